What follows belongs to an exercise in optimizing a design on an open flow for small area, a short achievable clock period and few clock cycles; a production flow would make more cautious choices. Where RTL was checked, it was by simulation tests only, not by an equivalence proof against the original. Order is by start time. A run may have started before the one above it ended, and the first run may already hold edits. The series may have gaps, and a smaller design here may also do less where the tests do not look. The RTL of runs 2 and 3 was laid out without a check of its function.

### design/flow/config.mk
export PLATFORM = sky130hd
export DESIGN_NAME = zmc_alu
export DESIGN_NICKNAME = zmc_alu
export VERILOG_FILES = /design/flow/design.v
export SDC_FILE = /design/flow/constraint.sdc
export NUM_CORES = 4
export LEC_CHECK = 0
export CAP_MARGIN = 20
export CORE_MARGIN = 2
export CORE_UTILIZATION = 40
export SLEW_MARGIN = 20
### design/flow/constraint.sdc
create_clock -name core_clock -period 16.0 [get_ports {clk}]
set_input_delay 3.2000 -clock core_clock [delete_from_list [all_inputs] [get_ports {clk}]]
set_output_delay 3.2000 -clock core_clock [all_outputs]
set_load 0.01 [all_outputs]
### design/flow/design.v
`timescale 1ns/10ps
module full_add (
	a,
	b,
	c_in,
	c_out,
	s
);
	input	a;
	input	b;
	input	c_in;
	output	c_out;
	output	s;
	reg c_out, s;
always @(*)
	begin
		{c_out,s} = a + b + c_in;
	end
endmodule
`timescale 1ns/10ps
module alu_arith (
	a_in,
	b_in,
	op_in,
	z_flag_in,
	s_flag_in,
	c_flag_in,
	ovr_flag_in,
	c_out,
	z_flag_out,
	s_flag_out,
	c_flag_out,
	ovr_flag_out,
	op_active	
);
	parameter data_wl	= 16;
	parameter op_wl 	= 8;
	input	[data_wl-1:0] 	a_in;
	input	[data_wl-1:0]	b_in;
	input 	[op_wl	-1:0]	op_in;
	input 	z_flag_in;
	input 	s_flag_in;
	input 	c_flag_in;
	input 	ovr_flag_in;
	output 	[data_wl-1:0]	c_out;
	output 	z_flag_out;
	output 	s_flag_out;
	output 	c_flag_out;
	output 	ovr_flag_out;
	output  op_active;
	wire 	z_flag_out;
	wire 	s_flag_out;
	wire 	c_flag_out;
	wire 	ovr_flag_out;
	reg  	[data_wl-1:0]		a_reg;
	reg 	[data_wl-1:0]		b_reg;
	reg 				carry_in_reg;
	wire 	[data_wl:0]		carry_reg;
	wire 	[data_wl-1:0]		s_reg;
	reg 	z_flag;
	reg 	s_flag;
	reg		c_flag;
	reg		ovr_flag;
	reg		op_active;
	parameter 	I_MOV	= 8'h00;
	parameter 	I_INC	= 8'h01;
	parameter 	I_NEG	= 8'h03;
	parameter 	I_DEC	= 8'h04;
	parameter 	I_ADD	= 8'h08;
	parameter 	I_SUB	= 8'h0B;
	parameter 	I_MOVC	= 8'h20;
	parameter 	I_INCC	= 8'h21;
	parameter 	I_NEGC	= 8'h23;
	parameter 	I_DECC	= 8'h24;
	parameter 	I_ADC	= 8'h28;
	parameter 	I_SUBC	= 8'h2B;
	genvar i;
	generate for (i = 0; i < data_wl; i = i + 1)
		begin: gen_loop	
			full_add full_add_i(a_reg[i],b_reg[i],carry_reg[i],carry_reg[i+1],s_reg[i]);  
		end 
	endgenerate
always @(*)
	begin
		a_reg	= 0;
		b_reg	= 0; 
		carry_in_reg = 1'b0;
		z_flag	= 1'h0;
		op_active = 1'b0;
		case(op_in)
			I_MOV:
				begin
					a_reg = 0;
					b_reg = b_in;
					carry_in_reg = 1'b0;
					op_active = 1'b1;
				end
			I_INC:	
				begin
					a_reg = 1;
					b_reg = b_in;
					carry_in_reg = 1'b0;
					op_active = 1'b1;
				end
			I_NEG:	
				begin
					a_reg = 0;
					b_reg = -b_in;
					carry_in_reg = 1'b0;
					op_active = 1'b1;
				end
			I_DEC:
				begin
					a_reg = -1;
					b_reg = b_in;
					carry_in_reg = 1'b0;
					op_active = 1'b1;
				end
			I_ADD:	
				begin
					a_reg = a_in;
					b_reg = b_in;
					carry_in_reg = 1'b0;
					op_active = 1'b1;
				end
			I_SUB:	
				begin
					a_reg = a_in;
					b_reg = -b_in;
					carry_in_reg = 1'b0;
					op_active = 1'b1;
				end
			I_MOVC:	 
				begin
					a_reg = 0;
					b_reg = b_in;
					carry_in_reg = 1'b0;
					op_active = 1'b1;
				end
			I_INCC:	
				begin
					a_reg = 0;
					b_reg = b_in;
					carry_in_reg = c_flag_in;
					op_active = 1'b1;
				end
			I_NEGC:	
				begin
					a_reg = -1;
					b_reg = -b_in;
					carry_in_reg  = c_flag_in;
					op_active = 1'b1;
				end
			I_DECC:	
				begin
					a_reg = -1;
					b_reg = b_in;
					carry_in_reg = c_flag_in;
					op_active = 1'b1;
				end
			I_ADC:	
				begin
					a_reg = a_in;
					b_reg = b_in;
					carry_in_reg = c_flag_in;
					op_active = 1'b1;
				end
			I_SUBC:	
				begin
					a_reg = a_in;
					b_reg = -b_in -1;
					carry_in_reg = c_flag_in;
					op_active = 1'b1;
				end
			default:
				begin
					op_active = 1'b0;
				end
		endcase
		if( op_in != I_MOVC && op_in != I_MOV)
			begin
				if (s_reg == 0 && op_in[7:4] == 4'h0) 
					begin		 
						z_flag = 1'h1;
					end
				else if(s_reg == 0 && op_in[7:4] == 4'h2 && z_flag_in == 1'b1)	 
					begin
						z_flag = 1'h1;
					end
				else 
					begin
						z_flag = 1'h0;
					end
				s_flag 		= s_reg[data_wl-1];		 
				c_flag 		= carry_reg[data_wl]; 		 
				ovr_flag 	= carry_reg[data_wl] ^ carry_reg[data_wl-1];	 
			end		
		else
			begin
				z_flag = z_flag_in;
				s_flag = s_flag_in;
				c_flag = c_flag_in;
				ovr_flag = ovr_flag_in;
			end
	end  
	assign carry_reg[0]	= carry_in_reg;
	assign c_out	= s_reg;	 
	assign z_flag_out 	= z_flag;
	assign s_flag_out 	= s_flag;	 
	assign c_flag_out 	= c_flag; 	 
	assign ovr_flag_out	= ovr_flag;	 
endmodule
module alu_logic (
	a_in,
	b_in,
	op_in,
	z_flag_in,
	s_flag_in,
	c_flag_in,
	ovr_flag_in,
	c_out,
	z_flag_out,
	s_flag_out,
	c_flag_out,
	ovr_flag_out,
	op_active	
);
	parameter data_wl	= 16;
	parameter op_wl 	= 8;
	input	[data_wl-1:0] 	a_in;
	input	[data_wl-1:0]	b_in;
	input 	[op_wl	-1:0]	op_in;
	input 	z_flag_in;
	input 	s_flag_in;
	input 	c_flag_in;
	input 	ovr_flag_in;
	output 	[data_wl-1:0]	c_out;
	output 	z_flag_out;
	output 	s_flag_out;
	output 	c_flag_out;
	output 	ovr_flag_out;
	output 	op_active;
	reg 	[data_wl-1:0]	c_reg;
	reg 	z_flag_out;
    	reg     s_flag_out;
	reg 	op_active;
	parameter 	I_LG_0			= 8'h40;
	parameter 	I_NOR			= 8'h41;
	parameter 	I_A_AND_NOT_B	= 8'h42;
	parameter 	I_NOT_B			= 8'h43;
	parameter 	I_NOT_A_AND_B	= 8'h44;
	parameter 	I_NOT_A			= 8'h45;
	parameter 	I_XOR			= 8'h46;
	parameter 	I_NAND			= 8'h47;
	parameter 	I_AND			= 8'h48;
	parameter 	I_XNOR			= 8'h49;
	parameter 	I_LG_A			= 8'h4A;
	parameter 	I_A_OR_NOT_B	= 8'h4B;
	parameter 	I_LG_B			= 8'h4C;
	parameter 	I_NOT_A_OR_B	= 8'h4D;
	parameter 	I_OR			= 8'h4E;
	parameter 	I_LG_1			= 8'h4F;
	assign 	c_flag_out	= c_flag_in;		 
	assign 	ovr_flag_out	= ovr_flag_in;
	always @(*)
	begin
		op_active = 1'b0;
		case(op_in)
			I_LG_0:
				begin
					c_reg = 0;
					op_active = 1'b1;
				end
			I_NOR:	
				begin
					c_reg = ~(a_in | b_in);
					op_active = 1'b1;
				end
			I_A_AND_NOT_B:	
				begin
					c_reg = a_in & (~b_in);
					op_active = 1'b1;
				end
			I_NOT_B:
				begin
					c_reg = (~b_in);
					op_active = 1'b1;
				end
			I_NOT_A_AND_B:	
				begin
					c_reg = (~a_in) & b_in;
					op_active = 1'b1;
				end
			I_NOT_A:		
				begin
					c_reg = (~a_in);
					op_active = 1'b1;
				end
			I_XOR:		
				begin
					c_reg = a_in ^ b_in;
					op_active = 1'b1;
				end
			I_NAND:			
				begin
					c_reg = ~(a_in & b_in);
					op_active = 1'b1;
				end
			I_AND:			
				begin
					c_reg = a_in & b_in;
					op_active = 1'b1;
				end
			I_XNOR:		
				begin
					c_reg = a_in ^~ b_in;
					op_active = 1'b1;
				end
			I_LG_A:		
				begin
					c_reg = a_in;
					op_active = 1'b1;
				end
			I_A_OR_NOT_B:	
				begin
					c_reg = a_in | (~b_in);
					op_active = 1'b1;
				end
			I_LG_B:			
				begin
					c_reg = b_in;
					op_active = 1'b1;
				end
			I_NOT_A_OR_B:	
				begin
					c_reg = (~a_in) | b_in;
					op_active = 1'b1;
				end
			I_OR:			
				begin
					c_reg = a_in | b_in;
					op_active = 1'b1;
				end
			I_LG_1:			
				begin
					c_reg = 1;
					op_active = 1'b1;
				end
			default:
				begin
					c_reg = 0;
				end
		endcase
		if (c_reg == 0)
			z_flag_out = 1'b1;
		else
			z_flag_out = 1'b0;
		s_flag_out 	=  c_reg[data_wl-1];
	end
	assign c_out = c_reg;
endmodule
module alu_shift (
	a_in,
	b_in,
	op_in,
	z_flag_in,
	s_flag_in,
	c_flag_in,
	ovr_flag_in,
	c_out,
	z_flag_out,
	s_flag_out,
	c_flag_out,
	ovr_flag_out,
	op_active	
);
	parameter data_wl	= 16;
	parameter op_wl 	= 8;
	input	[data_wl-1:0] 	a_in;
	input	[data_wl-1:0]	b_in;
	input 	[op_wl	-1:0]	op_in;
	input 	z_flag_in;
	input 	s_flag_in;
	input 	c_flag_in;
	input 	ovr_flag_in;
	output 	[data_wl-1:0]	c_out;
	output 	z_flag_out;
	output 	s_flag_out;
	output 	c_flag_out;
	output	ovr_flag_out;
	output  op_active;
	reg 	[data_wl-1:0]	c_reg;
	reg 	z_flag_out;
   	reg     s_flag_out;
	reg     c_flag_out;
	reg 	op_active_int;
	parameter 	I_SHR0 			= 8'h80; 		
	parameter 	I_SHR1 			= 8'h81; 		
	parameter 	I_SHRA 			= 8'h82; 		
	parameter 	I_SHRC 			= 8'h83; 		
	parameter 	I_ROTR 			= 8'h84; 		
	parameter 	I_ROTRC 		= 8'h85; 		
	parameter 	I_SHL0 			= 8'h88; 		
	parameter 	I_SHL1 			= 8'h89; 		
	parameter 	I_SHLA 			= 8'h8A; 		
	parameter 	I_SHLC 			= 8'h8B; 		
	parameter 	I_ROTL 			= 8'h8C; 		
	parameter 	I_ROTLC 		= 8'h8D; 
	assign ovr_flag_out = ovr_flag_in;
	always @(*)
	begin
		op_active_int = 1'b0;
		case(op_in)
			I_SHR0: 	 
				begin
					c_reg [data_wl-2:0] = b_in [data_wl-1:1];
					c_reg [data_wl-1] 	= 1'b0;
					c_flag_out			= c_flag_in;
					op_active_int 		= 1'b1;
				end
			I_SHR1:		 
				begin
					c_reg [data_wl-2:0] = b_in [data_wl-1:1];
					c_reg [data_wl-1]	= 1'b1;
					c_flag_out 			= c_flag_in;
					op_active_int 		= 1'b1;
				end
			I_SHRA: 	 
				begin
					c_reg [data_wl-2:0] = b_in [data_wl-1:1];
					c_reg [data_wl-1]	= b_in [data_wl-1];
					c_flag_out			= c_flag_in;
					op_active_int 		= 1'b1;
				end
			I_SHRC: 	 
				begin
					c_reg [data_wl-2:0] = b_in [data_wl-1:1];
					c_reg [data_wl-1]	= c_flag_in;
					c_flag_out			= c_flag_in;
					op_active_int 		= 1'b1;
				end
			I_ROTR: 	 
				begin
					c_reg [data_wl-2:0] = b_in [data_wl-1:1];
					c_reg [data_wl-1]	= b_in [0];
					c_flag_out		 	= c_flag_in;
					op_active_int 		= 1'b1;
				end
			I_ROTRC:
				begin
					c_reg [data_wl-2:0] = b_in [data_wl-1:1];
					c_reg [data_wl-1]	= c_flag_in;
					c_flag_out 			= b_in[0];
					op_active_int 		= 1'b1;
				end
			I_SHL0: 
				begin
					c_reg [data_wl-1:1] = b_in [data_wl-2:0];
					c_reg [0]		 	= 1'b0;
					c_flag_out 			= c_flag_in;
					op_active_int 		= 1'b1;
				end
			I_SHL1: 
				begin
					c_reg [data_wl-1:1] = b_in [data_wl-2:0];
					c_reg [0]		 	= 1'b1;
					c_flag_out 			= c_flag_in;
					op_active_int 		= 1'b1;
				end
			I_SHLA: 
				begin
					c_reg [data_wl-1:1] = b_in [data_wl-2:0];
					c_reg [0]		 	= b_in [0];  
					c_flag_out 			= c_flag_in;
					op_active_int 		= 1'b1;
				end
			I_SHLC: 
				begin
					c_reg [data_wl-1:1] = b_in [data_wl-2:0];
					c_reg [0]		 	= c_flag_in;
					c_flag_out 			= c_flag_in;
					op_active_int 		= 1'b1;
				end
			I_ROTL: 
				begin
					c_reg [data_wl-1:1] = b_in [data_wl-2:0];
					c_reg [0]		 	= b_in [data_wl-1];
					c_flag_out 			= c_flag_in;
					op_active_int 		= 1'b1;
				end
			I_ROTLC:
				begin
					c_reg [data_wl-1:1] = b_in [data_wl-2:0];
					c_reg [0]		 	= c_flag_in;
					c_flag_out 			= b_in [data_wl-1];
					op_active_int 		= 1'b1;
				end
			default:
				begin
					c_reg 		= 0;
					c_flag_out 	= 1'b0;
				end
		endcase
		if (c_reg == 0)
			z_flag_out = 1'b1;
		else
			z_flag_out = 1'b0;
		s_flag_out 	=  c_reg[data_wl-1];
	end
	assign c_out = c_reg;
	assign op_active = op_active_int;
endmodule
`timescale 1ns/10ps
module alu_mul (
	a_in,
	b_in,
	signd,
	clk,
	a_reset_l,
	ld,	
	p_out,
	valid,
	z_flag,
	s_flag
);
	parameter data_wl	= 16;
	parameter op_wl 	= 8;
	input	[data_wl-1:0] 	a_in;
	input	[data_wl-1:0]	b_in;
	input 					signd;		 
	input					clk;
	input					a_reset_l;
	input					ld;			 
	output 	[data_wl-1:0]	p_out;		 
	output					valid;		 
	output					z_flag;
	output					s_flag;
	reg 	[data_wl-1:0]		p_out_reg;
	reg 	[2*data_wl:0]		pa_reg, nxt_pa_reg;  
	reg		[data_wl-1:0]		a_reg, nxt_a_reg;
	reg		[data_wl-1:0]		b_reg, nxt_b_reg;
	reg 	ld_reg;
	reg		valid_reg, nxt_valid_reg;
	reg 	z_flag_reg;
	reg 	s_flag_reg;
	reg		[3:0] cnt, nxt_cnt;
	localparam [3:0]
    IDLE  = 4'b0001,
    ADD   = 4'b0010,
	OUTP  = 4'b0100;
	reg [3:0] current_state, next_state;
	always @(posedge clk or negedge a_reset_l)
	begin
		if (a_reset_l == 1'b0)
			begin
				current_state <= IDLE;
				pa_reg  <= 'b0;
				a_reg	<= 'b0;
				b_reg	<= 'b0;
				cnt  	<= 'b0;
				ld_reg	<= 'b0;
			end
		else
			begin
				current_state <= next_state;
				pa_reg 	<= nxt_pa_reg;
				a_reg	<= nxt_a_reg;
				b_reg	<= nxt_b_reg;
				cnt 	<= nxt_cnt;
				ld_reg	<= ld;
			end
	end
   	always @(*)
	begin	
		p_out_reg 	= 'b0;
		valid_reg 	= 1'b0;
		z_flag_reg 	= 1'b0;
		s_flag_reg 	= 1'b0;
		nxt_pa_reg 	= pa_reg;
		nxt_a_reg	= a_reg;
		nxt_b_reg	= b_reg;
		next_state	= current_state;
		nxt_cnt 	= cnt;
		case (current_state )
			IDLE:
				begin		
					p_out_reg 	= a_in;			
			  		if(ld_reg == 1'b1 && ld == 1'b1)
						begin
							nxt_pa_reg = 'b0;
							nxt_pa_reg[data_wl-1:0] = a_in;	 
							nxt_a_reg  = a_in;
							nxt_b_reg  = b_in;
							nxt_cnt    = 'b0;
							next_state = ADD;
						end
					else
						begin
							nxt_pa_reg = 'b0;
							nxt_a_reg  = 'b0;
							nxt_b_reg  = 'b0;
							nxt_cnt    = 'b0;
							next_state 	= IDLE;	 
						end	
				end
			ADD:
				begin
					if(pa_reg[0] == 1'b0) 
						begin
							nxt_pa_reg[2*data_wl:data_wl] = pa_reg[2*data_wl-1:data_wl] + 0;
							nxt_pa_reg = nxt_pa_reg >> 1;
						end
					else
						begin
							nxt_pa_reg[2*data_wl:data_wl] = pa_reg[2*data_wl-1:data_wl] + b_reg;
							nxt_pa_reg = nxt_pa_reg >> 1;
						end
					nxt_cnt  = cnt + 1;
					if(nxt_cnt == 0) 
						begin
							next_state = OUTP;
							p_out_reg = nxt_pa_reg[data_wl-1:0];	 
						end
					else 
						next_state = ADD;
				end
			OUTP:
				begin
					valid_reg = 1'b1;	 
					if(signd == 1'b1)	 
						begin
							if(a_reg[data_wl-1] == 1'b1 && b_reg[data_wl-1] == 1'b0 )		  
								begin
									p_out_reg = nxt_pa_reg[2*data_wl-1:data_wl] + (~b_reg+1);
									s_flag_reg = 1'b1;
								end
							else if(a_reg[data_wl-1] == 1'b0 && b_reg[data_wl-1] == 1'b1 )	  
								begin
									p_out_reg = nxt_pa_reg[2*data_wl-1:data_wl] + (~a_reg+1);
									s_flag_reg = 1'b1;
								end
							else if(a_reg[data_wl-1] == 1'b1 && b_reg[data_wl-1] == 1'b1 )	  
								p_out_reg = nxt_pa_reg[2*data_wl-1:data_wl] + (~a_reg+1) + (~b_reg+1);
							else
								p_out_reg = nxt_pa_reg[2*data_wl-1:data_wl];
						end
					else 
						begin
							p_out_reg = nxt_pa_reg[2*data_wl-1:data_wl];
							s_flag_reg = 1'b0;
						end
					if(nxt_pa_reg == 0)
						z_flag_reg = 1'b1;  
					else
						z_flag_reg = 1'b0;
					next_state = IDLE;
				end
			default:
				begin
				end
		endcase
	end  
	assign p_out = p_out_reg;
	assign valid = valid_reg;
	assign z_flag = z_flag_reg;
	assign s_flag = s_flag_reg;
endmodule 
`timescale 1ns/10ps
module alu_div (
	a_in,	 
	b_in,	 
	clk,
	a_reset_l,
	ld,	
	p_out,
	valid,
	z_flag,
	ovr_flag
);
	parameter data_wl	= 16;
	parameter op_wl 	= 8;
	input	[data_wl-1:0] 	a_in;  
	input	[data_wl-1:0]	b_in;  
	input	clk;
	input	a_reset_l;
	input	ld;
	output 	[data_wl-1:0]	p_out;
	output	valid;
	output	z_flag;
	output	ovr_flag;
	reg		[data_wl-1:0]	m_reg, nxt_m_reg, cm_reg, nxt_cm_reg; 	 
	reg 	[2*data_wl:0]	rd_reg, nxt_rd_reg;		         
	reg		[data_wl-1:0]	p_out_reg;
	reg 					ld_reg;
	reg						valid_reg, nxt_valid_reg;
	reg 					z_flag_reg;
	reg 					ovr_flag_reg;
	reg		[4:0] 			cnt, nxt_cnt;
	localparam [4:0]
   	IDLE  = 5'b00001,
	SUB1  = 5'b00010,
   	ADD1  = 5'b00100,
	ADD2  = 5'b01000,
	OUTP  = 5'b10000;
	reg [4:0] current_state, nxt_state;
	always @(posedge clk or negedge a_reset_l)
	begin
		if (a_reset_l == 1'b0)
			begin
				current_state <= IDLE;
				m_reg	<= 'b0;
				cm_reg	<= 'b0;
				rd_reg  <= 'b0;
				cnt  	<= 'b0;
				ld_reg	<= 'b0;
			end
		else
			begin
				current_state <= nxt_state;
				m_reg	<= nxt_m_reg;
				cm_reg	<= nxt_cm_reg;
				rd_reg  <= nxt_rd_reg;
				cnt 	<= nxt_cnt;
				ld_reg	<= ld;
			end
	end
   	always @(*)
	begin	
		p_out_reg 	= 'b0;
		valid_reg 	= 1'b0;
		nxt_m_reg	= m_reg;
		nxt_cm_reg 	= cm_reg;
		nxt_rd_reg 	= rd_reg;
		nxt_state	= current_state;
		nxt_cnt 	= cnt;
		z_flag_reg   = 'b0;
		ovr_flag_reg = 'b0;
		case (current_state)
			IDLE:
				begin	
				p_out_reg 	= a_in;				
			  		if(ld_reg == 1'b1 && ld == 1'b1)
						begin
							nxt_rd_reg 	= 'b0;
							nxt_rd_reg[data_wl-1:0] = a_in;	 
							nxt_m_reg	= b_in;
							nxt_cm_reg 	= (~b_in-1);
							nxt_cnt    	= data_wl-1;
							nxt_state 	= SUB1;
						end
					else
						begin
							nxt_rd_reg 	= rd_reg ;
							nxt_m_reg  	= 'b0;
							nxt_cm_reg 	= 'b0;
							nxt_cnt    	= 'b0;
							nxt_state  	= IDLE;	 
							end	
				end
			SUB1:
				begin
					nxt_rd_reg = nxt_rd_reg << 1;
					nxt_rd_reg[2*data_wl:data_wl]  = nxt_rd_reg[2*data_wl:data_wl] - {1'b0, m_reg};
					nxt_state  = ADD1;
				end	
			ADD1:
				begin
					if(rd_reg[2*data_wl]  == 1'b1 ) 
						begin
							nxt_rd_reg[0] = 1'b0;
							nxt_rd_reg = nxt_rd_reg << 1;
							nxt_rd_reg[2*data_wl:data_wl] = nxt_rd_reg[2*data_wl:data_wl] + {1'b0, m_reg};
						end
					else
						begin
							nxt_rd_reg[0] = 1'b1;
							nxt_rd_reg = nxt_rd_reg << 1;
							nxt_rd_reg[2*data_wl:data_wl] = nxt_rd_reg[2*data_wl:data_wl] - {1'b0, m_reg};
						end
					nxt_cnt = cnt - 1;
					if(nxt_cnt == 0)
						nxt_state = ADD2;
					else
						nxt_state = ADD1;
				end
			ADD2:
				begin
					if(rd_reg[2*data_wl]  == 1'b1 ) 
						begin
							nxt_rd_reg[0] = 1'b0;
							nxt_rd_reg[2*data_wl:data_wl] = nxt_rd_reg[2*data_wl:data_wl] + {1'b0, m_reg};
						end
					else
						begin
							nxt_rd_reg[0] = 1'b1;
						end
					p_out_reg = nxt_rd_reg[data_wl-1:0];
					valid_reg = 1'b0;	
					nxt_state = OUTP;
				end
			OUTP:
				begin
					valid_reg = 1'b1;
					if (rd_reg == 0)
						z_flag_reg = 1'b1;	
					else
						z_flag_reg = 1'b0;	
					if(b_in == 0)
						ovr_flag_reg 	= 1'b1;
					else
						ovr_flag_reg 	= 1'b0;
					p_out_reg = rd_reg[2*data_wl-1:data_wl];
					valid_reg = 1'b1;	
					nxt_state = IDLE;
				end
			default
				begin
					p_out_reg 	= 'b0;
					valid_reg 	= 1'b0;
					nxt_m_reg	= m_reg;
					nxt_cm_reg 	= cm_reg;
					nxt_state 	= IDLE;
				end
		endcase
	end  
	assign p_out = p_out_reg;
	assign valid = valid_reg;
	assign z_flag = z_flag_reg;
	assign ovr_flag = ovr_flag_reg;
endmodule 
`timescale 1ns/10ps
module alu_muldiv (
	a_in,
	b_in,
	op_in,
	clk,
	a_reset_l,
	z_flag_in,
	s_flag_in,
	c_flag_in,
	ovr_flag_in,
	c_out,
	z_flag_out,
	s_flag_out,
	c_flag_out,
	ovr_flag_out,
	valid_out,
	op_active	
);
	parameter data_wl	= 16;
	parameter op_wl 	= 8;
	input	[data_wl-1:0] 	a_in;
	input	[data_wl-1:0]	b_in;
	input 	[op_wl	-1:0]	op_in;
	output 	[data_wl-1:0]	c_out;
	input	clk;
	input	a_reset_l;	
	input 	z_flag_in;
	input 	s_flag_in;
	input 	c_flag_in;
	input 	ovr_flag_in;
	output 	z_flag_out;
	output 	s_flag_out;
	output 	c_flag_out;
	output 	ovr_flag_out;
	output	valid_out;
	output  op_active;
	parameter 	I_MUL	= 8'h02;
	parameter 	I_SMUL	= 8'h22;
	parameter 	I_DIV	= 8'h0F;
	reg ld_mul, ld_div;
	reg signd_int;
	reg [data_wl-1:0] c_out_int;
	reg valid_int;
	reg z_flag_int, s_flag_int, ovr_flag_int;
	wire  z_flag_mul, s_flag_mul;	
	wire  z_flag_div, ovr_flag_div;	
	wire  [data_wl-1:0]	c_out_div;
	wire  [data_wl-1:0]	c_out_mul;
	wire  valid_div, valid_mul;
	reg op_active_int;
	assign c_flag_out 	= c_flag_in;	 
always @(*)
	begin		
		ld_mul = 1'b0;
		ld_div = 1'b0;
		signd_int = 1'b0;
		valid_int = 1'b0;
		c_out_int = 'b0;
		z_flag_int = z_flag_in;
		s_flag_int = s_flag_in;
		ovr_flag_int = ovr_flag_in;
		op_active_int = 1'b0;
		case(op_in)
			I_MUL:
				begin
					ld_mul = 1'b1;
					signd_int = 1'b0;
					valid_int = valid_mul;
					c_out_int = c_out_mul;
					z_flag_int = z_flag_mul; 
					s_flag_int = s_flag_mul;
					op_active_int = 1'b1;
				end
			I_SMUL:
				begin
					ld_mul = 1'b1;
					signd_int = 1'b1;
					valid_int = valid_mul;
					c_out_int = c_out_mul;
					z_flag_int = z_flag_mul;
					s_flag_int = s_flag_mul;
					op_active_int = 1'b1;
				end
			I_DIV:
				begin
					ld_div = 1'b1;
					ld_mul = 1'b0;
					valid_int = valid_div;
					c_out_int = c_out_div;
					z_flag_int = z_flag_div;
					s_flag_int = s_flag_in;
					ovr_flag_int = ovr_flag_div;
					op_active_int = 1'b1;
				end	
			default:
				begin
					valid_int = 1'b0;
					op_active_int = 1'b0;
				end
		endcase
	end
alu_mul alu_mul_i (
	.a_in(a_in),
	.b_in(b_in),
	.signd(signd_int),
	.clk(clk),
	.a_reset_l(a_reset_l),
	.ld(ld_mul),	
	.p_out(c_out_mul),
	.valid(valid_mul),
	.z_flag(z_flag_mul),
	.s_flag(s_flag_mul)
);
alu_div alu_div_i(
	.a_in(a_in),	 
	.b_in(b_in),	 
	.clk(clk),
	.a_reset_l(a_reset_l),
	.ld(ld_div),	
	.p_out(c_out_div),
	.valid(valid_div),
	.z_flag(z_flag_div),
	.ovr_flag(ovr_flag_div)
);
assign c_out = c_out_int ;
assign z_flag_out = z_flag_int;
assign s_flag_out = s_flag_int;
assign ovr_flag_out = ovr_flag_int;
assign valid_out = valid_int ;
assign op_active = op_active_int;
endmodule 
`timescale 1ns/10ps
module alu_selector (
	c_in_arith,	 
	z_flag_in_arith,
	s_flag_in_arith,
	c_flag_in_arith,
	ovr_flag_in_arith,
	c_in_logic,	 
	z_flag_in_logic,
	s_flag_in_logic,
	c_flag_in_logic,
	ovr_flag_in_logic,
	c_in_shift,	 
	z_flag_in_shift,
	s_flag_in_shift,
	c_flag_in_shift,
	ovr_flag_in_shift,
	c_in_muldiv,	 
	z_flag_in_muldiv,
	s_flag_in_muldiv,
	c_flag_in_muldiv,
	ovr_flag_in_muldiv,
	valid_in_muldiv,
	op_in,		 
	active_vec,
	c_out,		 
	z_flag_out,
	s_flag_out,
	c_flag_out,
	ovr_flag_out
);
	parameter data_wl = 16;
	parameter op_wl   = 8;
	input   [data_wl-1:0]   c_in_arith;	 
	input   		z_flag_in_arith;
	input 			s_flag_in_arith;
	input 			c_flag_in_arith;
	input 			ovr_flag_in_arith;
	input   [data_wl-1:0]   c_in_logic;	 
	input   		z_flag_in_logic;
	input 			s_flag_in_logic;
	input			c_flag_in_logic;
	input			ovr_flag_in_logic;
	input   [data_wl-1:0]   c_in_shift;	 
	input   		z_flag_in_shift;
	input 			s_flag_in_shift;
	input			c_flag_in_shift;
	input			ovr_flag_in_shift;
	input   [data_wl-1:0]   c_in_muldiv;	 
	input   		z_flag_in_muldiv;
	input 			s_flag_in_muldiv;
	input			c_flag_in_muldiv;
	input			ovr_flag_in_muldiv;
	input			valid_in_muldiv;
	input	[op_wl	-1:0] 	op_in;		 
	input   [3:0]		active_vec;
	output  [data_wl-1:0]	c_out;		 
	output			z_flag_out;
	output			s_flag_out;	
	output			c_flag_out;
	output			ovr_flag_out;
	reg 	[data_wl:0]     c_reg;
	reg			z_flag_out_reg;
	reg			s_flag_out_reg;	
	reg			c_flag_out_reg;	
	reg			ovr_flag_out_reg;
	always @(*)
	begin
		case(active_vec)
			1: 
			 begin  
			     c_reg = c_in_arith;
			     z_flag_out_reg = z_flag_in_arith;
			     s_flag_out_reg = s_flag_in_arith;
			     c_flag_out_reg = c_flag_in_arith;
			     ovr_flag_out_reg = ovr_flag_in_arith;
			 end
			2: 
			 begin  
			     c_reg = c_in_logic;
			     z_flag_out_reg = z_flag_in_logic;
			     s_flag_out_reg = s_flag_in_logic;
			     c_flag_out_reg = c_flag_in_logic;
			     ovr_flag_out_reg = ovr_flag_in_logic;
			 end
			4: 
			 begin  
			     c_reg = c_in_shift;
			     z_flag_out_reg = z_flag_in_shift;
			     s_flag_out_reg = s_flag_in_shift;
			     c_flag_out_reg = c_flag_in_shift;	
			     ovr_flag_out_reg = ovr_flag_in_shift; 
			 end
			8: 
			 begin  
			     c_reg = c_in_muldiv;
			     z_flag_out_reg = z_flag_in_muldiv;
			     s_flag_out_reg = s_flag_in_muldiv;
			     c_flag_out_reg = c_flag_in_muldiv;
			     ovr_flag_out_reg = ovr_flag_in_muldiv;	
			 end
			default:
			 begin
			     c_reg = 0;
			     z_flag_out_reg = 0;
			     s_flag_out_reg = 0;
			     c_flag_out_reg = 0;
			     ovr_flag_out_reg = 0;	
			 end
		endcase		 
	end
	assign c_out = c_reg;
	assign z_flag_out = z_flag_out_reg;
	assign s_flag_out = s_flag_out_reg;
	assign c_flag_out = c_flag_out_reg;
	assign ovr_flag_out = ovr_flag_out_reg;
endmodule
`timescale 1ns/10ps
module zmc_alu (
	a_in,
	b_in,
	op_in,
	z_flag_in,
	s_flag_in,
	c_flag_in,
	ovr_flag_in,
	clk,
	a_reset_l,
	c_out,
	z_flag_out,
	s_flag_out,
	c_flag_out,
	ovr_flag_out,
	valid_out
);
parameter data_wl	= 16;
parameter op_wl 	= 8;
input	[data_wl-1:0] 	a_in;		 
input	[data_wl-1:0]	b_in;		 
input 	[op_wl	-1:0]	op_in;		 
input	s_flag_in;					 
input 	z_flag_in;
input 	c_flag_in;
input   ovr_flag_in;
input 	clk;
input	a_reset_l;
output 	[data_wl-1:0]	c_out;		 
output 	z_flag_out;					 
output 	s_flag_out;
output 	c_flag_out;
output 	ovr_flag_out;
output	valid_out;					 
wire [data_wl-1:0] c_out_arith;
wire [data_wl-1:0] c_out_logic;
wire [data_wl-1:0] c_out_shift;
wire [data_wl-1:0] c_out_muldiv;
wire [3:0] op_active_vec;
wire s_flag_out_arith, s_flag_out_logic, s_flag_out_shift, s_flag_out_muldiv;
wire z_flag_out_arith, z_flag_out_logic, z_flag_out_shift, z_flag_out_muldiv;
wire c_flag_out_arith, c_flag_out_logic, c_flag_out_shift, c_flag_out_muldiv;
wire ovr_flag_out_arith, ovr_flag_out_logic,ovr_flag_out_shift, ovr_flag_out_muldiv;
wire valid_out_muldiv;
assign valid_out = valid_out_muldiv;
alu_arith alu_arith_i (
	.a_in(a_in),
	.b_in(b_in),
	.op_in(op_in),
	.z_flag_in(z_flag_in),
	.s_flag_in(s_flag_in),
	.c_flag_in(c_flag_in),
	.ovr_flag_in(ovr_flag_in),
	.c_out(c_out_arith),
	.z_flag_out(z_flag_out_arith),
	.s_flag_out(s_flag_out_arith),
	.c_flag_out(c_flag_out_arith),
	.ovr_flag_out(ovr_flag_out_arith),
	.op_active(op_active_vec[0])	
);
alu_logic alu_logic_i (
	.a_in(a_in),
	.b_in(b_in),
	.op_in(op_in),
	.z_flag_in(z_flag_in),
	.s_flag_in(s_flag_in),
	.c_flag_in(c_flag_in),
	.ovr_flag_in(ovr_flag_in),
	.c_out(c_out_logic),
	.z_flag_out(z_flag_out_logic),
	.s_flag_out(s_flag_out_logic),
	.c_flag_out(c_flag_out_logic),
	.ovr_flag_out(ovr_flag_out_logic),
	.op_active(op_active_vec[1])	
);
alu_shift alu_shift_i (
	.a_in(a_in),
	.b_in(b_in),
	.op_in(op_in),
	.z_flag_in(z_flag_in),
	.s_flag_in(s_flag_in),
	.c_flag_in(c_flag_in),
	.ovr_flag_in(ovr_flag_in),
	.c_out(c_out_shift),
	.z_flag_out(z_flag_out_shift),
	.s_flag_out(s_flag_out_shift),
	.c_flag_out(c_flag_out_shift),
	.ovr_flag_out(ovr_flag_out_shift),
	.op_active(op_active_vec[2])	
);
alu_muldiv alu_muldiv_i (
	.a_in(a_in),
	.b_in(b_in),
	.op_in(op_in),
	.clk(clk),
	.a_reset_l(a_reset_l),
	.z_flag_in(z_flag_in),
	.s_flag_in(s_flag_in),
	.c_flag_in(c_flag_in),
	.ovr_flag_in(ovr_flag_in),
	.c_out(c_out_muldiv),
	.z_flag_out(z_flag_out_muldiv),
	.s_flag_out(s_flag_out_muldiv),
	.c_flag_out(c_flag_out_muldiv),
	.ovr_flag_out(ovr_flag_out_muldiv),
	.valid_out(valid_out_muldiv),
	.op_active(op_active_vec[3])	
);
alu_selector alu_selector_i (
	.c_in_arith(c_out_arith),
	.c_flag_in_arith(c_flag_out_arith),
	.ovr_flag_in_arith(ovr_flag_out_arith),
	.c_in_logic(c_out_logic),
	.c_flag_in_logic(c_flag_out_logic),
	.ovr_flag_in_logic(ovr_flag_out_logic),
	.c_in_shift(c_out_shift),
	.c_flag_in_shift(c_flag_out_shift),
	.ovr_flag_in_shift(ovr_flag_out_shift),
	.c_in_muldiv(c_out_muldiv),
	.c_flag_in_muldiv(c_flag_out_muldiv),
	.ovr_flag_in_muldiv(ovr_flag_out_muldiv),
	.valid_in_muldiv(valid_out_muldiv),
	.z_flag_in_arith(z_flag_out_arith),
	.s_flag_in_arith(s_flag_out_arith),
	.z_flag_in_logic(z_flag_out_logic),
	.s_flag_in_logic(s_flag_out_logic),
	.z_flag_in_shift(z_flag_out_shift),
	.s_flag_in_shift(s_flag_out_shift),
	.z_flag_in_muldiv(z_flag_out_muldiv),
	.s_flag_in_muldiv(s_flag_out_muldiv),
	.op_in(op_in),
	.active_vec(op_active_vec),
	.c_out(c_out),
	.z_flag_out(z_flag_out),
	.s_flag_out(s_flag_out),
	.c_flag_out(c_flag_out),
	.ovr_flag_out(ovr_flag_out)
);
endmodule
### design/flow/run.sh
#!/bin/bash
# synth_recipe.tcl (not shown) runs the flow's synth.tcl, then flattens the netlist and writes it again
# the make line also repeats each setting of config.mk as NAME=value (left out here)
make -C /OpenROAD-flow-scripts/flow DESIGN_CONFIG=/design/flow/config.mk WORK_HOME=/design/flow/orfs CLKGATE_MAP_FILE= SYNTH_SCRIPT=/design/flow/synth_recipe.tcl finish
==> results.txt, run 1 <==
run status complete, no violations; Yosys top cell area share 0.200; most used cell along the critical path fa_2; Critical Path Source Type primary input; initial antenna violation count 0; Max Cap Violations 0; nets@finish 2401; clock buffer depth 2; largest family of logic cells by synthesized area compound AO/OA/AOI/OAI gates; fin worst setup slack 0.290 ns; postcts setup bufs 0; Total Neg Setup Slack 0 ns; PortBufs 66; Slew Viols, Final 0; Yosys Warn Count 8; adder-cell share of the synthesized area 0.168; post-DR vias/cell 6.33; Place WS -1.42 ns; area grow syn2layout 13.4%; synth top area cells dfrtp_1 (20%), ha_1 (14%), o21ai_0 (5.1%); Final setup viols 0; Post-Syn Instances 2107; cts bufs inserted 17; Hold Vio Cnt, Final 0; mapped cell area 16300 µm²; first-pass GRT wire length 97.5 mm; Slowest-stage cell, CP fa_1; cell taking the most area after synthesis dfrtp_1; drt pass-1 iters 9; layout cells sized above 1 0.0906; top-count cell post-synth nand2_1; post-synthesis mux area share 0.0285; clock tree root buffer cell clkbuf_16; Net Count, Synth 2357; Clk pin slew, worst setup/hold paths 0.06 ns; number of H-tree levels 4; DIE HEIGHT 206 µm; I/O Pins 67; hold slack 0.537 ns; WP data required 12.80 ns; Synth Register Bits 132; Iter 0 DRT Violations 1880; Least-Margin Pin Slew 1.09 ns; core area 40000 µm²; Worst-Skew Late Latency 0.44 ns; max FFs per register 33; WL final 63.8 mm; Max FO, Critical Path 2; complex-gate fraction of the synthesized area 0.282; Initial Utilization 0.407; largest net degree at the start of global routing 86; dpl hpwl 48.4 mm; die area 42400 µm²; Simple-Gate Fraction of Synth Area 0.197; # placed instances 2657; total gr overflow 0; Rel. slew slack 0.270; Post-synth ARST share 1.00; CP max stage delay 0.56 ns; Setup CP Type primary input to primary output; vias in the first global route 16.1k; Cell variety after synth 103; Die X-Extent 206 µm; DRC errors left 0; routability cong. 1.00; highest clock rate 0.0637 GHz; routed len/inst 23.7 µm; RSZ-0062 raised after global routing no; Finished Layout Cells 2689; crit end category primary output; final worst path period share 0.982; Post-synth top cells nand2_1 (215), nor2_1 (185), ha_1 (181); diodes inserted 0; Post-Route Skew 0.0148 ns; critical path arrival 12.51 ns; worst hold path class flip-flop to flip-flop; Top FF cell, synth dfrtp_1; post-layout minimum cycle time 15.71 ns; number of enable flip-flop cells after synthesis 0; Final ANT Viol Nets 0; clk sinks 132; Total Routing Usage GR 0.301; Avg Cell Area, Syn 7.74 µm²; Synth Area in XOR/XNOR 0.0574; routed vias 17.0k; TritonCTS clock tree yes; post-synthesis sequential area ratio 0.203; # rows 73
cell type report:
type                            count  area (µm²)
Sequential cell                   132        3310
Multi-Input combinational cell   1717       12100
Clock inverter                     12         155
Inverter                          123         462
Clock buffer                       20         447
Tap cell                          525         657
Fill cell                        3981       21500
Timing Repair Buffer              160        1360
path summary, 6_finish.rpt:
check | cells after the start | slack [ns] | startpoint | endpoint
setup / recovery | 29 | 0.29 | op_in[2] | z_flag_out
hold / removal | 2 | 0.54 | alu_muldiv_i.alu_div_i.cnt[4]$_DFFE_PN0P_ | alu_muldiv_i.alu_div_i.cnt[4]$_DFFE_PN0P_
setup reg to reg | 12 | 12.47 | alu_muldiv_i.alu_mul_i.pa_reg[16]$_DFFE_PN0P_ | alu_muldiv_i.alu_mul_i.pa_reg[29]$_DFFE_PN0P_
hold reg to reg | 2 | 0.54 | alu_muldiv_i.alu_div_i.cnt[4]$_DFFE_PN0P_ | alu_muldiv_i.alu_div_i.cnt[4]$_DFFE_PN0P_
max in group asynchronous | 2 | 11.92 | a_reset_l | alu_muldiv_i.alu_div_i.rd_reg[28]$_DFFE_PN0P_
min in group asynchronous | 1 | 2.80 | a_reset_l | alu_muldiv_i.alu_mul_i.cnt[3]$_DFFE_PN0P_
through the flow:
step                area (µm²)  utilization
floorplan                16300            -
detailed placement       17800        0.445
global route             18500        0.462
finish                   18500        0.462
CTS                      18400        0.461
global placement         17800        0.445
cells in the final DEF (no fill, tap or decap), types with 24 or more instances in the layout:
master,Yosys,routed
clkdlybuf4s50_1,0,59
ha_1,181,181
mux2i_1,43,43
o221ai_1,28,27
a222oi_1,26,26
nand2_1,215,215
a21oi_1,126,125
a22oi_1,27,27
a21o_1,29,29
nor4_1,28,25
nor2_1,185,182
xnor2_1,81,81
o21ai_0,167,165
dfrtp_1,130,130
o22ai_1,50,50
a31oi_1,44,44
buf_4,6,93
nand3_1,46,46
xor2_1,24,24
nor3_1,65,64
inv_1,120,120
worst max-delay path: cells and delay by family:
kind,cells,cell delay (ns)
AO/OA/AOI/OAI,4,0.62
adder cells (fa/ha/maj),17,6.88
buffers and inverters,3,0.71
AND/OR/NAND/NOR,5,1.09
cells by family after synthesis:
logic type | count (synthesis)
xor gates and xnor gates | 106
DFF | 132
and+or+nand+nor | 673
muxes | 45
AOI/OAI and AO/OA | 687
buffers and inverters | 258
adders and majority gates | 206
layer usage:
metal	GRT usage	routed length, µm	vias up
li1	-	-	7886
met1	0.419	28000	8232
met2	0.462	28200	753
met3	0.0501	4950	140
met4	0.122	2620	0
met5	0	0	-
timing repair:
action	CTS	global route
gates cloned	0	0
gates resized for setup	25	12
pin swaps	3	5
hold buffers	0	0
endpoints found under the setup margin	6	4
Testbench counts, summed over its fixed seeds: cycles 22,642.
Power of run 1 is not shown: the default activity estimate is doubtful for this run.
==> run 2: changes to the inputs <==
==> design/flow/design.v (replaced) <==
`timescale 1ns/10ps
module pfx_add #(parameter N = 16) (
	input  [N-1:0] x,
	input  [N-1:0] y,
	input          cin,
	output [N-1:0] s,
	output [N-1:0] c,
	output         cout
);
	localparam L = $clog2(N);
	wire [N-1:0] g0 = x & y;
	wire [N-1:0] p0 = x ^ y;
	wire [N-1:0] G [0:L];
	wire [N-1:0] P [0:L];
	assign G[0] = {g0[N-1:1], g0[0] | (p0[0] & cin)};
	assign P[0] = p0;
	genvar l, i;
	generate
		for (l = 1; l <= L; l = l + 1) begin : lv
			for (i = 0; i < N; i = i + 1) begin : bt
				if ((i >> (l - 1)) & 1) begin : op
					localparam integer J = ((i >> (l - 1)) << (l - 1)) - 1;
					assign G[l][i] = G[l-1][i] | (P[l-1][i] & G[l-1][J]);
					assign P[l][i] = P[l-1][i] & P[l-1][J];
				end else begin : pass
					assign G[l][i] = G[l-1][i];
					assign P[l][i] = P[l-1][i];
				end
			end
		end
	endgenerate
	assign c = {G[L][N-2:0], cin};
	assign s = p0 ^ c;
	assign cout = G[L][N-1];
endmodule
`timescale 1ns/10ps
module mul_step (
	input  [16:0] h,      
	input  [16:0] A,      
	input  [7:0]  C,      
	input         neg,    
	output [24:0] t
);
	wire w1, w2, w3, w4, w5, w6, w7, w8, w9, w10, w11, w12, w13, w14, w15, w16, w17, w18, w19, w20, w21, w22, w23, w24, w25, w26, w27, w28, w29, w30, w31, w32, w33, w34, w35, w36, w37, w38, w39, w40, w41, w42, w43, w44, w45, w46, w47, w48, w49, w50, w51, w52, w53, w54, w55, w56, w57, w58, w59, w60, w61, w62, w63, w64, w65, w66, w67, w68, w69, w70, w71, w72, w73, w74, w75, w76, w77, w78, w79, w80, w81, w82, w83, w84, w85, w86, w87, w88, w89, w90, w91, w92, w93, w94, w95, w96, w97, w98, w99, w100, w101, w102, w103, w104, w105, w106, w107, w108, w109, w110, w111, w112, w113, w114, w115, w116, w117, w118, w119, w120, w121, w122, w123, w124, w125, w126, w127, w128, w129, w130, w131, w132, w133, w134, w135, w136, w137, w138, w139, w140, w141, w142, w143, w144, w145, w146, w147, w148, w149, w150, w151, w152, w153, w154, w155, w156, w157, w158, w159, w160, w161, w162, w163, w164, w165, w166, w167, w168, w169, w170, w171, w172, w173, w174, w175, w176, w177, w178, w179, w180, w181, w182, w183, w184, w185, w186, w187, w188, w189, w190, w191, w192, w193, w194, w195, w196, w197, w198, w199, w200, w201, w202, w203, w204, w205, w206, w207, w208, w209, w210, w211, w212, w213, w214, w215, w216, w217, w218, w219, w220, w221, w222, w223, w224, w225, w226, w227, w228, w229, w230, w231, w232, w233, w234, w235, w236, w237, w238, w239, w240, w241, w242, w243, w244, w245, w246, w247, w248, w249, w250, w251, w252, w253, w254, w255, w256, w257, w258;
	assign w1 = h[7] ^ (C[0] & A[7]);
	assign w2 = h[7] & (C[0] & A[7]);
	assign w3 = h[8] ^ (C[0] & A[8]);
	assign w4 = h[8] & (C[0] & A[8]);
	assign w5 = h[9] ^ (C[0] & A[9]);
	assign w6 = h[9] & (C[0] & A[9]);
	assign w7 = h[10] ^ (C[0] & A[10]);
	assign w8 = h[10] & (C[0] & A[10]);
	assign w9 = h[11] ^ (C[0] & A[11]);
	assign w10 = h[11] & (C[0] & A[11]);
	assign w11 = h[12] ^ (C[0] & A[12]);
	assign w12 = h[12] & (C[0] & A[12]);
	assign w13 = h[13] ^ (C[0] & A[13]);
	assign w14 = h[13] & (C[0] & A[13]);
	assign w15 = h[14] ^ (C[0] & A[14]);
	assign w16 = h[14] & (C[0] & A[14]);
	assign w17 = h[15] ^ (C[0] & A[15]);
	assign w18 = h[15] & (C[0] & A[15]);
	assign w19 = ~h[16] ^ ~(C[0] & A[16]);
	assign w20 = ~h[16] & ~(C[0] & A[16]);
	assign w21 = h[5] ^ (C[0] & A[5]);
	assign w22 = h[5] & (C[0] & A[5]);
	assign w23 = h[6] ^ (C[0] & A[6]) ^ (C[1] & A[5]);
	assign w24 = (h[6] & (C[0] & A[6])) | ((C[1] & A[5]) & (h[6] ^ (C[0] & A[6])));
	assign w25 = (C[2] & A[4]) ^ (C[3] & A[3]);
	assign w26 = (C[2] & A[4]) & (C[3] & A[3]);
	assign w27 = w1 ^ (C[1] & A[6]) ^ (C[2] & A[5]);
	assign w28 = (w1 & (C[1] & A[6])) | ((C[2] & A[5]) & (w1 ^ (C[1] & A[6])));
	assign w29 = (C[3] & A[4]) ^ (C[4] & A[3]) ^ (C[5] & A[2]);
	assign w30 = ((C[3] & A[4]) & (C[4] & A[3])) | ((C[5] & A[2]) & ((C[3] & A[4]) ^ (C[4] & A[3])));
	assign w31 = (C[6] & A[1]) ^ (C[7] & (A[0] ^ neg));
	assign w32 = (C[6] & A[1]) & (C[7] & (A[0] ^ neg));
	assign w33 = w2 ^ w3 ^ (C[1] & A[7]);
	assign w34 = (w2 & w3) | ((C[1] & A[7]) & (w2 ^ w3));
	assign w35 = (C[2] & A[6]) ^ (C[3] & A[5]) ^ (C[4] & A[4]);
	assign w36 = ((C[2] & A[6]) & (C[3] & A[5])) | ((C[4] & A[4]) & ((C[2] & A[6]) ^ (C[3] & A[5])));
	assign w37 = (C[5] & A[3]) ^ (C[6] & A[2]) ^ (C[7] & (A[1] ^ neg));
	assign w38 = ((C[5] & A[3]) & (C[6] & A[2])) | ((C[7] & (A[1] ^ neg)) & ((C[5] & A[3]) ^ (C[6] & A[2])));
	assign w39 = w4 ^ w5 ^ (C[1] & A[8]);
	assign w40 = (w4 & w5) | ((C[1] & A[8]) & (w4 ^ w5));
	assign w41 = (C[2] & A[7]) ^ (C[3] & A[6]) ^ (C[4] & A[5]);
	assign w42 = ((C[2] & A[7]) & (C[3] & A[6])) | ((C[4] & A[5]) & ((C[2] & A[7]) ^ (C[3] & A[6])));
	assign w43 = (C[5] & A[4]) ^ (C[6] & A[3]) ^ (C[7] & (A[2] ^ neg));
	assign w44 = ((C[5] & A[4]) & (C[6] & A[3])) | ((C[7] & (A[2] ^ neg)) & ((C[5] & A[4]) ^ (C[6] & A[3])));
	assign w45 = w6 ^ w7 ^ (C[1] & A[9]);
	assign w46 = (w6 & w7) | ((C[1] & A[9]) & (w6 ^ w7));
	assign w47 = (C[2] & A[8]) ^ (C[3] & A[7]) ^ (C[4] & A[6]);
	assign w48 = ((C[2] & A[8]) & (C[3] & A[7])) | ((C[4] & A[6]) & ((C[2] & A[8]) ^ (C[3] & A[7])));
	assign w49 = (C[5] & A[5]) ^ (C[6] & A[4]) ^ (C[7] & (A[3] ^ neg));
	assign w50 = ((C[5] & A[5]) & (C[6] & A[4])) | ((C[7] & (A[3] ^ neg)) & ((C[5] & A[5]) ^ (C[6] & A[4])));
	assign w51 = w8 ^ w9 ^ (C[1] & A[10]);
	assign w52 = (w8 & w9) | ((C[1] & A[10]) & (w8 ^ w9));
	assign w53 = (C[2] & A[9]) ^ (C[3] & A[8]) ^ (C[4] & A[7]);
	assign w54 = ((C[2] & A[9]) & (C[3] & A[8])) | ((C[4] & A[7]) & ((C[2] & A[9]) ^ (C[3] & A[8])));
	assign w55 = (C[5] & A[6]) ^ (C[6] & A[5]) ^ (C[7] & (A[4] ^ neg));
	assign w56 = ((C[5] & A[6]) & (C[6] & A[5])) | ((C[7] & (A[4] ^ neg)) & ((C[5] & A[6]) ^ (C[6] & A[5])));
	assign w57 = w10 ^ w11 ^ (C[1] & A[11]);
	assign w58 = (w10 & w11) | ((C[1] & A[11]) & (w10 ^ w11));
	assign w59 = (C[2] & A[10]) ^ (C[3] & A[9]) ^ (C[4] & A[8]);
	assign w60 = ((C[2] & A[10]) & (C[3] & A[9])) | ((C[4] & A[8]) & ((C[2] & A[10]) ^ (C[3] & A[9])));
	assign w61 = (C[5] & A[7]) ^ (C[6] & A[6]) ^ (C[7] & (A[5] ^ neg));
	assign w62 = ((C[5] & A[7]) & (C[6] & A[6])) | ((C[7] & (A[5] ^ neg)) & ((C[5] & A[7]) ^ (C[6] & A[6])));
	assign w63 = w12 ^ w13 ^ (C[1] & A[12]);
	assign w64 = (w12 & w13) | ((C[1] & A[12]) & (w12 ^ w13));
	assign w65 = (C[2] & A[11]) ^ (C[3] & A[10]) ^ (C[4] & A[9]);
	assign w66 = ((C[2] & A[11]) & (C[3] & A[10])) | ((C[4] & A[9]) & ((C[2] & A[11]) ^ (C[3] & A[10])));
	assign w67 = (C[5] & A[8]) ^ (C[6] & A[7]) ^ (C[7] & (A[6] ^ neg));
	assign w68 = ((C[5] & A[8]) & (C[6] & A[7])) | ((C[7] & (A[6] ^ neg)) & ((C[5] & A[8]) ^ (C[6] & A[7])));
	assign w69 = w14 ^ w15 ^ (C[1] & A[13]);
	assign w70 = (w14 & w15) | ((C[1] & A[13]) & (w14 ^ w15));
	assign w71 = (C[2] & A[12]) ^ (C[3] & A[11]) ^ (C[4] & A[10]);
	assign w72 = ((C[2] & A[12]) & (C[3] & A[11])) | ((C[4] & A[10]) & ((C[2] & A[12]) ^ (C[3] & A[11])));
	assign w73 = (C[5] & A[9]) ^ (C[6] & A[8]) ^ (C[7] & (A[7] ^ neg));
	assign w74 = ((C[5] & A[9]) & (C[6] & A[8])) | ((C[7] & (A[7] ^ neg)) & ((C[5] & A[9]) ^ (C[6] & A[8])));
	assign w75 = w16 ^ w17 ^ (C[1] & A[14]);
	assign w76 = (w16 & w17) | ((C[1] & A[14]) & (w16 ^ w17));
	assign w77 = (C[2] & A[13]) ^ (C[3] & A[12]) ^ (C[4] & A[11]);
	assign w78 = ((C[2] & A[13]) & (C[3] & A[12])) | ((C[4] & A[11]) & ((C[2] & A[13]) ^ (C[3] & A[12])));
	assign w79 = (C[5] & A[10]) ^ (C[6] & A[9]) ^ (C[7] & (A[8] ^ neg));
	assign w80 = ((C[5] & A[10]) & (C[6] & A[9])) | ((C[7] & (A[8] ^ neg)) & ((C[5] & A[10]) ^ (C[6] & A[9])));
	assign w81 = w18 ^ w19 ^ (C[1] & A[15]);
	assign w82 = (w18 & w19) | ((C[1] & A[15]) & (w18 ^ w19));
	assign w83 = (C[2] & A[14]) ^ (C[3] & A[13]) ^ (C[4] & A[12]);
	assign w84 = ((C[2] & A[14]) & (C[3] & A[13])) | ((C[4] & A[12]) & ((C[2] & A[14]) ^ (C[3] & A[13])));
	assign w85 = (C[5] & A[11]) ^ (C[6] & A[10]) ^ (C[7] & (A[9] ^ neg));
	assign w86 = ((C[5] & A[11]) & (C[6] & A[10])) | ((C[7] & (A[9] ^ neg)) & ((C[5] & A[11]) ^ (C[6] & A[10])));
	assign w87 = w20 ^ ~(C[1] & A[16]) ^ (C[2] & A[15]);
	assign w88 = (w20 & ~(C[1] & A[16])) | ((C[2] & A[15]) & (w20 ^ ~(C[1] & A[16])));
	assign w89 = (C[3] & A[14]) ^ (C[4] & A[13]) ^ (C[5] & A[12]);
	assign w90 = ((C[3] & A[14]) & (C[4] & A[13])) | ((C[5] & A[12]) & ((C[3] & A[14]) ^ (C[4] & A[13])));
	assign w91 = (C[6] & A[11]) ^ (C[7] & (A[10] ^ neg));
	assign w92 = (C[6] & A[11]) & (C[7] & (A[10] ^ neg));
	assign w93 = ~(C[2] & A[16]) ^ (C[3] & A[15]) ^ (C[4] & A[14]);
	assign w94 = (~(C[2] & A[16]) & (C[3] & A[15])) | ((C[4] & A[14]) & (~(C[2] & A[16]) ^ (C[3] & A[15])));
	assign w95 = (C[5] & A[13]) ^ (C[6] & A[12]);
	assign w96 = (C[5] & A[13]) & (C[6] & A[12]);
	assign w97 = ~(C[3] & A[16]) ^ (C[4] & A[15]);
	assign w98 = ~(C[3] & A[16]) & (C[4] & A[15]);
	assign w99 = h[3] ^ (C[0] & A[3]);
	assign w100 = h[3] & (C[0] & A[3]);
	assign w101 = h[4] ^ (C[0] & A[4]) ^ (C[1] & A[3]);
	assign w102 = (h[4] & (C[0] & A[4])) | ((C[1] & A[3]) & (h[4] ^ (C[0] & A[4])));
	assign w103 = (C[2] & A[2]) ^ (C[3] & A[1]);
	assign w104 = (C[2] & A[2]) & (C[3] & A[1]);
	assign w105 = w21 ^ (C[1] & A[4]) ^ (C[2] & A[3]);
	assign w106 = (w21 & (C[1] & A[4])) | ((C[2] & A[3]) & (w21 ^ (C[1] & A[4])));
	assign w107 = (C[3] & A[2]) ^ (C[4] & A[1]) ^ (C[5] & A[0]);
	assign w108 = ((C[3] & A[2]) & (C[4] & A[1])) | ((C[5] & A[0]) & ((C[3] & A[2]) ^ (C[4] & A[1])));
	assign w109 = w22 ^ w23 ^ w25;
	assign w110 = (w22 & w23) | (w25 & (w22 ^ w23));
	assign w111 = (C[4] & A[2]) ^ (C[5] & A[1]) ^ (C[6] & A[0]);
	assign w112 = ((C[4] & A[2]) & (C[5] & A[1])) | ((C[6] & A[0]) & ((C[4] & A[2]) ^ (C[5] & A[1])));
	assign w113 = w24 ^ w26 ^ w27;
	assign w114 = (w24 & w26) | (w27 & (w24 ^ w26));
	assign w115 = w29 ^ w31 ^ (C[7] & neg);
	assign w116 = (w29 & w31) | ((C[7] & neg) & (w29 ^ w31));
	assign w117 = w28 ^ w30 ^ w32;
	assign w118 = (w28 & w30) | (w32 & (w28 ^ w30));
	assign w119 = w33 ^ w35 ^ w37;
	assign w120 = (w33 & w35) | (w37 & (w33 ^ w35));
	assign w121 = w34 ^ w36 ^ w38;
	assign w122 = (w34 & w36) | (w38 & (w34 ^ w36));
	assign w123 = w39 ^ w41 ^ w43;
	assign w124 = (w39 & w41) | (w43 & (w39 ^ w41));
	assign w125 = w40 ^ w42 ^ w44;
	assign w126 = (w40 & w42) | (w44 & (w40 ^ w42));
	assign w127 = w45 ^ w47 ^ w49;
	assign w128 = (w45 & w47) | (w49 & (w45 ^ w47));
	assign w129 = w46 ^ w48 ^ w50;
	assign w130 = (w46 & w48) | (w50 & (w46 ^ w48));
	assign w131 = w51 ^ w53 ^ w55;
	assign w132 = (w51 & w53) | (w55 & (w51 ^ w53));
	assign w133 = w52 ^ w54 ^ w56;
	assign w134 = (w52 & w54) | (w56 & (w52 ^ w54));
	assign w135 = w57 ^ w59 ^ w61;
	assign w136 = (w57 & w59) | (w61 & (w57 ^ w59));
	assign w137 = w58 ^ w60 ^ w62;
	assign w138 = (w58 & w60) | (w62 & (w58 ^ w60));
	assign w139 = w63 ^ w65 ^ w67;
	assign w140 = (w63 & w65) | (w67 & (w63 ^ w65));
	assign w141 = w64 ^ w66 ^ w68;
	assign w142 = (w64 & w66) | (w68 & (w64 ^ w66));
	assign w143 = w69 ^ w71 ^ w73;
	assign w144 = (w69 & w71) | (w73 & (w69 ^ w71));
	assign w145 = w70 ^ w72 ^ w74;
	assign w146 = (w70 & w72) | (w74 & (w70 ^ w72));
	assign w147 = w75 ^ w77 ^ w79;
	assign w148 = (w75 & w77) | (w79 & (w75 ^ w77));
	assign w149 = w76 ^ w78 ^ w80;
	assign w150 = (w76 & w78) | (w80 & (w76 ^ w78));
	assign w151 = w81 ^ w83 ^ w85;
	assign w152 = (w81 & w83) | (w85 & (w81 ^ w83));
	assign w153 = w82 ^ w84 ^ w86;
	assign w154 = (w82 & w84) | (w86 & (w82 ^ w84));
	assign w155 = w87 ^ w89 ^ w91;
	assign w156 = (w87 & w89) | (w91 & (w87 ^ w89));
	assign w157 = w88 ^ w90 ^ w92;
	assign w158 = (w88 & w90) | (w92 & (w88 ^ w90));
	assign w159 = w93 ^ w95 ^ (C[7] & (A[11] ^ neg));
	assign w160 = (w93 & w95) | ((C[7] & (A[11] ^ neg)) & (w93 ^ w95));
	assign w161 = w94 ^ w96 ^ w97;
	assign w162 = (w94 & w96) | (w97 & (w94 ^ w96));
	assign w163 = (C[5] & A[14]) ^ (C[6] & A[13]) ^ (C[7] & (A[12] ^ neg));
	assign w164 = ((C[5] & A[14]) & (C[6] & A[13])) | ((C[7] & (A[12] ^ neg)) & ((C[5] & A[14]) ^ (C[6] & A[13])));
	assign w165 = w98 ^ ~(C[4] & A[16]) ^ (C[5] & A[15]);
	assign w166 = (w98 & ~(C[4] & A[16])) | ((C[5] & A[15]) & (w98 ^ ~(C[4] & A[16])));
	assign w167 = (C[6] & A[14]) ^ (C[7] & (A[13] ^ neg));
	assign w168 = (C[6] & A[14]) & (C[7] & (A[13] ^ neg));
	assign w169 = ~(C[5] & A[16]) ^ (C[6] & A[15]);
	assign w170 = ~(C[5] & A[16]) & (C[6] & A[15]);
	assign w171 = h[2] ^ (C[0] & A[2]);
	assign w172 = h[2] & (C[0] & A[2]);
	assign w173 = w99 ^ (C[1] & A[2]) ^ (C[2] & A[1]);
	assign w174 = (w99 & (C[1] & A[2])) | ((C[2] & A[1]) & (w99 ^ (C[1] & A[2])));
	assign w175 = w100 ^ w101 ^ w103;
	assign w176 = (w100 & w101) | (w103 & (w100 ^ w101));
	assign w177 = w102 ^ w104 ^ w105;
	assign w178 = (w102 & w104) | (w105 & (w102 ^ w104));
	assign w179 = w106 ^ w108 ^ w109;
	assign w180 = (w106 & w108) | (w109 & (w106 ^ w108));
	assign w181 = w110 ^ w112 ^ w113;
	assign w182 = (w110 & w112) | (w113 & (w110 ^ w112));
	assign w183 = w114 ^ w116 ^ w117;
	assign w184 = (w114 & w116) | (w117 & (w114 ^ w116));
	assign w185 = w118 ^ w120 ^ w121;
	assign w186 = (w118 & w120) | (w121 & (w118 ^ w120));
	assign w187 = w122 ^ w124 ^ w125;
	assign w188 = (w122 & w124) | (w125 & (w122 ^ w124));
	assign w189 = w126 ^ w128 ^ w129;
	assign w190 = (w126 & w128) | (w129 & (w126 ^ w128));
	assign w191 = w130 ^ w132 ^ w133;
	assign w192 = (w130 & w132) | (w133 & (w130 ^ w132));
	assign w193 = w134 ^ w136 ^ w137;
	assign w194 = (w134 & w136) | (w137 & (w134 ^ w136));
	assign w195 = w138 ^ w140 ^ w141;
	assign w196 = (w138 & w140) | (w141 & (w138 ^ w140));
	assign w197 = w142 ^ w144 ^ w145;
	assign w198 = (w142 & w144) | (w145 & (w142 ^ w144));
	assign w199 = w146 ^ w148 ^ w149;
	assign w200 = (w146 & w148) | (w149 & (w146 ^ w148));
	assign w201 = w150 ^ w152 ^ w153;
	assign w202 = (w150 & w152) | (w153 & (w150 ^ w152));
	assign w203 = w154 ^ w156 ^ w157;
	assign w204 = (w154 & w156) | (w157 & (w154 ^ w156));
	assign w205 = w158 ^ w160 ^ w161;
	assign w206 = (w158 & w160) | (w161 & (w158 ^ w160));
	assign w207 = w162 ^ w164 ^ w165;
	assign w208 = (w162 & w164) | (w165 & (w162 ^ w164));
	assign w209 = w166 ^ w168 ^ w169;
	assign w210 = (w166 & w168) | (w169 & (w166 ^ w168));
	assign w211 = w170 ^ ~(C[6] & A[16]);
	assign w212 = w170 & ~(C[6] & A[16]);
	assign w213 = h[1] ^ (C[0] & A[1]);
	assign w214 = h[1] & (C[0] & A[1]);
	assign w215 = w171 ^ (C[1] & A[1]) ^ (C[2] & A[0]);
	assign w216 = (w171 & (C[1] & A[1])) | ((C[2] & A[0]) & (w171 ^ (C[1] & A[1])));
	assign w217 = w172 ^ w173 ^ (C[3] & A[0]);
	assign w218 = (w172 & w173) | ((C[3] & A[0]) & (w172 ^ w173));
	assign w219 = w174 ^ w175 ^ (C[4] & A[0]);
	assign w220 = (w174 & w175) | ((C[4] & A[0]) & (w174 ^ w175));
	assign w221 = w176 ^ w177 ^ w107;
	assign w222 = (w176 & w177) | (w107 & (w176 ^ w177));
	assign w223 = w178 ^ w179 ^ w111;
	assign w224 = (w178 & w179) | (w111 & (w178 ^ w179));
	assign w225 = w180 ^ w181 ^ w115;
	assign w226 = (w180 & w181) | (w115 & (w180 ^ w181));
	assign w227 = w182 ^ w183 ^ w119;
	assign w228 = (w182 & w183) | (w119 & (w182 ^ w183));
	assign w229 = w184 ^ w185 ^ w123;
	assign w230 = (w184 & w185) | (w123 & (w184 ^ w185));
	assign w231 = w186 ^ w187 ^ w127;
	assign w232 = (w186 & w187) | (w127 & (w186 ^ w187));
	assign w233 = w188 ^ w189 ^ w131;
	assign w234 = (w188 & w189) | (w131 & (w188 ^ w189));
	assign w235 = w190 ^ w191 ^ w135;
	assign w236 = (w190 & w191) | (w135 & (w190 ^ w191));
	assign w237 = w192 ^ w193 ^ w139;
	assign w238 = (w192 & w193) | (w139 & (w192 ^ w193));
	assign w239 = w194 ^ w195 ^ w143;
	assign w240 = (w194 & w195) | (w143 & (w194 ^ w195));
	assign w241 = w196 ^ w197 ^ w147;
	assign w242 = (w196 & w197) | (w147 & (w196 ^ w197));
	assign w243 = w198 ^ w199 ^ w151;
	assign w244 = (w198 & w199) | (w151 & (w198 ^ w199));
	assign w245 = w200 ^ w201 ^ w155;
	assign w246 = (w200 & w201) | (w155 & (w200 ^ w201));
	assign w247 = w202 ^ w203 ^ w159;
	assign w248 = (w202 & w203) | (w159 & (w202 ^ w203));
	assign w249 = w204 ^ w205 ^ w163;
	assign w250 = (w204 & w205) | (w163 & (w204 ^ w205));
	assign w251 = w206 ^ w207 ^ w167;
	assign w252 = (w206 & w207) | (w167 & (w206 ^ w207));
	assign w253 = w208 ^ w209 ^ (C[7] & (A[14] ^ neg));
	assign w254 = (w208 & w209) | ((C[7] & (A[14] ^ neg)) & (w208 ^ w209));
	assign w255 = w210 ^ w211 ^ (C[7] & (A[15] ^ neg));
	assign w256 = (w210 & w211) | ((C[7] & (A[15] ^ neg)) & (w210 ^ w211));
	assign w257 = w212 ^ ~(C[7] & (A[16] ^ neg));
	assign w258 = w212 & ~(C[7] & (A[16] ^ neg));
	wire [24:0] xx = {w258, w256, w254, w252, w250, w248, w246, w244, w242, w240, w238, w236, w234, w232, w230, w228, w226, w224, w222, w220, w218, w216, w214, w213, h[0]};
	wire [24:0] yy = {1'b1, w257, w255, w253, w251, w249, w247, w245, w243, w241, w239, w237, w235, w233, w231, w229, w227, w225, w223, w221, w219, w217, w215, (C[1] & A[0]), (C[0] & A[0])};
	wire [24:0] cc;
	wire co;
	pfx_add #(25) add_i (.x(xx), .y(yy), .cin(1'b0), .s(t), .c(cc), .cout(co));
endmodule
`timescale 1ns/10ps
module div_step (
	input  [15:0] r,
	input         abit,
	input  [15:0] b,
	output [15:0] rn,
	output        q
);
	wire [16:0] tt = {r, abit};
	wire [16:0] d;
	wire [16:0] c;
	pfx_add #(17) sub_i (.x(tt), .y({1'b1, ~b}), .cin(1'b1), .s(d), .c(c), .cout(q));
	assign rn = q ? d[15:0] : tt[15:0];
endmodule
`timescale 1ns/10ps
module zmc_alu (
	input  [15:0] a_in,
	input  [15:0] b_in,
	input  [7:0]  op_in,
	input         z_flag_in,
	input         s_flag_in,
	input         c_flag_in,
	input         ovr_flag_in,
	input         clk,
	input         a_reset_l,
	output reg [15:0] c_out,
	output reg    z_flag_out,
	output reg    s_flag_out,
	output reg    c_flag_out,
	output reg    ovr_flag_out,
	output        valid_out
);
	wire [15:0] a = a_in;
	wire [15:0] b = b_in;
	wire [3:0]  n = op_in[3:0];
	wire        cont = op_in[5];
	wire        zi = z_flag_in, si = s_flag_in, ci = c_flag_in, vi = ovr_flag_in;
	wire hi00    = (op_in[7:6] == 2'b00) & ~op_in[4];
	wire n_arith = (n == 4'h0) | (n == 4'h1) | (n == 4'h3) | (n == 4'h4) | (n == 4'h8) | (n == 4'hB);
	wire g_arith = hi00 & n_arith;
	wire g_logic = (op_in[7:4] == 4'h4);
	wire g_shift = (op_in[7:4] == 4'h8) & ~(op_in[2] & op_in[1]);
	wire is_mul  = hi00 & (n == 4'h2);
	wire is_div  = (op_in == 8'h0F);
	wire is_md   = is_mul | is_div;
	wire signd   = op_in[5];
	wire        x_a    = (n == 4'h8) | (n == 4'hB);
	wire        x_ones = (n == 4'h4);
	wire        y_inv  = (n == 4'h3) | (n == 4'hB);
	wire        cin    = cont ? (ci & (n != 4'h0)) : ((n == 4'h1) | (n == 4'h3) | (n == 4'hB));
	wire [15:0] x = x_a ? a : {16{x_ones}};
	wire [15:0] y = y_inv ? ~b : b;
	wire [15:0] sum, carry;
	wire        c16;
	pfx_add #(16) add_i (.x(x), .y(y), .cin(cin), .s(sum), .c(carry), .cout(c16));
	wire        c15 = carry[15];
	wire        sum_zero = ((x ^ y) == {x[14:0] | y[14:0], cin});
	wire        b_nz   = |b;
	wire        b_lnz  = |b[14:0];
	wire        neg_sub = ~cont & y_inv;       
	wire        negc    = cont & (n == 4'h3);  
	reg ar_c, ar_v;
	always @(*) begin
		if (negc) begin
			ar_c = b_nz | ci;
			ar_v = ~ci & b[15] & ~b_lnz;
		end else if (neg_sub) begin
			ar_c = c16 & b_nz;
			ar_v = (c16 & b_nz) ^ (c15 & b_lnz);
		end else begin
			ar_c = c16;
			ar_v = c16 ^ c15;
		end
	end
	wire mov   = (n == 4'h0);
	wire ar_z  = mov ? zi : (sum_zero & (~cont | zi));
	wire ar_s  = mov ? si : sum[15];
	wire ar_cf = mov ? ci : ar_c;
	wire ar_vf = mov ? vi : ar_v;
	reg [15:0] lg;
	integer i;
	always @(*) begin
		for (i = 0; i < 16; i = i + 1)
			lg[i] = op_in[{b[i], a[i]}];
		if (n == 4'hF) lg = 16'h0001;
	end
	reg        sh_fill, sh_c;
	reg [15:0] sh;
	always @(*) begin
		sh_c = ci;
		case (op_in[2:0])
			3'd0: sh_fill = 1'b0;
			3'd1: sh_fill = 1'b1;
			3'd2: sh_fill = op_in[3] ? b[0] : b[15];
			3'd4: sh_fill = op_in[3] ? b[15] : b[0];
			default: sh_fill = ci;
		endcase
		if (op_in[2:0] == 3'd5) sh_c = op_in[3] ? b[15] : b[0];
		sh = op_in[3] ? {b[14:0], sh_fill} : {sh_fill, b[15:1]};
	end
	reg  [2:0]  cnt;
	reg         vreg;
	reg  [16:0] ra;    
	reg  [14:0] rb;    
	wire        first = (cnt == 3'd0);
	wire [24:0] t;
	mul_step mul_i (
		.h(first ? 17'd0 : ra),
		.A({signd & a[15], a}),
		.C(first ? b[7:0] : b[15:8]),
		.neg(signd & ~first),
		.t(t)
	);
	reg  [2:0] abits;
	always @(*) begin
		case (cnt)
			3'd0: abits = a[15:13];
			3'd1: abits = a[12:10];
			3'd2: abits = a[9:7];
			3'd3: abits = a[6:4];
			3'd4: abits = a[3:1];
			default: abits = {a[0], 2'b00};
		endcase
	end
	wire [15:0] r0 = first ? 16'd0 : ra[15:0];
	wire [15:0] r1, r2, r3;
	wire        q1, q2, q3;
	div_step d1 (.r(r0), .abit(abits[2]), .b(b), .rn(r1), .q(q1));
	div_step d2 (.r(r1), .abit(abits[1]), .b(b), .rn(r2), .q(q2));
	div_step d3 (.r(r2), .abit(abits[0]), .b(b), .rn(r3), .q(q3));
	wire div_last = (cnt == 3'd5);
	always @(posedge clk or negedge a_reset_l) begin
		if (!a_reset_l) begin
			cnt  <= 3'd0;
			vreg <= 1'b0;
		end else begin
			cnt  <= (is_md & ~vreg) ? cnt + 3'd1 : 3'd0;
			vreg <= ~vreg & ((is_mul & (cnt == 3'd1)) | (is_div & div_last));
		end
	end
	always @(posedge clk) begin
		if (is_mul) begin
			ra <= t[24:8];
			if (first) rb[7:0] <= t[7:0];
		end else if (is_div) begin
			ra <= {1'b0, div_last ? r1 : r3};
			if (~div_last) rb <= {rb[11:0], q1, q2, q3};
		end
	end
	assign valid_out = vreg;
	wire [15:0] md_out = vreg ? ra[15:0] :
	                     is_mul ? {t[7:0], rb[7:0]} : {rb[14:0], q1};
	wire a_z  = ~(|a);
	wire md_z = is_div ? (a_z & b_nz) : (a_z | ~b_nz);
	wire md_s = is_div ? si : (signd & (a[15] ^ b[15]));
	wire md_v = is_div ? ~b_nz : vi;
	always @(*) begin
		c_out = 16'd0; z_flag_out = 1'b0; s_flag_out = 1'b0; c_flag_out = 1'b0; ovr_flag_out = 1'b0;
		if (g_arith) begin
			c_out = sum; z_flag_out = ar_z; s_flag_out = ar_s; c_flag_out = ar_cf; ovr_flag_out = ar_vf;
		end else if (g_logic) begin
			c_out = lg; z_flag_out = (lg == 16'd0); s_flag_out = lg[15]; c_flag_out = ci; ovr_flag_out = vi;
		end else if (g_shift) begin
			c_out = sh; z_flag_out = (sh == 16'd0); s_flag_out = sh[15]; c_flag_out = sh_c; ovr_flag_out = vi;
		end else if (is_md) begin
			c_out = md_out; z_flag_out = md_z; s_flag_out = md_s; c_flag_out = ci; ovr_flag_out = md_v;
		end
	end
endmodule
==> run 2 against run 1 <==
Compared with the run above:
- clock skew is 0.012 ns lower
- maximum frequency is 24% higher
- cell count is 30% lower
- synthesized cell count is 31% lower
- routed wire length is 35% lower
- critical path depth is 5 higher
- die area is 26% lower
- global-route usage is 3.1 points lower
- area after synthesis is 26% lower
- design area is 28% lower
- register-to-register slack worse by 6.3 ns
- largest cell class unchanged
==> results.txt, run 2 <==
DIE HEIGHT 178 µm; Critical Path Source Type primary input; Hold Buf Count CTS 0; dpl hpwl 33.2 mm; total gr overflow 0; Final setup viols 0; Slowest-stage cell, CP clkdlybuf4s50_1; Setup crit start a_in[9]; Slew Viols, Final 0; Worst-Skew Late Latency 0.30 ns; reg-to-reg startpoint cnt[0]$_DFF_PN0_; final worst path period share 0.793; synth top area cells fa_1 (21%), ha_1 (13%), edfxtp_1 (8.0%); initial antenna violation count 0; Total Routing Usage GR 0.270; PortBufs 66; Final ANT Viol Nets 0; TritonCTS clock tree yes; WP data required 16.05 ns; Post-Syn Instances 1462; Initial Utilization 0.407; top-count cell post-synth inv_1; worst hold path class flip-flop to flip-flop; layout cells sized above 1 0.0464; Least-Margin Pin Slew 1.07 ns; mapped cell area 12100 µm²; DRC errors left 0; clock buffer depth 2; cell taking the most area after synthesis fa_1; number of enable flip-flop cells after synthesis 32; I/O Pins 67; RSZ-0062 raised after global routing no; WL final 41.8 mm; Place WS 3.19 ns; PostCTS Resize Cnt 0; Setup CP Type primary input to flip-flop; largest net degree at the start of global routing 38; Net Count, Synth 1762; Rel. slew slack 0.284; Iter 0 DRT Violations 1168; post-DR vias/cell 5.89; clock tree root buffer cell clkbuf_16; cts bufs inserted 5; Yosys Warn Count 4; Synth Register Bits 36; most common cell after layout, fill and taps aside inv_1; drt pass-1 iters 6; Post-synth top cells inv_1 (181), fa_1 (127), ha_1 (127); worst hold path cell count 0; highest clock rate 0.0788 GHz; postcts setup bufs 0; Total Neg Setup Slack 0 ns; crit end category flip-flop; most frequent cells in the layout inv_1 (181), fa_1 (127), ha_1 (127); routed vias 11.1k; post-synthesis sequential area ratio 0.0880; first-pass GRT wire length 64.8 mm; Max Cap Violations 0; number of H-tree levels 2; routability cong. 0.992; vias in the first global route 11.0k; Clk pin slew, worst setup/hold paths 0.07 ns; Hold Vio Cnt, Final 0; Worst Hold Launch rb[11]$_DFFE_PP_; critical path arrival 12.73 ns; Cell variety after synth 71; fin worst setup slack 3.32 ns; Post-synth ARST share 0.111; # rows 63; Avg Cell Area, Syn 8.25 µm²; Die X-Extent 178 µm; Top FF cell, synth edfxtp_1; CP max stage delay 0.75 ns; post-layout minimum cycle time 12.68 ns; Reg2Reg Depth 33; core area 29600 µm²; area grow syn2layout 10.3%; clk sinks 36; Post-Route Skew 0.00286 ns; run status complete, no violations; max FFs per register 17; number of fillers in the final layout 2963; die area 31600 µm²; nets@finish 1786; hold slack 0.457 ns; Max FO, Critical Path 21; Yosys top cell area share 0.211; routed len/inst 22.2 µm
==> run 2: cell count changes after synthesis, moves of 40 or more <==
| cell | before | now |
|---|---|---|
| inv_1 | 120 | 181 |
| a21oi_1 | 126 | 80 |
| dfrtp_1 | 130 | 4 |
| nor2_1 | 185 | 93 |
| o21ai_0 | 167 | 56 |
| nand2_1 | 215 | 125 |
| and2_1 | 6 | 46 |
| ha_1 | 181 | 127 |
| fa_1 | 23 | 127 |
==> run 2: final cells by class <==
| type | instances | area, µm² | share of cell area |
|---|---|---|---|
| multi-input combinational | 1166 | 10000 | 0.753 |
| clock inverter | 3 | 46.3 | 0.00348 |
| inverter | 181 | 679 | 0.0511 |
| timing repair buffer | 96 | 886 | 0.0666 |
| antenna | 1 | 2.50 | 0.000188 |
| sequential | 36 | 1060 | 0.0798 |
| clock buffer | 5 | 125 | 0.00941 |
| tap | 390 | 488 | 0.0367 |
==> run 2: final timing paths <==
check	endpoint	slack [ns]
max	ra[12]$_DFFE_PN_	3.32
min in group asynchronous	cnt[1]$_DFF_PN0_	3.13
max in group asynchronous	vreg$_DFF_PN0_	12.67
min	rb[14]$_DFFE_PP_	0.46
max reg2reg	ra[12]$_DFFE_PN_	6.15
min reg2reg	rb[14]$_DFFE_PP_	0.46
==> run 2: cells by family after synthesis <==
| kind of cell | after synthesis | share of synthesized area |
|---|---|---|
| buf+inv | 260 | 0.0828 |
| flops | 36 | 0.0880 |
| xor+xnor | 102 | 0.0741 |
| fa+ha+maj | 254 | 0.343 |
| compound gates | 303 | 0.165 |
| simple gates | 446 | 0.182 |
| mux | 61 | 0.0657 |
==> run 2: through the flow <==
step | instance area, µm² | util | std cells
final | 13300 | 0.449 | 1878
after global routing | 13300 | 0.449 | 1877
after CTS | 13300 | 0.449 | 1877
after detailed placement | 13100 | 0.443 | 1869
after global placement | 13100 | 0.443 | 1869
after floorplan | 12100 | - | 1462
==> run 2: metal layers <==
| layer | GRT usage | vias up | share of wire | wire length [µm] |
|---|---|---|---|---|
| met5 | 0 | - | 0 | 0 |
| met3 | 0.0383 | 90 | 0.084 | 3510 |
| li1 | - | 5022 | - | - |
| met4 | 0.0898 | 0 | 0.036 | 1520 |
| met1 | 0.371 | 5407 | 0.42 | 17800 |
| met2 | 0.436 | 551 | 0.45 | 19000 |
==> run 2: critical path, delay by kind of cell <==
| family | cells | cell delay [ns] |
|---|---|---|
| multiplexers | 3 | 1.26 |
| buffers and inverters | 5 | 1.22 |
| AND/OR/NAND/NOR | 5 | 1.78 |
| AO/OA/AOI/OAI | 17 | 4.10 |
| adder cells (fa/ha/maj) | 4 | 1.17 |
Power of run 2 is not shown: the default activity estimate is doubtful for this run.
==> run 3: changes to the inputs <==
--- a/design/flow/config.mk
+++ b/design/flow/config.mk
@@ -5,7 +5,9 @@
 export SDC_FILE = /design/flow/constraint.sdc
 export NUM_CORES = 4
 export LEC_CHECK = 0
+export ABC_CLOCK_PERIOD_IN_PS = 8000
 export CAP_MARGIN = 20
 export CORE_MARGIN = 2
 export CORE_UTILIZATION = 40
+export SETUP_SLACK_MARGIN = 5
 export SLEW_MARGIN = 20
==> run 3 against run 2 <==
Compared with the run above:
- count of clock-buffer cells in the layout did not move
- highest routed layer unchanged
- synthesized cell count did not move
- critical path type unchanged
- flip-flop and latch count did not move
- critical endpoint unchanged
- largest cell class unchanged
- still clean
- maximum frequency rose by 16%
- area after synthesis is the same
- worst hold slack improved by 0.0012 ns
- non-clock buffer count rose by 21
- cell count rose by 1.1%
- die area is the same
- clock skew about the same
==> results.txt, run 3 <==
dpl hpwl 33.2 mm; drt pass-1 iters 9; WP data required 16.05 ns; cts bufs inserted 5; Place WS 3.19 ns; RSZ-0062 raised after global routing yes; WL final 43.1 mm; Yosys top cell area share 0.211; Clk pin slew, worst setup/hold paths 0.07 ns; Slowest-stage cell, CP fa_1; Cell variety after synth 71; top-count cell post-synth inv_1; Post-synth top cells inv_1 (181), fa_1 (127), ha_1 (127); Post-Route Skew 0.00263 ns; CP max stage delay 0.43 ns; Yosys Warn Count 4; worst hold path class flip-flop to flip-flop; Final ANT Viol Nets 0; area grow syn2layout 15.0%; I/O Pins 67; Net Count, Synth 1762; TritonCTS clock tree yes; Hold Buf Count CTS 0; run status complete, no violations; Reg area 1060 µm²; post-layout minimum cycle time 10.91 ns; diodes inserted 0; number of enable flip-flop cells after synthesis 32; Post-Syn Instances 1462; end-of-flow core utilization 0.468; initial antenna violation count 0; Max FO, Critical Path 21; clk sinks 36; Rel. slew slack 0.263; Iter 0 DRT Violations 1116; critical path arrival 10.96 ns; mapped cell area 12100 µm²; Total Routing Usage GR 0.274; routed vias 11.3k; Total Neg Setup Slack 0 ns; DRC errors left 0; Worst-Skew Late Latency 0.30 ns; largest net degree at the start of global routing 38; Critical Path Source Type primary input; Least-Margin Pin Slew 1.10 ns; crit end category flip-flop; vias in the first global route 11.1k; nets@finish 1808; clock tree root buffer cell clkbuf_16; die area 31600 µm²; number of H-tree levels 2; highest clock rate 0.0916 GHz; multi-input logic area 10400 µm²; routed len/inst 22.7 µm; Final setup viols 0; Setup CP Type primary input to flip-flop; Synth Register Bits 36; routability cong. 0.992; total gr overflow 0; DIE HEIGHT 178 µm; Top FF cell, synth edfxtp_1; Initial Utilization 0.407; most common cell after layout, fill and taps aside inv_1; cell taking the most area after synthesis fa_1; Die X-Extent 178 µm; core area 29600 µm²; Slew Viols, Final 0; # rows 63; Hold Vio Cnt, Final 0; Post-synth ARST share 0.111; clock buffer depth 2; layout cells sized above 1 0.105; first-pass GRT wire length 65.6 mm; max FFs per register 17; most used cell along the critical path buf_4; post-synthesis sequential area ratio 0.0880; PortBufs 66; synth top area cells fa_1 (21%), ha_1 (13%), edfxtp_1 (8.0%); Avg Cell Area, Syn 8.25 µm²; most frequent cells in the layout inv_1 (178), fa_1 (126), ha_1 (123); number of fillers in the final layout 2908; Max Cap Violations 0; final worst path period share 0.682; fin worst setup slack 5.09 ns; post-DR vias/cell 5.98
run 3: cell counts after synthesis:
No cell type changed its count.
run 3: what timing repair did:
action,CTS,global route
gates cloned,1,1
pin swaps,5,15
buffers inserted,14,6
endpoints found under the setup margin,30,26
gates resized for setup,90,57
run 3: through the flow:
stage / instances / area (µm²) / hold slack (ns)
finish: 1899 / 13900 / 0.458
global route: 1899 / 13900 / 0.475
CTS: 1892 / 13600 / 0.455
detailed placement: 1869 / 13100 / 0.440
global placement: 1869 / 13100 / 0.437
floorplan: 1462 / 12100 / 0.426
run 3: cells by family (layout without fill, tap and decap cells):
logic type      count (synthesis)  in the layout  synth area share
mux                            61             61            0.0657
fa+ha+maj                     254            254             0.343
buf+inv                       260            306            0.0828
simple gates                  446            447             0.182
flops                          36             36            0.0880
xor+xnor                      102            102            0.0741
compound gates                303            303             0.165
run 3: routing by layer:
layer | track usage | part of all wire
met5 | 0 | 0
met4 | 0.0987 | 0.042
met3 | 0.0409 | 0.092
met2 | 0.440 | 0.45
met1 | 0.374 | 0.42
run 3: area by class of cell:
cell class / instances / share of cell area
multi-input combinational: 1167 / 0.748
timing repair buffer: 117 / 0.0790
sequential: 36 / 0.0765
inverter: 181 / 0.0493
tap: 390 / 0.0352
clock buffer: 5 / 0.00902
clock inverter: 3 / 0.00334
run 3: final timing paths:
path	slack [ns]	from	depth (start not counted)	endpoint
hold reg to reg	0.46	rb[9]$_DFFE_PP_	0	rb[12]$_DFFE_PP_
max in group asynchronous	12.68	a_reset_l	1	cnt[2]$_DFF_PN0_
setup reg to reg	7.52	cnt[0]$_DFF_PN0_	33	ra[12]$_DFFE_PN_
hold / removal	0.46	rb[9]$_DFFE_PP_	0	rb[12]$_DFFE_PP_
setup / recovery	5.09	a_in[15]	35	ra[12]$_DFFE_PN_
min in group asynchronous	3.13	a_reset_l	1	cnt[1]$_DFF_PN0_
run 3: critical path, delay by kind of cell:
family          cells  cell delay (ns)
compound gates     16             3.46
fa+ha+maj           4             1.31
buf+inv             6             1.14
mux                 3             1.05
simple gates        6             0.75
Power of run 3 is not shown: the default activity estimate is doubtful for this run.
==> run 4: changes to the inputs <==
--- a/design/flow/design.v
+++ b/design/flow/design.v
@@ -1,5 +1,5 @@
 `timescale 1ns/10ps
-module pfx_add #(parameter N = 16) (
+module pfx_add #(parameter N = 16, parameter L = 4) (
 	input  [N-1:0] x,
 	input  [N-1:0] y,
 	input          cin,
@@ -7,7 +7,6 @@
 	output [N-1:0] c,
 	output         cout
 );
-	localparam L = $clog2(N);
 	wire [N-1:0] g0 = x & y;
 	wire [N-1:0] p0 = x ^ y;
 	wire [N-1:0] G [0:L];
@@ -304,7 +303,7 @@
 	wire [24:0] yy = {1'b1, w257, w255, w253, w251, w249, w247, w245, w243, w241, w239, w237, w235, w233, w231, w229, w227, w225, w223, w221, w219, w217, w215, (C[1] & A[0]), (C[0] & A[0])};
 	wire [24:0] cc;
 	wire co;
-	pfx_add #(25) add_i (.x(xx), .y(yy), .cin(1'b0), .s(t), .c(cc), .cout(co));
+	pfx_add #(25, 5) add_i (.x(xx), .y(yy), .cin(1'b0), .s(t), .c(cc), .cout(co));
 endmodule
 `timescale 1ns/10ps
 module div_step (
@@ -317,7 +316,7 @@
 	wire [16:0] tt = {r, abit};
 	wire [16:0] d;
 	wire [16:0] c;
-	pfx_add #(17) sub_i (.x(tt), .y({1'b1, ~b}), .cin(1'b1), .s(d), .c(c), .cout(q));
+	pfx_add #(17, 5) sub_i (.x(tt), .y({1'b1, ~b}), .cin(1'b1), .s(d), .c(c), .cout(q));
 	assign rn = q ? d[15:0] : tt[15:0];
 endmodule
 `timescale 1ns/10ps
==> run 4 against run 3 <==
Compared with the run above:
- clock skew unchanged
- first-iteration DRC count unchanged
- design area unchanged
- routed wire length unchanged
- maximum frequency unchanged
- critical endpoint unchanged
- critical path depth unchanged
- utilization unchanged
- count of clock-buffer cells in the layout unchanged
==> results.txt, run 4 <==
CP max stage delay 0.43 ns; nets@finish 1808; clock buffer depth 2; WP data required 16.05 ns; Final ANT Viol Nets 0; largest family of logic cells by synthesized area adder cells; hold path endpoint rb[12]$_DFFE_PP_; DIE HEIGHT 178 µm; Total Neg Setup Slack 0 ns; highest clock rate 0.0916 GHz; complex-gate fraction of the synthesized area 0.165; layout cells sized above 1 0.105; post-DR vias/cell 5.98; Rel. slew slack 0.263; Synth Register Bits 36; metal3 WL 3.95 mm; DRC errors left 0; adder-cell share of the synthesized area 0.343; Post-Syn Instances 1462; Max FO, Critical Path 21; Yosys Warn Count 4; RSZ-0062 raised after global routing yes; synth top area cells fa_1 (21%), ha_1 (13%), edfxtp_1 (8.0%); routed len/inst 22.7 µm; Simple-Gate Fraction of Synth Area 0.182; Reg2Reg Depth 33; worst hold path class flip-flop to flip-flop; total gr overflow 0; dpl hpwl 33.2 mm; Critical Path Source Type primary input; core area 29600 µm²; Cell variety after synth 71; WL final 43.1 mm; reg-to-reg startpoint cnt[0]$_DFF_PN0_; most used cell along the critical path buf_4; Post-synth ARST share 0.111; area grow syn2layout 15.0%; most frequent cells in the layout inv_1 (178), fa_1 (126), ha_1 (123); PortBufs 66; M1 WL 18.0 mm; I/O Pins 67; run status complete, no violations; Post-synth top cells inv_1 (181), fa_1 (127), ha_1 (127); largest net degree at the start of global routing 38; Clk pin slew, worst setup/hold paths 0.07 ns; Worst Hold Launch rb[9]$_DFFE_PP_; drt pass-1 iters 9; Least-Margin Pin Slew 1.10 ns; post-synthesis sequential area ratio 0.0880; Final setup viols 0; Max Cap Violations 0; critical path arrival 10.96 ns; post-synthesis mux area share 0.0657; Reg2Reg Capture Point ra[12]$_DFFE_PN_; most common cell after layout, fill and taps aside inv_1; Worst-Skew Late Latency 0.30 ns; top-count cell post-synth inv_1; # rows 63; Slew Viols, Final 0; Hold Buf Count CTS 0; Setup CP Type primary input to flip-flop; cts bufs inserted 5; cell taking the most area after synthesis fa_1; Final Cell Area 13900 µm²; Die X-Extent 178 µm; Synth Area in XOR/XNOR 0.0741; Avg Cell Area, Syn 8.25 µm²; placed cell areas 13100 µm²; Post-Route Skew 0.00263 ns; number of enable flip-flop cells after synthesis 32; routability cong. 0.992; Net Count, Synth 1762; Slowest-stage cell, CP fa_1; crit end category flip-flop; post-layout minimum cycle time 10.91 ns; number of fillers in the final layout 2908; Initial Utilization 0.407; clk sinks 36; first-pass GRT wire length 65.6 mm; Yosys top cell area share 0.211; Hold Vio Cnt, Final 0; die area 31600 µm²; number of H-tree levels 2; clock tree root buffer cell clkbuf_16; vias in the first global route 11.1k; mapped cell area 12100 µm²; initial antenna violation count 0; TritonCTS clock tree yes; highest metal used met4; worst hold path cell count 0; diodes inserted 0; Total Routing Usage GR 0.274; Top FF cell, synth edfxtp_1; Met2 Routed Length 19.4 mm; final worst path period share 0.682; routed vias 11.3k; max FFs per register 17; flop-to-flop setup slack 7.52 ns; Iter 0 DRT Violations 1116
run 4: cell counts in the layout (fill, tap and decap cells not counted):
Identical to the previous run, type by type.
run 4: metrics by stage:
step | util | hold WS (ns) | setup slack [ns] | std cells
finish | 0.468 | 0.458 | 5.09 | 1899
global route | 0.468 | 0.475 | 4.74 | 1899
CTS | 0.458 | 0.455 | 4.84 | 1892
detailed placement | 0.443 | 0.440 | 3.19 | 1869
global placement | 0.443 | 0.437 | 3.53 | 1869
floorplan | - | 0.426 | 5.43 | 1462
run 4: logic make-up (layout without fill, tap and decap cells):
group / count (synthesis) / count (layout)
AOI/OAI and AO/OA: 303 / 303
buffers and inverters: 260 / 306
xor gates and xnor gates: 102 / 102
muxes: 61 / 61
adders and majority gates: 254 / 254
DFF: 36 / 36
and+or+nand+nor: 446 / 447
run 4: area by class of cell:
cell class	instances	area (µm²)	share of cell area
Inverter	181	683	0.0493
Clock inverter	3	46.3	0.00334
Multi-Input combinational cell	1167	10400	0.748
Sequential cell	36	1060	0.0765
Timing Repair Buffer	117	1090	0.0790
Tap cell	390	488	0.0352
Clock buffer	5	125	0.00902
run 4: worst max path at each step:
stage             start               end  slack [ns]  cells after the start
6_report       a_in[15]  ra[12]$_DFFE_PN_        5.09                     35
5_1_grt        a_in[15]  ra[12]$_DFFE_PN_        4.74                     35
4_1_cts        a_in[15]  ra[12]$_DFFE_PN_        4.84                     33
3_5_place_dp    a_in[9]  ra[12]$_DFFE_PN_        3.19                     34
3_3_place_gp    a_in[9]  ra[12]$_DFFE_PN_        3.53                     33
2_1_floorplan  a_in[15]   ra[8]$_DFFE_PN_        5.43                     36
run 4: what timing repair did:
action | in CTS | in global routing
pin swaps | 5 | 15
gates cloned | 1 | 1
endpoints found under the setup margin | 30 | 26
setup buffers | 14 | 6
gates resized for setup | 90 | 57
run 4: worst max-delay path: cells and delay by family:
family / cells / cell delay (ns)
AOI/OAI and AO/OA: 16 / 3.46
buffers and inverters: 6 / 1.14
muxes: 3 / 1.05
and+or+nand+nor: 6 / 0.75
adders and majority gates: 4 / 1.31
run 4: layer usage:
metal	up-vias	GRT usage
met5	-	0
met4	0	0.0987
met3	111	0.0409
met2	615	0.440
met1	5550	0.374
li1	5071	-
Testbench counts for the RTL of run 4, summed over its fixed seeds: cycles 6,584.
Power of run 4 is not shown: the default activity estimate is doubtful for this run.
==> run 5: changes to the inputs <==
==> design/flow/flow/run.sh (new file) <==
#!/bin/bash
set -e
sed 's/SETUP_SLACK_MARGIN=[0-9.]*/SETUP_SLACK_MARGIN=8/' standard.sh > standard_margin.sh
bash standard_margin.sh > standard.log 2>&1
==> design/flow/standard.sh (new file) <==
#!/bin/bash
# synth_recipe.tcl (not shown) runs the flow's synth.tcl, then flattens the netlist and writes it again
# the make line also repeats each setting of config.mk as NAME=value (left out here)
make -C /OpenROAD-flow-scripts/flow DESIGN_CONFIG=/design/flow/config.mk WORK_HOME=/design/flow/orfs CLKGATE_MAP_FILE= SYNTH_SCRIPT=/design/flow/synth_recipe.tcl "${@:-finish}"
removed: design/flow/run.sh
==> run 5 against run 4 <==
Compared with the run above:
- still clean on timing, DRC and antenna
- via count is 8.7% higher
- critical path depth is 15 lower
- non-clock buffer count is 161 higher
- cell count is 8.6% higher
- utilization is 9.6 points higher
- area after synthesis stayed put
- first-iteration DRC count is 24% higher
==> results.txt, run 5 <==
die area 31600 µm²; Total Neg Setup Slack 0 ns; mapped cell area 12100 µm²; Synth Register Bits 36; Clk pin slew, worst setup/hold paths 0.07 ns; clock tree root buffer cell clkbuf_16; Critical Path Source Type primary input; initial antenna violation count 1; Least-Margin Pin Slew 1.03 ns; Reg2Reg Depth 37; WL final 49.6 mm; global routing usage on met3 0.0666; Worst-Skew Late Latency 0.30 ns; Worst Hold Launch rb[11]$_DFFE_PP_; Reg2Reg Capture Point ra[4]$_DFFE_PN_; met1 global-route usage 0.398; RSZ-0062 raised after global routing yes; final worst path period share 0.653; GR Layer Usage met2 0.494; Final ANT Viol Nets 0; dpl hpwl 34.0 mm; first-pass GRT wire length 74.0 mm; post-synthesis sequential area ratio 0.0880; max FFs per register 17; total gr overflow 0; routability cong. 0.957; number of enable flip-flop cells after synthesis 32; Die X-Extent 178 µm; clock buffer depth 2; cell taking the most area after synthesis fa_1; Yosys top cell area share 0.211; routed vias 12.3k; top-count cell post-synth inv_1; Avg Cell Area, Syn 8.25 µm²; most frequent cells in the layout inv_1 (164), buf_4 (144), nand2_1 (116); Net Count, Synth 1762; I/O Pins 67; Post-synth ARST share 0.111; TritonCTS clock tree yes; post-layout minimum cycle time 10.45 ns; area grow syn2layout 38.5%; Initial Utilization 0.407; nets@finish 1970; core area 29600 µm²; Post-synth top cells inv_1 (181), fa_1 (127), ha_1 (127); number of H-tree levels 2; busiest grt layer met2; Total Routing Usage GR 0.314; run status complete, no violations; largest net degree at the start of global routing 38; # rows 63; DIE HEIGHT 178 µm; reg-to-reg startpoint cnt[1]$_DFF_PN0_; cts bufs inserted 5; Cell variety after synth 71; crit end category primary output; Rel. slew slack 0.309; DRC errors left 0; Setup CP Type primary input to primary output; routed len/inst 24.1 µm; most common cell after layout, fill and taps aside inv_1; hold path endpoint rb[14]$_DFFE_PP_; Post-Route Skew 0.00313 ns; Max Cap Violations 0; clk sinks 36; drt pass-1 iters 6; worst hold path class flip-flop to flip-flop; Hold Vio Cnt, Final 0; critical path arrival 7.25 ns; Top FF cell, synth edfxtp_1; worst hold path cell count 0; Final setup viols 0; Yosys Warn Count 4; layout cells sized above 1 0.327; post-DR vias/cell 5.98; synth top area cells fa_1 (21%), ha_1 (13%), edfxtp_1 (8.0%); WP data required 12.80 ns; vias in the first global route 12.5k; highest clock rate 0.0957 GHz; flop-to-flop setup slack 7.70 ns; Iter 0 DRT Violations 1388; Post-Syn Instances 1462; Max FO, Critical Path 5; Slew Viols, Final 0; PortBufs 66
run 5: timing repair:
item | CTS | global route
pin swaps | 108 | 109
endpoints found under the setup margin | 39 | 39
resized for setup | 438 | 140
cloned | 7 | 0
setup buffers | 117 | 57
hold buffers | 0 | 0
run 5: critical path, stage by stage:
cell and delay (ns):
buf_6 0.09, buf_6 0.11, mux2i_4 0.25, buf_6 0.14, buf_6 0.08, buf_6 0.08, buf_4 0.10, nor2b_2 0.04
fa_1 0.46, fa_1 0.50, fa_1 0.52, buf_4 0.16, fa_2 0.55, nand2_2 0.08, a21oi_2 0.16, a21oi_2 0.05
o221ai_2 0.24, o21ai_1 0.11, o21ai_1 0.13, buf_2 0.17
run 5: cell type report:
cell class / instances / area (µm²)
diodes: 1 / 2.50
clock buffers: 5 / 125
clock inverters: 3 / 18.8
fillers: 2624 / 12900
inverters: 181 / 696
multi-input cells: 1168 / 11600
flip-flops and latches: 36 / 1060
well taps: 390 / 488
repair buffers: 278 / 2720
run 5: how the worst max path moves through the flow:
stage	from	endpoint	slack, ns
final	b_in[0]	c_out[12]	5.55
after global routing	a_in[15]	ra[4]$_DFFE_PN_	5.38
after CTS	b_in[0]	c_out[15]	5.70
after detailed placement	a_in[15]	ra[12]$_DFFE_PN_	3.97
after global placement	b_in[1]	c_out[14]	4.04
after floorplan	b_in[0]	c_out[15]	5.98
run 5: layer usage:
layer  wire length [µm]  share of wire
met2              22100           0.45
met3               5000           0.10
met5                  0              0
met1              19200           0.39
met4               3290          0.066
run 5: per-stage QoR:
step	util	cell area [µm²]	setup WS (ns)	hold slack (ns)	std cells
after floorplan	-	12700	5.98	0.426	1462
after global placement	0.461	13700	4.04	0.435	1872
after detailed placement	0.461	13700	3.97	0.435	1872
after CTS	0.532	15800	5.70	0.447	2004
after global routing	0.564	16700	5.38	0.471	2062
final	0.564	16700	5.55	0.456	2062
run 5: cell families (layout without fill, tap and decap cells):
kind of cell / after synthesis / count (layout) / share of synthesized area
DFF: 36 / 36 / 0.0880
other: 0 / 1 / 0
buffers and inverters: 260 / 467 / 0.0828
AOI/OAI and AO/OA: 303 / 303 / 0.165
xor gates and xnor gates: 102 / 102 / 0.0741
adders and majority gates: 254 / 254 / 0.343
muxes: 61 / 61 / 0.0657
and+or+nand+nor: 446 / 448 / 0.182
Power of run 5 is not shown: the default activity estimate is doubtful for this run.
==> run 6: changes to the inputs <==
--- a/design/flow/design.v
+++ b/design/flow/design.v
@@ -306,20 +306,6 @@
 	pfx_add #(25, 5) add_i (.x(xx), .y(yy), .cin(1'b0), .s(t), .c(cc), .cout(co));
 endmodule
 `timescale 1ns/10ps
-module div_step (
-	input  [15:0] r,
-	input         abit,
-	input  [15:0] b,
-	output [15:0] rn,
-	output        q
-);
-	wire [16:0] tt = {r, abit};
-	wire [16:0] d;
-	wire [16:0] c;
-	pfx_add #(17, 5) sub_i (.x(tt), .y({1'b1, ~b}), .cin(1'b1), .s(d), .c(c), .cout(q));
-	assign rn = q ? d[15:0] : tt[15:0];
-endmodule
-`timescale 1ns/10ps
 module zmc_alu (
 	input  [15:0] a_in,
 	input  [15:0] b_in,
@@ -353,9 +339,11 @@
 	wire signd   = op_in[5];
 	wire        x_a    = (n == 4'h8) | (n == 4'hB);
 	wire        x_ones = (n == 4'h4);
-	wire        y_inv  = (n == 4'h3) | (n == 4'hB);
-	wire        cin    = cont ? (ci & (n != 4'h0)) : ((n == 4'h1) | (n == 4'h3) | (n == 4'hB));
-	wire [15:0] x = x_a ? a : {16{x_ones}};
+	wire        x_d    = (n == 4'hF);
+	wire        y_inv  = (n == 4'h3) | (n == 4'hB) | (n == 4'hF);
+	wire        cin    = cont ? (ci & (n != 4'h0)) : ((n == 4'h1) | (n == 4'h3) | (n == 4'hB) | (n == 4'hF));
+	wire [15:0] dx;
+	wire [15:0] x = x_a ? a : x_d ? dx : {16{x_ones}};
 	wire [15:0] y = y_inv ? ~b : b;
 	wire [15:0] sum, carry;
 	wire        c16;
@@ -405,11 +393,12 @@
 		if (op_in[2:0] == 3'd5) sh_c = op_in[3] ? b[15] : b[0];
 		sh = op_in[3] ? {b[14:0], sh_fill} : {sh_fill, b[15:1]};
 	end
-	reg  [2:0]  cnt;
-	reg         vreg;
+	reg         busy;  
+	reg         vreg;  
+	reg  [3:0]  pos;   
 	reg  [16:0] ra;    
 	reg  [14:0] rb;    
-	wire        first = (cnt == 3'd0);
+	wire        first = ~busy;
 	wire [24:0] t;
 	mul_step mul_i (
 		.h(first ? 17'd0 : ra),
@@ -418,45 +407,40 @@
 		.neg(signd & ~first),
 		.t(t)
 	);
-	reg  [2:0] abits;
+	reg  [3:0]  nf;
+	integer k;
 	always @(*) begin
-		case (cnt)
-			3'd0: abits = a[15:13];
-			3'd1: abits = a[12:10];
-			3'd2: abits = a[9:7];
-			3'd3: abits = a[6:4];
-			3'd4: abits = a[3:1];
-			default: abits = {a[0], 2'b00};
-		endcase
-	end
-	wire [15:0] r0 = first ? 16'd0 : ra[15:0];
-	wire [15:0] r1, r2, r3;
-	wire        q1, q2, q3;
-	div_step d1 (.r(r0), .abit(abits[2]), .b(b), .rn(r1), .q(q1));
-	div_step d2 (.r(r1), .abit(abits[1]), .b(b), .rn(r2), .q(q2));
-	div_step d3 (.r(r2), .abit(abits[0]), .b(b), .rn(r3), .q(q3));
-	wire div_last = (cnt == 3'd5);
+		nf = 4'd15;
+		for (k = 0; k < 16; k = k + 1)
+			if (b[k]) nf = 15 - k;
+	end
+	wire [15:0] r_init = {1'b0, a[15:1]} >> nf;
+	wire        abit = a[pos];
+	assign      dx = {ra[14:0], abit};
+	wire        q = ra[15] | c16;
+	wire [15:0] r_next = q ? sum : dx;
 	always @(posedge clk or negedge a_reset_l) begin
 		if (!a_reset_l) begin
-			cnt  <= 3'd0;
+			busy <= 1'b0;
 			vreg <= 1'b0;
 		end else begin
-			cnt  <= (is_md & ~vreg) ? cnt + 3'd1 : 3'd0;
-			vreg <= ~vreg & ((is_mul & (cnt == 3'd1)) | (is_div & div_last));
+			busy <= is_md & ~vreg;
+			vreg <= ~vreg & busy & (is_mul | (is_div & (pos == 4'd0)));
 		end
 	end
 	always @(posedge clk) begin
+		pos <= busy ? pos - 4'd1 : nf;
 		if (is_mul) begin
 			ra <= t[24:8];
-			if (first) rb[7:0] <= t[7:0];
-		end else if (is_div) begin
-			ra <= {1'b0, div_last ? r1 : r3};
-			if (~div_last) rb <= {rb[11:0], q1, q2, q3};
+			rb <= {7'd0, t[7:0]};
+		end else begin
+			ra <= {1'b0, busy ? r_next : r_init};
+			rb <= busy ? {rb[13:0], q} : 15'd0;
 		end
 	end
 	assign valid_out = vreg;
 	wire [15:0] md_out = vreg ? ra[15:0] :
-	                     is_mul ? {t[7:0], rb[7:0]} : {rb[14:0], q1};
+	                     is_mul ? {t[7:0], rb[7:0]} : {rb[14:0], q};
 	wire a_z  = ~(|a);
 	wire md_z = is_div ? (a_z & b_nz) : (a_z | ~b_nz);
 	wire md_s = is_div ? si : (signd & (a[15] ^ b[15]));
==> design/flow/run.sh (new file) <==
#!/bin/bash
# synth_recipe.tcl (not shown) runs the flow's synth.tcl, then flattens the netlist and writes it again
# the make line also repeats each setting of config.mk as NAME=value (left out here)
make -C /OpenROAD-flow-scripts/flow DESIGN_CONFIG=/design/flow/config.mk WORK_HOME=/design/flow/orfs CLKGATE_MAP_FILE= SYNTH_SCRIPT=/design/flow/synth_recipe.tcl finish
removed: design/flow/flow/run.sh
removed: design/flow/standard.sh
==> run 6 against run 5 <==
Compared with the run above:
- synthesized cell count decreased by 3.5%
- via count decreased by 14%
- cell count decreased by 11%
- non-clock buffer count decreased by 135
- largest cell class unchanged
- highest routed layer unchanged
==> results.txt, run 6 <==
most common cell after layout, fill and taps aside inv_1; Post-Route Skew 0.00709 ns; Die X-Extent 171 µm; first-pass GRT wire length 62.5 mm; synth top area cells fa_1 (21%), ha_1 (8.9%), mux2i_1 (7.3%); # rows 61; reg-to-reg startpoint busy$_DFF_PN0_; final worst path period share 0.685; DRC errors left 0; Least-Margin Pin Slew 1.00 ns; number of fillers in the final layout 2794; post-layout minimum cycle time 10.95 ns; routed vias 10.6k; Post-synth top cells inv_1 (204), nand2_1 (164), fa_1 (115); Iter 0 DRT Violations 1048; I/O Pins 67; Yosys Warn Count 3; WL final 41.5 mm; CP max stage delay 0.47 ns; Final setup viols 0; Finished Layout Cells 1834; Reg2Reg Capture Point ra[15]$_DFF_P_; worst hold path class flip-flop to flip-flop; Clk pin slew, worst setup/hold paths 0.06 ns; RSZ-0062 raised after global routing yes; total gr overflow 0; nets@finish 1694; die area 29200 µm²; end-of-flow core utilization 0.469; clock buffer depth 2; Reg2Reg Depth 24; top-count cell post-synth inv_1; post-DR vias/cell 5.80; number of enable flip-flop cells after synthesis 0; Worst Hold Launch rb[6]$_DFF_P_; hold path endpoint rb[7]$_DFF_P_; cts bufs inserted 5; cell taking the most area after synthesis fa_1; PortBufs 66; largest net degree at the start of global routing 62; core area 27600 µm²; Post-synth ARST share 0.0526; TritonCTS clock tree yes; Rel. slew slack 0.328; Max Cap Violations 0; layout cells sized above 1 0.131; Post-Syn Instances 1411; Final ANT Viol Nets 0; dpl hpwl 29.9 mm; routed len/inst 22.6 µm; critical path arrival 7.75 ns; Avg Cell Area, Syn 7.90 µm²; routability cong. 0.977; Worst-Skew Late Latency 0.30 ns; WP data required 12.80 ns; max FFs per register 17; post-synthesis sequential area ratio 0.0691; Top FF cell, synth dfxtp_1; run status complete, no violations; area grow syn2layout 16.3%; highest clock rate 0.0913 GHz; flop-to-flop setup slack 9.15 ns; Initial Utilization 0.404; Critical Path Source Type primary input; Cell variety after synth 76; DIE HEIGHT 171 µm; clock tree root buffer cell clkbuf_16; mapped cell area 11100 µm²; Slew Viols, Final 0; crit end category primary output; Net Count, Synth 1651; # placed instances 1776; Slowest-stage cell, CP mux4_2; Total Neg Setup Slack 0 ns; worst path cell trace clkdlybuf4s50_1 -> buf_12 -> mux4_2 -> mux4_2 -> mux2i_1 -> o21ai_2 -> a21oi_2 -> fa_2 -> inv_1 -> fa_2 -> a211oi_2 -> o21ai_2 -> nand3_2 -> nand3b_1 -> buf_4 -> a211oi_1 -> nor4bb_1 -> nor2_1 -> o311ai_1 -> dlygate4sd2_1; clk sinks 38; Setup CP Type primary input to primary output; Yosys top cell area share 0.206; vias in the first global route 10.3k; Max FO, Critical Path 10; worst hold path cell count 2; most frequent cells in the layout inv_1 (203), nand2_1 (162), fa_1 (111); Total Routing Usage GR 0.285; Hold Vio Cnt, Final 0; drt pass-1 iters 5; initial antenna violation count 2; hold slack 0.468 ns; number of H-tree levels 2; Synth Register Bits 38
-- run 6: cell types whose count changed after synthesis, moves of 32 or more --
cell | before | now
dfxtp_1 | 0 | 36
edfxtp_1 | 32 | 0
mux2i_1 | 36 | 81
nor2b_1 | 53 | 19
ha_1 | 127 | 79
nand2_1 | 125 | 164
-- run 6: layout make-up --
cell class	instances	area (µm²)	share of cell area
clock inverters	3	68.8	0.00531
well taps	378	473	0.0365
flip-flops and latches	38	772	0.0595
clock buffers	5	125	0.00965
multi-input cells	1061	9390	0.724
diodes	1	2.50	0.000193
repair buffers	143	1370	0.106
inverters	205	769	0.0593
-- run 6: layer usage --
metal	share of wire	routed length (µm)	GRT usage	up-vias
li1	-	-	-	4740
met1	0.42	17300	0.388	5286
met2	0.45	18600	0.453	495
met3	0.078	3220	0.0319	121
met4	0.054	2260	0.135	0
met5	0	0	0	-
-- run 6: worst max path at each step --
stage / slack, ns / end / startpoint / cells past startpoint
global route: 4.88 / c_out[15] / b_in[11] / 22
CTS: 4.98 / c_out[15] / b_in[13] / 20
global placement: 3.96 / c_out[15] / b_in[1] / 20
finish: 5.05 / ovr_flag_out / a_in[7] / 20
floorplan: 5.26 / c_out[15] / b_in[8] / 20
detailed placement: 3.78 / c_out[15] / b_in[1] / 20
-- run 6: cell families (layout without fill, tap and decap cells) --
| group | after synthesis | in the layout | synth area share |
|---|---|---|---|
| AND/OR/NAND/NOR | 418 | 419 | 0.183 |
| buffers and inverters | 314 | 356 | 0.110 |
| AO/OA/AOI/OAI | 251 | 252 | 0.150 |
| adder cells (fa/ha/maj) | 194 | 194 | 0.295 |
| multiplexers | 117 | 117 | 0.130 |
| XOR/XNOR | 79 | 79 | 0.0621 |
| flip-flops | 38 | 38 | 0.0691 |
| other | 0 | 1 | 0 |
-- run 6: per-stage QoR --
step	instance area [µm²]	worst slack, ns
after floorplan	11100	5.26
after global placement	12000	3.96
after detailed placement	12100	3.78
after CTS	12600	4.98
after global routing	13000	4.88
final	13000	5.05
-- run 6: what timing repair did --
| item | 4_1_cts | 5_1_grt |
|---|---|---|
| endpoints found under the setup margin | 18 | 14 |
| setup buffers | 24 | 22 |
| hold buffers | 0 | 0 |
| cloned | 0 | 3 |
| endpoints found under the hold margin | 0 | 0 |
| resized for setup | 79 | 60 |
| pin swaps | 10 | 14 |
-- run 6: worst max-delay path, delay by kind of cell --
| family | cells | cell delay [ns] |
|---|---|---|
| multiplexers | 3 | 1.10 |
| AND/OR/NAND/NOR | 4 | 0.57 |
| AO/OA/AOI/OAI | 6 | 0.99 |
| buffers and inverters | 5 | 1.24 |
| adder cells (fa/ha/maj) | 2 | 0.63 |
Testbench counts for the RTL of run 6, summed over its fixed seeds: cycles 6,068.
Power of run 6 is not shown: the default activity estimate is doubtful for this run.
==> run 7: changes to the inputs <==
--- a/design/flow/design.v
+++ b/design/flow/design.v
@@ -38,7 +38,8 @@
 	input  [16:0] A,      
 	input  [7:0]  C,      
 	input         neg,    
-	output [24:0] t
+	output [24:0] xx,
+	output [24:0] yy
 );
 	wire w1, w2, w3, w4, w5, w6, w7, w8, w9, w10, w11, w12, w13, w14, w15, w16, w17, w18, w19, w20, w21, w22, w23, w24, w25, w26, w27, w28, w29, w30, w31, w32, w33, w34, w35, w36, w37, w38, w39, w40, w41, w42, w43, w44, w45, w46, w47, w48, w49, w50, w51, w52, w53, w54, w55, w56, w57, w58, w59, w60, w61, w62, w63, w64, w65, w66, w67, w68, w69, w70, w71, w72, w73, w74, w75, w76, w77, w78, w79, w80, w81, w82, w83, w84, w85, w86, w87, w88, w89, w90, w91, w92, w93, w94, w95, w96, w97, w98, w99, w100, w101, w102, w103, w104, w105, w106, w107, w108, w109, w110, w111, w112, w113, w114, w115, w116, w117, w118, w119, w120, w121, w122, w123, w124, w125, w126, w127, w128, w129, w130, w131, w132, w133, w134, w135, w136, w137, w138, w139, w140, w141, w142, w143, w144, w145, w146, w147, w148, w149, w150, w151, w152, w153, w154, w155, w156, w157, w158, w159, w160, w161, w162, w163, w164, w165, w166, w167, w168, w169, w170, w171, w172, w173, w174, w175, w176, w177, w178, w179, w180, w181, w182, w183, w184, w185, w186, w187, w188, w189, w190, w191, w192, w193, w194, w195, w196, w197, w198, w199, w200, w201, w202, w203, w204, w205, w206, w207, w208, w209, w210, w211, w212, w213, w214, w215, w216, w217, w218, w219, w220, w221, w222, w223, w224, w225, w226, w227, w228, w229, w230, w231, w232, w233, w234, w235, w236, w237, w238, w239, w240, w241, w242, w243, w244, w245, w246, w247, w248, w249, w250, w251, w252, w253, w254, w255, w256, w257, w258;
 	assign w1 = h[7] ^ (C[0] & A[7]);
@@ -299,11 +300,8 @@
 	assign w256 = (w210 & w211) | ((C[7] & (A[15] ^ neg)) & (w210 ^ w211));
 	assign w257 = w212 ^ ~(C[7] & (A[16] ^ neg));
 	assign w258 = w212 & ~(C[7] & (A[16] ^ neg));
-	wire [24:0] xx = {w258, w256, w254, w252, w250, w248, w246, w244, w242, w240, w238, w236, w234, w232, w230, w228, w226, w224, w222, w220, w218, w216, w214, w213, h[0]};
-	wire [24:0] yy = {1'b1, w257, w255, w253, w251, w249, w247, w245, w243, w241, w239, w237, w235, w233, w231, w229, w227, w225, w223, w221, w219, w217, w215, (C[1] & A[0]), (C[0] & A[0])};
-	wire [24:0] cc;
-	wire co;
-	pfx_add #(25, 5) add_i (.x(xx), .y(yy), .cin(1'b0), .s(t), .c(cc), .cout(co));
+	assign xx = {w258, w256, w254, w252, w250, w248, w246, w244, w242, w240, w238, w236, w234, w232, w230, w228, w226, w224, w222, w220, w218, w216, w214, w213, h[0]};
+	assign yy = {1'b1, w257, w255, w253, w251, w249, w247, w245, w243, w241, w239, w237, w235, w233, w231, w229, w227, w225, w223, w221, w219, w217, w215, (C[1] & A[0]), (C[0] & A[0])};
 endmodule
 `timescale 1ns/10ps
 module zmc_alu (
@@ -340,11 +338,15 @@
 	wire        x_a    = (n == 4'h8) | (n == 4'hB);
 	wire        x_ones = (n == 4'h4);
 	wire        x_d    = (n == 4'hF);
+	wire        xy_m   = (n == 4'h2);
 	wire        y_inv  = (n == 4'h3) | (n == 4'hB) | (n == 4'hF);
-	wire        cin    = cont ? (ci & (n != 4'h0)) : ((n == 4'h1) | (n == 4'h3) | (n == 4'hB) | (n == 4'hF));
+	wire        c9;
+	wire        cin    = xy_m ? c9 :
+	                     cont ? (ci & (n != 4'h0)) : ((n == 4'h1) | (n == 4'h3) | (n == 4'hB) | (n == 4'hF));
 	wire [15:0] dx;
-	wire [15:0] x = x_a ? a : x_d ? dx : {16{x_ones}};
-	wire [15:0] y = y_inv ? ~b : b;
+	wire [24:0] mx, my;
+	wire [15:0] x = x_a ? a : x_d ? dx : xy_m ? mx[24:9] : {16{x_ones}};
+	wire [15:0] y = xy_m ? my[24:9] : y_inv ? ~b : b;
 	wire [15:0] sum, carry;
 	wire        c16;
 	pfx_add #(16) add_i (.x(x), .y(y), .cin(cin), .s(sum), .c(carry), .cout(c16));
@@ -399,14 +401,17 @@
 	reg  [16:0] ra;    
 	reg  [14:0] rb;    
 	wire        first = ~busy;
-	wire [24:0] t;
 	mul_step mul_i (
 		.h(first ? 17'd0 : ra),
 		.A({signd & a[15], a}),
 		.C(first ? b[7:0] : b[15:8]),
 		.neg(signd & ~first),
-		.t(t)
+		.xx(mx),
+		.yy(my)
 	);
+	wire [8:0] t_lo, t_lo_c;
+	pfx_add #(9, 4) mlo_i (.x(mx[8:0]), .y(my[8:0]), .cin(1'b0), .s(t_lo), .c(t_lo_c), .cout(c9));
+	wire [24:0] t = {sum, t_lo};
 	reg  [3:0]  nf;
 	integer k;
 	always @(*) begin
==> run 7 against run 6 <==
Compared with the run above:
- area after synthesis down 5.6%
- worst setup slack got worse by 1.8 ns
- critical path type unchanged
- global-route usage up 2.3 points
- routed wire length up 5.2%
- first-iteration DRC count is 11% higher
- still clean
- sequential share of layout area hardly changed
- design area up 0.25%
==> results.txt, run 7 <==
number of enable flip-flop cells after synthesis 0; Total Neg Setup Slack 0 ns; Critical Path Source Type primary input; PortBufs 66; Final ANT Viol Nets 0; diodes inserted 0; post-DR vias/cell 5.98; run status complete, no violations; Hold Buf Count CTS 0; die area 27600 µm²; number of fillers in the final layout 2545; RSZ-0062 raised after global routing yes; end-of-flow core utilization 0.500; CP delay by family, top adder cells; drt pass-1 iters 5; mapped cell area 10500 µm²; most frequent cells in the layout inv_1 (181), nand2_1 (155), fa_1 (100); Net Count, Synth 1599; initial antenna violation count 1; Yosys top cell area share 0.217; Synth Register Bits 38; Setup CP Type primary input to primary output; Slew Viols, Final 0; Reg2Reg Capture Point ra[8]$_DFF_P_; Initial Utilization 0.405; Final setup viols 0; post-layout minimum cycle time 12.76 ns; top-count cell post-synth inv_1; Iter 0 DRT Violations 1159; max FFs per register 17; clk sinks 38; crit end category primary output; worst hold path class flip-flop to flip-flop; Critical path buffers and inverters 6; clock tree root buffer cell clkbuf_16; Die X-Extent 166 µm; WP depth 27; largest net degree at the start of global routing 55; Post-synth ARST share 0.0526; Post-Syn Instances 1376; total gr overflow 0; Clk pin slew, worst setup/hold paths 0.06 ns; routed len/inst 24.4 µm; Reg2Reg Depth 31; cell taking the most area after synthesis fa_1; CP max stage delay 0.51 ns; cts bufs inserted 5; # rows 59; core area 26000 µm²; flop-to-flop setup slack 8.42 ns; dpl hpwl 31.0 mm; highest clock rate 0.0784 GHz; Max FO, Critical Path 4; layout cells sized above 1 0.216; crit path capture c_out[0]; routed vias 10.7k; Max Cap Violations 0; Slowest-stage cell, CP fa_1; Post-Route Skew 0.00791 ns; clock buffer depth 2; Avg Cell Area, Syn 7.65 µm²; Hold Vio Cnt, Final 0; Cell variety after synth 76; synth top area cells fa_1 (22%), ha_1 (7.5%), dfxtp_1 (6.8%); most used cell along the critical path fa_1; Rel. slew slack 0.278; routability cong. 0.959; first-pass GRT wire length 65.7 mm; final worst path period share 0.798; DRC errors left 0; most common cell after layout, fill and taps aside inv_1; TritonCTS clock tree yes; WP data required 12.80 ns; DIE HEIGHT 166 µm; Top FF cell, synth dfxtp_1; Post-synth top cells inv_1 (192), nand2_1 (161), fa_1 (114); Worst-Skew Late Latency 0.29 ns; area grow syn2layout 23.5%; I/O Pins 67; vias in the first global route 10.5k; Setup crit start b_in[0]; post-synthesis sequential area ratio 0.0732; reg-to-reg startpoint busy$_DFF_PN0_; WL final 43.6 mm; Total Routing Usage GR 0.308; Yosys Warn Count 3; nets@finish 1674; number of H-tree levels 2; Least-Margin Pin Slew 1.08 ns; critical path arrival 9.56 ns
## run 7: changes by cell type in the layout (fill, tap and decap cells not counted), moves of 12 or more
| cell | change |
|---|---|
| clkdlybuf4s50_1 | -17 |
| and2_1 | -27 |
| buf_2 | +15 |
| ha_1 | -30 |
| mux2i_1 | -54 |
| nand2b_1 | +16 |
| xor2_1 | -20 |
| buf_6 | +12 |
| nor2b_1 | +29 |
| inv_1 | -22 |
| o22a_1 | +13 |
| buf_4 | +21 |
| a21oi_1 | +29 |
## run 7: how the worst min path moves through the flow
stage | from | to | slack [ns] | cells past startpoint
after floorplan | rb[1]$_DFF_P_ | rb[2]$_DFF_P_ | 0.44 | 2
after CTS | rb[5]$_DFF_P_ | rb[6]$_DFF_P_ | 0.49 | 1
final | rb[5]$_DFF_P_ | rb[6]$_DFF_P_ | 0.48 | 1
after global placement | rb[12]$_SDFF_PP0_ | rb[13]$_SDFF_PP0_ | 0.47 | 1
after detailed placement | rb[5]$_DFF_P_ | rb[6]$_DFF_P_ | 0.47 | 1
after global routing | rb[12]$_SDFF_PP0_ | rb[13]$_SDFF_PP0_ | 0.51 | 1
## run 7: what timing repair did
action,4_1_cts,5_1_grt
setup endpoints to repair,20,20
hold endpoints to repair,0,0
cloned,0,1
setup buffers,43,25
resized for setup,201,114
pin swaps,51,79
## run 7: area by class of cell
type,count,area [µm²],area share
clock buffers,6,139,0.0107
clock inverters,2,60.1,0.00462
inverters,192,723,0.0556
multi-input cells,1042,9360,0.720
flip-flops and latches,38,772,0.0594
well taps,335,419,0.0322
repair buffers,172,1530,0.118
## run 7: cells by family after synthesis
group / Yosys count / share of synthesized area
DFF: 38 / 0.0732
muxes: 61 / 0.0836
adders and majority gates: 177 / 0.292
xor gates and xnor gates: 65 / 0.0541
buffers and inverters: 296 / 0.109
AOI/OAI and AO/OA: 283 / 0.174
and+or+nand+nor: 456 / 0.215
## run 7: metrics by stage
step | hold WS [ns] | setup WS, ns | instances | area, µm²
after floorplan | 0.436 | 3.54 | 1376 | 10700
after detailed placement | 0.472 | 1.58 | 1710 | 11600
final | 0.482 | 3.24 | 1787 | 13000
after global routing | 0.505 | 3.03 | 1787 | 13000
after global placement | 0.465 | 1.61 | 1710 | 11600
after CTS | 0.487 | 3.20 | 1761 | 12400
## run 7: routing by layer
layer	vias to the layer above	part of all wire	routed length, µm	GRT usage
met3	139	0.10	4480	0.0641
li1	4714	-	-	-
met1	5222	0.41	17800	0.416
met2	605	0.44	19200	0.488
met5	-	0	0	0
met4	0	0.048	2100	0.115
Testbench counts for the RTL of run 7, summed over its fixed seeds: cycles 6,068.
Power of run 7 is not shown: the default activity estimate is doubtful for this run.
==> run 8: changes to the inputs <==
--- a/design/flow/design.v
+++ b/design/flow/design.v
@@ -38,8 +38,7 @@
 	input  [16:0] A,      
 	input  [7:0]  C,      
 	input         neg,    
-	output [24:0] xx,
-	output [24:0] yy
+	output [24:0] t
 );
 	wire w1, w2, w3, w4, w5, w6, w7, w8, w9, w10, w11, w12, w13, w14, w15, w16, w17, w18, w19, w20, w21, w22, w23, w24, w25, w26, w27, w28, w29, w30, w31, w32, w33, w34, w35, w36, w37, w38, w39, w40, w41, w42, w43, w44, w45, w46, w47, w48, w49, w50, w51, w52, w53, w54, w55, w56, w57, w58, w59, w60, w61, w62, w63, w64, w65, w66, w67, w68, w69, w70, w71, w72, w73, w74, w75, w76, w77, w78, w79, w80, w81, w82, w83, w84, w85, w86, w87, w88, w89, w90, w91, w92, w93, w94, w95, w96, w97, w98, w99, w100, w101, w102, w103, w104, w105, w106, w107, w108, w109, w110, w111, w112, w113, w114, w115, w116, w117, w118, w119, w120, w121, w122, w123, w124, w125, w126, w127, w128, w129, w130, w131, w132, w133, w134, w135, w136, w137, w138, w139, w140, w141, w142, w143, w144, w145, w146, w147, w148, w149, w150, w151, w152, w153, w154, w155, w156, w157, w158, w159, w160, w161, w162, w163, w164, w165, w166, w167, w168, w169, w170, w171, w172, w173, w174, w175, w176, w177, w178, w179, w180, w181, w182, w183, w184, w185, w186, w187, w188, w189, w190, w191, w192, w193, w194, w195, w196, w197, w198, w199, w200, w201, w202, w203, w204, w205, w206, w207, w208, w209, w210, w211, w212, w213, w214, w215, w216, w217, w218, w219, w220, w221, w222, w223, w224, w225, w226, w227, w228, w229, w230, w231, w232, w233, w234, w235, w236, w237, w238, w239, w240, w241, w242, w243, w244, w245, w246, w247, w248, w249, w250, w251, w252, w253, w254, w255, w256, w257, w258;
 	assign w1 = h[7] ^ (C[0] & A[7]);
@@ -300,8 +299,11 @@
 	assign w256 = (w210 & w211) | ((C[7] & (A[15] ^ neg)) & (w210 ^ w211));
 	assign w257 = w212 ^ ~(C[7] & (A[16] ^ neg));
 	assign w258 = w212 & ~(C[7] & (A[16] ^ neg));
-	assign xx = {w258, w256, w254, w252, w250, w248, w246, w244, w242, w240, w238, w236, w234, w232, w230, w228, w226, w224, w222, w220, w218, w216, w214, w213, h[0]};
-	assign yy = {1'b1, w257, w255, w253, w251, w249, w247, w245, w243, w241, w239, w237, w235, w233, w231, w229, w227, w225, w223, w221, w219, w217, w215, (C[1] & A[0]), (C[0] & A[0])};
+	wire [24:0] xx = {w258, w256, w254, w252, w250, w248, w246, w244, w242, w240, w238, w236, w234, w232, w230, w228, w226, w224, w222, w220, w218, w216, w214, w213, h[0]};
+	wire [24:0] yy = {1'b1, w257, w255, w253, w251, w249, w247, w245, w243, w241, w239, w237, w235, w233, w231, w229, w227, w225, w223, w221, w219, w217, w215, (C[1] & A[0]), (C[0] & A[0])};
+	wire [24:0] cc;
+	wire co;
+	pfx_add #(25, 5) add_i (.x(xx), .y(yy), .cin(1'b0), .s(t), .c(cc), .cout(co));
 endmodule
 `timescale 1ns/10ps
 module zmc_alu (
@@ -338,15 +340,11 @@
 	wire        x_a    = (n == 4'h8) | (n == 4'hB);
 	wire        x_ones = (n == 4'h4);
 	wire        x_d    = (n == 4'hF);
-	wire        xy_m   = (n == 4'h2);
 	wire        y_inv  = (n == 4'h3) | (n == 4'hB) | (n == 4'hF);
-	wire        c9;
-	wire        cin    = xy_m ? c9 :
-	                     cont ? (ci & (n != 4'h0)) : ((n == 4'h1) | (n == 4'h3) | (n == 4'hB) | (n == 4'hF));
+	wire        cin    = cont ? (ci & (n != 4'h0)) : ((n == 4'h1) | (n == 4'h3) | (n == 4'hB) | (n == 4'hF));
 	wire [15:0] dx;
-	wire [24:0] mx, my;
-	wire [15:0] x = x_a ? a : x_d ? dx : xy_m ? mx[24:9] : {16{x_ones}};
-	wire [15:0] y = xy_m ? my[24:9] : y_inv ? ~b : b;
+	wire [15:0] x = x_a ? a : x_d ? dx : {16{x_ones}};
+	wire [15:0] y = y_inv ? ~b : b;
 	wire [15:0] sum, carry;
 	wire        c16;
 	pfx_add #(16) add_i (.x(x), .y(y), .cin(cin), .s(sum), .c(carry), .cout(c16));
@@ -401,17 +399,14 @@
 	reg  [16:0] ra;    
 	reg  [14:0] rb;    
 	wire        first = ~busy;
+	wire [24:0] t;
 	mul_step mul_i (
 		.h(first ? 17'd0 : ra),
 		.A({signd & a[15], a}),
 		.C(first ? b[7:0] : b[15:8]),
 		.neg(signd & ~first),
-		.xx(mx),
-		.yy(my)
+		.t(t)
 	);
-	wire [8:0] t_lo, t_lo_c;
-	pfx_add #(9, 4) mlo_i (.x(mx[8:0]), .y(my[8:0]), .cin(1'b0), .s(t_lo), .c(t_lo_c), .cout(c9));
-	wire [24:0] t = {sum, t_lo};
 	reg  [3:0]  nf;
 	integer k;
 	always @(*) begin
@@ -419,10 +414,12 @@
 		for (k = 0; k < 16; k = k + 1)
 			if (b[k]) nf = 15 - k;
 	end
+	wire        nf_small = b[15] | b[14];
 	wire [15:0] r_init = {1'b0, a[15:1]} >> nf;
 	wire        abit = a[pos];
-	assign      dx = {ra[14:0], abit};
-	wire        q = ra[15] | c16;
+	wire [3:0]  pos_m1 = (busy ? pos : nf) - 4'd1;
+	assign      dx = busy ? {ra[14:0], abit} : b[15] ? a : {1'b0, a[15:1]};
+	wire        q = (busy & ra[15]) | c16;
 	wire [15:0] r_next = q ? sum : dx;
 	always @(posedge clk or negedge a_reset_l) begin
 		if (!a_reset_l) begin
@@ -430,22 +427,22 @@
 			vreg <= 1'b0;
 		end else begin
 			busy <= is_md & ~vreg;
-			vreg <= ~vreg & busy & (is_mul | (is_div & (pos == 4'd0)));
+			vreg <= ~vreg & ((busy & (is_mul | (is_div & (pos == 4'd0)))) | (~busy & is_div & b[15]));
 		end
 	end
 	always @(posedge clk) begin
-		pos <= busy ? pos - 4'd1 : nf;
+		pos <= (busy | nf_small) ? pos_m1 : nf;
 		if (is_mul) begin
 			ra <= t[24:8];
 			rb <= {7'd0, t[7:0]};
 		end else begin
-			ra <= {1'b0, busy ? r_next : r_init};
-			rb <= busy ? {rb[13:0], q} : 15'd0;
+			ra <= {1'b0, (busy | nf_small) ? r_next : r_init};
+			rb <= busy ? {rb[13:0], q} : {14'd0, q & nf_small};
 		end
 	end
 	assign valid_out = vreg;
 	wire [15:0] md_out = vreg ? ra[15:0] :
-	                     is_mul ? {t[7:0], rb[7:0]} : {rb[14:0], q};
+	                     is_mul ? {t[7:0], rb[7:0]} : {busy ? rb[14:0] : 15'd0, q};
 	wire a_z  = ~(|a);
 	wire md_z = is_div ? (a_z & b_nz) : (a_z | ~b_nz);
 	wire md_s = is_div ? si : (signd & (a[15] ^ b[15]));
==> run 8 against run 7 <==
Compared with the run above:
- flip-flop and latch count unchanged
- first-iteration DRC count increased by 6.5%
- worst hold slack got worse by 0.016 ns
- critical path depth decreased by 10
- global-route usage decreased by 2.7 points
- count of clock-buffer cells in the layout decreased by 1
- utilization decreased by 3.7 points
- via count about the same
==> results.txt, run 8 <==
Setup CP Type primary input to primary output; nets@finish 1711; routed len/inst 21.8 µm; Clk pin slew, worst setup/hold paths 0.07 ns; Initial Utilization 0.403; largest net degree at the start of global routing 50; adder-cell share of the synthesized area 0.295; layout cells sized above 1 0.128; clock buffer depth 2; complex-gate fraction of the synthesized area 0.170; PortBufs 66; placed cell areas 12100 µm²; max FFs per register 17; cell taking the most area after synthesis fa_1; Reg2Reg Depth 21; DRC errors left 0; Iter 0 DRT Violations 1234; DIE HEIGHT 171 µm; drt pass-1 iters 7; Net Count, Synth 1676; TritonCTS clock tree yes; Yosys Warn Count 3; Top FF cell, synth dfxtp_1; worst hold path class flip-flop to flip-flop; post-synthesis mux area share 0.113; number of enable flip-flop cells after synthesis 0; end-of-flow core utilization 0.464; Post-synth ARST share 0.0526; Slew Viols, Final 0; initial antenna violation count 2; total gr overflow 0; flop-to-flop setup slack 9.41 ns; Reg2Reg Capture Point ra[15]$_DFF_P_; top-count cell post-synth inv_1; Rel. slew slack 0.273; highest clock rate 0.0918 GHz; cts bufs inserted 5; hold path endpoint rb[6]$_DFF_P_; worst hold path cell count 2; RSZ-0062 raised after global routing no; reg-to-reg startpoint busy$_DFF_PN0_; routability cong. 0.964; Avg Cell Area, Syn 7.76 µm²; Synth Register Bits 38; Hold Buf Count CTS 0; WP data required 12.80 ns; mapped cell area 11100 µm²; Post-Route Skew 0.00832 ns; routed vias 10.7k; # placed instances 1800; Die X-Extent 171 µm; most common cell after layout, fill and taps aside inv_1; Max Cap Violations 0; Cell variety after synth 78; clk sinks 38; Final Cell Area 12800 µm²; post-synthesis sequential area ratio 0.0691; Critical Path Source Type primary input; core area 27600 µm²; Least-Margin Pin Slew 1.09 ns; I/O Pins 67; Worst-Skew Late Latency 0.31 ns; number of H-tree levels 2; post-layout minimum cycle time 10.89 ns; area grow syn2layout 14.9%; most frequent cells in the layout inv_1 (201), nand2_1 (176), fa_1 (112); final worst path period share 0.681; Hold Vio Cnt, Final 0; die area 29200 µm²; Yosys top cell area share 0.207; WL final 40.3 mm; vias in the first global route 10.4k; Synth Area in XOR/XNOR 0.0574; post-DR vias/cell 5.78; dpl hpwl 29.9 mm; synth top area cells fa_1 (21%), ha_1 (8.9%), inv_1 (6.8%); Post-synth top cells inv_1 (202), nand2_1 (176), fa_1 (115); Final ANT Viol Nets 0; Total Routing Usage GR 0.281; crit end category primary output; Finished Layout Cells 1850; Final setup viols 0; number of fillers in the final layout 2803; run status complete, no violations; critical path arrival 7.69 ns; largest family of logic cells by synthesized area adder cells; clock tree root buffer cell clkbuf_16; Worst Hold Launch rb[5]$_DFF_P_; diodes inserted 0; first-pass GRT wire length 62.3 mm; Post-Syn Instances 1436; # rows 61; Max FO, Critical Path 29; Total Neg Setup Slack 0 ns; Simple-Gate Fraction of Synth Area 0.186
## run 8: changes by cell type after synthesis, sizes merged, moves of 14 or more
cell / previous run / this run
and2: 38 / 62
ha: 63 / 79
mux2: 12 / 32
mux2i: 29 / 45
nand2: 161 / 176
nand2b: 29 / 5
nor2b: 47 / 21
o21ai: 59 / 82
o22a: 15 / 1
xor2: 35 / 55
## run 8: logic make-up after synthesis
group,Yosys count
simple gates,429
buf+inv,314
compound gates,291
fa+ha+maj,194
mux,97
xor+xnor,73
flops,38
## run 8: through the flow
stage,hold WS [ns],setup WS [ns]
final,0.466,5.11
after detailed placement,0.453,3.58
after CTS,0.454,4.77
after floorplan,0.405,5.37
after global routing,0.496,5.00
after global placement,0.423,3.61
## run 8: timing repair
item	CTS	global route
resized for setup	109	56
setup endpoints to repair	18	16
setup buffers	30	11
gates cloned	1	0
pin swaps	11	15
## run 8: cell type report
class                           instances  area (µm²)  area share
Clock inverter                          3        68.8     0.00537
Tap cell                              378         473      0.0369
Clock buffer                            5         125     0.00977
Timing Repair Buffer                  136        1280      0.0999
Multi-Input combinational cell       1084        9320       0.727
Sequential cell                        38         771      0.0602
Inverter                              206         773      0.0604
## run 8: worst max path at each step
stage,from,slack [ns],depth (start not counted),endpoint
after floorplan,b_in[0],5.37,18,c_out[15]
after global placement,b_in[0],3.61,21,c_out[13]
after detailed placement,b_in[0],3.58,19,c_out[15]
after CTS,b_in[0],4.77,19,c_out[15]
after global routing,b_in[0],5.00,23,c_out[12]
final,b_in[15],5.11,17,c_out[14]
## run 8: per-layer routing
layer	track usage	vias to the layer above	share of wire
met1	0.388	5228	0.42
li1	-	4812	-
met5	0	-	0.00032
met4	0.115	2	0.047
met2	0.443	534	0.45
met3	0.0379	110	0.081
## run 8: critical path, cell delays in order
cell and delay [ns]:
clkdlybuf4s50_1 0.46, buf_4 0.38, mux2_2 0.38, a21oi_1 0.31, o21ai_0 0.24, a21o_1 0.28, fa_2 0.43, a211oi_2 0.27
o21a_1 0.23, nor4b_4 0.08, o31a_1 0.32, or3_1 0.37, a21oi_2 0.15, xor2_1 0.15, buf_4 0.15, o22ai_2 0.07
buf_2 0.20
Testbench counts for the RTL of run 8, summed over its fixed seeds: cycles 5,871.
Power of run 8 is not shown: the default activity estimate is doubtful for this run.
==> run 9: changes to the inputs <==
==> design/flow/flow/run.sh (new file) <==
#!/bin/bash
# Layout flow: the standard flow (standard.sh) with one change: the port
# buffers that global placement inserts on every input and output are
# sky130_fd_sc_hd__buf_2 instead of the cell the resizer picks by default.
# The output of the whole run goes to standard.log in this folder; ORFS keeps
# each step's log under orfs/logs.
set -e
export BUFFER_PORTS_ARGS="-buffer_cell sky130_fd_sc_hd__buf_2"
bash standard.sh > standard.log 2>&1
==> design/flow/standard.sh (new file) <==
#!/bin/bash
# synth_recipe.tcl (not shown) runs the flow's synth.tcl, then flattens the netlist and writes it again
# the make line also repeats each setting of config.mk as NAME=value (left out here)
make -C /OpenROAD-flow-scripts/flow DESIGN_CONFIG=/design/flow/config.mk WORK_HOME=/design/flow/orfs CLKGATE_MAP_FILE= SYNTH_SCRIPT=/design/flow/synth_recipe.tcl "${@:-finish}"
removed: design/flow/run.sh
==> run 9 against run 8 <==
Compared with the run above:
- still clean on timing, DRC and antenna
- cell count down 2.8%
- area after synthesis unchanged
- worst setup slack improved by 0.031 ns
- critical endpoint unchanged
- highest routed layer unchanged
==> results.txt, run 9 <==
Total Neg Setup Slack 0 ns; most frequent cells in the layout inv_1 (202), nand2_1 (176), fa_1 (115); layout cells sized above 1 0.118; end-of-flow core utilization 0.435; diodes inserted 0; RSZ-0062 raised after global routing yes; number of enable flip-flop cells after synthesis 0; Least-Margin Pin Slew 1.08 ns; synth top area cells fa_1 (21%), ha_1 (8.9%), inv_1 (6.8%); Simple-Gate Fraction of Synth Area 0.186; Reg2Reg Depth 22; DRC errors left 0; TritonCTS clock tree yes; first-pass GRT wire length 60.8 mm; Rel. slew slack 0.276; Post-synth top cells inv_1 (202), nand2_1 (176), fa_1 (115); most common cell after layout, fill and taps aside inv_1; crit end category primary output; post-synthesis sequential area ratio 0.0691; Slew Viols, Final 0; Initial Utilization 0.403; WP data required 12.80 ns; Yosys top cell area share 0.207; routed vias 10.5k; post-synthesis mux area share 0.113; Post-synth ARST share 0.0526; core area 27600 µm²; Synth Area in XOR/XNOR 0.0574; Post-Route Skew 0.00785 ns; Cell variety after synth 78; routed len/inst 21.7 µm; final worst path period share 0.679; Post-Syn Instances 1436; Iter 0 DRT Violations 1128; post-DR vias/cell 5.84; area grow syn2layout 7.82%; initial antenna violation count 1; Critical Path Source Type primary input; Total Routing Usage GR 0.273; Yosys Warn Count 3; worst hold path class flip-flop to flip-flop; Setup CP Type primary input to primary output; Avg Cell Area, Syn 7.76 µm²; Clk pin slew, worst setup/hold paths 0.07 ns; drt pass-1 iters 5; dpl hpwl 29.3 mm; PortBufs 66; die area 29200 µm²; run status complete, no violations; clock tree root buffer cell clkbuf_16; critical path arrival 7.66 ns; Net Count, Synth 1676; mapped cell area 11100 µm²; number of fillers in the final layout 2861; Final setup viols 0; Final ANT Viol Nets 0; routability cong. 0.999; DIE HEIGHT 171 µm; Max FO, Critical Path 13; largest family of logic cells by synthesized area adder cells; clock buffer depth 2; WL final 39.0 mm; Die X-Extent 171 µm; number of H-tree levels 2; top-count cell post-synth inv_1; highest clock rate 0.0921 GHz; Reg area 771 µm²; post-layout minimum cycle time 10.86 ns; Worst-Skew Late Latency 0.30 ns; max FFs per register 17; # rows 61; vias in the first global route 10.3k; Top FF cell, synth dfxtp_1; Max Cap Violations 0; multi-input logic area 9280 µm²; worst hold path cell count 2; Synth Register Bits 38; I/O Pins 67; largest net degree at the start of global routing 50; nets@finish 1659; clk sinks 38; Hold Vio Cnt, Final 0; Hold Buf Count CTS 0; cts bufs inserted 5; complex-gate fraction of the synthesized area 0.170; total gr overflow 0; cell taking the most area after synthesis fa_1; adder-cell share of the synthesized area 0.295
## run 9: metal layers
layer / up-vias / track usage / wire length, µm
met5: - / 0 / 11
met4: 2 / 0.115 / 1850
met3: 104 / 0.0349 / 2990
met2: 499 / 0.438 / 17500
met1: 5166 / 0.370 / 16600
li1: 4729 / - / -
## run 9: final timing paths
check	start	to	slack [ns]
hold / removal	rb[10]$_SDFF_PP0_	rb[11]$_SDFF_PP0_	0.45
setup / recovery	a_in[0]	c_out[14]	5.14
max in group asynchronous	a_reset_l	busy$_DFF_PN0_	13.24
min in group asynchronous	a_reset_l	busy$_DFF_PN0_	2.67
hold reg to reg	rb[10]$_SDFF_PP0_	rb[11]$_SDFF_PP0_	0.45
setup reg to reg	busy$_DFF_PN0_	ra[15]$_DFF_P_	9.52
## run 9: critical path, stage by stage
cell and delay, ns:
clkbuf_4 0.23, mux4_2 0.51, mux4_2 0.50, a21oi_4 0.21, o21ai_0 0.15, a21oi_2 0.24
fa_1 0.20, inv_1 0.05, fa_1 0.42, a211oi_2 0.24, o21a_1 0.22, nor4b_4 0.09
o31a_1 0.33, or3_1 0.33, a21oi_2 0.15, xor2_1 0.22, o22ai_1 0.16, buf_2 0.22
## run 9: cell families after synthesis
kind of cell	count (synthesis)
XOR/XNOR	73
buffers and inverters	314
flip-flops	38
AO/OA/AOI/OAI	291
AND/OR/NAND/NOR	429
multiplexers	97
adder cells (fa/ha/maj)	194
## run 9: layout make-up
class	count	area share
multi-input combinational	1084	0.772
sequential	38	0.0641
inverter	206	0.0646
timing repair buffer	84	0.0440
tap	378	0.0394
clock inverter	3	0.00573
clock buffer	5	0.0104
## run 9: what timing repair did
item,CTS,global route
pin swaps,1,5
setup buffers,1,3
setup endpoints to repair,13,9
resized for setup,10,44
## run 9: through the flow
step	instances	area [µm²]	hold slack, ns	setup WS, ns
6_report	1798	12000	0.454	5.14
5_1_grt	1798	12000	0.480	5.02
4_1_cts	1795	11900	0.463	5.04
3_5_place_dp	1786	11600	0.442	4.27
3_3_place_gp	1786	11600	0.443	4.45
2_1_floorplan	1436	11100	0.405	5.37
Power of run 9 is not shown: the default activity estimate is doubtful for this run.
==> run 10: changes to the inputs <==
==> design/flow/flow/run.sh (replaced) <==
#!/bin/bash
# Layout flow: the standard flow (standard.sh) with two changes: the port
# buffers that global placement inserts on every input and output are
# sky130_fd_sc_hd__buf_2 instead of the cell the resizer picks by default, and
# timing repair aims at 6 ns of setup slack instead of config.mk's 5.
# The output of the whole run goes to standard.log in this folder; ORFS keeps
# each step's log under orfs/logs.
set -e
export BUFFER_PORTS_ARGS="-buffer_cell sky130_fd_sc_hd__buf_2"
sed 's/SETUP_SLACK_MARGIN=[0-9.]*/SETUP_SLACK_MARGIN=6/' standard.sh > standard_margin.sh
bash standard_margin.sh > standard.log 2>&1
==> run 10 against run 9 <==
Compared with the run above:
- clock skew increased by 0.0014 ns
- area after synthesis unchanged
- synthesized cell count unchanged
- design area increased by 5.5%
- global-route usage increased by 0.062 points
- flip-flop and latch count unchanged
- via count increased by 1.8%
- register-to-register slack about the same
- first-iteration DRC count increased by 1.5%
- critical endpoint is now c_out[9]
==> results.txt, run 10 <==
crit path capture c_out[9]; Reg2Reg Depth 24; worst hold path class flip-flop to flip-flop; largest net degree at the start of global routing 50; layout cells sized above 1 0.175; Initial Utilization 0.403; synth top area cells fa_1 (21%), ha_1 (8.9%), inv_1 (6.8%); clk sinks 38; Iter 0 DRT Violations 1145; run status complete, no violations; reg-to-reg startpoint busy$_DFF_PN0_; routed vias 10.7k; cts bufs inserted 5; routed len/inst 21.8 µm; initial antenna violation count 0; Yosys Warn Count 3; number of H-tree levels 2; crit end category primary output; nets@finish 1700; Final ANT Viol Nets 0; clock tree root buffer cell clkbuf_16; Reg2Reg Capture Point ra[15]$_DFF_P_; Avg Cell Area, Syn 7.76 µm²; DIE HEIGHT 171 µm; final worst path period share 0.662; drt pass-1 iters 5; mapped cell area 11100 µm²; flop-to-flop setup slack 9.51 ns; Setup crit start op_in[2]; Yosys top cell area share 0.207; dpl hpwl 29.1 mm; DRC errors left 0; RSZ-0062 raised after global routing yes; area grow syn2layout 13.8%; routability cong. 0.935; Cell variety after synth 78; WP data required 12.80 ns; vias in the first global route 10.5k; core area 27600 µm²; diodes inserted 0; Post-synth top cells inv_1 (202), nand2_1 (176), fa_1 (115); highest clock rate 0.0945 GHz; Total Routing Usage GR 0.273; Rel. slew slack 0.212; I/O Pins 67; TritonCTS clock tree yes; Net Count, Synth 1676; cell taking the most area after synthesis fa_1; Max FO, Critical Path 47; Synth Register Bits 38; # rows 61; max FFs per register 17; first-pass GRT wire length 60.9 mm; Total Neg Setup Slack 0 ns; critical path arrival 7.39 ns; top-count cell post-synth inv_1; post-DR vias/cell 5.81; number of enable flip-flop cells after synthesis 0; Hold Buf Count CTS 0; Critical Path Source Type primary input; Die X-Extent 171 µm; clock buffer depth 2; Max Cap Violations 0; total gr overflow 0; post-synthesis sequential area ratio 0.0691; Post-Syn Instances 1436; Least-Margin Pin Slew 1.17 ns; Post-Route Skew 0.00922 ns; Clk pin slew, worst setup/hold paths 0.07 ns; WL final 40.1 mm; Slew Viols, Final 0; Hold Vio Cnt, Final 0; Final setup viols 0; most frequent cells in the layout inv_1 (199), nand2_1 (174), fa_1 (110); PortBufs 66; Post-synth ARST share 0.0526; Top FF cell, synth dfxtp_1; Setup CP Type primary input to primary output; Worst-Skew Late Latency 0.30 ns; die area 29200 µm²; most common cell after layout, fill and taps aside inv_1; post-layout minimum cycle time 10.59 ns; worst hold path cell count 2
run 10: worst min path at each step:
| stage | from | to | slack [ns] |
|---|---|---|---|
| floorplan | rb[10]$_SDFF_PP0_ | rb[11]$_SDFF_PP0_ | 0.40 |
| global placement | rb[10]$_SDFF_PP0_ | rb[11]$_SDFF_PP0_ | 0.44 |
| detailed placement | rb[10]$_SDFF_PP0_ | rb[11]$_SDFF_PP0_ | 0.44 |
| CTS | rb[10]$_SDFF_PP0_ | rb[11]$_SDFF_PP0_ | 0.45 |
| global route | rb[0]$_DFF_P_ | rb[1]$_DFF_P_ | 0.51 |
| finish | rb[2]$_DFF_P_ | rb[3]$_DFF_P_ | 0.48 |
run 10: cell type report:
type | count | area [µm²]
multi-input cells | 1084 | 9540
well taps | 378 | 473
clock buffers | 5 | 125
fillers | 2815 | 14900
repair buffers | 125 | 942
inverters | 206 | 782
clock inverters | 3 | 45.0
flip-flops and latches | 38 | 771
run 10: metal layers:
layer,global-route usage,vias up,part of all wire
met5,0,-,0
met4,0.133,0,0.052
met3,0.0273,111,0.079
met2,0.447,551,0.46
met1,0.362,5226,0.41
li1,-,4805,-
run 10: cells by family after synthesis:
logic type | share of synthesized area
adder cells (fa/ha/maj) | 0.295
AND/OR/NAND/NOR | 0.186
multiplexers | 0.113
AO/OA/AOI/OAI | 0.170
XOR/XNOR | 0.0574
flip-flops | 0.0691
buffers and inverters | 0.109
run 10: critical path, stage by stage:
cell	delay, ns
buf_2	0.67
nand2_1	0.48
o21ai_0	0.50
a21o_1	0.22
ha_1	0.26
o21ai_1	0.11
o21a_2	0.25
buf_4	0.14
buf_6	0.10
buf_6	0.10
nor2_4	0.15
a21oi_4	0.08
fa_2	0.38
xor2_2	0.17
o22a_1	0.23
o221ai_2	0.11
buf_2	0.19
run 10: through the flow:
stage	hold slack, ns	util	std cells	instance area (µm²)	setup slack (ns)
global route	0.510	0.459	1839	12700	5.29
finish	0.481	0.459	1839	12700	5.41
detailed placement	0.437	0.423	1782	11700	4.38
CTS	0.449	0.449	1824	12400	5.37
global placement	0.443	0.423	1782	11700	4.49
floorplan	0.405	-	1436	11300	5.82
run 10: repair_timing:
item,CTS,global route
setup buffers,34,15
gates resized for setup,78,36
endpoints found under the setup margin,20,18
pin swaps,28,44
Power of run 10 is not shown: the default activity estimate is doubtful for this run.
==> run 11: changes to the inputs <==
==> design/flow/flow/run.sh (replaced) <==
#!/bin/bash
# Layout flow: the standard flow (standard.sh) with two changes: the port
# buffers that global placement inserts on every input and output are
# sky130_fd_sc_hd__buf_2 instead of the cell the resizer picks by default, and
# timing repair aims at 7 ns of setup slack instead of config.mk's 5.
# The output of the whole run goes to standard.log in this folder; ORFS keeps
# each step's log under orfs/logs.
set -e
export BUFFER_PORTS_ARGS="-buffer_cell sky130_fd_sc_hd__buf_2"
sed 's/SETUP_SLACK_MARGIN=[0-9.]*/SETUP_SLACK_MARGIN=7/' standard.sh > standard_margin.sh
bash standard_margin.sh > standard.log 2>&1
==> run 11 against run 10 <==
Compared with the run above:
- utilization up 2.4 points
- global-route usage is 0.77 points higher
- register-to-register slack got worse by 0.11 ns
- non-clock buffer count up 27
- count of clock-buffer cells in the layout stayed put
- flip-flop and latch count stayed put
- critical path depth increased by 3
- worst setup slack improved by 0.11 ns
- worst hold slack worse by 0.016 ns
- area after synthesis stayed put
- maximum frequency rose by 1.1%
- clock skew is 0.0051 ns lower
- critical path type unchanged
- largest cell class unchanged
- highest routed layer unchanged
==> results.txt, run 11 <==
Post-synth top cells inv_1 (202), nand2_1 (176), fa_1 (115); # rows 61; Die X-Extent 171 µm; clock buffer depth 2; final worst path period share 0.654; top-count cell post-synth inv_1; Hold Buf Count CTS 0; area grow syn2layout 19.7%; worst hold path class flip-flop to flip-flop; number of fillers in the final layout 2734; Iter 0 DRT Violations 1049; max FFs per register 17; routability cong. 0.975; Top FF cell, synth dfxtp_1; WL final 40.7 mm; DRC errors left 0; WP data required 12.80 ns; Total Routing Usage GR 0.281; Critical Path Source Type primary input; Worst-Skew Late Latency 0.29 ns; DIE HEIGHT 171 µm; end-of-flow core utilization 0.483; Net Count, Synth 1676; diodes inserted 0; CP delay by family, top adder cells; largest net degree at the start of global routing 50; Max FO, Critical Path 7; layout cells sized above 1 0.200; Synth Register Bits 38; Max Cap Violations 0; Slew Viols, Final 0; dpl hpwl 29.4 mm; nets@finish 1727; post-synthesis sequential area ratio 0.0691; Yosys top cell area share 0.207; most frequent cells in the layout inv_1 (198), nand2_1 (175), fa_1 (110); mapped cell area 11100 µm²; total gr overflow 0; vias in the first global route 10.6k; post-DR vias/cell 5.78; RSZ-0062 raised after global routing yes; post-layout minimum cycle time 10.47 ns; CP max stage delay 0.56 ns; synth top area cells fa_1 (21%), ha_1 (8.9%), inv_1 (6.8%); Setup CP Type primary input to primary output; most used cell along the critical path fa_1; Initial Utilization 0.403; number of enable flip-flop cells after synthesis 0; highest clock rate 0.0955 GHz; Final ANT Viol Nets 0; I/O Pins 67; critical path arrival 7.27 ns; clk sinks 38; most common cell after layout, fill and taps aside inv_1; Reg area 771 µm²; Post-Syn Instances 1436; Final setup viols 0; Critical path buffers and inverters 6; cell taking the most area after synthesis fa_1; multi-input logic area 9670 µm²; routed len/inst 21.8 µm; Clk pin slew, worst setup/hold paths 0.06 ns; PortBufs 66; Post-synth ARST share 0.0526; clock tree root buffer cell clkbuf_16; Total Neg Setup Slack 0 ns; Cell variety after synth 78; crit end category primary output; Hold Vio Cnt, Final 0; run status complete, no violations; drt pass-1 iters 6; cts bufs inserted 5; Yosys Warn Count 3; core area 27600 µm²; Least-Margin Pin Slew 1.25 ns; routed vias 10.8k; initial antenna violation count 0; Post-Route Skew 0.00412 ns; worst path cell trace buf_2 -> inv_4 -> o21ai_4 -> buf_12 -> and2_1 -> fa_1 -> fa_1 -> inv_1 -> fa_1 -> inv_1 -> ha_1 -> o21a_1 -> o31a_1 -> o211ai_1 -> nand2_1 -> xor2_2 -> a22oi_2 -> o21ai_1 -> a221o_1 -> buf_2; Slowest-stage cell, CP fa_1; die area 29200 µm²; first-pass GRT wire length 62.4 mm; TritonCTS clock tree yes; Rel. slew slack 0.161; number of H-tree levels 2; Avg Cell Area, Syn 7.76 µm²; hold slack 0.465 ns
[run 11: cell count changes in the layout (fill, tap and decap cells not counted), moves of 3 or more]
cell	change
clkbuf_4	-3
buf_6	-9
buf_16	+15
nor2_2	+3
xor2_2	+5
ha_1	-3
a21oi_2	+3
xor2_1	-6
buf_4	+23
[run 11: logic make-up (layout without fill, tap and decap cells)]
family | after synthesis | in the layout | synth area share
and+or+nand+nor | 429 | 429 | 0.186
buffers and inverters | 314 | 366 | 0.109
AOI/OAI and AO/OA | 291 | 291 | 0.170
adders and majority gates | 194 | 194 | 0.295
muxes | 97 | 97 | 0.113
xor gates and xnor gates | 73 | 73 | 0.0574
DFF | 38 | 38 | 0.0691
[run 11: per-stage QoR]
stage	instances	instance area [µm²]	worst slack, ns
finish	1866	13300	5.53
global route	1866	13300	5.41
CTS	1844	13000	5.48
detailed placement	1781	11800	4.49
global placement	1781	11800	4.62
floorplan	1436	11500	5.82
[run 11: path summary, 6_finish.rpt]
kind | from | to | slack, ns | cells past startpoint
max in group asynchronous | a_reset_l | busy$_DFF_PN0_ | 13.22 | 1
setup reg to reg | busy$_DFF_PN0_ | ra[15]$_DFF_P_ | 9.40 | 25
hold / removal | rb[5]$_DFF_P_ | rb[6]$_DFF_P_ | 0.47 | 2
min in group asynchronous | a_reset_l | busy$_DFF_PN0_ | 2.68 | 1
setup / recovery | b_in[1] | c_out[15] | 5.53 | 20
hold reg to reg | rb[5]$_DFF_P_ | rb[6]$_DFF_P_ | 0.47 | 2
[run 11: tightest hold or removal path: stages, from the launching register on]
cell and delay [ns]:
dfxtp_1 0.32, nand2_1 0.06, nand2_1 0.04
[run 11: per-layer routing]
layer  GRT usage  vias up  part of all wire
li1            -     4856                 -
met4       0.130        0             0.061
met3      0.0361      160             0.078
met1       0.359     5220              0.40
met5           0        -                 0
met2       0.473      545              0.47
[run 11: final cells by class]
cell class | count | share of cell area
Clock inverter | 3 | 0.00516
Sequential cell | 38 | 0.0578
Clock buffer | 5 | 0.00938
Timing Repair Buffer | 152 | 0.109
Tap cell | 378 | 0.0355
Inverter | 206 | 0.0585
Multi-Input combinational cell | 1084 | 0.725
[run 11: timing repair]
action	4_1_cts	5_1_grt
setup endpoints to repair	20	20
pin swaps	36	23
setup buffers	54	21
cloned	1	0
gates resized for setup	136	24
Power of run 11 is not shown: the default activity estimate is doubtful for this run.
==> run 12: changes to the inputs <==
==> design/flow/design.v (replaced) <==
`timescale 1ns/10ps
module pfx_add #(parameter N = 16, parameter L = 4) (
	input  [N-1:0] x,
	input  [N-1:0] y,
	input          cin,
	output [N-1:0] s,
	output [N-1:0] c,
	output         cout
);
	wire [N-1:0] g0 = x & y;
	wire [N-1:0] p0 = x ^ y;
	wire [N-1:0] G [0:L];
	wire [N-1:0] P [0:L];
	assign G[0] = {g0[N-1:1], g0[0] | (p0[0] & cin)};
	assign P[0] = p0;
	genvar l, i;
	generate
		for (l = 1; l <= L; l = l + 1) begin : lv
			for (i = 0; i < N; i = i + 1) begin : bt
				if ((i >> (l - 1)) & 1) begin : op
					localparam integer J = ((i >> (l - 1)) << (l - 1)) - 1;
					assign G[l][i] = G[l-1][i] | (P[l-1][i] & G[l-1][J]);
					assign P[l][i] = P[l-1][i] & P[l-1][J];
				end else begin : pass
					assign G[l][i] = G[l-1][i];
					assign P[l][i] = P[l-1][i];
				end
			end
		end
	endgenerate
	assign c = {G[L][N-2:0], cin};
	assign s = p0 ^ c;
	assign cout = G[L][N-1];
endmodule
`timescale 1ns/10ps
module mul_step (
	input  [16:0] h,      
	input  [16:0] A,      
	input  [7:0]  C,      
	input         neg,    
	output [24:0] t
);
	wire w1, w2, w3, w4, w5, w6, w7, w8, w9, w10, w11, w12, w13, w14, w15, w16, w17, w18, w19, w20, w21, w22, w23, w24, w25, w26, w27, w28, w29, w30, w31, w32, w33, w34, w35, w36, w37, w38, w39, w40, w41, w42, w43, w44, w45, w46, w47, w48, w49, w50, w51, w52, w53, w54, w55, w56, w57, w58, w59, w60, w61, w62, w63, w64, w65, w66, w67, w68, w69, w70, w71, w72, w73, w74, w75, w76, w77, w78, w79, w80, w81, w82, w83, w84, w85, w86, w87, w88, w89, w90, w91, w92, w93, w94, w95, w96, w97, w98, w99, w100, w101, w102, w103, w104, w105, w106, w107, w108, w109, w110, w111, w112, w113, w114, w115, w116, w117, w118, w119, w120, w121, w122, w123, w124, w125, w126, w127, w128, w129, w130, w131, w132, w133, w134, w135, w136, w137, w138, w139, w140, w141, w142, w143, w144, w145, w146, w147, w148, w149, w150, w151, w152, w153, w154, w155, w156, w157, w158, w159, w160, w161, w162, w163, w164, w165, w166, w167, w168, w169, w170, w171, w172, w173, w174, w175, w176, w177, w178, w179, w180, w181, w182, w183, w184, w185, w186, w187, w188, w189, w190, w191, w192, w193, w194, w195, w196, w197, w198, w199, w200, w201, w202, w203, w204, w205, w206, w207, w208, w209, w210, w211, w212, w213, w214, w215, w216, w217, w218, w219, w220, w221, w222, w223, w224;
	assign w1 = h[1] ^ (C[0] & A[1]) ^ (C[1] & A[0]);
	assign w2 = (h[1] & (C[0] & A[1])) | (h[1] & (C[1] & A[0])) | ((C[0] & A[1]) & (C[1] & A[0]));
	assign w3 = h[2] ^ (C[0] & A[2]) ^ (C[1] & A[1]);
	assign w4 = (h[2] & (C[0] & A[2])) | (h[2] & (C[1] & A[1])) | ((C[0] & A[2]) & (C[1] & A[1]));
	assign w5 = (C[2] & A[0]) ^ w2 ^ w3;
	assign w6 = ((C[2] & A[0]) & w2) | ((C[2] & A[0]) & w3) | (w2 & w3);
	assign w7 = h[3] ^ (C[0] & A[3]) ^ (C[1] & A[2]);
	assign w8 = (h[3] & (C[0] & A[3])) | (h[3] & (C[1] & A[2])) | ((C[0] & A[3]) & (C[1] & A[2]));
	assign w9 = (C[2] & A[1]) ^ (C[3] & A[0]) ^ w4;
	assign w10 = ((C[2] & A[1]) & (C[3] & A[0])) | ((C[2] & A[1]) & w4) | ((C[3] & A[0]) & w4);
	assign w11 = w7 ^ w6 ^ w9;
	assign w12 = (w7 & w6) | (w7 & w9) | (w6 & w9);
	assign w13 = h[4] ^ (C[0] & A[4]) ^ (C[1] & A[3]);
	assign w14 = (h[4] & (C[0] & A[4])) | (h[4] & (C[1] & A[3])) | ((C[0] & A[4]) & (C[1] & A[3]));
	assign w15 = (C[2] & A[2]) ^ (C[3] & A[1]) ^ (C[4] & A[0]);
	assign w16 = ((C[2] & A[2]) & (C[3] & A[1])) | ((C[2] & A[2]) & (C[4] & A[0])) | ((C[3] & A[1]) & (C[4] & A[0]));
	assign w17 = w8 ^ w13 ^ w15;
	assign w18 = (w8 & w13) | (w8 & w15) | (w13 & w15);
	assign w19 = w10 ^ w17 ^ w12;
	assign w20 = (w10 & w17) | (w10 & w12) | (w17 & w12);
	assign w21 = h[5] ^ (C[0] & A[5]) ^ (C[1] & A[4]);
	assign w22 = (h[5] & (C[0] & A[5])) | (h[5] & (C[1] & A[4])) | ((C[0] & A[5]) & (C[1] & A[4]));
	assign w23 = (C[2] & A[3]) ^ (C[3] & A[2]) ^ (C[4] & A[1]);
	assign w24 = ((C[2] & A[3]) & (C[3] & A[2])) | ((C[2] & A[3]) & (C[4] & A[1])) | ((C[3] & A[2]) & (C[4] & A[1]));
	assign w25 = (C[5] & A[0]) ^ w14 ^ w16;
	assign w26 = ((C[5] & A[0]) & w14) | ((C[5] & A[0]) & w16) | (w14 & w16);
	assign w27 = w21 ^ w23 ^ w18;
	assign w28 = (w21 & w23) | (w21 & w18) | (w23 & w18);
	assign w29 = w25 ^ w27 ^ w20;
	assign w30 = (w25 & w27) | (w25 & w20) | (w27 & w20);
	assign w31 = h[6] ^ (C[0] & A[6]) ^ (C[1] & A[5]);
	assign w32 = (h[6] & (C[0] & A[6])) | (h[6] & (C[1] & A[5])) | ((C[0] & A[6]) & (C[1] & A[5]));
	assign w33 = (C[2] & A[4]) ^ (C[3] & A[3]) ^ (C[4] & A[2]);
	assign w34 = ((C[2] & A[4]) & (C[3] & A[3])) | ((C[2] & A[4]) & (C[4] & A[2])) | ((C[3] & A[3]) & (C[4] & A[2]));
	assign w35 = (C[5] & A[1]) ^ (C[6] & A[0]) ^ w22;
	assign w36 = ((C[5] & A[1]) & (C[6] & A[0])) | ((C[5] & A[1]) & w22) | ((C[6] & A[0]) & w22);
	assign w37 = w24 ^ w31 ^ w33;
	assign w38 = (w24 & w31) | (w24 & w33) | (w31 & w33);
	assign w39 = w26 ^ w35 ^ w37;
	assign w40 = (w26 & w35) | (w26 & w37) | (w35 & w37);
	assign w41 = w28 ^ w39 ^ w30;
	assign w42 = (w28 & w39) | (w28 & w30) | (w39 & w30);
	assign w43 = h[7] ^ (C[0] & A[7]) ^ (C[1] & A[6]);
	assign w44 = (h[7] & (C[0] & A[7])) | (h[7] & (C[1] & A[6])) | ((C[0] & A[7]) & (C[1] & A[6]));
	assign w45 = (C[2] & A[5]) ^ (C[3] & A[4]) ^ (C[4] & A[3]);
	assign w46 = ((C[2] & A[5]) & (C[3] & A[4])) | ((C[2] & A[5]) & (C[4] & A[3])) | ((C[3] & A[4]) & (C[4] & A[3]));
	assign w47 = (C[5] & A[2]) ^ (C[6] & A[1]) ^ (C[7] & (A[0] ^ neg));
	assign w48 = ((C[5] & A[2]) & (C[6] & A[1])) | ((C[5] & A[2]) & (C[7] & (A[0] ^ neg))) | ((C[6] & A[1]) & (C[7] & (A[0] ^ neg)));
	assign w49 = (C[7] & neg) ^ w32 ^ w34;
	assign w50 = ((C[7] & neg) & w32) | ((C[7] & neg) & w34) | (w32 & w34);
	assign w51 = w43 ^ w45 ^ w47;
	assign w52 = (w43 & w45) | (w43 & w47) | (w45 & w47);
	assign w53 = w36 ^ w38 ^ w49;
	assign w54 = (w36 & w38) | (w36 & w49) | (w38 & w49);
	assign w55 = w51 ^ w40 ^ w53;
	assign w56 = (w51 & w40) | (w51 & w53) | (w40 & w53);
	assign w57 = h[8] ^ (C[0] & A[8]) ^ (C[1] & A[7]);
	assign w58 = (h[8] & (C[0] & A[8])) | (h[8] & (C[1] & A[7])) | ((C[0] & A[8]) & (C[1] & A[7]));
	assign w59 = (C[2] & A[6]) ^ (C[3] & A[5]) ^ (C[4] & A[4]);
	assign w60 = ((C[2] & A[6]) & (C[3] & A[5])) | ((C[2] & A[6]) & (C[4] & A[4])) | ((C[3] & A[5]) & (C[4] & A[4]));
	assign w61 = (C[5] & A[3]) ^ (C[6] & A[2]) ^ (C[7] & (A[1] ^ neg));
	assign w62 = ((C[5] & A[3]) & (C[6] & A[2])) | ((C[5] & A[3]) & (C[7] & (A[1] ^ neg))) | ((C[6] & A[2]) & (C[7] & (A[1] ^ neg)));
	assign w63 = w44 ^ w46 ^ w48;
	assign w64 = (w44 & w46) | (w44 & w48) | (w46 & w48);
	assign w65 = w57 ^ w59 ^ w61;
	assign w66 = (w57 & w59) | (w57 & w61) | (w59 & w61);
	assign w67 = w50 ^ w52 ^ w63;
	assign w68 = (w50 & w52) | (w50 & w63) | (w52 & w63);
	assign w69 = w65 ^ w54 ^ w67;
	assign w70 = (w65 & w54) | (w65 & w67) | (w54 & w67);
	assign w71 = h[9] ^ (C[0] & A[9]) ^ (C[1] & A[8]);
	assign w72 = (h[9] & (C[0] & A[9])) | (h[9] & (C[1] & A[8])) | ((C[0] & A[9]) & (C[1] & A[8]));
	assign w73 = (C[2] & A[7]) ^ (C[3] & A[6]) ^ (C[4] & A[5]);
	assign w74 = ((C[2] & A[7]) & (C[3] & A[6])) | ((C[2] & A[7]) & (C[4] & A[5])) | ((C[3] & A[6]) & (C[4] & A[5]));
	assign w75 = (C[5] & A[4]) ^ (C[6] & A[3]) ^ (C[7] & (A[2] ^ neg));
	assign w76 = ((C[5] & A[4]) & (C[6] & A[3])) | ((C[5] & A[4]) & (C[7] & (A[2] ^ neg))) | ((C[6] & A[3]) & (C[7] & (A[2] ^ neg)));
	assign w77 = w58 ^ w60 ^ w62;
	assign w78 = (w58 & w60) | (w58 & w62) | (w60 & w62);
	assign w79 = w71 ^ w73 ^ w75;
	assign w80 = (w71 & w73) | (w71 & w75) | (w73 & w75);
	assign w81 = w64 ^ w66 ^ w77;
	assign w82 = (w64 & w66) | (w64 & w77) | (w66 & w77);
	assign w83 = w79 ^ w68 ^ w81;
	assign w84 = (w79 & w68) | (w79 & w81) | (w68 & w81);
	assign w85 = h[10] ^ (C[0] & A[10]) ^ (C[1] & A[9]);
	assign w86 = (h[10] & (C[0] & A[10])) | (h[10] & (C[1] & A[9])) | ((C[0] & A[10]) & (C[1] & A[9]));
	assign w87 = (C[2] & A[8]) ^ (C[3] & A[7]) ^ (C[4] & A[6]);
	assign w88 = ((C[2] & A[8]) & (C[3] & A[7])) | ((C[2] & A[8]) & (C[4] & A[6])) | ((C[3] & A[7]) & (C[4] & A[6]));
	assign w89 = (C[5] & A[5]) ^ (C[6] & A[4]) ^ (C[7] & (A[3] ^ neg));
	assign w90 = ((C[5] & A[5]) & (C[6] & A[4])) | ((C[5] & A[5]) & (C[7] & (A[3] ^ neg))) | ((C[6] & A[4]) & (C[7] & (A[3] ^ neg)));
	assign w91 = w72 ^ w74 ^ w76;
	assign w92 = (w72 & w74) | (w72 & w76) | (w74 & w76);
	assign w93 = w85 ^ w87 ^ w89;
	assign w94 = (w85 & w87) | (w85 & w89) | (w87 & w89);
	assign w95 = w78 ^ w80 ^ w91;
	assign w96 = (w78 & w80) | (w78 & w91) | (w80 & w91);
	assign w97 = w93 ^ w82 ^ w95;
	assign w98 = (w93 & w82) | (w93 & w95) | (w82 & w95);
	assign w99 = h[11] ^ (C[0] & A[11]) ^ (C[1] & A[10]);
	assign w100 = (h[11] & (C[0] & A[11])) | (h[11] & (C[1] & A[10])) | ((C[0] & A[11]) & (C[1] & A[10]));
	assign w101 = (C[2] & A[9]) ^ (C[3] & A[8]) ^ (C[4] & A[7]);
	assign w102 = ((C[2] & A[9]) & (C[3] & A[8])) | ((C[2] & A[9]) & (C[4] & A[7])) | ((C[3] & A[8]) & (C[4] & A[7]));
	assign w103 = (C[5] & A[6]) ^ (C[6] & A[5]) ^ (C[7] & (A[4] ^ neg));
	assign w104 = ((C[5] & A[6]) & (C[6] & A[5])) | ((C[5] & A[6]) & (C[7] & (A[4] ^ neg))) | ((C[6] & A[5]) & (C[7] & (A[4] ^ neg)));
	assign w105 = w86 ^ w88 ^ w90;
	assign w106 = (w86 & w88) | (w86 & w90) | (w88 & w90);
	assign w107 = w99 ^ w101 ^ w103;
	assign w108 = (w99 & w101) | (w99 & w103) | (w101 & w103);
	assign w109 = w92 ^ w94 ^ w105;
	assign w110 = (w92 & w94) | (w92 & w105) | (w94 & w105);
	assign w111 = w107 ^ w96 ^ w109;
	assign w112 = (w107 & w96) | (w107 & w109) | (w96 & w109);
	assign w113 = h[12] ^ (C[0] & A[12]) ^ (C[1] & A[11]);
	assign w114 = (h[12] & (C[0] & A[12])) | (h[12] & (C[1] & A[11])) | ((C[0] & A[12]) & (C[1] & A[11]));
	assign w115 = (C[2] & A[10]) ^ (C[3] & A[9]) ^ (C[4] & A[8]);
	assign w116 = ((C[2] & A[10]) & (C[3] & A[9])) | ((C[2] & A[10]) & (C[4] & A[8])) | ((C[3] & A[9]) & (C[4] & A[8]));
	assign w117 = (C[5] & A[7]) ^ (C[6] & A[6]) ^ (C[7] & (A[5] ^ neg));
	assign w118 = ((C[5] & A[7]) & (C[6] & A[6])) | ((C[5] & A[7]) & (C[7] & (A[5] ^ neg))) | ((C[6] & A[6]) & (C[7] & (A[5] ^ neg)));
	assign w119 = w100 ^ w102 ^ w104;
	assign w120 = (w100 & w102) | (w100 & w104) | (w102 & w104);
	assign w121 = w113 ^ w115 ^ w117;
	assign w122 = (w113 & w115) | (w113 & w117) | (w115 & w117);
	assign w123 = w106 ^ w108 ^ w119;
	assign w124 = (w106 & w108) | (w106 & w119) | (w108 & w119);
	assign w125 = w121 ^ w110 ^ w123;
	assign w126 = (w121 & w110) | (w121 & w123) | (w110 & w123);
	assign w127 = h[13] ^ (C[0] & A[13]) ^ (C[1] & A[12]);
	assign w128 = (h[13] & (C[0] & A[13])) | (h[13] & (C[1] & A[12])) | ((C[0] & A[13]) & (C[1] & A[12]));
	assign w129 = (C[2] & A[11]) ^ (C[3] & A[10]) ^ (C[4] & A[9]);
	assign w130 = ((C[2] & A[11]) & (C[3] & A[10])) | ((C[2] & A[11]) & (C[4] & A[9])) | ((C[3] & A[10]) & (C[4] & A[9]));
	assign w131 = (C[5] & A[8]) ^ (C[6] & A[7]) ^ (C[7] & (A[6] ^ neg));
	assign w132 = ((C[5] & A[8]) & (C[6] & A[7])) | ((C[5] & A[8]) & (C[7] & (A[6] ^ neg))) | ((C[6] & A[7]) & (C[7] & (A[6] ^ neg)));
	assign w133 = w114 ^ w116 ^ w118;
	assign w134 = (w114 & w116) | (w114 & w118) | (w116 & w118);
	assign w135 = w127 ^ w129 ^ w131;
	assign w136 = (w127 & w129) | (w127 & w131) | (w129 & w131);
	assign w137 = w120 ^ w122 ^ w133;
	assign w138 = (w120 & w122) | (w120 & w133) | (w122 & w133);
	assign w139 = w135 ^ w124 ^ w137;
	assign w140 = (w135 & w124) | (w135 & w137) | (w124 & w137);
	assign w141 = h[14] ^ (C[0] & A[14]) ^ (C[1] & A[13]);
	assign w142 = (h[14] & (C[0] & A[14])) | (h[14] & (C[1] & A[13])) | ((C[0] & A[14]) & (C[1] & A[13]));
	assign w143 = (C[2] & A[12]) ^ (C[3] & A[11]) ^ (C[4] & A[10]);
	assign w144 = ((C[2] & A[12]) & (C[3] & A[11])) | ((C[2] & A[12]) & (C[4] & A[10])) | ((C[3] & A[11]) & (C[4] & A[10]));
	assign w145 = (C[5] & A[9]) ^ (C[6] & A[8]) ^ (C[7] & (A[7] ^ neg));
	assign w146 = ((C[5] & A[9]) & (C[6] & A[8])) | ((C[5] & A[9]) & (C[7] & (A[7] ^ neg))) | ((C[6] & A[8]) & (C[7] & (A[7] ^ neg)));
	assign w147 = w128 ^ w130 ^ w132;
	assign w148 = (w128 & w130) | (w128 & w132) | (w130 & w132);
	assign w149 = w141 ^ w143 ^ w145;
	assign w150 = (w141 & w143) | (w141 & w145) | (w143 & w145);
	assign w151 = w134 ^ w136 ^ w147;
	assign w152 = (w134 & w136) | (w134 & w147) | (w136 & w147);
	assign w153 = w149 ^ w138 ^ w151;
	assign w154 = (w149 & w138) | (w149 & w151) | (w138 & w151);
	assign w155 = h[15] ^ (C[0] & A[15]) ^ (C[1] & A[14]);
	assign w156 = (h[15] & (C[0] & A[15])) | (h[15] & (C[1] & A[14])) | ((C[0] & A[15]) & (C[1] & A[14]));
	assign w157 = (C[2] & A[13]) ^ (C[3] & A[12]) ^ (C[4] & A[11]);
	assign w158 = ((C[2] & A[13]) & (C[3] & A[12])) | ((C[2] & A[13]) & (C[4] & A[11])) | ((C[3] & A[12]) & (C[4] & A[11]));
	assign w159 = (C[5] & A[10]) ^ (C[6] & A[9]) ^ (C[7] & (A[8] ^ neg));
	assign w160 = ((C[5] & A[10]) & (C[6] & A[9])) | ((C[5] & A[10]) & (C[7] & (A[8] ^ neg))) | ((C[6] & A[9]) & (C[7] & (A[8] ^ neg)));
	assign w161 = w142 ^ w144 ^ w146;
	assign w162 = (w142 & w144) | (w142 & w146) | (w144 & w146);
	assign w163 = w155 ^ w157 ^ w159;
	assign w164 = (w155 & w157) | (w155 & w159) | (w157 & w159);
	assign w165 = w148 ^ w150 ^ w161;
	assign w166 = (w148 & w150) | (w148 & w161) | (w150 & w161);
	assign w167 = w163 ^ w152 ^ w165;
	assign w168 = (w163 & w152) | (w163 & w165) | (w152 & w165);
	assign w169 = ~h[16] ^ ~(C[0] & A[16]) ^ (C[1] & A[15]);
	assign w170 = (~h[16] & ~(C[0] & A[16])) | (~h[16] & (C[1] & A[15])) | (~(C[0] & A[16]) & (C[1] & A[15]));
	assign w171 = (C[2] & A[14]) ^ (C[3] & A[13]) ^ (C[4] & A[12]);
	assign w172 = ((C[2] & A[14]) & (C[3] & A[13])) | ((C[2] & A[14]) & (C[4] & A[12])) | ((C[3] & A[13]) & (C[4] & A[12]));
	assign w173 = (C[5] & A[11]) ^ (C[6] & A[10]) ^ (C[7] & (A[9] ^ neg));
	assign w174 = ((C[5] & A[11]) & (C[6] & A[10])) | ((C[5] & A[11]) & (C[7] & (A[9] ^ neg))) | ((C[6] & A[10]) & (C[7] & (A[9] ^ neg)));
	assign w175 = w156 ^ w158 ^ w160;
	assign w176 = (w156 & w158) | (w156 & w160) | (w158 & w160);
	assign w177 = w169 ^ w171 ^ w173;
	assign w178 = (w169 & w171) | (w169 & w173) | (w171 & w173);
	assign w179 = w162 ^ w164 ^ w175;
	assign w180 = (w162 & w164) | (w162 & w175) | (w164 & w175);
	assign w181 = w177 ^ w166 ^ w179;
	assign w182 = (w177 & w166) | (w177 & w179) | (w166 & w179);
	assign w183 = ~(C[1] & A[16]) ^ (C[2] & A[15]) ^ (C[3] & A[14]);
	assign w184 = (~(C[1] & A[16]) & (C[2] & A[15])) | (~(C[1] & A[16]) & (C[3] & A[14])) | ((C[2] & A[15]) & (C[3] & A[14]));
	assign w185 = (C[4] & A[13]) ^ (C[5] & A[12]) ^ (C[6] & A[11]);
	assign w186 = ((C[4] & A[13]) & (C[5] & A[12])) | ((C[4] & A[13]) & (C[6] & A[11])) | ((C[5] & A[12]) & (C[6] & A[11]));
	assign w187 = (C[7] & (A[10] ^ neg)) ^ w170 ^ w172;
	assign w188 = ((C[7] & (A[10] ^ neg)) & w170) | ((C[7] & (A[10] ^ neg)) & w172) | (w170 & w172);
	assign w189 = w174 ^ w183 ^ w185;
	assign w190 = (w174 & w183) | (w174 & w185) | (w183 & w185);
	assign w191 = w176 ^ w178 ^ w187;
	assign w192 = (w176 & w178) | (w176 & w187) | (w178 & w187);
	assign w193 = w189 ^ w180 ^ w191;
	assign w194 = (w189 & w180) | (w189 & w191) | (w180 & w191);
	assign w195 = ~(C[2] & A[16]) ^ (C[3] & A[15]) ^ (C[4] & A[14]);
	assign w196 = (~(C[2] & A[16]) & (C[3] & A[15])) | (~(C[2] & A[16]) & (C[4] & A[14])) | ((C[3] & A[15]) & (C[4] & A[14]));
	assign w197 = (C[5] & A[13]) ^ (C[6] & A[12]) ^ (C[7] & (A[11] ^ neg));
	assign w198 = ((C[5] & A[13]) & (C[6] & A[12])) | ((C[5] & A[13]) & (C[7] & (A[11] ^ neg))) | ((C[6] & A[12]) & (C[7] & (A[11] ^ neg)));
	assign w199 = w184 ^ w186 ^ w195;
	assign w200 = (w184 & w186) | (w184 & w195) | (w186 & w195);
	assign w201 = w197 ^ w188 ^ w190;
	assign w202 = (w197 & w188) | (w197 & w190) | (w188 & w190);
	assign w203 = w199 ^ w192 ^ w201;
	assign w204 = (w199 & w192) | (w199 & w201) | (w192 & w201);
	assign w205 = ~(C[3] & A[16]) ^ (C[4] & A[15]) ^ (C[5] & A[14]);
	assign w206 = (~(C[3] & A[16]) & (C[4] & A[15])) | (~(C[3] & A[16]) & (C[5] & A[14])) | ((C[4] & A[15]) & (C[5] & A[14]));
	assign w207 = (C[6] & A[13]) ^ (C[7] & (A[12] ^ neg)) ^ w196;
	assign w208 = ((C[6] & A[13]) & (C[7] & (A[12] ^ neg))) | ((C[6] & A[13]) & w196) | ((C[7] & (A[12] ^ neg)) & w196);
	assign w209 = w198 ^ w205 ^ w200;
	assign w210 = (w198 & w205) | (w198 & w200) | (w205 & w200);
	assign w211 = w207 ^ w202 ^ w209;
	assign w212 = (w207 & w202) | (w207 & w209) | (w202 & w209);
	assign w213 = ~(C[4] & A[16]) ^ (C[5] & A[15]) ^ (C[6] & A[14]);
	assign w214 = (~(C[4] & A[16]) & (C[5] & A[15])) | (~(C[4] & A[16]) & (C[6] & A[14])) | ((C[5] & A[15]) & (C[6] & A[14]));
	assign w215 = (C[7] & (A[13] ^ neg)) ^ w206 ^ w213;
	assign w216 = ((C[7] & (A[13] ^ neg)) & w206) | ((C[7] & (A[13] ^ neg)) & w213) | (w206 & w213);
	assign w217 = w208 ^ w215 ^ w210;
	assign w218 = (w208 & w215) | (w208 & w210) | (w215 & w210);
	assign w219 = ~(C[5] & A[16]) ^ (C[6] & A[15]) ^ (C[7] & (A[14] ^ neg));
	assign w220 = (~(C[5] & A[16]) & (C[6] & A[15])) | (~(C[5] & A[16]) & (C[7] & (A[14] ^ neg))) | ((C[6] & A[15]) & (C[7] & (A[14] ^ neg)));
	assign w221 = w214 ^ w219 ^ w216;
	assign w222 = (w214 & w219) | (w214 & w216) | (w219 & w216);
	assign w223 = ~(C[6] & A[16]) ^ (C[7] & (A[15] ^ neg)) ^ w220;
	assign w224 = (~(C[6] & A[16]) & (C[7] & (A[15] ^ neg))) | (~(C[6] & A[16]) & w220) | ((C[7] & (A[15] ^ neg)) & w220);
	wire [24:0] xx = {1'b1, ~(C[7] & (A[16] ^ neg)), w223, w221, w212, w204, w194, w182, w168, w154, w140, w126, w112, w98, w84, w70, w56, w55, w41, w29, w19, w11, w5, w1, h[0]};
	wire [24:0] yy = {1'b0, w224, w222, w218, w217, w211, w203, w193, w181, w167, w153, w139, w125, w111, w97, w83, w69, w42, 1'b0, 1'b0, 1'b0, 1'b0, 1'b0, 1'b0, (C[0] & A[0])};
	wire [24:0] cc;
	wire co;
	pfx_add #(25, 5) add_i (.x(xx), .y(yy), .cin(1'b0), .s(t), .c(cc), .cout(co));
endmodule
`timescale 1ns/10ps
module zmc_alu (
	input  [15:0] a_in,
	input  [15:0] b_in,
	input  [7:0]  op_in,
	input         z_flag_in,
	input         s_flag_in,
	input         c_flag_in,
	input         ovr_flag_in,
	input         clk,
	input         a_reset_l,
	output reg [15:0] c_out,
	output reg    z_flag_out,
	output reg    s_flag_out,
	output reg    c_flag_out,
	output reg    ovr_flag_out,
	output        valid_out
);
	wire [15:0] a = a_in;
	wire [15:0] b = b_in;
	wire [3:0]  n = op_in[3:0];
	wire        cont = op_in[5];
	wire        zi = z_flag_in, si = s_flag_in, ci = c_flag_in, vi = ovr_flag_in;
	wire hi00    = (op_in[7:6] == 2'b00) & ~op_in[4];
	wire n_arith = (n == 4'h0) | (n == 4'h1) | (n == 4'h3) | (n == 4'h4) | (n == 4'h8) | (n == 4'hB);
	wire g_arith = hi00 & n_arith;
	wire g_logic = (op_in[7:4] == 4'h4);
	wire g_shift = (op_in[7:4] == 4'h8) & ~(op_in[2] & op_in[1]);
	wire is_mul  = hi00 & (n == 4'h2);
	wire is_div  = (op_in == 8'h0F);
	wire is_md   = is_mul | is_div;
	wire signd   = op_in[5];
	wire        x_a    = (n == 4'h8) | (n == 4'hB);
	wire        x_ones = (n == 4'h4);
	wire        x_d    = (n == 4'hF);
	wire        y_inv  = (n == 4'h3) | (n == 4'hB) | (n == 4'hF);
	wire        cin    = cont ? (ci & (n != 4'h0)) : ((n == 4'h1) | (n == 4'h3) | (n == 4'hB) | (n == 4'hF));
	wire [15:0] dx;
	wire [15:0] x = x_a ? a : x_d ? dx : {16{x_ones}};
	wire [15:0] y = y_inv ? ~b : b;
	wire [15:0] sum, carry;
	wire        c16;
	pfx_add #(16) add_i (.x(x), .y(y), .cin(cin), .s(sum), .c(carry), .cout(c16));
	wire        c15 = carry[15];
	wire        sum_zero = ((x ^ y) == {x[14:0] | y[14:0], cin});
	wire        b_nz   = |b;
	wire        b_lnz  = |b[14:0];
	wire        neg_sub = ~cont & y_inv;       
	wire        negc    = cont & (n == 4'h3);  
	reg ar_c, ar_v;
	always @(*) begin
		if (negc) begin
			ar_c = b_nz | ci;
			ar_v = ~ci & b[15] & ~b_lnz;
		end else if (neg_sub) begin
			ar_c = c16 & b_nz;
			ar_v = (c16 & b_nz) ^ (c15 & b_lnz);
		end else begin
			ar_c = c16;
			ar_v = c16 ^ c15;
		end
	end
	wire mov   = (n == 4'h0);
	wire ar_z  = mov ? zi : (sum_zero & (~cont | zi));
	wire ar_s  = mov ? si : sum[15];
	wire ar_cf = mov ? ci : ar_c;
	wire ar_vf = mov ? vi : ar_v;
	reg [15:0] lg;
	integer i;
	always @(*) begin
		for (i = 0; i < 16; i = i + 1)
			lg[i] = op_in[{b[i], a[i]}];
		if (n == 4'hF) lg = 16'h0001;
	end
	reg        sh_fill, sh_c;
	reg [15:0] sh;
	always @(*) begin
		sh_c = ci;
		case (op_in[2:0])
			3'd0: sh_fill = 1'b0;
			3'd1: sh_fill = 1'b1;
			3'd2: sh_fill = op_in[3] ? b[0] : b[15];
			3'd4: sh_fill = op_in[3] ? b[15] : b[0];
			default: sh_fill = ci;
		endcase
		if (op_in[2:0] == 3'd5) sh_c = op_in[3] ? b[15] : b[0];
		sh = op_in[3] ? {b[14:0], sh_fill} : {sh_fill, b[15:1]};
	end
	reg         busy;  
	reg         vreg;  
	reg  [3:0]  pos;   
	reg  [16:0] ra;    
	reg  [14:0] rb;    
	wire        first = ~busy;
	wire [24:0] t;
	mul_step mul_i (
		.h(first ? 17'd0 : ra),
		.A({signd & a[15], a}),
		.C(first ? b[7:0] : b[15:8]),
		.neg(signd & ~first),
		.t(t)
	);
	reg  [3:0]  nf;
	integer k;
	always @(*) begin
		nf = 4'd15;
		for (k = 0; k < 16; k = k + 1)
			if (b[k]) nf = 15 - k;
	end
	wire        nf_small = b[15] | b[14];
	wire [15:0] r_init = {1'b0, a[15:1]} >> nf;
	wire        abit = a[pos];
	wire [3:0]  pos_m1 = (busy ? pos : nf) - 4'd1;
	assign      dx = busy ? {ra[14:0], abit} : b[15] ? a : {1'b0, a[15:1]};
	wire        q = (busy & ra[15]) | c16;
	wire [15:0] r_next = q ? sum : dx;
	always @(posedge clk or negedge a_reset_l) begin
		if (!a_reset_l) begin
			busy <= 1'b0;
			vreg <= 1'b0;
		end else begin
			busy <= is_md & ~vreg;
			vreg <= ~vreg & ((busy & (is_mul | (is_div & (pos == 4'd0)))) | (~busy & is_div & b[15]));
		end
	end
	always @(posedge clk) begin
		pos <= (busy | nf_small) ? pos_m1 : nf;
		if (is_mul) begin
			ra <= t[24:8];
			rb <= {7'd0, t[7:0]};
		end else begin
			ra <= {1'b0, (busy | nf_small) ? r_next : r_init};
			rb <= busy ? {rb[13:0], q} : {14'd0, q & nf_small};
		end
	end
	assign valid_out = vreg;
	wire [15:0] md_out = vreg ? ra[15:0] :
	                     is_mul ? {t[7:0], rb[7:0]} : {busy ? rb[14:0] : 15'd0, q};
	wire a_z  = ~(|a);
	wire md_z = is_div ? (a_z & b_nz) : (a_z | ~b_nz);
	wire md_s = is_div ? si : (signd & (a[15] ^ b[15]));
	wire md_v = is_div ? ~b_nz : vi;
	always @(*) begin
		c_out = 16'd0; z_flag_out = 1'b0; s_flag_out = 1'b0; c_flag_out = 1'b0; ovr_flag_out = 1'b0;
		if (g_arith) begin
			c_out = sum; z_flag_out = ar_z; s_flag_out = ar_s; c_flag_out = ar_cf; ovr_flag_out = ar_vf;
		end else if (g_logic) begin
			c_out = lg; z_flag_out = (lg == 16'd0); s_flag_out = lg[15]; c_flag_out = ci; ovr_flag_out = vi;
		end else if (g_shift) begin
			c_out = sh; z_flag_out = (sh == 16'd0); s_flag_out = sh[15]; c_flag_out = sh_c; ovr_flag_out = vi;
		end else if (is_md) begin
			c_out = md_out; z_flag_out = md_z; s_flag_out = md_s; c_flag_out = ci; ovr_flag_out = md_v;
		end
	end
endmodule
==> design/flow/flow/run.sh (replaced) <==
#!/bin/bash
# Layout flow: the standard flow (standard.sh) with one change: the port
# buffers that global placement inserts on every input and output are
# sky130_fd_sc_hd__buf_2 instead of the cell the resizer picks by default.
# The output of the whole run goes to standard.log in this folder; ORFS keeps
# each step's log under orfs/logs.
set -e
export BUFFER_PORTS_ARGS="-buffer_cell sky130_fd_sc_hd__buf_2"
bash standard.sh > standard.log 2>&1
==> run 12 against run 11 <==
Compared with the run above:
- still clean on timing, DRC and antenna
- routed wire length up 5.9%
- synthesized cell count shrank 3.4%
- count of clock-buffer cells in the layout is the same
- critical path type unchanged
==> results.txt, run 12 <==
DRC errors left 0; largest family of logic cells by synthesized area adder cells; Synth Register Bits 38; Final ANT Viol Nets 0; busiest grt layer met2; final worst path period share 0.683; Total Routing Usage GR 0.299; Cell variety after synth 93; Max FO, Critical Path 25; hold slack 0.462 ns; highest clock rate 0.0916 GHz; post-DR vias/cell 6.20; area grow syn2layout 9.21%; critical path arrival 7.72 ns; post-synthesis mux area share 0.127; vias in the first global route 10.5k; number of enable flip-flop cells after synthesis 0; Yosys top cell area share 0.215; Least-Margin Pin Slew 1.14 ns; WL final 43.1 mm; met1 global-route usage 0.409; Initial Utilization 0.410; Setup CP Type primary input to primary output; complex-gate fraction of the synthesized area 0.173; Final setup viols 0; Avg Cell Area, Syn 7.98 µm²; Top FF cell, synth dfxtp_1; RSZ-0062 raised after global routing no; worst hold path class flip-flop to flip-flop; core area 27000 µm²; clk sinks 38; Post-synth top cells nand2_1 (182), inv_1 (132), fa_1 (119); post-layout minimum cycle time 10.92 ns; diodes inserted 0; total gr overflow 0; Hold Buf Count CTS 0; Hold Vio Cnt, Final 0; Iter 0 DRT Violations 1186; first-pass GRT wire length 64.7 mm; nets@finish 1599; Post-synth ARST share 0.0526; routed vias 10.7k; max FFs per register 17; Clk pin slew, worst setup/hold paths 0.07 ns; Post-Syn Instances 1387; die area 29000 µm²; GR Layer Usage met2 0.466; most common cell after layout, fill and taps aside nand2_1; TritonCTS clock tree yes; Max Cap Violations 0; largest net degree at the start of global routing 66; Simple-Gate Fraction of Synth Area 0.206; routed len/inst 25.0 µm; Die X-Extent 170 µm; global routing usage on met3 0.0660; Slew Viols, Final 0; clock tree root buffer cell clkbuf_16; DIE HEIGHT 170 µm; Total Neg Setup Slack 0 ns; cell taking the most area after synthesis fa_1; cts bufs inserted 5; mapped cell area 11100 µm²; adder-cell share of the synthesized area 0.275; post-synthesis sequential area ratio 0.0696; I/O Pins 67; number of H-tree levels 2; routability cong. 0.982; clock buffer depth 2; Yosys Warn Count 3; top-count cell post-synth nand2_1; Rel. slew slack 0.238; synth top area cells fa_1 (22%), mux2i_1 (7.7%), dfxtp_1 (6.5%); most frequent cells in the layout nand2_1 (181), inv_1 (129), fa_1 (112); crit end category primary output; Worst-Skew Late Latency 0.30 ns; initial antenna violation count 0; worst hold path cell count 1; PortBufs 66; WP data required 12.80 ns; dpl hpwl 32.3 mm; drt pass-1 iters 5; # rows 60; Reg2Reg Depth 19; Synth Area in XOR/XNOR 0.0562; layout cells sized above 1 0.144; Net Count, Synth 1605; run status complete, no violations; Critical Path Source Type primary input; Post-Route Skew 0.0139 ns
[run 12: worst paths after layout]
kind / startpoint / to / slack, ns
max in group asynchronous: a_reset_l / busy$_DFF_PN0_ / 13.21
max reg2reg: busy$_DFF_PN0_ / ra[9]$_DFF_P_ / 9.62
max: a_in[15] / c_out[0] / 5.08
min reg2reg: rb[9]$_SDFF_PP0_ / rb[10]$_SDFF_PP0_ / 0.46
min: rb[9]$_SDFF_PP0_ / rb[10]$_SDFF_PP0_ / 0.46
min in group asynchronous: a_reset_l / vreg$_DFF_PN0_ / 2.68
[run 12: logic make-up after synthesis]
family / count (synthesis)
simple gates: 460
compound gates: 281
buf+inv: 251
fa+ha+maj: 172
mux: 114
xor+xnor: 71
flops: 38
[run 12: repair_timing]
action | CTS | global route
setup endpoints to repair | 10 | 7
buffers inserted | 3 | 16
resized for setup | 26 | 65
cloned | 1 | 1
hold endpoints to repair | 0 | 0
pin swaps | 3 | 26
[run 12: metrics by stage]
step | area (µm²) | setup slack [ns] | utilization | cells
after floorplan | 11100 | 5.46 | - | 1387
after global placement | 11400 | 4.60 | 0.423 | 1694
after detailed placement | 11400 | 4.57 | 0.423 | 1694
after CTS | 11800 | 5.02 | 0.435 | 1706
after global routing | 12100 | 5.00 | 0.447 | 1723
final | 12100 | 5.08 | 0.447 | 1723
[run 12: cell type report]
type	instances	area, µm²
fillers	2707	14900
multi-input cells	1098	9360
repair buffers	104	830
flip-flops and latches	38	772
inverters	134	503
well taps	341	427
clock buffers	5	125
clock inverters	3	68.8
[run 12: metal layers]
metal,wire length (µm),vias to the layer above
met4,1810,0
li1,-,4702
met1,18000,5237
met3,4280,126
met5,0,-
met2,19000,625
[run 12: critical path: stages]
cell	delay [ns]
buf_8	0.15
mux4_2	0.48
mux4_2	0.52
o21ai_4	0.20
o21ai_2	0.11
a21oi_2	0.19
inv_2	0.05
fa_2	0.34
fa_2	0.41
a211oi_2	0.27
o21bai_2	0.13
o211ai_2	0.23
a21boi_4	0.11
a311oi_4	0.40
buf_12	0.17
a211oi_1	0.07
a21oi_1	0.27
o221ai_1	0.18
buf_2	0.20
Testbench counts for the RTL of run 12, summed over its fixed seeds: cycles 5,871.
Power of run 12 is not shown: the default activity estimate is doubtful for this run.
==> run 13: changes to the inputs <==
--- a/design/flow/config.mk
+++ b/design/flow/config.mk
@@ -5,7 +5,7 @@
 export SDC_FILE = /design/flow/constraint.sdc
 export NUM_CORES = 4
 export LEC_CHECK = 0
-export ABC_CLOCK_PERIOD_IN_PS = 8000
+export ABC_CLOCK_PERIOD_IN_PS = 5000
 export CAP_MARGIN = 20
 export CORE_MARGIN = 2
 export CORE_UTILIZATION = 40
==> run 13 against run 12 <==
Compared with the run above:
- critical path depth unchanged
- global-route usage stayed put
- register-to-register slack barely moved
- area after synthesis did not move
- flip-flop and latch count stayed put
- clock skew is the same
- cell count is the same
- count of clock-buffer cells in the layout unchanged
- critical endpoint unchanged
==> results.txt, run 13 <==
Synth Register Bits 38; Total Routing Usage GR 0.299; crit end category primary output; die area 29000 µm²; hold slack 0.462 ns; Worst Hold Launch rb[9]$_SDFF_PP0_; nets@finish 1599; CP max stage delay 0.52 ns; Post-Route Skew 0.0139 ns; top-count cell post-synth nand2_1; Net Count, Synth 1605; routability cong. 0.982; vias in the first global route 10.5k; RSZ-0062 raised after global routing no; Reg area 772 µm²; clock tree root buffer cell clkbuf_16; Hold Vio Cnt, Final 0; DIE HEIGHT 170 µm; Final Cell Area 12100 µm²; synth top area cells fa_1 (22%), mux2i_1 (7.7%), dfxtp_1 (6.5%); post-synthesis sequential area ratio 0.0696; Final setup viols 0; layout cells sized above 1 0.144; mapped cell area 11100 µm²; placed cell areas 11400 µm²; Rel. slew slack 0.238; CP delay by family, top compound AO/OA/AOI/OAI gates; reg-to-reg startpoint busy$_DFF_PN0_; most common cell after layout, fill and taps aside nand2_1; Final ANT Viol Nets 0; total gr overflow 0; drt pass-1 iters 5; WP data required 12.80 ns; Setup CP Type primary input to primary output; run status complete, no violations; TritonCTS clock tree yes; clk sinks 38; Yosys top cell area share 0.215; number of fillers in the final layout 2707; diodes inserted 0; routed vias 10.7k; final worst path period share 0.683; Setup crit start a_in[15]; post-DR vias/cell 6.20; dpl hpwl 32.3 mm; Yosys Warn Count 3; Max Cap Violations 0; Slowest-stage cell, CP mux4_2; Worst-Skew Late Latency 0.30 ns; Iter 0 DRT Violations 1186; PortBufs 66; Avg Cell Area, Syn 7.98 µm²; number of enable flip-flop cells after synthesis 0; Cell variety after synth 93; Critical Path Source Type primary input; first-pass GRT wire length 64.7 mm; # rows 60; Hold Buf Count CTS 0; Post-synth top cells nand2_1 (182), inv_1 (132), fa_1 (119); Least-Margin Pin Slew 1.14 ns; worst path cell trace buf_8 -> mux4_2 -> mux4_2 -> o21ai_4 -> o21ai_2 -> a21oi_2 -> inv_2 -> fa_2 -> fa_2 -> a211oi_2 -> o21bai_2 -> o211ai_2 -> a21boi_4 -> a311oi_4 -> buf_12 -> a211oi_1 -> a21oi_1 -> o221ai_1 -> buf_2; initial antenna violation count 0; area grow syn2layout 9.21%; worst hold path class flip-flop to flip-flop; largest net degree at the start of global routing 66; max FFs per register 17; post-layout minimum cycle time 10.92 ns; critical path arrival 7.72 ns; DRC errors left 0; Post-Syn Instances 1387; routed len/inst 25.0 µm; Initial Utilization 0.410; multi-input logic area 9360 µm²; I/O Pins 67; Die X-Extent 170 µm; core area 27000 µm²; cts bufs inserted 5; cell taking the most area after synthesis fa_1; highest clock rate 0.0916 GHz; most frequent cells in the layout nand2_1 (181), inv_1 (129), fa_1 (112); number of H-tree levels 2; Critical path buffers and inverters 4; Post-synth ARST share 0.0526; Top FF cell, synth dfxtp_1; clock buffer depth 2; Clk pin slew, worst setup/hold paths 0.07 ns; Total Neg Setup Slack 0 ns; Max FO, Critical Path 25; Slew Viols, Final 0; WL final 43.1 mm
[run 13: cell counts after synthesis]
Identical to the previous run, type by type.
[run 13: cell families after synthesis]
kind of cell	Yosys count	share of synthesized area
mux	114	0.127
flops	38	0.0696
fa+ha+maj	172	0.275
simple gates	460	0.206
compound gates	281	0.173
buf+inv	251	0.0925
xor+xnor	71	0.0562
[run 13: path summary, 6_finish.rpt]
check	end	slack, ns	cells past startpoint
max in group asynchronous	busy$_DFF_PN0_	13.21	1
min reg2reg	rb[10]$_SDFF_PP0_	0.46	1
min in group asynchronous	vreg$_DFF_PN0_	2.68	1
max	c_out[0]	5.08	19
min	rb[10]$_SDFF_PP0_	0.46	1
max reg2reg	ra[9]$_DFF_P_	9.62	19
[run 13: routing by layer]
metal | vias up | global-route usage | share of wire
met5 | - | 0 | 0
li1 | 4702 | - | -
met4 | 0 | 0.100 | 0.042
met3 | 126 | 0.0660 | 0.099
met1 | 5237 | 0.409 | 0.42
met2 | 625 | 0.466 | 0.44
[run 13: per-stage QoR]
stage	instances	util	worst slack, ns
after global placement	1694	0.423	4.60
after detailed placement	1694	0.423	4.57
final	1723	0.447	5.08
after global routing	1723	0.447	5.00
after floorplan	1387	-	5.46
after CTS	1706	0.435	5.02
[run 13: layout make-up]
class                      instances  area share
clock inverter                     3     0.00569
timing repair buffer             104      0.0686
clock buffer                       5      0.0103
inverter                         134      0.0416
multi-input combinational       1098       0.775
sequential                        38      0.0639
tap                              341      0.0353
[run 13: what timing repair did]
action / CTS / global route
pin swaps: 3 / 26
gates cloned: 1 / 1
resized for setup: 26 / 65
buffers inserted: 3 / 16
setup endpoints to repair: 10 / 7
Power of run 13 is not shown: the default activity estimate is doubtful for this run.
==> run 14: changes to the inputs <==
--- a/design/flow/design.v
+++ b/design/flow/design.v
@@ -308,8 +308,10 @@
 	wire        x_d    = (n == 4'hF);
 	wire        y_inv  = (n == 4'h3) | (n == 4'hB) | (n == 4'hF);
 	wire        cin    = cont ? (ci & (n != 4'h0)) : ((n == 4'h1) | (n == 4'h3) | (n == 4'hB) | (n == 4'hF));
+	wire        sel_a, sel_a1, sel_r;
 	wire [15:0] dx;
-	wire [15:0] x = x_a ? a : x_d ? dx : {16{x_ones}};
+	wire [15:0] x = ({16{sel_a}} & a) | ({16{sel_a1}} & {1'b0, a[15:1]}) |
+	                ({16{sel_r}} & dx) | {16{x_ones}};
 	wire [15:0] y = y_inv ? ~b : b;
 	wire [15:0] sum, carry;
 	wire        c16;
@@ -382,11 +384,15 @@
 	end
 	wire        nf_small = b[15] | b[14];
 	wire [15:0] r_init = {1'b0, a[15:1]} >> nf;
-	wire        abit = a[pos];
+	reg         abit;  
 	wire [3:0]  pos_m1 = (busy ? pos : nf) - 4'd1;
-	assign      dx = busy ? {ra[14:0], abit} : b[15] ? a : {1'b0, a[15:1]};
+	wire [3:0]  pos_next = (busy | nf_small) ? pos_m1 : nf;
+	assign      dx = {ra[14:0], abit};
+	assign      sel_r  = x_d & busy;
+	assign      sel_a  = x_a | (x_d & ~busy & b[15]);
+	assign      sel_a1 = x_d & ~busy & ~b[15];
 	wire        q = (busy & ra[15]) | c16;
-	wire [15:0] r_next = q ? sum : dx;
+	wire [15:0] r_next = q ? sum : x;
 	always @(posedge clk or negedge a_reset_l) begin
 		if (!a_reset_l) begin
 			busy <= 1'b0;
@@ -397,7 +403,8 @@
 		end
 	end
 	always @(posedge clk) begin
-		pos <= (busy | nf_small) ? pos_m1 : nf;
+		pos  <= pos_next;
+		abit <= a[pos_next];
 		if (is_mul) begin
 			ra <= t[24:8];
 			rb <= {7'd0, t[7:0]};
--- a/design/flow/config.mk
+++ b/design/flow/config.mk
@@ -5,7 +5,7 @@
 export SDC_FILE = /design/flow/constraint.sdc
 export NUM_CORES = 4
 export LEC_CHECK = 0
-export ABC_CLOCK_PERIOD_IN_PS = 5000
+export ABC_CLOCK_PERIOD_IN_PS = 8000
 export CAP_MARGIN = 20
 export CORE_MARGIN = 2
 export CORE_UTILIZATION = 40
==> run 14 against run 13 <==
Compared with the run above:
- register-to-register slack better by 0.33 ns
- utilization shrank 0.96 points
- clock skew shrank 0.0030 ns
- die area shrank 7.2%
- routed wire length is 14% lower
- critical path depth fell by 1
- critical endpoint is now c_out[14]
- flip-flop and latch count grew 1
==> results.txt, run 14 <==
initial antenna violation count 0; Final Cell Area 11000 µm²; total gr overflow 0; worst hold path class flip-flop to flip-flop; Hold Vio Cnt, Final 0; dpl hpwl 28.1 mm; drt pass-1 iters 5; Cell variety after synth 67; Die X-Extent 164 µm; core area 25200 µm²; area grow syn2layout 7.51%; post-layout minimum cycle time 10.85 ns; vias in the first global route 9546; Total Neg Setup Slack 0 ns; routed vias 9741; first-pass GRT wire length 57.8 mm; cell taking the most area after synthesis fa_1; WP data required 12.80 ns; worst path cell trace buf_2 -> mux2_4 -> and2_1 -> fa_1 -> fa_1 -> fa_1 -> fa_1 -> inv_1 -> fa_1 -> nand2b_1 -> o21a_1 -> nor2_2 -> a21oi_1 -> nor2_1 -> a21oi_1 -> o221a_2 -> o21ai_1 -> buf_2; number of fillers in the final layout 2614; Post-synth top cells nand2_1 (161), inv_1 (123), fa_1 (119); nets@finish 1501; run status complete, no violations; most used cell along the critical path fa_1; TritonCTS clock tree yes; Final ANT Viol Nets 0; Clk pin slew, worst setup/hold paths 0.06 ns; Post-Route Skew 0.0109 ns; Post-synth ARST share 0.0513; mapped cell area 10300 µm²; max FFs per register 17; Slowest-stage cell, CP fa_1; Max Cap Violations 0; PortBufs 66; final worst path period share 0.678; CP max stage delay 0.47 ns; reg-to-reg startpoint busy$_DFF_PN0_; post-DR vias/cell 6.03; post-synthesis sequential area ratio 0.0771; critical path arrival 7.65 ns; most common cell after layout, fill and taps aside nand2_1; Least-Margin Pin Slew 1.01 ns; DRC errors left 0; Top FF cell, synth dfxtp_1; Slew Viols, Final 0; Setup CP Type primary input to primary output; top-count cell post-synth nand2_1; Place WS 4.19 ns; placed cell areas 10700 µm²; highest clock rate 0.0921 GHz; crit end category primary output; flop-to-flop setup slack 9.95 ns; Critical Path Source Type primary input; Avg Cell Area, Syn 7.96 µm²; routability cong. 0.976; Final setup viols 0; Post-Syn Instances 1288; clock tree root buffer cell clkbuf_16; die area 26900 µm²; Rel. slew slack 0.325; Hold Buf Count CTS 0; routed len/inst 23.0 µm; Total Routing Usage GR 0.284; cts bufs inserted 5; hold path endpoint rb[13]$_SDFF_PP0_; number of H-tree levels 2; Yosys top cell area share 0.232; synth top area cells fa_1 (23%), dfxtp_1 (7.2%), ha_1 (6.3%); DIE HEIGHT 164 µm; RSZ-0062 raised after global routing yes; Synth Register Bits 39; Initial Utilization 0.407; diodes inserted 0; Worst Hold Launch rb[12]$_SDFF_PP0_; end-of-flow core utilization 0.438; Yosys Warn Count 3; clock buffer depth 2; WL final 37.2 mm; # rows 58; most frequent cells in the layout nand2_1 (160), inv_1 (123), fa_1 (119); clk sinks 39; Net Count, Synth 1505; I/O Pins 67; fin worst setup slack 5.15 ns; number of enable flip-flop cells after synthesis 0; Max FO, Critical Path 8; Reg2Reg Depth 18; Reg2Reg Capture Point ra[8]$_DFF_P_; Iter 0 DRT Violations 1133; layout cells sized above 1 0.112; largest net degree at the start of global routing 45; Worst-Skew Late Latency 0.30 ns; worst hold path cell count 1
run 14: cell count changes after synthesis, moves of 13 or more:
| cell | delta |
|---|---|
| a221oi_1 | +13 |
| o21ai_0 | -17 |
| clkbuf_1 | +17 |
| mux2i_1 | -32 |
| buf_2 | -21 |
| xnor2_1 | +15 |
| nand2_1 | -21 |
run 14: layout make-up:
type                            instances  area [µm²]  share of cell area
Clock buffer                            6         129              0.0117
Clock inverter                          2        12.5             0.00114
Inverter                              124         465              0.0422
Multi-Input combinational cell       1022        8660               0.786
Sequential cell                        39         791              0.0717
Tap cell                              330         413              0.0375
Timing Repair Buffer                   92         547              0.0496
run 14: routing by layer:
layer,part of all wire,global-route usage
met5,0,0
met4,0.042,0.116
met3,0.089,0.0336
met2,0.44,0.440
met1,0.43,0.400
run 14: cell families (layout without fill, tap and decap cells):
| group | Yosys count | count (layout) | synth area share |
|---|---|---|---|
| and+or+nand+nor | 435 | 435 | 0.207 |
| AOI/OAI and AO/OA | 263 | 263 | 0.172 |
| buffers and inverters | 227 | 224 | 0.0854 |
| adders and majority gates | 171 | 171 | 0.296 |
| muxes | 79 | 79 | 0.0993 |
| xor gates and xnor gates | 74 | 74 | 0.0632 |
| DFF | 39 | 39 | 0.0771 |
run 14: worst max-delay path by stage:
stage	depth (start not counted)	endpoint	startpoint	slack (ns)
detailed placement	18	c_out[0]	op_in[1]	4.19
CTS	16	c_out[0]	op_in[3]	5.01
global route	19	c_out[0]	op_in[0]	4.97
global placement	18	c_out[0]	op_in[1]	4.29
floorplan	19	c_out[0]	op_in[1]	5.11
finish	18	c_out[14]	b_in[8]	5.15
run 14: through the flow:
| stage | hold WS [ns] | cells |
|---|---|---|
| global placement | 0.438 | 1602 |
| floorplan | 0.429 | 1288 |
| detailed placement | 0.440 | 1602 |
| global route | 0.476 | 1615 |
| finish | 0.451 | 1615 |
| CTS | 0.455 | 1610 |
run 14: timing repair:
item / CTS / global route
pin swaps: 0 / 2
hold endpoints to repair: 0 / 0
resized for setup: 8 / 17
endpoints found under the setup margin: 8 / 7
buffers inserted: 0 / 5
run 14: critical path: cells and delay by family:
family / cells / cell delay, ns
adders and majority gates: 5 / 2.14
and+or+nand+nor: 4 / 0.75
AOI/OAI and AO/OA: 5 / 0.79
buffers and inverters: 3 / 0.41
muxes: 1 / 0.33
Testbench counts for the RTL of run 14, summed over its fixed seeds: cycles 5,871.
Power of run 14 is not shown: the default activity estimate is doubtful for this run.
==> run 15: changes to the inputs <==
--- a/design/flow/config.mk
+++ b/design/flow/config.mk
@@ -9,5 +9,5 @@
 export CAP_MARGIN = 20
 export CORE_MARGIN = 2
 export CORE_UTILIZATION = 40
-export SETUP_SLACK_MARGIN = 5
+export SETUP_SLACK_MARGIN = 4
 export SLEW_MARGIN = 20
==> run 15 against run 14 <==
Compared with the run above:
- first-iteration DRC count shrank 4.6%
- sequential share of layout area grew 0.082 points
- routed wire length shrank 0.37%
==> results.txt, run 15 <==
Critical path buffers and inverters 5; Post-synth ARST share 0.0513; post-synthesis sequential area ratio 0.0771; Net Count, Synth 1505; I/O Pins 67; synth top area cells fa_1 (23%), dfxtp_1 (7.2%), ha_1 (6.3%); run status complete, no violations; Post-synth top cells nand2_1 (161), inv_1 (123), fa_1 (119); Max FO, Critical Path 27; Yosys Warn Count 3; Yosys top cell area share 0.232; Worst-Skew Late Latency 0.29 ns; cell taking the most area after synthesis fa_1; Die X-Extent 164 µm; post-layout minimum cycle time 11.61 ns; adder-cell share of the synthesized area 0.296; Post-Syn Instances 1288; total gr overflow 0; final worst path period share 0.725; CP max stage delay 0.64 ns; Slowest-stage cell, CP o41ai_1; PortBufs 66; area grow syn2layout 6.29%; Total Routing Usage GR 0.284; Hold Vio Cnt, Final 0; Final setup viols 0; Hold Buf Count CTS 0; Slew Viols, Final 0; Least-Margin Pin Slew 0.988 ns; number of H-tree levels 2; core area 25200 µm²; DRC errors left 0; Post-Route Skew 0.00826 ns; Synth Area in XOR/XNOR 0.0632; Avg Cell Area, Syn 7.96 µm²; Clk pin slew, worst setup/hold paths 0.06 ns; largest family of logic cells by synthesized area adder cells; number of fillers in the final layout 2626; cts bufs inserted 5; post-synthesis mux area share 0.0993; Synth Register Bits 39; routed vias 9736; diodes inserted 0; initial antenna violation count 0; # rows 58; top-count cell post-synth nand2_1; Max Cap Violations 0; layout cells sized above 1 0.102; routability cong. 0.976; worst path cell trace buf_2 -> and2_1 -> nand3_1 -> nor3_1 -> buf_4 -> a221o_1 -> a21oi_1 -> fa_1 -> inv_1 -> fa_1 -> a211oi_1 -> o21ai_0 -> nand4_1 -> a21oi_1 -> o22a_1 -> buf_4 -> nor2_1 -> o41ai_1 -> buf_2; Critical Path Source Type primary input; dpl hpwl 28.1 mm; Rel. slew slack 0.340; number of enable flip-flop cells after synthesis 0; vias in the first global route 9578; Top FF cell, synth dfxtp_1; TritonCTS clock tree yes; Final ANT Viol Nets 0; Iter 0 DRT Violations 1081; PostCTS Resize Cnt 0; nets@finish 1496; clock tree root buffer cell clkbuf_16; most frequent cells in the layout nand2_1 (161), inv_1 (123), fa_1 (119); clk sinks 39; Cell variety after synth 67; mapped cell area 10300 µm²; max FFs per register 17; complex-gate fraction of the synthesized area 0.172; die area 26900 µm²; post-DR vias/cell 6.05; clock buffer depth 2; worst hold path class flip-flop to flip-flop; largest net degree at the start of global routing 45; first-pass GRT wire length 57.8 mm; drt pass-1 iters 7; Setup CP Type primary input to primary output; critical path arrival 8.41 ns; Total Neg Setup Slack 0 ns; RSZ-0062 raised after global routing no; most common cell after layout, fill and taps aside nand2_1; DIE HEIGHT 164 µm; CP delay by family, top compound AO/OA/AOI/OAI gates; Initial Utilization 0.407; WL final 37.1 mm; crit end category primary output; WP data required 12.80 ns; postcts setup bufs 0; Simple-Gate Fraction of Synth Area 0.207; routed len/inst 23.0 µm; highest clock rate 0.0862 GHz
==> run 15: path summary, 6_finish.rpt <==
| kind | slack (ns) | depth (start not counted) | startpoint | endpoint |
|---|---|---|---|---|
| worst max-delay path | 4.39 | 19 | op_in[1] | c_out[0] |
| worst min-delay path | 0.45 | 1 | rb[12]$_SDFF_PP0_ | rb[13]$_SDFF_PP0_ |
| worst max register to register | 9.80 | 18 | busy$_DFF_PN0_ | ra[8]$_DFF_P_ |
| worst min register to register | 0.45 | 1 | rb[12]$_SDFF_PP0_ | rb[13]$_SDFF_PP0_ |
| max in group asynchronous | 13.22 | 1 | a_reset_l | busy$_DFF_PN0_ |
| min in group asynchronous | 2.68 | 1 | a_reset_l | vreg$_DFF_PN0_ |
==> run 15: cell type report <==
type / count / area, µm² / share of cell area
Clock buffer: 6 / 129 / 0.0118
Clock inverter: 2 / 12.5 / 0.00115
Inverter: 124 / 465 / 0.0427
Multi-Input combinational cell: 1022 / 8600 / 0.789
Sequential cell: 39 / 791 / 0.0726
Tap cell: 330 / 413 / 0.0379
Timing Repair Buffer: 87 / 488 / 0.0448
==> run 15: kinds of logic (layout without fill, tap and decap cells) <==
group	count (synthesis)	in the layout
muxes	79	79
buffers and inverters	227	219
adders and majority gates	171	171
and+or+nand+nor	435	435
DFF	39	39
AOI/OAI and AO/OA	263	263
xor gates and xnor gates	74	74
==> run 15: metal layers <==
| layer | share of wire | up-vias | wire length, µm | GRT usage |
|---|---|---|---|---|
| met4 | 0.043 | 0 | 1590 | 0.109 |
| met5 | 0 | - | 0 | 0 |
| met2 | 0.44 | 484 | 16400 | 0.439 |
| met3 | 0.089 | 105 | 3300 | 0.0419 |
| met1 | 0.43 | 4801 | 15800 | 0.399 |
| li1 | - | 4346 | - | - |
==> run 15: through the flow <==
| step | util | worst slack (ns) | instance area, µm² | instances | hold WS [ns] |
|---|---|---|---|---|---|
| global placement | 0.427 | 4.29 | 10700 | 1602 | 0.438 |
| CTS | 0.432 | 4.17 | 10900 | 1610 | 0.455 |
| finish | 0.433 | 4.39 | 10900 | 1610 | 0.452 |
| floorplan | - | 5.11 | 10300 | 1288 | 0.429 |
| global route | 0.433 | 4.02 | 10900 | 1610 | 0.476 |
| detailed placement | 0.427 | 4.19 | 10700 | 1602 | 0.440 |
Power of run 15 is not shown: the default activity estimate is doubtful for this run.
==> run 16: changes to the inputs <==
==> design/flow/flow/run.sh (replaced) <==
#!/bin/bash
# Layout flow: the standard flow (standard.sh) with two changes: the port
# buffers that global placement inserts on every input and output are
# sky130_fd_sc_hd__buf_2 instead of the cell the resizer picks by default, and
# timing repair aims at 6 ns of setup slack instead of config.mk's 5.
# The output of the whole run goes to standard.log in this folder; ORFS keeps
# each step's log under orfs/logs.
set -e
export BUFFER_PORTS_ARGS="-buffer_cell sky130_fd_sc_hd__buf_2"
sed 's/SETUP_SLACK_MARGIN=[0-9.]*/SETUP_SLACK_MARGIN=6/' standard.sh > standard_margin.sh
bash standard_margin.sh > standard.log 2>&1
--- a/design/flow/config.mk
+++ b/design/flow/config.mk
@@ -9,5 +9,5 @@
 export CAP_MARGIN = 20
 export CORE_MARGIN = 2
 export CORE_UTILIZATION = 40
-export SETUP_SLACK_MARGIN = 4
+export SETUP_SLACK_MARGIN = 5
 export SLEW_MARGIN = 20
==> run 16 against run 15 <==
Compared with the run above:
- still clean
- routed wire length increased by 3.1%
- largest cell class unchanged
- clock skew rose by 0.0067 ns
- sequential share of layout area shrank 0.53 points
- critical path type unchanged
- worst hold slack improved by 0.012 ns
- via count increased by 3.0%
- first-iteration DRC count rose by 7.4%
- worst setup slack improved by 1.2 ns
- critical endpoint is now c_out[15]
- cell count up 2.7%
- non-clock buffer count grew 43
- critical path depth decreased by 1
- utilization is 3.5 points higher
- maximum frequency is 12% higher
==> results.txt, run 16 <==
run status complete, no violations; Top FF cell, synth dfxtp_1; Total Neg Setup Slack 0 ns; mapped cell area 10300 µm²; DRC errors left 0; Post-synth ARST share 0.0513; Avg Cell Area, Syn 7.96 µm²; PortBufs 66; routed len/inst 23.1 µm; Iter 0 DRT Violations 1161; Critical Path Source Type primary input; Initial Utilization 0.407; routed vias 10.0k; dpl hpwl 27.7 mm; synth top area cells fa_1 (23%), dfxtp_1 (7.2%), ha_1 (6.3%); Reg2Reg Capture Point ra[8]$_DFF_P_; die area 26900 µm²; cell taking the most area after synthesis fa_1; WP data required 12.80 ns; Finished Layout Cells 1653; post-synthesis mux area share 0.0993; Post-Route Skew 0.0150 ns; most frequent cells in the layout nand2_1 (158), inv_1 (118), fa_1 (109); Place WS 4.75 ns; Rel. slew slack 0.367; number of enable flip-flop cells after synthesis 0; Final ANT Viol Nets 0; worst hold path class flip-flop to flip-flop; Clk pin slew, worst setup/hold paths 0.06 ns; Total Routing Usage GR 0.284; Yosys Warn Count 3; post-DR vias/cell 6.07; Cell variety after synth 67; Yosys top cell area share 0.232; routability cong. 0.982; worst hold path cell count 1; largest net degree at the start of global routing 45; crit end category primary output; TritonCTS clock tree yes; Least-Margin Pin Slew 0.945 ns; Hold Vio Cnt, Final 0; DIE HEIGHT 164 µm; final worst path period share 0.650; Worst-Skew Late Latency 0.31 ns; flop-to-flop setup slack 10.01 ns; fin worst setup slack 5.60 ns; drt pass-1 iters 8; first-pass GRT wire length 57.3 mm; critical path arrival 7.20 ns; total gr overflow 0; clk sinks 39; adder-cell share of the synthesized area 0.296; Synth Area in XOR/XNOR 0.0632; number of fillers in the final layout 2519; layout cells sized above 1 0.177; Reg area 792 µm²; Reg2Reg Depth 17; multi-input logic area 8910 µm²; diodes inserted 0; Worst Hold Launch rb[8]$_SDFF_PP0_; Die X-Extent 164 µm; # placed instances 1597; clock tree root buffer cell clkbuf_16; WL final 38.2 mm; RSZ-0062 raised after global routing yes; Hold Buf Count CTS 0; Max Cap Violations 0; Setup CP Type primary input to primary output; nets@finish 1539; complex-gate fraction of the synthesized area 0.172; Net Count, Synth 1505; core area 25200 µm²; top-count cell post-synth nand2_1; # rows 58; initial antenna violation count 0; post-synthesis sequential area ratio 0.0771; Synth Register Bits 39; clock buffer depth 2; Setup crit start a_in[1]; Slew Viols, Final 0; Post-Syn Instances 1288; number of H-tree levels 2; post-layout minimum cycle time 10.40 ns; Post-synth top cells nand2_1 (161), inv_1 (123), fa_1 (119); reg-to-reg startpoint busy$_DFF_PN0_; I/O Pins 67; Simple-Gate Fraction of Synth Area 0.207; area grow syn2layout 14.8%; Max FO, Critical Path 14; max FFs per register 17; cts bufs inserted 5; largest family of logic cells by synthesized area adder cells; Final setup viols 0; vias in the first global route 9395; hold path endpoint rb[9]$_SDFF_PP0_; highest clock rate 0.0962 GHz; most common cell after layout, fill and taps aside nand2_1
==> run 16: routing by layer <==
layer  part of all wire  wire length [µm]  global-route usage
met3              0.094              3580              0.0364
met5                  0                 0                   0
met4              0.054              2050               0.130
met2               0.45             17000               0.445
met1               0.41             15600               0.391
==> run 16: cells by family (layout without fill, tap and decap cells) <==
| logic type | count (synthesis) | count (layout) |
|---|---|---|
| AND/OR/NAND/NOR | 435 | 435 |
| adder cells (fa/ha/maj) | 171 | 171 |
| buffers and inverters | 227 | 262 |
| XOR/XNOR | 74 | 74 |
| multiplexers | 79 | 79 |
| flip-flops | 39 | 39 |
| AO/OA/AOI/OAI | 263 | 263 |
==> run 16: worst max path at each step <==
stage	cells past startpoint	to	slack (ns)
6_report	18	c_out[15]	5.60
5_1_grt	17	c_out[15]	5.47
4_1_cts	17	c_out[15]	5.53
3_5_place_dp	18	ovr_flag_out	4.75
3_3_place_gp	18	ovr_flag_out	4.89
2_1_floorplan	16	c_out[15]	5.92
==> run 16: stage by stage <==
stage | hold WS, ns | util | instance area (µm²)
floorplan | 0.429 | - | 10400
global placement | 0.435 | 0.428 | 10800
detailed placement | 0.440 | 0.428 | 10800
CTS | 0.457 | 0.450 | 11300
global route | 0.469 | 0.467 | 11800
finish | 0.464 | 0.467 | 11800
==> run 16: final cells by class <==
type	count	area share
Clock inverter	3	0.00372
Clock buffer	5	0.0106
Inverter	124	0.0399
Tap cell	330	0.0351
Timing Repair Buffer	130	0.0863
Multi-Input combinational cell	1022	0.757
Sequential cell	39	0.0673
==> run 16: critical path, stage by stage <==
cell	delay, ns
buf_2	0.36
and2_4	0.23
fa_2	0.19
inv_2	0.04
fa_1	0.52
inv_2	0.05
fa_2	0.35
fa_2	0.34
inv_2	0.06
fa_2	0.44
nand2b_4	0.17
nor3_4	0.30
xnor2_4	0.17
a211oi_4	0.11
a21oi_2	0.20
nor2_1	0.06
o31a_1	0.26
buf_2	0.13
==> run 16: timing repair <==
item | CTS | global route
pin swaps | 17 | 22
gates cloned | 1 | 3
setup buffers | 16 | 28
endpoints found under the setup margin | 20 | 14
gates resized for setup | 63 | 37
Power of run 16 is not shown: the default activity estimate is doubtful for this run.
==> run 17: changes to the inputs <==
==> design/flow/design.v (replaced) <==
`timescale 1ns/10ps
module pfx_add #(parameter N = 16, parameter L = 4) (
	input  [N-1:0] x,
	input  [N-1:0] y,
	input          cin,
	output [N-1:0] s,
	output [N-1:0] c,
	output         cout
);
	wire [N-1:0] g0 = x & y;
	wire [N-1:0] p0 = x ^ y;
	wire [N-1:0] G [0:L];
	wire [N-1:0] P [0:L];
	assign G[0] = {g0[N-1:1], g0[0] | (p0[0] & cin)};
	assign P[0] = p0;
	genvar l, i;
	generate
		for (l = 1; l <= L; l = l + 1) begin : lv
			for (i = 0; i < N; i = i + 1) begin : bt
				if ((i >> (l - 1)) & 1) begin : op
					localparam integer J = ((i >> (l - 1)) << (l - 1)) - 1;
					assign G[l][i] = G[l-1][i] | (P[l-1][i] & G[l-1][J]);
					assign P[l][i] = P[l-1][i] & P[l-1][J];
				end else begin : pass
					assign G[l][i] = G[l-1][i];
					assign P[l][i] = P[l-1][i];
				end
			end
		end
	endgenerate
	assign c = {G[L][N-2:0], cin};
	assign s = p0 ^ c;
	assign cout = G[L][N-1];
endmodule
`timescale 1ns/10ps
module mul_step (
	input  [16:0] h,      
	input  [16:0] A,      
	input  [7:0]  C,      
	input         neg,    
	input         nb,     
	output [24:0] t
);
	wire w1, w2, w3, w4, w5, w6, w7, w8, w9, w10, w11, w12, w13, w14, w15, w16, w17, w18, w19, w20, w21, w22, w23, w24, w25, w26, w27, w28, w29, w30, w31, w32, w33, w34, w35, w36, w37, w38, w39, w40, w41, w42, w43, w44, w45, w46, w47, w48, w49, w50, w51, w52, w53, w54, w55, w56, w57, w58, w59, w60, w61, w62, w63, w64, w65, w66, w67, w68, w69, w70, w71, w72, w73, w74, w75, w76, w77, w78, w79, w80, w81, w82, w83, w84, w85, w86, w87, w88, w89, w90, w91, w92, w93, w94, w95, w96, w97, w98, w99, w100, w101, w102, w103, w104, w105, w106, w107, w108, w109, w110, w111, w112, w113, w114, w115, w116, w117, w118, w119, w120, w121, w122, w123, w124, w125, w126, w127, w128, w129, w130, w131, w132, w133, w134, w135, w136, w137, w138, w139, w140, w141, w142, w143, w144, w145, w146, w147, w148, w149, w150, w151, w152, w153, w154, w155, w156, w157, w158, w159, w160, w161, w162, w163, w164, w165, w166, w167, w168, w169, w170, w171, w172, w173, w174, w175, w176, w177, w178, w179, w180, w181, w182, w183, w184, w185, w186, w187, w188, w189, w190, w191, w192, w193, w194, w195, w196, w197, w198, w199, w200, w201, w202, w203, w204, w205, w206, w207, w208, w209, w210, w211, w212, w213, w214, w215, w216, w217, w218, w219, w220, w221, w222, w223, w224, w225, w226, w227, w228, w229, w230, w231, w232, w233, w234, w235, w236, w237, w238, w239, w240, w241, w242;
	assign w1 = h[15] ^ (C[0] & A[15]) ^ (C[1] & A[14]);
	assign w2 = (h[15] & (C[0] & A[15])) | ((C[1] & A[14]) & (h[15] ^ (C[0] & A[15])));
	assign w3 = ~h[16] ^ ~(C[0] & A[16]) ^ (C[1] & A[15]);
	assign w4 = (~h[16] & ~(C[0] & A[16])) | ((C[1] & A[15]) & (~h[16] ^ ~(C[0] & A[16])));
	assign w5 = h[5] ^ (C[0] & A[5]) ^ (C[1] & A[4]);
	assign w6 = (h[5] & (C[0] & A[5])) | ((C[1] & A[4]) & (h[5] ^ (C[0] & A[5])));
	assign w7 = h[6] ^ (C[0] & A[6]) ^ (C[1] & A[5]);
	assign w8 = (h[6] & (C[0] & A[6])) | ((C[1] & A[5]) & (h[6] ^ (C[0] & A[6])));
	assign w9 = (C[2] & A[4]) ^ (C[3] & A[3]) ^ (C[4] & A[2]);
	assign w10 = ((C[2] & A[4]) & (C[3] & A[3])) | ((C[4] & A[2]) & ((C[2] & A[4]) ^ (C[3] & A[3])));
	assign w11 = h[7] ^ (C[0] & A[7]) ^ (C[1] & A[6]);
	assign w12 = (h[7] & (C[0] & A[7])) | ((C[1] & A[6]) & (h[7] ^ (C[0] & A[7])));
	assign w13 = (C[2] & A[5]) ^ (C[3] & A[4]) ^ (C[4] & A[3]);
	assign w14 = ((C[2] & A[5]) & (C[3] & A[4])) | ((C[4] & A[3]) & ((C[2] & A[5]) ^ (C[3] & A[4])));
	assign w15 = (C[5] & A[2]) ^ (C[6] & A[1]) ^ (C[7] & (A[0] ^ neg));
	assign w16 = ((C[5] & A[2]) & (C[6] & A[1])) | ((C[7] & (A[0] ^ neg)) & ((C[5] & A[2]) ^ (C[6] & A[1])));
	assign w17 = h[8] ^ (C[0] & A[8]) ^ (C[1] & A[7]);
	assign w18 = (h[8] & (C[0] & A[8])) | ((C[1] & A[7]) & (h[8] ^ (C[0] & A[8])));
	assign w19 = (C[2] & A[6]) ^ (C[3] & A[5]) ^ (C[4] & A[4]);
	assign w20 = ((C[2] & A[6]) & (C[3] & A[5])) | ((C[4] & A[4]) & ((C[2] & A[6]) ^ (C[3] & A[5])));
	assign w21 = (C[5] & A[3]) ^ (C[6] & A[2]) ^ (C[7] & (A[1] ^ neg));
	assign w22 = ((C[5] & A[3]) & (C[6] & A[2])) | ((C[7] & (A[1] ^ neg)) & ((C[5] & A[3]) ^ (C[6] & A[2])));
	assign w23 = h[9] ^ (C[0] & A[9]) ^ (C[1] & A[8]);
	assign w24 = (h[9] & (C[0] & A[9])) | ((C[1] & A[8]) & (h[9] ^ (C[0] & A[9])));
	assign w25 = (C[2] & A[7]) ^ (C[3] & A[6]) ^ (C[4] & A[5]);
	assign w26 = ((C[2] & A[7]) & (C[3] & A[6])) | ((C[4] & A[5]) & ((C[2] & A[7]) ^ (C[3] & A[6])));
	assign w27 = (C[5] & A[4]) ^ (C[6] & A[3]) ^ (C[7] & (A[2] ^ neg));
	assign w28 = ((C[5] & A[4]) & (C[6] & A[3])) | ((C[7] & (A[2] ^ neg)) & ((C[5] & A[4]) ^ (C[6] & A[3])));
	assign w29 = h[10] ^ (C[0] & A[10]) ^ (C[1] & A[9]);
	assign w30 = (h[10] & (C[0] & A[10])) | ((C[1] & A[9]) & (h[10] ^ (C[0] & A[10])));
	assign w31 = (C[2] & A[8]) ^ (C[3] & A[7]) ^ (C[4] & A[6]);
	assign w32 = ((C[2] & A[8]) & (C[3] & A[7])) | ((C[4] & A[6]) & ((C[2] & A[8]) ^ (C[3] & A[7])));
	assign w33 = (C[5] & A[5]) ^ (C[6] & A[4]) ^ (C[7] & (A[3] ^ neg));
	assign w34 = ((C[5] & A[5]) & (C[6] & A[4])) | ((C[7] & (A[3] ^ neg)) & ((C[5] & A[5]) ^ (C[6] & A[4])));
	assign w35 = h[11] ^ (C[0] & A[11]) ^ (C[1] & A[10]);
	assign w36 = (h[11] & (C[0] & A[11])) | ((C[1] & A[10]) & (h[11] ^ (C[0] & A[11])));
	assign w37 = (C[2] & A[9]) ^ (C[3] & A[8]) ^ (C[4] & A[7]);
	assign w38 = ((C[2] & A[9]) & (C[3] & A[8])) | ((C[4] & A[7]) & ((C[2] & A[9]) ^ (C[3] & A[8])));
	assign w39 = (C[5] & A[6]) ^ (C[6] & A[5]) ^ (C[7] & (A[4] ^ neg));
	assign w40 = ((C[5] & A[6]) & (C[6] & A[5])) | ((C[7] & (A[4] ^ neg)) & ((C[5] & A[6]) ^ (C[6] & A[5])));
	assign w41 = h[12] ^ (C[0] & A[12]) ^ (C[1] & A[11]);
	assign w42 = (h[12] & (C[0] & A[12])) | ((C[1] & A[11]) & (h[12] ^ (C[0] & A[12])));
	assign w43 = (C[2] & A[10]) ^ (C[3] & A[9]) ^ (C[4] & A[8]);
	assign w44 = ((C[2] & A[10]) & (C[3] & A[9])) | ((C[4] & A[8]) & ((C[2] & A[10]) ^ (C[3] & A[9])));
	assign w45 = (C[5] & A[7]) ^ (C[6] & A[6]) ^ (C[7] & (A[5] ^ neg));
	assign w46 = ((C[5] & A[7]) & (C[6] & A[6])) | ((C[7] & (A[5] ^ neg)) & ((C[5] & A[7]) ^ (C[6] & A[6])));
	assign w47 = h[13] ^ (C[0] & A[13]) ^ (C[1] & A[12]);
	assign w48 = (h[13] & (C[0] & A[13])) | ((C[1] & A[12]) & (h[13] ^ (C[0] & A[13])));
	assign w49 = (C[2] & A[11]) ^ (C[3] & A[10]) ^ (C[4] & A[9]);
	assign w50 = ((C[2] & A[11]) & (C[3] & A[10])) | ((C[4] & A[9]) & ((C[2] & A[11]) ^ (C[3] & A[10])));
	assign w51 = (C[5] & A[8]) ^ (C[6] & A[7]) ^ (C[7] & (A[6] ^ neg));
	assign w52 = ((C[5] & A[8]) & (C[6] & A[7])) | ((C[7] & (A[6] ^ neg)) & ((C[5] & A[8]) ^ (C[6] & A[7])));
	assign w53 = h[14] ^ (C[0] & A[14]) ^ (C[1] & A[13]);
	assign w54 = (h[14] & (C[0] & A[14])) | ((C[1] & A[13]) & (h[14] ^ (C[0] & A[14])));
	assign w55 = (C[2] & A[12]) ^ (C[3] & A[11]) ^ (C[4] & A[10]);
	assign w56 = ((C[2] & A[12]) & (C[3] & A[11])) | ((C[4] & A[10]) & ((C[2] & A[12]) ^ (C[3] & A[11])));
	assign w57 = (C[5] & A[9]) ^ (C[6] & A[8]) ^ (C[7] & (A[7] ^ neg));
	assign w58 = ((C[5] & A[9]) & (C[6] & A[8])) | ((C[7] & (A[7] ^ neg)) & ((C[5] & A[9]) ^ (C[6] & A[8])));
	assign w59 = w1 ^ (C[2] & A[13]) ^ (C[3] & A[12]);
	assign w60 = (w1 & (C[2] & A[13])) | ((C[3] & A[12]) & (w1 ^ (C[2] & A[13])));
	assign w61 = (C[4] & A[11]) ^ (C[5] & A[10]) ^ (C[6] & A[9]);
	assign w62 = ((C[4] & A[11]) & (C[5] & A[10])) | ((C[6] & A[9]) & ((C[4] & A[11]) ^ (C[5] & A[10])));
	assign w63 = (C[7] & (A[8] ^ neg)) ^ nb;
	assign w64 = (C[7] & (A[8] ^ neg)) & nb;
	assign w65 = w2 ^ w3 ^ (C[2] & A[14]);
	assign w66 = (w2 & w3) | ((C[2] & A[14]) & (w2 ^ w3));
	assign w67 = (C[3] & A[13]) ^ (C[4] & A[12]) ^ (C[5] & A[11]);
	assign w68 = ((C[3] & A[13]) & (C[4] & A[12])) | ((C[5] & A[11]) & ((C[3] & A[13]) ^ (C[4] & A[12])));
	assign w69 = (C[6] & A[10]) ^ (C[7] & (A[9] ^ neg));
	assign w70 = (C[6] & A[10]) & (C[7] & (A[9] ^ neg));
	assign w71 = w4 ^ ~(C[1] & A[16]) ^ (C[2] & A[15]);
	assign w72 = (w4 & ~(C[1] & A[16])) | ((C[2] & A[15]) & (w4 ^ ~(C[1] & A[16])));
	assign w73 = (C[3] & A[14]) ^ (C[4] & A[13]) ^ (C[5] & A[12]);
	assign w74 = ((C[3] & A[14]) & (C[4] & A[13])) | ((C[5] & A[12]) & ((C[3] & A[14]) ^ (C[4] & A[13])));
	assign w75 = (C[6] & A[11]) ^ (C[7] & (A[10] ^ neg));
	assign w76 = (C[6] & A[11]) & (C[7] & (A[10] ^ neg));
	assign w77 = ~(C[2] & A[16]) ^ (C[3] & A[15]) ^ (C[4] & A[14]);
	assign w78 = (~(C[2] & A[16]) & (C[3] & A[15])) | ((C[4] & A[14]) & (~(C[2] & A[16]) ^ (C[3] & A[15])));
	assign w79 = (C[5] & A[13]) ^ (C[6] & A[12]) ^ (C[7] & (A[11] ^ neg));
	assign w80 = ((C[5] & A[13]) & (C[6] & A[12])) | ((C[7] & (A[11] ^ neg)) & ((C[5] & A[13]) ^ (C[6] & A[12])));
	assign w81 = ~(C[3] & A[16]) ^ (C[4] & A[15]) ^ (C[5] & A[14]);
	assign w82 = (~(C[3] & A[16]) & (C[4] & A[15])) | ((C[5] & A[14]) & (~(C[3] & A[16]) ^ (C[4] & A[15])));
	assign w83 = h[3] ^ (C[0] & A[3]) ^ (C[1] & A[2]);
	assign w84 = (h[3] & (C[0] & A[3])) | ((C[1] & A[2]) & (h[3] ^ (C[0] & A[3])));
	assign w85 = h[4] ^ (C[0] & A[4]) ^ (C[1] & A[3]);
	assign w86 = (h[4] & (C[0] & A[4])) | ((C[1] & A[3]) & (h[4] ^ (C[0] & A[4])));
	assign w87 = (C[2] & A[2]) ^ (C[3] & A[1]) ^ (C[4] & A[0]);
	assign w88 = ((C[2] & A[2]) & (C[3] & A[1])) | ((C[4] & A[0]) & ((C[2] & A[2]) ^ (C[3] & A[1])));
	assign w89 = w5 ^ (C[2] & A[3]) ^ (C[3] & A[2]);
	assign w90 = (w5 & (C[2] & A[3])) | ((C[3] & A[2]) & (w5 ^ (C[2] & A[3])));
	assign w91 = (C[4] & A[1]) ^ (C[5] & A[0]);
	assign w92 = (C[4] & A[1]) & (C[5] & A[0]);
	assign w93 = w6 ^ w7 ^ w9;
	assign w94 = (w6 & w7) | (w9 & (w6 ^ w7));
	assign w95 = (C[5] & A[1]) ^ (C[6] & A[0]);
	assign w96 = (C[5] & A[1]) & (C[6] & A[0]);
	assign w97 = w8 ^ w10 ^ w11;
	assign w98 = (w8 & w10) | (w11 & (w8 ^ w10));
	assign w99 = w13 ^ w15;
	assign w100 = w13 & w15;
	assign w101 = w12 ^ w14 ^ w16;
	assign w102 = (w12 & w14) | (w16 & (w12 ^ w14));
	assign w103 = w17 ^ w19 ^ w21;
	assign w104 = (w17 & w19) | (w21 & (w17 ^ w19));
	assign w105 = w18 ^ w20 ^ w22;
	assign w106 = (w18 & w20) | (w22 & (w18 ^ w20));
	assign w107 = w23 ^ w25 ^ w27;
	assign w108 = (w23 & w25) | (w27 & (w23 ^ w25));
	assign w109 = w24 ^ w26 ^ w28;
	assign w110 = (w24 & w26) | (w28 & (w24 ^ w26));
	assign w111 = w29 ^ w31 ^ w33;
	assign w112 = (w29 & w31) | (w33 & (w29 ^ w31));
	assign w113 = w30 ^ w32 ^ w34;
	assign w114 = (w30 & w32) | (w34 & (w30 ^ w32));
	assign w115 = w35 ^ w37 ^ w39;
	assign w116 = (w35 & w37) | (w39 & (w35 ^ w37));
	assign w117 = w36 ^ w38 ^ w40;
	assign w118 = (w36 & w38) | (w40 & (w36 ^ w38));
	assign w119 = w41 ^ w43 ^ w45;
	assign w120 = (w41 & w43) | (w45 & (w41 ^ w43));
	assign w121 = w42 ^ w44 ^ w46;
	assign w122 = (w42 & w44) | (w46 & (w42 ^ w44));
	assign w123 = w47 ^ w49 ^ w51;
	assign w124 = (w47 & w49) | (w51 & (w47 ^ w49));
	assign w125 = w48 ^ w50 ^ w52;
	assign w126 = (w48 & w50) | (w52 & (w48 ^ w50));
	assign w127 = w53 ^ w55 ^ w57;
	assign w128 = (w53 & w55) | (w57 & (w53 ^ w55));
	assign w129 = w54 ^ w56 ^ w58;
	assign w130 = (w54 & w56) | (w58 & (w54 ^ w56));
	assign w131 = w59 ^ w61 ^ w63;
	assign w132 = (w59 & w61) | (w63 & (w59 ^ w61));
	assign w133 = w60 ^ w62 ^ w64;
	assign w134 = (w60 & w62) | (w64 & (w60 ^ w62));
	assign w135 = w65 ^ w67 ^ w69;
	assign w136 = (w65 & w67) | (w69 & (w65 ^ w67));
	assign w137 = w66 ^ w68 ^ w70;
	assign w138 = (w66 & w68) | (w70 & (w66 ^ w68));
	assign w139 = w71 ^ w73 ^ w75;
	assign w140 = (w71 & w73) | (w75 & (w71 ^ w73));
	assign w141 = w72 ^ w74 ^ w76;
	assign w142 = (w72 & w74) | (w76 & (w72 ^ w74));
	assign w143 = w77 ^ w79;
	assign w144 = w77 & w79;
	assign w145 = w78 ^ w80 ^ w81;
	assign w146 = (w78 & w80) | (w81 & (w78 ^ w80));
	assign w147 = (C[6] & A[13]) ^ (C[7] & (A[12] ^ neg));
	assign w148 = (C[6] & A[13]) & (C[7] & (A[12] ^ neg));
	assign w149 = w82 ^ ~(C[4] & A[16]) ^ (C[5] & A[15]);
	assign w150 = (w82 & ~(C[4] & A[16])) | ((C[5] & A[15]) & (w82 ^ ~(C[4] & A[16])));
	assign w151 = (C[6] & A[14]) ^ (C[7] & (A[13] ^ neg));
	assign w152 = (C[6] & A[14]) & (C[7] & (A[13] ^ neg));
	assign w153 = ~(C[5] & A[16]) ^ (C[6] & A[15]) ^ (C[7] & (A[14] ^ neg));
	assign w154 = (~(C[5] & A[16]) & (C[6] & A[15])) | ((C[7] & (A[14] ^ neg)) & (~(C[5] & A[16]) ^ (C[6] & A[15])));
	assign w155 = h[2] ^ (C[0] & A[2]) ^ (C[1] & A[1]);
	assign w156 = (h[2] & (C[0] & A[2])) | ((C[1] & A[1]) & (h[2] ^ (C[0] & A[2])));
	assign w157 = w83 ^ (C[2] & A[1]) ^ (C[3] & A[0]);
	assign w158 = (w83 & (C[2] & A[1])) | ((C[3] & A[0]) & (w83 ^ (C[2] & A[1])));
	assign w159 = w84 ^ w85 ^ w87;
	assign w160 = (w84 & w85) | (w87 & (w84 ^ w85));
	assign w161 = w86 ^ w88 ^ w89;
	assign w162 = (w86 & w88) | (w89 & (w86 ^ w88));
	assign w163 = w90 ^ w92 ^ w93;
	assign w164 = (w90 & w92) | (w93 & (w90 ^ w92));
	assign w165 = w94 ^ w96 ^ w97;
	assign w166 = (w94 & w96) | (w97 & (w94 ^ w96));
	assign w167 = w98 ^ w100 ^ w101;
	assign w168 = (w98 & w100) | (w101 & (w98 ^ w100));
	assign w169 = w102 ^ w104 ^ w105;
	assign w170 = (w102 & w104) | (w105 & (w102 ^ w104));
	assign w171 = w106 ^ w108 ^ w109;
	assign w172 = (w106 & w108) | (w109 & (w106 ^ w108));
	assign w173 = w110 ^ w112 ^ w113;
	assign w174 = (w110 & w112) | (w113 & (w110 ^ w112));
	assign w175 = w114 ^ w116 ^ w117;
	assign w176 = (w114 & w116) | (w117 & (w114 ^ w116));
	assign w177 = w118 ^ w120 ^ w121;
	assign w178 = (w118 & w120) | (w121 & (w118 ^ w120));
	assign w179 = w122 ^ w124 ^ w125;
	assign w180 = (w122 & w124) | (w125 & (w122 ^ w124));
	assign w181 = w126 ^ w128 ^ w129;
	assign w182 = (w126 & w128) | (w129 & (w126 ^ w128));
	assign w183 = w130 ^ w132 ^ w133;
	assign w184 = (w130 & w132) | (w133 & (w130 ^ w132));
	assign w185 = w134 ^ w136 ^ w137;
	assign w186 = (w134 & w136) | (w137 & (w134 ^ w136));
	assign w187 = w138 ^ w140 ^ w141;
	assign w188 = (w138 & w140) | (w141 & (w138 ^ w140));
	assign w189 = w142 ^ w144 ^ w145;
	assign w190 = (w142 & w144) | (w145 & (w142 ^ w144));
	assign w191 = w146 ^ w148 ^ w149;
	assign w192 = (w146 & w148) | (w149 & (w146 ^ w148));
	assign w193 = w150 ^ w152 ^ w153;
	assign w194 = (w150 & w152) | (w153 & (w150 ^ w152));
	assign w195 = w154 ^ ~(C[6] & A[16]) ^ (C[7] & (A[15] ^ neg));
	assign w196 = (w154 & ~(C[6] & A[16])) | ((C[7] & (A[15] ^ neg)) & (w154 ^ ~(C[6] & A[16])));
	assign w197 = h[1] ^ (C[0] & A[1]) ^ (C[1] & A[0]);
	assign w198 = (h[1] & (C[0] & A[1])) | ((C[1] & A[0]) & (h[1] ^ (C[0] & A[1])));
	assign w199 = w155 ^ (C[2] & A[0]);
	assign w200 = w155 & (C[2] & A[0]);
	assign w201 = w156 ^ w157;
	assign w202 = w156 & w157;
	assign w203 = w158 ^ w159;
	assign w204 = w158 & w159;
	assign w205 = w160 ^ w161 ^ w91;
	assign w206 = (w160 & w161) | (w91 & (w160 ^ w161));
	assign w207 = w162 ^ w163 ^ w95;
	assign w208 = (w162 & w163) | (w95 & (w162 ^ w163));
	assign w209 = w164 ^ w165 ^ w99;
	assign w210 = (w164 & w165) | (w99 & (w164 ^ w165));
	assign w211 = w166 ^ w167 ^ w103;
	assign w212 = (w166 & w167) | (w103 & (w166 ^ w167));
	assign w213 = w168 ^ w169 ^ w107;
	assign w214 = (w168 & w169) | (w107 & (w168 ^ w169));
	assign w215 = w170 ^ w171 ^ w111;
	assign w216 = (w170 & w171) | (w111 & (w170 ^ w171));
	assign w217 = w172 ^ w173 ^ w115;
	assign w218 = (w172 & w173) | (w115 & (w172 ^ w173));
	assign w219 = w174 ^ w175 ^ w119;
	assign w220 = (w174 & w175) | (w119 & (w174 ^ w175));
	assign w221 = w176 ^ w177 ^ w123;
	assign w222 = (w176 & w177) | (w123 & (w176 ^ w177));
	assign w223 = w178 ^ w179 ^ w127;
	assign w224 = (w178 & w179) | (w127 & (w178 ^ w179));
	assign w225 = w180 ^ w181 ^ w131;
	assign w226 = (w180 & w181) | (w131 & (w180 ^ w181));
	assign w227 = w182 ^ w183 ^ w135;
	assign w228 = (w182 & w183) | (w135 & (w182 ^ w183));
	assign w229 = w184 ^ w185 ^ w139;
	assign w230 = (w184 & w185) | (w139 & (w184 ^ w185));
	assign w231 = w186 ^ w187 ^ w143;
	assign w232 = (w186 & w187) | (w143 & (w186 ^ w187));
	assign w233 = w188 ^ w189 ^ w147;
	assign w234 = (w188 & w189) | (w147 & (w188 ^ w189));
	assign w235 = w190 ^ w191 ^ w151;
	assign w236 = (w190 & w191) | (w151 & (w190 ^ w191));
	assign w237 = w192 ^ w193;
	assign w238 = w192 & w193;
	assign w239 = w194 ^ w195;
	assign w240 = w194 & w195;
	assign w241 = w196 ^ ~(C[7] & (A[16] ^ neg));
	assign w242 = w196 & ~(C[7] & (A[16] ^ neg));
	wire [24:0] xx = {w242, w240, w238, w236, w234, w232, w230, w228, w226, w224, w222, w220, w218, w216, w214, w212, w210, w208, w206, w204, w202, w200, w198, w197, h[0]};
	wire [24:0] yy = {1'b1, w241, w239, w237, w235, w233, w231, w229, w227, w225, w223, w221, w219, w217, w215, w213, w211, w209, w207, w205, w203, w201, w199, 1'b0, (C[0] & A[0])};
	wire [24:0] cc;
	wire co;
	pfx_add #(25, 5) add_i (.x(xx), .y(yy), .cin(1'b0), .s(t), .c(cc), .cout(co));
endmodule
`timescale 1ns/10ps
module zmc_alu (
	input  [15:0] a_in,
	input  [15:0] b_in,
	input  [7:0]  op_in,
	input         z_flag_in,
	input         s_flag_in,
	input         c_flag_in,
	input         ovr_flag_in,
	input         clk,
	input         a_reset_l,
	output reg [15:0] c_out,
	output reg    z_flag_out,
	output reg    s_flag_out,
	output reg    c_flag_out,
	output reg    ovr_flag_out,
	output        valid_out
);
	wire [15:0] a = a_in;
	wire [15:0] b = b_in;
	wire [3:0]  n = op_in[3:0];
	wire        cont = op_in[5];
	wire        zi = z_flag_in, si = s_flag_in, ci = c_flag_in, vi = ovr_flag_in;
	wire hi00    = (op_in[7:6] == 2'b00) & ~op_in[4];
	wire n_arith = (n == 4'h0) | (n == 4'h1) | (n == 4'h3) | (n == 4'h4) | (n == 4'h8) | (n == 4'hB);
	wire g_arith = hi00 & n_arith;
	wire g_logic = (op_in[7:4] == 4'h4);
	wire g_shift = (op_in[7:4] == 4'h8) & ~(op_in[2] & op_in[1]);
	wire is_mul  = hi00 & (n == 4'h2);
	wire is_div  = (op_in == 8'h0F);
	wire is_md   = is_mul | is_div;
	wire signd   = op_in[5];
	wire        x_a    = (n == 4'h8) | (n == 4'hB);
	wire        x_ones = (n == 4'h4);
	wire        x_d    = (n == 4'hF);
	wire        y_inv  = (n == 4'h3) | (n == 4'hB) | (n == 4'hF);
	wire        cin    = cont ? (ci & (n != 4'h0)) : ((n == 4'h1) | (n == 4'h3) | (n == 4'hB) | (n == 4'hF));
	wire        sel_a, sel_a1, sel_r;
	wire [15:0] dx;
	wire [15:0] x = ({16{sel_a}} & a) | ({16{sel_a1}} & {1'b0, a[15:1]}) |
	                ({16{sel_r}} & dx) | {16{x_ones}};
	wire [15:0] y = y_inv ? ~b : b;
	wire [15:0] sum, carry;
	wire        c16;
	pfx_add #(16) add_i (.x(x), .y(y), .cin(cin), .s(sum), .c(carry), .cout(c16));
	wire        c15 = carry[15];
	wire        sum_zero = ((x ^ y) == {x[14:0] | y[14:0], cin});
	wire        b_nz   = |b;
	wire        b_lnz  = |b[14:0];
	wire        neg_sub = ~cont & y_inv;       
	wire        negc    = cont & (n == 4'h3);  
	reg ar_c, ar_v;
	always @(*) begin
		if (negc) begin
			ar_c = b_nz | ci;
			ar_v = ~ci & b[15] & ~b_lnz;
		end else if (neg_sub) begin
			ar_c = c16 & b_nz;
			ar_v = (c16 & b_nz) ^ (c15 & b_lnz);
		end else begin
			ar_c = c16;
			ar_v = c16 ^ c15;
		end
	end
	wire mov   = (n == 4'h0);
	wire ar_z  = mov ? zi : (sum_zero & (~cont | zi));
	wire ar_s  = mov ? si : sum[15];
	wire ar_cf = mov ? ci : ar_c;
	wire ar_vf = mov ? vi : ar_v;
	reg [15:0] lg;
	integer i;
	always @(*) begin
		for (i = 0; i < 16; i = i + 1)
			lg[i] = op_in[{b[i], a[i]}];
		if (n == 4'hF) lg = 16'h0001;
	end
	reg        sh_fill, sh_c;
	reg [15:0] sh;
	always @(*) begin
		sh_c = ci;
		case (op_in[2:0])
			3'd0: sh_fill = 1'b0;
			3'd1: sh_fill = 1'b1;
			3'd2: sh_fill = op_in[3] ? b[0] : b[15];
			3'd4: sh_fill = op_in[3] ? b[15] : b[0];
			default: sh_fill = ci;
		endcase
		if (op_in[2:0] == 3'd5) sh_c = op_in[3] ? b[15] : b[0];
		sh = op_in[3] ? {b[14:0], sh_fill} : {sh_fill, b[15:1]};
	end
	reg         busy;  
	reg         vreg;  
	reg  [3:0]  pos;   
	reg  [16:0] ra;    
	reg  [14:0] rb;    
	wire        first = ~busy;
	wire [24:0] t;
	mul_step mul_i (
		.h(first ? 17'd0 : ra),
		.A({signd & a[15], a}),
		.C(first ? b[7:0] : b[15:8]),
		.neg(signd & ~first),
		.nb(signd & first & b[15]),
		.t(t)
	);
	reg  [3:0]  nf;
	integer k;
	always @(*) begin
		nf = 4'd15;
		for (k = 0; k < 16; k = k + 1)
			if (b[k]) nf = 15 - k;
	end
	wire        nf_small = b[15] | b[14];
	wire [15:0] r_init = {1'b0, a[15:1]} >> nf;
	reg         abit;  
	wire [3:0]  pos_m1 = (busy ? pos : nf) - 4'd1;
	wire [3:0]  pos_next = (busy | nf_small) ? pos_m1 : nf;
	assign      dx = {ra[14:0], abit};
	assign      sel_r  = x_d & busy;
	assign      sel_a  = x_a | (x_d & ~busy & b[15]);
	assign      sel_a1 = x_d & ~busy & ~b[15];
	wire        q = (busy & ra[15]) | c16;
	wire [15:0] r_next = q ? sum : x;
	always @(posedge clk or negedge a_reset_l) begin
		if (!a_reset_l) begin
			busy <= 1'b0;
			vreg <= 1'b0;
		end else begin
			busy <= is_md & ~vreg;
			vreg <= ~vreg & ((busy & (is_mul | (is_div & (pos == 4'd0)))) | (~busy & is_div & b[15]));
		end
	end
	always @(posedge clk) begin
		pos  <= pos_next;
		abit <= a[pos_next];
		if (is_mul) begin
			ra <= t[24:8];
			rb <= {7'd0, t[7:0]};
		end else begin
			ra <= {1'b0, (busy | nf_small) ? r_next : r_init};
			rb <= busy ? {rb[13:0], q} : {14'd0, q & nf_small};
		end
	end
	assign valid_out = vreg;
	wire [15:0] md_out = vreg ? ra[15:0] :
	                     is_mul ? {t[7:0], rb[7:0]} : {busy ? rb[14:0] : 15'd0, q};
	wire a_z  = ~(|a);
	wire md_z = is_div ? (a_z & b_nz) : (a_z | ~b_nz);
	wire md_s = is_div ? si : (signd & (a[15] ^ b[15]));
	wire md_v = is_div ? ~b_nz : vi;
	always @(*) begin
		c_out = 16'd0; z_flag_out = 1'b0; s_flag_out = 1'b0; c_flag_out = 1'b0; ovr_flag_out = 1'b0;
		if (g_arith) begin
			c_out = sum; z_flag_out = ar_z; s_flag_out = ar_s; c_flag_out = ar_cf; ovr_flag_out = ar_vf;
		end else if (g_logic) begin
			c_out = lg; z_flag_out = (lg == 16'd0); s_flag_out = lg[15]; c_flag_out = ci; ovr_flag_out = vi;
		end else if (g_shift) begin
			c_out = sh; z_flag_out = (sh == 16'd0); s_flag_out = sh[15]; c_flag_out = sh_c; ovr_flag_out = vi;
		end else if (is_md) begin
			c_out = md_out; z_flag_out = md_z; s_flag_out = md_s; c_flag_out = ci; ovr_flag_out = md_v;
		end
	end
endmodule
==> design/flow/flow/run.sh (replaced) <==
#!/bin/bash
# Layout flow: the standard flow (standard.sh) with one change: the port
# buffers that global placement inserts on every input and output are
# sky130_fd_sc_hd__buf_2 instead of the cell the resizer picks by default.
# The output of the whole run goes to standard.log in this folder; ORFS keeps
# each step's log under orfs/logs.
set -e
export BUFFER_PORTS_ARGS="-buffer_cell sky130_fd_sc_hd__buf_2"
bash standard.sh > standard.log 2>&1
==> run 17 against run 16 <==
Compared with the run above:
- count of clock-buffer cells in the layout up 1
- critical path depth unchanged
- utilization fell by 3.6 points
- largest cell class unchanged
- non-clock buffer count shrank 43
- still clean
- maximum frequency shrank 3.4%
- design area is 1.0% lower
- synthesized cell count is 7.2% higher
==> results.txt, run 17 <==
PortBufs 66; metal3 WL 3.65 mm; Yosys Warn Count 3; Avg Cell Area, Syn 7.99 µm²; routed vias 10.3k; vias in the first global route 10.2k; max FFs per register 17; Max Cap Violations 0; WL final 39.7 mm; worst path cell trace clkbuf_4 -> mux2_4 -> and2_1 -> fa_1 -> fa_1 -> inv_1 -> fa_1 -> fa_1 -> inv_1 -> ha_4 -> nand4_1 -> nand2_1 -> xor2_2 -> a21oi_1 -> o21ai_0 -> a21oi_1 -> o22ai_1 -> buf_2; Slowest-stage cell, CP fa_1; Initial Utilization 0.408; final worst path period share 0.673; layout cells sized above 1 0.116; area grow syn2layout 5.65%; core area 27000 µm²; fin worst setup slack 5.23 ns; Worst Hold Launch rb[13]$_SDFF_PP0_; DRC errors left 0; Max FO, Critical Path 8; first-pass GRT wire length 60.9 mm; total gr overflow 0; Critical Path Source Type primary input; DIE HEIGHT 170 µm; number of fillers in the final layout 2798; Place WS 4.69 ns; nets@finish 1599; TritonCTS clock tree yes; Hold Vio Cnt, Final 0; synth top area cells fa_1 (21%), ha_1 (7.9%), dfxtp_1 (6.7%); M1 WL 16.6 mm; clock tree root buffer cell clkbuf_16; routed len/inst 23.2 µm; RSZ-0062 raised after global routing no; most used cell along the critical path fa_1; Slew Viols, Final 0; post-DR vias/cell 6.04; I/O Pins 67; Post-Syn Instances 1381; Least-Margin Pin Slew 1.05 ns; post-layout minimum cycle time 10.77 ns; Final setup viols 0; mapped cell area 11000 µm²; run status complete, no violations; Final ANT Viol Nets 0; Total Routing Usage GR 0.280; clock buffer depth 2; Rel. slew slack 0.293; clk sinks 39; top-count cell post-synth inv_1; Yosys top cell area share 0.209; Setup crit start b_in[8]; CP max stage delay 0.55 ns; Hold Buf Count CTS 0; Top FF cell, synth dfxtp_1; WP data required 12.80 ns; die area 28900 µm²; number of H-tree levels 2; Total Neg Setup Slack 0 ns; Post-synth ARST share 0.0513; Cell variety after synth 88; Setup CP Type primary input to primary output; placed cell areas 11300 µm²; highest clock rate 0.0929 GHz; Met2 Routed Length 17.6 mm; routability cong. 0.973; worst hold path class flip-flop to flip-flop; Clk pin slew, worst setup/hold paths 0.07 ns; drt pass-1 iters 5; Net Count, Synth 1612; most frequent cells in the layout inv_1 (179), nand2_1 (170), fa_1 (115); most common cell after layout, fill and taps aside inv_1; number of enable flip-flop cells after synthesis 0; Die X-Extent 170 µm; crit end category primary output; dpl hpwl 29.8 mm; Post-synth top cells inv_1 (179), nand2_1 (170), fa_1 (115); largest net degree at the start of global routing 51; cell taking the most area after synthesis fa_1; reg-to-reg startpoint busy$_DFF_PN0_; Final Cell Area 11700 µm²; # rows 60; critical path arrival 7.57 ns; post-synthesis sequential area ratio 0.0717; Synth Register Bits 39; cts bufs inserted 5; Worst-Skew Late Latency 0.30 ns; highest metal used met4; Post-Route Skew 0.00756 ns; Iter 0 DRT Violations 900; initial antenna violation count 0
[run 17: critical path, delay by kind of cell]
kind            cells  cell delay [ns]
fa+ha+maj           5             2.28
simple gates        3             0.46
xor+xnor            1             0.20
mux                 1             0.32
compound gates      4             0.61
buf+inv             4             0.47
[run 17: final timing paths]
kind	to	slack, ns	depth (start not counted)
max	c_out[14]	5.23	18
min	rb[14]$_SDFF_PP0_	0.49	1
max reg2reg	ra[15]$_DFF_P_	9.09	21
min reg2reg	rb[14]$_SDFF_PP0_	0.49	1
max in group asynchronous	vreg$_DFF_PN0_	13.24	1
min in group asynchronous	busy$_DFF_PN0_	2.67	1
[run 17: logic make-up after synthesis]
family,share of synthesized area
AND/OR/NAND/NOR,0.179
buffers and inverters,0.114
AO/OA/AOI/OAI,0.191
multiplexers,0.0953
flip-flops,0.0717
adder cells (fa/ha/maj),0.288
XOR/XNOR,0.0611
[run 17: per-layer routing]
metal,global-route usage,vias to the layer above
li1,-,4643
met1,0.371,5097
met2,0.436,490
met3,0.0663,111
met4,0.122,0
met5,0,-
[run 17: final cells by class]
type                       instances  area [µm²]  area share
multi-input combinational       1054        9070       0.778
sequential                        39         791      0.0679
inverter                         181         682      0.0585
timing repair buffer              87         497      0.0426
tap                              341         427      0.0366
clock buffer                       6         129      0.0111
clock inverter                     2        60.1     0.00515
antenna                            1        2.50    0.000215
[run 17: metrics by stage]
stage	instances	utilization	hold WS (ns)
after floorplan	1381	-	0.450
after global placement	1697	0.420	0.467
after detailed placement	1697	0.420	0.483
after CTS	1708	0.428	0.492
after global routing	1710	0.431	0.506
final	1711	0.431	0.485
[run 17: repair_timing]
item,CTS,global route
endpoints found under the setup margin,4,7
resized for setup,5,13
pin swaps,0,5
buffers inserted,3,2
Testbench counts for the RTL of run 17, summed over its fixed seeds: cycles 5,871.
Power of run 17 is not shown: the default activity estimate is doubtful for this run.
==> run 18: changes to the inputs <==
--- a/design/flow/design.v
+++ b/design/flow/design.v
@@ -322,11 +322,11 @@
 	wire is_div  = (op_in == 8'h0F);
 	wire is_md   = is_mul | is_div;
 	wire signd   = op_in[5];
-	wire        x_a    = (n == 4'h8) | (n == 4'hB);
-	wire        x_ones = (n == 4'h4);
-	wire        x_d    = (n == 4'hF);
-	wire        y_inv  = (n == 4'h3) | (n == 4'hB) | (n == 4'hF);
-	wire        cin    = cont ? (ci & (n != 4'h0)) : ((n == 4'h1) | (n == 4'h3) | (n == 4'hB) | (n == 4'hF));
+	wire        x_a    = op_in[3] & ~op_in[2];                
+	wire        x_ones = ~op_in[3] & op_in[2];                
+	wire        x_d    = op_in[3] & op_in[2];                 
+	wire        y_inv  = op_in[1] & op_in[0];                 
+	wire        cin    = cont ? (ci & (op_in[3] | op_in[2] | op_in[0])) : op_in[0];
 	wire        sel_a, sel_a1, sel_r;
 	wire [15:0] dx;
 	wire [15:0] x = ({16{sel_a}} & a) | ({16{sel_a1}} & {1'b0, a[15:1]}) |
==> run 18 against run 17 <==
Compared with the run above:
- non-clock buffer count shrank 3
- utilization grew 0.29 points
- worst hold slack gained 0.0096 ns
- first-iteration DRC count grew 37%
==> results.txt, run 18 <==
run status complete, no violations; cts bufs inserted 5; worst hold path class flip-flop to flip-flop; nets@finish 1564; WL final 38.5 mm; Iter 0 DRT Violations 1236; I/O Pins 67; Post-synth top cells inv_1 (182), nand2_1 (165), fa_1 (115); area grow syn2layout 6.02%; worst path cell trace buf_2 -> mux2_4 -> and2_1 -> fa_1 -> inv_1 -> fa_1 -> inv_1 -> fa_1 -> inv_1 -> fa_1 -> inv_1 -> ha_1 -> nor3_1 -> o21ai_0 -> o21ai_1 -> xnor2_1 -> a221o_1 -> o21ai_0 -> o211ai_1 -> buf_2; Yosys Warn Count 3; Final ANT Viol Nets 0; dpl hpwl 29.8 mm; # rows 59; Hold Buf Count CTS 0; drt pass-1 iters 6; largest net degree at the start of global routing 69; Final setup viols 0; routability cong. 0.980; post-synthesis mux area share 0.104; number of enable flip-flop cells after synthesis 0; Slowest-stage cell, CP fa_1; Net Count, Synth 1576; Synth Register Bits 39; Worst-Skew Late Latency 0.29 ns; clock tree root buffer cell clkbuf_16; post-DR vias/cell 6.09; WP data required 12.80 ns; CP delay by family, top adder cells; post-synthesis sequential area ratio 0.0737; Avg Cell Area, Syn 7.98 µm²; most common cell after layout, fill and taps aside inv_1; Setup CP Type primary input to primary output; Rel. slew slack 0.311; Least-Margin Pin Slew 1.03 ns; end-of-flow core utilization 0.434; mapped cell area 10700 µm²; PortBufs 66; Post-synth ARST share 0.0513; highest clock rate 0.0926 GHz; Final Cell Area 11400 µm²; Post-Route Skew 0.00784 ns; post-layout minimum cycle time 10.80 ns; clock buffer depth 2; worst hold path cell count 1; Post-Syn Instances 1345; clk sinks 39; initial antenna violation count 0; adder-cell share of the synthesized area 0.296; routed len/inst 23.1 µm; Clk pin slew, worst setup/hold paths 0.06 ns; first-pass GRT wire length 58.8 mm; Die X-Extent 168 µm; DRC errors left 0; total gr overflow 0; DIE HEIGHT 168 µm; vias in the first global route 9774; Total Neg Setup Slack 0 ns; Max FO, Critical Path 8; cell taking the most area after synthesis fa_1; critical path arrival 7.60 ns; Top FF cell, synth dfxtp_1; Critical Path Source Type primary input; Cell variety after synth 77; largest family of logic cells by synthesized area adder cells; Simple-Gate Fraction of Synth Area 0.189; TritonCTS clock tree yes; Initial Utilization 0.410; die area 28200 µm²; Critical path buffers and inverters 6; final worst path period share 0.675; complex-gate fraction of the synthesized area 0.171; core area 26200 µm²; RSZ-0062 raised after global routing yes; Yosys top cell area share 0.215; WP depth 20; placed cell areas 11100 µm²; synth top area cells fa_1 (21%), ha_1 (8.2%), dfxtp_1 (6.9%); max FFs per register 17; Synth Area in XOR/XNOR 0.0612; routed vias 10.2k; Max Cap Violations 0; diodes inserted 0; top-count cell post-synth inv_1; number of H-tree levels 2; layout cells sized above 1 0.109; Slew Viols, Final 0; CP max stage delay 0.52 ns; most frequent cells in the layout inv_1 (182), nand2_1 (165), fa_1 (115); Total Routing Usage GR 0.272; crit end category primary output; Hold Vio Cnt, Final 0; hold slack 0.495 ns; Reg2Reg Depth 22
[run 18: cell families after synthesis]
logic type	count (synthesis)
compound gates	259
xor+xnor	75
fa+ha+maj	185
buf+inv	285
flops	39
mux	84
simple gates	418
[run 18: routing by layer]
layer,GRT usage,routed length [µm],vias up
met5,0,0,-
li1,-,-,4534
met3,0.0512,3990,92
met2,0.427,17000,597
met1,0.376,16000,4942
met4,0.0941,1500,0
[run 18: timing repair]
action	CTS	global route
setup buffers	0	4
pin swaps	0	0
endpoints found under the setup margin	1	3
gates resized for setup	1	6
[run 18: stage by stage]
stage / std cells / worst slack (ns)
after floorplan: 1345 / 5.34
after global placement: 1656 / 5.04
after detailed placement: 1656 / 4.97
after CTS: 1664 / 5.05
after global routing: 1669 / 4.99
final: 1669 / 5.20
[run 18: area by class of cell]
| type | count | area [µm²] |
|---|---|---|
| well taps | 335 | 419 |
| repair buffers | 84 | 465 |
| clock inverters | 2 | 35.0 |
| inverters | 182 | 683 |
| clock buffers | 6 | 139 |
| flip-flops and latches | 39 | 791 |
| multi-input cells | 1021 | 8840 |
| fillers | 2695 | 14800 |
[run 18: worst paths after layout]
path | from | slack (ns) | to
max | b_in[0] | 5.20 | c_out[15]
min | rb[8]$_SDFF_PP0_ | 0.49 | rb[9]$_SDFF_PP0_
max reg2reg | busy$_DFF_PN0_ | 9.42 | ra[15]$_DFF_P_
min reg2reg | rb[8]$_SDFF_PP0_ | 0.49 | rb[9]$_SDFF_PP0_
max in group asynchronous | a_reset_l | 13.23 | vreg$_DFF_PN0_
min in group asynchronous | a_reset_l | 2.68 | busy$_DFF_PN0_
Testbench counts for the RTL of run 18, summed over its fixed seeds: cycles 5,871.
Power of run 18 is not shown: the default activity estimate is doubtful for this run.
==> run 19: changes to the inputs <==
==> design/flow/design.v (replaced) <==
`timescale 1ns/10ps
module pfx_add #(parameter N = 16, parameter L = 4) (
	input  [N-1:0] x,
	input  [N-1:0] y,
	input          cin,
	output [N-1:0] s,
	output [N-1:0] c,
	output         cout
);
	wire [N-1:0] g0 = x & y;
	wire [N-1:0] p0 = x ^ y;
	wire [N-1:0] G [0:L];
	wire [N-1:0] P [0:L];
	assign G[0] = {g0[N-1:1], g0[0] | (p0[0] & cin)};
	assign P[0] = p0;
	genvar l, i;
	generate
		for (l = 1; l <= L; l = l + 1) begin : lv
			for (i = 0; i < N; i = i + 1) begin : bt
				if ((i >> (l - 1)) & 1) begin : op
					localparam integer J = ((i >> (l - 1)) << (l - 1)) - 1;
					assign G[l][i] = G[l-1][i] | (P[l-1][i] & G[l-1][J]);
					assign P[l][i] = P[l-1][i] & P[l-1][J];
				end else begin : pass
					assign G[l][i] = G[l-1][i];
					assign P[l][i] = P[l-1][i];
				end
			end
		end
	endgenerate
	assign c = {G[L][N-2:0], cin};
	assign s = p0 ^ c;
	assign cout = G[L][N-1];
endmodule
`timescale 1ns/10ps
module mul_step (
	input  [16:0] h,      
	input  [16:0] A,      
	input  [7:0]  C,      
	input         neg,    
	output [24:0] t
);
	wire w1, w2, w3, w4, w5, w6, w7, w8, w9, w10, w11, w12, w13, w14, w15, w16, w17, w18, w19, w20, w21, w22, w23, w24, w25, w26, w27, w28, w29, w30, w31, w32, w33, w34, w35, w36, w37, w38, w39, w40, w41, w42, w43, w44, w45, w46, w47, w48, w49, w50, w51, w52, w53, w54, w55, w56, w57, w58, w59, w60, w61, w62, w63, w64, w65, w66, w67, w68, w69, w70, w71, w72, w73, w74, w75, w76, w77, w78, w79, w80, w81, w82, w83, w84, w85, w86, w87, w88, w89, w90, w91, w92, w93, w94, w95, w96, w97, w98, w99, w100, w101, w102, w103, w104, w105, w106, w107, w108, w109, w110, w111, w112, w113, w114, w115, w116, w117, w118, w119, w120, w121, w122, w123, w124, w125, w126, w127, w128, w129, w130, w131, w132, w133, w134, w135, w136, w137, w138, w139, w140, w141, w142, w143, w144, w145, w146, w147, w148, w149, w150, w151, w152, w153, w154, w155, w156, w157, w158, w159, w160, w161, w162, w163, w164, w165, w166, w167, w168, w169, w170, w171, w172, w173, w174, w175, w176, w177, w178, w179, w180, w181, w182, w183, w184, w185, w186, w187, w188, w189, w190, w191, w192, w193, w194, w195, w196, w197, w198, w199, w200, w201, w202, w203, w204, w205, w206, w207, w208, w209, w210, w211, w212, w213, w214, w215, w216, w217, w218, w219, w220, w221, w222, w223, w224;
	assign w1 = h[1] ^ (C[0] & A[1]) ^ (C[1] & A[0]);
	assign w2 = (h[1] & (C[0] & A[1])) | (h[1] & (C[1] & A[0])) | ((C[0] & A[1]) & (C[1] & A[0]));
	assign w3 = h[2] ^ (C[0] & A[2]) ^ (C[1] & A[1]);
	assign w4 = (h[2] & (C[0] & A[2])) | (h[2] & (C[1] & A[1])) | ((C[0] & A[2]) & (C[1] & A[1]));
	assign w5 = (C[2] & A[0]) ^ w2 ^ w3;
	assign w6 = ((C[2] & A[0]) & w2) | ((C[2] & A[0]) & w3) | (w2 & w3);
	assign w7 = h[3] ^ (C[0] & A[3]) ^ (C[1] & A[2]);
	assign w8 = (h[3] & (C[0] & A[3])) | (h[3] & (C[1] & A[2])) | ((C[0] & A[3]) & (C[1] & A[2]));
	assign w9 = (C[2] & A[1]) ^ (C[3] & A[0]) ^ w4;
	assign w10 = ((C[2] & A[1]) & (C[3] & A[0])) | ((C[2] & A[1]) & w4) | ((C[3] & A[0]) & w4);
	assign w11 = w7 ^ w6 ^ w9;
	assign w12 = (w7 & w6) | (w7 & w9) | (w6 & w9);
	assign w13 = h[4] ^ (C[0] & A[4]) ^ (C[1] & A[3]);
	assign w14 = (h[4] & (C[0] & A[4])) | (h[4] & (C[1] & A[3])) | ((C[0] & A[4]) & (C[1] & A[3]));
	assign w15 = (C[2] & A[2]) ^ (C[3] & A[1]) ^ (C[4] & A[0]);
	assign w16 = ((C[2] & A[2]) & (C[3] & A[1])) | ((C[2] & A[2]) & (C[4] & A[0])) | ((C[3] & A[1]) & (C[4] & A[0]));
	assign w17 = w8 ^ w13 ^ w15;
	assign w18 = (w8 & w13) | (w8 & w15) | (w13 & w15);
	assign w19 = w10 ^ w17 ^ w12;
	assign w20 = (w10 & w17) | (w10 & w12) | (w17 & w12);
	assign w21 = h[5] ^ (C[0] & A[5]) ^ (C[1] & A[4]);
	assign w22 = (h[5] & (C[0] & A[5])) | (h[5] & (C[1] & A[4])) | ((C[0] & A[5]) & (C[1] & A[4]));
	assign w23 = (C[2] & A[3]) ^ (C[3] & A[2]) ^ (C[4] & A[1]);
	assign w24 = ((C[2] & A[3]) & (C[3] & A[2])) | ((C[2] & A[3]) & (C[4] & A[1])) | ((C[3] & A[2]) & (C[4] & A[1]));
	assign w25 = (C[5] & A[0]) ^ w14 ^ w16;
	assign w26 = ((C[5] & A[0]) & w14) | ((C[5] & A[0]) & w16) | (w14 & w16);
	assign w27 = w21 ^ w23 ^ w18;
	assign w28 = (w21 & w23) | (w21 & w18) | (w23 & w18);
	assign w29 = w25 ^ w27 ^ w20;
	assign w30 = (w25 & w27) | (w25 & w20) | (w27 & w20);
	assign w31 = h[6] ^ (C[0] & A[6]) ^ (C[1] & A[5]);
	assign w32 = (h[6] & (C[0] & A[6])) | (h[6] & (C[1] & A[5])) | ((C[0] & A[6]) & (C[1] & A[5]));
	assign w33 = (C[2] & A[4]) ^ (C[3] & A[3]) ^ (C[4] & A[2]);
	assign w34 = ((C[2] & A[4]) & (C[3] & A[3])) | ((C[2] & A[4]) & (C[4] & A[2])) | ((C[3] & A[3]) & (C[4] & A[2]));
	assign w35 = (C[5] & A[1]) ^ (C[6] & A[0]) ^ w22;
	assign w36 = ((C[5] & A[1]) & (C[6] & A[0])) | ((C[5] & A[1]) & w22) | ((C[6] & A[0]) & w22);
	assign w37 = w24 ^ w31 ^ w33;
	assign w38 = (w24 & w31) | (w24 & w33) | (w31 & w33);
	assign w39 = w26 ^ w35 ^ w37;
	assign w40 = (w26 & w35) | (w26 & w37) | (w35 & w37);
	assign w41 = w28 ^ w39 ^ w30;
	assign w42 = (w28 & w39) | (w28 & w30) | (w39 & w30);
	assign w43 = h[7] ^ (C[0] & A[7]) ^ (C[1] & A[6]);
	assign w44 = (h[7] & (C[0] & A[7])) | (h[7] & (C[1] & A[6])) | ((C[0] & A[7]) & (C[1] & A[6]));
	assign w45 = (C[2] & A[5]) ^ (C[3] & A[4]) ^ (C[4] & A[3]);
	assign w46 = ((C[2] & A[5]) & (C[3] & A[4])) | ((C[2] & A[5]) & (C[4] & A[3])) | ((C[3] & A[4]) & (C[4] & A[3]));
	assign w47 = (C[5] & A[2]) ^ (C[6] & A[1]) ^ (C[7] & (A[0] ^ neg));
	assign w48 = ((C[5] & A[2]) & (C[6] & A[1])) | ((C[5] & A[2]) & (C[7] & (A[0] ^ neg))) | ((C[6] & A[1]) & (C[7] & (A[0] ^ neg)));
	assign w49 = (C[7] & neg) ^ w32 ^ w34;
	assign w50 = ((C[7] & neg) & w32) | ((C[7] & neg) & w34) | (w32 & w34);
	assign w51 = w43 ^ w45 ^ w47;
	assign w52 = (w43 & w45) | (w43 & w47) | (w45 & w47);
	assign w53 = w36 ^ w38 ^ w49;
	assign w54 = (w36 & w38) | (w36 & w49) | (w38 & w49);
	assign w55 = w51 ^ w40 ^ w53;
	assign w56 = (w51 & w40) | (w51 & w53) | (w40 & w53);
	assign w57 = h[8] ^ (C[0] & A[8]) ^ (C[1] & A[7]);
	assign w58 = (h[8] & (C[0] & A[8])) | (h[8] & (C[1] & A[7])) | ((C[0] & A[8]) & (C[1] & A[7]));
	assign w59 = (C[2] & A[6]) ^ (C[3] & A[5]) ^ (C[4] & A[4]);
	assign w60 = ((C[2] & A[6]) & (C[3] & A[5])) | ((C[2] & A[6]) & (C[4] & A[4])) | ((C[3] & A[5]) & (C[4] & A[4]));
	assign w61 = (C[5] & A[3]) ^ (C[6] & A[2]) ^ (C[7] & (A[1] ^ neg));
	assign w62 = ((C[5] & A[3]) & (C[6] & A[2])) | ((C[5] & A[3]) & (C[7] & (A[1] ^ neg))) | ((C[6] & A[2]) & (C[7] & (A[1] ^ neg)));
	assign w63 = w44 ^ w46 ^ w48;
	assign w64 = (w44 & w46) | (w44 & w48) | (w46 & w48);
	assign w65 = w57 ^ w59 ^ w61;
	assign w66 = (w57 & w59) | (w57 & w61) | (w59 & w61);
	assign w67 = w50 ^ w52 ^ w63;
	assign w68 = (w50 & w52) | (w50 & w63) | (w52 & w63);
	assign w69 = w65 ^ w54 ^ w67;
	assign w70 = (w65 & w54) | (w65 & w67) | (w54 & w67);
	assign w71 = h[9] ^ (C[0] & A[9]) ^ (C[1] & A[8]);
	assign w72 = (h[9] & (C[0] & A[9])) | (h[9] & (C[1] & A[8])) | ((C[0] & A[9]) & (C[1] & A[8]));
	assign w73 = (C[2] & A[7]) ^ (C[3] & A[6]) ^ (C[4] & A[5]);
	assign w74 = ((C[2] & A[7]) & (C[3] & A[6])) | ((C[2] & A[7]) & (C[4] & A[5])) | ((C[3] & A[6]) & (C[4] & A[5]));
	assign w75 = (C[5] & A[4]) ^ (C[6] & A[3]) ^ (C[7] & (A[2] ^ neg));
	assign w76 = ((C[5] & A[4]) & (C[6] & A[3])) | ((C[5] & A[4]) & (C[7] & (A[2] ^ neg))) | ((C[6] & A[3]) & (C[7] & (A[2] ^ neg)));
	assign w77 = w58 ^ w60 ^ w62;
	assign w78 = (w58 & w60) | (w58 & w62) | (w60 & w62);
	assign w79 = w71 ^ w73 ^ w75;
	assign w80 = (w71 & w73) | (w71 & w75) | (w73 & w75);
	assign w81 = w64 ^ w66 ^ w77;
	assign w82 = (w64 & w66) | (w64 & w77) | (w66 & w77);
	assign w83 = w79 ^ w68 ^ w81;
	assign w84 = (w79 & w68) | (w79 & w81) | (w68 & w81);
	assign w85 = h[10] ^ (C[0] & A[10]) ^ (C[1] & A[9]);
	assign w86 = (h[10] & (C[0] & A[10])) | (h[10] & (C[1] & A[9])) | ((C[0] & A[10]) & (C[1] & A[9]));
	assign w87 = (C[2] & A[8]) ^ (C[3] & A[7]) ^ (C[4] & A[6]);
	assign w88 = ((C[2] & A[8]) & (C[3] & A[7])) | ((C[2] & A[8]) & (C[4] & A[6])) | ((C[3] & A[7]) & (C[4] & A[6]));
	assign w89 = (C[5] & A[5]) ^ (C[6] & A[4]) ^ (C[7] & (A[3] ^ neg));
	assign w90 = ((C[5] & A[5]) & (C[6] & A[4])) | ((C[5] & A[5]) & (C[7] & (A[3] ^ neg))) | ((C[6] & A[4]) & (C[7] & (A[3] ^ neg)));
	assign w91 = w72 ^ w74 ^ w76;
	assign w92 = (w72 & w74) | (w72 & w76) | (w74 & w76);
	assign w93 = w85 ^ w87 ^ w89;
	assign w94 = (w85 & w87) | (w85 & w89) | (w87 & w89);
	assign w95 = w78 ^ w80 ^ w91;
	assign w96 = (w78 & w80) | (w78 & w91) | (w80 & w91);
	assign w97 = w93 ^ w82 ^ w95;
	assign w98 = (w93 & w82) | (w93 & w95) | (w82 & w95);
	assign w99 = h[11] ^ (C[0] & A[11]) ^ (C[1] & A[10]);
	assign w100 = (h[11] & (C[0] & A[11])) | (h[11] & (C[1] & A[10])) | ((C[0] & A[11]) & (C[1] & A[10]));
	assign w101 = (C[2] & A[9]) ^ (C[3] & A[8]) ^ (C[4] & A[7]);
	assign w102 = ((C[2] & A[9]) & (C[3] & A[8])) | ((C[2] & A[9]) & (C[4] & A[7])) | ((C[3] & A[8]) & (C[4] & A[7]));
	assign w103 = (C[5] & A[6]) ^ (C[6] & A[5]) ^ (C[7] & (A[4] ^ neg));
	assign w104 = ((C[5] & A[6]) & (C[6] & A[5])) | ((C[5] & A[6]) & (C[7] & (A[4] ^ neg))) | ((C[6] & A[5]) & (C[7] & (A[4] ^ neg)));
	assign w105 = w86 ^ w88 ^ w90;
	assign w106 = (w86 & w88) | (w86 & w90) | (w88 & w90);
	assign w107 = w99 ^ w101 ^ w103;
	assign w108 = (w99 & w101) | (w99 & w103) | (w101 & w103);
	assign w109 = w92 ^ w94 ^ w105;
	assign w110 = (w92 & w94) | (w92 & w105) | (w94 & w105);
	assign w111 = w107 ^ w96 ^ w109;
	assign w112 = (w107 & w96) | (w107 & w109) | (w96 & w109);
	assign w113 = h[12] ^ (C[0] & A[12]) ^ (C[1] & A[11]);
	assign w114 = (h[12] & (C[0] & A[12])) | (h[12] & (C[1] & A[11])) | ((C[0] & A[12]) & (C[1] & A[11]));
	assign w115 = (C[2] & A[10]) ^ (C[3] & A[9]) ^ (C[4] & A[8]);
	assign w116 = ((C[2] & A[10]) & (C[3] & A[9])) | ((C[2] & A[10]) & (C[4] & A[8])) | ((C[3] & A[9]) & (C[4] & A[8]));
	assign w117 = (C[5] & A[7]) ^ (C[6] & A[6]) ^ (C[7] & (A[5] ^ neg));
	assign w118 = ((C[5] & A[7]) & (C[6] & A[6])) | ((C[5] & A[7]) & (C[7] & (A[5] ^ neg))) | ((C[6] & A[6]) & (C[7] & (A[5] ^ neg)));
	assign w119 = w100 ^ w102 ^ w104;
	assign w120 = (w100 & w102) | (w100 & w104) | (w102 & w104);
	assign w121 = w113 ^ w115 ^ w117;
	assign w122 = (w113 & w115) | (w113 & w117) | (w115 & w117);
	assign w123 = w106 ^ w108 ^ w119;
	assign w124 = (w106 & w108) | (w106 & w119) | (w108 & w119);
	assign w125 = w121 ^ w110 ^ w123;
	assign w126 = (w121 & w110) | (w121 & w123) | (w110 & w123);
	assign w127 = h[13] ^ (C[0] & A[13]) ^ (C[1] & A[12]);
	assign w128 = (h[13] & (C[0] & A[13])) | (h[13] & (C[1] & A[12])) | ((C[0] & A[13]) & (C[1] & A[12]));
	assign w129 = (C[2] & A[11]) ^ (C[3] & A[10]) ^ (C[4] & A[9]);
	assign w130 = ((C[2] & A[11]) & (C[3] & A[10])) | ((C[2] & A[11]) & (C[4] & A[9])) | ((C[3] & A[10]) & (C[4] & A[9]));
	assign w131 = (C[5] & A[8]) ^ (C[6] & A[7]) ^ (C[7] & (A[6] ^ neg));
	assign w132 = ((C[5] & A[8]) & (C[6] & A[7])) | ((C[5] & A[8]) & (C[7] & (A[6] ^ neg))) | ((C[6] & A[7]) & (C[7] & (A[6] ^ neg)));
	assign w133 = w114 ^ w116 ^ w118;
	assign w134 = (w114 & w116) | (w114 & w118) | (w116 & w118);
	assign w135 = w127 ^ w129 ^ w131;
	assign w136 = (w127 & w129) | (w127 & w131) | (w129 & w131);
	assign w137 = w120 ^ w122 ^ w133;
	assign w138 = (w120 & w122) | (w120 & w133) | (w122 & w133);
	assign w139 = w135 ^ w124 ^ w137;
	assign w140 = (w135 & w124) | (w135 & w137) | (w124 & w137);
	assign w141 = h[14] ^ (C[0] & A[14]) ^ (C[1] & A[13]);
	assign w142 = (h[14] & (C[0] & A[14])) | (h[14] & (C[1] & A[13])) | ((C[0] & A[14]) & (C[1] & A[13]));
	assign w143 = (C[2] & A[12]) ^ (C[3] & A[11]) ^ (C[4] & A[10]);
	assign w144 = ((C[2] & A[12]) & (C[3] & A[11])) | ((C[2] & A[12]) & (C[4] & A[10])) | ((C[3] & A[11]) & (C[4] & A[10]));
	assign w145 = (C[5] & A[9]) ^ (C[6] & A[8]) ^ (C[7] & (A[7] ^ neg));
	assign w146 = ((C[5] & A[9]) & (C[6] & A[8])) | ((C[5] & A[9]) & (C[7] & (A[7] ^ neg))) | ((C[6] & A[8]) & (C[7] & (A[7] ^ neg)));
	assign w147 = w128 ^ w130 ^ w132;
	assign w148 = (w128 & w130) | (w128 & w132) | (w130 & w132);
	assign w149 = w141 ^ w143 ^ w145;
	assign w150 = (w141 & w143) | (w141 & w145) | (w143 & w145);
	assign w151 = w134 ^ w136 ^ w147;
	assign w152 = (w134 & w136) | (w134 & w147) | (w136 & w147);
	assign w153 = w149 ^ w138 ^ w151;
	assign w154 = (w149 & w138) | (w149 & w151) | (w138 & w151);
	assign w155 = h[15] ^ (C[0] & A[15]) ^ (C[1] & A[14]);
	assign w156 = (h[15] & (C[0] & A[15])) | (h[15] & (C[1] & A[14])) | ((C[0] & A[15]) & (C[1] & A[14]));
	assign w157 = (C[2] & A[13]) ^ (C[3] & A[12]) ^ (C[4] & A[11]);
	assign w158 = ((C[2] & A[13]) & (C[3] & A[12])) | ((C[2] & A[13]) & (C[4] & A[11])) | ((C[3] & A[12]) & (C[4] & A[11]));
	assign w159 = (C[5] & A[10]) ^ (C[6] & A[9]) ^ (C[7] & (A[8] ^ neg));
	assign w160 = ((C[5] & A[10]) & (C[6] & A[9])) | ((C[5] & A[10]) & (C[7] & (A[8] ^ neg))) | ((C[6] & A[9]) & (C[7] & (A[8] ^ neg)));
	assign w161 = w142 ^ w144 ^ w146;
	assign w162 = (w142 & w144) | (w142 & w146) | (w144 & w146);
	assign w163 = w155 ^ w157 ^ w159;
	assign w164 = (w155 & w157) | (w155 & w159) | (w157 & w159);
	assign w165 = w148 ^ w150 ^ w161;
	assign w166 = (w148 & w150) | (w148 & w161) | (w150 & w161);
	assign w167 = w163 ^ w152 ^ w165;
	assign w168 = (w163 & w152) | (w163 & w165) | (w152 & w165);
	assign w169 = ~h[16] ^ ~(C[0] & A[16]) ^ (C[1] & A[15]);
	assign w170 = (~h[16] & ~(C[0] & A[16])) | (~h[16] & (C[1] & A[15])) | (~(C[0] & A[16]) & (C[1] & A[15]));
	assign w171 = (C[2] & A[14]) ^ (C[3] & A[13]) ^ (C[4] & A[12]);
	assign w172 = ((C[2] & A[14]) & (C[3] & A[13])) | ((C[2] & A[14]) & (C[4] & A[12])) | ((C[3] & A[13]) & (C[4] & A[12]));
	assign w173 = (C[5] & A[11]) ^ (C[6] & A[10]) ^ (C[7] & (A[9] ^ neg));
	assign w174 = ((C[5] & A[11]) & (C[6] & A[10])) | ((C[5] & A[11]) & (C[7] & (A[9] ^ neg))) | ((C[6] & A[10]) & (C[7] & (A[9] ^ neg)));
	assign w175 = w156 ^ w158 ^ w160;
	assign w176 = (w156 & w158) | (w156 & w160) | (w158 & w160);
	assign w177 = w169 ^ w171 ^ w173;
	assign w178 = (w169 & w171) | (w169 & w173) | (w171 & w173);
	assign w179 = w162 ^ w164 ^ w175;
	assign w180 = (w162 & w164) | (w162 & w175) | (w164 & w175);
	assign w181 = w177 ^ w166 ^ w179;
	assign w182 = (w177 & w166) | (w177 & w179) | (w166 & w179);
	assign w183 = ~(C[1] & A[16]) ^ (C[2] & A[15]) ^ (C[3] & A[14]);
	assign w184 = (~(C[1] & A[16]) & (C[2] & A[15])) | (~(C[1] & A[16]) & (C[3] & A[14])) | ((C[2] & A[15]) & (C[3] & A[14]));
	assign w185 = (C[4] & A[13]) ^ (C[5] & A[12]) ^ (C[6] & A[11]);
	assign w186 = ((C[4] & A[13]) & (C[5] & A[12])) | ((C[4] & A[13]) & (C[6] & A[11])) | ((C[5] & A[12]) & (C[6] & A[11]));
	assign w187 = (C[7] & (A[10] ^ neg)) ^ w170 ^ w172;
	assign w188 = ((C[7] & (A[10] ^ neg)) & w170) | ((C[7] & (A[10] ^ neg)) & w172) | (w170 & w172);
	assign w189 = w174 ^ w183 ^ w185;
	assign w190 = (w174 & w183) | (w174 & w185) | (w183 & w185);
	assign w191 = w176 ^ w178 ^ w187;
	assign w192 = (w176 & w178) | (w176 & w187) | (w178 & w187);
	assign w193 = w189 ^ w180 ^ w191;
	assign w194 = (w189 & w180) | (w189 & w191) | (w180 & w191);
	assign w195 = ~(C[2] & A[16]) ^ (C[3] & A[15]) ^ (C[4] & A[14]);
	assign w196 = (~(C[2] & A[16]) & (C[3] & A[15])) | (~(C[2] & A[16]) & (C[4] & A[14])) | ((C[3] & A[15]) & (C[4] & A[14]));
	assign w197 = (C[5] & A[13]) ^ (C[6] & A[12]) ^ (C[7] & (A[11] ^ neg));
	assign w198 = ((C[5] & A[13]) & (C[6] & A[12])) | ((C[5] & A[13]) & (C[7] & (A[11] ^ neg))) | ((C[6] & A[12]) & (C[7] & (A[11] ^ neg)));
	assign w199 = w184 ^ w186 ^ w195;
	assign w200 = (w184 & w186) | (w184 & w195) | (w186 & w195);
	assign w201 = w197 ^ w188 ^ w190;
	assign w202 = (w197 & w188) | (w197 & w190) | (w188 & w190);
	assign w203 = w199 ^ w192 ^ w201;
	assign w204 = (w199 & w192) | (w199 & w201) | (w192 & w201);
	assign w205 = ~(C[3] & A[16]) ^ (C[4] & A[15]) ^ (C[5] & A[14]);
	assign w206 = (~(C[3] & A[16]) & (C[4] & A[15])) | (~(C[3] & A[16]) & (C[5] & A[14])) | ((C[4] & A[15]) & (C[5] & A[14]));
	assign w207 = (C[6] & A[13]) ^ (C[7] & (A[12] ^ neg)) ^ w196;
	assign w208 = ((C[6] & A[13]) & (C[7] & (A[12] ^ neg))) | ((C[6] & A[13]) & w196) | ((C[7] & (A[12] ^ neg)) & w196);
	assign w209 = w198 ^ w205 ^ w200;
	assign w210 = (w198 & w205) | (w198 & w200) | (w205 & w200);
	assign w211 = w207 ^ w202 ^ w209;
	assign w212 = (w207 & w202) | (w207 & w209) | (w202 & w209);
	assign w213 = ~(C[4] & A[16]) ^ (C[5] & A[15]) ^ (C[6] & A[14]);
	assign w214 = (~(C[4] & A[16]) & (C[5] & A[15])) | (~(C[4] & A[16]) & (C[6] & A[14])) | ((C[5] & A[15]) & (C[6] & A[14]));
	assign w215 = (C[7] & (A[13] ^ neg)) ^ w206 ^ w213;
	assign w216 = ((C[7] & (A[13] ^ neg)) & w206) | ((C[7] & (A[13] ^ neg)) & w213) | (w206 & w213);
	assign w217 = w208 ^ w215 ^ w210;
	assign w218 = (w208 & w215) | (w208 & w210) | (w215 & w210);
	assign w219 = ~(C[5] & A[16]) ^ (C[6] & A[15]) ^ (C[7] & (A[14] ^ neg));
	assign w220 = (~(C[5] & A[16]) & (C[6] & A[15])) | (~(C[5] & A[16]) & (C[7] & (A[14] ^ neg))) | ((C[6] & A[15]) & (C[7] & (A[14] ^ neg)));
	assign w221 = w214 ^ w219 ^ w216;
	assign w222 = (w214 & w219) | (w214 & w216) | (w219 & w216);
	assign w223 = ~(C[6] & A[16]) ^ (C[7] & (A[15] ^ neg)) ^ w220;
	assign w224 = (~(C[6] & A[16]) & (C[7] & (A[15] ^ neg))) | (~(C[6] & A[16]) & w220) | ((C[7] & (A[15] ^ neg)) & w220);
	wire [24:0] xx = {1'b1, ~(C[7] & (A[16] ^ neg)), w223, w221, w212, w204, w194, w182, w168, w154, w140, w126, w112, w98, w84, w70, w56, w55, w41, w29, w19, w11, w5, w1, h[0]};
	wire [24:0] yy = {1'b0, w224, w222, w218, w217, w211, w203, w193, w181, w167, w153, w139, w125, w111, w97, w83, w69, w42, 1'b0, 1'b0, 1'b0, 1'b0, 1'b0, 1'b0, (C[0] & A[0])};
	wire [24:0] cc;
	wire co;
	pfx_add #(25, 5) add_i (.x(xx), .y(yy), .cin(1'b0), .s(t), .c(cc), .cout(co));
endmodule
`timescale 1ns/10ps
module zmc_alu (
	input  [15:0] a_in,
	input  [15:0] b_in,
	input  [7:0]  op_in,
	input         z_flag_in,
	input         s_flag_in,
	input         c_flag_in,
	input         ovr_flag_in,
	input         clk,
	input         a_reset_l,
	output reg [15:0] c_out,
	output reg    z_flag_out,
	output reg    s_flag_out,
	output reg    c_flag_out,
	output reg    ovr_flag_out,
	output        valid_out
);
	wire [15:0] a = a_in;
	wire [15:0] b = b_in;
	wire [3:0]  n = op_in[3:0];
	wire        cont = op_in[5];
	wire        zi = z_flag_in, si = s_flag_in, ci = c_flag_in, vi = ovr_flag_in;
	wire hi00    = (op_in[7:6] == 2'b00) & ~op_in[4];
	wire n_arith = (n == 4'h0) | (n == 4'h1) | (n == 4'h3) | (n == 4'h4) | (n == 4'h8) | (n == 4'hB);
	wire g_arith = hi00 & n_arith;
	wire g_logic = (op_in[7:4] == 4'h4);
	wire g_shift = (op_in[7:4] == 4'h8) & ~(op_in[2] & op_in[1]);
	wire is_mul  = hi00 & (n == 4'h2);
	wire is_div  = (op_in == 8'h0F);
	wire is_md   = is_mul | is_div;
	wire signd   = op_in[5];
	wire        x_a    = op_in[3] & ~op_in[2];                
	wire        x_ones = ~op_in[3] & op_in[2];                
	wire        x_d    = op_in[3] & op_in[2];                 
	wire        y_inv  = op_in[1] & op_in[0];                 
	wire        cin    = cont ? (ci & (op_in[3] | op_in[2] | op_in[0])) : op_in[0];
	wire        sel_a, sel_a1, sel_r;
	wire [15:0] dx;
	wire [15:0] x = ({16{sel_a}} & a) | ({16{sel_a1}} & {1'b0, a[15:1]}) |
	                ({16{sel_r}} & dx) | {16{x_ones}};
	wire [15:0] y = y_inv ? ~b : b;
	wire [15:0] sum, carry;
	wire        c16;
	pfx_add #(16) add_i (.x(x), .y(y), .cin(cin), .s(sum), .c(carry), .cout(c16));
	wire        c15 = carry[15];
	wire        sum_zero = ((x ^ y) == {x[14:0] | y[14:0], cin});
	wire        b_nz   = |b;
	wire        b_lnz  = |b[14:0];
	wire        neg_sub = ~cont & y_inv;       
	wire        negc    = cont & (n == 4'h3);  
	reg ar_c, ar_v;
	always @(*) begin
		if (negc) begin
			ar_c = b_nz | ci;
			ar_v = ~ci & b[15] & ~b_lnz;
		end else if (neg_sub) begin
			ar_c = c16 & b_nz;
			ar_v = (c16 & b_nz) ^ (c15 & b_lnz);
		end else begin
			ar_c = c16;
			ar_v = c16 ^ c15;
		end
	end
	wire mov   = (n == 4'h0);
	wire ar_z  = mov ? zi : (sum_zero & (~cont | zi));
	wire ar_s  = mov ? si : sum[15];
	wire ar_cf = mov ? ci : ar_c;
	wire ar_vf = mov ? vi : ar_v;
	reg [15:0] lg;
	integer i;
	always @(*) begin
		for (i = 0; i < 16; i = i + 1)
			lg[i] = op_in[{b[i], a[i]}];
		if (n == 4'hF) lg = 16'h0001;
	end
	reg        sh_fill, sh_c;
	reg [15:0] sh;
	always @(*) begin
		sh_c = ci;
		case (op_in[2:0])
			3'd0: sh_fill = 1'b0;
			3'd1: sh_fill = 1'b1;
			3'd2: sh_fill = op_in[3] ? b[0] : b[15];
			3'd4: sh_fill = op_in[3] ? b[15] : b[0];
			default: sh_fill = ci;
		endcase
		if (op_in[2:0] == 3'd5) sh_c = op_in[3] ? b[15] : b[0];
		sh = op_in[3] ? {b[14:0], sh_fill} : {sh_fill, b[15:1]};
	end
	reg         busy;  
	reg         vreg;  
	reg  [3:0]  pos;   
	reg  [16:0] ra;    
	reg  [14:0] rb;    
	wire        first = ~busy;
	wire [24:0] t;
	mul_step mul_i (
		.h(first ? 17'd0 : ra),
		.A({signd & a[15], a}),
		.C(first ? b[7:0] : b[15:8]),
		.neg(signd & ~first),
		.t(t)
	);
	reg  [3:0]  nf;
	integer k;
	always @(*) begin
		nf = 4'd15;
		for (k = 0; k < 16; k = k + 1)
			if (b[k]) nf = 15 - k;
	end
	wire        nf_small = b[15] | b[14];
	wire [15:0] r_init = {1'b0, a[15:1]} >> nf;
	reg         abit;  
	wire [3:0]  pos_m1 = (busy ? pos : nf) - 4'd1;
	wire [3:0]  pos_next = (busy | nf_small) ? pos_m1 : nf;
	assign      dx = {ra[14:0], abit};
	assign      sel_r  = x_d & busy;
	assign      sel_a  = x_a | (x_d & ~busy & b[15]);
	assign      sel_a1 = x_d & ~busy & ~b[15];
	wire        q = (busy & ra[15]) | c16;
	wire [15:0] r_next = q ? sum : x;
	always @(posedge clk or negedge a_reset_l) begin
		if (!a_reset_l) begin
			busy <= 1'b0;
			vreg <= 1'b0;
		end else begin
			busy <= is_md & ~vreg;
			vreg <= ~vreg & ((busy & (is_mul | (is_div & (pos == 4'd0)))) | (~busy & is_div & b[15]));
		end
	end
	always @(posedge clk) begin
		pos  <= pos_next;
		abit <= a[pos_next];
		if (is_mul) begin
			ra <= t[24:8];
			rb <= {7'd0, t[7:0]};
		end else begin
			ra <= {1'b0, (busy | nf_small) ? r_next : r_init};
			rb <= busy ? {rb[13:0], q} : {14'd0, q & nf_small};
		end
	end
	assign valid_out = vreg;
	wire [15:0] md_out = vreg ? ra[15:0] :
	                     is_mul ? {t[7:0], rb[7:0]} : {busy ? rb[14:0] : 15'd0, q};
	wire a_z  = ~(|a);
	wire md_z = is_div ? (a_z & b_nz) : (a_z | ~b_nz);
	wire md_s = is_div ? si : (signd & (a[15] ^ b[15]));
	wire md_v = is_div ? ~b_nz : vi;
	always @(*) begin
		c_out = 16'd0; z_flag_out = 1'b0; s_flag_out = 1'b0; c_flag_out = 1'b0; ovr_flag_out = 1'b0;
		if (g_arith) begin
			c_out = sum; z_flag_out = ar_z; s_flag_out = ar_s; c_flag_out = ar_cf; ovr_flag_out = ar_vf;
		end else if (g_logic) begin
			c_out = lg; z_flag_out = (lg == 16'd0); s_flag_out = lg[15]; c_flag_out = ci; ovr_flag_out = vi;
		end else if (g_shift) begin
			c_out = sh; z_flag_out = (sh == 16'd0); s_flag_out = sh[15]; c_flag_out = sh_c; ovr_flag_out = vi;
		end else if (is_md) begin
			c_out = md_out; z_flag_out = md_z; s_flag_out = md_s; c_flag_out = ci; ovr_flag_out = md_v;
		end
	end
endmodule
==> run 19 against run 18 <==
Compared with the run above:
- still clean on timing, DRC and antenna
- utilization fell by 0.53 points
- worst hold slack got worse by 0.031 ns
- first-iteration DRC count up 4.7%
- global-route usage up 2.4 points
- non-clock buffer count increased by 4
- count of clock-buffer cells in the layout down 1
- largest cell class unchanged
- highest routed layer unchanged
==> results.txt, run 19 <==
number of enable flip-flop cells after synthesis 0; # rows 59; largest net degree at the start of global routing 55; most common cell after layout, fill and taps aside nand2_1; highest clock rate 0.0929 GHz; clk sinks 39; Slew Viols, Final 0; total gr overflow 0; Die X-Extent 166 µm; cts bufs inserted 5; layout cells sized above 1 0.113; run status complete, no violations; vias in the first global route 9958; Final ANT Viol Nets 0; core area 25900 µm²; Total Neg Setup Slack 0 ns; routed len/inst 24.9 µm; Clk pin slew, worst setup/hold paths 0.06 ns; Avg Cell Area, Syn 7.88 µm²; Max Cap Violations 0; Total Routing Usage GR 0.296; Final setup viols 0; diodes inserted 0; crit end category primary output; routability cong. 1.04; DIE HEIGHT 166 µm; Post-Syn Instances 1332; area grow syn2layout 5.80%; TritonCTS clock tree yes; post-DR vias/cell 6.13; Top FF cell, synth dfxtp_1; Synth Register Bits 39; RSZ-0062 raised after global routing yes; Cell variety after synth 87; Max FO, Critical Path 9; Yosys Warn Count 3; number of fillers in the final layout 2737; Hold Buf Count CTS 0; routed vias 10.2k; Post-Route Skew 0.0114 ns; die area 27600 µm²; Yosys top cell area share 0.227; Reg2Reg Depth 20; WP data required 12.80 ns; Post-synth top cells nand2_1 (159), inv_1 (142), fa_1 (119); Worst-Skew Late Latency 0.30 ns; Rel. slew slack 0.395; clock tree root buffer cell clkbuf_16; post-synthesis sequential area ratio 0.0753; synth top area cells fa_1 (23%), dfxtp_1 (7.1%), ha_1 (6.2%); Setup CP Type primary input to primary output; hold slack 0.464 ns; Post-synth ARST share 0.0513; clock buffer depth 2; WL final 41.4 mm; cell taking the most area after synthesis fa_1; Hold Vio Cnt, Final 0; PortBufs 66; number of H-tree levels 2; CP max stage delay 0.51 ns; critical path arrival 7.57 ns; DRC errors left 0; Critical Path Source Type primary input; drt pass-1 iters 6; Initial Utilization 0.405; most frequent cells in the layout nand2_1 (159), inv_1 (142), fa_1 (119); dpl hpwl 31.6 mm; Iter 0 DRT Violations 1294; final worst path period share 0.673; I/O Pins 67; Slowest-stage cell, CP a221oi_1; Net Count, Synth 1549; worst hold path cell count 1; worst hold path class flip-flop to flip-flop; mapped cell area 10500 µm²; initial antenna violation count 0; worst path cell trace clkbuf_4 -> mux2_4 -> and2_1 -> fa_1 -> fa_1 -> fa_1 -> fa_1 -> inv_1 -> fa_1 -> nand2b_1 -> o21ai_0 -> nand3b_1 -> a221oi_1 -> o21ai_0 -> o21ai_0 -> buf_2; post-layout minimum cycle time 10.77 ns; most used cell along the critical path fa_1; Least-Margin Pin Slew 0.904 ns; flop-to-flop setup slack 9.10 ns; max FFs per register 17; nets@finish 1547; first-pass GRT wire length 62.0 mm; top-count cell post-synth nand2_1
==> run 19: changes by cell type after synthesis, moves of 10 or more <==
cell / before / now
a21oi_1: 38 / 71
and2_1: 54 / 36
and3_1: 15 / 4
buf_2: 25 / 7
ha_1: 70 / 52
inv_1: 182 / 142
nor2_1: 73 / 93
nor2b_1: 4 / 26
o211ai_1: 12 / 22
xor2_1: 36 / 26
==> run 19: timing repair <==
item | 4_1_cts | 5_1_grt
setup buffers | 0 | 6
endpoints found under the setup margin | 1 | 6
resized for setup | 2 | 7
cloned | 0 | 1
pin swaps | 0 | 3
==> run 19: worst paths after layout <==
check | start | endpoint
max | b_in[1] | c_out[14]
min | rb[8]$_SDFF_PP0_ | rb[9]$_SDFF_PP0_
max reg2reg | busy$_DFF_PN0_ | ra[14]$_DFF_P_
min reg2reg | rb[8]$_SDFF_PP0_ | rb[9]$_SDFF_PP0_
max in group asynchronous | a_reset_l | vreg$_DFF_PN0_
min in group asynchronous | a_reset_l | busy$_DFF_PN0_
==> run 19: per-stage QoR <==
stage / utilization / setup slack [ns] / instance area (µm²) / std cells
6_report: 0.429 / 5.23 / 11100 / 1666
3_5_place_dp: 0.419 / 4.99 / 10900 / 1651
4_1_cts: 0.426 / 5.07 / 11000 / 1659
5_1_grt: 0.429 / 4.96 / 11100 / 1666
2_1_floorplan: - / 5.53 / 10500 / 1332
3_3_place_gp: 0.418 / 5.03 / 10800 / 1650
==> run 19: per-layer routing <==
layer	vias to the layer above	wire, µm	global-route usage
li1	4519	-	-
met1	5005	16700	0.401
met2	592	18300	0.452
met3	91	4940	0.0949
met4	0	1430	0.0870
met5	-	0	0
==> run 19: area by class of cell <==
| type | instances | area, µm² | share of cell area |
|---|---|---|---|
| multi-input cells | 1051 | 8690 | 0.782 |
| flip-flops and latches | 39 | 791 | 0.0712 |
| inverters | 145 | 548 | 0.0493 |
| repair buffers | 88 | 498 | 0.0448 |
| well taps | 335 | 419 | 0.0377 |
| clock buffers | 5 | 125 | 0.0113 |
| clock inverters | 3 | 43.8 | 0.00394 |
==> run 19: cell families after synthesis <==
logic type	after synthesis	share of synthesized area
fa+ha+maj	171	0.289
mux	71	0.0851
buf+inv	243	0.101
xor+xnor	68	0.0567
compound gates	288	0.183
simple gates	452	0.209
flops	39	0.0753
==> run 19: worst max-delay path, delay by kind of cell <==
family                     cells  cell delay [ns]
buffers and inverters          3             0.47
muxes                          1             0.36
adders and majority gates      5             2.07
AOI/OAI and AO/OA              4             0.93
and+or+nand+nor                3             0.52
Testbench counts for the RTL of run 19, summed over its fixed seeds: cycles 5,871.
Power of run 19 is not shown: the default activity estimate is doubtful for this run.
==> run 20: changes to the inputs <==
--- a/design/flow/config.mk
+++ b/design/flow/config.mk
@@ -8,6 +8,6 @@
 export ABC_CLOCK_PERIOD_IN_PS = 8000
 export CAP_MARGIN = 20
 export CORE_MARGIN = 2
-export CORE_UTILIZATION = 40
+export CORE_UTILIZATION = 60
 export SETUP_SLACK_MARGIN = 5
 export SLEW_MARGIN = 20
==> run 20 against run 19 <==
Compared with the run above:
- non-clock buffer count decreased by 4
- via count up 0.55%
- cell count shrank 6.8%
- maximum frequency decreased by 1.3%
- routed wire length is 11% lower
- design area down 1.6%
==> results.txt, run 20 <==
Cell variety after synth 87; Total Neg Setup Slack 0 ns; Final setup viols 0; M1 WL 14.2 mm; post-DR vias/cell 6.61; post-synthesis sequential area ratio 0.0753; Final ANT Viol Nets 0; largest net degree at the start of global routing 55; Total Routing Usage GR 0.397; PortBufs 66; Final Cell Area 10900 µm²; Post-synth ARST share 0.0513; Least-Margin Pin Slew 1.09 ns; clock tree root buffer cell clkbuf_16; Met2 Routed Length 16.1 mm; Max FO, Critical Path 9; placed cell areas 10700 µm²; WP data required 12.80 ns; final worst path period share 0.682; Slowest-stage cell, CP a221oi_1; Hold Vio Cnt, Final 0; max FFs per register 17; number of H-tree levels 2; Max Cap Violations 0; Yosys top cell area share 0.227; WL final 37.0 mm; Post-Route Skew 0.00535 ns; Yosys Warn Count 3; reg-to-reg startpoint busy$_DFF_PN0_; cts bufs inserted 5; metal3 WL 4.58 mm; post-layout minimum cycle time 10.91 ns; Top FF cell, synth dfxtp_1; diodes inserted 0; dpl hpwl 28.6 mm; routed vias 10.3k; critical path arrival 7.71 ns; layout cells sized above 1 0.110; Slew Viols, Final 0; die area 18600 µm²; Die X-Extent 136 µm; number of enable flip-flop cells after synthesis 0; worst path cell trace buf_2 -> mux2_4 -> and2_1 -> fa_1 -> fa_1 -> fa_1 -> fa_1 -> inv_1 -> fa_1 -> nand2b_1 -> o21ai_0 -> nand3b_1 -> a221oi_1 -> o21ai_0 -> o21ai_0 -> buf_2; first-pass GRT wire length 55.0 mm; TritonCTS clock tree yes; nets@finish 1544; Setup CP Type primary input to primary output; highest metal used met4; Avg Cell Area, Syn 7.88 µm²; initial antenna violation count 0; clk sinks 39; Critical Path Source Type primary input; Iter 0 DRT Violations 1304; drt pass-1 iters 8; DIE HEIGHT 136 µm; most common cell after layout, fill and taps aside nand2_1; I/O Pins 67; Worst-Skew Late Latency 0.29 ns; Synth Register Bits 39; most frequent cells in the layout nand2_1 (159), inv_1 (142), fa_1 (119); RSZ-0062 raised after global routing yes; Post-synth top cells nand2_1 (159), inv_1 (142), fa_1 (119); routed len/inst 23.8 µm; Clk pin slew, worst setup/hold paths 0.06 ns; CP max stage delay 0.58 ns; Net Count, Synth 1549; cell taking the most area after synthesis fa_1; DRC errors left 0; routability cong. 1.06; most used cell along the critical path fa_1; # rows 48; Post-Syn Instances 1332; Rel. slew slack 0.272; area grow syn2layout 4.06%; synth top area cells fa_1 (23%), dfxtp_1 (7.1%), ha_1 (6.2%); vias in the first global route 9414; worst hold path class flip-flop to flip-flop; Setup crit start b_in[0]; Worst Hold Launch rb[8]$_SDFF_PP0_; core area 17200 µm²; top-count cell post-synth nand2_1; Initial Utilization 0.611; total gr overflow 0; run status complete, no violations; highest clock rate 0.0917 GHz; clock buffer depth 2; mapped cell area 10500 µm²; crit end category primary output
## run 20: path summary, 6_finish.rpt
path,end,slack (ns),cells past startpoint
min in group asynchronous,vreg$_DFF_PN0_,2.68,1
min,rb[9]$_SDFF_PP0_,0.47,1
max,c_out[14],5.09,16
min reg2reg,rb[9]$_SDFF_PP0_,0.47,1
max in group asynchronous,vreg$_DFF_PN0_,13.21,1
max reg2reg,ra[14]$_DFF_P_,9.16,20
## run 20: layout make-up
| type | count | area (µm²) |
|---|---|---|
| clock buffer | 5 | 125 |
| clock inverter | 3 | 23.8 |
| fill | 1577 | 6250 |
| inverter | 145 | 548 |
| multi-input combinational | 1052 | 8690 |
| sequential | 39 | 792 |
| tap | 225 | 282 |
| timing repair buffer | 84 | 470 |
## run 20: repair_timing
| action | in CTS | in global routing |
|---|---|---|
| gates cloned | 0 | 2 |
| setup buffers | 0 | 3 |
| pin swaps | 1 | 2 |
| gates resized for setup | 1 | 7 |
| endpoints found under the setup margin | 1 | 7 |
| hold buffers | 0 | 0 |
| hold endpoints to repair | 0 | 0 |
## run 20: worst max-delay path, delay by kind of cell
family | cells | cell delay (ns)
adder cells (fa/ha/maj) | 5 | 2.12
AO/OA/AOI/OAI | 4 | 1.00
AND/OR/NAND/NOR | 3 | 0.53
buffers and inverters | 3 | 0.47
multiplexers | 1 | 0.37
## run 20: logic make-up after synthesis
group | synth area share
AO/OA/AOI/OAI | 0.183
flip-flops | 0.0753
buffers and inverters | 0.101
XOR/XNOR | 0.0567
adder cells (fa/ha/maj) | 0.289
AND/OR/NAND/NOR | 0.209
multiplexers | 0.0851
## run 20: per-layer routing
layer,global-route usage,vias to the layer above
met5,0,-
met4,0.166,0
met3,0.0999,164
met2,0.609,692
met1,0.533,4888
li1,-,4519
## run 20: per-stage QoR
step           hold WS, ns  cells  setup WS (ns)   util
2_1_floorplan        0.429   1332           5.53      -
3_3_place_gp         0.450   1540           4.91  0.623
3_5_place_dp         0.449   1540           4.84  0.623
4_1_cts              0.466   1548           5.03  0.632
5_1_grt              0.488   1553           4.98  0.636
6_report             0.466   1553           5.09  0.636
Power of run 20 is not shown: the default activity estimate is doubtful for this run.
==> run 21: changes to the inputs <==
==> design/flow/flow/run.sh (replaced) <==
#!/bin/bash
# Layout flow: the standard flow (standard.sh) with two changes: the port
# buffers that global placement inserts on every input and output are
# sky130_fd_sc_hd__buf_2 instead of the cell the resizer picks by default, and
# timing repair aims at 5.5 ns of setup slack instead of config.mk's 5.
# The output of the whole run goes to standard.log in this folder; ORFS keeps
# each step's log under orfs/logs.
set -e
export BUFFER_PORTS_ARGS="-buffer_cell sky130_fd_sc_hd__buf_2"
sed 's/SETUP_SLACK_MARGIN=[0-9.]*/SETUP_SLACK_MARGIN=5.5/' standard.sh > standard_margin.sh
bash standard_margin.sh > standard.log 2>&1
--- a/design/flow/config.mk
+++ b/design/flow/config.mk
@@ -8,6 +8,6 @@
 export ABC_CLOCK_PERIOD_IN_PS = 8000
 export CAP_MARGIN = 20
 export CORE_MARGIN = 2
-export CORE_UTILIZATION = 60
+export CORE_UTILIZATION = 40
 export SETUP_SLACK_MARGIN = 5
 export SLEW_MARGIN = 20
==> run 21 against run 20 <==
Compared with the run above:
- routed wire length up 13%
- still clean on timing, DRC and antenna
- global-route usage is 9.9 points lower
- register-to-register slack lost 0.07 ns
- die area up 48%
- largest cell class unchanged
- via count is essentially flat
- design area grew 3.4%
- non-clock buffer count is 10 higher
==> results.txt, run 21 <==
Hold Buf Count CTS 0; Die X-Extent 166 µm; post-DR vias/cell 6.14; Setup CP Type primary input to primary output; max FFs per register 17; number of fillers in the final layout 2721; mapped cell area 10500 µm²; routability cong. 1.04; Worst-Skew Late Latency 0.29 ns; initial antenna violation count 0; Net Count, Synth 1549; run status complete, no violations; Final setup viols 0; critical path arrival 7.32 ns; Slew Viols, Final 0; Total Routing Usage GR 0.298; routed len/inst 25.0 µm; post-synthesis sequential area ratio 0.0753; Least-Margin Pin Slew 0.911 ns; largest net degree at the start of global routing 55; final worst path period share 0.657; Total Neg Setup Slack 0 ns; DRC errors left 0; first-pass GRT wire length 62.5 mm; clock buffer depth 2; # rows 59; worst hold path class flip-flop to flip-flop; PortBufs 66; Post-synth top cells nand2_1 (159), inv_1 (142), fa_1 (119); cell taking the most area after synthesis fa_1; top-count cell post-synth nand2_1; DIE HEIGHT 166 µm; dpl hpwl 31.6 mm; clock tree root buffer cell clkbuf_16; area grow syn2layout 7.59%; Max FO, Critical Path 9; Rel. slew slack 0.391; diodes inserted 0; Final ANT Viol Nets 0; Post-synth ARST share 0.0513; Critical Path Source Type primary input; RSZ-0062 raised after global routing yes; synth top area cells fa_1 (23%), dfxtp_1 (7.1%), ha_1 (6.2%); Post-Route Skew 0.00801 ns; Top FF cell, synth dfxtp_1; Yosys Warn Count 3; Clk pin slew, worst setup/hold paths 0.07 ns; Cell variety after synth 87; Max Cap Violations 0; vias in the first global route 10.1k; Hold Vio Cnt, Final 0; nets@finish 1552; layout cells sized above 1 0.131; routed vias 10.3k; die area 27600 µm²; Iter 0 DRT Violations 1249; clk sinks 39; total gr overflow 0; core area 25900 µm²; Avg Cell Area, Syn 7.88 µm²; TritonCTS clock tree yes; Post-Syn Instances 1332; Initial Utilization 0.405; most frequent cells in the layout nand2_1 (159), inv_1 (140), fa_1 (113); crit end category primary output; number of H-tree levels 2; highest clock rate 0.0951 GHz; most common cell after layout, fill and taps aside nand2_1; post-layout minimum cycle time 10.52 ns; I/O Pins 67; WL final 41.8 mm; Synth Register Bits 39; WP data required 12.80 ns; drt pass-1 iters 6; cts bufs inserted 5; Yosys top cell area share 0.227; number of enable flip-flop cells after synthesis 0
[run 21: final timing paths]
check | from | to | slack [ns] | cells after the start
worst min-delay path | rb[8]$_SDFF_PP0_ | rb[9]$_SDFF_PP0_ | 0.46 | 1
worst max register to register | busy$_DFF_PN0_ | ra[14]$_DFF_P_ | 9.09 | 20
min in group asynchronous | a_reset_l | busy$_DFF_PN0_ | 2.69 | 1
max in group asynchronous | a_reset_l | vreg$_DFF_PN0_ | 13.22 | 1
worst max-delay path | b_in[2] | c_out[15] | 5.48 | 18
worst min register to register | rb[8]$_SDFF_PP0_ | rb[9]$_SDFF_PP0_ | 0.46 | 1
[run 21: layer usage]
layer	part of all wire	global-route usage
met1	0.40	0.399
met3	0.12	0.101
met2	0.44	0.457
met4	0.034	0.0881
met5	0	0
[run 21: worst max-delay path, stage by stage]
cell and delay [ns]:
clkbuf_4 0.20, mux2i_4 0.22, buf_6 0.19, nor2b_1 0.08, fa_1 0.51, fa_2 0.37
inv_2 0.06, fa_1 0.40, fa_2 0.38, fa_2 0.48, nor3_4 0.25, xnor2_2 0.10
a211oi_2 0.24, a21oi_2 0.06, nor2_2 0.22, nor3_2 0.07, a21oi_1 0.12, buf_2 0.14
[run 21: area by class of cell]
type	count	area [µm²]	area share
tap	335	419	0.0371
multi-input combinational	1050	8760	0.776
inverter	145	546	0.0483
timing repair buffer	94	611	0.0540
sequential	39	791	0.0700
clock inverter	3	43.8	0.00388
clock buffer	5	125	0.0111
[run 21: timing repair]
item | 4_1_cts | 5_1_grt
gates cloned | 0 | 1
buffers inserted | 4 | 7
pin swaps | 5 | 18
setup endpoints to repair | 10 | 11
resized for setup | 19 | 38
[run 21: kinds of logic (layout without fill, tap and decap cells)]
group / count (synthesis) / count (layout) / synth area share
and+or+nand+nor: 452 / 452 / 0.209
AOI/OAI and AO/OA: 288 / 288 / 0.183
buffers and inverters: 243 / 247 / 0.101
adders and majority gates: 171 / 171 / 0.289
muxes: 71 / 71 / 0.0851
xor gates and xnor gates: 68 / 68 / 0.0567
DFF: 39 / 39 / 0.0753
[run 21: through the flow]
step / utilization / cells / instance area [µm²] / hold WS [ns] / setup WS (ns)
floorplan: - / 1332 / 10500 / 0.429 / 5.53
global placement: 0.418 / 1650 / 10800 / 0.443 / 5.03
detailed placement: 0.419 / 1651 / 10900 / 0.451 / 4.99
CTS: 0.429 / 1663 / 11100 / 0.466 / 5.46
global route: 0.436 / 1671 / 11300 / 0.501 / 5.33
finish: 0.436 / 1671 / 11300 / 0.463 / 5.48
Power of run 21 is not shown: the default activity estimate is doubtful for this run.
==> run 22: changes to the inputs <==
==> design/flow/flow/run.sh (replaced) <==
#!/bin/bash
# Layout flow: the standard flow (standard.sh) with two changes: the port
# buffers that global placement inserts on every input and output are
# sky130_fd_sc_hd__buf_4 instead of the cell the resizer picks by default, and
# timing repair aims at 5.5 ns of setup slack instead of config.mk's 5.
# The output of the whole run goes to standard.log in this folder; ORFS keeps
# each step's log under orfs/logs.
set -e
export BUFFER_PORTS_ARGS="-buffer_cell sky130_fd_sc_hd__buf_4"
sed 's/SETUP_SLACK_MARGIN=[0-9.]*/SETUP_SLACK_MARGIN=5.5/' standard.sh > standard_margin.sh
bash standard_margin.sh > standard.log 2>&1
==> run 22 against run 21 <==
Compared with the run above:
- synthesized cell count unchanged
- sequential share of layout area fell by 0.066 points
- count of clock-buffer cells in the layout unchanged
- design area grew 1.1%
- clock skew down 0.00057 ns
- routed wire length down 1.3%
- cell count stayed put
- critical path type unchanged
- highest routed layer unchanged
==> results.txt, run 22 <==
top-count cell post-synth nand2_1; Finished Layout Cells 1671; I/O Pins 67; Post-synth top cells nand2_1 (159), inv_1 (142), fa_1 (119); clock buffer depth 2; cell taking the most area after synthesis fa_1; Post-Syn Instances 1332; Post-Route Skew 0.00743 ns; RSZ-0062 raised after global routing yes; diodes inserted 0; most common cell after layout, fill and taps aside nand2_1; post-DR vias/cell 6.11; Iter 0 DRT Violations 1470; Max FO, Critical Path 12; routability cong. 1.01; Slew Viols, Final 0; largest net degree at the start of global routing 55; synth top area cells fa_1 (23%), dfxtp_1 (7.1%), ha_1 (6.2%); initial antenna violation count 0; Least-Margin Pin Slew 0.958 ns; DIE HEIGHT 166 µm; placed cell areas 11000 µm²; Final ANT Viol Nets 0; Die X-Extent 166 µm; die area 27600 µm²; Cell variety after synth 87; post-layout minimum cycle time 10.51 ns; post-synthesis sequential area ratio 0.0753; Max Cap Violations 0; Final setup viols 0; Yosys Warn Count 3; layout cells sized above 1 0.135; worst hold path class flip-flop to flip-flop; crit end category primary output; Avg Cell Area, Syn 7.88 µm²; TritonCTS clock tree yes; worst hold path cell count 1; nets@finish 1552; final worst path period share 0.657; number of enable flip-flop cells after synthesis 0; critical path arrival 7.31 ns; fin worst setup slack 5.49 ns; Setup CP Type primary input to primary output; drt pass-1 iters 6; Total Routing Usage GR 0.298; clk sinks 39; Total Neg Setup Slack 0 ns; Net Count, Synth 1549; Clk pin slew, worst setup/hold paths 0.06 ns; Place WS 4.99 ns; routed vias 10.2k; highest clock rate 0.0952 GHz; Final Cell Area 11400 µm²; first-pass GRT wire length 63.0 mm; Worst-Skew Late Latency 0.29 ns; max FFs per register 17; total gr overflow 0; cts bufs inserted 5; mapped cell area 10500 µm²; dpl hpwl 31.6 mm; most frequent cells in the layout nand2_1 (159), inv_1 (139), fa_1 (110); run status complete, no violations; PortBufs 66; Critical Path Source Type primary input; number of H-tree levels 2; Initial Utilization 0.405; # placed instances 1647; Synth Register Bits 39; routed len/inst 24.7 µm; clock tree root buffer cell clkbuf_16; vias in the first global route 10.1k; Rel. slew slack 0.359; Hold Vio Cnt, Final 0; core area 25900 µm²; WP data required 12.80 ns; Reg2Reg Depth 20; DRC errors left 0; WL final 41.2 mm; Yosys top cell area share 0.227; Post-synth ARST share 0.0513; # rows 59; Top FF cell, synth dfxtp_1; area grow syn2layout 8.78%
-- run 22: cell count changes in the layout (fill, tap and decap cells not counted), sizes merged --
cell      before  now
buf           88   94
clkbuf        11    5
bufinv         1    0
clkinvlp       0    1
-- run 22: final timing paths --
check,start,to,slack (ns)
min in group asynchronous,a_reset_l,vreg$_DFF_PN0_,2.68
worst min-delay path,rb[10]$_SDFF_PP0_,rb[11]$_SDFF_PP0_,0.46
max in group asynchronous,a_reset_l,vreg$_DFF_PN0_,13.22
worst max-delay path,b_in[1],c_out[15],5.49
worst min register to register,rb[10]$_SDFF_PP0_,rb[11]$_SDFF_PP0_,0.46
worst max register to register,busy$_DFF_PN0_,ra[14]$_DFF_P_,9.32
-- run 22: per-layer routing --
layer / track usage / part of all wire
met5: 0 / 0
met4: 0.0922 / 0.034
met3: 0.0777 / 0.11
met2: 0.458 / 0.44
met1: 0.412 / 0.41
-- run 22: cell families after synthesis --
group / after synthesis / synth area share
AOI/OAI and AO/OA: 288 / 0.183
xor gates and xnor gates: 68 / 0.0567
adders and majority gates: 171 / 0.289
buffers and inverters: 243 / 0.101
DFF: 39 / 0.0753
muxes: 71 / 0.0851
and+or+nand+nor: 452 / 0.209
-- run 22: area by class of cell --
| type | instances | area [µm²] |
|---|---|---|
| repair buffers | 94 | 756 |
| multi-input cells | 1050 | 8770 |
| well taps | 335 | 419 |
| fillers | 2617 | 14500 |
| inverters | 145 | 548 |
| clock inverters | 3 | 15.0 |
| clock buffers | 5 | 125 |
| flip-flops and latches | 39 | 792 |
-- run 22: worst max-delay path, stage by stage --
cell	delay, ns
buf_12	0.11
mux2_4	0.32
buf_4	0.16
buf_6	0.14
and2_1	0.17
fa_1	0.54
fa_2	0.45
fa_2	0.54
inv_2	0.04
fa_2	0.45
nor3_4	0.24
xnor2_2	0.11
a211oi_2	0.25
a21oi_2	0.06
nor2_2	0.19
nor3_2	0.05
a21oi_1	0.13
buf_4	0.13
-- run 22: what timing repair did --
item / 4_1_cts / 5_1_grt
pin swaps: 6 / 17
hold buffers: 0 / 0
setup endpoints to repair: 5 / 10
setup buffers: 4 / 12
endpoints found under the hold margin: 0 / 0
resized for setup: 14 / 38
-- run 22: stage by stage --
stage	hold WS, ns	utilization
6_report	0.460	0.441
5_1_grt	0.477	0.441
4_1_cts	0.463	0.433
3_5_place_dp	0.448	0.424
3_3_place_gp	0.437	0.424
2_1_floorplan	0.429	-
Power of run 22 is not shown: the default activity estimate is doubtful for this run.
==> run 23: changes to the inputs <==
==> design/flow/flow/run.sh (replaced) <==
#!/bin/bash
# Layout flow: the standard flow (standard.sh) with two changes: the port
# buffers that global placement inserts on every input and output are
# sky130_fd_sc_hd__buf_2 instead of the cell the resizer picks by default, and
# timing repair aims at 5.5 ns of setup slack instead of config.mk's 5.
# The output of the whole run goes to standard.log in this folder; ORFS keeps
# each step's log under orfs/logs.
set -e
export BUFFER_PORTS_ARGS="-buffer_cell sky130_fd_sc_hd__buf_2"
sed 's/SETUP_SLACK_MARGIN=[0-9.]*/SETUP_SLACK_MARGIN=5.5/' standard.sh > standard_margin.sh
bash standard_margin.sh > standard.log 2>&1
--- a/design/flow/config.mk
+++ b/design/flow/config.mk
@@ -5,6 +5,7 @@
 export SDC_FILE = /design/flow/constraint.sdc
 export NUM_CORES = 4
 export LEC_CHECK = 0
+export ABC_AREA = 1
 export ABC_CLOCK_PERIOD_IN_PS = 8000
 export CAP_MARGIN = 20
 export CORE_MARGIN = 2
==> run 23 against run 22 <==
Compared with the run above:
- synthesized cell count is 16% higher
- worst hold slack worse by 0.018 ns
- maximum frequency is 0.99% higher
- worst setup slack better by 0.10 ns
- area after synthesis is 3.1% lower
- critical path depth is 2 higher
- design area is 1.6% lower
- non-clock buffer count is 5 higher
==> results.txt, run 23 <==
post-DR vias/cell 5.81; number of fillers in the final layout 2703; Worst-Skew Late Latency 0.31 ns; largest net degree at the start of global routing 51; Reg2Reg Capture Point ra[9]$_DFF_P_; PortBufs 66; initial antenna violation count 0; Total Routing Usage GR 0.324; Max FO, Critical Path 22; RSZ-0062 raised after global routing no; flop-to-flop setup slack 9.54 ns; multi-input logic area 8240 µm²; Total Neg Setup Slack 0 ns; first-pass GRT wire length 64.7 mm; Reg2Reg Depth 24; cts bufs inserted 5; clk sinks 39; clock tree root buffer cell clkbuf_16; Initial Utilization 0.405; Slowest-stage cell, CP fa_1; Hold Vio Cnt, Final 0; Slew Viols, Final 0; WL final 43.1 mm; Final ANT Viol Nets 0; hold path endpoint rb[11]$_SDFF_PP0_; CP delay by family, top adder cells; Avg Cell Area, Syn 6.60 µm²; layout cells sized above 1 0.124; Cell variety after synth 55; Critical path buffers and inverters 7; diodes inserted 0; routed len/inst 22.6 µm; Net Count, Synth 1759; Setup CP Type primary input to primary output; cell taking the most area after synthesis fa_1; Worst Hold Launch rb[10]$_SDFF_PP0_; number of H-tree levels 2; worst hold path class flip-flop to flip-flop; most common cell after layout, fill and taps aside nand2_1; routed vias 11.1k; Yosys Warn Count 3; Clk pin slew, worst setup/hold paths 0.06 ns; core area 25100 µm²; hold slack 0.441 ns; vias in the first global route 10.4k; DIE HEIGHT 164 µm; Critical Path Source Type primary input; worst path cell trace buf_4 -> inv_1 -> buf_4 -> nand2_1 -> o21ai_0 -> buf_4 -> a21oi_1 -> o21ai_0 -> fa_1 -> inv_1 -> fa_1 -> fa_1 -> ha_1 -> inv_1 -> a21oi_2 -> o21ai_2 -> a31oi_4 -> a211oi_2 -> nand2_1 -> buf_2; end-of-flow core utilization 0.448; worst hold path cell count 2; routability cong. 0.968; Yosys top cell area share 0.234; Synth Register Bits 39; number of enable flip-flop cells after synthesis 0; drt pass-1 iters 6; mapped cell area 10200 µm²; WP data required 12.80 ns; run status complete, no violations; fin worst setup slack 5.60 ns; clock buffer depth 2; die area 26700 µm²; final worst path period share 0.650; Place WS 4.86 ns; critical path arrival 7.20 ns; top-count cell post-synth nand2_1; Least-Margin Pin Slew 1.09 ns; reg-to-reg startpoint busy$_DFF_PN0_; Rel. slew slack 0.266; CP max stage delay 0.50 ns; # rows 58; total gr overflow 0; max FFs per register 17; Setup crit start b_in[15]; Reg area 791 µm²; Post-Syn Instances 1542; post-layout minimum cycle time 10.40 ns; Post-Route Skew 0.0107 ns; Iter 0 DRT Violations 1415; highest clock rate 0.0961 GHz; Final setup viols 0; most frequent cells in the layout nand2_1 (325), inv_1 (213), nand3_1 (131); crit end category primary output; Die X-Extent 164 µm; Max Cap Violations 0; dpl hpwl 33.8 mm; nets@finish 1792; synth top area cells fa_1 (23%), nand2_1 (12%), inv_1 (8.4%); Post-synth top cells nand2_1 (328), inv_1 (229), nor2_1 (132); Top FF cell, synth dfxtp_1; Hold Buf Count CTS 0; TritonCTS clock tree yes; I/O Pins 67; DRC errors left 0; area grow syn2layout 10.4%; post-synthesis sequential area ratio 0.0777; Post-synth ARST share 0.0513
## run 23: changes by cell type after synthesis, moves of 15 or more
cell      delta
and2_1      -35
clkbuf_1    -19
nor2_1      +39
nand3_1     +96
mux2i_1     -45
nor2b_1     -26
o21ai_0     +53
inv_1       +87
a22oi_1     -15
nand2_1    +169
xnor2_1     -33
nand2b_1    -15
## run 23: worst max-delay path by stage
| stage | endpoint | cells after the start |
|---|---|---|
| after floorplan | c_out[15] | 19 |
| after global placement | c_out[15] | 18 |
| after detailed placement | c_out[15] | 18 |
| after CTS | c_out[15] | 21 |
| after global routing | c_out[15] | 17 |
| final | c_out[15] | 20 |
## run 23: worst reg2reg max path, cell delays in order (launching register included)
cell        delay [ns]
dfrtp_1           0.33
buf_4             0.42
inv_1             0.50
nand2_1           0.17
nand2_1           0.18
clkinvlp_4        0.36
nand2_1           0.13
fa_1              0.55
inv_1             0.05
fa_1              0.38
fa_1              0.53
fa_1              0.41
ha_1              0.34
a21oi_1           0.20
o21ai_2           0.10
a21oi_1           0.19
nor2_1            0.09
nor2_2            0.21
nor2_1            0.06
nand2_1           0.11
a21oi_4           0.11
fa_1              0.40
xor2_1            0.32
nor2_1            0.10
a31oi_1           0.13
## run 23: repair_timing
item	4_1_cts	5_1_grt
setup buffers	2	21
pin swaps	0	7
gates cloned	0	1
resized for setup	16	48
setup endpoints to repair	12	10
## run 23: logic make-up (layout without fill, tap and decap cells)
group / Yosys count / in the layout / share of synthesized area
and+or+nand+nor: 653 / 653 / 0.278
buffers and inverters: 327 / 361 / 0.126
DFF: 39 / 39 / 0.0777
xor gates and xnor gates: 40 / 40 / 0.0344
adders and majority gates: 171 / 171 / 0.298
AOI/OAI and AO/OA: 312 / 312 / 0.186
## run 23: cell type report
type | count | area share
clock buffers | 5 | 0.0111
clock inverters | 3 | 0.00390
inverters | 253 | 0.0888
multi-input cells | 1176 | 0.733
flip-flops and latches | 39 | 0.0704
well taps | 330 | 0.0367
repair buffers | 99 | 0.0552
repair inverters | 1 | 0.000445
## run 23: metrics by stage
stage	instance area, µm²	std cells
finish	11200	1906
global route	11200	1906
CTS	10900	1884
detailed placement	10700	1874
global placement	10700	1874
floorplan	10200	1542
## run 23: layer usage
metal	share of wire	up-vias	track usage
li1	-	5084	-
met1	0.41	5287	0.452
met2	0.43	587	0.489
met3	0.11	116	0.0736
met4	0.043	0	0.120
met5	0	-	0
Power of run 23 is not shown: the default activity estimate is doubtful for this run.
==> run 24: changes to the inputs <==
==> design/flow/flow/run.sh (replaced) <==
#!/bin/bash
# Layout flow: the standard flow (standard.sh) with two changes: the port
# buffers that global placement inserts on every input and output are
# sky130_fd_sc_hd__buf_2 instead of the cell the resizer picks by default, and
# timing repair aims at 6 ns of setup slack instead of config.mk's 5.
# The output of the whole run goes to standard.log in this folder; ORFS keeps
# each step's log under orfs/logs.
set -e
export BUFFER_PORTS_ARGS="-buffer_cell sky130_fd_sc_hd__buf_2"
sed 's/SETUP_SLACK_MARGIN=[0-9.]*/SETUP_SLACK_MARGIN=6/' standard.sh > standard_margin.sh
bash standard_margin.sh > standard.log 2>&1
==> run 24 against run 23 <==
Compared with the run above:
- first-iteration DRC count is 1.3% higher
- design area is 7.9% higher
- critical endpoint unchanged
- still clean on timing, DRC and antenna
- maximum frequency is 2.3% higher
==> results.txt, run 24 <==
dpl hpwl 33.4 mm; diodes inserted 0; Least-Margin Pin Slew 0.930 ns; highest clock rate 0.0983 GHz; Hold Vio Cnt, Final 0; core area 25100 µm²; Cell variety after synth 55; synth top area cells fa_1 (23%), nand2_1 (12%), inv_1 (8.4%); Max FO, Critical Path 5; hold path endpoint rb[12]$_SDFF_PP0_; Yosys Warn Count 3; Synth Register Bits 39; most common cell after layout, fill and taps aside nand2_1; Top FF cell, synth dfxtp_1; Rel. slew slack 0.380; Critical Path Source Type primary input; vias in the first global route 10.7k; most frequent cells in the layout nand2_1 (308), inv_1 (203), nand3_1 (128); max FFs per register 17; Clk pin slew, worst setup/hold paths 0.07 ns; Max Cap Violations 0; post-layout minimum cycle time 10.17 ns; Worst Hold Launch rb[11]$_SDFF_PP0_; WL final 44.3 mm; PortBufs 66; critical path arrival 6.97 ns; routability cong. 1.03; DRC errors left 0; Slew Viols, Final 0; Post-Syn Instances 1542; drt pass-1 iters 7; flop-to-flop setup slack 9.24 ns; RSZ-0062 raised after global routing yes; Total Routing Usage GR 0.326; clk sinks 39; Reg2Reg Depth 27; # rows 58; number of H-tree levels 2; WP data required 12.80 ns; area grow syn2layout 19.2%; Post-Route Skew 0.00828 ns; routed len/inst 22.7 µm; total gr overflow 0; DIE HEIGHT 164 µm; post-synthesis sequential area ratio 0.0777; cell taking the most area after synthesis fa_1; reg-to-reg startpoint busy$_DFF_PN0_; post-DR vias/cell 5.94; Yosys top cell area share 0.234; crit end category primary output; Reg2Reg Capture Point ra[9]$_DFF_P_; routed vias 11.6k; layout cells sized above 1 0.192; largest net degree at the start of global routing 51; Finished Layout Cells 1948; number of enable flip-flop cells after synthesis 0; Initial Utilization 0.405; top-count cell post-synth nand2_1; Post-synth ARST share 0.0513; I/O Pins 67; TritonCTS clock tree yes; first-pass GRT wire length 65.2 mm; Worst-Skew Late Latency 0.29 ns; Avg Cell Area, Syn 6.60 µm²; mapped cell area 10200 µm²; Net Count, Synth 1759; Final setup viols 0; placed cell areas 10600 µm²; Post-synth top cells nand2_1 (328), inv_1 (229), nor2_1 (132); clock tree root buffer cell clkbuf_16; # placed instances 1871; die area 26700 µm²; Final Cell Area 12100 µm²; number of fillers in the final layout 2594; Final ANT Viol Nets 0; final worst path period share 0.636; run status complete, no violations; initial antenna violation count 0; worst hold path class flip-flop to flip-flop; worst hold path cell count 2; clock buffer depth 2; nets@finish 1834; Total Neg Setup Slack 0 ns; Setup CP Type primary input to primary output; Die X-Extent 164 µm; cts bufs inserted 5; Iter 0 DRT Violations 1433
run 24: how the worst max path moves through the flow:
stage,from,endpoint,slack [ns],cells past startpoint
finish,b_in[9],c_out[15],5.83,20
global route,b_in[9],c_out[15],5.77,20
CTS,b_in[0],c_out[15],5.87,19
detailed placement,b_in[2],c_out[15],4.79,16
global placement,b_in[2],c_out[15],4.94,18
floorplan,b_in[15],c_out[15],6.04,19
run 24: cell type report:
class / count / area (µm²) / share of cell area
timing repair buffer: 139 / 1070 / 0.0883
clock buffer: 5 / 125 / 0.0103
tap: 330 / 413 / 0.0340
clock inverter: 3 / 43.8 / 0.00361
timing repair inverter: 3 / 20.0 / 0.00165
sequential: 39 / 791 / 0.0652
inverter: 253 / 1060 / 0.0877
multi-input combinational: 1176 / 8600 / 0.709
run 24: critical path, stage by stage:
cell and delay (ns):
buf_6 0.12, inv_4 0.06, nand2_2 0.05, nand2_4 0.13, nor2_2 0.05, fa_1 0.46, fa_2 0.38, fa_2 0.37
fa_2 0.34, inv_2 0.06, fa_2 0.20, fa_2 0.45, nor2_2 0.15, nand2_2 0.11, a21oi_2 0.19, o21ai_4 0.09
a31oi_4 0.22, a211oi_2 0.10, nand2_1 0.09, buf_2 0.12
run 24: timing repair:
item / in CTS / in global routing
pin swaps: 16 / 31
resized for setup: 110 / 106
endpoints found under the setup margin: 17 / 13
cloned: 3 / 3
hold buffers: 0 / 0
buffers inserted: 33 / 30
hold endpoints to repair: 0 / 0
run 24: cells by family (layout without fill, tap and decap cells):
family / after synthesis / in the layout / synth area share
AOI/OAI and AO/OA: 312 / 312 / 0.186
and+or+nand+nor: 653 / 653 / 0.278
DFF: 39 / 39 / 0.0777
xor gates and xnor gates: 40 / 40 / 0.0344
adders and majority gates: 171 / 171 / 0.298
buffers and inverters: 327 / 403 / 0.126
run 24: stage by stage:
step                setup WS [ns]  hold slack (ns)  utilization
global route                 5.77            0.472        0.483
detailed placement           4.79            0.437        0.424
CTS                          5.87            0.447        0.456
global placement             4.94            0.424        0.424
finish                       5.83            0.444        0.483
floorplan                    6.04            0.405            -
run 24: layer usage:
layer | wire (µm) | GRT usage
met2 | 19300 | 0.510
met5 | 0 | 0
met3 | 4930 | 0.0609
met4 | 2150 | 0.106
met1 | 17900 | 0.454
Power of run 24 is not shown: the default activity estimate is doubtful for this run.
==> run 25: changes to the inputs <==
==> design/flow/flow/run.sh (replaced) <==
#!/bin/bash
# Layout flow: the standard flow (standard.sh) with two changes: the port
# buffers that global placement inserts on every input and output are
# sky130_fd_sc_hd__buf_2 instead of the cell the resizer picks by default, and
# timing repair aims at 5 ns of setup slack instead of config.mk's 5.
# The output of the whole run goes to standard.log in this folder; ORFS keeps
# each step's log under orfs/logs.
set -e
export BUFFER_PORTS_ARGS="-buffer_cell sky130_fd_sc_hd__buf_2"
sed 's/SETUP_SLACK_MARGIN=[0-9.]*/SETUP_SLACK_MARGIN=5/' standard.sh > standard_margin.sh
bash standard_margin.sh > standard.log 2>&1
==> run 25 against run 24 <==
Compared with the run above:
- global-route usage down 0.30 points
- worst hold slack worse by 0.0015 ns
- non-clock buffer count down 56
- critical path depth down 2
- area after synthesis unchanged
- die area unchanged
- via count down 4.9%
- first-iteration DRC count down 4.7%
- routed wire length down 3.5%
- flip-flop and latch count unchanged
- design area down 9.8%
- critical path type unchanged
- largest cell class unchanged
==> results.txt, run 25 <==
synth top area cells fa_1 (23%), nand2_1 (12%), inv_1 (8.4%); Setup crit start a_in[3]; Cell variety after synth 55; initial antenna violation count 0; Avg Cell Area, Syn 6.60 µm²; CP max stage delay 0.48 ns; I/O Pins 67; Clk pin slew, worst setup/hold paths 0.06 ns; layout cells sized above 1 0.0962; RSZ-0062 raised after global routing no; DRC errors left 0; routed len/inst 22.6 µm; PortBufs 66; post-DR vias/cell 5.82; Total Routing Usage GR 0.323; crit end category primary output; adder-cell share of the synthesized area 0.298; dpl hpwl 33.8 mm; highest clock rate 0.0924 GHz; TritonCTS clock tree yes; Yosys Warn Count 3; Post-Syn Instances 1542; crit path capture c_out[15]; multi-input logic area 8140 µm²; max FFs per register 17; run status complete, no violations; post-synthesis sequential area ratio 0.0777; nets@finish 1775; Top FF cell, synth dfxtp_1; Iter 0 DRT Violations 1365; Post-synth ARST share 0.0513; largest family of logic cells by synthesized area adder cells; Slowest-stage cell, CP fa_1; number of H-tree levels 2; WP depth 18; Die X-Extent 164 µm; Hold Buf Count CTS 0; Final ANT Viol Nets 0; most used cell along the critical path fa_1; WP data required 12.80 ns; clock buffer depth 2; WL final 42.7 mm; complex-gate fraction of the synthesized area 0.186; worst path cell trace buf_2 -> clkinv_1 -> nor2_1 -> fa_1 -> fa_1 -> inv_1 -> fa_1 -> fa_1 -> fa_1 -> inv_1 -> ha_1 -> inv_1 -> a21oi_1 -> o21ai_0 -> a31oi_1 -> a211oi_1 -> nand2_1 -> buf_2; most frequent cells in the layout nand2_1 (326), inv_1 (224), nand3_1 (131); final worst path period share 0.676; number of enable flip-flop cells after synthesis 0; largest net degree at the start of global routing 51; Rel. slew slack 0.193; Max Cap Violations 0; area grow syn2layout 7.54%; Max FO, Critical Path 11; Reg2Reg Depth 24; Reg area 791 µm²; flop-to-flop setup slack 9.32 ns; most common cell after layout, fill and taps aside nand2_1; Worst Hold Launch rb[10]$_SDFF_PP0_; first-pass GRT wire length 64.3 mm; cts bufs inserted 5; Slew Viols, Final 0; # rows 58; post-synthesis mux area share 0; routed vias 11.0k; Hold Vio Cnt, Final 0; diodes inserted 0; Critical path buffers and inverters 6; DIE HEIGHT 164 µm; worst hold path class flip-flop to flip-flop; Yosys top cell area share 0.234; critical path arrival 7.62 ns; reg-to-reg startpoint busy$_DFF_PN0_; clk sinks 39; Simple-Gate Fraction of Synth Area 0.278; number of fillers in the final layout 2725; Post-synth top cells nand2_1 (328), inv_1 (229), nor2_1 (132); top-count cell post-synth nand2_1; Least-Margin Pin Slew 1.20 ns; mapped cell area 10200 µm²; post-layout minimum cycle time 10.82 ns; Initial Utilization 0.405; Net Count, Synth 1759; Post-Route Skew 0.00978 ns; vias in the first global route 10.3k; CP delay by family, top adder cells; Total Neg Setup Slack 0 ns; routability cong. 0.968; total gr overflow 0; worst hold path cell count 2; Worst-Skew Late Latency 0.30 ns; Final setup viols 0; Setup CP Type primary input to primary output; Synth Area in XOR/XNOR 0.0344; Critical Path Source Type primary input; clock tree root buffer cell clkbuf_16; core area 25100 µm²; cell taking the most area after synthesis fa_1; Reg2Reg Capture Point ra[9]$_DFF_P_; die area 26700 µm²; drt pass-1 iters 6; Synth Register Bits 39
## run 25: cell counts after synthesis
No cell type changed its count.
## run 25: what timing repair did
| item | in CTS | in global routing |
|---|---|---|
| endpoints found under the hold margin | 0 | 0 |
| setup buffers | 0 | 7 |
| pin swaps | 0 | 0 |
| gates resized for setup | 2 | 13 |
| setup endpoints to repair | 2 | 12 |
## run 25: metal layers
metal | vias to the layer above | global-route usage | share of wire
met2 | 583 | 0.486 | 0.44
met3 | 103 | 0.0769 | 0.11
li1 | 5048 | - | -
met1 | 5262 | 0.448 | 0.41
met5 | - | 0 | 0
met4 | 0 | 0.123 | 0.044
## run 25: metrics by stage
step	hold WS, ns	utilization	setup WS (ns)	area (µm²)	instances
floorplan	0.405	-	5.78	10200	1542
global placement	0.421	0.425	4.97	10700	1874
CTS	0.441	0.432	5.10	10800	1882
detailed placement	0.431	0.425	4.86	10700	1874
global route	0.464	0.436	5.00	10900	1889
finish	0.443	0.436	5.18	10900	1889
## run 25: how the worst min path moves through the flow
stage                              endpoint
final                     rb[11]$_SDFF_PP0_
after global routing      rb[12]$_SDFF_PP0_
after CTS                 rb[11]$_SDFF_PP0_
after detailed placement  rb[11]$_SDFF_PP0_
after global placement    rb[11]$_SDFF_PP0_
after floorplan            rb[9]$_SDFF_PP0_
## run 25: worst min-delay path, cell delays in order, from the launching register on
cell	delay (ns)
dfxtp_1	0.30
inv_1	0.04
nor2_1	0.05
## run 25: final cells by class
type / count / share of cell area
Sequential cell: 39 / 0.0722
Clock inverter: 3 / 0.00400
Timing Repair Buffer: 83 / 0.0421
Tap cell: 330 / 0.0377
Multi-Input combinational cell: 1176 / 0.744
Clock buffer: 5 / 0.0114
Inverter: 253 / 0.0885
## run 25: cells by family after synthesis
kind of cell    after synthesis
simple gates                653
buf+inv                     327
fa+ha+maj                   171
xor+xnor                     40
compound gates              312
flops                        39
Power of run 25 is not shown: the default activity estimate is doubtful for this run.
==> run 26: changes to the inputs <==
--- a/design/flow/design.v
+++ b/design/flow/design.v
@@ -317,7 +317,7 @@
 	wire        c16;
 	pfx_add #(16) add_i (.x(x), .y(y), .cin(cin), .s(sum), .c(carry), .cout(c16));
 	wire        c15 = carry[15];
-	wire        sum_zero = ((x ^ y) == {x[14:0] | y[14:0], cin});
+	wire        sum_zero = (sum == 16'd0);
 	wire        b_nz   = |b;
 	wire        b_lnz  = |b[14:0];
 	wire        neg_sub = ~cont & y_inv;       
==> design/flow/flow/run.sh (replaced) <==
#!/bin/bash
# Layout flow: the standard flow (standard.sh) with two changes: the port
# buffers that global placement inserts on every input and output are
# sky130_fd_sc_hd__buf_2 instead of the cell the resizer picks by default, and
# timing repair aims at 5.5 ns of setup slack instead of config.mk's 5.
# The output of the whole run goes to standard.log in this folder; ORFS keeps
# each step's log under orfs/logs.
set -e
export BUFFER_PORTS_ARGS="-buffer_cell sky130_fd_sc_hd__buf_2"
sed 's/SETUP_SLACK_MARGIN=[0-9.]*/SETUP_SLACK_MARGIN=5.5/' standard.sh > standard_margin.sh
bash standard_margin.sh > standard.log 2>&1
==> run 26 against run 25 <==
Compared with the run above:
- global-route usage is 0.49 points higher
- maximum frequency is 4.2% higher
- via count is 0.90% higher
- die area is 3.3% lower
==> results.txt, run 26 <==
run status complete, no violations; # rows 57; crit end category primary output; post-DR vias/cell 5.88; Max FO, Critical Path 12; first-pass GRT wire length 64.0 mm; multi-input logic area 8000 µm²; Final Cell Area 11200 µm²; routability cong. 0.999; Initial Utilization 0.406; PortBufs 66; reg-to-reg startpoint busy$_DFF_PN0_; Reg2Reg Depth 24; Post-synth ARST share 0.0513; placed cell areas 10300 µm²; Iter 0 DRT Violations 1477; Net Count, Synth 1710; Worst-Skew Late Latency 0.30 ns; TritonCTS clock tree yes; Setup crit start op_in[3]; Clk pin slew, worst setup/hold paths 0.07 ns; dpl hpwl 33.0 mm; routed len/inst 22.9 µm; Yosys top cell area share 0.242; most frequent cells in the layout nand2_1 (329), inv_1 (190), nor2_1 (144); DIE HEIGHT 161 µm; max FFs per register 17; core area 24200 µm²; area grow syn2layout 13.7%; Final setup viols 0; synth top area cells fa_1 (24%), nand2_1 (13%), inv_1 (8.1%); most used cell along the critical path nand2_2; Post-synth top cells nand2_1 (336), inv_1 (212), nor2_1 (150); WP data required 12.80 ns; number of H-tree levels 2; post-synthesis sequential area ratio 0.0804; highest clock rate 0.0963 GHz; number of enable flip-flop cells after synthesis 0; Final ANT Viol Nets 0; CP max stage delay 0.46 ns; routed vias 11.1k; Setup CP Type primary input to primary output; number of fillers in the final layout 2597; clock tree root buffer cell clkbuf_16; mapped cell area 9840 µm²; crit path capture z_flag_out; Avg Cell Area, Syn 6.52 µm²; Post-Route Skew 0.0175 ns; DRC errors left 0; Critical Path Source Type primary input; Total Routing Usage GR 0.328; Reg2Reg Capture Point ra[9]$_DFF_P_; post-layout minimum cycle time 10.38 ns; critical path arrival 7.18 ns; Die X-Extent 161 µm; layout cells sized above 1 0.148; cell taking the most area after synthesis fa_1; flop-to-flop setup slack 9.52 ns; initial antenna violation count 1; vias in the first global route 10.2k; Max Cap Violations 0; Hold Buf Count CTS 0; die area 25900 µm²; total gr overflow 0; Least-Margin Pin Slew 1.20 ns; Slew Viols, Final 0; Hold Vio Cnt, Final 0; Yosys Warn Count 3; final worst path period share 0.649; drt pass-1 iters 6; diodes inserted 0; clock buffer depth 2; Post-Syn Instances 1509; Rel. slew slack 0.190; Total Neg Setup Slack 0 ns; clk sinks 39; WL final 43.2 mm; cts bufs inserted 5; I/O Pins 67; Slowest-stage cell, CP fa_2; largest net degree at the start of global routing 40; Synth Register Bits 39; Cell variety after synth 55; worst hold path class flip-flop to flip-flop; Reg area 791 µm²; Top FF cell, synth dfxtp_1; RSZ-0062 raised after global routing no; nets@finish 1764; top-count cell post-synth nand2_1; most common cell after layout, fill and taps aside nand2_1
[run 26: cell count changes after synthesis, moves of 6 or more]
cell / previous run / this run
inv_1: 229 / 212
o22ai_1: 23 / 10
a221oi_1: 3 / 9
nor2_1: 132 / 150
a211oi_1: 22 / 10
o21ai_1: 7 / 14
ha_1: 52 / 36
nand3_1: 131 / 122
nand2_1: 328 / 336
[run 26: worst min-delay path by stage]
| stage | end | depth (start not counted) | startpoint | slack [ns] |
|---|---|---|---|---|
| 2_1_floorplan | rb[10]$_SDFF_PP0_ | 2 | rb[9]$_SDFF_PP0_ | 0.40 |
| 3_3_place_gp | rb[13]$_SDFF_PP0_ | 2 | rb[12]$_SDFF_PP0_ | 0.43 |
| 3_5_place_dp | rb[10]$_SDFF_PP0_ | 2 | rb[9]$_SDFF_PP0_ | 0.43 |
| 4_1_cts | rb[10]$_SDFF_PP0_ | 2 | rb[9]$_SDFF_PP0_ | 0.44 |
| 5_1_grt | rb[10]$_SDFF_PP0_ | 2 | rb[9]$_SDFF_PP0_ | 0.46 |
| 6_report | rb[10]$_SDFF_PP0_ | 2 | rb[9]$_SDFF_PP0_ | 0.44 |
[run 26: critical path: cells and delay by family]
family	cells	cell delay, ns
compound gates	5	0.91
buf+inv	5	0.74
fa+ha+maj	2	0.84
simple gates	16	1.53
[run 26: cell families (layout without fill, tap and decap cells)]
kind of cell               Yosys count  in the layout  synth area share
adders and majority gates          155            155             0.288
AOI/OAI and AO/OA                  301            301             0.183
xor gates and xnor gates            36             36            0.0320
buffers and inverters              309            364             0.123
and+or+nand+nor                    669            669             0.293
DFF                                 39             39            0.0804
[run 26: metrics by stage]
stage                     worst slack, ns  std cells  hold WS [ns]   util
final                                5.62       1888         0.441  0.462
after global placement               5.08       1837         0.426  0.426
after global routing                 5.48       1888         0.460  0.462
after floorplan                      5.91       1509         0.405      -
after CTS                            5.49       1861         0.444  0.446
after detailed placement             5.02       1837         0.426  0.426
[run 26: what timing repair did]
item	in CTS	in global routing
setup endpoints to repair	7	5
cloned	4	1
gates resized for setup	40	56
pin swaps	4	18
buffers inserted	12	26
[run 26: area by class of cell]
cell class | count | share of cell area
clock buffer | 7 | 0.0119
timing repair inverter | 1 | 0.000447
timing repair buffer | 120 | 0.0795
inverter | 235 | 0.0840
multi-input combinational | 1161 | 0.715
clock inverter | 1 | 0.00268
sequential | 39 | 0.0707
tap | 324 | 0.0362
[run 26: routing by layer]
| metal | routed length [µm] | vias up | track usage |
|---|---|---|---|
| li1 | - | 4998 | - |
| met5 | 12 | - | 0 |
| met2 | 18400 | 697 | 0.502 |
| met1 | 17700 | 5277 | 0.448 |
| met4 | 2200 | 2 | 0.125 |
| met3 | 4830 | 121 | 0.0808 |
Testbench counts for the RTL of run 26, summed over its fixed seeds: cycles 5,871.
Power of run 26 is not shown: the default activity estimate is doubtful for this run.
==> run 27: changes to the inputs <==
==> design/flow/flow/run.sh (replaced) <==
#!/bin/bash
# Layout flow: the standard flow (standard.sh) with two changes: the port
# buffers that global placement inserts on every input and output are
# sky130_fd_sc_hd__buf_2 instead of the cell the resizer picks by default, and
# timing repair aims at 5 ns of setup slack instead of config.mk's 5.
# The output of the whole run goes to standard.log in this folder; ORFS keeps
# each step's log under orfs/logs.
set -e
export BUFFER_PORTS_ARGS="-buffer_cell sky130_fd_sc_hd__buf_2"
sed 's/SETUP_SLACK_MARGIN=[0-9.]*/SETUP_SLACK_MARGIN=5/' standard.sh > standard_margin.sh
bash standard_margin.sh > standard.log 2>&1
==> run 27 against run 26 <==
Compared with the run above:
- synthesized cell count unchanged
- utilization down 2.3 points
- routed wire length down 3.4%
- cell count down 1.8%
- area after synthesis unchanged
- flip-flop and latch count unchanged
- register-to-register slack worse by 0.08 ns
- non-clock buffer count down 33
- sequential share of layout area up 0.36 points
- critical path depth down 10
- via count down 2.3%
- die area unchanged
==> results.txt, run 27 <==
Final setup viols 0; Final ANT Viol Nets 0; I/O Pins 67; die area 25900 µm²; Cell variety after synth 55; Reg2Reg Depth 23; Total Neg Setup Slack 0 ns; RSZ-0062 raised after global routing yes; Worst-Skew Late Latency 0.30 ns; cts bufs inserted 5; Avg Cell Area, Syn 6.52 µm²; highest clock rate 0.0931 GHz; largest net degree at the start of global routing 59; adder-cell share of the synthesized area 0.288; reg-to-reg startpoint busy$_DFF_PN0_; # rows 57; first-pass GRT wire length 62.6 mm; crit end category primary output; routability cong. 0.999; Post-Syn Instances 1509; Simple-Gate Fraction of Synth Area 0.293; nets@finish 1730; cell taking the most area after synthesis fa_1; multi-input logic area 7860 µm²; Top FF cell, synth dfxtp_1; largest family of logic cells by synthesized area simple AND/OR/NAND/NOR gates; post-DR vias/cell 5.85; # placed instances 1837; TritonCTS clock tree yes; post-synthesis sequential area ratio 0.0804; clock tree root buffer cell clkbuf_16; Synth Register Bits 39; worst hold path class flip-flop to flip-flop; flop-to-flop setup slack 9.44 ns; worst hold path cell count 2; vias in the first global route 10.1k; Slew Viols, Final 0; synth top area cells fa_1 (24%), nand2_1 (13%), inv_1 (8.1%); layout cells sized above 1 0.0961; WL final 41.7 mm; Post-synth ARST share 0.0513; DIE HEIGHT 161 µm; Post-synth top cells nand2_1 (336), inv_1 (212), nor2_1 (150); Reg area 791 µm²; Iter 0 DRT Violations 1388; Finished Layout Cells 1854; Die X-Extent 161 µm; drt pass-1 iters 5; number of H-tree levels 2; Net Count, Synth 1710; WP data required 12.80 ns; Max FO, Critical Path 10; Hold Buf Count CTS 0; core area 24200 µm²; Max Cap Violations 0; routed len/inst 22.5 µm; Reg2Reg Capture Point ra[9]$_DFF_P_; DRC errors left 0; clock buffer depth 2; Post-Route Skew 0.0170 ns; Yosys top cell area share 0.242; Worst Hold Launch rb[9]$_SDFF_PP0_; Synth Area in XOR/XNOR 0.0320; mapped cell area 9840 µm²; Place WS 5.02 ns; Critical Path Source Type primary input; Clk pin slew, worst setup/hold paths 0.07 ns; Least-Margin Pin Slew 1.08 ns; fin worst setup slack 5.26 ns; Rel. slew slack 0.279; max FFs per register 17; Yosys Warn Count 3; run status complete, no violations; most common cell after layout, fill and taps aside nand2_1; top-count cell post-synth nand2_1; initial antenna violation count 0; dpl hpwl 33.0 mm; critical path arrival 7.54 ns; PortBufs 66; Setup CP Type primary input to primary output; number of enable flip-flop cells after synthesis 0; diodes inserted 0; Hold Vio Cnt, Final 0; complex-gate fraction of the synthesized area 0.183; Initial Utilization 0.406; clk sinks 39; post-layout minimum cycle time 10.74 ns; number of fillers in the final layout 2622; Total Routing Usage GR 0.320; final worst path period share 0.672; post-synthesis mux area share 0; most frequent cells in the layout nand2_1 (335), inv_1 (209), nor2_1 (148); hold path endpoint rb[10]$_SDFF_PP0_; total gr overflow 0; area grow syn2layout 8.19%; routed vias 10.8k
run 27: cell count changes in the layout (fill, tap and decap cells not counted), moves of 5 or more:
cell	change
clkinvlp_4	-9
inv_2	-10
inv_1	+19
buf_4	-27
buf_2	+7
nand2_1	+6
nand3_1	+5
buf_6	-8
run 27: how the worst max path moves through the flow:
stage	start	end	cells after the start
finish	a_in[4]	c_out[15]	18
global route	b_in[15]	z_flag_out	31
CTS	op_in[3]	z_flag_out	31
detailed placement	op_in[3]	z_flag_out	31
global placement	op_in[3]	z_flag_out	31
floorplan	a_in[4]	c_out[15]	17
run 27: worst max-delay path, stage by stage:
cell        delay (ns)
buf_2             0.29
clkinvlp_4        0.35
nor2_1            0.23
fa_1              0.46
fa_1              0.41
inv_1             0.09
fa_1              0.43
fa_1              0.42
fa_1              0.38
inv_1             0.07
ha_1              0.22
inv_1             0.09
a21oi_1           0.06
o21ai_0           0.15
a31oi_1           0.19
a211oi_1          0.28
nand2_1           0.07
buf_2             0.14
run 27: cell families (layout without fill, tap and decap cells):
group / count (synthesis) / in the layout
simple gates: 669 / 669
buf+inv: 309 / 330
compound gates: 301 / 301
fa+ha+maj: 155 / 155
flops: 39 / 39
xor+xnor: 36 / 36
run 27: per-layer routing:
layer / track usage / share of wire
met5: 0 / 0
met1: 0.442 / 0.42
met2: 0.488 / 0.43
met4: 0.123 / 0.048
met3: 0.0728 / 0.10
run 27: stage by stage:
step | hold WS, ns | util | area [µm²]
final | 0.442 | 0.439 | 10600
after global routing | 0.460 | 0.439 | 10600
after CTS | 0.444 | 0.433 | 10500
after detailed placement | 0.426 | 0.426 | 10300
after global placement | 0.426 | 0.426 | 10300
after floorplan | 0.405 | - | 9840
run 27: final cells by class:
cell class                      instances  share of cell area
Clock buffer                            7              0.0125
Clock inverter                          1             0.00282
Inverter                              235              0.0843
Multi-Input combinational cell       1161               0.738
Sequential cell                        39              0.0743
Tap cell                              324              0.0381
Timing Repair Buffer                   87              0.0498
run 27: repair_timing:
item / in CTS / in global routing
buffers inserted: 0 / 7
gates resized for setup: 0 / 21
endpoints found under the setup margin: 0 / 3
Power of run 27 is not shown: the default activity estimate is doubtful for this run.
==> run 28: changes to the inputs <==
--- a/design/flow/design.v
+++ b/design/flow/design.v
@@ -33,6 +33,33 @@
 	assign cout = G[L][N-1];
 endmodule
 `timescale 1ns/10ps
+module bk_add #(parameter N = 16) (
+	input  [N-1:0] x,
+	input  [N-1:0] y,
+	input          cin,
+	output [N-1:0] s
+);
+	wire [N-1:0] p = x ^ y;
+	reg  [N-1:0] G, P;
+	integer d, i;
+	always @(*) begin
+		G = x & y;
+		P = p;
+		G[0] = G[0] | (P[0] & cin);
+		for (d = 1; d < N; d = d * 2)
+			for (i = 2 * d - 1; i < N; i = i + 2 * d) begin
+				G[i] = G[i] | (P[i] & G[i-d]);
+				P[i] = P[i] & P[i-d];
+			end
+		for (d = N / 4; d >= 1; d = d / 2)
+			for (i = 3 * d - 1; i < N; i = i + 2 * d) begin
+				G[i] = G[i] | (P[i] & G[i-d]);
+				P[i] = P[i] & P[i-d];
+			end
+	end
+	assign s = p ^ {G[N-2:0], cin};
+endmodule
+`timescale 1ns/10ps
 module mul_step (
 	input  [16:0] h,      
 	input  [16:0] A,      
@@ -267,9 +294,10 @@
 	assign w224 = (~(C[6] & A[16]) & (C[7] & (A[15] ^ neg))) | (~(C[6] & A[16]) & w220) | ((C[7] & (A[15] ^ neg)) & w220);
 	wire [24:0] xx = {1'b1, ~(C[7] & (A[16] ^ neg)), w223, w221, w212, w204, w194, w182, w168, w154, w140, w126, w112, w98, w84, w70, w56, w55, w41, w29, w19, w11, w5, w1, h[0]};
 	wire [24:0] yy = {1'b0, w224, w222, w218, w217, w211, w203, w193, w181, w167, w153, w139, w125, w111, w97, w83, w69, w42, 1'b0, 1'b0, 1'b0, 1'b0, 1'b0, 1'b0, (C[0] & A[0])};
-	wire [24:0] cc;
+	wire [8:0] cc;
 	wire co;
-	pfx_add #(25, 5) add_i (.x(xx), .y(yy), .cin(1'b0), .s(t), .c(cc), .cout(co));
+	pfx_add #(9, 4) add_lo (.x(xx[8:0]), .y(yy[8:0]), .cin(1'b0), .s(t[8:0]), .c(cc), .cout(co));
+	bk_add #(16) add_hi (.x(xx[24:9]), .y(yy[24:9]), .cin(co), .s(t[24:9]));
 endmodule
 `timescale 1ns/10ps
 module zmc_alu (
==> run 28 against run 27 <==
Compared with the run above:
- worst setup slack worse by 0.054 ns
- critical path type unchanged
- worst hold slack worse by 0.0064 ns
- clock skew down 0.014 ns
- critical endpoint unchanged
- global-route usage down 0.37 points
- area after synthesis down 1.4%
- still clean on timing, DRC and antenna
- cell count down 3.5%
- utilization up 0.45 points
- non-clock buffer count down 6
==> results.txt, run 28 <==
run status complete, no violations; Setup CP Type primary input to primary output; Yosys top cell area share 0.262; clk sinks 39; worst path cell trace buf_2 -> inv_1 -> nand2_1 -> nand2_1 -> nor2_1 -> fa_1 -> fa_1 -> fa_1 -> fa_1 -> inv_1 -> fa_1 -> nand3b_1 -> nor2_1 -> a21oi_1 -> o21ai_1 -> a31oi_1 -> a211oi_1 -> nand2_1 -> buf_2; Cell variety after synth 60; number of H-tree levels 2; Yosys Warn Count 4; Final ANT Viol Nets 0; CP max stage delay 0.45 ns; Post-Route Skew 0.00278 ns; drt pass-1 iters 8; DIE HEIGHT 160 µm; Post-synth ARST share 0.0513; Initial Utilization 0.411; Synth Register Bits 39; flop-to-flop setup slack 8.15 ns; layout cells sized above 1 0.0980; largest net degree at the start of global routing 59; die area 25500 µm²; mapped cell area 9700 µm²; Post-Syn Instances 1454; total gr overflow 0; critical path arrival 7.60 ns; WL final 40.5 mm; Die X-Extent 160 µm; # rows 56; busiest grt layer met2; Slew Viols, Final 0; cell taking the most area after synthesis fa_1; routability cong. 1.01; global routing usage on met3 0.0738; most frequent cells in the layout nand2_1 (315), inv_1 (200), nor2_1 (144); Total Neg Setup Slack 0 ns; GR Layer Usage met2 0.482; PortBufs 66; most used cell along the critical path fa_1; dpl hpwl 32.2 mm; Slowest-stage cell, CP fa_1; diodes inserted 0; Max FO, Critical Path 7; post-synthesis sequential area ratio 0.0815; Net Count, Synth 1659; clock buffer depth 2; Total Routing Usage GR 0.316; WP data required 12.80 ns; cts bufs inserted 5; highest clock rate 0.0926 GHz; Critical Path Source Type primary input; met1 global-route usage 0.441; end-of-flow core utilization 0.444; Least-Margin Pin Slew 1.14 ns; max FFs per register 17; number of enable flip-flop cells after synthesis 0; nets@finish 1674; DRC errors left 0; routed len/inst 22.7 µm; post-DR vias/cell 5.90; TritonCTS clock tree yes; top-count cell post-synth nand2_1; I/O Pins 67; final worst path period share 0.675; Top FF cell, synth dfxtp_1; Iter 0 DRT Violations 1421; Clk pin slew, worst setup/hold paths 0.06 ns; routed vias 10.6k; core area 23600 µm²; clock tree root buffer cell clkbuf_16; RSZ-0062 raised after global routing no; Final setup viols 0; synth top area cells fa_1 (26%), nand2_1 (12%), inv_1 (7.9%); Hold Vio Cnt, Final 0; area grow syn2layout 7.96%; worst hold path class flip-flop to flip-flop; first-pass GRT wire length 61.6 mm; Worst-Skew Late Latency 0.29 ns; vias in the first global route 9969; crit end category primary output; initial antenna violation count 0; most common cell after layout, fill and taps aside nand2_1; Rel. slew slack 0.227; Post-synth top cells nand2_1 (316), inv_1 (204), nor2_1 (147); Avg Cell Area, Syn 6.67 µm²; post-layout minimum cycle time 10.80 ns; Max Cap Violations 0; Hold Buf Count CTS 0
==> run 28: changes by cell type after synthesis, sizes merged, moves of 7 or more <==
cell   before  now
fa        119  127
o21ai     122  101
nand3     125  111
a21oi      84   91
nand2     348  333
nor2      159  151
==> run 28: logic make-up (layout without fill, tap and decap cells) <==
group           Yosys count  in the layout  synth area share
flops                    39             39            0.0815
simple gates            625            625             0.277
fa+ha+maj               159            159             0.303
compound gates          294            294             0.184
xor+xnor                 36             36            0.0325
buf+inv                 301            317             0.122
==> run 28: repair_timing <==
| item | CTS | global route |
|---|---|---|
| resized for setup | 1 | 20 |
| buffers inserted | 0 | 4 |
| setup endpoints to repair | 2 | 4 |
| pin swaps | 0 | 2 |
==> run 28: stage by stage <==
| stage | worst slack, ns | cell area, µm² | hold slack [ns] | cells |
|---|---|---|---|---|
| after detailed placement | 4.92 | 10200 | 0.427 | 1777 |
| after global placement | 4.98 | 10200 | 0.425 | 1777 |
| after CTS | 5.03 | 10400 | 0.436 | 1785 |
| after floorplan | 5.87 | 9700 | 0.405 | 1454 |
| final | 5.20 | 10500 | 0.436 | 1789 |
| after global routing | 5.00 | 10500 | 0.464 | 1789 |
==> run 28: final cells by class <==
type / instances / area [µm²]
fill: 2569 / 13100
multi-input combinational: 1114 / 7760
inverter: 228 / 876
sequential: 39 / 791
timing repair buffer: 81 / 455
tap: 319 / 399
clock buffer: 6 / 129
clock inverter: 2 / 60.1
==> run 28: worst paths after layout <==
path                                      to               from  depth (start not counted)
setup / recovery                   c_out[15]            b_in[1]                         19
hold reg to reg            rb[12]$_SDFF_PP0_  rb[11]$_SDFF_PP0_                          2
max in group asynchronous     vreg$_DFF_PN0_          a_reset_l                          1
min in group asynchronous     busy$_DFF_PN0_          a_reset_l                          1
hold / removal             rb[12]$_SDFF_PP0_  rb[11]$_SDFF_PP0_                          2
setup reg to reg              ra[15]$_DFF_P_     busy$_DFF_PN0_                         33
==> run 28: routing by layer <==
layer,wire [µm],part of all wire,up-vias
met3,4280,0.11,100
met5,0,0,-
met4,1550,0.038,0
li1,-,-,4740
met1,16700,0.41,5126
met2,18000,0.44,594
==> run 28: critical path: cells and delay by family <==
| kind | cells | cell delay (ns) |
|---|---|---|
| AND/OR/NAND/NOR | 6 | 1.02 |
| buffers and inverters | 4 | 0.51 |
| AO/OA/AOI/OAI | 4 | 0.77 |
| adder cells (fa/ha/maj) | 5 | 2.10 |
Testbench counts for the RTL of run 28, summed over its fixed seeds: cycles 5,871.
Power of run 28 is not shown: the default activity estimate is doubtful for this run.
==> run 29: changes to the inputs <==
==> design/flow/flow/run.sh (replaced) <==
#!/bin/bash
# Layout flow: the standard flow (standard.sh) with two changes: the port
# buffers that global placement inserts on every input and output are
# sky130_fd_sc_hd__buf_2 instead of the cell the resizer picks by default, and
# timing repair aims at 5.5 ns of setup slack instead of config.mk's 5.
# The output of the whole run goes to standard.log in this folder; ORFS keeps
# each step's log under orfs/logs.
set -e
export BUFFER_PORTS_ARGS="-buffer_cell sky130_fd_sc_hd__buf_2"
sed 's/SETUP_SLACK_MARGIN=[0-9.]*/SETUP_SLACK_MARGIN=5.5/' standard.sh > standard_margin.sh
bash standard_margin.sh > standard.log 2>&1
==> run 29 against run 28 <==
Compared with the run above:
- still clean on timing, DRC and antenna
- routed wire length increased by 2.8%
- first-iteration DRC count increased by 4.2%
- design area increased by 6.5%
- global-route usage increased by 0.23 points
- register-to-register slack improved by 0.12 ns
- maximum frequency increased by 4.2%
- flip-flop and latch count unchanged
- critical endpoint unchanged
==> results.txt, run 29 <==
drt pass-1 iters 6; Avg Cell Area, Syn 6.67 µm²; Final ANT Viol Nets 0; PortBufs 66; Max Cap Violations 0; Post-Route Skew 0.00446 ns; mapped cell area 9700 µm²; routability cong. 1.01; top-count cell post-synth nand2_1; Cell variety after synth 60; global routing usage on met3 0.0766; Least-Margin Pin Slew 1.24 ns; TritonCTS clock tree yes; routed vias 10.8k; die area 25500 µm²; number of H-tree levels 2; core area 23600 µm²; Max FO, Critical Path 6; DIE HEIGHT 160 µm; number of enable flip-flop cells after synthesis 0; Initial Utilization 0.411; routed len/inst 22.8 µm; number of fillers in the final layout 2503; area grow syn2layout 14.9%; highest clock rate 0.0965 GHz; final worst path period share 0.647; WP data required 12.80 ns; initial antenna violation count 0; Slew Viols, Final 0; most common cell after layout, fill and taps aside nand2_1; Worst-Skew Late Latency 0.30 ns; busiest grt layer met2; RSZ-0062 raised after global routing yes; # rows 56; met1 global-route usage 0.441; post-synthesis sequential area ratio 0.0815; Post-synth ARST share 0.0513; Rel. slew slack 0.163; critical path arrival 7.16 ns; diodes inserted 0; Reg area 791 µm²; I/O Pins 67; vias in the first global route 10.1k; flop-to-flop setup slack 8.27 ns; layout cells sized above 1 0.157; crit end category primary output; Final setup viols 0; worst hold path class flip-flop to flip-flop; dpl hpwl 32.2 mm; Synth Register Bits 39; post-DR vias/cell 5.89; clk sinks 39; max FFs per register 17; most frequent cells in the layout nand2_1 (307), inv_1 (184), nor2_1 (137); synth top area cells fa_1 (26%), nand2_1 (12%), inv_1 (7.9%); reg-to-reg startpoint busy$_DFF_PN0_; Die X-Extent 160 µm; Hold Buf Count CTS 0; post-layout minimum cycle time 10.36 ns; Net Count, Synth 1659; Worst Hold Launch rb[11]$_SDFF_PP0_; Reg2Reg Capture Point ra[15]$_DFF_P_; largest net degree at the start of global routing 59; Clk pin slew, worst setup/hold paths 0.06 ns; cell taking the most area after synthesis fa_1; Iter 0 DRT Violations 1480; Total Neg Setup Slack 0 ns; Post-synth top cells nand2_1 (316), inv_1 (204), nor2_1 (147); clock buffer depth 2; run status complete, no violations; WL final 41.7 mm; DRC errors left 0; Post-Syn Instances 1454; Total Routing Usage GR 0.319; hold path endpoint rb[12]$_SDFF_PP0_; cts bufs inserted 5; Hold Vio Cnt, Final 0; first-pass GRT wire length 62.0 mm; Top FF cell, synth dfxtp_1; worst hold path cell count 2; Yosys top cell area share 0.262; Critical Path Source Type primary input; Setup CP Type primary input to primary output; GR Layer Usage met2 0.490; Yosys Warn Count 4; clock tree root buffer cell clkbuf_16; nets@finish 1716; multi-input logic area 7940 µm²; total gr overflow 0; Reg2Reg Depth 31
==> run 29: cell count changes in the layout (fill, tap and decap cells not counted), moves of 4 or more <==
| cell | change |
|---|---|
| buf_4 | +32 |
| inv_1 | -16 |
| clkinvlp_4 | +8 |
| nand2_1 | -8 |
| buf_2 | -7 |
| nor2_1 | -7 |
| fa_1 | -6 |
| fa_2 | +6 |
| inv_2 | +6 |
| buf_6 | +5 |
| nand2_4 | +5 |
| buf_12 | +4 |
| clkbuf_4 | +4 |
| nor2_2 | +4 |
==> run 29: cell type report <==
class / instances / area share
sequential: 39 / 0.0709
multi-input combinational: 1114 / 0.712
timing repair inverter: 1 / 0.000449
tap: 319 / 0.0358
clock inverter: 2 / 0.00539
inverter: 228 / 0.0832
clock buffer: 6 / 0.0116
timing repair buffer: 122 / 0.0809
==> run 29: worst max-delay path by stage <==
stage / startpoint / end / slack [ns]
finish: b_in[12] / c_out[15] / 5.64
CTS: op_in[3] / z_flag_out / 5.43
floorplan: a_in[2] / c_out[15] / 5.87
global route: op_in[3] / c_out[0] / 5.47
global placement: op_in[3] / z_flag_out / 4.98
detailed placement: op_in[3] / z_flag_out / 4.92
==> run 29: critical path, cell delays in order <==
cell and delay, ns:
buf_2 0.14, clkinvlp_4 0.11, nand2_1 0.06, o21ai_1 0.09, buf_6 0.17, buf_12 0.13
inv_1 0.18, nand2_1 0.11, fa_1 0.38, inv_1 0.09, fa_1 0.40, fa_1 0.49
inv_1 0.05, fa_2 0.56, nor2_2 0.06, buf_4 0.14, o21ai_4 0.20, a31oi_4 0.12
a211oi_2 0.27, nand2_1 0.07, buf_2 0.14
==> run 29: cell families (layout without fill, tap and decap cells) <==
logic type,count (synthesis),in the layout,share of synthesized area
AOI/OAI and AO/OA,294,294,0.184
xor gates and xnor gates,36,36,0.0325
adders and majority gates,159,159,0.303
buffers and inverters,301,359,0.122
DFF,39,39,0.0815
and+or+nand+nor,625,625,0.277
==> run 29: routing by layer <==
layer | part of all wire | up-vias
met5 | 0 | -
li1 | - | 4830
met1 | 0.40 | 5220
met4 | 0.039 | 0
met3 | 0.11 | 104
met2 | 0.45 | 630
==> run 29: per-stage QoR <==
| stage | utilization | setup WS, ns | instances | hold slack [ns] | instance area [µm²] |
|---|---|---|---|---|---|
| floorplan | - | 5.87 | 1454 | 0.405 | 9700 |
| global placement | 0.431 | 4.98 | 1777 | 0.425 | 10200 |
| detailed placement | 0.431 | 4.92 | 1777 | 0.427 | 10200 |
| CTS | 0.445 | 5.43 | 1794 | 0.436 | 10500 |
| global route | 0.472 | 5.47 | 1831 | 0.464 | 11100 |
| finish | 0.472 | 5.64 | 1831 | 0.432 | 11100 |
==> run 29: timing repair <==
action,CTS,global route
pin swaps,2,20
setup buffers,8,34
setup endpoints to repair,10,8
cloned,1,3
gates resized for setup,27,80
Power of run 29 is not shown: the default activity estimate is doubtful for this run.
==> run 30: changes to the inputs <==
==> design/flow/flow/run.sh (replaced) <==
#!/bin/bash
# Layout flow: the standard flow (standard.sh) with two changes: the port
# buffers that global placement inserts on every input and output are
# sky130_fd_sc_hd__buf_2 instead of the cell the resizer picks by default, and
# timing repair aims at 5 ns of setup slack instead of config.mk's 5.
# The output of the whole run goes to standard.log in this folder; ORFS keeps
# each step's log under orfs/logs.
set -e
export BUFFER_PORTS_ARGS="-buffer_cell sky130_fd_sc_hd__buf_2"
sed 's/SETUP_SLACK_MARGIN=[0-9.]*/SETUP_SLACK_MARGIN=5/' standard.sh > standard_margin.sh
bash standard_margin.sh > standard.log 2>&1
--- a/design/flow/config.mk
+++ b/design/flow/config.mk
@@ -7,8 +7,8 @@
 export LEC_CHECK = 0
 export ABC_AREA = 1
 export ABC_CLOCK_PERIOD_IN_PS = 8000
-export CAP_MARGIN = 20
+export CAP_MARGIN = 10
 export CORE_MARGIN = 2
 export CORE_UTILIZATION = 40
 export SETUP_SLACK_MARGIN = 5
-export SLEW_MARGIN = 20
+export SLEW_MARGIN = 10
==> run 30 against run 29 <==
Compared with the run above:
- still clean
- first-iteration DRC count fell by 4.0%
- global-route usage fell by 0.23 points
- design area fell by 6.1%
- critical path type unchanged
==> results.txt, run 30 <==
run status complete, no violations; Die X-Extent 160 µm; Total Neg Setup Slack 0 ns; Initial Utilization 0.411; top-count cell post-synth nand2_1; Net Count, Synth 1659; mapped cell area 9700 µm²; Worst Hold Launch rb[11]$_SDFF_PP0_; final worst path period share 0.675; nets@finish 1674; cts bufs inserted 5; DRC errors left 0; DIE HEIGHT 160 µm; end-of-flow core utilization 0.444; layout cells sized above 1 0.0980; WP data required 12.80 ns; reg-to-reg startpoint busy$_DFF_PN0_; most common cell after layout, fill and taps aside nand2_1; area grow syn2layout 7.96%; WL final 40.5 mm; highest clock rate 0.0926 GHz; Clk pin slew, worst setup/hold paths 0.06 ns; Cell variety after synth 60; Hold Vio Cnt, Final 0; synth top area cells fa_1 (26%), nand2_1 (12%), inv_1 (7.9%); max FFs per register 17; post-layout minimum cycle time 10.80 ns; core area 23600 µm²; number of H-tree levels 2; worst path cell trace buf_2 -> inv_1 -> nand2_1 -> nand2_1 -> nor2_1 -> fa_1 -> fa_1 -> fa_1 -> fa_1 -> inv_1 -> fa_1 -> nand3b_1 -> nor2_1 -> a21oi_1 -> o21ai_1 -> a31oi_1 -> a211oi_1 -> nand2_1 -> buf_2; post-DR vias/cell 5.90; vias in the first global route 9969; clock tree root buffer cell clkbuf_16; Max FO, Critical Path 7; number of fillers in the final layout 2569; critical path arrival 7.60 ns; crit end category primary output; Final ANT Viol Nets 0; Reg area 791 µm²; RSZ-0062 raised after global routing no; post-synthesis sequential area ratio 0.0815; initial antenna violation count 0; worst hold path class flip-flop to flip-flop; largest net degree at the start of global routing 59; routed len/inst 22.7 µm; dpl hpwl 32.2 mm; clock buffer depth 2; Post-synth top cells nand2_1 (316), inv_1 (204), nor2_1 (147); Setup CP Type primary input to primary output; Iter 0 DRT Violations 1421; Least-Margin Pin Slew 1.14 ns; Rel. slew slack 0.227; Slowest-stage cell, CP fa_1; Critical Path Source Type primary input; CP max stage delay 0.45 ns; most frequent cells in the layout nand2_1 (315), inv_1 (200), nor2_1 (144); Post-synth ARST share 0.0513; multi-input logic area 7760 µm²; Top FF cell, synth dfxtp_1; Max Cap Violations 0; Worst-Skew Late Latency 0.29 ns; clk sinks 39; PortBufs 66; Final setup viols 0; die area 25500 µm²; Synth Register Bits 39; routed vias 10.6k; cell taking the most area after synthesis fa_1; Avg Cell Area, Syn 6.67 µm²; most used cell along the critical path fa_1; routability cong. 1.01; number of enable flip-flop cells after synthesis 0; Post-Syn Instances 1454; Post-Route Skew 0.00278 ns; drt pass-1 iters 8; total gr overflow 0; Yosys top cell area share 0.262; Setup crit start b_in[1]; I/O Pins 67; first-pass GRT wire length 61.6 mm; Yosys Warn Count 4; Hold Buf Count CTS 0; Slew Viols, Final 0; diodes inserted 0; # rows 56; Total Routing Usage GR 0.316; TritonCTS clock tree yes
==> run 30: cell counts after synthesis <==
Identical to the previous run, type by type.
==> run 30: logic make-up (layout without fill, tap and decap cells) <==
logic type | count (synthesis) | after routing | share of synthesized area
XOR/XNOR | 36 | 36 | 0.0325
AND/OR/NAND/NOR | 625 | 625 | 0.277
buffers and inverters | 301 | 317 | 0.122
adder cells (fa/ha/maj) | 159 | 159 | 0.303
flip-flops | 39 | 39 | 0.0815
AO/OA/AOI/OAI | 294 | 294 | 0.184
==> run 30: final timing paths <==
kind	slack, ns	endpoint	cells after the start
worst min-delay path	0.44	rb[12]$_SDFF_PP0_	2
worst min register to register	0.44	rb[12]$_SDFF_PP0_	2
max in group asynchronous	13.23	vreg$_DFF_PN0_	1
min in group asynchronous	2.68	busy$_DFF_PN0_	1
worst max-delay path	5.20	c_out[15]	19
worst max register to register	8.15	ra[15]$_DFF_P_	33
==> run 30: layout make-up <==
class | instances | share of cell area
flip-flops and latches | 39 | 0.0755
clock buffers | 6 | 0.0123
repair buffers | 81 | 0.0435
clock inverters | 2 | 0.00573
well taps | 319 | 0.0381
inverters | 228 | 0.0836
multi-input cells | 1114 | 0.741
==> run 30: per-stage QoR <==
stage               std cells  worst slack [ns]  hold WS, ns  area [µm²]
detailed placement       1777              4.92        0.427       10200
finish                   1789              5.20        0.436       10500
global route             1789              5.00        0.464       10500
floorplan                1454              5.87        0.405        9700
global placement         1777              4.98        0.425       10200
CTS                      1785              5.03        0.436       10400
==> run 30: routing by layer <==
| layer | global-route usage | wire length [µm] |
|---|---|---|
| met4 | 0.108 | 1550 |
| met1 | 0.441 | 16700 |
| met3 | 0.0738 | 4280 |
| met2 | 0.482 | 18000 |
| met5 | 0 | 0 |
==> run 30: worst max-delay path, delay by kind of cell <==
| kind | cells | cell delay (ns) |
|---|---|---|
| fa+ha+maj | 5 | 2.10 |
| simple gates | 6 | 1.02 |
| compound gates | 4 | 0.77 |
| buf+inv | 4 | 0.51 |
==> run 30: what timing repair did <==
action | CTS | global route
buffers inserted | 0 | 4
gates resized for setup | 1 | 20
endpoints found under the setup margin | 2 | 4
pin swaps | 0 | 2
endpoints found under the hold margin | 0 | 0
Power of run 30 is not shown: the default activity estimate is doubtful for this run.
==> run 31: changes to the inputs <==
==> design/flow/flow/run.sh (replaced) <==
#!/bin/bash
# Layout flow: the standard flow (standard.sh) with two changes: the port
# buffers that global placement inserts on every input and output are
# sky130_fd_sc_hd__buf_2 instead of the cell the resizer picks by default, and
# timing repair aims at 4.5 ns of setup slack instead of config.mk's 5.
# The output of the whole run goes to standard.log in this folder; ORFS keeps
# each step's log under orfs/logs.
set -e
export BUFFER_PORTS_ARGS="-buffer_cell sky130_fd_sc_hd__buf_2"
sed 's/SETUP_SLACK_MARGIN=[0-9.]*/SETUP_SLACK_MARGIN=4.5/' standard.sh > standard_margin.sh
bash standard_margin.sh > standard.log 2>&1
--- a/design/flow/config.mk
+++ b/design/flow/config.mk
@@ -7,8 +7,8 @@
 export LEC_CHECK = 0
 export ABC_AREA = 1
 export ABC_CLOCK_PERIOD_IN_PS = 8000
-export CAP_MARGIN = 10
+export CAP_MARGIN = 20
 export CORE_MARGIN = 2
 export CORE_UTILIZATION = 40
 export SETUP_SLACK_MARGIN = 5
-export SLEW_MARGIN = 10
+export SLEW_MARGIN = 20
==> run 31 against run 30 <==
Compared with the run above:
- synthesized cell count unchanged
- still clean on timing, DRC and antenna
- flip-flop and latch count is the same
- critical path type unchanged
- maximum frequency down 2.2%
- non-clock buffer count is 4 lower
- highest routed layer unchanged
==> results.txt, run 31 <==
run status complete, no violations; Slowest-stage cell, CP fa_1; diodes inserted 0; Final setup viols 0; Reg2Reg Depth 35; complex-gate fraction of the synthesized area 0.184; Least-Margin Pin Slew 1.14 ns; final worst path period share 0.690; crit end category primary output; Max FO, Critical Path 17; dpl hpwl 32.2 mm; routed len/inst 22.7 µm; adder-cell share of the synthesized area 0.303; most used cell along the critical path nand2_1; CP max stage delay 0.49 ns; most common cell after layout, fill and taps aside nand2_1; first-pass GRT wire length 61.6 mm; top-count cell post-synth nand2_1; I/O Pins 67; number of H-tree levels 2; Final Cell Area 10400 µm²; Critical path buffers and inverters 7; routed vias 10.6k; Synth Area in XOR/XNOR 0.0325; clock tree root buffer cell clkbuf_16; Post-Syn Instances 1454; worst hold path class flip-flop to flip-flop; hold slack 0.434 ns; Final ANT Viol Nets 0; clk sinks 39; number of fillers in the final layout 2580; Total Neg Setup Slack 0 ns; cell taking the most area after synthesis fa_1; most frequent cells in the layout nand2_1 (316), inv_1 (204), nor2_1 (147); Reg area 791 µm²; Clk pin slew, worst setup/hold paths 0.06 ns; worst hold path cell count 2; placed cell areas 10200 µm²; postcts setup bufs 0; nets@finish 1670; max FFs per register 17; post-layout minimum cycle time 11.05 ns; multi-input logic area 7730 µm²; Setup crit start b_in[15]; routability cong. 1.01; TritonCTS clock tree yes; Post-Route Skew 0.00257 ns; Hold Vio Cnt, Final 0; Initial Utilization 0.411; Synth Register Bits 39; RSZ-0062 raised after global routing no; number of enable flip-flop cells after synthesis 0; initial antenna violation count 0; synth top area cells fa_1 (26%), nand2_1 (12%), inv_1 (7.9%); mapped cell area 9700 µm²; Critical Path Source Type primary input; Hold Buf Count CTS 0; Avg Cell Area, Syn 6.67 µm²; largest net degree at the start of global routing 59; PortBufs 66; Slew Viols, Final 0; WP data required 12.80 ns; post-synthesis sequential area ratio 0.0815; Net Count, Synth 1659; DRC errors left 0; critical path arrival 7.85 ns; CP delay by family, top simple AND/OR/NAND/NOR gates; Die X-Extent 160 µm; post-DR vias/cell 5.91; Post-synth ARST share 0.0513; Post-synth top cells nand2_1 (316), inv_1 (204), nor2_1 (147); Max Cap Violations 0; Worst Hold Launch rb[11]$_SDFF_PP0_; die area 25500 µm²; post-synthesis mux area share 0; WP depth 30; Iter 0 DRT Violations 1386; vias in the first global route 9962; # rows 56; Yosys top cell area share 0.262; Worst-Skew Late Latency 0.30 ns; Cell variety after synth 60; WL final 40.5 mm; Yosys Warn Count 4; layout cells sized above 1 0.0880; core area 23600 µm²; Place WS 4.92 ns; largest family of logic cells by synthesized area adder cells; Total Routing Usage GR 0.316; clock buffer depth 2; highest clock rate 0.0905 GHz; Setup CP Type primary input to primary output; Top FF cell, synth dfxtp_1; cts bufs inserted 5; Simple-Gate Fraction of Synth Area 0.277; drt pass-1 iters 7; Rel. slew slack 0.229; reg-to-reg startpoint busy$_DFF_PN0_; fin worst setup slack 4.95 ns; DIE HEIGHT 160 µm; area grow syn2layout 7.08%; PostCTS Resize Cnt 0; total gr overflow 0
## run 31: changes by cell type in the layout (fill, tap and decap cells not counted), sizes merged
| cell | before | now |
|---|---|---|
| buf | 81 | 77 |
| clkinvlp | 4 | 0 |
| clkinv | 11 | 13 |
| inv | 213 | 215 |
## run 31: final timing paths
kind | to | slack (ns)
min in group asynchronous | busy$_DFF_PN0_ | 2.67
max in group asynchronous | vreg$_DFF_PN0_ | 13.23
worst max-delay path | z_flag_out | 4.95
worst min register to register | rb[12]$_SDFF_PP0_ | 0.43
worst max register to register | ra[15]$_DFF_P_ | 8.15
worst min-delay path | rb[12]$_SDFF_PP0_ | 0.43
## run 31: worst min-delay path, stage by stage (launching register included)
cell and delay (ns):
dfxtp_1 0.30, inv_1 0.04, nor2_1 0.05
## run 31: cell families after synthesis
logic type | Yosys count
buffers and inverters | 301
AOI/OAI and AO/OA | 294
and+or+nand+nor | 625
xor gates and xnor gates | 36
DFF | 39
adders and majority gates | 159
## run 31: per-layer routing
metal / track usage / routed length [µm] / vias to the layer above
li1: - / - / 4737
met3: 0.0738 / 4220 / 111
met1: 0.441 / 16800 / 5137
met2: 0.483 / 17800 / 570
met5: 0 / 0 / -
met4: 0.107 / 1700 / 0
## run 31: cell type report
type	count	area share
repair buffers	77	0.0401
clock inverters	2	0.00578
inverters	228	0.0825
well taps	319	0.0384
multi-input cells	1114	0.745
flip-flops and latches	39	0.0761
clock buffers	6	0.0124
## run 31: stage by stage
| stage | std cells | util |
|---|---|---|
| 2_1_floorplan | 1454 | - |
| 3_3_place_gp | 1777 | 0.431 |
| 3_5_place_dp | 1777 | 0.431 |
| 4_1_cts | 1785 | 0.439 |
| 5_1_grt | 1785 | 0.440 |
| 6_report | 1785 | 0.440 |
Power of run 31 is not shown: the default activity estimate is doubtful for this run.

==> re-timing with driven ports <==
The flow's constraints put no driver on any port. The routed layouts listed below were extracted and timed again, unchanged, in two steps.
Step 1, drivers: a clkbuf_16 drives clk and a buf_2 each remaining input, both assumed.
Step 2 also shifts input and output timing later by t, the mid clock arrival at the registers, as if the neighbouring blocks saw the same clock.
Three values: no drivers, after step 1, after step 2; two values: the first two.
run | t, ns | slack for setup (ns) | worst hold slack (ns) | worst setup path after step 2 | slew at the worst register clock pin (ns)
run 1 | 0.487 | 0.290 / 0.266 / 0.266 | 0.537 / 0.537 / 0.537 | input to output | 0.07 / 0.07
run 2 | 0.343 | 3.317 / 3.333 / 2.990 | 0.457 / 0.457 / 0.457 | input to register | 0.07 / 0.07
run 3 | 0.344 | 5.088 / 5.110 / 4.770 | 0.458 / 0.458 / 0.458 | input to register | 0.07 / 0.07
run 4 | 0.344 | 5.088 / 5.110 / 4.770 | 0.458 / 0.458 / 0.458 | input to register | 0.07 / 0.07
run 5 | 0.338 | 5.552 / 5.522 / 5.376 | 0.456 / 0.456 / 0.456 | input to register | 0.07 / 0.07
run 6 | 0.336 | 5.048 / 5.026 / 5.026 | 0.468 / 0.468 / 0.468 | input to output | 0.07 / 0.07
run 7 | 0.322 | 3.238 / 3.191 / 3.191 | 0.482 / 0.482 / 0.482 | input to output | 0.07 / 0.07
run 8 | 0.339 | 5.110 / 5.081 / 5.081 | 0.466 / 0.466 / 0.466 | input to output | 0.07 / 0.07
run 9 | 0.332 | 5.141 / 5.117 / 5.117 | 0.454 / 0.454 / 0.454 | input to output | 0.07 / 0.07
run 10 | 0.328 | 5.414 / 5.390 / 5.390 | 0.481 / 0.481 / 0.481 | input to output | 0.07 / 0.07
run 11 | 0.319 | 5.528 / 5.413 / 5.413 | 0.465 / 0.465 / 0.465 | input to output | 0.06 / 0.06
run 12 | 0.330 | 5.078 / 5.026 / 5.026 | 0.462 / 0.462 / 0.462 | input to output | 0.07 / 0.07
run 13 | 0.330 | 5.078 / 5.026 / 5.026 | 0.462 / 0.462 / 0.462 | input to output | 0.07 / 0.07
run 14 | 0.336 | 5.145 / 5.122 / 5.122 | 0.451 / 0.451 / 0.451 | input to output | 0.07 / 0.07
run 15 | 0.332 | 4.395 / 4.369 / 4.369 | 0.452 / 0.452 / 0.452 | input to output | 0.07 / 0.07
run 16 | 0.349 | 5.603 / 5.561 / 5.561 | 0.464 / 0.464 / 0.464 | input to output | 0.07 / 0.07
run 17 | 0.344 | 5.232 / 5.207 / 5.207 | 0.485 / 0.485 / 0.485 | input to output | 0.07 / 0.07
run 18 | 0.331 | 5.202 / 5.180 / 5.180 | 0.495 / 0.495 / 0.495 | input to output | 0.06 / 0.06
run 19 | 0.336 | 5.234 / 5.214 / 5.214 | 0.464 / 0.464 / 0.464 | input to output | 0.07 / 0.07
run 20 | 0.324 | 5.094 / 5.073 / 5.073 | 0.466 / 0.466 / 0.466 | input to output | 0.06 / 0.06
run 21 | 0.334 | 5.484 / 5.440 / 5.440 | 0.463 / 0.463 / 0.463 | input to output | 0.07 / 0.07
run 22 | 0.332 | 5.495 / 5.446 / 5.446 | 0.460 / 0.460 / 0.460 | input to output | 0.07 / 0.07
run 23 | 0.345 | 5.598 / 5.563 / 5.563 | 0.441 / 0.441 / 0.441 | input to output | 0.07 / 0.07
run 24 | 0.332 | 5.829 / 5.783 / 5.783 | 0.444 / 0.444 / 0.444 | input to output | 0.07 / 0.07
run 25 | 0.341 | 5.180 / 5.151 / 5.151 | 0.443 / 0.443 / 0.443 | input to output | 0.07 / 0.07
run 26 | 0.332 | 5.617 / 5.598 / 5.598 | 0.441 / 0.441 / 0.441 | input to output | 0.07 / 0.07
run 27 | 0.329 | 5.256 / 5.235 / 5.235 | 0.442 / 0.442 / 0.442 | input to output | 0.07 / 0.07
run 28 | 0.337 | 5.201 / 5.181 / 5.181 | 0.436 / 0.436 / 0.436 | input to output | 0.06 / 0.06
run 29 | 0.338 | 5.640 / 5.616 / 5.616 | 0.432 / 0.432 / 0.432 | input to output | 0.06 / 0.06
run 30 | 0.337 | 5.201 / 5.181 / 5.181 | 0.436 / 0.436 / 0.436 | input to output | 0.06 / 0.06
run 31 | 0.338 | 4.953 / 4.931 / 4.931 | 0.434 / 0.434 / 0.434 | input to output | 0.06 / 0.06
After both steps every run listed still meets setup and hold. For run 2, which loses most, drivers alone change the setup slack by +0.016 ns; drivers and shift together by -0.327 ns.
